What follows belongs to an exercise in optimizing a design on an open flow for small area; a production flow would make more cautious choices. RTL that was checked went through simulation tests only; none was proved equivalent to the original. Runs are listed by start time; runs that overlapped did not see each other's results, and the first one shown may already differ from the original design. Not every run is shown, and edits may drop behaviour that the tests do not exercise. Function not checked in runs 1 to 4, 8, 9, 11, 19, 20, 22 to 24, 30, 34, 37, 40, 41 and 47: the RTL went through the layout flow alone. No activity file was given, so power comes from the tool's default toggle rates.

==> design/flow/design.v <==
module mux2to1(out, sel, in1 ,in2);
output out;
input sel,in1,in2;
wire a,b,c;
not(a,sel);
nand(b,in1,a);
nand(c,sel,in2);
nand(out,b,c);
endmodule
module carryLookAheadAdder4bit(sum, cout, a, b, c0);
output [3:0] sum;
output cout;
input [3:0] a,b;
input c0;
wire p0,p1,p2,p3,p0not,p1not,p2not,p3not;
wire g0,g1,g2,g3,g0not,g1not,g2not,g3not;
wire c1,c2,c3,c0not;
not(c0not,c0);
nand(g0not,a[0],b[0]);
not(g0,g0not);
xnor(p0not,a[0],b[0]);
not(p0,p0not);
nand(g1not,a[1],b[1]);
not(g1,g1not);
xnor(p1not,a[1],b[1]);
not(p1,p1not);
nand(g2not,a[2],b[2]);
not(g2,g2not);
xnor(p2not,a[2],b[2]);
not(p2,p2not);
nand(g3not,a[3],b[3]);
not(g3,g3not);
xnor(p3not,a[3],b[3]);
not(p3,p3not);
cy1 carry1(.c1(c1),.p0(p0),.c0(c0),.g0not(g0not));
cy2 carry2(.c2(c2),.p0(p0),.p1(p1),.c0not(c0not),.g0(g0),.g1not(g1not));
cy3 carry3(.c3(c3),.p1(p1),.p2(p2),.p0not(p0not),.c0(c0),.g0not(g0not),.g1(g1),.g2not(g2not));
cy4 carry4(.c4(cout),.p2(p2),.p3(p3),.p1(p1),.p0(p0),.c0not(c0not),.g0(g0),.g1(g1),.g2(g2),.g3(g3));
xor(sum[0],p0,c0);
xor(sum[1],p1,c1);
xor(sum[2],p2,c2);
xor(sum[3],p3,c3);
endmodule 
module cy1(c1,p0,c0,g0not);
output c1;
input p0,c0,g0not;
wire a;
nand(a,p0,c0);
nand(c1,a,g0not);
endmodule
module cy2(c2,p0,p1,c0not,g0,g1not);
output c2;
input p0,p1,c0not,g0,g1not;
wire a,b,c,d;
nand(a,p0,p1);
nor(c,a,c0not);
nand(b,p1,g0);
nand(d,b,g1not);
or(c2,c,d);
endmodule
module cy3(c3,p1,p2,p0not,c0,g0not,g1,g2not);
output c3;
input p1,p2,p0not,c0,g0not,g1,g2not;
wire a,b,c,e,f,g,h;
nand(a,p1,p2);
or(g,a,g0not);
nand(b,p2,g1);
nor(c,a,p0not);
nand(e,b,g2not);
nand(f,c,c0);
nand(h,f,g);
or(c3,h,e);
endmodule 
module cy4(c4,p2,p3,p1,p0,c0not,g0,g1,g2,g3);
output c4;
input p2,p3,p1,p0,c0not,g0,g1,g2,g3;
wire a,b,c,d,e,f,g,h,i,j,k,l,m;
and(a,p3,g2);
and(b,p3,p2);
nand(c,p3,p2);
nand(d,p1,g0);
nand(e,p3,p2);
nand(f,p1,p0);
nor(g,g3,a);
nand(h,b,g1);
or(i,c,d);
or(j,e,f);
and(k,h,i);
or(l,j,c0not);
and(m,k,l);
nand(c4,g,m);
endmodule 
module carrySlelectAdder4bit (sum, cout, a, b, cin);
output [3:0] sum;
output cout;
input [3:0] a,b;
input cin;
wire [3:0] sum_0, sum_1;
wire cout_0, cout_1;
carryLookAheadAdder4bit cla0(sum_0[3:0], cout_0, a, b, 1'b0);
carryLookAheadAdder4bit cla1(sum_1[3:0], cout_1, a, b, 1'b1);
mux2to1 m0(sum[0], cin, sum_0[0], sum_1[0]);
mux2to1 m1(sum[1], cin, sum_0[1], sum_1[1]);
mux2to1 m2(sum[2], cin, sum_0[2], sum_1[2]);
mux2to1 m3(sum[3], cin, sum_0[3], sum_1[3]);
mux2to1 m4(cout, cin, cout_0, cout_1);
endmodule
module carrySelectAdder32bit(sum, in1, in2);
output [31:0] sum;
input [31:0] in1, in2;
wire c0,c1,c2,c3,c4,c5,c6,cout;
carrySlelectAdder4bit cla0(sum[3:0], c0, in1[3:0], in2[3:0], 1'b0);
carrySlelectAdder4bit cla1(sum[7:4], c1, in1[7:4], in2[7:4], c0);
carrySlelectAdder4bit cla2(sum[11:8], c2, in1[11:8], in2[11:8], c1);
carrySlelectAdder4bit cla3(sum[15:12], c3, in1[15:12], in2[15:12], c2);
carrySlelectAdder4bit cla4(sum[19:16], c4, in1[19:16], in2[19:16], c3);
carrySlelectAdder4bit cla5(sum[23:20], c5, in1[23:20], in2[23:20], c4);
carrySlelectAdder4bit cla6(sum[27:24], c6, in1[27:24], in2[27:24], c5);
carrySlelectAdder4bit cla7(sum[31:28], cout, in1[31:28], in2[31:28], c6);
endmodule
module carrySelectAdder40bit(sum, in1, in2);
output [39:0] sum;
input [39:0] in1, in2;
wire c0,c1,c2,c3,c4,c5,c6,c7,c8,cout;
carrySlelectAdder4bit cla0(sum[3:0], c0, in1[3:0], in2[3:0], 1'b0);
carrySlelectAdder4bit cla1(sum[7:4], c1, in1[7:4], in2[7:4], c0);
carrySlelectAdder4bit cla2(sum[11:8], c2, in1[11:8], in2[11:8], c1);
carrySlelectAdder4bit cla3(sum[15:12], c3, in1[15:12], in2[15:12], c2);
carrySlelectAdder4bit cla4(sum[19:16], c4, in1[19:16], in2[19:16], c3);
carrySlelectAdder4bit cla5(sum[23:20], c5, in1[23:20], in2[23:20], c4);
carrySlelectAdder4bit cla6(sum[27:24], c6, in1[27:24], in2[27:24], c5);
carrySlelectAdder4bit cla7(sum[31:28], c7, in1[31:28], in2[31:28], c6);
carrySlelectAdder4bit cla8(sum[35:32], c8, in1[35:32], in2[35:32], c7);
carrySlelectAdder4bit cla9(sum[39:36], cout, in1[39:36], in2[39:36], c8);
endmodule
module fullAdder(sum,cout,a,b,cin);
output sum,cout;
input a,b,cin;
wire m,n,o;
xor(m,a,b);
and(n,a,b);
xor(sum,m,cin);
and(o,m,cin);
or(cout,o,n);
endmodule 
module carrySaveAdder32bit(sum,carry,in1,in2,in3);
output [31:0] sum, carry;
input [31:0] in1, in2, in3;
wire garbage;
assign carry[0] = 1'b0;
fullAdder f0(.sum(sum[0]),.cout(carry[1]),.a(in1[0]),.b(in2[0]),.cin(in3[0]));
fullAdder f1(.sum(sum[1]),.cout(carry[2]),.a(in1[1]),.b(in2[1]),.cin(in3[1]));
fullAdder f2(.sum(sum[2]),.cout(carry[3]),.a(in1[2]),.b(in2[2]),.cin(in3[2]));
fullAdder f3(.sum(sum[3]),.cout(carry[4]),.a(in1[3]),.b(in2[3]),.cin(in3[3]));
fullAdder f4(.sum(sum[4]),.cout(carry[5]),.a(in1[4]),.b(in2[4]),.cin(in3[4]));
fullAdder f5(.sum(sum[5]),.cout(carry[6]),.a(in1[5]),.b(in2[5]),.cin(in3[5]));
fullAdder f6(.sum(sum[6]),.cout(carry[7]),.a(in1[6]),.b(in2[6]),.cin(in3[6]));
fullAdder f7(.sum(sum[7]),.cout(carry[8]),.a(in1[7]),.b(in2[7]),.cin(in3[7]));
fullAdder f8(.sum(sum[8]),.cout(carry[9]),.a(in1[8]),.b(in2[8]),.cin(in3[8]));
fullAdder f9(.sum(sum[9]),.cout(carry[10]),.a(in1[9]),.b(in2[9]),.cin(in3[9]));
fullAdder f10(.sum(sum[10]),.cout(carry[11]),.a(in1[10]),.b(in2[10]),.cin(in3[10]));
fullAdder f11(.sum(sum[11]),.cout(carry[12]),.a(in1[11]),.b(in2[11]),.cin(in3[11]));
fullAdder f12(.sum(sum[12]),.cout(carry[13]),.a(in1[12]),.b(in2[12]),.cin(in3[12]));
fullAdder f13(.sum(sum[13]),.cout(carry[14]),.a(in1[13]),.b(in2[13]),.cin(in3[13]));
fullAdder f14(.sum(sum[14]),.cout(carry[15]),.a(in1[14]),.b(in2[14]),.cin(in3[14]));
fullAdder f15(.sum(sum[15]),.cout(carry[16]),.a(in1[15]),.b(in2[15]),.cin(in3[15]));
fullAdder f16(.sum(sum[16]),.cout(carry[17]),.a(in1[16]),.b(in2[16]),.cin(in3[16]));
fullAdder f17(.sum(sum[17]),.cout(carry[18]),.a(in1[17]),.b(in2[17]),.cin(in3[17]));
fullAdder f18(.sum(sum[18]),.cout(carry[19]),.a(in1[18]),.b(in2[18]),.cin(in3[18]));
fullAdder f19(.sum(sum[19]),.cout(carry[20]),.a(in1[19]),.b(in2[19]),.cin(in3[19]));
fullAdder f20(.sum(sum[20]),.cout(carry[21]),.a(in1[20]),.b(in2[20]),.cin(in3[20]));
fullAdder f21(.sum(sum[21]),.cout(carry[22]),.a(in1[21]),.b(in2[21]),.cin(in3[21]));
fullAdder f22(.sum(sum[22]),.cout(carry[23]),.a(in1[22]),.b(in2[22]),.cin(in3[22]));
fullAdder f23(.sum(sum[23]),.cout(carry[24]),.a(in1[23]),.b(in2[23]),.cin(in3[23]));
fullAdder f24(.sum(sum[24]),.cout(carry[25]),.a(in1[24]),.b(in2[24]),.cin(in3[24]));
fullAdder f25(.sum(sum[25]),.cout(carry[26]),.a(in1[25]),.b(in2[25]),.cin(in3[25]));
fullAdder f26(.sum(sum[26]),.cout(carry[27]),.a(in1[26]),.b(in2[26]),.cin(in3[26]));
fullAdder f27(.sum(sum[27]),.cout(carry[28]),.a(in1[27]),.b(in2[27]),.cin(in3[27]));
fullAdder f28(.sum(sum[28]),.cout(carry[29]),.a(in1[28]),.b(in2[28]),.cin(in3[28]));
fullAdder f29(.sum(sum[29]),.cout(carry[30]),.a(in1[29]),.b(in2[29]),.cin(in3[29]));
fullAdder f30(.sum(sum[30]),.cout(carry[31]),.a(in1[30]),.b(in2[30]),.cin(in3[30]));
fullAdder f31(.sum(sum[31]),.cout(garbage),.a(in1[31]),.b(in2[31]),.cin(in3[31]));
endmodule 
module boothEncoderDecoder(PPIJ, BIP1, BI, BIM1, AJ, AJM1);
output PPIJ;
input BIP1, BI, BIM1, AJ, AJM1;
wire a,b,c,d,e,f,g,h,i;
xor(a,BI,BIM1);
xor(b,BIP1,BI);
xor(c,BIP1,AJM1);
xor(d,BI,BIM1);
xor(e,BIP1,AJ);
nand(f,b,c);
nand(g,d,e);
nor(h,a,f);
not(i,h);
nand(PPIJ,i,g);
endmodule  
module partialProductGenerator(PP, neg, MD, MRIP1, MRI, MRIM1);
output [17:0] PP;
output neg;
input [15:0] MD;
input MRIP1, MRI, MRIM1;
boothEncoderDecoder PP0(PP[0], MRIP1, MRI, MRIM1, MD[0], 1'b0);
boothEncoderDecoder PP1(PP[1], MRIP1, MRI, MRIM1, MD[1], MD[0]);
boothEncoderDecoder PP2(PP[2], MRIP1, MRI, MRIM1, MD[2], MD[1]);
boothEncoderDecoder PP3(PP[3], MRIP1, MRI, MRIM1, MD[3], MD[2]);
boothEncoderDecoder PP4(PP[4], MRIP1, MRI, MRIM1, MD[4], MD[3]);
boothEncoderDecoder PP5(PP[5], MRIP1, MRI, MRIM1, MD[5], MD[4]);
boothEncoderDecoder PP6(PP[6], MRIP1, MRI, MRIM1, MD[6], MD[5]);
boothEncoderDecoder PP7(PP[7], MRIP1, MRI, MRIM1, MD[7], MD[6]);
boothEncoderDecoder PP8(PP[8], MRIP1, MRI, MRIM1, MD[8], MD[7]);
boothEncoderDecoder PP9(PP[9], MRIP1, MRI, MRIM1, MD[9], MD[8]);
boothEncoderDecoder PP10(PP[10], MRIP1, MRI, MRIM1, MD[10], MD[9]);
boothEncoderDecoder PP11(PP[11], MRIP1, MRI, MRIM1, MD[11], MD[10]);
boothEncoderDecoder PP12(PP[12], MRIP1, MRI, MRIM1, MD[12], MD[11]);
boothEncoderDecoder PP13(PP[13], MRIP1, MRI, MRIM1, MD[13], MD[12]);
boothEncoderDecoder PP14(PP[14], MRIP1, MRI, MRIM1, MD[14], MD[13]);
boothEncoderDecoder PP15(PP[15], MRIP1, MRI, MRIM1, MD[15], MD[14]);
boothEncoderDecoder PP16(PP[16], MRIP1, MRI, MRIM1, MD[15], MD[15]);
boothEncoderDecoder PP17(PP[17], MRIP1, MRI, MRIM1, MD[15], MD[15]);
getNegBit n0(neg,MD[15],PP[17],MRIP1, MRI, MRIM1);
endmodule
module getNegBit(neg,MD_MSB, PP_MSB,MRIP1, MRI, MRIM1);
output neg;
input MRIP1, MRI, MRIM1, MD_MSB, PP_MSB;
wire all_1, all_0, a,b,c,d,e,f;
nand(a,MRIP1,MRI);
not(b,MRIM1);
nor(all_1,a,b);
nor(c,MRIP1,MRI);
not(d,MRIM1);
and(all_0,c,d);
nor(e,all_0,all_1);
xor(f,PP_MSB,MD_MSB);
and(neg,e,f);
endmodule
module generatePartialProducts(PP0,PP1,PP2,PP3,PP4,PP5,PP6,PP7,PP8,neg,MD,MR);
output [17:0] PP0,PP1,PP2,PP3,PP4,PP5,PP6,PP7,PP8;
output [7:0] neg;
input [15:0] MD, MR;
wire not_used;
partialProductGenerator P0(PP0, neg[0], MD, MR[1], MR[0], 1'b0);
partialProductGenerator P1(PP1, neg[1], MD, MR[3], MR[2], MR[1]);
partialProductGenerator P2(PP2, neg[2], MD, MR[5], MR[4], MR[3]);
partialProductGenerator P3(PP3, neg[3], MD, MR[7], MR[6], MR[5]);
partialProductGenerator P4(PP4, neg[4], MD, MR[9], MR[8], MR[7]);
partialProductGenerator P5(PP5, neg[5], MD, MR[11], MR[10], MR[9]);
partialProductGenerator P6(PP6, neg[6], MD, MR[13], MR[12], MR[11]);
partialProductGenerator P7(PP7, neg[7], MD, MR[15], MR[14], MR[13]);
partialProductGenerator P8(PP8, not_used, MD, MR[15] ,MR[15], MR[15]);
endmodule
module mac_16bit(out_rounded,md,mr,clk,rst);
parameter NON_ZERO_WEIGHTS = 27,
					FRACTIONAL_BITS = 8;
output reg [26:0] out_rounded;
input [15:0] md,mr;               
input clk,rst;
reg [15:0] MD,MR;
reg [39:0] acc;
wire [39:0] mult_out;
wire [17:0] PP0,PP1,PP2,PP3,PP4,PP5,PP6,PP7,PP8;
reg [31:0] PP0_reg,PP1_reg,PP2_reg,PP3_reg,PP4_reg,PP5_reg,PP6_reg,PP7_reg,PP8_reg;
wire [31:0] PP0_FULL,PP1_FULL,PP2_FULL,PP3_FULL,PP4_FULL,PP5_FULL,PP6_FULL,PP7_FULL,PP8_FULL;
wire [7:0] neg;
wire [31:0] sum0,carry0,sum1,carry1,sum2,carry2,sum3,carry3,sum4,carry4,sum5,carry5,sum6,carry6;
wire [39:0] new_acc;
reg [2:0] setup_count;
reg setup_completed;
reg signed [$clog2(NON_ZERO_WEIGHTS)+1:0] count;
wire [26:0] out_rounded_wire;
generatePartialProducts PP(.PP0(PP0),.PP1(PP1),.PP2(PP2),.PP3(PP3),.PP4(PP4),.PP5(PP5),.PP6(PP6),.PP7(PP7),.PP8(PP8),.neg(neg),.MD(MD),.MR(MR));
genvar i;
assign PP0_FULL[16:0] = PP0;
for(i=31; i>16; i=i-1) begin
  assign PP0_FULL[i] = PP0_FULL[16];
end
assign PP1_FULL[18:2] = PP1;
for(i=31; i>18; i=i-1) begin
  assign PP1_FULL[i] = PP1_FULL[18];
end
assign PP1_FULL[1] = 1'b0;
assign PP1_FULL[0] = neg[0];
assign PP2_FULL[20:4] = PP2;
for(i=31; i>20; i=i-1) begin
  assign PP2_FULL[i] = PP2_FULL[20];
end
assign PP2_FULL[3] = 1'b0;
assign PP2_FULL[2] = neg[1];
for(i=0; i<2; i=i+1) begin
  assign PP2_FULL[i] = 1'b0;
end
assign PP3_FULL[22:6] = PP3;
for(i=31; i>22; i=i-1) begin
  assign PP3_FULL[i] = PP3_FULL[22];
end
assign PP3_FULL[5] = 1'b0;
assign PP3_FULL[4] = neg[2];
for(i=0; i<4; i=i+1) begin
  assign PP3_FULL[i] = 1'b0;
end
assign PP4_FULL[24:8] = PP4;
for(i=31; i>24; i=i-1) begin
  assign PP4_FULL[i] = PP4_FULL[24];
end
assign PP4_FULL[7] = 1'b0;
assign PP4_FULL[6] = neg[3];
for(i=0; i<6; i=i+1) begin
  assign PP4_FULL[i] = 1'b0;
end
assign PP5_FULL[26:10] = PP5;
for(i=31; i>26; i=i-1) begin
  assign PP5_FULL[i] = PP5_FULL[26];
end
assign PP5_FULL[9] = 1'b0;
assign PP5_FULL[8] = neg[4];
for(i=0; i<8; i=i+1) begin
  assign PP5_FULL[i] = 1'b0;
end
assign PP6_FULL[28:12] = PP6;
for(i=31; i>28; i=i-1) begin
  assign PP6_FULL[i] = PP6_FULL[28];
end
assign PP6_FULL[11] = 1'b0;
assign PP6_FULL[10] = neg[5];
for(i=0; i<10; i=i+1) begin
  assign PP6_FULL[i] = 1'b0;
end
assign PP7_FULL[30:14] = PP7;
assign PP7_FULL[31] = PP7_FULL[30];
assign PP7_FULL[13] = 1'b0;
assign PP7_FULL[12] = neg[6];
for(i=0; i<12; i=i+1) begin
  assign PP7_FULL[i] = 1'b0;
end
assign PP8_FULL[31:16] = PP8[15:0];
assign PP8_FULL[15] = 1'b0;
assign PP8_FULL[14] = neg[7];
for(i=0; i<14; i=i+1) begin
  assign PP8_FULL[i] = 1'b0;
end
carrySaveAdder32bit csa0(.sum(sum0),.carry(carry0),.in1(PP0_reg),.in2(PP1_reg),.in3(PP2_reg));
carrySaveAdder32bit csa1(.sum(sum1),.carry(carry1),.in1(PP3_reg),.in2(PP4_reg),.in3(PP5_reg));
carrySaveAdder32bit csa2(.sum(sum2),.carry(carry2),.in1(PP6_reg),.in2(PP7_reg),.in3(PP8_reg));
carrySaveAdder32bit csa3(.sum(sum3),.carry(carry3),.in1(sum0),.in2(carry0),.in3(sum1));
carrySaveAdder32bit csa4(.sum(sum4),.carry(carry4),.in1(carry1),.in2(sum2),.in3(carry2));
carrySaveAdder32bit csa5(.sum(sum5),.carry(carry5),.in1(sum3),.in2(carry3),.in3(sum4));
carrySaveAdder32bit csa6(.sum(sum6),.carry(carry6),.in1(sum5),.in2(carry5),.in3(carry4));
carrySelectAdder32bit cla0(.sum(mult_out[31:0]), .in1(sum6), .in2(carry6));
for(i=32; i<40; i=i+1) begin
  assign mult_out[i] = mult_out[31];
end
carrySelectAdder40bit cla1(.sum(new_acc), .in1(mult_out), .in2(acc));
assign out_rounded_wire = acc[FRACTIONAL_BITS + 26 : FRACTIONAL_BITS];
always @ (posedge clk) begin
		if(setup_count == 3 && !setup_completed && rst) begin
				setup_completed <= 1;
				MD <= md;
				MR <= mr;
				PP0_reg <= PP0_FULL;
				PP1_reg <= PP1_FULL;
				PP2_reg <= PP2_FULL;
				PP3_reg <= PP3_FULL;
				PP4_reg <= PP4_FULL;
				PP5_reg <= PP5_FULL;
				PP6_reg <= PP6_FULL;
				PP7_reg <= PP7_FULL;
				PP8_reg <= PP8_FULL;
				acc <= new_acc;
				out_rounded <= out_rounded_wire;
				count <= 1;
		end
		else if(!setup_completed && rst) begin
				MD <= md;
				MR <= mr;
				PP0_reg <= PP0_FULL;
				PP1_reg <= PP1_FULL;
				PP2_reg <= PP2_FULL;
				PP3_reg <= PP3_FULL;
				PP4_reg <= PP4_FULL;
				PP5_reg <= PP5_FULL;
				PP6_reg <= PP6_FULL;
				PP7_reg <= PP7_FULL;
				PP8_reg <= PP8_FULL;
				acc <= new_acc;
				out_rounded <= out_rounded_wire;
				setup_count <= setup_count + 1;
		end
		if(count >0 && rst) begin
				MD <= md;
				MR <= mr;
				PP0_reg <= PP0_FULL;
				PP1_reg <= PP1_FULL;
				PP2_reg <= PP2_FULL;
				PP3_reg <= PP3_FULL;
				PP4_reg <= PP4_FULL;
				PP5_reg <= PP5_FULL;
				PP6_reg <= PP6_FULL;
				PP7_reg <= PP7_FULL;
				PP8_reg <= PP8_FULL;
				if (count == NON_ZERO_WEIGHTS) begin
						acc <= mult_out;
						count <= 1;
				end
				else begin
						acc <= new_acc;
						count <= count + 1;
				end
				out_rounded <= out_rounded_wire;
		end
		if(!rst) begin
				acc <= 0;
				MD <= 0;
				MR <= 0;
				out_rounded <= 0;
				setup_count <= 0;
				setup_completed <= 0;
				count <= 0;
				PP0_reg <= 0;
				PP1_reg <= 0;
				PP2_reg <= 0;
				PP3_reg <= 0;
				PP4_reg <= 0;
				PP5_reg <= 0;
				PP6_reg <= 0;
				PP7_reg <= 0;
				PP8_reg <= 0;
		end
		if(count == 256) begin
				acc <= 0;
				out_rounded <= 0;
				setup_count <= 1;
				setup_completed <= 0;
				count <= 0;
				PP0_reg <= 0;
				PP1_reg <= 0;
				PP2_reg <= 0;
				PP3_reg <= 0;
				PP4_reg <= 0;
				PP5_reg <= 0;
				PP6_reg <= 0;
				PP7_reg <= 0;
				PP8_reg <= 0;
		end
end
endmodule
module processing_element(activation, weight, out, clk, rst);
parameter NON_ZERO_WEIGHTS = 108,
					SPECIAL_CASE = 0,
					FRACTIONAL_BITS = 8,
					BIT_SIZE = 16;
output reg signed [BIT_SIZE-1:0] out;
input [BIT_SIZE-1:0] activation, weight;
input clk, rst;
wire signed [26:0] out_27bit;
reg signed [26:0] shifted_out;
reg [BIT_SIZE-1:0] activation_reg, weight_reg;
mac_16bit #(.NON_ZERO_WEIGHTS(NON_ZERO_WEIGHTS), .FRACTIONAL_BITS(FRACTIONAL_BITS)) mac0 (out_27bit,activation_reg,weight_reg,clk,rst);
always @ (posedge clk) begin
		if(!rst) begin
				activation_reg <= 0;
				weight_reg <= 0;
				out <= 0;
				shifted_out <= 0;
		end
		else begin
		activation_reg <= activation;
		weight_reg <= weight;
		out <= out_27bit[BIT_SIZE-1:0];
		end
end
endmodule
==> design/flow/run.sh <==
#!/bin/bash
# synth_recipe.tcl (not shown) runs the flow's synth.tcl, then flattens the netlist and writes it again
# the make line also repeats each setting of config.mk as NAME=value (left out here)
make -C /OpenROAD-flow-scripts/flow DESIGN_CONFIG=/design/flow/config.mk WORK_HOME=/design/flow/orfs CLKGATE_MAP_FILE= SYNTH_SCRIPT=/design/flow/synth_recipe.tcl finish
==> design/flow/config.mk <==
export PLATFORM = sky130hd
export DESIGN_NAME = processing_element
export DESIGN_NICKNAME = processing_element
export VERILOG_FILES = /design/flow/design.v
export SDC_FILE = /design/flow/constraint.sdc
export NUM_CORES = 4
export LEC_CHECK = 0
export CAP_MARGIN = 20
export CORE_MARGIN = 2
export CORE_UTILIZATION = 40
export SLEW_MARGIN = 20
==> design/flow/constraint.sdc <==
create_clock -name core_clock -period 6.5 [get_ports {clk}]
set_input_delay 1.3000 -clock core_clock [delete_from_list [all_inputs] [get_ports {clk}]]
set_output_delay 1.3000 -clock core_clock [all_outputs]
set_load 0.01 [all_outputs]
==> results of run 1 <==
cell usage in the layout (no fill, tap or decap), types with 4 or more instances in the layout:
cell type,n
a211oi_1,32
a2111oi_0,6
fa_1,96
a21oi_1,215
nand2_1,265
inv_1,196
clkbuf_16,31
xor2_1,22
o211ai_1,11
and3_1,19
and2_1,62
a221o_1,92
clkdlybuf4s50_1,48
a311oi_1,8
mux2i_1,12
nor2_1,93
dfxtp_1,258
or3_1,5
clkbuf_8,6
a21o_1,7
nor4_1,6
nand2b_1,4
o221ai_1,92
buf_4,37
nand3b_1,4
nor3_1,9
bufinv_16,5
a31oi_1,7
ha_1,117
clkinv_2,6
o21ai_0,35
nand3_1,103
xnor2_1,52
a2bb2oi_1,9
layer usage:
metal | vias to the layer above | part of all wire [%] | global-route usage (%)
li1 | 7089 | - | -
met1 | 6963 | 47 | 27.64
met2 | 397 | 45 | 31.84
met3 | 75 | 5.5 | 2.853
met4 | 0 | 3.1 | 6.270
met5 | - | 0 | 0
worst register-to-register path: stages (launching register included):
cell	delay, ps
dfxtp_1	330
fa_1	530
inv_1	60
fa_1	500
fa_1	540
inv_1	50
fa_1	590
ha_2	330
ha_1	210
o21a_1	170
o21ai_0	180
and2_1	180
and2_4	160
mux2i_2	230
ha_1	300
ha_1	210
or4_1	580
nor3_4	330
o31ai_4	130
or2_1	250
a211oi_2	180
o31a_1	140
cell type report:
type	count	area (um^2)
Clock buffer	39	865.8
Clock inverter	16	232.7
Fill cell	4295	23630
Inverter	197	744.5
Multi-Input combinational cell	1438	10850
Sequential cell	261	5238
Tap cell	585	732.0
Timing Repair Buffer	87	783.3
final timing paths:
kind | cells past startpoint | from | to | slack [ps]
min | 2 | weight_reg[12] | mac0.MR[12] | 430
min reg2reg | 2 | weight_reg[12] | mac0.MR[12] | 430
max reg2reg | 21 | mac0.PP1_reg[13] | mac0.acc[23] | 280
max | 21 | mac0.PP1_reg[13] | mac0.acc[23] | 280
stage by stage:
| step | hold slack (ps) | utilization (%) |
|---|---|---|
| after floorplan | 421.8 | - |
| after global placement | 426.5 | 42.43 |
| after detailed placement | 428.7 | 42.47 |
| after CTS | 432.9 | 45.02 |
| after global routing | 448.9 | 45.13 |
| final | 429.5 | 45.13 |
cell families (layout without fill, tap and decap cells):
logic type               count (synthesis)  count (layout)  synth area share (%)
AO/OA/AOI/OAI                          547             547                 22.33
XOR/XNOR                                78              78                 3.987
adder cells (fa/ha/maj)                214             214                 19.44
buffers and inverters                  386             339                 8.333
flip-flops                             261             261                 29.95
multiplexers                            14              14                0.8018
AND/OR/NAND/NOR                        585             585                 15.15
power groups by stage:
stage                     clock network [mW]  logic [mW]  registers [mW]
after CTS                               1.91        1.77            1.87
after global routing                    1.97        2.02            1.89
after floorplan                            0        1.38            1.86
final                                   1.86        1.80            1.87
after global placement                     0        1.72            1.90
after detailed placement                   0        1.76            1.91
timing repair:
action	in CTS	in global routing
endpoints found under the setup margin	0	3
hold buffers	0	0
setup buffers	0	3
gates resized for setup	0	5
endpoints found under the hold margin	0	0
==> results.json, run 1 <==
{
  "place_area_um2": 18290,
  "pwr-share-seq_pct": 33.8,
  "row_count": 76,
  "cp.required_ps": 7020,
  "hpwlAfterDp_mm": 29.76,
  "overflow": 0,
  "p_int_mw": 3.587,
  "finalWorstPathRequiredPeriod_ps": 6218,
  "hp-class": "reg -> reg",
  "path_max_fanout": 6,
  "critPathTopFamily": "adder cells",
  "cp_slowest_stage_delay_ps": 590,
  "startpoint_type": "register",
  "port_buffers": 49,
  "yosys-top-cells-area": "dfxtp_1, fa_1, ha_1",
  "cp_data_arrival_time_ps": 6740,
  "drive_above_1_share_pct": 5.741,
  "die_h_um": 213.0,
  "cts.sinks": 261,
  "wl_per_cell_um": 16.98,
  "start_util_pct": 40.57,
  "synth-main-ff-cell": "dfxtp_1",
  "hold_viol_final": 0,
  "clockBufferDepth": 3,
  "synth-edff-count": 1,
  "clkLatencyLatePin_ps": 600,
  "worst_clock_skew_ps": 29.70,
  "antenna_found_initial": 0,
  "outcome": "no timing/DRC/antenna violations",
  "setup.worst_path.class": "reg -> reg",
  "avgSynthCellArea_um2": 8.383,
  "grt_setup_unrepaired": "false",
  "timing.fmax_mhz": 160.8,
  "swShare_pct": 35.18,
  "final_area_um2": 19440,
  "ys_types": 63,
  "drv_slew": 0,
  "grt_pass1_wl_mm": 72.59,
  "coreArea_um2": 43080,
  "io_pins": 50,
  "routed_via_density": 5.537,
  "power_frac_clock_pct": 33.6,
  "yosysMostFrequentCell": "nand2_1",
  "largest_reg_flops": 24,
  "crit_top_cell": "fa_1",
  "synthArstFlopShare_pct": 0,
  "synth_top_cell_area_share_pct": 29.78,
  "routed_wl_mm": 44.54,
  "dieWidth_um": 213.0,
  "grt_pass1_vias": 13710,
  "fin_tns_setup_ps": 0,
  "yosysSeqAreaShare_pct": 29.95,
  "ctsHtreeMaxLevel": 1,
  "yosys_warnings": 2,
  "yosysTopAreaCell": "dfxtp_1",
  "drtIter0Drc": 1263,
  "first_pass_iters": 5,
  "p_comb_share_pct": 32.5,
  "final_min_period_over_clock_period_pct": 95.66,
  "grt_max_degree": 168,
  "slowest_stage": "fa_1",
  "placed_cells": 2565,
  "fp.dieArea_um2": 45380,
  "worst_slack_ps": 282.4,
  "diodes": 0,
  "path_cells": "fa_1, inv_1, fa_1, fa_1, inv_1, fa_1, ha_2, ha_1, o21a_1, o21ai_0, and2_1, and2_4, mux2i_2, ha_1, ha_1, or4_1, nor3_4, o31ai_4, or2_1, a211oi_2, o31a_1",
  "p_per_area_nw_per_um2": 284.7,
  "ant_nets": 0,
  "crit_buf_inv": 2,
  "drc_errors": 0,
  "fin_nets": 2264,
  "cts_tree": "built",
  "peakVddDrop_mv": 0.2320,
  "p_switching_mw": 1.947,
  "areaGrowthSynthToFinish_pct": 11.24,
  "p_total_mw": 5.534,
  "cap_violations": 0,
  "dp_slack_ps": 186.6,
  "p_leak_nw": 7.480,
  "fin_cells": 2623,
  "track_usage_pct": 19.88,
  "cts_inserted_buffers": 31,
  "via_count": 14520,
  "setup_viol_count_final": 0,
  "largest_register": "mac0.acc",
  "gp_congestion": 0.8436,
  "relSlewSlack_pct": 23.09,
  "synthesis.area_um2": 17480,
  "cts-root-buf": "clkbuf_16",
  "synth_commonest_cells": "nand2_1, dfxtp_1, a21oi_1, inv_1, clkbuf_1",
  "worstSetupEndpointType": "register",
  "worst_pin_slew_ps": 1152,
  "syn_inst": 2085,
  "synth_seq_cells": 261,
  "clkTransAtPathRegs_ps": 60
}
==> run 2, diff against run 1 <==
==> design/flow/design.v (replaced) <==
module processing_element(activation, weight, out, clk, rst);
parameter NON_ZERO_WEIGHTS = 108,
          SPECIAL_CASE = 0,
          FRACTIONAL_BITS = 8,
          BIT_SIZE = 16;
output reg signed [BIT_SIZE-1:0] out;
input [BIT_SIZE-1:0] activation, weight;
input clk, rst;
reg [23:0] s;
reg [15:0] d1, d2, d3, d4;
reg [6:0] cnt;       
reg valid;           
wire [23:0] prod = $signed(activation) * $signed(weight);
wire load = (cnt == 0);
always @(posedge clk) begin
  s <= (load ? 24'd0 : s) + prod;
  d1 <= s[FRACTIONAL_BITS+15:FRACTIONAL_BITS];
  d2 <= d1;
  d3 <= d2;
  d4 <= d3;
  if (!rst) begin
    cnt <= 0;
    valid <= 1'b0;
    out <= 0;
  end else begin
    cnt <= (cnt == NON_ZERO_WEIGHTS - 1) ? 7'd0 : cnt + 7'd1;
    valid <= valid | (cnt == 4);
    out <= valid ? d4 : 16'd0;
  end
end
endmodule
==> run 2 against run 1 <==
  * Critical path depth shrank 2
  * Die area shrank 35%
  * Largest cell class unchanged
  * Clock skew shrank 20 ps
  * Setup slack lost 150 ps
  * Final cell count shrank 36%
==> results.json, run 2 <==
{
  "largest_reg_flops": 24,
  "row_count": 61,
  "placed_cells": 1663,
  "cp.required_ps": 6770,
  "hpwlAfterDp_mm": 19.77,
  "syn_inst": 1162,
  "coreArea_um2": 27780,
  "wl_per_cell_um": 13.94,
  "worst_clock_skew_ps": 9.521,
  "grt_pass1_vias": 8003,
  "cts_inserted_buffers": 9,
  "die_h_um": 171.8,
  "startpoint_type": "primary input",
  "synth_top_cell_area_share_pct": 37.14,
  "track_usage_pct": 16.58,
  "clkTransAtPathRegs_ps": 70,
  "overflow": 0,
  "cts_tree": "built",
  "worst_pin_slew_ps": 845.0,
  "worstHoldStart": "d3[4]",
  "slowest_stage": "fa_1",
  "setup_viol_count_final": 0,
  "cap_violations": 0,
  "gp_congestion": 0.8340,
  "r2r-start": "cnt[0]",
  "cp.depth": 19,
  "first_pass_iters": 6,
  "path_cells": "clkdlybuf4s50_1, buf_6, and2_1, fa_1, fa_1, inv_1, fa_1, inv_1, fa_1, fa_1, inv_1, fa_1, inv_2, ha_4, nand4_1, a2111oi_4, o2111ai_2, a21oi_2, xnor2_1",
  "synth-main-ff-cell": "dfxtp_1",
  "final_min_period_over_clock_period_pct": 98.01,
  "hp-class": "reg -> reg",
  "critPathLaunch": "activation[13]",
  "avgSynthCellArea_um2": 9.695,
  "routed_via_density": 4.528,
  "io_pins": 50,
  "relSlewSlack_pct": 42.93,
  "path_max_fanout": 11,
  "port_buffers": 49,
  "diodes": 0,
  "via_count": 7634,
  "fp.dieArea_um2": 29520,
  "drtIter0Drc": 270,
  "yosys_warnings": 1,
  "start_util_pct": 40.55,
  "ctsHtreeMaxLevel": 3,
  "drive_above_1_share_pct": 13.07,
  "post-route-util_pct": 49.02,
  "worstHoldPathCells": 0,
  "yosysTopAreaCell": "fa_1",
  "fin_nets": 1630,
  "hold_ws_ps": 325.0,
  "dp_slack_ps": -585.5,
  "worstSetupEndpointType": "register",
  "yosysMostFrequentCell": "inv_1",
  "crit_buf_inv": 6,
  "drv_slew": 0,
  "yosys-top-cells-area": "fa_1, dfxtp_1, inv_1",
  "hold_viol_final": 0,
  "finalWorstPathRequiredPeriod_ps": 6371,
  "largest_register": "s",
  "areaGrowthSynthToFinish_pct": 20.89,
  "ys_types": 45,
  "dieWidth_um": 171.8,
  "synth_commonest_cells": "inv_1, fa_1, and2_1, dfxtp_1, nand2_1",
  "nFillCells": 2669,
  "final_common_cell": "inv_1",
  "r2r_cells": 20,
  "ant_nets": 0,
  "synth-edff-count": 0,
  "synthesis.area_um2": 11270,
  "outcome": "no timing/DRC/antenna violations",
  "cp_data_arrival_time_ps": 6640,
  "setup.worst_path.class": "in -> reg",
  "crit_top_cell": "fa_1",
  "clockBufferDepth": 2,
  "critPathTopFamily": "adder cells",
  "synthArstFlopShare_pct": 0,
  "cp_slowest_stage_delay_ps": 520,
  "layout_common_cells": "inv_1, fa_1, and2_1",
  "grt_max_degree": 21,
  "worst_slack_ps": 129.3,
  "routed_wl_mm": 23.50,
  "clkLatencyLatePin_ps": 340,
  "synth_seq_cells": 112,
  "grt_pass1_wl_mm": 38.32,
  "cts.sinks": 112,
  "drc_errors": 0,
  "timing.fmax_mhz": 157.0,
  "cts-root-buf": "clkbuf_16",
  "antenna_found_initial": 0,
  "fin_cells": 1686,
  "yosysSeqAreaShare_pct": 19.90
}
## run 2: cell count changes after synthesis, sizes merged, moves of 112 or more
cell and delta:
a21oi -205, nand2 -176, dfxtp -148, fa +113
inv +112, clkbuf -139
## run 2: metal layers
layer  GRT usage (%)  wire length, um
met4           3.434              350
met1           21.07             9823
met2           30.14            12610
met5               0                0
met3           2.209              715
## run 2: worst reg2reg max path, stage by stage (launching register included)
cell,delay (ps)
dfxtp_1,330
inv_1,60
ha_1,160
nand4b_1,510
and2_1,430
ha_1,290
inv_1,50
fa_1,490
inv_1,50
fa_1,500
inv_1,60
fa_1,480
fa_1,500
inv_1,50
ha_1,320
and4_4,230
o21ai_2,90
a2111oi_4,460
o2111ai_2,200
a21oi_2,160
xnor2_1,140
## run 2: worst paths after layout
path | to | slack [ps]
hold reg to reg | d4[4] | 320
hold / removal | d4[4] | 320
setup / recovery | s[23] | 130
setup reg to reg | s[23] | 870
## run 2: repair_timing
action                                  CTS  global route
hold buffers                              0             0
buffers inserted                          0             3
pin swaps                                 3            23
endpoints found under the setup margin    5            11
gates resized for setup                  12            57
gates cloned                              0             5
## run 2: logic make-up (layout without fill, tap and decap cells)
group	count (synthesis)	after routing	share of synthesized area, %
and+or+nand+nor	314	314	15.07
adders and majority gates	292	292	46.36
buffers and inverters	344	490	11.49
muxes	1	1	0.08885
AOI/OAI and AO/OA	52	52	3.365
xor gates and xnor gates	47	47	3.721
DFF	112	112	19.90
## run 2: cell type report
cell class	instances	area, um^2	area share (%)
tap	378	473.0	3.473
clock inverter	4	37.54	0.2756
sequential	112	2242	16.46
clock buffer	11	252.7	1.856
inverter	308	1156	8.489
multi-input combinational	706	7880	57.86
timing repair buffer	167	1578	11.58
## run 2: stage by stage
step	area [um^2]	setup TNS (ps)
after CTS	13350	0
final	13620	0
after global placement	13030	-4111
after floorplan	11270	0
after detailed placement	13030	-4769
after global routing	13620	-16.06
Power of run 2 is not shown: default switching activity piles up to over one toggle a cycle in this logic, so the estimate is an artifact.
--- run 3: outline of the changes from run 2 ---
design/flow/design.v: 31 -> 1216 lines; modules unchanged: 0
  processing_element: edited, 31 -> 1210 lines, not shown
  pe_fa: new, 6 lines
==> module pe_fa as of run 3 <==
module pe_fa(a, b, c, s, co);
input a, b, c;
output s, co;
assign s = a ^ b ^ c;
assign co = (a & b) | (a & c) | (b & c);
endmodule
--- a/design/flow/config.mk
+++ b/design/flow/config.mk
@@ -11 +11,2 @@
 export SLEW_MARGIN = 20
+export SYNTH_HIERARCHICAL = 1
==> run 3 against run 2 <==
  * The layout now fails its checks (setup timing)
  * Die area down 25%
  * Design area down 26%
  * Sequential cell count unchanged
  * Setup slack got worse by 4200 ps
  * Synthesized cell count decreased by 41%
  * Critical path type unchanged
  * Clock-buffer cell count fell by 1
  * Critical path depth is 10 higher
  * Sequential share of layout area is 5.8 points higher
  * Maximum frequency down 40%
  * Clock skew is 2.8 ps lower
==> results.json, run 3 <==
{
  "synth-edff-count": 0,
  "clkTransAtPathRegs_ps": 70,
  "coreArea_um2": 20820,
  "cts_inserted_buffers": 9,
  "routed_wl_mm": 20.59,
  "yosysTopAreaCell": "fa_1",
  "ant_nets": 0,
  "worst_slack_ps": -4096,
  "largest_register": "s_n",
  "final_min_period_over_clock_period_pct": 163.0,
  "drv_slew": 0,
  "clkLatencyLatePin_ps": 330,
  "yosys-top-cells-area": "fa_1, dfxtp_1, nand2_1",
  "synth-main-ff-cell": "dfxtp_1",
  "worst_pin_slew_ps": 790.0,
  "grt_pass1_vias": 5964,
  "synth_commonest_cells": "fa_1, nand2_1, dfxtp_1, clkbuf_1, or2_2",
  "avgSynthCellArea_um2": 12.20,
  "cts.sinks": 112,
  "yosys_warnings": 7,
  "grt_max_degree": 20,
  "outcome": "finished with violations",
  "timing.rr.end": "s_n[23]",
  "drc_errors": 0,
  "setup.worst_path.class": "in -> reg",
  "cap_violations": 0,
  "drive_above_1_share_pct": 19.11,
  "antenna_found_initial": 0,
  "crit_top_cell": "fa_2",
  "gp_congestion": 0.9171,
  "diodes": 0,
  "synth_seq_cells": 112,
  "grt_pass1_wl_mm": 32.76,
  "finalWorstPathRequiredPeriod_ps": 10600,
  "cp-endpoint": "s_n[23]",
  "largest_reg_flops": 24,
  "dieWidth_um": 149.2,
  "die_h_um": 149.2,
  "start_util_pct": 40.48,
  "clockBufferDepth": 2,
  "final_common_cell": "nand2_1",
  "drtIter0Drc": 408,
  "io_pins": 50,
  "routed_via_density": 4.996,
  "grt_setup_unrepaired": "true",
  "worst_clock_skew_ps": 6.697,
  "fin_nets": 1049,
  "overflow": 0,
  "hp-class": "reg -> reg",
  "worstHoldStart": "d2[2]",
  "critPathLaunch": "weight[1]",
  "track_usage_pct": 19.67,
  "ctsHtreeMaxLevel": 3,
  "timing.fmax_mhz": 94.37,
  "worstSetupEndpointType": "register",
  "synth_top_cell_area_share_pct": 53.92,
  "cp_data_arrival_time_ps": 10820,
  "r2r_cells": 32,
  "cp_slowest_stage_delay_ps": 480,
  "hpwlAfterDp_mm": 16.27,
  "syn_inst": 691,
  "slowest_stage": "fa_1",
  "yosysMostFrequentCell": "fa_1",
  "hold_viol_final": 0,
  "synthesis.area_um2": 8428,
  "cp.required_ps": 6720,
  "row_count": 53,
  "layout_common_cells": "nand2_1, fa_1, dfxtp_1",
  "synthArstFlopShare_pct": 0,
  "r2r-start": "cnt[1]",
  "cts-root-buf": "clkbuf_16",
  "path_max_fanout": 3,
  "fp.dieArea_um2": 22250,
  "reg2reg_slack_ps": -4070,
  "first_pass_iters": 7,
  "relSlewSlack_pct": 46.65,
  "placed_cells": 1042,
  "yosysSeqAreaShare_pct": 26.60,
  "startpoint_type": "primary input",
  "areaGrowthSynthToFinish_pct": 19.39,
  "cts_tree": "built",
  "port_buffers": 49,
  "via_count": 5321,
  "setup_viol_count_final": 11,
  "ys_types": 25,
  "violations": "setup timing",
  "fin_cells": 1065,
  "wl_per_cell_um": 19.33
}
## run 3: cell types whose count changed after synthesis, moves of 4 or more
cell / delta
fa_1: +18
a21o_1: -12
and3_1: -18
nand2_1: +126
or2_2: +23
a21oi_1: -12
xnor2_1: -26
ha_1: -81
and2_1: -145
inv_1: -304
nand2b_1: -4
xor2_1: -6
## run 3: modules after synthesis (local to each module, per instance)
module,cells,area (um^2),flip-flops and latches,copies in the design
processing_element,464,3884,112,1
pe_fa,1,20.02,0,227
## run 3: stage by stage
step	instance area, um^2	hold slack, ps	worst slack, ps	util, %	setup TNS, ps
3_3_place_gp	9662	311.9	-5084	46.40	-34460
3_5_place_dp	9662	312.1	-5193	46.40	-35310
6_report	10060	325.2	-4096	48.32	-21950
5_1_grt	10060	332.4	-4346	48.32	-23830
4_1_cts	10060	324.6	-4118	48.31	-22070
2_1_floorplan	8645	309.6	-3887	-	-19490
## run 3: worst min-delay path by stage
stage | to | slack (ps) | cells after the start
2_1_floorplan | d2[0] | 310 | 0
3_3_place_gp | d4[1] | 310 | 0
3_5_place_dp | d4[0] | 310 | 0
4_1_cts | d2[4] | 320 | 0
5_1_grt | d3[2] | 330 | 0
6_report | d3[2] | 330 | 0
## run 3: area by class of cell
type / instances / area, um^2
fill: 1878 / 10760
multi-input combinational: 554 / 6225
sequential: 112 / 2245
timing repair buffer: 105 / 932.1
tap: 275 / 344.1
clock buffer: 10 / 239.0
clock inverter: 5 / 62.56
inverter: 4 / 15.01
## run 3: metal layers
layer	track usage (%)	up-vias	routed length, um
li1	-	2234	-
met1	27.08	2795	8489
met2	31.31	259	9849
met3	5.076	33	1902
met4	5.143	0	345
met5	0	-	0
## run 3: critical path, delay by kind of cell
kind | cells | cell delay (ps)
fa+ha+maj | 23 | 8400
xor+xnor | 4 | 840
buf+inv | 1 | 220
simple gates | 1 | 60
## run 3: what timing repair did
action,CTS,global route
gates resized for setup,35,1
setup endpoints to repair,13,11
pin swaps,24,0
setup buffers,8,0
hold buffers,0,0
## run 3: cells by family (layout without fill, tap and decap cells)
family | count (synthesis) | in the layout | share of synthesized area (%)
DFF | 112 | 112 | 26.60
adders and majority gates | 229 | 229 | 54.22
AOI/OAI and AO/OA | 5 | 5 | 0.4009
buffers and inverters | 40 | 124 | 1.781
and+or+nand+nor | 285 | 285 | 14.37
other | 2 | 17 | 0.08911
xor gates and xnor gates | 18 | 18 | 2.539
Power of run 3 is not shown: the default activity estimate is doubtful for this run.
==> run 4, diff against run 3 <==
--- a/design/flow/design.v
+++ b/design/flow/design.v
@@ -682,25 +682,2 @@
 wire fs668;
-wire rc669;
-wire rc670;
-wire rc671;
-wire rc672;
-wire rc673;
-wire rc674;
-wire rc675;
-wire rc676;
-wire rc677;
-wire rc678;
-wire rc679;
-wire rc680;
-wire rc681;
-wire rc682;
-wire rc683;
-wire rc684;
-wire rc685;
-wire rc686;
-wire rc687;
-wire rc688;
-wire rc689;
-wire rc690;
-wire rc691;
 assign pp1 = ~(activation[0] & weight[0]);
@@ -1169,26 +1146,3 @@
 assign fs668 = fs666 ^ fc658 ^ fs667;
-pe_fa u_fa205 (.a(pp1), .b(ac229), .c(1'b1), .s(nxt[0]), .co(rc669));
-pe_fa u_fa206 (.a(fs253), .b(1'b1), .c(rc669), .s(nxt[1]), .co(rc670));
-pe_fa u_fa207 (.a(fs257), .b(1'b1), .c(rc670), .s(nxt[2]), .co(rc671));
-pe_fa u_fa208 (.a(fs263), .b(1'b1), .c(rc671), .s(nxt[3]), .co(rc672));
-pe_fa u_fa209 (.a(fs271), .b(1'b1), .c(rc672), .s(nxt[4]), .co(rc673));
-pe_fa u_fa210 (.a(fs281), .b(1'b1), .c(rc673), .s(nxt[5]), .co(rc674));
-pe_fa u_fa211 (.a(fs293), .b(1'b1), .c(rc674), .s(nxt[6]), .co(rc675));
-pe_fa u_fa212 (.a(fs307), .b(1'b1), .c(rc675), .s(nxt[7]), .co(rc676));
-pe_fa u_fa213 (.a(fs323), .b(1'b1), .c(rc676), .s(nxt[8]), .co(rc677));
-pe_fa u_fa214 (.a(fs341), .b(1'b1), .c(rc677), .s(nxt[9]), .co(rc678));
-pe_fa u_fa215 (.a(fs361), .b(1'b1), .c(rc678), .s(nxt[10]), .co(rc679));
-pe_fa u_fa216 (.a(fs383), .b(1'b1), .c(rc679), .s(nxt[11]), .co(rc680));
-pe_fa u_fa217 (.a(fs407), .b(1'b1), .c(rc680), .s(nxt[12]), .co(rc681));
-pe_fa u_fa218 (.a(fs433), .b(1'b1), .c(rc681), .s(nxt[13]), .co(rc682));
-pe_fa u_fa219 (.a(fs461), .b(1'b1), .c(rc682), .s(nxt[14]), .co(rc683));
-pe_fa u_fa220 (.a(fs491), .b(1'b1), .c(rc683), .s(nxt[15]), .co(rc684));
-pe_fa u_fa221 (.a(fc492), .b(fs521), .c(rc684), .s(nxt[16]), .co(rc685));
-pe_fa u_fa222 (.a(fc522), .b(fs549), .c(rc685), .s(nxt[17]), .co(rc686));
-pe_fa u_fa223 (.a(fc550), .b(fs575), .c(rc686), .s(nxt[18]), .co(rc687));
-pe_fa u_fa224 (.a(fc576), .b(fs599), .c(rc687), .s(nxt[19]), .co(rc688));
-pe_fa u_fa225 (.a(fc600), .b(fs621), .c(rc688), .s(nxt[20]), .co(rc689));
-pe_fa u_fa226 (.a(fc622), .b(fs641), .c(rc689), .s(nxt[21]), .co(rc690));
-pe_fa u_fa227 (.a(fc642), .b(fs659), .c(rc690), .s(nxt[22]), .co(rc691));
-assign nxt[23] = fc660 ^ fs668 ^ rc691;
+assign nxt = {fc660, fc642, fc622, fc600, fc576, fc550, fc522, fc492, fs491, fs461, fs433, fs407, fs383, fs361, fs341, fs323, fs307, fs293, fs281, fs271, fs263, fs257, fs253, pp1} + {fs668, fs659, fs641, fs621, fs599, fs575, fs549, fs521, 1'b1, 1'b1, 1'b1, 1'b1, 1'b1, 1'b1, 1'b1, 1'b1, 1'b1, 1'b1, 1'b1, 1'b1, 1'b1, 1'b1, 1'b1, ac229} + 24'd1;
 always @(posedge clk) begin
==> run 4 against run 3 <==
  * Still fails the layout checks on setup timing
  * Global-route usage up 0.32 points
  * Clock skew up 3.4 ps
  * Wire length up 1.7%
  * Area after synthesis up 1.6%
  * Clock-buffer cell count down 1
  * Setup slack better by 2400 ps
  * Utilization up 1.2 points
  * Sequential cell count unchanged
  * Design area up 3.5%
  * Non-clock buffer count up 25
  * Highest routed layer unchanged
==> results.json, run 4 <==
{
  "synthArstFlopShare_pct": 0,
  "hpwlAfterDp_mm": 16.71,
  "multi_input_area_um2": 6360,
  "path_max_fanout": 4,
  "via_count": 5619,
  "setup.worst_path.class": "in -> reg",
  "worstSetupEndpointType": "register",
  "fin_cells": 1146,
  "crit_buf_inv": 2,
  "gp_congestion": 0.9195,
  "cts_inserted_buffers": 9,
  "worst_slack_ps": -1669,
  "coreArea_um2": 21020,
  "largest_reg_flops": 24,
  "yosysSeqAreaShare_pct": 26.19,
  "wl_per_cell_um": 18.27,
  "cap_violations": 0,
  "start_util_pct": 40.73,
  "grt_max_degree": 21,
  "overflow": 0,
  "drive_above_1_share_pct": 18.76,
  "routed_wl_mm": 20.94,
  "cts.sinks": 112,
  "path_cells": "dlygate4sd2_1, buf_6, nand2_4, fa_2, fa_2, fa_2, fa_2, fa_2, fa_2, fa_2, fa_2, fa_2, fa_2, fa_2, fa_2, fa_2, fa_2, fa_2, or4_4, o211ai_4, a31oi_4, o41ai_2, xnor2_1",
  "first_pass_iters": 5,
  "dieWidth_um": 150.3,
  "yosysMostFrequentCell": "nand2_1",
  "worst_pin_slew_ps": 553.7,
  "finalWorstPathRequiredPeriod_ps": 8169,
  "cp_slowest_stage_delay_ps": 460,
  "routed_via_density": 4.903,
  "synth_seq_cells": 112,
  "die_h_um": 150.3,
  "outcome": "finished with violations",
  "synth_top_cell_area_share_pct": 47.70,
  "setup_viol_count_final": 11,
  "ys_types": 36,
  "clkTransAtPathRegs_ps": 70,
  "drtIter0Drc": 358,
  "grt_pass1_wl_mm": 33.66,
  "ant_nets": 0,
  "port_buffers": 49,
  "yosysTopAreaCell": "fa_1",
  "placed_cells": 1124,
  "track_usage_pct": 19.99,
  "regArea_um2": 2243,
  "fp.dieArea_um2": 22590,
  "row_count": 53,
  "slowest_stage": "fa_2",
  "cts-root-buf": "clkbuf_16",
  "synth-main-ff-cell": "dfxtp_1",
  "ctsHtreeMaxLevel": 3,
  "synth-edff-count": 0,
  "fin_nets": 1113,
  "drc_errors": 0,
  "final_common_cell": "nand2_1",
  "synth_commonest_cells": "nand2_1, fa_1, dfxtp_1, clkbuf_1, nor2_1",
  "cp_data_arrival_time_ps": 8440,
  "violations": "setup timing",
  "io_pins": 50,
  "timing.fmax_mhz": 122.4,
  "startpoint_type": "primary input",
  "avgSynthCellArea_um2": 11.30,
  "grt_setup_unrepaired": "true",
  "areaGrowthSynthToFinish_pct": 21.63,
  "synthesis.area_um2": 8562,
  "yosys-top-cells-area": "fa_1, dfxtp_1, nand2_1",
  "place_area_um2": 9937,
  "met2_usage_pct": 30.89,
  "final_area_um2": 10410,
  "met3_usage_pct": 4.000,
  "cts_tree": "built",
  "layout_common_cells": "nand2_1, fa_1, dfxtp_1",
  "crit_top_cell": "fa_2",
  "clkLatencyLatePin_ps": 340,
  "final_min_period_over_clock_period_pct": 125.7,
  "syn_inst": 758,
  "drv_slew": 0,
  "antenna_found_initial": 2,
  "cp.required_ps": 6770,
  "hold_viol_final": 0,
  "largest_register": "s_n",
  "grt.met1_usage_pct": 28.64,
  "hold_ws_ps": 327.7,
  "clockBufferDepth": 2,
  "hp-class": "reg -> reg",
  "nFillCells": 1903,
  "dp_slack_ps": -2410,
  "critPathTopFamily": "adder cells",
  "yosys_warnings": 7,
  "busiest_layer": "met2",
  "worst_clock_skew_ps": 10.08,
  "relSlewSlack_pct": 62.69,
  "grt_pass1_vias": 6048
}
[run 4: changes by cell type in the layout (fill, tap and decap cells not counted), moves of 4 or more]
cell | before | now
nand3_1 | 3 | 7
conb_1 | 17 | 1
fa_2 | 41 | 16
nor3_1 | 0 | 5
nor2_1 | 22 | 33
buf_4 | 47 | 71
nand2_1 | 210 | 215
inv_1 | 2 | 6
ha_1 | 1 | 9
xor2_1 | 3 | 12
xnor2_1 | 11 | 26
[run 4: modules after synthesis, one instance, submodules excluded]
module	cell area [um^2]	flip-flops and latches	copies in the design
pe_fa	20.02	0	204
processing_element	4478	112	1
[run 4: path summary, 6_finish.rpt]
check / slack (ps) / cells past startpoint / to / start
hold / removal: 330 / 0 / d2[7] / d1[7]
setup reg to reg: -1640 / 25 / s_n[22] / cnt[0]
setup / recovery: -1670 / 23 / s_n[22] / weight[2]
hold reg to reg: 330 / 0 / d2[7] / d1[7]
[run 4: metal layers]
metal / vias to the layer above / wire [um]
met5: - / 0
met4: 0 / 391
met3: 31 / 1423
met2: 201 / 9517
met1: 2850 / 9609
li1: 2537 / -
[run 4: area by class of cell]
cell class              count  area share [%]
well taps                 275           3.304
clock buffers               9           2.163
flip-flops and latches    112           21.54
inverters                   9          0.3244
diodes                      2         0.04806
clock inverters             7          0.5647
multi-input cells         602           61.07
repair buffers            130           10.98
[run 4: cell families (layout without fill, tap and decap cells)]
logic type               after synthesis  count (layout)  share of synthesized area [%]
AND/OR/NAND/NOR                      328             328                          16.79
adder cells (fa/ha/maj)              215             215                          49.31
other                                  1               3                        0.04380
buffers and inverters                 44             155                          1.929
XOR/XNOR                              40              40                          4.253
flip-flops                           112             112                          26.19
AO/OA/AOI/OAI                         18              18                          1.491
[run 4: timing repair]
item,CTS,global route
hold buffers,0,0
resized for setup,40,9
buffers inserted,3,3
setup endpoints to repair,12,11
hold endpoints to repair,0,0
pin swaps,12,5
[run 4: stage by stage]
stage	TNS, ps	util [%]
2_1_floorplan	-11770	-
3_3_place_gp	-20660	47.27
3_5_place_dp	-21360	47.27
4_1_cts	-13420	49.26
5_1_grt	-15110	49.54
6_report	-13370	49.54
Power of run 4 is left out: the tool's default activity adds up to more than one toggle a clock period on the data nets, which glitch-free logic cannot reach.
--- run 5: outline of the changes from run 4 ---
design/flow/design.v: 1170 -> 1176 lines; modules unchanged: 1
  processing_element: edited, 1164 -> 1164 lines, not shown
  pe_ha: new, 6 lines
==> module pe_ha as of run 5 <==
module pe_ha(a, b, s, co);
input a, b;
output s, co;
assign s = ~(a ^ b);
assign co = a | b;
endmodule
==> run 5 against run 4 <==
  * The run now finishes clean
  * Synthesized cell count grew 16%
  * Critical path depth fell by 7
  * Via count is 8.8% higher
  * Final cell count grew 8.7%
  * First-iteration DRC count increased by 25%
  * Global-route usage is 1.9 points lower
  * Sequential cell count is the same
==> results.json, run 5 <==
{
  "avgSynthCellArea_um2": 10.45,
  "synth-main-ff-cell": "dfxtp_1",
  "fin_nets": 1220,
  "r2r_cells": 21,
  "overflow": 0,
  "startpoint_type": "primary input",
  "drv_slew": 0,
  "io_pins": 50,
  "clkTransAtPathRegs_ps": 80,
  "worst_pin_slew_ps": 554.0,
  "synth-edff-count": 0,
  "start_util_pct": 40.69,
  "routed_via_density": 4.909,
  "relSlewSlack_pct": 62.68,
  "setup_viol_count_final": 0,
  "yosysTopAreaCell": "fa_1",
  "grt_setup_unrepaired": "false",
  "hold_viol_final": 0,
  "track_usage_pct": 18.05,
  "ys_types": 49,
  "cap_violations": 0,
  "synthesis.area_um2": 9185,
  "syn_inst": 879,
  "cts_setup_buffers": 0,
  "drtIter0Drc": 448,
  "row_count": 55,
  "fin_tns_setup_ps": 0,
  "drc_errors": 0,
  "cp.required_ps": 6790,
  "dieWidth_um": 155.5,
  "yosysMostFrequentCell": "nand2_1",
  "cp-endpoint": "s_n[21]",
  "reg2reg_slack_ps": 640,
  "antenna_found_initial": 0,
  "ctsHtreeMaxLevel": 3,
  "nFillCells": 2146,
  "diodes": 0,
  "grt_pass1_wl_mm": 34.09,
  "clkLatencyLatePin_ps": 350,
  "synth_seq_cells": 112,
  "yosys_warnings": 7,
  "port_buffers": 49,
  "hpwlAfterDp_mm": 17.10,
  "cts_tree": "built",
  "grt_pass1_vias": 6407,
  "wl_per_cell_um": 16.26,
  "first_pass_iters": 5,
  "synth_commonest_cells": "nand2_1, fa_1, dfxtp_1, inv_1, ha_1",
  "largest_register": "s_n",
  "final_min_period_over_clock_period_pct": 94.45,
  "finalWorstPathRequiredPeriod_ps": 6140,
  "layout_common_cells": "nand2_1, fa_1, dfxtp_1",
  "r2r-start": "cnt[0]",
  "cts_inserted_buffers": 9,
  "via_count": 6116,
  "outcome": "no timing/DRC/antenna violations",
  "worstSetupEndpointType": "register",
  "largest_reg_flops": 24,
  "yosysSeqAreaShare_pct": 24.41,
  "synth_top_cell_area_share_pct": 41.41,
  "final_common_cell": "nand2_1",
  "die_h_um": 155.5,
  "drive_above_1_share_pct": 11.13,
  "cts_resized": 0,
  "worst_clock_skew_ps": 9.906,
  "grt_max_degree": 25,
  "cp_data_arrival_time_ps": 6430,
  "areaGrowthSynthToFinish_pct": 15.72,
  "routed_wl_mm": 20.26,
  "fp.dieArea_um2": 24190,
  "setup.worst_path.class": "in -> reg",
  "path_max_fanout": 6,
  "coreArea_um2": 22570,
  "clockBufferDepth": 2,
  "cts-root-buf": "clkbuf_16",
  "critPathLaunch": "activation[3]",
  "hp-class": "reg -> reg",
  "cts.sinks": 112,
  "gp_congestion": 0.8911,
  "timing.rr.end": "s_n[21]",
  "cts_hold_buf": 0,
  "timing.fmax_mhz": 162.9,
  "ant_nets": 0,
  "yosys-top-cells-area": "fa_1, dfxtp_1, nand2_1",
  "synthArstFlopShare_pct": 0
}
-- run 5: how the worst min path moves through the flow --
stage / start / to / slack [ps] / cells after the start
after global routing: d2[6] / d3[6] / 330 / 0
final: d1[9] / d2[9] / 320 / 0
after detailed placement: d2[10] / d3[10] / 310 / 0
after CTS: d1[9] / d2[9] / 320 / 0
after floorplan: d1[0] / d2[0] / 310 / 0
after global placement: d3[0] / d4[0] / 310 / 0
-- run 5: area by class of cell --
cell class,instances,area [um^2],share of cell area [%]
multi-input cells,659,6520,61.34
repair buffers,106,930.9,8.758
clock inverters,7,98.84,0.9300
well taps,285,356.6,3.355
flip-flops and latches,112,2242,21.09
inverters,68,255.2,2.401
clock buffers,9,225.2,2.119
-- run 5: per-stage QoR --
stage	instances	hold slack (ps)	worst slack, ps	area, um^2	util [%]
floorplan	879	309.6	528.8	9185	-
global placement	1230	310.9	50.36	10300	45.65
finish	1246	321.6	360.5	10630	47.09
global route	1246	325.6	104.9	10630	47.09
CTS	1246	322.4	383.7	10630	47.09
detailed placement	1230	312.1	40.79	10300	45.65
-- run 5: cell families (layout without fill, tap and decap cells) --
group                    after synthesis  after routing  synth area share, %
AO/OA/AOI/OAI                         53             53                4.318
XOR/XNOR                              41             41                3.910
adder cells (fa/ha/maj)              230            230                46.86
buffers and inverters                108            190                4.604
flip-flops                           112            112                24.41
multiplexers                           1              1               0.1090
other                                  1              1              0.04083
AND/OR/NAND/NOR                      333            333                15.75
-- run 5: Yosys stat by module (local to each module, per instance) --
module              copies in the design  cells inside
pe_fa                                189             1
processing_element                     1           615
pe_ha                                 15             5
-- run 5: worst max-delay path, stage by stage --
cell and delay (ps):
clkdlybuf4s50_1 620, nand2_1 130, fa_1 560, fa_1 430, fa_1 470, fa_1 400
fa_1 510, fa_1 410, ha_1 320, a21o_1 210, a21o_1 170, a21oi_1 170
nor2b_1 180, a31oi_2 80, nor4b_1 310, a211o_1 140
-- run 5: metal layers --
| layer | GRT usage (%) | share of wire, % | vias to the layer above |
|---|---|---|---|
| met5 | 0 | 0 | - |
| met4 | 3.189 | 0.70 | 0 |
| met3 | 2.389 | 5.6 | 8 |
| met2 | 27.71 | 44 | 203 |
| met1 | 27.75 | 50 | 3064 |
| li1 | - | - | 2841 |
Power of run 5 is left out for the same reason.
==> run 6, diff against run 5 <==
--- a/design/flow/config.mk
+++ b/design/flow/config.mk
@@ -10,2 +10,3 @@
 export CORE_UTILIZATION = 40
+export GPL_TIMING_DRIVEN = 0
 export SLEW_MARGIN = 20
==> run 6 against run 5 <==
  * Register-to-register slack got worse by 70 ps
  * First-iteration DRC count decreased by 33%
  * Clock-buffer cell count unchanged
  * Global-route usage decreased by 0.43 points
==> results.json, run 6 <==
{
  "outcome": "no timing/DRC/antenna violations",
  "cp.required_ps": 6740,
  "yosysSeqAreaShare_pct": 24.41,
  "cts-root-buf": "clkbuf_16",
  "clkLatencyLatePin_ps": 340,
  "clkTransAtPathRegs_ps": 80,
  "startpoint_type": "primary input",
  "synthAdderAreaFrac_pct": 46.86,
  "finalWorstPathRequiredPeriod_ps": 6266,
  "cp_data_arrival_time_ps": 6510,
  "antenna_found_initial": 0,
  "hp-class": "reg -> reg",
  "final_min_period_over_clock_period_pct": 96.40,
  "cts_hold_buf": 0,
  "largest_reg_flops": 24,
  "track_usage_pct": 17.62,
  "synth_top_cell_area_share_pct": 41.41,
  "cts.sinks": 112,
  "worstHoldStart": "d2[6]",
  "diodes": 0,
  "synth_commonest_cells": "nand2_1, fa_1, dfxtp_1, inv_1, ha_1",
  "largest_register": "s_n",
  "synth_compound_area_share_pct": 4.318,
  "final_common_cell": "nand2_1",
  "place_area_um2": 9992,
  "synth-main-ff-cell": "dfxtp_1",
  "path_cells": "clkdlybuf4s50_1, buf_2, nand2_1, fa_1, fa_1, fa_1, fa_1, fa_1, ha_1, nand2_1, nor3_1, o21ai_1, a31oi_2, nor4b_2, a211o_1",
  "coreArea_um2": 22570,
  "path_max_fanout": 10,
  "via_count": 5951,
  "fp.dieArea_um2": 24190,
  "muxShareOfSynthArea_pct": 0.1090,
  "hold_viol_final": 0,
  "overflow": 0,
  "synth_seq_cells": 112,
  "yosysTopAreaCell": "fa_1",
  "worstHoldPathCells": 0,
  "r2r-start": "cnt[0]",
  "worst_pin_slew_ps": 725.5,
  "fin_tns_setup_ps": 0,
  "row_count": 55,
  "r2r_cells": 21,
  "grt_pass1_wl_mm": 33.17,
  "synthArstFlopShare_pct": 0,
  "grt_max_degree": 23,
  "drtIter0Drc": 300,
  "cts_inserted_buffers": 9,
  "first_pass_iters": 5,
  "yosys_warnings": 7,
  "final_area_um2": 10350,
  "drive_above_1_share_pct": 8.244,
  "timing.rr.end": "s_n[18]",
  "grt_pass1_vias": 6256,
  "post-route-util_pct": 45.85,
  "worst_clock_skew_ps": 10.74,
  "routed_wl_mm": 19.84,
  "placed_cells": 1209,
  "critPathLaunch": "activation[4]",
  "synth-edff-count": 0,
  "drv_slew": 0,
  "yosys.area_share.simple_pct": 15.75,
  "crit_top_cell": "fa_1",
  "areaGrowthSynthToFinish_pct": 12.67,
  "hpwlAfterDp_mm": 16.18,
  "avgSynthCellArea_um2": 10.45,
  "fin_cells": 1219,
  "port_buffers": 45,
  "setup_viol_count_final": 0,
  "synthesis.area_um2": 9185,
  "worstSetupEndpointType": "register",
  "setup.worst_path.class": "in -> reg",
  "wl_per_cell_um": 16.28,
  "timing.fmax_mhz": 159.6,
  "fin_nets": 1193,
  "reg2reg_slack_ps": 570,
  "gp_congestion": 0.8707,
  "cts_setup_buffers": 0,
  "start_util_pct": 40.69,
  "regArea_um2": 2242,
  "clockBufferDepth": 2,
  "relSlewSlack_pct": 51.55,
  "ys_types": 49,
  "die_h_um": 155.5,
  "ctsHtreeMaxLevel": 3,
  "syn_inst": 879,
  "yosys.area_share.xor_xnor_pct": 3.910,
  "synth_top_family_by_area": "adder cells",
  "io_pins": 50,
  "nFillCells": 2165,
  "multi_input_area_um2": 6536,
  "slowest_stage": "clkdlybuf4s50_1",
  "cp_slowest_stage_delay_ps": 660,
  "drc_errors": 0,
  "min_to": "d3[6]",
  "yosysMostFrequentCell": "nand2_1",
  "ant_nets": 0,
  "cap_violations": 0,
  "routed_via_density": 4.882,
  "cts_tree": "built",
  "grt_setup_unrepaired": "false",
  "dieWidth_um": 155.5,
  "yosys-top-cells-area": "fa_1, dfxtp_1, nand2_1",
  "layout_common_cells": "nand2_1, fa_1, dfxtp_1"
}
[run 6: cell counts after synthesis]
Identical to the previous run, type by type.
[run 6: cells by family after synthesis]
family | count (synthesis)
other | 1
buffers and inverters | 108
DFF | 112
AOI/OAI and AO/OA | 53
adders and majority gates | 230
xor gates and xnor gates | 41
muxes | 1
and+or+nand+nor | 333
[run 6: layout make-up]
class	instances	share of cell area, %
Clock inverter	7	0.7254
Inverter	68	2.466
Clock buffer	9	2.176
Sequential cell	112	21.67
Multi-Input combinational cell	659	63.16
Timing Repair Buffer	45	4.546
Tap cell	285	3.446
Buffer	34	1.814
[run 6: critical path, delay by kind of cell]
family,cells,cell delay (ps)
compound gates,3,790
fa+ha+maj,6,2940
buf+inv,2,980
simple gates,4,490
[run 6: timing repair]
item	4_1_cts	5_1_grt
setup endpoints to repair	6	7
gates resized for setup	14	44
endpoints found under the hold margin	0	0
[run 6: worst max-delay path by stage]
stage | endpoint | slack [ps] | cells after the start
floorplan | s_n[21] | 530 | 16
detailed placement | s_n[21] | -600 | 17
finish | s_n[21] | 230 | 15
CTS | s_n[21] | 10 | 17
global placement | s_n[21] | -540 | 17
global route | s_n[21] | 1 | 17
[run 6: metal layers]
metal,global-route usage [%],vias to the layer above,wire (um)
li1,-,2781,-
met1,25.76,2991,9501
met2,28.32,165,9154
met3,2.194,14,986
met4,3.888,0,201
met5,0,-,0
[run 6: Yosys stat by module (local to each module, per instance)]
module              copies in the design  flops+latches  area (um^2)
processing_element                     1            112         4989
pe_ha                                 15              0        27.53
pe_fa                                189              0        20.02
[run 6: metrics by stage]
stage               setup slack [ps]  hold WS [ps]
finish                         233.9         324.0
global placement              -543.7         309.9
floorplan                      528.8         309.6
CTS                            13.68         322.3
global route                  0.9903         331.4
detailed placement            -601.6         312.1
Power of run 6 is left out for the same reason.
==> run 7, diff against run 6 <==
--- a/design/flow/config.mk
+++ b/design/flow/config.mk
@@ -10,2 +10,3 @@
 export CORE_UTILIZATION = 40
+export CTS_BUF_LIST = sky130_fd_sc_hd__clkbuf_8
 export GPL_TIMING_DRIVEN = 0
==> run 7 against run 6 <==
  * Critical path depth up 1
  * Die area stayed put
  * Maximum frequency down 0.57%
  * Still clean
  * First-iteration DRC count is 16% lower
  * Synthesized cell count unchanged
  * Final cell count is 0.16% higher
==> results.json, run 7 <==
{
  "finalWorstPathRequiredPeriod_ps": 6302,
  "port_buffers": 45,
  "overflow": 0,
  "setup_viol_count_final": 0,
  "worstSetupEndpointType": "register",
  "routed_wl_mm": 19.79,
  "ctsHtreeMaxLevel": 3,
  "hpwlAfterDp_mm": 16.18,
  "cts_inserted_buffers": 9,
  "row_count": 55,
  "setup.worst_path.class": "in -> reg",
  "grt_pass1_wl_mm": 33.06,
  "drtIter0Drc": 251,
  "hp-class": "reg -> reg",
  "dp_slack_ps": -601.6,
  "ant_nets": 0,
  "cp_data_arrival_time_ps": 6560,
  "final_min_period_over_clock_period_pct": 96.96,
  "cp.required_ps": 6760,
  "nFillCells": 2175,
  "synth-edff-count": 0,
  "yosysTopAreaCell": "fa_1",
  "yosys_warnings": 7,
  "io_pins": 50,
  "startpoint_type": "primary input",
  "wl_per_cell_um": 16.20,
  "fp.dieArea_um2": 24190,
  "fin_tns_setup_ps": 0,
  "yosysSeqAreaShare_pct": 24.41,
  "synth_commonest_cells": "nand2_1, fa_1, dfxtp_1, inv_1, ha_1",
  "cts_resized": 10,
  "cts_tree": "built",
  "gp_congestion": 0.8707,
  "cap_violations": 0,
  "synth_top_cell_area_share_pct": 41.41,
  "layout_common_cells": "nand2_1, fa_1, dfxtp_1",
  "first_pass_iters": 5,
  "synth-main-ff-cell": "dfxtp_1",
  "hold_ws_ps": 327.2,
  "synthesis.area_um2": 9185,
  "coreArea_um2": 22570,
  "yosys-top-cells-area": "fa_1, dfxtp_1, nand2_1",
  "timing.fmax_mhz": 158.7,
  "drive_above_1_share_pct": 8.226,
  "grt_max_degree": 23,
  "clkTransAtPathRegs_ps": 120,
  "path_max_fanout": 7,
  "diodes": 0,
  "relSlewSlack_pct": 52.91,
  "drv_slew": 0,
  "regArea_um2": 2242,
  "multi_input_area_um2": 6534,
  "outcome": "no timing/DRC/antenna violations",
  "drc_errors": 0,
  "syn_inst": 879,
  "ys_types": 49,
  "cts_hold_buf": 0,
  "final_common_cell": "nand2_1",
  "routed_via_density": 4.863,
  "cts.sinks": 112,
  "grt_pass1_vias": 6297,
  "clkLatencyLatePin_ps": 370,
  "largest_register": "s_n",
  "synth_seq_cells": 112,
  "clockBufferDepth": 2,
  "worst_slack_ps": 197.9,
  "via_count": 5938,
  "dieWidth_um": 155.5,
  "avgSynthCellArea_um2": 10.45,
  "cts-root-buf": "clkbuf_8",
  "hold_viol_final": 0,
  "grt_setup_unrepaired": "false",
  "cts_setup_buffers": 0,
  "track_usage_pct": 17.63,
  "largest_reg_flops": 24,
  "areaGrowthSynthToFinish_pct": 11.59,
  "die_h_um": 155.5,
  "start_util_pct": 40.69,
  "worst_pin_slew_ps": 705.2,
  "worst_clock_skew_ps": 16.63,
  "yosysMostFrequentCell": "nand2_1",
  "synthArstFlopShare_pct": 0,
  "antenna_found_initial": 0,
  "fin_nets": 1195
}
run 7: path summary, 6_finish.rpt:
check,from,end,slack [ps],cells past startpoint
hold reg to reg,d1[8],d2[8],330,0
setup reg to reg,cnt[0],s_n[18],580,21
hold / removal,d1[8],d2[8],330,0
setup / recovery,activation[1],s_n[23],200,16
run 7: metrics by stage:
step | util [%] | instances | area (um^2)
6_report | 45.41 | 1221 | 10250
5_1_grt | 45.41 | 1221 | 10250
4_1_cts | 45.15 | 1222 | 10190
3_5_place_dp | 44.27 | 1209 | 9992
3_3_place_gp | 44.27 | 1209 | 9992
2_1_floorplan | - | 879 | 9185
run 7: layout make-up:
| type | instances | share of cell area, % |
|---|---|---|
| plain buffers | 36 | 1.917 |
| clock buffers | 9 | 1.209 |
| clock inverters | 7 | 0.7324 |
| inverters | 68 | 2.490 |
| multi-input cells | 659 | 63.75 |
| flip-flops and latches | 112 | 21.88 |
| well taps | 285 | 3.479 |
| repair buffers | 45 | 4.553 |
run 7: metal layers:
layer / GRT usage [%] / part of all wire [%]
met1: 25.21 / 47
met5: 0 / 0
met4: 4.631 / 1.3
met3: 2.944 / 5.5
met2: 28.04 / 46
run 7: kinds of logic after synthesis:
| family | after synthesis | share of synthesized area [%] |
|---|---|---|
| compound gates | 53 | 4.318 |
| other cells | 1 | 0.04083 |
| flops | 112 | 24.41 |
| mux | 1 | 0.1090 |
| xor+xnor | 41 | 3.910 |
| buf+inv | 108 | 4.604 |
| fa+ha+maj | 230 | 46.86 |
| simple gates | 333 | 15.75 |
run 7: per-module statistics from Yosys, one instance, submodules excluded:
module | flip-flops and latches | cells
pe_fa | 0 | 1
pe_ha | 0 | 5
processing_element | 112 | 615
run 7: worst max-delay path, stage by stage:
cell and delay, ps:
clkdlybuf4s50_1 730, nand2_1 150, fa_1 510, fa_1 530, fa_1 420, fa_1 390, fa_1 510, fa_1 420
ha_1 370, a21o_1 220, a21o_1 170, a21oi_1 190, nor2b_1 190, a31oi_2 90, a31oi_1 260, xnor2_1 90
Power of run 7 is left out for the same reason.
==> run 8: too many edits to list; what changed since run 7 <==
design/flow/design.v: 1176 -> 1316 lines; modules unchanged: 1
  processing_element: edited, 1164 -> 1294 lines, not shown
  pe_a22o: new, 5 lines
  pe_a22oi: new, 5 lines
  pe_ha: edited, 6 -> 6 lines
==> module pe_a22o as of run 8 <==
module pe_a22o(a, b, c, d, y);
input a, b, c, d;
output y;
assign y = (a & b) | (c & d);
endmodule
==> module pe_a22oi as of run 8 <==
module pe_a22oi(a, b, c, d, y);
input a, b, c, d;
output y;
assign y = ~((a & b) | (c & d));
endmodule
==> module pe_ha as of run 8 <==
module pe_ha(a, b, s, co);
input a, b;
output s, co;
assign s = a ^ b;
assign co = a & b;
endmodule
==> run 8 against run 7 <==
  * Still clean on timing, DRC and antenna
  * Setup slack worse by 31 ps
  * Worst hold slack better by 1.1 ps
  * Area after synthesis fell by 5.0%
  * Wire length fell by 6.4%
==> results.json, run 8 <==
{
  "cts_tree": "built",
  "port_buffers": 32,
  "grt_setup_unrepaired": "false",
  "reg2reg_slack_ps": 600,
  "slowest_stage": "fa_1",
  "hpwlAfterDp_mm": 15.77,
  "outcome": "no timing/DRC/antenna violations",
  "clockBufferDepth": 2,
  "synthArstFlopShare_pct": 0,
  "avgSynthCellArea_um2": 11.39,
  "overflow": 0,
  "grt_max_degree": 22,
  "cts-root-buf": "clkbuf_8",
  "yosysTopAreaCell": "fa_1",
  "worstSetupEndpointType": "register",
  "routed_wl_mm": 18.52,
  "yosysMostFrequentCell": "fa_1",
  "start_util_pct": 40.36,
  "synth-main-ff-cell": "dfxtp_1",
  "yosysSeqAreaShare_pct": 25.70,
  "critPathLaunch": "weight[10]",
  "routed_via_density": 5.066,
  "multi_input_area_um2": 6391,
  "grt_pass1_wl_mm": 30.28,
  "clkTransAtPathRegs_ps": 110,
  "cts_inserted_buffers": 9,
  "fin_nets": 1015,
  "regArea_um2": 2242,
  "startpoint_type": "primary input",
  "drv_slew": 0,
  "dieWidth_um": 151.7,
  "setup.worst_path.class": "in -> reg",
  "final_common_cell": "fa_1",
  "synthesis.area_um2": 8726,
  "cap_violations": 0,
  "yosys-top-cells-area": "fa_1, dfxtp_1, xnor2_1",
  "drtIter0Drc": 199,
  "clkLatencyLatePin_ps": 370,
  "worst_pin_slew_ps": 987.8,
  "timing.fmax_mhz": 157.9,
  "row_count": 54,
  "ant_nets": 0,
  "nFillCells": 2123,
  "relSlewSlack_pct": 33.45,
  "layout_common_cells": "fa_1, xnor2_1, a22o_1",
  "diodes": 0,
  "synth_commonest_cells": "fa_1, xnor2_1, a22o_1, dfxtp_1, ha_1",
  "fin_tns_setup_ps": 0,
  "syn_inst": 766,
  "largest_reg_flops": 24,
  "crit_top_cell": "fa_1",
  "coreArea_um2": 21620,
  "cp_slowest_stage_delay_ps": 590,
  "cts_hold_buf": 0,
  "grt_pass1_vias": 5564,
  "ys_types": 47,
  "hp-class": "reg -> reg",
  "yosys_warnings": 7,
  "synth-edff-count": 0,
  "path_max_fanout": 10,
  "drive_above_1_share_pct": 6.137,
  "final_area_um2": 9784,
  "fp.dieArea_um2": 23010,
  "path_cells": "clkdlybuf4s50_1, ha_1, nand2b_2, buf_4, xnor2_1, a22o_1, fa_1, fa_1, fa_1, fa_1, ha_1, a21o_1, a21oi_2, nand3_1, a221o_1, inv_1, fa_1, inv_1",
  "place_area_um2": 9497,
  "finalWorstPathRequiredPeriod_ps": 6333,
  "largest_register": "s",
  "post-route-util_pct": 45.25,
  "first_pass_iters": 4,
  "drc_errors": 0,
  "areaGrowthSynthToFinish_pct": 12.13,
  "track_usage_pct": 17.14,
  "ctsHtreeMaxLevel": 3,
  "final_min_period_over_clock_period_pct": 97.44,
  "wl_per_cell_um": 16.67,
  "cts.sinks": 112,
  "cp_data_arrival_time_ps": 6650,
  "hold_viol_final": 0,
  "worstHoldStart": "d1[11]",
  "setup_viol_count_final": 0,
  "synth_seq_cells": 112,
  "gp_congestion": 0.8473,
  "antenna_found_initial": 0,
  "cp.required_ps": 6820,
  "via_count": 5628,
  "worst_clock_skew_ps": 14.90,
  "io_pins": 50,
  "synth_top_cell_area_share_pct": 28.45,
  "die_h_um": 151.7,
  "r2r-start": "cnt[0]"
}
[run 8: path summary, 6_finish.rpt]
kind | cells past startpoint | end
max reg2reg | 18 | s[22]
min reg2reg | 0 | d2[11]
min | 0 | d2[11]
max | 18 | s[16]
[run 8: logic make-up (layout without fill, tap and decap cells)]
logic type	count (synthesis)	count (layout)	share of synthesized area [%]
fa+ha+maj	155	155	32.89
xor+xnor	143	143	14.35
simple gates	119	119	8.044
compound gates	168	168	15.82
mux	2	2	0.2294
buf+inv	65	109	2.882
other cells	2	23	0.08607
flops	112	112	25.70
[run 8: cell type report]
class | count | share of cell area [%]
clock buffers | 9 | 1.266
repair buffers | 35 | 3.657
multi-input cells | 610 | 65.32
clock inverters | 7 | 0.7289
plain buffers | 29 | 1.419
well taps | 280 | 3.581
flip-flops and latches | 112 | 22.92
inverters | 29 | 1.113
[run 8: timing repair]
item,in CTS,in global routing
gates resized for setup,22,11
buffers inserted,2,0
setup endpoints to repair,12,6
cloned,0,0
[run 8: per-stage QoR]
stage	setup slack (ps)	hold slack (ps)	std cells
after floorplan	33.31	309.6	787
after detailed placement	-1321	312.1	1100
after CTS	12.15	330.0	1112
final	166.6	328.3	1111
after global routing	1.789	333.3	1111
after global placement	-1256	311.3	1099
[run 8: worst max-delay path, delay by kind of cell]
family / cells / cell delay (ps)
AOI/OAI and AO/OA: 4 / 1060
buffers and inverters: 4 / 830
and+or+nand+nor: 2 / 390
xor gates and xnor gates: 1 / 150
adders and majority gates: 7 / 2900
[run 8: Yosys stat by module (local to each module, per instance)]
module	copies in the design	flops+latches	cells inside
processing_element	1	112	535
pe_fa	119	0	1
pe_a22o	108	0	1
pe_a22oi	4	0	1
[run 8: layer usage]
metal / vias up / global-route usage, % / share of wire, %
li1: 2746 / - / -
met1: 2751 / 24.99 / 51
met3: 22 / 1.317 / 2.7
met4: 0 / 4.537 / 1.4
met2: 109 / 27.64 / 45
met5: - / 0 / 0
Power of run 8 is not shown: the default activity estimate is doubtful for this run.
==> run 9, diff against run 8 <==
--- a/design/flow/design.v
+++ b/design/flow/design.v
@@ -671,24 +671,2 @@
 wire P657;
-wire G658;
-wire P659;
-wire G660;
-wire P661;
-wire G662;
-wire P663;
-wire G664;
-wire P665;
-wire G666;
-wire P667;
-wire G668;
-wire P669;
-wire G670;
-wire P671;
-wire G672;
-wire P673;
-wire G674;
-wire P675;
-wire G676;
-wire P677;
-wire G678;
-wire P679;
 assign one1 = weight[0] ^ 1'b0;
@@ -1173,82 +1151,60 @@
 assign P599 = p575 & p573;
-assign G600 = g532 | (p533 & G576);
-assign P601 = p533 & P577;
-assign G602 = G578 | (P579 & G576);
-assign P603 = P579 & P577;
-assign G604 = g540 | (p541 & G580);
-assign P605 = p541 & P581;
-assign G606 = G582 | (P583 & G580);
-assign P607 = P583 & P581;
-assign G608 = g548 | (p549 & G584);
-assign P609 = p549 & P585;
-assign G610 = G586 | (P587 & G584);
-assign P611 = P587 & P585;
-assign G612 = g556 | (p557 & G588);
-assign P613 = p557 & P589;
-assign G614 = G590 | (P591 & G588);
-assign P615 = P591 & P589;
-assign G616 = g564 | (p565 & G592);
-assign P617 = p565 & P593;
-assign G618 = G594 | (P595 & G592);
-assign P619 = P595 & P593;
-assign G620 = g572 | (p573 & G596);
-assign P621 = p573 & P597;
-assign G622 = G598 | (P599 & G596);
-assign P623 = P599 & P597;
-assign G624 = g536 | (p537 & G602);
-assign P625 = p537 & P603;
-assign G626 = G580 | (P581 & G602);
-assign P627 = P581 & P603;
-assign G628 = G604 | (P605 & G602);
-assign P629 = P605 & P603;
-assign G630 = G606 | (P607 & G602);
-assign P631 = P607 & P603;
-assign G632 = g552 | (p553 & G610);
-assign P633 = p553 & P611;
-assign G634 = G588 | (P589 & G610);
-assign P635 = P589 & P611;
-assign G636 = G612 | (P613 & G610);
-assign P637 = P613 & P611;
-assign G638 = G614 | (P615 & G610);
-assign P639 = P615 & P611;
-assign G640 = g568 | (p569 & G618);
-assign P641 = p569 & P619;
-assign G642 = G596 | (P597 & G618);
-assign P643 = P597 & P619;
-assign G644 = G620 | (P621 & G618);
-assign P645 = P621 & P619;
-assign G646 = G622 | (P623 & G618);
-assign P647 = P623 & P619;
-assign G648 = g544 | (p545 & G630);
-assign P649 = p545 & P631;
-assign G650 = G584 | (P585 & G630);
-assign P651 = P585 & P631;
-assign G652 = G608 | (P609 & G630);
-assign P653 = P609 & P631;
-assign G654 = G610 | (P611 & G630);
-assign P655 = P611 & P631;
-assign G656 = G632 | (P633 & G630);
-assign P657 = P633 & P631;
-assign G658 = G634 | (P635 & G630);
-assign P659 = P635 & P631;
-assign G660 = G636 | (P637 & G630);
-assign P661 = P637 & P631;
-assign G662 = G638 | (P639 & G630);
-assign P663 = P639 & P631;
-assign G664 = g560 | (p561 & G662);
-assign P665 = p561 & P663;
-assign G666 = G592 | (P593 & G662);
-assign P667 = P593 & P663;
-assign G668 = G616 | (P617 & G662);
-assign P669 = P617 & P663;
-assign G670 = G618 | (P619 & G662);
-assign P671 = P619 & P663;
-assign G672 = G640 | (P641 & G662);
-assign P673 = P641 & P663;
-assign G674 = G642 | (P643 & G662);
-assign P675 = P643 & P663;
-assign G676 = G644 | (P645 & G662);
-assign P677 = P645 & P663;
-assign G678 = G646 | (P647 & G662);
-assign P679 = P647 & P663;
+assign G600 = G578 | (P579 & G576);
+assign P601 = P579 & P577;
+assign G602 = G582 | (P583 & G580);
+assign P603 = P583 & P581;
+assign G604 = G586 | (P587 & G584);
+assign P605 = P587 & P585;
+assign G606 = G590 | (P591 & G588);
+assign P607 = P591 & P589;
+assign G608 = G594 | (P595 & G592);
+assign P609 = P595 & P593;
+assign G610 = G598 | (P599 & G596);
+assign P611 = P599 & P597;
+assign G612 = G602 | (P603 & G600);
+assign P613 = P603 & P601;
+assign G614 = G606 | (P607 & G604);
+assign P615 = P607 & P605;
+assign G616 = G610 | (P611 & G608);
+assign P617 = P611 & P609;
+assign G618 = G614 | (P615 & G612);
+assign P619 = P615 & P613;
+assign G620 = G616 | (P617 & G618);
+assign P621 = P617 & P619;
+assign G622 = G604 | (P605 & G612);
+assign P623 = P605 & P613;
+assign G624 = G608 | (P609 & G618);
+assign P625 = P609 & P619;
+assign G626 = G580 | (P581 & G600);
+assign P627 = P581 & P601;
+assign G628 = G584 | (P585 & G612);
+assign P629 = P585 & P613;
+assign G630 = G588 | (P589 & G622);
+assign P631 = P589 & P623;
+assign G632 = G592 | (P593 & G618);
+assign P633 = P593 & P619;
+assign G634 = G596 | (P597 & G624);
+assign P635 = P597 & P625;
+assign G636 = g532 | (p533 & G576);
+assign P637 = p533 & P577;
+assign G638 = g536 | (p537 & G600);
+assign P639 = p537 & P601;
+assign G640 = g540 | (p541 & G626);
+assign P641 = p541 & P627;
+assign G642 = g544 | (p545 & G612);
+assign P643 = p545 & P613;
+assign G644 = g548 | (p549 & G628);
+assign P645 = p549 & P629;
+assign G646 = g552 | (p553 & G622);
+assign P647 = p553 & P623;
+assign G648 = g556 | (p557 & G630);
+assign P649 = p557 & P631;
+assign G650 = g560 | (p561 & G618);
+assign P651 = p561 & P619;
+assign G652 = g564 | (p565 & G632);
+assign P653 = p565 & P633;
+assign G654 = g568 | (p569 & G624);
+assign P655 = p569 & P625;
+assign G656 = g572 | (p573 & G634);
+assign P657 = p573 & P635;
 assign nxt[0] = p529;
@@ -1256,23 +1212,23 @@
 assign nxt[2] = (p533 ^ G576);
-assign nxt[3] = (p535 ^ G600);
-assign nxt[4] = (p537 ^ G602);
-assign nxt[5] = (p539 ^ G624);
+assign nxt[3] = (p535 ^ G636);
+assign nxt[4] = (p537 ^ G600);
+assign nxt[5] = (p539 ^ G638);
 assign nxt[6] = (p541 ^ G626);
-assign nxt[7] = (p543 ^ G628);
-assign nxt[8] = (p545 ^ G630);
-assign nxt[9] = (p547 ^ G648);
-assign nxt[10] = (p549 ^ G650);
-assign nxt[11] = (p551 ^ G652);
-assign nxt[12] = (p553 ^ G654);
-assign nxt[13] = (p555 ^ G656);
-assign nxt[14] = (p557 ^ G658);
-assign nxt[15] = (p559 ^ G660);
-assign nxt[16] = (p561 ^ G662);
-assign nxt[17] = (p563 ^ G664);
-assign nxt[18] = (p565 ^ G666);
-assign nxt[19] = (p567 ^ G668);
-assign nxt[20] = (p569 ^ G670);
-assign nxt[21] = (p571 ^ G672);
-assign nxt[22] = (p573 ^ G674);
-assign nxt[23] = (p575 ^ G676);
+assign nxt[7] = (p543 ^ G640);
+assign nxt[8] = (p545 ^ G612);
+assign nxt[9] = (p547 ^ G642);
+assign nxt[10] = (p549 ^ G628);
+assign nxt[11] = (p551 ^ G644);
+assign nxt[12] = (p553 ^ G622);
+assign nxt[13] = (p555 ^ G646);
+assign nxt[14] = (p557 ^ G630);
+assign nxt[15] = (p559 ^ G648);
+assign nxt[16] = (p561 ^ G618);
+assign nxt[17] = (p563 ^ G650);
+assign nxt[18] = (p565 ^ G632);
+assign nxt[19] = (p567 ^ G652);
+assign nxt[20] = (p569 ^ G624);
+assign nxt[21] = (p571 ^ G654);
+assign nxt[22] = (p573 ^ G634);
+assign nxt[23] = (p575 ^ G656);
 always @(posedge clk) begin
==> run 9 against run 8 <==
  * Still clean
  * Clock skew rose by 4.2 ps
  * Wire length is 0.90% lower
  * Non-clock buffer count increased by 18
  * Highest routed layer unchanged
==> results.json, run 9 <==
{
  "cts_inserted_buffers": 9,
  "cts_tree": "built",
  "fin_nets": 1008,
  "worstHoldPathCells": 0,
  "io_pins": 50,
  "yosysMostFrequentCell": "fa_1",
  "synthesis.area_um2": 8621,
  "min_to": "d2[11]",
  "timing.rr.end": "s[23]",
  "clkLatencyLatePin_ps": 390,
  "wl_per_cell_um": 16.79,
  "r2r_cells": 20,
  "final_min_period_over_clock_period_pct": 97.34,
  "drv_slew": 0,
  "r2r-start": "cnt[4]",
  "timing.fmax_mhz": 158.1,
  "areaGrowthSynthToFinish_pct": 17.29,
  "die_h_um": 150.8,
  "row_count": 53,
  "worstSetupEndpointType": "register",
  "cp.required_ps": 6820,
  "hp-class": "reg -> reg",
  "hold_ws_ps": 333.3,
  "routed_wl_mm": 18.35,
  "cts.sinks": 112,
  "yosysTopAreaCell": "fa_1",
  "placed_cells": 1066,
  "routed_via_density": 5.027,
  "synth_commonest_cells": "fa_1, xnor2_1, a22o_1, dfxtp_1, ha_1",
  "port_buffers": 32,
  "grt_pass1_wl_mm": 30.50,
  "hold_viol_final": 0,
  "relSlewSlack_pct": 46.12,
  "fin_cells": 1093,
  "worst_slack_ps": 173.0,
  "setup.worst_path.class": "in -> reg",
  "gp_congestion": 0.8384,
  "slowest_stage": "fa_1",
  "first_pass_iters": 4,
  "via_count": 5494,
  "grt_pass1_vias": 5711,
  "yosys-top-cells-area": "fa_1, dfxtp_1, xnor2_1",
  "clkTransAtPathRegs_ps": 110,
  "fp.dieArea_um2": 22740,
  "largest_reg_flops": 24,
  "largest_register": "s",
  "synth-main-ff-cell": "dfxtp_1",
  "avgSynthCellArea_um2": 11.71,
  "ys_types": 40,
  "cp_data_arrival_time_ps": 6650,
  "yosys_warnings": 7,
  "nFillCells": 1977,
  "layout_common_cells": "a22o_1, dfxtp_1, xnor2_1",
  "drtIter0Drc": 264,
  "critPathTopFamily": "adder cells",
  "coreArea_um2": 21090,
  "syn_inst": 736,
  "fin_tns_setup_ps": 0,
  "reg2reg_slack_ps": 500,
  "synth_seq_cells": 112,
  "ant_nets": 0,
  "crit_top_cell": "fa_1",
  "outcome": "no timing/DRC/antenna violations",
  "dieWidth_um": 150.8,
  "synth_top_cell_area_share_pct": 30.42,
  "yosysSeqAreaShare_pct": 26.01,
  "start_util_pct": 40.88,
  "ctsHtreeMaxLevel": 3,
  "cp.depth": 20,
  "path_cells": "clkdlybuf4s50_1, ha_1, nand2b_4, buf_6, inv_2, fa_1, fa_2, fa_1, fa_1, fa_1, ha_4, a21oi_4, o21ai_4, a31oi_4, a31oi_4, o41a_1, fa_2, xnor2_2, xnor2_1, xnor2_1",
  "hpwlAfterDp_mm": 15.04,
  "track_usage_pct": 17.72,
  "crit_buf_inv": 3,
  "startpoint_type": "primary input",
  "setup_viol_count_final": 0,
  "synth-edff-count": 0,
  "antenna_found_initial": 0,
  "cts-root-buf": "clkbuf_8",
  "overflow": 0,
  "cp_slowest_stage_delay_ps": 590,
  "clockBufferDepth": 2,
  "drc_errors": 0,
  "drive_above_1_share_pct": 14.67,
  "finalWorstPathRequiredPeriod_ps": 6327,
  "worstHoldStart": "d1[11]",
  "dp_slack_ps": -1329,
  "path_max_fanout": 4,
  "cap_violations": 0,
  "worst_pin_slew_ps": 808.2,
  "final_common_cell": "a22o_1",
  "cts_hold_buf": 0,
  "grt_max_degree": 22,
  "worst_clock_skew_ps": 19.10,
  "synthArstFlopShare_pct": 0,
  "diodes": 0
}
-- run 9: cell type report --
cell class	instances	area, um^2	share of cell area (%)
plain buffers	33	226.5	2.240
clock inverters	7	71.32	0.7054
flip-flops and latches	112	2242	22.18
inverters	27	101.3	1.002
clock buffers	9	123.9	1.225
well taps	275	344.1	3.403
multi-input cells	581	6541	64.70
repair buffers	49	460.4	4.554
-- run 9: kinds of logic (layout without fill, tap and decap cells) --
kind of cell / Yosys count / count (layout) / share of synthesized area, %
compound gates: 154 / 154 / 14.73
xor+xnor: 141 / 141 / 14.33
fa+ha+maj: 161 / 161 / 34.78
buf+inv: 64 / 125 / 3.019
flops: 112 / 112 / 26.01
other cells: 2 / 23 / 0.08712
simple gates: 102 / 102 / 7.054
-- run 9: per-module statistics from Yosys (local to each module, per instance) --
module / times used / cells / cell area, um^2
processing_element: 1 / 505 / 5243
pe_a22o: 108 / 1 / 8.758
pe_a22oi: 4 / 1 / 12.51
pe_fa: 119 / 1 / 20.02
-- run 9: worst max-delay path by stage --
stage                     endpoint        from  slack (ps)
after global routing         s[23]  weight[14]          -3
after CTS                    s[23]   weight[2]         0.9
final                        s[23]  weight[14]         170
after global placement       s[23]   weight[9]       -1490
after detailed placement     s[23]   weight[1]       -1330
after floorplan              s[23]   weight[1]           7
-- run 9: worst reg2reg max path: stages, from the launching register on --
cell and delay, ps:
dfxtp_1 380, nor4_1 270, and2_1 170, and2b_2 280
buf_2 280, nor2b_1 110, fa_1 560, fa_2 450
fa_2 400, fa_1 470, fa_1 590, ha_4 230
a21oi_4 160, o21ai_4 90, a31oi_4 190, a31oi_4 130
o41a_1 370, fa_2 370, xnor2_2 140, xnor2_1 170
xnor2_1 130
-- run 9: metrics by stage --
step	utilization [%]	area (um^2)
final	47.95	10110
after global placement	44.44	9371
after detailed placement	44.57	9398
after CTS	47.48	10010
after floorplan	-	8707
after global routing	47.95	10110
-- run 9: timing repair --
item                                    4_1_cts  5_1_grt
endpoints found under the setup margin       11        1
resized for setup                            93       28
pin swaps                                    34       32
buffers inserted                             14        1
-- run 9: layer usage --
layer	wire length [um]	global-route usage (%)	up-vias
met5	0	0	-
met4	223	4.065	0
met3	599	2.380	14
met2	8548	28.66	106
met1	8975	25.46	2732
li1	-	-	2642
Power of run 9 is not shown: the default activity estimate is doubtful for this run.
--- run 10: outline of the changes from run 9 ---
design/flow/design.v: 1272 -> 1316 lines; modules unchanged: 4
  processing_element: edited, 1250 -> 1294 lines, shown in part
==> module processing_element, changes in run 10, first 26 of 274 lines <==
@@ -671,2 +671,24 @@
 wire P657;
+wire G658;
+wire P659;
+wire G660;
+wire P661;
+wire G662;
+wire P663;
+wire G664;
+wire P665;
+wire G666;
+wire P667;
+wire G668;
+wire P669;
+wire G670;
+wire P671;
+wire G672;
+wire P673;
+wire G674;
+wire P675;
+wire G676;
+wire P677;
+wire G678;
+wire P679;
 assign one1 = weight[0] ^ 1'b0;
@@ -955,18 +977,18 @@
removed: design/flow/run.sh
==> design/flow/flow/run.sh (new file) <==
#!/bin/bash
# Standard layout, with ports buffered by a small buffer instead of ORFS's default choice.
set -euo pipefail
export BUFFER_PORTS_ARGS="-buffer_cell sky130_fd_sc_hd__buf_2"
bash standard.sh > standard_flow.log 2>&1
==> design/flow/standard.sh (new file) <==
#!/bin/bash
# synth_recipe.tcl (not shown) runs the flow's synth.tcl, then flattens the netlist and writes it again
# the make line also repeats each setting of config.mk as NAME=value (left out here)
make -C /OpenROAD-flow-scripts/flow DESIGN_CONFIG=/design/flow/config.mk WORK_HOME=/design/flow/orfs CLKGATE_MAP_FILE= SYNTH_SCRIPT=/design/flow/synth_recipe.tcl "${@:-finish}"
==> run 10 against run 9 <==
  * Sequential cell count is the same
  * Area after synthesis shrank 0.48%
  * Critical path depth shrank 2
  * Design area shrank 7.6%
  * Utilization shrank 3.5 points
  * Setup slack gained 68 ps
  * Register-to-register slack gained 210 ps
  * Global-route usage shrank 0.72 points
  * First-iteration DRC count shrank 8.3%
  * Worst hold slack lost 9.1 ps
  * Wire length shrank 2.6%
  * Final cell count shrank 0.18%
==> results.json, run 10 <==
{
  "cts_tree": "built",
  "cp_data_arrival_time_ps": 6580,
  "final_min_period_over_clock_period_pct": 96.30,
  "clkTransAtPathRegs_ps": 110,
  "final_common_cell": "xnor2_1",
  "grt_max_degree": 21,
  "worst_clock_skew_ps": 11.40,
  "slowest_stage": "fa_1",
  "cts.sinks": 112,
  "diodes": 0,
  "overflow": 0,
  "synth_top_cell_area_share_pct": 26.13,
  "ys_types": 47,
  "cp.required_ps": 6820,
  "avgSynthCellArea_um2": 11.22,
  "dp_slack_ps": -689.3,
  "die_h_um": 150.5,
  "synth-edff-count": 0,
  "hold_viol_final": 0,
  "via_count": 5578,
  "ctsHtreeMaxLevel": 3,
  "routed_via_density": 5.113,
  "routed_wl_mm": 17.87,
  "layout_common_cells": "xnor2_1, a22o_1, dfxtp_1",
  "fp.dieArea_um2": 22640,
  "row_count": 53,
  "synthesis.area_um2": 8579,
  "track_usage_pct": 16.99,
  "timing.fmax_mhz": 159.8,
  "cap_violations": 0,
  "synth_top_family_by_area": "adder cells",
  "coreArea_um2": 21020,
  "cts_hold_buf": 0,
  "ant_nets": 0,
  "yosysSeqAreaShare_pct": 26.13,
  "clkLatencyLatePin_ps": 380,
  "gp_congestion": 0.8538,
  "io_pins": 50,
  "largest_register": "s",
  "crit_buf_inv": 4,
  "yosys.area_share.xor_xnor_pct": 14.60,
  "grt_pass1_vias": 5526,
  "synth-main-ff-cell": "dfxtp_1",
  "outcome": "no timing/DRC/antenna violations",
  "drive_above_1_share_pct": 8.824,
  "grt_pass1_wl_mm": 29.75,
  "path_max_fanout": 10,
  "critPathTopFamily": "adder cells",
  "yosys_warnings": 7,
  "syn_inst": 765,
  "worst_slack_ps": 240.8,
  "synthArstFlopShare_pct": 0,
  "hp-class": "reg -> reg",
  "drtIter0Drc": 242,
  "port_buffers": 32,
  "first_pass_iters": 4,
  "worst_pin_slew_ps": 963.8,
  "antenna_found_initial": 0,
  "path_cells": "buf_2, ha_1, nand2b_1, buf_2, xnor2_1, a22o_1, fa_1, fa_1, fa_1, fa_1, ha_1, a21o_1, a21oi_1, nand3_1, a221o_1, inv_1, fa_1, inv_1",
  "synth_seq_cells": 112,
  "wl_per_cell_um": 16.38,
  "cts_inserted_buffers": 9,
  "finalWorstPathRequiredPeriod_ps": 6259,
  "cp_slowest_stage_delay_ps": 560,
  "crit_top_cell": "fa_1",
  "clockBufferDepth": 2,
  "hpwlAfterDp_mm": 15.36,
  "cts-root-buf": "clkbuf_8",
  "largest_reg_flops": 24,
  "dieWidth_um": 150.5,
  "setup_viol_count_final": 0,
  "nFillCells": 2004,
  "yosysMostFrequentCell": "xnor2_1",
  "areaGrowthSynthToFinish_pct": 8.838,
  "synth_commonest_cells": "xnor2_1, a22o_1, dfxtp_1, fa_1, ha_1",
  "synth_compound_area_share_pct": 16.09,
  "fin_nets": 1000,
  "yosys-top-cells-area": "dfxtp_1, fa_1, xnor2_1",
  "start_util_pct": 40.81,
  "yosys.area_share.simple_pct": 8.181,
  "worstSetupEndpointType": "register",
  "startpoint_type": "primary input",
  "muxShareOfSynthArea_pct": 0.2333,
  "drc_errors": 0,
  "relSlewSlack_pct": 35.07,
  "setup.worst_path.class": "in -> reg",
  "drv_slew": 0,
  "synthAdderAreaFrac_pct": 31.79,
  "yosysTopAreaCell": "dfxtp_1",
  "grt_setup_unrepaired": "false"
}
-- run 10: logic make-up (layout without fill, tap and decap cells) --
kind of cell    Yosys count  count (layout)
xor+xnor                143             143
other cells               1               4
fa+ha+maj               155             155
buf+inv                  65             113
simple gates            119             119
mux                       2               2
compound gates          168             168
flops                   112             112
-- run 10: final cells by class --
class / instances / area (um^2) / share of cell area, %
inverter: 29 / 108.9 / 1.166
clock buffer: 10 / 137.6 / 1.474
timing repair buffer: 36 / 202.7 / 2.171
tap: 275 / 344.1 / 3.685
buffer: 32 / 128.9 / 1.380
multi-input combinational: 591 / 6112 / 65.46
sequential: 112 / 2242 / 24.01
clock inverter: 6 / 61.31 / 0.6566
-- run 10: path summary, 6_finish.rpt --
path                                start  endpoint  slack (ps)  cells after the start
worst max-delay path            weight[3]     s[16]         240                     18
worst min register to register      d3[6]     d4[6]         320                      0
worst min-delay path                d3[6]     d4[6]         320                      0
worst max register to register     cnt[0]     s[22]         710                     18
-- run 10: stage by stage --
stage	cell area, um^2	instances	setup TNS, ps	hold WS [ps]	utilization (%)
after detailed placement	9128	1078	-3600	312.1	43.42
after global placement	9097	1075	-4235	310.3	43.28
after floorplan	8593	768	0	309.6	-
after CTS	9333	1094	0	323.1	44.40
after global routing	9338	1091	0	328.3	44.42
final	9338	1091	0	324.2	44.42
-- run 10: per-module statistics from Yosys, one instance, submodules excluded --
module,cells inside,times used
pe_a22o,1,108
pe_a22oi,1,4
pe_fa,1,100
pe_ha,1,19
processing_element,534,1
-- run 10: timing repair --
item                                    CTS  global route
setup buffers                             0             1
hold endpoints to repair                  0             0
endpoints found under the setup margin    5             3
resized for setup                         2             0
-- run 10: metal layers --
metal | share of wire (%) | routed length, um | up-vias | GRT usage (%)
li1 | - | - | 2750 | -
met1 | 51 | 9095 | 2728 | 24.73
met2 | 45 | 8017 | 87 | 27.14
met3 | 3.0 | 543 | 13 | 1.939
met4 | 1.2 | 210 | 0 | 4.009
met5 | 0 | 0 | - | 0
Power of run 10 is not shown: the default activity estimate is doubtful for this run.
==> run 11, diff against run 10 <==
--- a/design/flow/design.v
+++ b/design/flow/design.v
@@ -671,24 +671,2 @@
 wire P657;
-wire G658;
-wire P659;
-wire G660;
-wire P661;
-wire G662;
-wire P663;
-wire G664;
-wire P665;
-wire G666;
-wire P667;
-wire G668;
-wire P669;
-wire G670;
-wire P671;
-wire G672;
-wire P673;
-wire G674;
-wire P675;
-wire G676;
-wire P677;
-wire G678;
-wire P679;
 assign one1 = weight[0] ^ 1'b0;
@@ -1173,82 +1151,60 @@
 assign P599 = p575 & p573;
-assign G600 = g532 | (p533 & G576);
-assign P601 = p533 & P577;
-assign G602 = G578 | (P579 & G576);
-assign P603 = P579 & P577;
-assign G604 = g540 | (p541 & G580);
-assign P605 = p541 & P581;
-assign G606 = G582 | (P583 & G580);
-assign P607 = P583 & P581;
-assign G608 = g548 | (p549 & G584);
-assign P609 = p549 & P585;
-assign G610 = G586 | (P587 & G584);
-assign P611 = P587 & P585;
-assign G612 = g556 | (p557 & G588);
-assign P613 = p557 & P589;
-assign G614 = G590 | (P591 & G588);
-assign P615 = P591 & P589;
-assign G616 = g564 | (p565 & G592);
-assign P617 = p565 & P593;
-assign G618 = G594 | (P595 & G592);
-assign P619 = P595 & P593;
-assign G620 = g572 | (p573 & G596);
-assign P621 = p573 & P597;
-assign G622 = G598 | (P599 & G596);
-assign P623 = P599 & P597;
-assign G624 = g536 | (p537 & G602);
-assign P625 = p537 & P603;
-assign G626 = G580 | (P581 & G602);
-assign P627 = P581 & P603;
-assign G628 = G604 | (P605 & G602);
-assign P629 = P605 & P603;
-assign G630 = G606 | (P607 & G602);
-assign P631 = P607 & P603;
-assign G632 = g552 | (p553 & G610);
-assign P633 = p553 & P611;
-assign G634 = G588 | (P589 & G610);
-assign P635 = P589 & P611;
-assign G636 = G612 | (P613 & G610);
-assign P637 = P613 & P611;
-assign G638 = G614 | (P615 & G610);
-assign P639 = P615 & P611;
-assign G640 = g568 | (p569 & G618);
-assign P641 = p569 & P619;
-assign G642 = G596 | (P597 & G618);
-assign P643 = P597 & P619;
-assign G644 = G620 | (P621 & G618);
-assign P645 = P621 & P619;
-assign G646 = G622 | (P623 & G618);
-assign P647 = P623 & P619;
-assign G648 = g544 | (p545 & G630);
-assign P649 = p545 & P631;
-assign G650 = G584 | (P585 & G630);
-assign P651 = P585 & P631;
-assign G652 = G608 | (P609 & G630);
-assign P653 = P609 & P631;
-assign G654 = G610 | (P611 & G630);
-assign P655 = P611 & P631;
-assign G656 = G632 | (P633 & G630);
-assign P657 = P633 & P631;
-assign G658 = G634 | (P635 & G630);
-assign P659 = P635 & P631;
-assign G660 = G636 | (P637 & G630);
-assign P661 = P637 & P631;
-assign G662 = G638 | (P639 & G630);
-assign P663 = P639 & P631;
-assign G664 = g560 | (p561 & G662);
-assign P665 = p561 & P663;
-assign G666 = G592 | (P593 & G662);
-assign P667 = P593 & P663;
-assign G668 = G616 | (P617 & G662);
-assign P669 = P617 & P663;
-assign G670 = G618 | (P619 & G662);
-assign P671 = P619 & P663;
-assign G672 = G640 | (P641 & G662);
-assign P673 = P641 & P663;
-assign G674 = G642 | (P643 & G662);
-assign P675 = P643 & P663;
-assign G676 = G644 | (P645 & G662);
-assign P677 = P645 & P663;
-assign G678 = G646 | (P647 & G662);
-assign P679 = P647 & P663;
+assign G600 = G578 | (P579 & G576);
+assign P601 = P579 & P577;
+assign G602 = G582 | (P583 & G580);
+assign P603 = P583 & P581;
+assign G604 = G586 | (P587 & G584);
+assign P605 = P587 & P585;
+assign G606 = G590 | (P591 & G588);
+assign P607 = P591 & P589;
+assign G608 = G594 | (P595 & G592);
+assign P609 = P595 & P593;
+assign G610 = G598 | (P599 & G596);
+assign P611 = P599 & P597;
+assign G612 = G602 | (P603 & G600);
+assign P613 = P603 & P601;
+assign G614 = G606 | (P607 & G604);
+assign P615 = P607 & P605;
+assign G616 = G610 | (P611 & G608);
+assign P617 = P611 & P609;
+assign G618 = G614 | (P615 & G612);
+assign P619 = P615 & P613;
+assign G620 = G616 | (P617 & G618);
+assign P621 = P617 & P619;
+assign G622 = G604 | (P605 & G612);
+assign P623 = P605 & P613;
+assign G624 = G608 | (P609 & G618);
+assign P625 = P609 & P619;
+assign G626 = G580 | (P581 & G600);
+assign P627 = P581 & P601;
+assign G628 = G584 | (P585 & G612);
+assign P629 = P585 & P613;
+assign G630 = G588 | (P589 & G622);
+assign P631 = P589 & P623;
+assign G632 = G592 | (P593 & G618);
+assign P633 = P593 & P619;
+assign G634 = G596 | (P597 & G624);
+assign P635 = P597 & P625;
+assign G636 = g532 | (p533 & G576);
+assign P637 = p533 & P577;
+assign G638 = g536 | (p537 & G600);
+assign P639 = p537 & P601;
+assign G640 = g540 | (p541 & G626);
+assign P641 = p541 & P627;
+assign G642 = g544 | (p545 & G612);
+assign P643 = p545 & P613;
+assign G644 = g548 | (p549 & G628);
+assign P645 = p549 & P629;
+assign G646 = g552 | (p553 & G622);
+assign P647 = p553 & P623;
+assign G648 = g556 | (p557 & G630);
+assign P649 = p557 & P631;
+assign G650 = g560 | (p561 & G618);
+assign P651 = p561 & P619;
+assign G652 = g564 | (p565 & G632);
+assign P653 = p565 & P633;
+assign G654 = g568 | (p569 & G624);
+assign P655 = p569 & P625;
+assign G656 = g572 | (p573 & G634);
+assign P657 = p573 & P635;
 assign nxt[0] = p529;
@@ -1256,23 +1212,23 @@
 assign nxt[2] = (p533 ^ G576);
-assign nxt[3] = (p535 ^ G600);
-assign nxt[4] = (p537 ^ G602);
-assign nxt[5] = (p539 ^ G624);
+assign nxt[3] = (p535 ^ G636);
+assign nxt[4] = (p537 ^ G600);
+assign nxt[5] = (p539 ^ G638);
 assign nxt[6] = (p541 ^ G626);
-assign nxt[7] = (p543 ^ G628);
-assign nxt[8] = (p545 ^ G630);
-assign nxt[9] = (p547 ^ G648);
-assign nxt[10] = (p549 ^ G650);
-assign nxt[11] = (p551 ^ G652);
-assign nxt[12] = (p553 ^ G654);
-assign nxt[13] = (p555 ^ G656);
-assign nxt[14] = (p557 ^ G658);
-assign nxt[15] = (p559 ^ G660);
-assign nxt[16] = (p561 ^ G662);
-assign nxt[17] = (p563 ^ G664);
-assign nxt[18] = (p565 ^ G666);
-assign nxt[19] = (p567 ^ G668);
-assign nxt[20] = (p569 ^ G670);
-assign nxt[21] = (p571 ^ G672);
-assign nxt[22] = (p573 ^ G674);
-assign nxt[23] = (p575 ^ G676);
+assign nxt[7] = (p543 ^ G640);
+assign nxt[8] = (p545 ^ G612);
+assign nxt[9] = (p547 ^ G642);
+assign nxt[10] = (p549 ^ G628);
+assign nxt[11] = (p551 ^ G644);
+assign nxt[12] = (p553 ^ G622);
+assign nxt[13] = (p555 ^ G646);
+assign nxt[14] = (p557 ^ G630);
+assign nxt[15] = (p559 ^ G648);
+assign nxt[16] = (p561 ^ G618);
+assign nxt[17] = (p563 ^ G650);
+assign nxt[18] = (p565 ^ G632);
+assign nxt[19] = (p567 ^ G652);
+assign nxt[20] = (p569 ^ G624);
+assign nxt[21] = (p571 ^ G654);
+assign nxt[22] = (p573 ^ G634);
+assign nxt[23] = (p575 ^ G656);
 always @(posedge clk) begin
==> design/flow/run.sh (new file) <==
#!/bin/bash
# synth_recipe.tcl (not shown) runs the flow's synth.tcl, then flattens the netlist and writes it again
# the make line also repeats each setting of config.mk as NAME=value (left out here)
make -C /OpenROAD-flow-scripts/flow DESIGN_CONFIG=/design/flow/config.mk WORK_HOME=/design/flow/orfs CLKGATE_MAP_FILE= SYNTH_SCRIPT=/design/flow/synth_recipe.tcl finish
removed: design/flow/flow/run.sh
removed: design/flow/standard.sh
==> run 11 against run 10 <==
  * Synthesized cell count fell by 3.9%
  * Worst hold slack got worse by 5.7 ps
  * Design area rose by 5.0%
  * First-iteration DRC count fell by 2.9%
  * Area after synthesis fell by 1.2%
  * Register-to-register slack got worse by 280 ps
  * Sequential cell count did not move
  * Die area fell by 1.2%
  * Wire length rose by 0.94%
  * Setup slack got worse by 55 ps
  * Highest routed layer unchanged
  * Utilization rose by 2.5 points
==> results.json, run 11 <==
{
  "grt_setup_unrepaired": "false",
  "drc_errors": 0,
  "path_cells": "clkbuf_4, buf_8, buf_12, nor2b_4, a22oi_2, fa_1, fa_1, fa_2, fa_1, fa_1, ha_4, a21oi_2, o31ai_1, a31oi_1, buf_4, a31oi_2, o41a_1, fa_2, xnor2_2, xnor2_1, xnor2_1",
  "finalWorstPathRequiredPeriod_ps": 6314,
  "timing.fmax_mhz": 158.4,
  "outcome": "no timing/DRC/antenna violations",
  "synth-edff-count": 0,
  "hp-class": "reg -> reg",
  "diodes": 0,
  "startpoint_type": "primary input",
  "overflow": 0,
  "synthesis.area_um2": 8474,
  "worst_clock_skew_ps": 17.05,
  "path_max_fanout": 10,
  "cap_violations": 0,
  "dieWidth_um": 149.6,
  "via_count": 5462,
  "slowest_stage": "fa_1",
  "synth_commonest_cells": "xnor2_1, a22o_1, dfxtp_1, fa_1, ha_1",
  "synth_top_cell_area_share_pct": 26.46,
  "layout_common_cells": "xnor2_1, a22o_1, dfxtp_1",
  "wl_per_cell_um": 16.68,
  "port_buffers": 32,
  "yosysMostFrequentCell": "xnor2_1",
  "setup_viol_count_final": 0,
  "worst_pin_slew_ps": 820.6,
  "ys_types": 40,
  "cts_inserted_buffers": 9,
  "clockBufferDepth": 2,
  "cp_slowest_stage_delay_ps": 570,
  "cts.sinks": 112,
  "crit_top_cell": "fa_1",
  "io_pins": 50,
  "fp.dieArea_um2": 22370,
  "relSlewSlack_pct": 45.30,
  "yosys-top-cells-area": "dfxtp_1, fa_1, xnor2_1",
  "antenna_found_initial": 0,
  "fin_nets": 996,
  "gp_congestion": 0.8731,
  "cp.required_ps": 6810,
  "grt_max_degree": 23,
  "cts-root-buf": "clkbuf_8",
  "die_h_um": 149.6,
  "ant_nets": 0,
  "drv_slew": 0,
  "cts_tree": "built",
  "routed_via_density": 5.053,
  "largest_register": "s",
  "first_pass_iters": 5,
  "areaGrowthSynthToFinish_pct": 15.68,
  "synth_seq_cells": 112,
  "ctsHtreeMaxLevel": 3,
  "row_count": 53,
  "synth-main-ff-cell": "dfxtp_1",
  "avgSynthCellArea_um2": 11.53,
  "final_min_period_over_clock_period_pct": 97.14,
  "drive_above_1_share_pct": 13.28,
  "yosysSeqAreaShare_pct": 26.46,
  "cp_data_arrival_time_ps": 6630,
  "track_usage_pct": 17.27,
  "hpwlAfterDp_mm": 14.58,
  "worstSetupEndpointType": "register",
  "clkTransAtPathRegs_ps": 120,
  "hold_viol_final": 0,
  "grt_pass1_wl_mm": 29.82,
  "start_util_pct": 40.57,
  "largest_reg_flops": 24,
  "coreArea_um2": 20890,
  "yosys_warnings": 7,
  "fin_cells": 1081,
  "synthArstFlopShare_pct": 0,
  "setup.worst_path.class": "in -> reg",
  "syn_inst": 735,
  "routed_wl_mm": 18.03,
  "yosysTopAreaCell": "dfxtp_1",
  "placed_cells": 1047,
  "drtIter0Drc": 235,
  "clkLatencyLatePin_ps": 390,
  "grt_pass1_vias": 5672
}
[run 11: timing repair]
item                                    CTS  global route
hold buffers                              0             0
gates resized for setup                  65            37
pin swaps                                18            22
setup buffers                            11             9
endpoints found under the setup margin    9             1
[run 11: critical path: cells and delay by family]
family                   cells  cell delay [ps]
XOR/XNOR                     3              450
AND/OR/NAND/NOR              1              240
buffers and inverters        4              600
AO/OA/AOI/OAI                6              900
adder cells (fa/ha/maj)      7             3110
[run 11: final cells by class]
type	instances	area [um^2]
fillers	1997	11090
multi-input cells	562	6188
flip-flops and latches	112	2242
repair buffers	54	465.4
well taps	275	344.1
plain buffers	35	261.5
clock buffers	9	123.9
inverters	27	101.3
clock inverters	7	76.32
[run 11: cells by family after synthesis]
family                   synth area share (%)
adder cells (fa/ha/maj)                 33.69
AO/OA/AOI/OAI                           14.99
flip-flops                              26.46
XOR/XNOR                                14.57
buffers and inverters                   3.071
AND/OR/NAND/NOR                         7.175
other                                 0.04425
[run 11: modules after synthesis, one instance, submodules excluded]
module / flip-flops and latches / area [um^2] / copies in the design / cells
pe_a22o: 0 / 8.758 / 108 / 1
pe_a22oi: 0 / 12.51 / 4 / 1
pe_fa: 0 / 20.02 / 100 / 1
pe_ha: 0 / 12.51 / 19 / 1
processing_element: 112 / 5239 / 1 / 504
[run 11: metrics by stage]
stage | setup slack, ps | TNS [ps] | hold slack (ps) | cell area [um^2] | utilization (%)
final | 186.1 | 0 | 318.5 | 9803 | 46.93
after global routing | 7.231 | 0 | 327.1 | 9803 | 46.93
after CTS | 4.660 | 0 | 318.2 | 9629 | 46.10
after detailed placement | -1308 | -7481 | 312.1 | 9184 | 43.97
after global placement | -1386 | -8526 | 310.4 | 9158 | 43.84
after floorplan | 35.47 | 0 | 309.6 | 8493 | -
[run 11: path summary, 6_finish.rpt]
check / start / to / slack (ps) / depth (start not counted)
worst max-delay path: weight[1] / s[23] / 190 / 21
worst min register to register: d1[11] / d2[11] / 320 / 0
worst min-delay path: d1[11] / d2[11] / 320 / 0
worst max register to register: cnt[4] / s[23] / 430 / 21
[run 11: routing by layer]
metal | track usage [%] | wire [um]
met5 | 0 | 0
met4 | 4.619 | 213
met3 | 3.262 | 710
met2 | 27.68 | 8386
met1 | 24.00 | 8724
Power of run 11 is not shown: the default activity estimate is doubtful for this run.
==> run 12, diff against run 11 <==
==> design/flow/design.v: back to that of run 10 <==
==> design/flow/flow/run.sh (new file) <==
#!/bin/bash
# Standard layout, with ports buffered by a small buffer instead of ORFS's default choice.
set -euo pipefail
export BUFFER_PORTS_ARGS="-buffer_cell sky130_fd_sc_hd__buf_1"
bash standard.sh > standard_flow.log 2>&1
==> design/flow/standard.sh (new file) <==
#!/bin/bash
# synth_recipe.tcl (not shown) runs the flow's synth.tcl, then flattens the netlist and writes it again
# the make line also repeats each setting of config.mk as NAME=value (left out here)
make -C /OpenROAD-flow-scripts/flow DESIGN_CONFIG=/design/flow/config.mk WORK_HOME=/design/flow/orfs CLKGATE_MAP_FILE= SYNTH_SCRIPT=/design/flow/synth_recipe.tcl "${@:-finish}"
removed: design/flow/run.sh
==> run 12 against run 11 <==
  * Non-clock buffer count down 19
  * Clock skew down 1.9 ps
  * Final cell count up 1.2%
  * Clock-buffer cell count unchanged
  * Via count up 2.4%
==> results.json, run 12 <==
{
  "clockBufferDepth": 2,
  "worst_slack_ps": 199.9,
  "first_pass_iters": 4,
  "final_common_cell": "xnor2_1",
  "clkLatencyLatePin_ps": 380,
  "io_pins": 50,
  "synth_seq_cells": 112,
  "synthArstFlopShare_pct": 0,
  "placed_cells": 1078,
  "gp_congestion": 0.8532,
  "largest_reg_flops": 24,
  "syn_inst": 765,
  "yosys_warnings": 7,
  "path_max_fanout": 11,
  "ys_types": 47,
  "wl_met2_mm": 8.045,
  "regArea_um2": 2242,
  "worstSetupEndpointType": "register",
  "cts_tree": "built",
  "synth_commonest_cells": "xnor2_1, a22o_1, dfxtp_1, fa_1, ha_1",
  "dp_slack_ps": -745.9,
  "yosysMostFrequentCell": "xnor2_1",
  "yosys.area_share.xor_xnor_pct": 14.60,
  "synthAdderAreaFrac_pct": 31.79,
  "wl_met3_um": 564,
  "hold_viol_final": 0,
  "routed_via_density": 5.112,
  "clkTransAtPathRegs_ps": 110,
  "setup_viol_count_final": 0,
  "reg2reg_slack_ps": 760,
  "yosysSeqAreaShare_pct": 26.13,
  "track_usage_pct": 17.00,
  "wl_met1_mm": 9.141,
  "critPathLaunch": "weight[1]",
  "synth_compound_area_share_pct": 16.09,
  "cp.required_ps": 6780,
  "row_count": 53,
  "routed_wl_mm": 17.96,
  "hp-class": "reg -> reg",
  "top_layer_used": "met4",
  "dieWidth_um": 150.5,
  "timing.fmax_mhz": 158.7,
  "worst_pin_slew_ps": 959.6,
  "cts_inserted_buffers": 9,
  "wl_per_cell_um": 16.42,
  "start_util_pct": 40.81,
  "finalWorstPathRequiredPeriod_ps": 6300,
  "cts-root-buf": "clkbuf_8",
  "ctsHtreeMaxLevel": 3,
  "cap_violations": 0,
  "muxShareOfSynthArea_pct": 0.2333,
  "grt_max_degree": 23,
  "yosys.area_share.simple_pct": 8.181,
  "diodes": 0,
  "avgSynthCellArea_um2": 11.22,
  "yosysTopAreaCell": "dfxtp_1",
  "drive_above_1_share_pct": 5.861,
  "synthesis.area_um2": 8579,
  "synth-edff-count": 0,
  "nFillCells": 2042,
  "antenna_found_initial": 0,
  "cp_data_arrival_time_ps": 6580,
  "synth-main-ff-cell": "dfxtp_1",
  "worstHoldStart": "d1[10]",
  "drtIter0Drc": 211,
  "overflow": 0,
  "cts.sinks": 112,
  "port_buffers": 32,
  "ant_nets": 0,
  "final_min_period_over_clock_period_pct": 96.92,
  "grt_pass1_wl_mm": 29.72,
  "grt_setup_unrepaired": "false",
  "outcome": "no timing/DRC/antenna violations",
  "layout_common_cells": "xnor2_1, a22o_1, dfxtp_1",
  "fp.dieArea_um2": 22640,
  "die_h_um": 150.5,
  "fin_cells": 1094,
  "hpwlAfterDp_mm": 15.32,
  "largest_register": "s",
  "startpoint_type": "primary input",
  "cts_hold_buf": 0,
  "setup.worst_path.class": "in -> reg",
  "grt_pass1_vias": 5519,
  "relSlewSlack_pct": 35.35,
  "via_count": 5593,
  "drc_errors": 0,
  "synth_top_family_by_area": "adder cells",
  "yosys-top-cells-area": "dfxtp_1, fa_1, xnor2_1",
  "fin_nets": 1003,
  "worst_clock_skew_ps": 15.18,
  "drv_slew": 0,
  "coreArea_um2": 21020,
  "areaGrowthSynthToFinish_pct": 8.736,
  "r2r-start": "cnt[0]",
  "synth_top_cell_area_share_pct": 26.13,
  "multi_input_area_um2": 6137
}
-- run 12: cell count changes in the layout (fill, tap and decap cells not counted), moves of 8 or more --
cell / previous run / this run
fa_1: 97 / 105
clkdlybuf4s50_1: 18 / 0
and2_1: 2 / 25
nor2b_1: 24 / 7
buf_4: 22 / 6
fa_2: 15 / 0
xnor2_1: 114 / 122
buf_1: 0 / 34
-- run 12: final timing paths --
path | endpoint | cells after the start
hold / removal | d2[10] | 0
setup / recovery | s[22] | 17
setup reg to reg | s[22] | 18
hold reg to reg | d2[10] | 0
-- run 12: modules after synthesis (local to each module, per instance) --
module,cells,flip-flops and latches
pe_a22o,1,0
pe_a22oi,1,0
pe_fa,1,0
pe_ha,1,0
processing_element,534,112
-- run 12: routing by layer --
metal	GRT usage, %	vias to the layer above
li1	-	2761
met1	24.68	2724
met2	27.18	93
met3	2.061	15
met4	3.868	0
met5	0	-
-- run 12: cell families (layout without fill, tap and decap cells) --
| logic type | count (synthesis) | in the layout |
|---|---|---|
| and+or+nand+nor | 119 | 120 |
| buffers and inverters | 65 | 115 |
| AOI/OAI and AO/OA | 168 | 168 |
| other | 1 | 4 |
| xor gates and xnor gates | 143 | 143 |
| adders and majority gates | 155 | 155 |
| DFF | 112 | 112 |
| muxes | 2 | 2 |
-- run 12: what timing repair did --
item	CTS	global route
setup buffers	0	3
gates cloned	0	1
hold endpoints to repair	0	0
resized for setup	2	5
endpoints found under the setup margin	6	6
-- run 12: worst max-delay path: stages --
cell	delay (ps)
buf_1	190
clkbuf_2	340
buf_2	340
nor2b_4	330
a22oi_2	120
fa_1	540
fa_1	420
fa_1	400
fa_1	520
fa_1	420
ha_1	350
and3_2	230
nand3_1	220
a2111oi_2	440
or3_4	240
a21oi_2	60
xnor2_1	120
-- run 12: final cells by class --
cell class / instances / area share, %
inverter: 29 / 1.167
multi-input combinational: 592 / 65.79
tap: 275 / 3.688
buffer: 32 / 1.381
clock buffer: 9 / 1.328
clock inverter: 7 / 0.8450
sequential: 112 / 24.03
timing repair buffer: 38 / 1.770
-- run 12: per-stage QoR --
step | utilization, % | TNS (ps) | cell area [um^2] | hold slack, ps
2_1_floorplan | - | 0 | 8593 | 309.6
6_report | 44.38 | 0 | 9329 | 323.0
3_5_place_dp | 43.23 | -4397 | 9087 | 312.1
5_1_grt | 44.38 | 0 | 9329 | 318.9
3_3_place_gp | 43.09 | -4940 | 9057 | 311.2
4_1_cts | 44.22 | 0 | 9296 | 320.9
Power of run 12 is not shown: the default activity estimate is doubtful for this run.
==> run 13, diff against run 12 <==
--- a/design/flow/design.v
+++ b/design/flow/design.v
@@ -8,4 +8,4 @@
 input clk, rst;
-reg [23:0] s;
-reg [15:0] d1, d2, d3, d4;
+reg [23:0] s_n;        
+reg [15:0] d1, d2, d3, d4;   
 reg [6:0] cnt;       
@@ -953,26 +953,26 @@
 pe_a22o u_sel112 (.a(one238), .b(x250), .c(two239), .d(x249), .y(pp260));
-assign ac261 = s[0] & ~load;
-assign ac262 = s[1] & ~load;
-assign ac263 = s[2] & ~load;
-assign ac264 = s[3] & ~load;
-assign ac265 = s[4] & ~load;
-assign ac266 = s[5] & ~load;
-assign ac267 = s[6] & ~load;
-assign ac268 = s[7] & ~load;
-assign ac269 = s[8] & ~load;
-assign ac270 = s[9] & ~load;
-assign ac271 = s[10] & ~load;
-assign ac272 = s[11] & ~load;
-assign ac273 = s[12] & ~load;
-assign ac274 = s[13] & ~load;
-assign ac275 = s[14] & ~load;
-assign ac276 = s[15] & ~load;
-assign ac277 = s[16] & ~load;
-assign ac278 = s[17] & ~load;
-assign ac279 = s[18] & ~load;
-assign ac280 = s[19] & ~load;
-assign ac281 = s[20] & ~load;
-assign ac282 = s[21] & ~load;
-assign ac283 = s[22] & ~load;
-assign ac284 = s[23] & ~load;
+assign ac261 = ~(s_n[0] | load);
+assign ac262 = ~(s_n[1] | load);
+assign ac263 = ~(s_n[2] | load);
+assign ac264 = ~(s_n[3] | load);
+assign ac265 = ~(s_n[4] | load);
+assign ac266 = ~(s_n[5] | load);
+assign ac267 = ~(s_n[6] | load);
+assign ac268 = ~(s_n[7] | load);
+assign ac269 = ~(s_n[8] | load);
+assign ac270 = ~(s_n[9] | load);
+assign ac271 = ~(s_n[10] | load);
+assign ac272 = ~(s_n[11] | load);
+assign ac273 = ~(s_n[12] | load);
+assign ac274 = ~(s_n[13] | load);
+assign ac275 = ~(s_n[14] | load);
+assign ac276 = ~(s_n[15] | load);
+assign ac277 = ~(s_n[16] | load);
+assign ac278 = ~(s_n[17] | load);
+assign ac279 = ~(s_n[18] | load);
+assign ac280 = ~(s_n[19] | load);
+assign ac281 = ~(s_n[20] | load);
+assign ac282 = ~(s_n[21] | load);
+assign ac283 = ~(s_n[22] | load);
+assign ac284 = ~(s_n[23] | load);
 pe_ha u_ha113 (.a(ac275), .b(neg240), .s(hs285), .co(hc286));
@@ -1278,4 +1278,4 @@
 always @(posedge clk) begin
-  s <= nxt;
-  d1 <= s[FRACTIONAL_BITS+15:FRACTIONAL_BITS];
+  s_n <= ~nxt;
+  d1 <= s_n[FRACTIONAL_BITS+15:FRACTIONAL_BITS];
   d2 <= d1;
@@ -1290,3 +1290,3 @@
     valid <= valid | (cnt == 4);
-    out <= valid ? d4 : 16'd0;
+    out <= valid ? ~d4 : 16'd0;
   end
==> run 13 against run 12 <==
  * Still clean on timing, DRC and antenna
  * Maximum frequency up 1.2%
  * Register-to-register slack worse by 180 ps
  * Area after synthesis down 0.67%
  * Clock-buffer cell count unchanged
  * Design area down 0.60%
  * Worst hold slack better by 6.9 ps
  * Utilization down 0.13 points
  * Setup slack better by 74 ps
  * Largest cell class unchanged
  * Highest routed layer unchanged
==> results.json, run 13 <==
{
  "final_common_cell": "a22o_1",
  "timing.fmax_mhz": 160.6,
  "cap_violations": 0,
  "io_pins": 50,
  "largest_register": "s_n",
  "fin_tns_setup_ps": 0,
  "synth_top_family_by_area": "adder cells",
  "yosys-top-cells-area": "dfxtp_1, fa_1, a22o_1",
  "r2r_cells": 19,
  "clockBufferDepth": 2,
  "clkTransAtPathRegs_ps": 100,
  "routed_wl_mm": 17.65,
  "yosysSeqAreaShare_pct": 26.31,
  "grt.met1_usage_pct": 24.55,
  "cp_data_arrival_time_ps": 6470,
  "syn_inst": 756,
  "setup.worst_path.class": "in -> reg",
  "first_pass_iters": 4,
  "via_count": 5506,
  "ant_nets": 0,
  "hold_viol_final": 0,
  "cp.depth": 17,
  "dieWidth_um": 150.0,
  "die_h_um": 150.0,
  "finalWorstPathRequiredPeriod_ps": 6226,
  "overflow": 0,
  "yosys_warnings": 7,
  "place_area_um2": 9030,
  "diodes": 0,
  "areaGrowthSynthToFinish_pct": 8.809,
  "final_area_um2": 9273,
  "worst_clock_skew_ps": 9.740,
  "drc_errors": 0,
  "synthesis.area_um2": 8522,
  "grt_pass1_wl_mm": 29.04,
  "layout_common_cells": "a22o_1, xnor2_1, dfxtp_1",
  "worst_pin_slew_ps": 933.8,
  "hold_ws_ps": 329.8,
  "cts-root-buf": "clkbuf_8",
  "routed_via_density": 5.079,
  "met3_usage_pct": 1.402,
  "final_min_period_over_clock_period_pct": 95.78,
  "synth_seq_cells": 112,
  "synth_compound_area_share_pct": 16.94,
  "synth_top_cell_area_share_pct": 26.31,
  "outcome": "no timing/DRC/antenna violations",
  "ctsHtreeMaxLevel": 3,
  "synth-main-ff-cell": "dfxtp_1",
  "largest_reg_flops": 24,
  "busiest_layer": "met2",
  "grt_pass1_vias": 5430,
  "grt_setup_unrepaired": "false",
  "crit_top_cell": "fa_1",
  "cts_hold_buf": 0,
  "wl_per_cell_um": 16.28,
  "ys_types": 53,
  "met2_usage_pct": 26.10,
  "antenna_found_initial": 0,
  "row_count": 53,
  "critPathTopFamily": "adder cells",
  "synth-edff-count": 0,
  "fin_nets": 995,
  "synth_commonest_cells": "a22o_1, xnor2_1, dfxtp_1, fa_1",
  "synthArstFlopShare_pct": 0,
  "hpwlAfterDp_mm": 15.20,
  "yosysTopAreaCell": "dfxtp_1",
  "yosysMostFrequentCell": "a22o_1",
  "cts.sinks": 112,
  "drv_slew": 0,
  "drive_above_1_share_pct": 7.664,
  "relSlewSlack_pct": 37.09,
  "worstHoldPathCells": 0,
  "cp.required_ps": 6750,
  "drtIter0Drc": 206,
  "worstSetupEndpointType": "register",
  "cts_inserted_buffers": 9,
  "avgSynthCellArea_um2": 11.27,
  "port_buffers": 33,
  "path_max_fanout": 10,
  "crit_buf_inv": 2,
  "cp_slowest_stage_delay_ps": 530,
  "setup_viol_count_final": 0,
  "yosys.area_share.xor_xnor_pct": 14.80,
  "synthAdderAreaFrac_pct": 32.01,
  "muxShareOfSynthArea_pct": 0.1321,
  "slowest_stage": "fa_1",
  "start_util_pct": 40.67,
  "clkLatencyLatePin_ps": 350,
  "hp-class": "reg -> reg",
  "grt_max_degree": 19,
  "coreArea_um2": 20960,
  "cts_tree": "built",
  "path_cells": "buf_1, ha_1, nand2b_2, buf_2, xnor2_1, a22o_1, fa_1, fa_1, fa_1, fa_1, ha_1, nand4_1, a2111oi_2, o21ai_2, a211oi_2, o21ai_1, o2bb2ai_1",
  "track_usage_pct": 16.50,
  "fp.dieArea_um2": 22490,
  "yosys.area_share.simple_pct": 7.018,
  "startpoint_type": "primary input",
  "gp_congestion": 0.8712
}
-- run 13: cell types whose count changed after synthesis, moves of 3 or more --
cell | previous run | this run
a21o_1 | 10 | 5
and2_1 | 25 | 5
and3_1 | 18 | 2
inv_1 | 29 | 24
nand2_1 | 7 | 10
nand3_1 | 7 | 4
nor2_1 | 14 | 50
nor2b_1 | 8 | 5
nor3_1 | 6 | 3
nor4_1 | 0 | 4
o21ai_0 | 14 | 11
xnor2_1 | 122 | 114
xor2_1 | 21 | 30
-- run 13: kinds of logic after synthesis --
family	Yosys count
AOI/OAI and AO/OA	168
adders and majority gates	155
xor gates and xnor gates	144
and+or+nand+nor	115
DFF	112
buffers and inverters	60
other	1
muxes	1
-- run 13: Yosys stat by module, one instance, submodules excluded --
module              times used  cell area [um^2]  cells  flip-flops and latches
processing_element           1              5286    525                     112
pe_fa                      100             20.02      1                       0
pe_a22oi                     4             12.51      1                       0
pe_ha                       19             12.51      1                       0
pe_a22o                    108             8.758      1                       0
-- run 13: what timing repair did --
action	4_1_cts	5_1_grt
setup endpoints to repair	7	4
gates resized for setup	2	8
setup buffers	0	6
-- run 13: worst paths after layout --
check             slack [ps]  startpoint       to
setup reg to reg         580      cnt[0]  s_n[23]
hold / removal           330       d2[6]    d3[6]
setup / recovery         270   weight[3]  s_n[23]
hold reg to reg          330       d2[6]    d3[6]
-- run 13: layer usage --
| layer | up-vias | wire length (um) |
|---|---|---|
| li1 | 2722 | - |
| met2 | 91 | 7821 |
| met3 | 9 | 546 |
| met5 | - | 0 |
| met1 | 2684 | 9101 |
| met4 | 0 | 176 |
-- run 13: final cells by class --
class                   count  area (um^2)
plain buffers              31        131.4
clock buffers               9        123.9
clock inverters             5        71.32
fillers                  2052        11680
inverters                  24        90.09
multi-input cells         587         6086
flip-flops and latches    112         2242
well taps                 275        344.1
repair buffers             41        183.9
-- run 13: metrics by stage --
| step | utilization, % | setup WS [ps] | cells |
|---|---|---|---|
| 4_1_cts | 44.02 | 100.7 | 1081 |
| 3_3_place_gp | 42.97 | -623.7 | 1067 |
| 5_1_grt | 44.25 | 9.399 | 1084 |
| 3_5_place_dp | 43.09 | -673.0 | 1069 |
| 2_1_floorplan | - | 190.8 | 759 |
| 6_report | 44.25 | 274.4 | 1084 |
Power of run 13 is not shown: the default activity estimate is doubtful for this run.
==> run 14, diff against run 13 <==
--- a/design/flow/config.mk
+++ b/design/flow/config.mk
@@ -9,3 +9,3 @@
 export CORE_MARGIN = 2
-export CORE_UTILIZATION = 40
+export CORE_UTILIZATION = 60
 export CTS_BUF_LIST = sky130_fd_sc_hd__clkbuf_8
==> run 14 against run 13 <==
  * Worst hold slack lost 11 ps
  * Via count grew 2.9%
  * Sequential share of layout area increased by 0.33 points
  * Area after synthesis unchanged
  * Die area fell by 33%
  * Setup slack got worse by 20 ps
  * Sequential cell count unchanged
  * Register-to-register slack worse by 90 ps
  * Utilization grew 22 points
  * Maximum frequency shrank 0.32%
==> results.json, run 14 <==
{
  "synth_compound_area_share_pct": 16.94,
  "dieWidth_um": 123.2,
  "startpoint_type": "primary input",
  "cts_inserted_buffers": 9,
  "synthArstFlopShare_pct": 0,
  "fin_cells": 985,
  "cts_tree": "built",
  "muxShareOfSynthArea_pct": 0.1321,
  "hold_viol_final": 0,
  "hpwlAfterDp_mm": 14.98,
  "synth_top_family_by_area": "adder cells",
  "ctsHtreeMaxLevel": 3,
  "cts-root-buf": "clkbuf_8",
  "synth-main-ff-cell": "dfxtp_1",
  "via_count": 5666,
  "path_max_fanout": 16,
  "worstHoldPathCells": 0,
  "coreArea_um2": 13880,
  "diodes": 0,
  "yosys.area_share.simple_pct": 7.018,
  "clkLatencyLatePin_ps": 380,
  "r2r-start": "cnt[0]",
  "hp-class": "reg -> reg",
  "yosys-top-cells-area": "dfxtp_1, fa_1, a22o_1",
  "worst_clock_skew_ps": 15.48,
  "critPathLaunch": "weight[1]",
  "track_usage_pct": 25.89,
  "worstHoldStart": "d1[10]",
  "outcome": "no timing/DRC/antenna violations",
  "largest_reg_flops": 24,
  "clockBufferDepth": 2,
  "yosys.area_share.xor_xnor_pct": 14.80,
  "routed_via_density": 5.752,
  "final_min_period_over_clock_period_pct": 96.08,
  "yosysSeqAreaShare_pct": 26.31,
  "grt_pass1_wl_mm": 29.66,
  "layout_common_cells": "a22o_1, xnor2_1, dfxtp_1",
  "start_util_pct": 61.39,
  "antenna_found_initial": 0,
  "placed_cells": 973,
  "synth_commonest_cells": "a22o_1, xnor2_1, dfxtp_1, fa_1",
  "r2r_cells": 19,
  "yosys_warnings": 7,
  "setup_viol_count_final": 0,
  "largest_register": "s_n",
  "reg2reg_slack_ps": 490,
  "relSlewSlack_pct": 29.12,
  "io_pins": 50,
  "synth-edff-count": 0,
  "drtIter0Drc": 355,
  "avgSynthCellArea_um2": 11.27,
  "cts_hold_buf": 0,
  "synth_seq_cells": 112,
  "cp.required_ps": 6770,
  "grt_pass1_vias": 5853,
  "yosysMostFrequentCell": "a22o_1",
  "synthesis.area_um2": 8522,
  "drc_errors": 0,
  "ys_types": 53,
  "worstSetupEndpointType": "register",
  "cts.sinks": 112,
  "port_buffers": 33,
  "cp_data_arrival_time_ps": 6520,
  "timing.fmax_mhz": 160.1,
  "fin_nets": 989,
  "drive_above_1_share_pct": 7.453,
  "first_pass_iters": 5,
  "finalWorstPathRequiredPeriod_ps": 6245,
  "die_h_um": 123.2,
  "ant_nets": 0,
  "grt_max_degree": 22,
  "synthAdderAreaFrac_pct": 32.01,
  "nFillCells": 1142,
  "syn_inst": 756,
  "fp.dieArea_um2": 15170,
  "gp_congestion": 0.9079,
  "worst_pin_slew_ps": 1056,
  "routed_wl_mm": 18.13,
  "areaGrowthSynthToFinish_pct": 7.326,
  "timing.rr.end": "s_n[23]",
  "min_to": "d2[10]",
  "wl_per_cell_um": 18.41,
  "cap_violations": 0,
  "synth_top_cell_area_share_pct": 26.31,
  "overflow": 0,
  "drv_slew": 0,
  "setup.worst_path.class": "in -> reg",
  "final_common_cell": "a22o_1",
  "row_count": 43,
  "yosysTopAreaCell": "dfxtp_1",
  "clkTransAtPathRegs_ps": 120
}
run 14: timing repair:
action | in CTS | in global routing
pin swaps | 0 | 0
gates resized for setup | 2 | 14
buffers inserted | 0 | 1
endpoints found under the hold margin | 0 | 0
endpoints found under the setup margin | 6 | 6
run 14: cell families (layout without fill, tap and decap cells):
group                      count (synthesis)  count (layout)
AOI/OAI and AO/OA                        168             168
xor gates and xnor gates                 144             144
adders and majority gates                155             155
buffers and inverters                     60             106
DFF                                      112             112
muxes                                      1               1
other                                      1               4
and+or+nand+nor                          115             115
run 14: worst max-delay path: stages:
cell and delay [ps]:
buf_1 170, clkbuf_2 350, buf_2 360, nor2b_4 220, buf_12 160, a22oi_2 70, fa_1 540, fa_1 430
fa_1 400, fa_1 520, fa_1 410, ha_1 330, a21o_1 190, a21o_1 220, a221o_1 340, and2_1 200
nor4_1 210, o2bb2ai_1 90
run 14: per-module statistics from Yosys, one instance, submodules excluded:
module	flops+latches	copies in the design	area, um^2
pe_a22o	0	108	8.758
processing_element	112	1	5286
pe_a22oi	0	4	12.51
pe_fa	0	100	20.02
pe_ha	0	19	12.51
run 14: cell type report:
class                      instances  area (um^2)  share of cell area (%)
clock buffer                      10        137.6                   1.505
sequential                       112         2242                   24.51
multi-input combinational        587         6088                   66.57
timing repair buffer              35        151.4                   1.655
clock inverter                     6        71.32                  0.7798
inverter                          24        90.09                  0.9850
tap                              180        225.2                   2.462
buffer                            31        140.1                   1.532
run 14: routing by layer:
metal | vias up | GRT usage, % | share of wire (%)
met1 | 2751 | 36.02 | 47
met3 | 32 | 5.028 | 6.0
met5 | - | 0 | 0
li1 | 2707 | - | -
met4 | 0 | 7.102 | 1.9
met2 | 176 | 41.45 | 45
run 14: stage by stage:
step | TNS (ps) | cell area (um^2) | setup slack, ps | hold slack, ps | util [%]
finish | 0 | 9146 | 254.6 | 319.3 | 65.89
global route | -1.398 | 9146 | -1.398 | 325.7 | 65.89
CTS | 0 | 9111 | 37.72 | 318.2 | 65.64
detailed placement | -4264 | 8904 | -697.9 | 312.1 | 64.14
global placement | -3844 | 8885 | -620.8 | 310.2 | 64.01
floorplan | 0 | 8536 | 190.8 | 309.6 | -
run 14: how the worst max path moves through the flow:
stage	to	slack, ps	depth (start not counted)
detailed placement	s_n[23]	-700	17
finish	s_n[23]	250	18
global placement	s_n[23]	-620	15
CTS	s_n[23]	40	18
global route	s_n[23]	-1	18
floorplan	s_n[23]	190	16
Power of run 14 is not shown: the default activity estimate is doubtful for this run.
==> run 15, diff against run 14 <==
--- a/design/flow/config.mk
+++ b/design/flow/config.mk
@@ -9,4 +9,5 @@
 export CORE_MARGIN = 2
-export CORE_UTILIZATION = 60
-export CTS_BUF_LIST = sky130_fd_sc_hd__clkbuf_8
+export CORE_UTILIZATION = 40
+export CTS_BUF_LIST = sky130_fd_sc_hd__clkbuf_16
+export CTS_CLUSTER_SIZE = 30
 export GPL_TIMING_DRIVEN = 0
==> run 15 against run 14 <==
  * Final cell count increased by 10%
  * Sequential share of layout area shrank 0.62 points
  * Area after synthesis is the same
  * Wire length is 2.4% lower
  * Non-clock buffer count up 6
  * Clock skew shrank 7.7 ps
  * Critical endpoint unchanged
==> results.json, run 15 <==
{
  "fin_nets": 996,
  "grt_pass1_vias": 5411,
  "largest_register": "s_n",
  "hp-class": "reg -> reg",
  "worst_clock_skew_ps": 7.799,
  "dieWidth_um": 150.0,
  "syn_inst": 756,
  "dp_slack_ps": -673.0,
  "synth_commonest_cells": "a22o_1, xnor2_1, dfxtp_1, fa_1",
  "fin_cells": 1085,
  "grt_max_degree": 19,
  "worst_pin_slew_ps": 995.5,
  "setup_viol_count_final": 0,
  "antenna_found_initial": 0,
  "ctsHtreeMaxLevel": 3,
  "finalWorstPathRequiredPeriod_ps": 6223,
  "die_h_um": 150.0,
  "hold_ws_ps": 324.4,
  "drive_above_1_share_pct": 7.778,
  "cts.sinks": 112,
  "grt_setup_unrepaired": "false",
  "cts_inserted_buffers": 9,
  "post-route-util_pct": 44.78,
  "port_buffers": 33,
  "clkTransAtPathRegs_ps": 70,
  "setup.worst_path.class": "in -> reg",
  "synthesis.area_um2": 8522,
  "slowest_stage": "fa_1",
  "start_util_pct": 40.67,
  "areaGrowthSynthToFinish_pct": 10.10,
  "diodes": 0,
  "cts_tree": "built",
  "grt_pass1_wl_mm": 29.06,
  "crit_top_cell": "fa_1",
  "layout_common_cells": "a22o_1, xnor2_1, dfxtp_1",
  "hold_viol_final": 0,
  "track_usage_pct": 16.51,
  "worstSetupEndpointType": "register",
  "yosysTopAreaCell": "dfxtp_1",
  "cts_hold_buf": 0,
  "crit_buf_inv": 2,
  "cp_slowest_stage_delay_ps": 530,
  "yosys_warnings": 7,
  "routed_via_density": 5.088,
  "yosys-top-cells-area": "dfxtp_1, fa_1, a22o_1",
  "final_min_period_over_clock_period_pct": 95.75,
  "synth_top_cell_area_share_pct": 26.31,
  "timing.fmax_mhz": 160.7,
  "io_pins": 50,
  "drtIter0Drc": 217,
  "cap_violations": 0,
  "fp.dieArea_um2": 22490,
  "ys_types": 53,
  "placed_cells": 1069,
  "first_pass_iters": 4,
  "ant_nets": 0,
  "synth_seq_cells": 112,
  "drc_errors": 0,
  "hpwlAfterDp_mm": 15.20,
  "via_count": 5520,
  "startpoint_type": "primary input",
  "drv_slew": 0,
  "routed_wl_mm": 17.69,
  "critPathTopFamily": "adder cells",
  "synth-main-ff-cell": "dfxtp_1",
  "yosysMostFrequentCell": "a22o_1",
  "coreArea_um2": 20960,
  "worst_slack_ps": 276.6,
  "cts-root-buf": "clkbuf_16",
  "wl_per_cell_um": 16.30,
  "path_cells": "buf_1, ha_1, nand2b_2, buf_2, xnor2_1, a22o_1, fa_1, fa_1, fa_1, fa_1, ha_1, nand4_1, a2111oi_2, o21ai_2, a211oi_2, o21ai_1, o2bb2ai_1",
  "largest_reg_flops": 24,
  "path_max_fanout": 10,
  "final_common_cell": "a22o_1",
  "row_count": 53,
  "cp.required_ps": 6720,
  "synth-edff-count": 0,
  "yosysSeqAreaShare_pct": 26.31,
  "relSlewSlack_pct": 33.63,
  "cp_data_arrival_time_ps": 6440,
  "overflow": 0,
  "clockBufferDepth": 2,
  "outcome": "no timing/DRC/antenna violations",
  "clkLatencyLatePin_ps": 330,
  "avgSynthCellArea_um2": 11.27,
  "synthArstFlopShare_pct": 0,
  "gp_congestion": 0.8712,
  "nFillCells": 2041
}
## run 15: cell types whose count changed in the layout (fill, tap and decap cells not counted), sizes merged
cell,previous run,this run
nor2b,5,6
clkbuf,37,33
buf,39,48
bufinv,0,1
inv,26,24
## run 15: per-stage QoR
| stage | instance area (um^2) | setup TNS (ps) |
|---|---|---|
| after floorplan | 8536 | 0 |
| after global placement | 9004 | -4111 |
| after detailed placement | 9030 | -3831 |
| after CTS | 9325 | 0 |
| after global routing | 9383 | 0 |
| final | 9383 | 0 |
## run 15: final cells by class
cell class / instances / area [um^2] / share of cell area, %
plain buffers: 31 / 131.4 / 1.400
flip-flops and latches: 112 / 2242 / 23.90
inverters: 24 / 90.09 / 0.9601
well taps: 275 / 344.1 / 3.667
clock inverters: 5 / 71.32 / 0.7601
repair buffers: 41 / 183.9 / 1.960
multi-input cells: 588 / 6095 / 64.96
clock buffers: 9 / 225.2 / 2.400
## run 15: per-module statistics from Yosys (local to each module, per instance)
module	cells	area (um^2)
pe_fa	1	20.02
processing_element	525	5286
pe_ha	1	12.51
pe_a22oi	1	12.51
pe_a22o	1	8.758
## run 15: path summary, 6_finish.rpt
check	start	to	slack, ps	depth (start not counted)
setup / recovery	weight[3]	s_n[23]	280	17
hold / removal	d1[3]	d2[3]	320	0
setup reg to reg	cnt[0]	s_n[23]	590	19
hold reg to reg	d1[3]	d2[3]	320	0
## run 15: cells by family after synthesis
| family | share of synthesized area [%] |
|---|---|
| other cells | 0.04400 |
| compound gates | 16.94 |
| simple gates | 7.018 |
| flops | 26.31 |
| xor+xnor | 14.80 |
| buf+inv | 2.746 |
| fa+ha+maj | 32.01 |
| mux | 0.1321 |
## run 15: routing by layer
layer,global-route usage (%),vias to the layer above,share of wire (%)
met1,24.64,2679,50
met3,1.585,11,4.2
met5,0,-,0
li1,-,2730,-
met4,3.491,0,0.96
met2,26.00,100,44
## run 15: worst reg2reg max path, cell delays in order (launching register included)
cell,delay (ps)
dfxtp_1,330
inv_1,60
ha_1,140
nor4b_2,340
and2_1,180
clkbuf_1,270
clkbuf_1,380
nor2_1,130
ha_1,330
fa_1,510
fa_1,460
fa_1,530
fa_1,420
ha_1,420
nand4_1,160
a2111oi_2,330
o21ai_2,180
a211oi_2,380
o21ai_1,130
o2bb2ai_1,140
## run 15: repair_timing
| action | in CTS | in global routing |
|---|---|---|
| gates resized for setup | 2 | 8 |
| endpoints found under the setup margin | 7 | 6 |
| setup buffers | 0 | 6 |
| gates cloned | 0 | 1 |
Power of run 15 is not shown: the default activity estimate is doubtful for this run.
==> run 16, diff against run 15 <==
==> design/flow/flow/run.sh (replaced) <==
#!/bin/bash
# Standard layout; ports buffered with a small buffer, synthesis buffers removed before placement.
set -euo pipefail
export BUFFER_PORTS_ARGS="-buffer_cell sky130_fd_sc_hd__buf_1"
export REMOVE_ABC_BUFFERS=1
bash standard.sh > standard_flow.log 2>&1
--- a/design/flow/config.mk
+++ b/design/flow/config.mk
@@ -10,4 +10,3 @@
 export CORE_UTILIZATION = 40
-export CTS_BUF_LIST = sky130_fd_sc_hd__clkbuf_16
-export CTS_CLUSTER_SIZE = 30
+export CTS_BUF_LIST = sky130_fd_sc_hd__clkbuf_8
 export GPL_TIMING_DRIVEN = 0
==> run 16 against run 15 <==
  * Design area down 2.4%
  * Worst hold slack worse by 4.7 ps
  * Critical path depth down 1
  * Non-clock buffer count down 20
  * Register-to-register slack better by 50 ps
  * Utilization down 1.1 points
  * Maximum frequency up 1.0%
  * Sequential cell count unchanged
  * Synthesized cell count unchanged
  * Sequential share of layout area up 0.60 points
  * Clock skew up 12 ps
  * Clock-buffer cell count up 1
==> results.json, run 16 <==
{
  "reg2reg_slack_ps": 640,
  "routed_via_density": 5.076,
  "cts.sinks": 112,
  "dieWidth_um": 150.0,
  "gp_congestion": 0.8132,
  "grt_setup_unrepaired": "false",
  "fp.dieArea_um2": 22490,
  "synth_seq_cells": 112,
  "first_pass_iters": 5,
  "cap_violations": 0,
  "r2r-start": "cnt[1]",
  "overflow": 0,
  "drive_above_1_share_pct": 6.068,
  "worstSetupEndpointType": "register",
  "startpoint_type": "primary input",
  "syn_inst": 756,
  "avgSynthCellArea_um2": 11.27,
  "critPathLaunch": "weight[1]",
  "grt_max_degree": 24,
  "r2r_cells": 17,
  "io_pins": 50,
  "cts_inserted_buffers": 9,
  "synth-edff-count": 0,
  "drc_errors": 0,
  "clkLatencyLatePin_ps": 370,
  "crit_buf_inv": 1,
  "synth_commonest_cells": "a22o_1, xnor2_1, dfxtp_1, fa_1",
  "synth-main-ff-cell": "dfxtp_1",
  "cp_data_arrival_time_ps": 6430,
  "yosysMostFrequentCell": "a22o_1",
  "cp.required_ps": 6770,
  "cts_hold_buf": 0,
  "coreArea_um2": 20960,
  "yosys_warnings": 7,
  "cp_slowest_stage_delay_ps": 550,
  "final_min_period_over_clock_period_pct": 94.78,
  "synthesis.area_um2": 8522,
  "antenna_found_initial": 0,
  "via_count": 5411,
  "cp.depth": 16,
  "synth_top_cell_area_share_pct": 26.31,
  "crit_top_cell": "fa_1",
  "clockBufferDepth": 2,
  "hp-class": "reg -> reg",
  "outcome": "no timing/DRC/antenna violations",
  "wl_per_cell_um": 15.29,
  "layout_common_cells": "a22o_1, xnor2_1, dfxtp_1",
  "timing.rr.end": "s_n[23]",
  "row_count": 53,
  "relSlewSlack_pct": 32.54,
  "cts-root-buf": "clkbuf_8",
  "fin_nets": 975,
  "final_common_cell": "a22o_1",
  "cts_tree": "built",
  "diodes": 0,
  "critPathTopFamily": "adder cells",
  "hold_ws_ps": 319.6,
  "placed_cells": 1050,
  "drv_slew": 0,
  "slowest_stage": "fa_1",
  "track_usage_pct": 15.50,
  "worst_clock_skew_ps": 19.69,
  "yosysSeqAreaShare_pct": 26.31,
  "largest_reg_flops": 24,
  "yosys-top-cells-area": "dfxtp_1, fa_1, a22o_1",
  "path_max_fanout": 22,
  "timing.fmax_mhz": 162.3,
  "grt_pass1_wl_mm": 27.70,
  "hold_viol_final": 0,
  "fin_cells": 1066,
  "grt_pass1_vias": 5396,
  "ys_types": 53,
  "worst_pin_slew_ps": 1005,
  "ctsHtreeMaxLevel": 3,
  "hpwlAfterDp_mm": 14.21,
  "worstHoldStart": "d1[2]",
  "ant_nets": 0,
  "port_buffers": 49,
  "areaGrowthSynthToFinish_pct": 7.414,
  "path_cells": "buf_2, ha_1, nand2b_2, xnor2_1, a22o_1, fa_1, fa_1, fa_1, fa_1, ha_1, nand4_1, a2111oi_2, o21ai_2, a211oi_2, o21ai_1, o2bb2ai_1",
  "largest_register": "s_n",
  "cp-endpoint": "s_n[23]",
  "finalWorstPathRequiredPeriod_ps": 6161,
  "yosysTopAreaCell": "dfxtp_1",
  "clkTransAtPathRegs_ps": 110,
  "synthArstFlopShare_pct": 0,
  "die_h_um": 150.0,
  "start_util_pct": 40.67,
  "routed_wl_mm": 16.30,
  "drtIter0Drc": 218,
  "setup_viol_count_final": 0,
  "setup.worst_path.class": "in -> reg"
}
[run 16: worst register-to-register path: stages, from the launching register on]
cell and delay (ps):
dfxtp_1 340, inv_1 60, ha_1 140, nor4b_2 320, and2_1 790, nor2_1 140
ha_1 360, fa_1 510, fa_1 470, fa_1 530, fa_1 420, ha_1 420
nand4_1 150, a2111oi_2 330, o21ai_2 180, a211oi_2 360, o21ai_1 120, o2bb2ai_1 130
[run 16: cell families after synthesis]
| group | count (synthesis) | synth area share (%) |
|---|---|---|
| buffers and inverters | 60 | 2.746 |
| AND/OR/NAND/NOR | 115 | 7.018 |
| AO/OA/AOI/OAI | 168 | 16.94 |
| other | 1 | 0.04400 |
| flip-flops | 112 | 26.31 |
| XOR/XNOR | 144 | 14.80 |
| multiplexers | 1 | 0.1321 |
| adder cells (fa/ha/maj) | 155 | 32.01 |
[run 16: per-layer routing]
metal | wire length, um | vias to the layer above | part of all wire [%] | track usage [%]
met5 | 0 | - | 0 | 0
met4 | 248 | 0 | 1.5 | 4.811
li1 | - | 2679 | - | -
met2 | 7101 | 98 | 44 | 24.43
met3 | 616 | 20 | 3.8 | 1.799
met1 | 8335 | 2614 | 51 | 22.28
[run 16: worst min-delay path by stage]
stage	slack (ps)	depth (start not counted)	end
2_1_floorplan	310	0	d2[0]
3_3_place_gp	310	0	d4[13]
3_5_place_dp	310	0	d2[9]
4_1_cts	320	0	d2[2]
5_1_grt	320	0	d2[2]
6_report	320	0	d2[2]
[run 16: final cells by class]
| class | instances | area (um^2) |
|---|---|---|
| fillers | 2035 | 11800 |
| flip-flops and latches | 112 | 2242 |
| multi-input cells | 587 | 6073 |
| well taps | 275 | 344.1 |
| clock inverters | 6 | 58.81 |
| repair buffers | 52 | 207.7 |
| clock buffers | 10 | 137.6 |
| inverters | 24 | 90.09 |
[run 16: through the flow]
stage / setup TNS, ps / setup slack [ps] / utilization [%] / instance area (um^2)
after floorplan: 0 / 413.3 / - / 8389
after global placement: -7314 / -970.5 / 42.55 / 8917
after detailed placement: -2486 / -422.0 / 42.69 / 8945
after CTS: 0 / 162.7 / 43.64 / 9144
after global routing: 0 / 7.764 / 43.68 / 9154
final: 0 / 339.4 / 43.68 / 9154
[run 16: Yosys stat by module (local to each module, per instance)]
| module | flops+latches | copies in the design |
|---|---|---|
| processing_element | 112 | 1 |
| pe_a22oi | 0 | 4 |
| pe_a22o | 0 | 108 |
| pe_ha | 0 | 19 |
| pe_fa | 0 | 100 |
[run 16: what timing repair did]
item,CTS,global route
gates cloned,0,0
resized for setup,1,3
buffers inserted,0,0
setup endpoints to repair,1,4
Power of run 16 is not shown: the default activity estimate is doubtful for this run.
==> run 17, diff against run 16 <==
--- a/design/flow/flow/run.sh
+++ b/design/flow/flow/run.sh
@@ -5,2 +5,4 @@
 export REMOVE_ABC_BUFFERS=1
+export RECOVER_POWER=100
+export CTS_ARGS="-sink_clustering_enable -sink_clustering_size 30 -sink_clustering_max_diameter 200 -buf_list sky130_fd_sc_hd__clkbuf_16 -repair_clock_nets"
 bash standard.sh > standard_flow.log 2>&1
==> run 17 against run 16 <==
  * Clock skew shrank 9.2 ps
  * Die area is the same
  * Maximum frequency shrank 0.93%
  * Area after synthesis is the same
  * Critical path type unchanged
  * Sequential cell count is the same
  * Clock-buffer cell count shrank 1
  * Synthesized cell count is the same
  * Critical endpoint is now s_n[17]
  * Global-route usage is essentially flat
  * Utilization grew 0.35 points
  * Non-clock buffer count is the same
  * Wire length grew 0.22%
  * Via count shrank 0.22%
  * Highest routed layer unchanged
==> results.json, run 17 <==
{
  "diodes": 0,
  "hpwlAfterDp_mm": 14.21,
  "avgSynthCellArea_um2": 11.27,
  "die_h_um": 150.0,
  "synth-main-ff-cell": "dfxtp_1",
  "syn_inst": 756,
  "finalWorstPathRequiredPeriod_ps": 6218,
  "final_min_period_over_clock_period_pct": 95.66,
  "worstHoldStart": "d1[2]",
  "ys_types": 53,
  "grt_pass1_wl_mm": 27.66,
  "drtIter0Drc": 213,
  "dp_slack_ps": -422.0,
  "io_pins": 50,
  "fp.dieArea_um2": 22490,
  "antenna_found_initial": 0,
  "clockBufferDepth": 2,
  "drive_above_1_share_pct": 5.563,
  "cts.sinks": 112,
  "worst_slack_ps": 281.9,
  "grt_setup_unrepaired": "false",
  "path_max_fanout": 15,
  "via_count": 5399,
  "r2r-start": "cnt[0]",
  "start_util_pct": 40.67,
  "critPathTopFamily": "adder cells",
  "routed_wl_mm": 16.34,
  "setup.worst_path.class": "in -> reg",
  "hp-class": "reg -> reg",
  "relSlewSlack_pct": 34.08,
  "clkLatencyLatePin_ps": 340,
  "areaGrowthSynthToFinish_pct": 8.281,
  "synthArstFlopShare_pct": 0,
  "cts-root-buf": "clkbuf_16",
  "cts_tree": "built",
  "timing.fmax_mhz": 160.8,
  "final_common_cell": "a22o_1",
  "synth_top_cell_area_share_pct": 26.31,
  "drv_slew": 0,
  "largest_reg_flops": 24,
  "first_pass_iters": 4,
  "cp_data_arrival_time_ps": 6450,
  "slowest_stage": "nand2b_1",
  "routed_via_density": 5.065,
  "ant_nets": 0,
  "cp.required_ps": 6730,
  "hold_viol_final": 0,
  "largest_register": "s_n",
  "worstSetupEndpointType": "register",
  "cap_violations": 0,
  "worst_clock_skew_ps": 10.44,
  "layout_common_cells": "a22o_1, xnor2_1, dfxtp_1",
  "clkTransAtPathRegs_ps": 70,
  "cts_setup_buffers": 0,
  "yosysMostFrequentCell": "a22o_1",
  "path_cells": "clkbuf_1, ha_1, nand2b_1, xnor2_1, a22o_1, fa_1, fa_1, fa_1, fa_1, ha_1, and4_1, a221oi_2, nand2_4, fa_1, xnor2_1",
  "startpoint_type": "primary input",
  "wl_per_cell_um": 15.33,
  "worst_pin_slew_ps": 982.2,
  "drc_errors": 0,
  "yosys-top-cells-area": "dfxtp_1, fa_1, a22o_1",
  "cp_slowest_stage_delay_ps": 640,
  "crit_top_cell": "fa_1",
  "grt_pass1_vias": 5387,
  "yosysTopAreaCell": "dfxtp_1",
  "crit_buf_inv": 1,
  "synth_seq_cells": 112,
  "gp_congestion": 0.8132,
  "critPathLaunch": "weight[9]",
  "yosysSeqAreaShare_pct": 26.31,
  "synth_commonest_cells": "a22o_1, xnor2_1, dfxtp_1, fa_1",
  "cts_inserted_buffers": 9,
  "port_buffers": 49,
  "row_count": 53,
  "fin_nets": 975,
  "synth-edff-count": 0,
  "dieWidth_um": 150.0,
  "setup_viol_count_final": 0,
  "yosys_warnings": 7,
  "track_usage_pct": 15.47,
  "outcome": "no timing/DRC/antenna violations",
  "grt_max_degree": 24,
  "nFillCells": 2026,
  "ctsHtreeMaxLevel": 3,
  "coreArea_um2": 20960,
  "synthesis.area_um2": 8522,
  "cts_hold_buf": 0,
  "overflow": 0
}
[run 17: final cells by class]
| class | instances | area [um^2] | share of cell area (%) |
|---|---|---|---|
| clock buffer | 9 | 225.2 | 2.441 |
| clock inverter | 7 | 62.56 | 0.6780 |
| inverter | 24 | 90.09 | 0.9763 |
| multi-input combinational | 587 | 6056 | 65.63 |
| sequential | 112 | 2242 | 24.30 |
| tap | 275 | 344.1 | 3.729 |
| timing repair buffer | 52 | 207.7 | 2.251 |
[run 17: layer usage]
metal	vias up	GRT usage, %	part of all wire [%]
li1	2677	-	-
met1	2602	22.30	51
met2	101	24.38	44
met3	19	1.890	3.5
met4	0	4.528	1.5
met5	-	0	0
[run 17: through the flow]
step                      setup TNS [ps]  instances  instance area [um^2]  utilization (%)  hold slack [ps]
final                                  0       1066                  9228            44.04            320.5
after CTS                              0       1066                  9235            44.07            321.2
after global routing                   0       1066                  9228            44.04            322.9
after global placement             -7314       1047                  8917            42.55            311.7
after detailed placement           -2486       1050                  8945            42.69            312.1
after floorplan                        0        723                  8389                -            309.6
[run 17: logic make-up after synthesis]
group                    share of synthesized area, %
AO/OA/AOI/OAI                                   16.94
XOR/XNOR                                        14.80
adder cells (fa/ha/maj)                         32.01
buffers and inverters                           2.746
flip-flops                                      26.31
multiplexers                                   0.1321
other                                         0.04400
AND/OR/NAND/NOR                                 7.018
[run 17: worst reg2reg max path, stage by stage, from the launching register on]
cell      delay [ps]
dfxtp_1          330
inv_1             60
ha_1             150
nor4b_2          320
and2_1           790
nor2_1           140
ha_1             350
fa_1             510
fa_1             470
fa_1             530
fa_1             420
ha_1             370
and4_1           190
a221oi_2         530
nand2_4          120
fa_1             400
xnor2_1          130
[run 17: what timing repair did]
action,CTS,global route
setup endpoints to repair,4,4
endpoints found under the hold margin,0,0
resized for setup,1,4
[run 17: worst paths after layout]
path	endpoint	slack, ps	cells past startpoint
setup reg to reg	s_n[17]	590	16
hold / removal	d2[2]	320	0
setup / recovery	s_n[17]	280	15
hold reg to reg	d2[2]	320	0
[run 17: modules after synthesis, one instance, submodules excluded]
| module | cells | area, um^2 | flip-flops and latches |
|---|---|---|---|
| pe_a22oi | 1 | 12.51 | 0 |
| pe_a22o | 1 | 8.758 | 0 |
| pe_fa | 1 | 20.02 | 0 |
| processing_element | 525 | 5286 | 112 |
| pe_ha | 1 | 12.51 | 0 |
Power of run 17 is not shown: the default activity estimate is doubtful for this run.
==> run 18, diff against run 17 <==
==> design/flow/flow/run.sh (replaced) <==
#!/bin/bash
# Standard layout; ports buffered with a small buffer, synthesis buffers removed before placement.
set -euo pipefail
export BUFFER_PORTS_ARGS="-buffer_cell sky130_fd_sc_hd__buf_1"
export REMOVE_ABC_BUFFERS=1
export RECOVER_POWER=100
export CTS_ARGS="-buf_list sky130_fd_sc_hd__clkbuf_16 -repair_clock_nets"
bash standard.sh > standard_flow.log 2>&1
==> run 18 against run 17 <==
  * Still clean on timing, DRC and antenna
  * Largest cell class unchanged
  * Wire length did not move
  * Critical path depth stayed put
  * Non-clock buffer count unchanged
  * Sequential cell count is the same
  * Area after synthesis unchanged
  * Design area stayed put
  * Sequential share of layout area did not move
  * Register-to-register slack about the same
  * Synthesized cell count unchanged
  * Global-route usage unchanged
  * Clock skew is the same
  * Critical endpoint unchanged
==> results.json, run 18 <==
{
  "drtIter0Drc": 213,
  "min_to": "d2[2]",
  "largest_register": "s_n",
  "slowest_stage": "nand2b_1",
  "clkTransAtPathRegs_ps": 70,
  "worst_pin_slew_ps": 982.2,
  "timing.fmax_mhz": 160.8,
  "startpoint_type": "primary input",
  "cp.required_ps": 6730,
  "cts-root-buf": "clkbuf_16",
  "synth_top_cell_area_share_pct": 26.31,
  "areaGrowthSynthToFinish_pct": 8.281,
  "yosysSeqAreaShare_pct": 26.31,
  "hpwlAfterDp_mm": 14.21,
  "layout_common_cells": "a22o_1, xnor2_1, dfxtp_1",
  "antenna_found_initial": 0,
  "drc_errors": 0,
  "yosys_warnings": 7,
  "synthesis.area_um2": 8522,
  "setup.worst_path.class": "in -> reg",
  "syn_inst": 756,
  "wl_per_cell_um": 15.33,
  "hold_viol_final": 0,
  "grt_setup_unrepaired": "false",
  "dieWidth_um": 150.0,
  "gp_congestion": 0.8132,
  "synth_commonest_cells": "a22o_1, xnor2_1, dfxtp_1, fa_1",
  "finalWorstPathRequiredPeriod_ps": 6218,
  "largest_reg_flops": 24,
  "reg2reg_slack_ps": 590,
  "ant_nets": 0,
  "coreArea_um2": 20960,
  "path_max_fanout": 15,
  "cts_tree": "built",
  "worstHoldStart": "d1[2]",
  "final_area_um2": 9228,
  "yosysTopAreaCell": "dfxtp_1",
  "cts.sinks": 112,
  "worstSetupEndpointType": "register",
  "synth-main-ff-cell": "dfxtp_1",
  "grt_pass1_wl_mm": 27.66,
  "critPathLaunch": "weight[9]",
  "setup_viol_count_final": 0,
  "drv_slew": 0,
  "r2r_cells": 16,
  "via_count": 5399,
  "io_pins": 50,
  "fin_tns_setup_ps": 0,
  "path_cells": "clkbuf_1, ha_1, nand2b_1, xnor2_1, a22o_1, fa_1, fa_1, fa_1, fa_1, ha_1, and4_1, a221oi_2, nand2_4, fa_1, xnor2_1",
  "grt_max_degree": 24,
  "ys_types": 53,
  "cap_violations": 0,
  "fp.dieArea_um2": 22490,
  "nFillCells": 2026,
  "row_count": 53,
  "yosys-top-cells-area": "dfxtp_1, fa_1, a22o_1",
  "cp_data_arrival_time_ps": 6450,
  "final_min_period_over_clock_period_pct": 95.66,
  "grt_pass1_vias": 5387,
  "r2r-start": "cnt[0]",
  "yosysMostFrequentCell": "a22o_1",
  "worstHoldPathCells": 0,
  "drive_above_1_share_pct": 5.563,
  "place_area_um2": 8945,
  "port_buffers": 49,
  "overflow": 0,
  "worst_clock_skew_ps": 10.44,
  "timing.rr.end": "s_n[17]",
  "die_h_um": 150.0,
  "avgSynthCellArea_um2": 11.27,
  "first_pass_iters": 4,
  "routed_wl_mm": 16.34,
  "relSlewSlack_pct": 34.08,
  "clockBufferDepth": 2,
  "synth-edff-count": 0,
  "hp-class": "reg -> reg",
  "fin_nets": 975,
  "cts_inserted_buffers": 9,
  "cp_slowest_stage_delay_ps": 640,
  "synthArstFlopShare_pct": 0,
  "cts_setup_buffers": 0,
  "outcome": "no timing/DRC/antenna violations",
  "diodes": 0,
  "ctsHtreeMaxLevel": 3,
  "start_util_pct": 40.67,
  "routed_via_density": 5.065,
  "clkLatencyLatePin_ps": 340,
  "final_common_cell": "a22o_1",
  "synth_seq_cells": 112,
  "track_usage_pct": 15.47,
  "crit_top_cell": "fa_1"
}
## run 18: worst max-delay path: cells and delay by family
| kind | cells | cell delay [ps] |
|---|---|---|
| adders and majority gates | 7 | 2860 |
| and+or+nand+nor | 3 | 950 |
| AOI/OAI and AO/OA | 2 | 800 |
| xor gates and xnor gates | 2 | 320 |
| buffers and inverters | 1 | 220 |
## run 18: routing by layer
layer  up-vias  global-route usage (%)  wire length [um]
li1       2677                       -                 -
met1      2602                   22.30              8385
met2       101                   24.38              7132
met3        19                   1.890               572
met4         0                   4.528               248
met5         -                       0                 0
## run 18: area by class of cell
| cell class | instances | area, um^2 | share of cell area [%] |
|---|---|---|---|
| inverter | 24 | 90.09 | 0.9763 |
| sequential | 112 | 2242 | 24.30 |
| tap | 275 | 344.1 | 3.729 |
| multi-input combinational | 587 | 6056 | 65.63 |
| timing repair buffer | 52 | 207.7 | 2.251 |
| clock inverter | 7 | 62.56 | 0.6780 |
| clock buffer | 9 | 225.2 | 2.441 |
## run 18: worst max path at each step
stage	end	cells after the start	slack, ps
2_1_floorplan	s_n[17]	13	410
3_3_place_gp	s_n[23]	16	-970
3_5_place_dp	s_n[23]	16	-420
4_1_cts	s_n[23]	15	120
5_1_grt	s_n[23]	16	80
6_report	s_n[17]	15	280
## run 18: logic make-up (layout without fill, tap and decap cells)
kind of cell	count (synthesis)	after routing	synth area share [%]
AOI/OAI and AO/OA	168	168	16.94
adders and majority gates	155	155	32.01
xor gates and xnor gates	144	144	14.80
and+or+nand+nor	115	115	7.018
DFF	112	112	26.31
buffers and inverters	60	92	2.746
other	1	4	0.04400
muxes	1	1	0.1321
## run 18: stage by stage
stage               std cells  worst slack, ps  hold slack (ps)  util (%)
floorplan                 723            413.3            309.6         -
global placement         1047           -970.5            311.7     42.55
detailed placement       1050           -422.0            312.1     42.69
CTS                      1066            118.5            321.2     44.07
global route             1066            76.72            322.9     44.04
finish                   1066            281.9            320.5     44.04
## run 18: modules after synthesis, one instance, submodules excluded
module | area (um^2) | copies in the design
processing_element | 5286 | 1
pe_fa | 20.02 | 100
pe_a22oi | 12.51 | 4
pe_ha | 12.51 | 19
pe_a22o | 8.758 | 108
## run 18: repair_timing
| action | CTS | global route |
|---|---|---|
| resized for setup | 1 | 4 |
| setup endpoints to repair | 4 | 4 |
| hold buffers | 0 | 0 |
| pin swaps | 0 | 0 |
Power of run 18 is not shown: the default activity estimate is doubtful for this run.
--- run 19: outline of the changes from run 18 ---
design/flow/design.v: 1316 -> 1132 lines; modules unchanged: 4
  processing_element: edited, 1294 -> 1110 lines, not shown
--- a/design/flow/flow/run.sh
+++ b/design/flow/flow/run.sh
@@ -6,3 +6,2 @@
 export RECOVER_POWER=100
-export CTS_ARGS="-buf_list sky130_fd_sc_hd__clkbuf_16 -repair_clock_nets"
 bash standard.sh > standard_flow.log 2>&1
==> run 19 against run 18 <==
  * Utilization increased by 2.4 points
  * Die area decreased by 1.5%
  * Sequential share of layout area about the same
  * Global-route usage increased by 1.8 points
  * Design area increased by 2.8%
  * Clock skew increased by 10 ps
  * Critical path depth increased by 2
  * Maximum frequency decreased by 1.7%
  * Via count decreased by 1.7%
  * Clock-buffer cell count increased by 8
  * Critical endpoint is now s[17]
==> results.json, run 19 <==
{
  "synthAdderAreaFrac_pct": 36.59,
  "cp_data_arrival_time_ps": 6630,
  "cts_hold_buf": 0,
  "hold_ws_ps": 325.1,
  "synth_top_family_by_area": "adder cells",
  "placed_cells": 966,
  "track_usage_pct": 17.26,
  "finalWorstPathRequiredPeriod_ps": 6326,
  "yosys.area_share.xor_xnor_pct": 13.79,
  "largest_register": "s",
  "drtIter0Drc": 344,
  "synth-edff-count": 0,
  "fin_cells": 1015,
  "worstSetupEndpointType": "register",
  "overflow": 0,
  "first_pass_iters": 4,
  "cap_violations": 0,
  "syn_inst": 680,
  "synthesis.area_um2": 8391,
  "relSlewSlack_pct": 43.72,
  "fin_nets": 937,
  "yosysMostFrequentCell": "fa_1",
  "die_h_um": 148.8,
  "clockBufferDepth": 2,
  "hpwlAfterDp_mm": 13.64,
  "fin_tns_setup_ps": 0,
  "hold_viol_final": 0,
  "drc_errors": 0,
  "startpoint_type": "primary input",
  "port_buffers": 49,
  "cts.sinks": 115,
  "setup_viol_count_final": 0,
  "io_pins": 50,
  "yosysTopAreaCell": "fa_1",
  "row_count": 52,
  "start_util_pct": 41.07,
  "p_total_mw": 4.587,
  "synthArstFlopShare_pct": 0,
  "drv_slew": 0,
  "p_leak_nw": 3.930,
  "outcome": "no timing/DRC/antenna violations",
  "via_count": 5306,
  "yosysSeqAreaShare_pct": 27.44,
  "ctsHtreeMaxLevel": 4,
  "peakVddDrop_mv": 0.6807,
  "path_max_fanout": 22,
  "worst_pin_slew_ps": 833.3,
  "synth_seq_cells": 115,
  "grt_pass1_wl_mm": 29.53,
  "reg2reg_slack_ps": 430,
  "ant_nets": 0,
  "timing.fmax_mhz": 158.1,
  "routed_wl_mm": 17.93,
  "wl_per_cell_um": 17.67,
  "coreArea_um2": 20430,
  "grt_setup_unrepaired": "false",
  "yosys-top-cells-area": "fa_1, dfxtp_1, a22o_1",
  "areaGrowthSynthToFinish_pct": 13.05,
  "ys_types": 29,
  "setup.worst_path.class": "in -> reg",
  "avgSynthCellArea_um2": 12.34,
  "final_min_period_over_clock_period_pct": 97.33,
  "hp-class": "reg -> reg",
  "layout_common_cells": "a22o_1, dfxtp_1, fa_1",
  "routed_via_density": 5.228,
  "worst_clock_skew_ps": 20.51,
  "yosys.area_share.simple_pct": 6.069,
  "synth_top_cell_area_share_pct": 29.59,
  "gp_congestion": 0.8564,
  "cts_inserted_buffers": 17,
  "synth_commonest_cells": "fa_1, a22o_1, dfxtp_1, xnor2_1, ha_1",
  "clkTransAtPathRegs_ps": 80,
  "muxShareOfSynthArea_pct": 0,
  "cts-root-buf": "clkbuf_8",
  "cp.required_ps": 6810,
  "drive_above_1_share_pct": 13.02,
  "p_per_area_nw_per_um2": 483.6,
  "grt_max_degree": 27,
  "diodes": 0,
  "largest_reg_flops": 24,
  "clkLatencyLatePin_ps": 440,
  "dieWidth_um": 148.8,
  "synth_compound_area_share_pct": 13.67,
  "fp.dieArea_um2": 22150,
  "antenna_found_initial": 0,
  "synth-main-ff-cell": "dfxtp_1",
  "yosys_warnings": 7,
  "grt_pass1_vias": 5669,
  "cts_tree": "built"
}
-- run 19: cell count changes in the layout (fill, tap and decap cells not counted), moves of 11 or more --
cell / delta
nor2_1: -45
and2_1: +18
clkbuf_8: +17
and3_1: +14
buf_4: +13
inv_1: -13
xor2_1: -12
fa_2: +11
-- run 19: cells by family after synthesis --
group,after synthesis
adders and majority gates,171
AOI/OAI and AO/OA,133
xor gates and xnor gates,129
DFF,115
and+or+nand+nor,83
buffers and inverters,48
other,1
-- run 19: layout make-up --
type / instances / area, um^2
clock buffer: 17 / 234.0
clock inverter: 15 / 133.9
sequential: 115 / 2302
timing repair buffer: 66 / 329.1
tap: 270 / 337.8
multi-input combinational: 521 / 6107
fill: 1898 / 10940
inverter: 11 / 41.29
-- run 19: per-stage QoR --
step	utilization [%]	area, um^2	setup WS [ps]
3_5_place_dp	43.03	8791	-1612
3_3_place_gp	42.90	8765	-2069
6_report	46.43	9485	173.6
5_1_grt	46.43	9485	29.36
2_1_floorplan	-	8243	-659.2
4_1_cts	46.26	9450	17.36
-- run 19: where the power goes --
part           leakage [nW]  switching (mW)  internal, mW
Clock                 0.180           0.331         0.279
Sequential            0.962          0.0897          1.10
Combinational          2.79            1.36          1.42
Total                  3.93            1.78          2.81
-- run 19: worst paths after layout --
check | cells past startpoint | from | endpoint
max | 17 | weight[1] | s[17]
min | 0 | d2[3] | d3[3]
max reg2reg | 16 | cnt[2] | s[23]
min reg2reg | 0 | d2[3] | d3[3]
-- run 19: timing repair --
action	in CTS	in global routing
gates resized for setup	54	6
pin swaps	3	3
buffers inserted	15	1
gates cloned	0	1
setup endpoints to repair	5	1
endpoints found under the hold margin	0	0
-- run 19: Yosys stat by module (local to each module, per instance) --
module              copies in the design  area (um^2)  flip-flops and latches  cells
pe_fa                                124        20.02                       0      1
pe_a22o                              108        8.758                       0      1
pe_ha                                 38        12.51                       0      1
pe_a22oi                               4        12.51                       0      1
processing_element                     1         4437                     115    406
-- run 19: worst max-delay path, cell delays in order --
cell and delay [ps]:
buf_8 200, ha_2 200, nand2b_4 210, buf_4 190, buf_4 210, xnor2_1 110, a22o_1 230, fa_1 440
fa_1 390, fa_1 510, fa_1 410, ha_1 200, fa_1 380, fa_1 390, fa_1 400, fa_1 400
fa_1 420
-- run 19: layer usage --
layer	share of wire [%]	vias to the layer above	wire length (um)	global-route usage, %
met4	2.0	0	364	5.857
met1	47	2672	8340	23.68
met5	0	-	0	0
met3	4.9	24	882	3.456
met2	47	155	8344	27.48
li1	-	2455	-	-
## Run 20: large edit since run 19, in outline
design/flow/design.v: 1132 -> 1117 lines; modules unchanged: 4
  processing_element: edited, 1110 -> 1095 lines, shown in part
==> module processing_element, changes in run 20, first 63 of 957 lines <==
@@ -14,4 +14,4 @@
 wire [23:0] nxt;
-reg [2:0] cr;          
-wire [2:0] nxt_c;
+reg [1:0] cr;          
+wire [1:0] nxt_c;
 wire [23:0] res;        
@@ -303,252 +303,252 @@
 wire ak286;
-wire ak287;
-wire hs288;
-wire hc289;
-wire hs290;
-wire hc291;
-wire hs292;
-wire hc293;
-wire fs294;
-wire fc295;
-wire hs296;
-wire hc297;
-wire hs298;
-wire hc299;
-wire hs300;
-wire hc301;
-wire hs302;
-wire hc303;
-wire hs304;
-wire hc305;
-wire fs306;
-wire fc307;
-wire hs308;
-wire hc309;
-wire fs310;
-wire fc311;
-wire hs312;
-wire hc313;
-wire fs314;
-wire fc315;
-wire fs316;
-wire fc317;
-wire hs318;
-wire hc319;
-wire fs320;
-wire fc321;
-wire fs322;
-wire fc323;
-wire fs324;
-wire fc325;
-wire fs326;
-wire fc327;
-wire fs328;
-wire fc329;
-wire fs330;
-wire fc331;
-wire fs332;
-wire fc333;
-wire fs334;
-wire fc335;
-wire fs336;
-wire fc337;
-wire fs338;
-wire fc339;
-wire fs340;
==> run 20 against run 19 <==
  * Now fails the layout checks on setup timing
  * Critical path depth rose by 2
  * Area after synthesis shrank 1.0%
  * Combinational power is 4% higher
  * Clock skew shrank 1.6 ps
  * Clock-buffer cell count up 1
  * Largest cell class unchanged
  * Highest routed layer unchanged
==> results.json, run 20 <==
{
  "reg2reg_slack_ps": -220,
  "fin_tns_setup_ps": -328.0,
  "die_h_um": 148.1,
  "largest_reg_flops": 24,
  "drive_above_1_share_pct": 19.50,
  "cts-root-buf": "clkbuf_8",
  "dp_slack_ps": -2412,
  "ctsHtreeMaxLevel": 4,
  "drc_errors": 0,
  "grt_max_degree": 23,
  "p_leak_nw": 4.082,
  "met2_usage_pct": 30.67,
  "clockBufferDepth": 2,
  "worst_pin_slew_ps": 803.7,
  "routed_via_density": 5.250,
  "setup_viol_count_final": 1,
  "avgSynthCellArea_um2": 12.32,
  "overflow": 0,
  "met3_usage_pct": 3.313,
  "synth_top_cell_area_share_pct": 29.64,
  "cts_hold_buf": 0,
  "outcome": "finished with violations",
  "gp_congestion": 0.8853,
  "worst_slack_ps": -328.0,
  "worst_clock_skew_ps": 18.93,
  "peakVddDrop_mv": 0.4895,
  "cp_data_arrival_time_ps": 7140,
  "r2r-start": "cnt[0]",
  "ant_nets": 0,
  "hp-class": "reg -> reg",
  "p_per_area_nw_per_um2": 482.6,
  "worstSetupEndpointType": "register",
  "fin_nets": 952,
  "relSlewSlack_pct": 45.72,
  "first_pass_iters": 4,
  "setup.worst_path.class": "in -> reg",
  "hold_ws_ps": 326.1,
  "drv_slew": 0,
  "cap_violations": 0,
  "cp.required_ps": 6820,
  "cts.sinks": 114,
  "startpoint_type": "primary input",
  "via_count": 5429,
  "yosysSeqAreaShare_pct": 27.47,
  "synth_commonest_cells": "fa_1, a22o_1, dfxtp_1, xnor2_1, ha_1",
  "grt_setup_unrepaired": "true",
  "timing.rr.end": "s[23]",
  "yosys-top-cells-area": "fa_1, dfxtp_1, a22o_1",
  "wl_per_cell_um": 18.25,
  "violations": "setup timing",
  "cts_inserted_buffers": 17,
  "yosysMostFrequentCell": "fa_1",
  "areaGrowthSynthToFinish_pct": 17.55,
  "hold_viol_final": 0,
  "synthArstFlopShare_pct": 0,
  "synth-main-ff-cell": "dfxtp_1",
  "r2r_cells": 20,
  "path_max_fanout": 22,
  "clkLatencyLatePin_ps": 440,
  "syn_inst": 674,
  "synth-edff-count": 0,
  "yosysTopAreaCell": "fa_1",
  "start_util_pct": 40.92,
  "yosys_warnings": 7,
  "layout_common_cells": "a22o_1, dfxtp_1, fa_1",
  "grt_pass1_vias": 5892,
  "routed_wl_mm": 18.87,
  "port_buffers": 49,
  "final_min_period_over_clock_period_pct": 105.0,
  "clkTransAtPathRegs_ps": 70,
  "drtIter0Drc": 298,
  "synth_seq_cells": 114,
  "grt_pass1_wl_mm": 31.35,
  "row_count": 52,
  "diodes": 0,
  "fp.dieArea_um2": 21940,
  "timing.fmax_mhz": 146.5,
  "antenna_found_initial": 0,
  "track_usage_pct": 18.48,
  "coreArea_um2": 20300,
  "cts_tree": "built",
  "grt.met1_usage_pct": 24.68,
  "dieWidth_um": 148.1,
  "finalWorstPathRequiredPeriod_ps": 6828,
  "p_total_mw": 4.713,
  "largest_register": "s",
  "critPathLaunch": "weight[1]",
  "synthesis.area_um2": 8307,
  "cp-endpoint": "s[23]",
  "final_common_cell": "a22o_1",
  "ys_types": 29,
  "busiest_layer": "met2",
  "hpwlAfterDp_mm": 13.85,
  "io_pins": 50
}
-- run 20: layer usage --
| metal | part of all wire, % | routed length (um) |
|---|---|---|
| met5 | 0 | 0 |
| met1 | 45 | 8494 |
| met3 | 4.7 | 883 |
| met4 | 1.5 | 286 |
| met2 | 49 | 9206 |
-- run 20: cells by family after synthesis --
group / count (synthesis) / synth area share, %
adders and majority gates: 167 / 36.27
AOI/OAI and AO/OA: 133 / 13.81
xor gates and xnor gates: 129 / 13.93
DFF: 114 / 27.47
and+or+nand+nor: 82 / 6.055
buffers and inverters: 48 / 2.410
other: 1 / 0.04514
-- run 20: worst min-delay path by stage --
stage | from | end | slack [ps] | depth (start not counted)
after floorplan | d1[0] | d2[0] | 310 | 0
after global placement | d2[4] | d3[4] | 310 | 0
after detailed placement | d1[9] | d2[9] | 310 | 0
after CTS | d3[5] | d4[5] | 330 | 0
after global routing | d2[7] | d3[7] | 330 | 0
final | d2[4] | d3[4] | 330 | 0
-- run 20: per-stage QoR --
stage / cells / util, % / area [um^2]
floorplan: 640 / - / 8159
global placement: 959 / 42.76 / 8681
global route: 1034 / 48.10 / 9764
detailed placement: 961 / 42.95 / 8718
finish: 1034 / 48.10 / 9764
CTS: 1015 / 46.70 / 9479
-- run 20: what timing repair did --
action                                  4_1_cts  5_1_grt
gates resized for setup                      64       38
endpoints found under the setup margin        8        4
buffers inserted                             20       19
pin swaps                                    15       24
gates cloned                                  2        0
-- run 20: final cells by class --
class                           count  area, um^2
Tap cell                          270       337.8
Timing Repair Buffer               90       565.5
Clock inverter                     14       138.9
Inverter                           11       41.29
Fill cell                        1890       10540
Sequential cell                   114        2282
Multi-Input combinational cell    517        6151
Clock buffer                       18       247.7
-- run 20: power breakdown --
| group | leakage (nW) | switching (mW) | internal, mW |
|---|---|---|---|
| clock | 0.200 | 0.290 | 0.348 |
| combinational | 2.93 | 1.43 | 1.46 |
| sequential | 0.953 | 0.0841 | 1.10 |
-- run 20: modules after synthesis, one instance, submodules excluded --
module	cells	cell area, um^2	copies in the design
processing_element	404	4410	1
pe_fa	1	20.02	123
pe_a22oi	1	12.51	4
pe_ha	1	12.51	35
pe_a22o	1	8.758	108
-- run 20: worst max-delay path: stages --
cell	delay, ps
buf_12	150
ha_4	190
nand2b_4	220
xnor2_1	180
a22o_1	230
ha_1	300
fa_1	470
fa_2	370
fa_1	510
fa_1	440
fa_2	380
fa_2	350
fa_2	350
fa_2	360
fa_2	380
fa_2	400
xor2_2	150
xnor3_1	200
xnor3_1	200
==> run 21, diff against run 20 <==
==> design/flow/design.v: back to that of run 13 <==
==> run 21 against run 20 <==
  * The run now finishes clean
  * Area after synthesis increased by 2.6%
  * Utilization decreased by 4.5 points
  * Die area increased by 2.5%
  * Setup slack improved by 690 ps
  * Clock-buffer cell count decreased by 8
  * Clock skew increased by 0.51 ps
  * Sequential cell count decreased by 2
  * Design area decreased by 6.4%
  * Wire length decreased by 14%
  * Synthesized cell count increased by 12%
  * Via count decreased by 0.39%
  * Worst hold slack got worse by 6.4 ps
==> results.json, run 21 <==
{
  "outcome": "no timing/DRC/antenna violations",
  "drtIter0Drc": 215,
  "relSlewSlack_pct": 32.62,
  "worstSetupEndpointType": "register",
  "synth_commonest_cells": "a22o_1, xnor2_1, dfxtp_1, fa_1",
  "wl_per_cell_um": 15.31,
  "overflow": 0,
  "reg2reg_slack_ps": 670,
  "grt_pass1_vias": 5396,
  "ctsHtreeMaxLevel": 3,
  "diodes": 0,
  "crit_top_cell": "fa_1",
  "setup.worst_path.class": "in -> reg",
  "startpoint_type": "primary input",
  "timing.fmax_mhz": 162.8,
  "hp-class": "reg -> reg",
  "routed_wl_mm": 16.32,
  "clkTransAtPathRegs_ps": 110,
  "fin_cells": 1066,
  "synth-edff-count": 0,
  "first_pass_iters": 4,
  "yosysTopAreaCell": "dfxtp_1",
  "fin_nets": 975,
  "yosysSeqAreaShare_pct": 26.31,
  "final_common_cell": "a22o_1",
  "clockBufferDepth": 2,
  "ant_nets": 0,
  "avgSynthCellArea_um2": 11.27,
  "synthesis.area_um2": 8522,
  "dp_slack_ps": -422.0,
  "areaGrowthSynthToFinish_pct": 7.224,
  "finalWorstPathRequiredPeriod_ps": 6141,
  "row_count": 53,
  "drv_slew": 0,
  "die_h_um": 150.0,
  "via_count": 5408,
  "fp.dieArea_um2": 22490,
  "placed_cells": 1050,
  "worst_pin_slew_ps": 1004,
  "synthArstFlopShare_pct": 0,
  "routed_via_density": 5.073,
  "yosys_warnings": 7,
  "port_buffers": 49,
  "synth_seq_cells": 112,
  "largest_reg_flops": 24,
  "hold_viol_final": 0,
  "final_min_period_over_clock_period_pct": 94.48,
  "cts-root-buf": "clkbuf_8",
  "cts.sinks": 112,
  "drive_above_1_share_pct": 5.563,
  "syn_inst": 756,
  "layout_common_cells": "a22o_1, xnor2_1, dfxtp_1",
  "hpwlAfterDp_mm": 14.21,
  "worst_slack_ps": 359.0,
  "setup_viol_count_final": 0,
  "start_util_pct": 40.67,
  "grt_setup_unrepaired": "false",
  "coreArea_um2": 20960,
  "cp.required_ps": 6770,
  "synth_top_cell_area_share_pct": 26.31,
  "drc_errors": 0,
  "cap_violations": 0,
  "cp_slowest_stage_delay_ps": 550,
  "clkLatencyLatePin_ps": 370,
  "track_usage_pct": 15.50,
  "yosysMostFrequentCell": "a22o_1",
  "worst_clock_skew_ps": 19.44,
  "slowest_stage": "fa_1",
  "grt_max_degree": 24,
  "synth-main-ff-cell": "dfxtp_1",
  "path_max_fanout": 22,
  "io_pins": 50,
  "gp_congestion": 0.8132,
  "dieWidth_um": 150.0,
  "ys_types": 53,
  "cts_tree": "built",
  "grt_pass1_wl_mm": 27.70,
  "path_cells": "buf_2, ha_1, nand2b_2, xnor2_1, a22o_1, fa_1, fa_1, fa_1, fa_1, ha_1, nand4_1, a2111oi_2, o21ai_2, a211oi_2, nor3_1, xor2_1",
  "yosys-top-cells-area": "dfxtp_1, fa_1, a22o_1",
  "largest_register": "s_n",
  "cts_inserted_buffers": 9,
  "cp_data_arrival_time_ps": 6410,
  "antenna_found_initial": 0
}
-- run 21: cell types whose count changed in the layout (fill, tap and decap cells not counted), sizes merged, moves of 11 or more --
cell / delta
nor2: +45
inv: +13
clkbuf: -20
and2: -21
a21oi: +11
xor2: +11
and3: -14
fa: -18
buf: -26
-- run 21: logic make-up (layout without fill, tap and decap cells) --
group / Yosys count / in the layout / synth area share (%)
other: 1 / 4 / 0.04400
AND/OR/NAND/NOR: 115 / 115 / 7.018
adder cells (fa/ha/maj): 155 / 155 / 32.01
AO/OA/AOI/OAI: 168 / 168 / 16.94
multiplexers: 1 / 1 / 0.1321
buffers and inverters: 60 / 92 / 2.746
flip-flops: 112 / 112 / 26.31
XOR/XNOR: 144 / 144 / 14.80
-- run 21: path summary, 6_finish.rpt --
| kind | startpoint | to | depth (start not counted) |
|---|---|---|---|
| min | d1[2] | d2[2] | 0 |
| min reg2reg | d1[2] | d2[2] | 0 |
| max reg2reg | cnt[0] | s_n[22] | 17 |
| max | weight[1] | s_n[22] | 16 |
-- run 21: area by class of cell --
cell class / instances / area, um^2
fillers: 2040 / 11820
multi-input cells: 587 / 6057
flip-flops and latches: 112 / 2242
well taps: 275 / 344.1
repair buffers: 52 / 207.7
clock buffers: 10 / 137.6
inverters: 24 / 90.09
clock inverters: 6 / 58.81
-- run 21: modules after synthesis (local to each module, per instance) --
module | flip-flops and latches | cells inside | copies in the design | area [um^2]
processing_element | 112 | 525 | 1 | 5286
pe_fa | 0 | 1 | 100 | 20.02
pe_a22oi | 0 | 1 | 4 | 12.51
pe_ha | 0 | 1 | 19 | 12.51
pe_a22o | 0 | 1 | 108 | 8.758
-- run 21: worst max-delay path: cells and delay by family --
family	cells	cell delay [ps]
buffers and inverters	1	430
xor gates and xnor gates	2	300
and+or+nand+nor	3	700
AOI/OAI and AO/OA	4	1100
adders and majority gates	6	2560
-- run 21: layer usage --
layer  up-vias  routed length, um  track usage (%)
met5         -                  0                0
met4         0                248            4.811
met1      2614               8364            22.28
li1       2677                  -                -
met3        20                595            1.799
met2        97               7114            24.43
-- run 21: through the flow --
| step | setup TNS [ps] | instance area [um^2] | hold slack (ps) | utilization [%] |
|---|---|---|---|---|
| finish | 0 | 9138 | 319.6 | 43.61 |
| global route | 0 | 9138 | 324.8 | 43.61 |
| CTS | 0 | 9144 | 321.9 | 43.64 |
| detailed placement | -2486 | 8945 | 312.1 | 42.69 |
| global placement | -7314 | 8917 | 311.7 | 42.55 |
| floorplan | 0 | 8389 | 309.6 | - |
-- run 21: timing repair --
action / CTS / global route
hold buffers: 0 / 0
setup buffers: 0 / 0
pin swaps: 0 / 0
resized for setup: 1 / 3
setup endpoints to repair: 1 / 4
Power of run 21 is not shown: the default activity estimate is doubtful for this run.
## Run 22: large edit since run 21, in outline
design/flow/design.v: 1316 -> 1325 lines; modules unchanged: 4
  processing_element: edited, 1294 -> 1303 lines, shown in part
==> module processing_element, changes in run 22, first 68 of 772 lines <==
@@ -298,87 +298,87 @@
 wire ac284;
-wire hs285;
-wire hc286;
-wire hs287;
-wire hc288;
-wire fs289;
-wire fc290;
-wire hs291;
-wire hc292;
-wire hs293;
-wire hc294;
-wire hs295;
-wire hc296;
-wire fs297;
-wire fc298;
-wire hs299;
-wire hc300;
-wire fs301;
-wire fc302;
-wire hs303;
-wire hc304;
-wire fs305;
-wire fc306;
-wire fs307;
-wire fc308;
-wire hs309;
-wire hc310;
-wire fs311;
-wire fc312;
-wire fs313;
-wire fc314;
-wire hs315;
-wire hc316;
-wire fs317;
-wire fc318;
-wire fs319;
-wire fc320;
-wire fs321;
-wire fc322;
-wire fs323;
-wire fc324;
-wire fs325;
-wire fc326;
-wire fs327;
-wire fc328;
-wire fs329;
-wire fc330;
-wire fs331;
-wire fc332;
-wire fs333;
-wire fc334;
-wire fs335;
-wire fc336;
-wire fs337;
-wire fc338;
-wire fs339;
-wire fc340;
-wire fs341;
-wire fc342;
-wire fs343;
-wire fc344;
-wire fs345;
-wire fc346;
-wire fs347;
-wire fc348;
-wire fs349;
-wire fc350;
==> run 22 against run 21 <==
  * Die area fell by 1.4%
  * Sequential cell count did not move
  * Maximum frequency fell by 1.5%
==> results.json, run 22 <==
{
  "io_pins": 50,
  "overflow": 0,
  "cts_hold_buf": 0,
  "yosysSeqAreaShare_pct": 26.70,
  "routed_via_density": 5.045,
  "cp.required_ps": 6780,
  "drv_slew": 0,
  "finalWorstPathRequiredPeriod_ps": 6233,
  "synth_commonest_cells": "xnor2_1, a22o_1, dfxtp_1, fa_1, ha_1",
  "row_count": 53,
  "grt_max_degree": 25,
  "grt_pass1_vias": 5437,
  "yosys.area_share.simple_pct": 6.691,
  "path_cells": "clkbuf_4, ha_1, nand2b_2, xnor2_1, a22o_1, fa_1, fa_1, fa_1, fa_1, ha_1, a21o_1, a21o_1, a21o_1, nor3_1, o21ai_1, and4_1, o211a_1, a211o_1",
  "crit_top_cell": "fa_1",
  "setup.worst_path.class": "in -> reg",
  "fin_nets": 970,
  "timing.fmax_mhz": 160.4,
  "die_h_um": 148.9,
  "synthArstFlopShare_pct": 0,
  "path_max_fanout": 22,
  "setup_viol_count_final": 0,
  "coreArea_um2": 20820,
  "yosys_warnings": 7,
  "final_common_cell": "xnor2_1",
  "cp_slowest_stage_delay_ps": 530,
  "antenna_found_initial": 0,
  "cts_setup_buffers": 0,
  "clockBufferDepth": 2,
  "synth_seq_cells": 112,
  "drive_above_1_share_pct": 5.478,
  "areaGrowthSynthToFinish_pct": 8.210,
  "cts_resized": 1,
  "largest_register": "s_n",
  "ys_types": 39,
  "first_pass_iters": 4,
  "muxShareOfSynthArea_pct": 0,
  "via_count": 5348,
  "clkLatencyLatePin_ps": 390,
  "worstSetupEndpointType": "register",
  "hpwlAfterDp_mm": 13.75,
  "startpoint_type": "primary input",
  "avgSynthCellArea_um2": 11.18,
  "cap_violations": 0,
  "synth-edff-count": 0,
  "routed_wl_mm": 16.81,
  "synthAdderAreaFrac_pct": 32.36,
  "clkTransAtPathRegs_ps": 110,
  "gp_congestion": 0.8345,
  "cts.sinks": 112,
  "fin_cells": 1060,
  "ctsHtreeMaxLevel": 3,
  "hold_viol_final": 0,
  "grt_setup_unrepaired": "false",
  "yosysTopAreaCell": "dfxtp_1",
  "yosysMostFrequentCell": "xnor2_1",
  "placed_cells": 1043,
  "worst_clock_skew_ps": 21.41,
  "drtIter0Drc": 257,
  "wl_per_cell_um": 15.86,
  "synth_top_family_by_area": "adder cells",
  "drc_errors": 0,
  "synth_top_cell_area_share_pct": 26.70,
  "cts-root-buf": "clkbuf_8",
  "synth_compound_area_share_pct": 16.06,
  "grt_pass1_wl_mm": 28.17,
  "port_buffers": 49,
  "worst_pin_slew_ps": 925.3,
  "synth-main-ff-cell": "dfxtp_1",
  "layout_common_cells": "xnor2_1, a22o_1, dfxtp_1",
  "yosys.area_share.xor_xnor_pct": 15.32,
  "yosys-top-cells-area": "dfxtp_1, fa_1, xnor2_1",
  "start_util_pct": 40.33,
  "cts_tree": "built",
  "diodes": 0,
  "outcome": "no timing/DRC/antenna violations",
  "dieWidth_um": 148.9,
  "track_usage_pct": 16.26,
  "cp_data_arrival_time_ps": 6510,
  "hp-class": "reg -> reg",
  "relSlewSlack_pct": 38.32,
  "synthesis.area_um2": 8397,
  "ant_nets": 0,
  "syn_inst": 751,
  "final_min_period_over_clock_period_pct": 95.89,
  "fp.dieArea_um2": 22170,
  "largest_reg_flops": 24,
  "cts_inserted_buffers": 9,
  "slowest_stage": "fa_1"
}
## run 22: worst paths after layout
check	from	to	slack, ps	depth (start not counted)
setup reg to reg	cnt[0]	s_n[23]	440	20
setup / recovery	weight[1]	s_n[23]	270	18
hold / removal	d2[0]	d3[0]	330	0
hold reg to reg	d2[0]	d3[0]	330	0
## run 22: area by class of cell
type	instances	area, um^2
fill	2084	11740
multi-input combinational	575	5937
sequential	112	2242
tap	275	344.1
timing repair buffer	53	229.0
clock buffer	9	123.9
inverter	29	108.9
clock inverter	7	101.3
## run 22: cells by family (layout without fill, tap and decap cells)
family / after synthesis / count (layout)
compound gates: 165 / 165
fa+ha+maj: 156 / 156
xor+xnor: 146 / 146
flops: 112 / 112
simple gates: 108 / 108
buf+inv: 64 / 98
## run 22: per-module statistics from Yosys (local to each module, per instance)
module              copies in the design  cells inside  cell area [um^2]
pe_ha                                 21             1             12.51
pe_fa                                 97             1             20.02
pe_a22oi                               4             1             12.51
pe_a22o                              108             1             8.758
processing_element                     1           521              5196
## run 22: per-layer routing
metal / up-vias / wire length, um / GRT usage, %
met5: - / 0 / 0
met4: 0 / 265 / 4.286
met3: 16 / 702 / 2.477
met2: 99 / 7402 / 26.18
met1: 2590 / 8444 / 22.95
li1: 2643 / - / -
## run 22: through the flow
step / worst slack [ps] / setup TNS, ps / util (%) / area [um^2] / hold slack, ps
after global placement: -1367 / -11240 / 42.23 / 8793 / 312.2
after floorplan: 303.6 / 0 / - / 8265 / 309.6
after global routing: 92.50 / 0 / 43.64 / 9086 / 341.1
after CTS: 88.88 / 0 / 43.52 / 9062 / 330.7
after detailed placement: -633.3 / -3005 / 42.43 / 8835 / 312.1
final: 267.1 / 0 / 43.64 / 9086 / 328.8
## run 22: worst max-delay path, delay by kind of cell
family	cells	cell delay, ps
buffers and inverters	1	280
adder cells (fa/ha/maj)	6	2430
XOR/XNOR	1	260
AO/OA/AOI/OAI	7	1390
AND/OR/NAND/NOR	3	830
Power of run 22 is not shown: the default activity estimate is doubtful for this run.
## Run 23: large edit since run 22, in outline
design/flow/design.v: 1325 -> 1272 lines; modules unchanged: 4
  processing_element: edited, 1303 -> 1250 lines, shown in part
==> module processing_element, changes in run 23, first 66 of 1282 lines <==
@@ -305,28 +305,28 @@
 wire es291;
-wire ec292;
-wire es293;
-wire ec294;
-wire es295;
-wire ec296;
-wire es297;
-wire es298;
-wire ec299;
-wire es300;
-wire ec301;
-wire es302;
-wire ec303;
-wire es304;
-wire es305;
-wire ec306;
-wire es307;
+wire hs292;
+wire hc293;
+wire hs294;
+wire hc295;
+wire fs296;
+wire fc297;
+wire hs298;
+wire hc299;
+wire fs300;
+wire fc301;
+wire hs302;
+wire hc303;
+wire fs304;
+wire fc305;
+wire fs306;
+wire fc307;
 wire hs308;
 wire hc309;
-wire hs310;
-wire hc311;
-wire hs312;
-wire hc313;
-wire fs314;
-wire fc315;
-wire hs316;
-wire hc317;
+wire fs310;
+wire fc311;
+wire fs312;
+wire fc313;
+wire hs314;
+wire hc315;
+wire fs316;
+wire fc317;
 wire fs318;
@@ -343,4 +343,4 @@
 wire fc329;
-wire hs330;
-wire hc331;
+wire fs330;
+wire fc331;
 wire fs332;
@@ -363,336 +363,309 @@
 wire fc349;
-wire fs350;
-wire fc351;
+wire hs350;
+wire hc351;
==> run 23 against run 22 <==
  * Design area is 5.0% higher
  * Worst hold slack worse by 6.5 ps
  * Maximum frequency is 0.36% lower
  * Still clean
  * Critical path type unchanged
  * Setup slack worse by 23 ps
  * Largest cell class unchanged
  * Die area is 0.26% higher
  * Wire length is 9.9% higher
==> results.json, run 23 <==
{
  "worstHoldStart": "d2[11]",
  "coreArea_um2": 20820,
  "hp-class": "reg -> reg",
  "cp.required_ps": 6830,
  "worst_clock_skew_ps": 14.02,
  "clkLatencyLatePin_ps": 390,
  "worst_slack_ps": 244.4,
  "synth-main-ff-cell": "dfxtp_1",
  "grt_pass1_vias": 5539,
  "yosysMostFrequentCell": "a22o_1",
  "cts_tree": "built",
  "io_pins": 50,
  "syn_inst": 742,
  "cts.sinks": 112,
  "synth_top_cell_area_share_pct": 26.63,
  "fp.dieArea_um2": 22220,
  "startpoint_type": "primary input",
  "drtIter0Drc": 251,
  "grt_pass1_wl_mm": 29.70,
  "gp_congestion": 0.8320,
  "avgSynthCellArea_um2": 11.35,
  "timing.fmax_mhz": 159.9,
  "areaGrowthSynthToFinish_pct": 13.29,
  "cts_inserted_buffers": 9,
  "row_count": 53,
  "yosys-top-cells-area": "dfxtp_1, fa_1, a22o_1",
  "worstSetupEndpointType": "register",
  "drive_above_1_share_pct": 11.55,
  "worst_pin_slew_ps": 745.5,
  "dieWidth_um": 149.1,
  "start_util_pct": 40.43,
  "dp_slack_ps": -1524,
  "synth-edff-count": 0,
  "clkTransAtPathRegs_ps": 120,
  "critPathLaunch": "weight[3]",
  "fin_nets": 994,
  "wl_per_cell_um": 17.11,
  "fin_cells": 1080,
  "final_area_um2": 9538,
  "grt_max_degree": 23,
  "drc_errors": 0,
  "final_common_cell": "a22o_1",
  "cap_violations": 0,
  "hold_viol_final": 0,
  "via_count": 5564,
  "cp_data_arrival_time_ps": 6580,
  "clockBufferDepth": 2,
  "place_area_um2": 8838,
  "drv_slew": 0,
  "cts_hold_buf": 0,
  "setup.worst_path.class": "in -> reg",
  "diodes": 0,
  "final_min_period_over_clock_period_pct": 96.24,
  "synthesis.area_um2": 8419,
  "die_h_um": 149.1,
  "antenna_found_initial": 0,
  "outcome": "no timing/DRC/antenna violations",
  "routed_via_density": 5.152,
  "finalWorstPathRequiredPeriod_ps": 6256,
  "yosysSeqAreaShare_pct": 26.63,
  "cts-root-buf": "clkbuf_8",
  "relSlewSlack_pct": 50.14,
  "ys_types": 39,
  "setup_viol_count_final": 0,
  "synthArstFlopShare_pct": 0,
  "yosys_warnings": 7,
  "ctsHtreeMaxLevel": 3,
  "ant_nets": 0,
  "hpwlAfterDp_mm": 14.21,
  "track_usage_pct": 17.40,
  "port_buffers": 49,
  "path_max_fanout": 6,
  "largest_reg_flops": 24,
  "synth_commonest_cells": "a22o_1, xnor2_1, dfxtp_1, fa_1, ha_1",
  "largest_register": "s_n",
  "placed_cells": 1034,
  "routed_wl_mm": 18.48,
  "synth_seq_cells": 112,
  "layout_common_cells": "a22o_1, xnor2_1, dfxtp_1",
  "grt_setup_unrepaired": "false",
  "first_pass_iters": 7,
  "yosysTopAreaCell": "dfxtp_1",
  "r2r-start": "cnt[0]",
  "overflow": 0
}
## run 23: changes by cell type in the layout (fill, tap and decap cells not counted), sizes merged, moves of 3 or more
cell   delta
buf      +27
inv      +11
fa        +9
o21ai     -6
ha        -5
a21o      +4
or2       -4
xnor2     -4
a21oi     -3
nand2     -3
## run 23: final cells by class
class	instances	area, um^2
Clock buffer	9	123.9
Clock inverter	7	111.4
Fill cell	2029	11280
Inverter	41	153.9
Multi-Input combinational cell	557	6102
Sequential cell	112	2242
Tap cell	275	344.1
Timing Repair Buffer	79	460.4
## run 23: path summary, 6_finish.rpt
| path | slack, ps | endpoint | depth (start not counted) |
|---|---|---|---|
| worst max-delay path | 240 | s_n[23] | 21 |
| worst min-delay path | 320 | d3[11] | 0 |
| worst max register to register | 420 | s_n[23] | 21 |
| worst min register to register | 320 | d3[11] | 0 |
## run 23: worst max-delay path, stage by stage
cell and delay (ps):
buf_2 160, ha_2 190, nand2b_4 190, buf_4 180, xnor2_1 140, a22o_1 250
ha_1 310, fa_1 410, fa_1 510, fa_1 450, ha_4 320, and4_1 250
nand3_1 110, a21o_4 230, a2111oi_4 420, o41ai_2 150, fa_2 370, xnor2_1 180
xnor2_1 150, xnor2_1 150, xnor2_1 130
## run 23: layer usage
layer	vias to the layer above	global-route usage, %	wire length (um)
li1	2645	-	-
met1	2779	23.99	8765
met2	120	27.97	8485
met3	20	3.028	848
met4	0	5.524	380
met5	-	0	0
## run 23: modules after synthesis (local to each module, per instance)
module              area (um^2)  times used
pe_fa                     20.02          99
pe_a22oi                  12.51           4
processing_element         5216           1
pe_a22o                   8.758         108
pe_ha                     12.51          18
## run 23: cells by family after synthesis
family / count (synthesis) / synth area share (%)
fa+ha+maj: 160 / 33.68
compound gates: 156 / 15.60
xor+xnor: 141 / 14.67
flops: 112 / 26.63
simple gates: 97 / 5.900
buf+inv: 75 / 3.477
other cells: 1 / 0.04454
## run 23: what timing repair did
item | CTS | global route
setup endpoints to repair | 9 | 1
setup buffers | 13 | 16
gates cloned | 1 | 0
pin swaps | 2 | 3
gates resized for setup | 35 | 15
## run 23: metrics by stage
stage	hold WS [ps]	utilization [%]	setup TNS [ps]
3_5_place_dp	312.1	42.45	-8077
4_1_cts	318.6	44.89	0
2_1_floorplan	309.6	-	-208.5
5_1_grt	335.8	45.81	0
6_report	322.2	45.81	0
3_3_place_gp	311.2	42.32	-17010
Power of run 23 is not shown: the default activity estimate is doubtful for this run.
--- run 24: outline of the changes from run 23 ---
design/flow/design.v: 1272 -> 1348 lines; modules unchanged: 2
  processing_element: edited, 1250 -> 1326 lines, not shown
  pe_o22ai: new, 5 lines
  pe_o22a: new, 5 lines
  removed: pe_a22o, pe_a22oi
==> module pe_o22ai as of run 24 <==
module pe_o22ai(a, b, c, d, y);
input a, b, c, d;
output y;
assign y = ~((a | b) & (c | d));
endmodule
==> module pe_o22a as of run 24 <==
module pe_o22a(a, b, c, d, y);
input a, b, c, d;
output y;
assign y = (a | b) & (c | d);
endmodule
==> run 24 against run 23 <==
  * Utilization is 1.6 points lower
  * Sequential cell count stayed put
  * Die area is 2.3% lower
  * Final cell count is 0.19% lower
  * Critical path depth is 6 lower
  * First-iteration DRC count is 22% higher
==> results.json, run 24 <==
{
  "cts_tree": "built",
  "largest_register": "s_n",
  "hold_viol_final": 0,
  "io_pins": 50,
  "synth_commonest_cells": "xnor2_1, dfxtp_1, o22ai_1, fa_1",
  "worstSetupEndpointType": "register",
  "grt_pass1_wl_mm": 27.52,
  "routed_wl_mm": 16.18,
  "reg2reg_slack_ps": 700,
  "worst_pin_slew_ps": 1081,
  "nFillCells": 1986,
  "overflow": 0,
  "yosysTopAreaCell": "dfxtp_1",
  "synthArstFlopShare_pct": 0,
  "coreArea_um2": 20170,
  "synth-edff-count": 0,
  "cts-root-buf": "clkbuf_8",
  "path_max_fanout": 22,
  "row_count": 52,
  "via_count": 5540,
  "ctsHtreeMaxLevel": 3,
  "cp.required_ps": 6770,
  "clockBufferDepth": 2,
  "timing.fmax_mhz": 163.5,
  "grt_pass1_vias": 5414,
  "first_pass_iters": 5,
  "cts.sinks": 112,
  "relSlewSlack_pct": 27.91,
  "drtIter0Drc": 306,
  "cts_inserted_buffers": 9,
  "cp_data_arrival_time_ps": 6390,
  "syn_inst": 763,
  "die_h_um": 147.3,
  "areaGrowthSynthToFinish_pct": 8.555,
  "clkLatencyLatePin_ps": 370,
  "grt_max_degree": 24,
  "synth_seq_cells": 112,
  "start_util_pct": 40.75,
  "synth_top_cell_area_share_pct": 27.28,
  "r2r_cells": 19,
  "routed_via_density": 5.139,
  "port_buffers": 49,
  "hpwlAfterDp_mm": 13.70,
  "drc_errors": 0,
  "gp_congestion": 0.8813,
  "diodes": 0,
  "clkTransAtPathRegs_ps": 100,
  "multi_input_area_um2": 5714,
  "wl_per_cell_um": 15.01,
  "ant_nets": 0,
  "avgSynthCellArea_um2": 10.77,
  "track_usage_pct": 15.87,
  "antenna_found_initial": 0,
  "final_common_cell": "xnor2_1",
  "yosys-top-cells-area": "dfxtp_1, fa_1, xnor2_1",
  "yosysMostFrequentCell": "xnor2_1",
  "cap_violations": 0,
  "drive_above_1_share_pct": 5.693,
  "final_min_period_over_clock_period_pct": 94.07,
  "setup_viol_count_final": 0,
  "startpoint_type": "primary input",
  "yosysSeqAreaShare_pct": 27.28,
  "hp-class": "reg -> reg",
  "fp.dieArea_um2": 21710,
  "dp_slack_ps": -448.5,
  "finalWorstPathRequiredPeriod_ps": 6115,
  "synth-main-ff-cell": "dfxtp_1",
  "setup.worst_path.class": "in -> reg",
  "largest_reg_flops": 24,
  "cts_hold_buf": 0,
  "fin_nets": 991,
  "grt_setup_unrepaired": "false",
  "worst_slack_ps": 385.3,
  "layout_common_cells": "xnor2_1, dfxtp_1, o22ai_1",
  "worstHoldPathCells": 0,
  "synthesis.area_um2": 8219,
  "worst_clock_skew_ps": 11.65,
  "ys_types": 53,
  "drv_slew": 0,
  "regArea_um2": 2242,
  "dieWidth_um": 147.3,
  "outcome": "no timing/DRC/antenna violations",
  "yosys_warnings": 7
}
[run 24: cell type report]
class	count	area share [%]
clock inverter	6	0.9255
tap	270	3.786
multi-input combinational	584	64.04
timing repair buffer	58	2.973
inverter	38	1.599
sequential	112	25.13
clock buffer	10	1.543
[run 24: cells by family after synthesis]
kind of cell	count (synthesis)	synth area share, %
compound gates	169	14.23
fa+ha+maj	154	32.94
xor+xnor	144	15.34
simple gates	115	6.896
flops	112	27.28
buf+inv	68	3.258
other cells	1	0.04563
[run 24: worst paths after layout]
path / start / to
setup reg to reg: cnt[4] / s_n[22]
hold reg to reg: d1[2] / d2[2]
hold / removal: d1[2] / d2[2]
setup / recovery: weight[1] / s_n[17]
[run 24: per-module statistics from Yosys, one instance, submodules excluded]
module	flops+latches	copies in the design	cells	cell area [um^2]
pe_ha	0	18	1	12.51
pe_o22a	0	4	1	8.758
pe_o22ai	0	108	1	6.256
processing_element	112	1	534	5301
pe_fa	0	99	1	20.02
[run 24: through the flow]
step | TNS, ps | hold slack (ps) | util (%) | cells | cell area, um^2
final | 0 | 322.8 | 44.24 | 1078 | 8922
after CTS | 0 | 322.7 | 44.03 | 1071 | 8881
after global routing | 0 | 326.2 | 44.24 | 1078 | 8922
after detailed placement | -2378 | 312.1 | 42.92 | 1055 | 8656
after global placement | -6991 | 311.5 | 42.74 | 1053 | 8620
after floorplan | 0 | 309.6 | - | 734 | 8098
[run 24: routing by layer]
metal | part of all wire [%] | GRT usage, % | up-vias
met5 | 0 | 0 | -
met3 | 3.5 | 2.205 | 13
li1 | - | - | 2736
met2 | 44 | 24.21 | 119
met1 | 52 | 23.69 | 2672
met4 | 1.2 | 4.231 | 0
[run 24: critical path, stage by stage]
cell	delay, ps
buf_2	460
nor3_1	160
a21oi_2	590
o22ai_1	200
fa_1	520
fa_1	460
fa_1	530
fa_1	410
ha_1	360
inv_1	190
nor3_1	100
a221oi_4	350
nand2_1	190
fa_1	410
xnor2_1	130
[run 24: what timing repair did]
| item | 4_1_cts | 5_1_grt |
|---|---|---|
| setup endpoints to repair | 1 | 3 |
| resized for setup | 1 | 2 |
| hold endpoints to repair | 0 | 0 |
| pin swaps | 0 | 1 |
| buffers inserted | 0 | 7 |
Power of run 24 is not shown: the default activity estimate is doubtful for this run.
## Run 25: large edit since run 24, in outline
design/flow/design.v: 1348 -> 1357 lines; modules unchanged: 4
  processing_element: edited, 1326 -> 1335 lines, shown in part
==> module processing_element, changes in run 25, first 66 of 1326 lines <==
@@ -321,28 +321,28 @@
 wire es307;
-wire hs308;
-wire hc309;
-wire hs310;
-wire hc311;
-wire fs312;
-wire fc313;
-wire hs314;
-wire hc315;
-wire fs316;
-wire fc317;
-wire hs318;
-wire hc319;
-wire fs320;
-wire fc321;
-wire fs322;
-wire fc323;
+wire ec308;
+wire es309;
+wire ec310;
+wire es311;
+wire ec312;
+wire es313;
+wire es314;
+wire ec315;
+wire es316;
+wire ec317;
+wire es318;
+wire ec319;
+wire es320;
+wire es321;
+wire ec322;
+wire es323;
 wire hs324;
 wire hc325;
-wire fs326;
-wire fc327;
-wire fs328;
-wire fc329;
-wire hs330;
-wire hc331;
-wire fs332;
-wire fc333;
+wire hs326;
+wire hc327;
+wire hs328;
+wire hc329;
+wire fs330;
+wire fc331;
+wire hs332;
+wire hc333;
 wire fs334;
@@ -359,4 +359,4 @@
 wire fc345;
-wire fs346;
-wire fc347;
+wire hs346;
+wire hc347;
 wire fs348;
@@ -379,331 +379,336 @@
 wire fc365;
-wire hs366;
-wire hc367;
+wire fs366;
+wire fc367;
==> run 25 against run 24 <==
  * Final cell count decreased by 1.3%
  * Synthesized cell count is 1.3% lower
  * Critical path depth rose by 4
  * Wire length is 5.3% higher
  * Maximum frequency down 0.93%
  * Clock-buffer cell count shrank 1
  * Non-clock buffer count shrank 3
  * Largest cell class unchanged
==> results.json, run 25 <==
{
  "outcome": "no timing/DRC/antenna violations",
  "largest_register": "s_n",
  "gp_congestion": 0.8968,
  "r2r_cells": 18,
  "start_util_pct": 40.35,
  "yosysTopAreaCell": "dfxtp_1",
  "synthesis.area_um2": 8085,
  "first_pass_iters": 6,
  "cts_inserted_buffers": 9,
  "grt_pass1_wl_mm": 27.84,
  "io_pins": 50,
  "drtIter0Drc": 217,
  "diodes": 0,
  "worstSetupEndpointType": "register",
  "areaGrowthSynthToFinish_pct": 8.929,
  "routed_wl_mm": 17.04,
  "yosysMostFrequentCell": "xnor2_1",
  "yosys_warnings": 7,
  "path_max_fanout": 22,
  "largest_reg_flops": 24,
  "dp_slack_ps": -86.92,
  "overflow": 0,
  "synth-main-ff-cell": "dfxtp_1",
  "synth_top_cell_area_share_pct": 27.73,
  "clkTransAtPathRegs_ps": 100,
  "hpwlAfterDp_mm": 13.57,
  "antenna_found_initial": 0,
  "track_usage_pct": 16.19,
  "relSlewSlack_pct": 19.62,
  "worst_slack_ps": 327.7,
  "startpoint_type": "primary input",
  "row_count": 52,
  "synthArstFlopShare_pct": 0,
  "clkLatencyLatePin_ps": 380,
  "worst_pin_slew_ps": 1199,
  "cts-root-buf": "clkbuf_8",
  "drc_errors": 0,
  "ctsHtreeMaxLevel": 3,
  "routed_via_density": 5.127,
  "critPathLaunch": "weight[1]",
  "coreArea_um2": 20040,
  "syn_inst": 753,
  "fp.dieArea_um2": 21370,
  "fin_nets": 981,
  "hp-class": "reg -> reg",
  "synth_commonest_cells": "xnor2_1, dfxtp_1, o22ai_1, fa_1, ha_1",
  "cts_hold_buf": 0,
  "drive_above_1_share_pct": 5.290,
  "nFillCells": 1979,
  "cap_violations": 0,
  "yosysSeqAreaShare_pct": 27.73,
  "yosys-top-cells-area": "dfxtp_1, fa_1, xnor2_1",
  "synth-edff-count": 0,
  "hold_viol_final": 0,
  "ant_nets": 0,
  "avgSynthCellArea_um2": 10.74,
  "cts.sinks": 112,
  "clockBufferDepth": 2,
  "finalWorstPathRequiredPeriod_ps": 6172,
  "cts_tree": "built",
  "grt_setup_unrepaired": "false",
  "cp.required_ps": 6770,
  "worst_clock_skew_ps": 17.55,
  "fin_cells": 1064,
  "setup_viol_count_final": 0,
  "dieWidth_um": 146.2,
  "via_count": 5455,
  "cts_setup_buffers": 0,
  "cts_resized": 0,
  "synth_seq_cells": 112,
  "wl_per_cell_um": 16.02,
  "reg2reg_slack_ps": 420,
  "drv_slew": 0,
  "cp_data_arrival_time_ps": 6440,
  "layout_common_cells": "xnor2_1, dfxtp_1, o22ai_1",
  "final_min_period_over_clock_period_pct": 94.96,
  "die_h_um": 146.2,
  "timing.fmax_mhz": 162.0,
  "timing.rr.end": "s_n[23]",
  "grt_pass1_vias": 5468,
  "final_common_cell": "xnor2_1",
  "setup.worst_path.class": "in -> reg",
  "placed_cells": 1049,
  "grt_max_degree": 25,
  "cp-endpoint": "s_n[23]",
  "r2r-start": "cnt[0]",
  "ys_types": 41,
  "port_buffers": 49
}
## run 25: modules after synthesis (local to each module, per instance)
module              flops+latches  copies in the design  area (um^2)  cells
pe_fa                           0                    97        20.02      1
pe_ha                           0                    21        12.51      1
pe_o22ai                        0                   108        6.256      1
processing_element            112                     1         5170    523
pe_o22a                         0                     4        8.758      1
## run 25: per-stage QoR
| stage | hold slack, ps | area, um^2 | utilization (%) | setup TNS [ps] |
|---|---|---|---|---|
| floorplan | 309.6 | 7971 | - | 0 |
| global placement | 312.2 | 8493 | 42.38 | -11260 |
| detailed placement | 312.1 | 8592 | 42.88 | -86.92 |
| CTS | 320.2 | 8797 | 43.90 | 0 |
| global route | 334.8 | 8807 | 43.95 | 0 |
| finish | 323.4 | 8807 | 43.95 | 0 |
## run 25: cell type report
cell class | instances | area [um^2] | area share, %
Clock buffer | 9 | 123.9 | 1.406
Timing Repair Buffer | 55 | 252.7 | 2.870
Clock inverter | 5 | 81.33 | 0.9234
Tap cell | 270 | 337.8 | 3.836
Multi-Input combinational cell | 576 | 5630 | 63.93
Inverter | 37 | 138.9 | 1.577
Sequential cell | 112 | 2242 | 25.46
## run 25: cells by family after synthesis
family / count (synthesis) / share of synthesized area (%)
compound gates: 165 / 13.15
fa+ha+maj: 156 / 33.61
xor+xnor: 146 / 15.91
flops: 112 / 27.73
simple gates: 108 / 6.469
buf+inv: 66 / 3.126
## run 25: worst min-delay path by stage
stage,from,end,cells after the start
floorplan,d1[0],d2[0],0
global placement,d3[15],d4[15],0
detailed placement,d1[12],d2[12],0
CTS,d3[11],d4[11],0
global route,d2[8],d3[8],0
finish,d3[11],d4[11],0
## run 25: worst max-delay path: stages
cell,delay (ps)
buf_2,300
ha_1,320
nor2_2,260
buf_6,240
xnor2_1,110
o22ai_1,230
fa_1,470
fa_1,430
fa_1,550
fa_1,420
ha_1,320
a21o_1,170
a21o_1,170
a21o_1,180
nor3_1,120
o21ai_1,150
and4_1,250
o211a_1,230
a211o_1,210
## run 25: metal layers
layer / part of all wire [%] / vias up / GRT usage, % / wire, um
met5: 0 / - / 0 / 0
met4: 1.6 / 0 / 4.660 / 279
met3: 4.6 / 14 / 2.750 / 786
met2: 44 / 123 / 25.78 / 7530
met1: 50 / 2627 / 22.83 / 8443
li1: - / 2691 / - / -
Power of run 25 is not shown: the default activity estimate is doubtful for this run.
==> run 26, diff against run 25 <==
--- a/design/flow/flow/run.sh
+++ b/design/flow/flow/run.sh
@@ -6,2 +6,3 @@
 export RECOVER_POWER=100
+export CTS_ARGS="-sink_clustering_enable -repair_clock_nets -buf_list sky130_fd_sc_hd__clkbuf_8 -dont_use_dummy_load"
 bash standard.sh > standard_flow.log 2>&1
--- a/design/flow/config.mk
+++ b/design/flow/config.mk
@@ -7,3 +7,3 @@
 export LEC_CHECK = 0
-export CAP_MARGIN = 20
+export CAP_MARGIN = 0
 export CORE_MARGIN = 2
@@ -12,3 +12,3 @@
 export GPL_TIMING_DRIVEN = 0
-export SLEW_MARGIN = 20
+export SLEW_MARGIN = 0
 export SYNTH_HIERARCHICAL = 1
==> run 26 against run 25 <==
  * Non-clock buffer count decreased by 2
  * Clock skew rose by 12 ps
  * Sequential cell count stayed put
  * Register-to-register slack improved by 50 ps
  * Critical path type unchanged
  * Via count hardly changed
  * Design area down 1.0%
  * Area after synthesis unchanged
  * Wire length fell by 0.64%
  * Worst hold slack got worse by 10 ps
  * Clock-buffer cell count did not move
  * First-iteration DRC count increased by 1.4%
  * Die area is the same
==> results.json, run 26 <==
{
  "slowest_stage": "nor2_2",
  "drtIter0Drc": 220,
  "synthArstFlopShare_pct": 0,
  "yosys_warnings": 7,
  "cp.required_ps": 6770,
  "cts_hold_buf": 0,
  "fin_cells": 1057,
  "hpwlAfterDp_mm": 13.57,
  "synth_commonest_cells": "xnor2_1, dfxtp_1, o22ai_1, fa_1, ha_1",
  "grt_pass1_wl_mm": 27.67,
  "grt_pass1_vias": 5434,
  "worstHoldStart": "d2[8]",
  "outcome": "no timing/DRC/antenna violations",
  "placed_cells": 1047,
  "synth_top_cell_area_share_pct": 27.73,
  "setup.worst_path.class": "in -> reg",
  "fin_tns_setup_ps": 0,
  "yosys-top-cells-area": "dfxtp_1, fa_1, xnor2_1",
  "fp.dieArea_um2": 21370,
  "r2r-start": "cnt[0]",
  "row_count": 52,
  "clkTransAtPathRegs_ps": 100,
  "hold_viol_final": 0,
  "drv_slew": 0,
  "met3_usage_pct": 2.250,
  "critPathTopFamily": "adder cells",
  "place_area_um2": 8566,
  "yosysSeqAreaShare_pct": 27.73,
  "gp_congestion": 0.8968,
  "clkLatencyLatePin_ps": 380,
  "cts_tree": "built",
  "avgSynthCellArea_um2": 10.74,
  "busiest_layer": "met2",
  "dp_slack_ps": -1032,
  "final_common_cell": "xnor2_1",
  "port_buffers": 49,
  "grt.met1_usage_pct": 22.85,
  "first_pass_iters": 4,
  "worstSetupEndpointType": "register",
  "grt_max_degree": 25,
  "final_min_period_over_clock_period_pct": 94.78,
  "cts.sinks": 112,
  "worst_slack_ps": 339.2,
  "cts_inserted_buffers": 9,
  "multi_input_area_um2": 5629,
  "timing.fmax_mhz": 162.3,
  "fin_nets": 979,
  "drc_errors": 0,
  "syn_inst": 753,
  "path_cells": "buf_1, ha_1, nor2_2, ha_1, ha_1, fa_1, fa_1, fa_1, fa_1, ha_1, a21o_1, a21o_1, nor3_1, o21ai_1, and4_1, o211a_1, a211o_1",
  "synth_seq_cells": 112,
  "areaGrowthSynthToFinish_pct": 7.815,
  "grt_setup_unrepaired": "false",
  "cap_violations": 0,
  "setup_viol_count_final": 0,
  "dieWidth_um": 146.2,
  "ys_types": 41,
  "track_usage_pct": 16.03,
  "die_h_um": 146.2,
  "met2_usage_pct": 25.94,
  "wl_per_cell_um": 16.02,
  "routed_wl_mm": 16.93,
  "relSlewSlack_pct": 19.63,
  "via_count": 5458,
  "final_area_um2": 8717,
  "cts-root-buf": "clkbuf_8",
  "synthesis.area_um2": 8085,
  "drive_above_1_share_pct": 4.447,
  "largest_reg_flops": 24,
  "regArea_um2": 2242,
  "overflow": 0,
  "finalWorstPathRequiredPeriod_ps": 6161,
  "coreArea_um2": 20040,
  "ctsHtreeMaxLevel": 3,
  "largest_register": "s_n",
  "nFillCells": 1976,
  "synth-main-ff-cell": "dfxtp_1",
  "worst_pin_slew_ps": 1199,
  "routed_via_density": 5.164,
  "crit_buf_inv": 1,
  "worst_clock_skew_ps": 29.48,
  "clockBufferDepth": 2,
  "cp_data_arrival_time_ps": 6430,
  "cp_slowest_stage_delay_ps": 630,
  "synth-edff-count": 0,
  "yosysTopAreaCell": "dfxtp_1",
  "start_util_pct": 40.35,
  "yosysMostFrequentCell": "xnor2_1",
  "path_max_fanout": 13,
  "antenna_found_initial": 0,
  "ant_nets": 0,
  "diodes": 0,
  "io_pins": 50,
  "startpoint_type": "primary input",
  "hp-class": "reg -> reg",
  "layout_common_cells": "xnor2_1, dfxtp_1, o22ai_1",
  "critPathLaunch": "weight[11]"
}
[run 26: cell counts after synthesis]
Identical to the previous run, type by type.
[run 26: final cells by class]
| type | count | share of cell area, % |
|---|---|---|
| flip-flops and latches | 112 | 25.72 |
| multi-input cells | 576 | 64.58 |
| clock buffers | 9 | 1.421 |
| well taps | 270 | 3.875 |
| inverters | 37 | 1.593 |
| repair buffers | 53 | 2.813 |
[run 26: per-stage QoR]
stage	util [%]	hold slack (ps)
floorplan	-	309.6
global placement	42.38	312.2
detailed placement	42.74	312.1
CTS	43.43	308.5
global route	43.50	324.8
finish	43.50	313.1
[run 26: cell families after synthesis]
| logic type | after synthesis | synth area share (%) |
|---|---|---|
| AOI/OAI and AO/OA | 165 | 13.15 |
| adders and majority gates | 156 | 33.61 |
| buffers and inverters | 66 | 3.126 |
| DFF | 112 | 27.73 |
| xor gates and xnor gates | 146 | 15.91 |
| and+or+nand+nor | 108 | 6.469 |
[run 26: worst paths after layout]
| check | to | slack [ps] | cells after the start |
|---|---|---|---|
| max | s_n[23] | 340 | 17 |
| min | d3[8] | 310 | 0 |
| max reg2reg | s_n[23] | 470 | 19 |
| min reg2reg | d3[8] | 310 | 0 |
[run 26: metal layers]
metal  vias to the layer above  wire (um)
met5                         -          0
met4                         0        242
met3                        13        660
met2                       106       7617
met1                      2659       8411
li1                       2680          -
[run 26: modules after synthesis, one instance, submodules excluded]
module	flops+latches	area, um^2	times used
pe_fa	0	20.02	97
pe_ha	0	12.51	21
pe_o22a	0	8.758	4
pe_o22ai	0	6.256	108
processing_element	112	5170	1
[run 26: what timing repair did]
item | CTS | global route
cloned | 0 | 1
pin swaps | 0 | 1
resized for setup | 4 | 6
hold endpoints to repair | 0 | 0
setup buffers | 0 | 0
setup endpoints to repair | 9 | 3
Power of run 26 is not shown: the default activity estimate is doubtful for this run.
==> run 27, diff against run 26 <==
--- a/design/flow/config.mk
+++ b/design/flow/config.mk
@@ -7,3 +7,3 @@
 export LEC_CHECK = 0
-export CAP_MARGIN = 0
+export CAP_MARGIN = 20
 export CORE_MARGIN = 2
@@ -12,3 +12,3 @@
 export GPL_TIMING_DRIVEN = 0
-export SLEW_MARGIN = 0
+export SLEW_MARGIN = 20
 export SYNTH_HIERARCHICAL = 1
==> run 27 against run 26 <==
  * Still clean on timing, DRC and antenna
  * Register-to-register slack worse by 40 ps
  * Area after synthesis is the same
  * First-iteration DRC count fell by 2.7%
  * Global-route usage is 0.15 points higher
  * Sequential share of layout area about the same
  * Non-clock buffer count rose by 2
  * Maximum frequency fell by 0.19%
  * Synthesized cell count unchanged
  * Critical path depth up 2
==> results.json, run 27 <==
{
  "drtIter0Drc": 214,
  "cts_tree": "built",
  "first_pass_iters": 5,
  "layout_common_cells": "xnor2_1, dfxtp_1, o22ai_1",
  "cp.required_ps": 6770,
  "clkLatencyLatePin_ps": 370,
  "fin_cells": 1059,
  "worst_pin_slew_ps": 1201,
  "r2r_cells": 18,
  "hold_viol_final": 0,
  "drv_slew": 0,
  "startpoint_type": "primary input",
  "path_max_fanout": 22,
  "avgSynthCellArea_um2": 10.74,
  "routed_via_density": 5.167,
  "finalWorstPathRequiredPeriod_ps": 6172,
  "cap_violations": 0,
  "yosys_warnings": 7,
  "synth-main-ff-cell": "dfxtp_1",
  "ctsHtreeMaxLevel": 3,
  "fin_nets": 981,
  "cp_slowest_stage_delay_ps": 550,
  "yosysTopAreaCell": "dfxtp_1",
  "drc_errors": 0,
  "worstSetupEndpointType": "register",
  "diodes": 0,
  "path_cells": "buf_2, ha_1, nor2_2, buf_6, xnor2_1, o22ai_1, fa_1, fa_1, fa_1, fa_1, ha_1, a21o_1, a21o_1, a21o_1, nor3_1, o21ai_1, and4_1, o211a_1, a211o_1",
  "worst_slack_ps": 327.7,
  "dieWidth_um": 146.2,
  "fp.dieArea_um2": 21370,
  "outcome": "no timing/DRC/antenna violations",
  "syn_inst": 753,
  "ant_nets": 0,
  "timing.fmax_mhz": 162.0,
  "port_buffers": 49,
  "largest_reg_flops": 24,
  "grt_max_degree": 25,
  "critPathTopFamily": "adder cells",
  "yosysSeqAreaShare_pct": 27.73,
  "hpwlAfterDp_mm": 13.57,
  "cts_resized": 0,
  "cp_data_arrival_time_ps": 6440,
  "final_common_cell": "xnor2_1",
  "cts_inserted_buffers": 9,
  "slowest_stage": "fa_1",
  "synth_seq_cells": 112,
  "reg2reg_slack_ps": 430,
  "post-route-util_pct": 43.54,
  "worstHoldPathCells": 0,
  "setup_viol_count_final": 0,
  "antenna_found_initial": 0,
  "synthArstFlopShare_pct": 0,
  "start_util_pct": 40.35,
  "placed_cells": 1049,
  "cts.sinks": 112,
  "routed_wl_mm": 17.02,
  "synth-edff-count": 0,
  "cts_setup_buffers": 0,
  "areaGrowthSynthToFinish_pct": 7.923,
  "ys_types": 41,
  "hp-class": "reg -> reg",
  "synth_commonest_cells": "xnor2_1, dfxtp_1, o22ai_1, fa_1, ha_1",
  "grt_pass1_vias": 5462,
  "crit_top_cell": "fa_1",
  "track_usage_pct": 16.18,
  "synth_top_cell_area_share_pct": 27.73,
  "nFillCells": 1989,
  "via_count": 5472,
  "final_min_period_over_clock_period_pct": 94.96,
  "setup.worst_path.class": "in -> reg",
  "yosysMostFrequentCell": "xnor2_1",
  "crit_buf_inv": 2,
  "die_h_um": 146.2,
  "grt_setup_unrepaired": "false",
  "drive_above_1_share_pct": 4.689,
  "relSlewSlack_pct": 19.49,
  "clkTransAtPathRegs_ps": 100,
  "io_pins": 50,
  "cp.depth": 19,
  "row_count": 52,
  "grt_pass1_wl_mm": 27.81,
  "coreArea_um2": 20040,
  "clockBufferDepth": 2,
  "dp_slack_ps": -86.92,
  "cts_hold_buf": 0,
  "largest_register": "s_n",
  "synthesis.area_um2": 8085,
  "wl_per_cell_um": 16.07,
  "worst_clock_skew_ps": 20.18,
  "cts-root-buf": "clkbuf_8",
  "yosys-top-cells-area": "dfxtp_1, fa_1, xnor2_1",
  "gp_congestion": 0.8968,
  "overflow": 0
}
-- run 27: worst paths after layout --
path | endpoint | startpoint
setup / recovery | s_n[23] | weight[1]
hold / removal | d4[11] | d3[11]
setup reg to reg | s_n[23] | cnt[0]
hold reg to reg | d4[11] | d3[11]
-- run 27: worst reg2reg max path, stage by stage (launching register included) --
cell     delay, ps
dfxtp_1        340
inv_1           60
ha_1           130
or4b_1         610
nor3_4         560
nor2_1         130
ha_1           230
ha_1           190
fa_1           390
fa_1           450
fa_1           420
fa_1           510
fa_1           420
ha_1           330
a21o_1         200
o31a_1         320
and4_1         240
o211a_1        230
a211o_1        210
-- run 27: logic make-up (layout without fill, tap and decap cells) --
| family | Yosys count | count (layout) | synth area share, % |
|---|---|---|---|
| AO/OA/AOI/OAI | 165 | 165 | 13.15 |
| AND/OR/NAND/NOR | 108 | 109 | 6.469 |
| flip-flops | 112 | 112 | 27.73 |
| XOR/XNOR | 146 | 146 | 15.91 |
| adder cells (fa/ha/maj) | 156 | 156 | 33.61 |
| buffers and inverters | 66 | 101 | 3.126 |
-- run 27: stage by stage --
stage	hold slack, ps	cell area [um^2]	setup TNS, ps
final	309.0	8726	0
after global routing	316.4	8726	0
after CTS	306.4	8716	0
after detailed placement	312.1	8592	-86.92
after global placement	312.2	8493	-11260
after floorplan	309.6	7971	0
-- run 27: layout make-up --
| class | instances | area [um^2] | share of cell area (%) |
|---|---|---|---|
| multi-input combinational | 576 | 5630 | 64.53 |
| sequential | 112 | 2242 | 25.70 |
| tap | 270 | 337.8 | 3.872 |
| timing repair buffer | 55 | 252.7 | 2.896 |
| inverter | 37 | 138.9 | 1.592 |
| clock buffer | 9 | 123.9 | 1.420 |
-- run 27: per-module statistics from Yosys, one instance, submodules excluded --
| module | cell area [um^2] | flip-flops and latches | cells inside |
|---|---|---|---|
| processing_element | 5170 | 112 | 523 |
| pe_fa | 20.02 | 0 | 1 |
| pe_ha | 12.51 | 0 | 1 |
| pe_o22a | 8.758 | 0 | 1 |
| pe_o22ai | 6.256 | 0 | 1 |
-- run 27: per-layer routing --
layer	up-vias	GRT usage, %	share of wire (%)	wire length (um)
li1	2685	-	-	-
met5	-	0	0	0
met2	125	25.73	44	7531
met4	0	4.660	1.6	278
met1	2648	22.83	49	8385
met3	14	2.750	4.9	827
Power of run 27 is not shown: the default activity estimate is doubtful for this run.
==> run 28, diff against run 27 <==
--- a/design/flow/flow/run.sh
+++ b/design/flow/flow/run.sh
@@ -6,3 +6,3 @@
 export RECOVER_POWER=100
-export CTS_ARGS="-sink_clustering_enable -repair_clock_nets -buf_list sky130_fd_sc_hd__clkbuf_8 -dont_use_dummy_load"
+export CTS_ARGS="-sink_clustering_enable -repair_clock_nets -buf_list sky130_fd_sc_hd__clkbuf_8 -dont_use_dummy_load -sink_buffer_max_cap_derate 1.0"
 bash standard.sh > standard_flow.log 2>&1
--- a/design/flow/config.mk
+++ b/design/flow/config.mk
@@ -7,3 +7,3 @@
 export LEC_CHECK = 0
-export CAP_MARGIN = 20
+export CAP_MARGIN = 0
 export CORE_MARGIN = 2
@@ -12,3 +12,3 @@
 export GPL_TIMING_DRIVEN = 0
-export SLEW_MARGIN = 20
+export SLEW_MARGIN = 0
 export SYNTH_HIERARCHICAL = 1
==> run 28 against run 27 <==
  * Worst hold slack better by 4.2 ps
  * Clock skew increased by 9.3 ps
  * Sequential share of layout area hardly changed
  * Final cell count fell by 0.19%
  * Utilization about the same
  * Setup slack improved by 11 ps
  * Via count decreased by 0.26%
  * Register-to-register slack better by 40 ps
  * Critical path type unchanged
  * Synthesized cell count did not move
  * Design area is 0.10% lower
  * Maximum frequency rose by 0.19%
  * Clock-buffer cell count unchanged
==> results.json, run 28 <==
{
  "dp_slack_ps": -1032,
  "met2_usage_pct": 25.94,
  "nFillCells": 1976,
  "ctsHtreeMaxLevel": 3,
  "drv_slew": 0,
  "gp_congestion": 0.8968,
  "grt_pass1_wl_mm": 27.67,
  "clkLatencyLatePin_ps": 380,
  "synth_top_cell_area_share_pct": 27.73,
  "layout_common_cells": "xnor2_1, dfxtp_1, o22ai_1",
  "worst_clock_skew_ps": 29.48,
  "final_common_cell": "xnor2_1",
  "coreArea_um2": 20040,
  "cts_tree": "built",
  "routed_via_density": 5.164,
  "worst_slack_ps": 339.2,
  "via_count": 5458,
  "diodes": 0,
  "setup_viol_count_final": 0,
  "die_h_um": 146.2,
  "syn_inst": 753,
  "hold_viol_final": 0,
  "antenna_found_initial": 0,
  "cts.sinks": 112,
  "clkTransAtPathRegs_ps": 100,
  "fin_nets": 979,
  "timing.rr.end": "s_n[23]",
  "r2r_cells": 19,
  "min_to": "d3[8]",
  "synthArstFlopShare_pct": 0,
  "ant_nets": 0,
  "synth_seq_cells": 112,
  "fp.dieArea_um2": 21370,
  "ys_types": 41,
  "synth-edff-count": 0,
  "grt_pass1_vias": 5434,
  "track_usage_pct": 16.03,
  "worst_pin_slew_ps": 1199,
  "startpoint_type": "primary input",
  "avgSynthCellArea_um2": 10.74,
  "grt_max_degree": 25,
  "cap_violations": 0,
  "hp-class": "reg -> reg",
  "worstSetupEndpointType": "register",
  "cts_hold_buf": 0,
  "yosys_warnings": 7,
  "drive_above_1_share_pct": 4.447,
  "r2r-start": "cnt[0]",
  "port_buffers": 49,
  "first_pass_iters": 4,
  "areaGrowthSynthToFinish_pct": 7.815,
  "busiest_layer": "met2",
  "cts-root-buf": "clkbuf_8",
  "hold_ws_ps": 313.1,
  "grt.met1_usage_pct": 22.85,
  "yosysTopAreaCell": "dfxtp_1",
  "cts_inserted_buffers": 9,
  "hpwlAfterDp_mm": 13.57,
  "cp_data_arrival_time_ps": 6430,
  "start_util_pct": 40.35,
  "yosysMostFrequentCell": "xnor2_1",
  "final_min_period_over_clock_period_pct": 94.78,
  "cts_setup_buffers": 0,
  "worstHoldStart": "d2[8]",
  "reg2reg_slack_ps": 470,
  "synth-main-ff-cell": "dfxtp_1",
  "largest_reg_flops": 24,
  "path_max_fanout": 13,
  "io_pins": 50,
  "synthesis.area_um2": 8085,
  "synth_commonest_cells": "xnor2_1, dfxtp_1, o22ai_1, fa_1, ha_1",
  "overflow": 0,
  "yosysSeqAreaShare_pct": 27.73,
  "clockBufferDepth": 2,
  "cp.required_ps": 6770,
  "met3_usage_pct": 2.250,
  "timing.fmax_mhz": 162.3,
  "wl_per_cell_um": 16.02,
  "drtIter0Drc": 220,
  "drc_errors": 0,
  "setup.worst_path.class": "in -> reg",
  "dieWidth_um": 146.2,
  "worstHoldPathCells": 0,
  "grt_setup_unrepaired": "false",
  "yosys-top-cells-area": "dfxtp_1, fa_1, xnor2_1",
  "row_count": 52,
  "routed_wl_mm": 16.93,
  "largest_register": "s_n",
  "finalWorstPathRequiredPeriod_ps": 6161,
  "relSlewSlack_pct": 19.63,
  "outcome": "no timing/DRC/antenna violations"
}
==> run 28: per-stage QoR <==
step                      cells  util (%)  TNS (ps)  area (um^2)
after detailed placement   1047     42.74     -6979         8566
after global placement     1043     42.38    -11260         8493
after floorplan             724         -         0         7971
after global routing       1057     43.50         0         8717
after CTS                  1056     43.43         0         8703
final                      1057     43.50         0         8717
==> run 28: cell families after synthesis <==
logic type | Yosys count | synth area share [%]
compound gates | 165 | 13.15
fa+ha+maj | 156 | 33.61
xor+xnor | 146 | 15.91
flops | 112 | 27.73
simple gates | 108 | 6.469
buf+inv | 66 | 3.126
==> run 28: cell type report <==
class | instances | area, um^2 | share of cell area, %
repair buffers | 53 | 245.2 | 2.813
well taps | 270 | 337.8 | 3.875
clock buffers | 9 | 123.9 | 1.421
flip-flops and latches | 112 | 2242 | 25.72
multi-input cells | 576 | 5629 | 64.58
inverters | 37 | 138.9 | 1.593
==> run 28: worst max path at each step <==
stage                    to        from  cells after the start  slack [ps]
global placement    s_n[23]   weight[1]                     18       -1380
detailed placement  s_n[23]   weight[1]                     17       -1030
global route        s_n[23]   weight[1]                     17          30
CTS                 s_n[23]   weight[1]                     19         120
floorplan           s_n[23]   weight[5]                     17          30
finish              s_n[23]  weight[11]                     17         340
==> run 28: critical path, stage by stage <==
cell,delay (ps)
buf_1,130
ha_1,240
nor2_2,630
ha_1,280
ha_1,250
fa_1,510
fa_1,440
fa_1,540
fa_1,440
ha_1,350
a21o_1,170
a21o_1,180
nor3_1,120
o21ai_1,150
and4_1,260
o211a_1,230
a211o_1,210
==> run 28: modules after synthesis (local to each module, per instance) <==
module              flip-flops and latches  cells inside
pe_fa                                    0             1
processing_element                     112           523
pe_o22a                                  0             1
pe_o22ai                                 0             1
pe_ha                                    0             1
==> run 28: metal layers <==
layer | wire length (um) | share of wire (%)
met3 | 660 | 3.9
met4 | 242 | 1.4
met2 | 7617 | 45
met1 | 8411 | 50
met5 | 0 | 0
==> run 28: repair_timing <==
item | CTS | global route
gates resized for setup | 4 | 6
cloned | 0 | 1
pin swaps | 0 | 1
endpoints found under the setup margin | 9 | 3
Power of run 28 is not shown: the default activity estimate is doubtful for this run.
==> run 29, diff against run 28 <==
==> design/flow/flow/run.sh (replaced) <==
#!/bin/bash
# Standard layout; ports buffered with a small buffer, synthesis buffers removed before placement.
set -euo pipefail
export BUFFER_PORTS_ARGS="-buffer_cell sky130_fd_sc_hd__buf_1"
export REMOVE_ABC_BUFFERS=1
export RECOVER_POWER=100
export CTS_ARGS="-sink_clustering_enable -repair_clock_nets -buf_list sky130_fd_sc_hd__clkbuf_8 -dont_use_dummy_load"
bash standard.sh > standard_flow.log 2>&1
--- a/design/flow/config.mk
+++ b/design/flow/config.mk
@@ -9,3 +9,3 @@
 export CORE_MARGIN = 2
-export CORE_UTILIZATION = 40
+export CORE_UTILIZATION = 65
 export CTS_BUF_LIST = sky130_fd_sc_hd__clkbuf_8
==> run 29 against run 28 <==
  * Critical endpoint unchanged
  * Clock-buffer cell count did not move
  * Worst hold slack got worse by 2.2 ps
  * Still clean
  * Non-clock buffer count did not move
  * Sequential share of layout area rose by 0.35 points
  * Maximum frequency fell by 1.7%
  * Via count rose by 4.8%
  * Synthesized cell count did not move
==> results.json, run 29 <==
{
  "fin_nets": 979,
  "ctsHtreeMaxLevel": 3,
  "finalWorstPathRequiredPeriod_ps": 6267,
  "cts.sinks": 112,
  "drc_errors": 0,
  "syn_inst": 753,
  "relSlewSlack_pct": 25.11,
  "antenna_found_initial": 0,
  "largest_register": "s_n",
  "hp-class": "reg -> reg",
  "cp.depth": 17,
  "worstHoldPathCells": 0,
  "regArea_um2": 2242,
  "place_area_um2": 8438,
  "synth-edff-count": 0,
  "grt_pass1_vias": 5814,
  "setup.worst_path.class": "in -> reg",
  "synth_seq_cells": 112,
  "port_buffers": 49,
  "synthesis.area_um2": 8085,
  "via_count": 5719,
  "multi_input_area_um2": 5639,
  "io_pins": 50,
  "critPathTopFamily": "adder cells",
  "row_count": 40,
  "clkLatencyLatePin_ps": 390,
  "ant_nets": 0,
  "cp_data_arrival_time_ps": 6530,
  "start_util_pct": 67.03,
  "r2r_cells": 19,
  "worst_slack_ps": 233.0,
  "worst_pin_slew_ps": 1123,
  "hpwlAfterDp_mm": 13.90,
  "cp.required_ps": 6770,
  "gp_congestion": 0.9121,
  "dieWidth_um": 115.5,
  "wl_met2_mm": 7.829,
  "cts_hold_buf": 0,
  "path_max_fanout": 22,
  "yosysSeqAreaShare_pct": 27.73,
  "synth_top_cell_area_share_pct": 27.73,
  "final_min_period_over_clock_period_pct": 96.42,
  "drive_above_1_share_pct": 4.574,
  "grt_pass1_wl_mm": 28.79,
  "hold_viol_final": 0,
  "cap_violations": 0,
  "outcome": "no timing/DRC/antenna violations",
  "drv_slew": 0,
  "setup_viol_count_final": 0,
  "worstSetupEndpointType": "register",
  "routed_via_density": 5.988,
  "clockBufferDepth": 2,
  "layout_common_cells": "xnor2_1, dfxtp_1, o22ai_1",
  "wl_met3_mm": 1.333,
  "fp.dieArea_um2": 13350,
  "startpoint_type": "primary input",
  "cts_tree": "built",
  "cts-root-buf": "clkbuf_8",
  "final_common_cell": "xnor2_1",
  "cp_slowest_stage_delay_ps": 540,
  "overflow": 0,
  "synth_commonest_cells": "xnor2_1, dfxtp_1, o22ai_1, fa_1, ha_1",
  "yosys-top-cells-area": "dfxtp_1, fa_1, xnor2_1",
  "coreArea_um2": 12060,
  "grt_max_degree": 25,
  "yosysTopAreaCell": "dfxtp_1",
  "diodes": 0,
  "avgSynthCellArea_um2": 10.74,
  "hold_ws_ps": 311.0,
  "cts_inserted_buffers": 9,
  "grt_setup_unrepaired": "false",
  "routed_wl_mm": 17.35,
  "drtIter0Drc": 447,
  "final_area_um2": 8600,
  "yosysMostFrequentCell": "xnor2_1",
  "crit_buf_inv": 2,
  "yosys_warnings": 7,
  "synth-main-ff-cell": "dfxtp_1",
  "worst_clock_skew_ps": 35.14,
  "die_h_um": 115.5,
  "dp_slack_ps": -1177,
  "nFillCells": 914,
  "areaGrowthSynthToFinish_pct": 6.360,
  "cts_setup_buffers": 0,
  "post-route-util_pct": 71.30,
  "first_pass_iters": 6,
  "largest_reg_flops": 24,
  "ys_types": 41,
  "top_layer_used": "met4",
  "clkTransAtPathRegs_ps": 90,
  "timing.fmax_mhz": 159.6,
  "synthArstFlopShare_pct": 0,
  "path_cells": "buf_2, ha_1, inv_1, o22ai_1, fa_1, fa_1, fa_1, fa_1, ha_1, a21o_1, a21o_1, a21o_1, nor3_1, o21ai_1, and4_1, o211a_1, a211o_1",
  "wl_met1_mm": 7.855,
  "crit_top_cell": "fa_1",
  "track_usage_pct": 27.79,
  "slowest_stage": "fa_1",
  "wl_per_cell_um": 18.17
}
-- run 29: metrics by stage --
step | cells | TNS (ps)
finish | 955 | 0
global route | 955 | 0
floorplan | 724 | 0
detailed placement | 945 | -8708
global placement | 941 | -11050
CTS | 954 | 0
-- run 29: cell families (layout without fill, tap and decap cells) --
family	count (synthesis)	in the layout	synth area share [%]
xor gates and xnor gates	146	146	15.91
DFF	112	112	27.73
buffers and inverters	66	99	3.126
adders and majority gates	156	156	33.61
AOI/OAI and AO/OA	165	165	13.15
and+or+nand+nor	108	109	6.469
-- run 29: timing repair --
action | CTS | global route
pin swaps | 0 | 1
setup endpoints to repair | 10 | 3
cloned | 0 | 1
gates resized for setup | 4 | 8
-- run 29: routing by layer --
| metal | vias up | track usage [%] |
|---|---|---|
| li1 | 2671 | - |
| met1 | 2790 | 38.59 |
| met2 | 231 | 44.17 |
| met3 | 27 | 6.015 |
| met4 | 0 | 8.353 |
| met5 | - | 0 |
-- run 29: area by class of cell --
type | count | share of cell area, %
clock buffer | 9 | 1.440
inverter | 37 | 1.615
tap | 168 | 2.444
timing repair buffer | 53 | 2.852
sequential | 112 | 26.07
multi-input combinational | 576 | 65.58
-- run 29: per-module statistics from Yosys (local to each module, per instance) --
module / cell area (um^2) / cells inside / copies in the design / flops+latches
pe_fa: 20.02 / 1 / 97 / 0
pe_ha: 12.51 / 1 / 21 / 0
pe_o22a: 8.758 / 1 / 4 / 0
pe_o22ai: 6.256 / 1 / 108 / 0
processing_element: 5170 / 523 / 1 / 112
-- run 29: path summary, 6_finish.rpt --
check                 start      end  slack, ps
setup reg to reg     cnt[0]  s_n[23]        430
hold reg to reg       d2[4]    d3[4]        310
hold / removal        d2[4]    d3[4]        310
setup / recovery  weight[1]  s_n[23]        230
Power of run 29 is not shown: the default activity estimate is doubtful for this run.
--- run 30: outline of the changes from run 29 ---
design/flow/design.v: 1357 -> 1348 lines; modules unchanged: 4
  processing_element: edited, 1335 -> 1326 lines, shown in part
==> module processing_element, changes in run 30, first 53 of 815 lines <==
@@ -314,89 +314,89 @@
 wire ac300;
-wire es301;
-wire ec302;
-wire es303;
-wire ec304;
-wire es305;
-wire ec306;
-wire es307;
-wire ec308;
-wire es309;
-wire ec310;
-wire es311;
-wire ec312;
-wire es313;
-wire es314;
-wire ec315;
-wire es316;
-wire ec317;
-wire es318;
-wire ec319;
-wire es320;
-wire es321;
-wire ec322;
-wire es323;
-wire hs324;
-wire hc325;
-wire hs326;
-wire hc327;
-wire hs328;
-wire hc329;
-wire fs330;
-wire fc331;
-wire hs332;
-wire hc333;
-wire fs334;
-wire fc335;
-wire fs336;
-wire fc337;
-wire fs338;
-wire fc339;
-wire fs340;
-wire fc341;
-wire fs342;
-wire fc343;
-wire fs344;
-wire fc345;
-wire hs346;
-wire hc347;
-wire fs348;
-wire fc349;
-wire fs350;
-wire fc351;
--- a/design/flow/config.mk
+++ b/design/flow/config.mk
@@ -9,3 +9,3 @@
 export CORE_MARGIN = 2
-export CORE_UTILIZATION = 65
+export CORE_UTILIZATION = 40
 export CTS_BUF_LIST = sky130_fd_sc_hd__clkbuf_8
==> run 30 against run 29 <==
  * Still clean on timing, DRC and antenna
  * Maximum frequency grew 1.4%
  * Critical path depth grew 1
  * Clock skew fell by 3.1 ps
  * Design area rose by 1.4%
  * Register-to-register slack improved by 710 ps
  * Via count down 3.3%
  * Die area rose by 59%
  * Wire length decreased by 2.4%
  * Utilization is 27 points lower
  * Final cell count up 10%
  * Global-route usage decreased by 11 points
  * Largest cell class unchanged
  * Highest routed layer unchanged
==> results.json, run 30 <==
{
  "final_common_cell": "xnor2_1",
  "multi_input_area_um2": 5627,
  "io_pins": 50,
  "drive_above_1_share_pct": 4.188,
  "syn_inst": 750,
  "hold_viol_final": 0,
  "grt_pass1_vias": 5576,
  "nFillCells": 1919,
  "gp_congestion": 0.8765,
  "drtIter0Drc": 254,
  "fin_tns_setup_ps": 0,
  "largest_reg_flops": 24,
  "slowest_stage": "fa_1",
  "largest_register": "s_n",
  "worst_slack_ps": 316.5,
  "ys_types": 42,
  "grt_setup_unrepaired": "false",
  "clockBufferDepth": 2,
  "cap_violations": 0,
  "yosys_warnings": 7,
  "synthesis.area_um2": 8044,
  "place_area_um2": 8561,
  "overflow": 0,
  "outcome": "no timing/DRC/antenna violations",
  "yosysTopAreaCell": "dfxtp_1",
  "final_min_period_over_clock_period_pct": 95.13,
  "setup.worst_path.class": "in -> reg",
  "first_pass_iters": 5,
  "track_usage_pct": 16.52,
  "start_util_pct": 41.06,
  "synth_seq_cells": 112,
  "final_area_um2": 8716,
  "areaGrowthSynthToFinish_pct": 8.353,
  "layout_common_cells": "xnor2_1, dfxtp_1, o22ai_1",
  "hp-class": "reg -> reg",
  "worstSetupEndpointType": "register",
  "cts_inserted_buffers": 9,
  "dieWidth_um": 145.8,
  "port_buffers": 49,
  "row_count": 51,
  "worst_pin_slew_ps": 1253,
  "cp_slowest_stage_delay_ps": 510,
  "drc_errors": 0,
  "dp_slack_ps": -1163,
  "path_max_fanout": 22,
  "cp_data_arrival_time_ps": 6450,
  "wl_per_cell_um": 16.08,
  "yosysMostFrequentCell": "xnor2_1",
  "routed_wl_mm": 16.93,
  "drv_slew": 0,
  "relSlewSlack_pct": 16.47,
  "crit_buf_inv": 2,
  "finalWorstPathRequiredPeriod_ps": 6184,
  "grt_max_degree": 23,
  "startpoint_type": "primary input",
  "cts_tree": "built",
  "path_cells": "buf_2, ha_1, nor2_2, buf_8, xnor2_1, o22ai_1, fa_1, fa_1, fa_1, fa_1, fa_1, ha_1, a21o_1, a21oi_1, o21ai_0, a31oi_1, o21ai_0, xnor2_1",
  "worst_clock_skew_ps": 31.99,
  "coreArea_um2": 19590,
  "die_h_um": 145.8,
  "avgSynthCellArea_um2": 10.73,
  "ctsHtreeMaxLevel": 3,
  "cts.sinks": 112,
  "synth-main-ff-cell": "dfxtp_1",
  "synth_commonest_cells": "xnor2_1, dfxtp_1, o22ai_1, fa_1, nor2_1",
  "fin_nets": 978,
  "routed_via_density": 5.253,
  "synth-edff-count": 0,
  "regArea_um2": 2242,
  "clkTransAtPathRegs_ps": 110,
  "critPathTopFamily": "adder cells",
  "synthArstFlopShare_pct": 0,
  "fp.dieArea_um2": 21260,
  "hpwlAfterDp_mm": 13.91,
  "yosysSeqAreaShare_pct": 27.87,
  "setup_viol_count_final": 0,
  "cts-root-buf": "clkbuf_8",
  "antenna_found_initial": 0,
  "ant_nets": 0,
  "crit_top_cell": "fa_1",
  "yosys-top-cells-area": "dfxtp_1, fa_1, xnor2_1",
  "clkLatencyLatePin_ps": 380,
  "timing.fmax_mhz": 161.7,
  "grt_pass1_wl_mm": 28.45,
  "diodes": 0,
  "cp.required_ps": 6760,
  "via_count": 5531,
  "hold_ws_ps": 293.3,
  "synth_top_cell_area_share_pct": 27.87
}
[run 30: what timing repair did]
item,4_1_cts,5_1_grt
endpoints found under the hold margin,0,0
endpoints found under the setup margin,11,4
setup buffers,0,0
hold buffers,0,0
gates resized for setup,5,5
[run 30: final cells by class]
class	count	share of cell area (%)
multi-input combinational	581	64.56
sequential	112	25.72
tap	265	3.804
timing repair buffer	55	3.158
clock buffer	9	1.421
inverter	31	1.335
[run 30: cell families after synthesis]
group           after synthesis  synth area share (%)
compound gates              167                 13.52
fa+ha+maj                   154                 33.75
xor+xnor                    145                 15.79
flops                       112                 27.87
simple gates                111                 6.144
buf+inv                      60                 2.877
other cells                   1               0.04662
[run 30: final timing paths]
check	cells after the start	slack, ps	start	to
worst max-delay path	18	320	weight[1]	s_n[23]
worst min-delay path	0	290	d2[11]	d3[11]
worst max register to register	17	1140	cnt[4]	s_n[23]
worst min register to register	0	290	d2[11]	d3[11]
[run 30: layer usage]
metal	vias up	GRT usage, %	part of all wire [%]
met1	2714	23.44	49
met4	0	4.461	1.1
met2	137	26.49	46
met5	-	0	0
li1	2667	-	-
met3	13	2.382	4.4
[run 30: modules after synthesis, one instance, submodules excluded]
module / copies in the design / cell area, um^2 / flops+latches / cells inside
pe_o22ai: 108 / 6.256 / 0 / 1
pe_fa: 101 / 20.02 / 0 / 1
pe_o22a: 4 / 8.758 / 0 / 1
processing_element: 1 / 5086 / 112 / 519
pe_ha: 18 / 12.51 / 0 / 1
[run 30: through the flow]
step                      std cells  util (%)
after floorplan                 724         -
after global placement         1038     43.16
after detailed placement       1044     43.70
after CTS                      1053     44.36
after global routing           1053     44.49
final                          1053     44.49
Power of run 30 is not shown: the default activity estimate is doubtful for this run.
==> run 31: too many edits to list; what changed since run 30 <==
design/flow/design.v: 1348 -> 1348 lines; modules unchanged: 4
  processing_element: edited, 1326 -> 1326 lines, shown in part
==> module processing_element, changes in run 31, first 53 of 1394 lines <==
@@ -314,397 +314,396 @@
 wire ac300;
-wire fs301;
-wire fc302;
-wire fs303;
-wire fc304;
-wire fs305;
-wire fc306;
-wire fs307;
-wire fc308;
-wire fs309;
-wire fc310;
-wire fs311;
-wire fc312;
-wire fs313;
-wire fc314;
-wire fs315;
-wire fc316;
-wire fs317;
-wire fc318;
-wire fs319;
-wire fc320;
-wire fs321;
-wire fc322;
-wire fs323;
-wire fc324;
-wire fs325;
-wire fc326;
-wire fs327;
-wire fc328;
-wire fs329;
-wire fc330;
-wire hs331;
-wire hc332;
-wire fs333;
-wire fc334;
-wire fs335;
-wire fc336;
-wire hs337;
-wire hc338;
-wire fs339;
-wire fc340;
-wire fs341;
-wire fc342;
-wire hs343;
-wire hc344;
-wire fs345;
-wire fc346;
-wire fs347;
-wire fc348;
-wire fs349;
-wire fc350;
-wire fs351;
--- a/design/flow/config.mk
+++ b/design/flow/config.mk
@@ -9,3 +9,3 @@
 export CORE_MARGIN = 2
-export CORE_UTILIZATION = 40
+export CORE_UTILIZATION = 55
 export CTS_BUF_LIST = sky130_fd_sc_hd__clkbuf_8
==> run 31 against run 30 <==
  * Sequential cell count unchanged
  * Clock skew increased by 0.90 ps
  * Design area decreased by 1.4%
  * Worst hold slack got worse by 3.0 ps
  * Area after synthesis unchanged
  * Setup slack got worse by 42 ps
  * Maximum frequency decreased by 0.68%
  * Via count increased by 2.2%
  * Die area decreased by 27%
==> results.json, run 31 <==
{
  "worstHoldStart": "d3[15]",
  "yosys-top-cells-area": "dfxtp_1, fa_1, xnor2_1",
  "worst_clock_skew_ps": 32.89,
  "fin_tns_setup_ps": 0,
  "drive_above_1_share_pct": 4.436,
  "largest_reg_flops": 24,
  "cts_hold_buf": 0,
  "ys_types": 42,
  "cp_data_arrival_time_ps": 6460,
  "grt_max_degree": 23,
  "overflow": 0,
  "cts_inserted_buffers": 9,
  "final_area_um2": 8596,
  "cts_tree": "built",
  "synthesis.area_um2": 8044,
  "busiest_layer": "met2",
  "fin_cells": 973,
  "drv_slew": 0,
  "nFillCells": 1281,
  "synth_seq_cells": 112,
  "gp_congestion": 0.9216,
  "clkLatencyLatePin_ps": 370,
  "met2_usage_pct": 35.13,
  "worst_pin_slew_ps": 1327,
  "cts_setup_buffers": 0,
  "port_buffers": 49,
  "hpwlAfterDp_mm": 14.02,
  "largest_register": "s_n",
  "yosysSeqAreaShare_pct": 27.87,
  "setup.worst_path.class": "in -> reg",
  "cts.sinks": 112,
  "via_count": 5650,
  "synthArstFlopShare_pct": 0,
  "antenna_found_initial": 0,
  "drtIter0Drc": 334,
  "yosys_warnings": 7,
  "ant_nets": 0,
  "grt.met1_usage_pct": 33.46,
  "r2r-start": "cnt[3]",
  "dieWidth_um": 124.9,
  "yosysMostFrequentCell": "xnor2_1",
  "track_usage_pct": 22.55,
  "cp_slowest_stage_delay_ps": 1000,
  "grt_setup_unrepaired": "false",
  "finalWorstPathRequiredPeriod_ps": 6226,
  "yosysTopAreaCell": "dfxtp_1",
  "startpoint_type": "primary input",
  "areaGrowthSynthToFinish_pct": 6.859,
  "path_max_fanout": 16,
  "avgSynthCellArea_um2": 10.68,
  "worstHoldPathCells": 0,
  "io_pins": 50,
  "grt_pass1_wl_mm": 28.31,
  "cts-root-buf": "clkbuf_8",
  "grt_pass1_vias": 5595,
  "critPathLaunch": "weight[9]",
  "cp.required_ps": 6730,
  "fp.dieArea_um2": 15610,
  "synth-main-ff-cell": "dfxtp_1",
  "crit_top_cell": "fa_1",
  "routed_wl_mm": 17.00,
  "outcome": "no timing/DRC/antenna violations",
  "setup_viol_count_final": 0,
  "row_count": 44,
  "final_common_cell": "xnor2_1",
  "diodes": 0,
  "post-route-util_pct": 59.59,
  "timing.fmax_mhz": 160.6,
  "syn_inst": 753,
  "drc_errors": 0,
  "hp-class": "reg -> reg",
  "die_h_um": 124.9,
  "placed_cells": 964,
  "synth-edff-count": 0,
  "ctsHtreeMaxLevel": 3,
  "path_cells": "buf_1, inv_1, nor3_1, a21oi_1, o22ai_1, fa_1, ha_1, fa_1, fa_1, ha_1, o21ai_0, nor2_1, a311o_2, nand2_1, nand2_1, a21oi_1, fa_1",
  "clockBufferDepth": 2,
  "worstSetupEndpointType": "register",
  "cap_violations": 0,
  "slowest_stage": "a21oi_1",
  "wl_per_cell_um": 17.48,
  "synth_top_cell_area_share_pct": 27.87,
  "final_min_period_over_clock_period_pct": 95.78,
  "clkTransAtPathRegs_ps": 110,
  "coreArea_um2": 14420,
  "start_util_pct": 55.77,
  "fin_nets": 978,
  "layout_common_cells": "xnor2_1, dfxtp_1, o22ai_1",
  "met3_usage_pct": 3.637,
  "relSlewSlack_pct": 11.50,
  "r2r_cells": 21,
  "hold_viol_final": 0,
  "synth_commonest_cells": "xnor2_1, dfxtp_1, o22ai_1, fa_1, nor2_1",
  "first_pass_iters": 5,
  "routed_via_density": 5.807,
  "place_area_um2": 8452
}
-- run 31: final timing paths --
check | end | slack (ps)
hold reg to reg | d4[15] | 290
hold / removal | d4[15] | 290
setup reg to reg | s_n[22] | 980
setup / recovery | s_n[16] | 270
-- run 31: cells by family (layout without fill, tap and decap cells) --
group	after synthesis	after routing	share of synthesized area, %
AO/OA/AOI/OAI	167	167	13.52
XOR/XNOR	145	145	15.79
adder cells (fa/ha/maj)	153	153	33.50
buffers and inverters	64	99	3.064
flip-flops	112	112	27.87
other	1	2	0.04662
AND/OR/NAND/NOR	111	111	6.206
-- run 31: metal layers --
| layer | share of wire, % | wire length [um] |
|---|---|---|
| met2 | 45 | 7621 |
| met4 | 0.80 | 136 |
| met5 | 0 | 0 |
| met1 | 49 | 8296 |
| met3 | 5.6 | 949 |
-- run 31: through the flow --
step | hold slack (ps) | worst slack (ps)
6_report | 290.4 | 274.1
5_1_grt | 295.0 | 10.24
4_1_cts | 291.2 | 59.62
3_5_place_dp | 312.1 | -1030
3_3_place_gp | 309.8 | -1243
2_1_floorplan | 309.6 | 135.0
-- run 31: timing repair --
action | 4_1_cts | 5_1_grt
resized for setup | 3 | 5
hold endpoints to repair | 0 | 0
setup endpoints to repair | 11 | 7
-- run 31: Yosys stat by module (local to each module, per instance) --
| module | cells inside | copies in the design |
|---|---|---|
| processing_element | 524 | 1 |
| pe_fa | 1 | 100 |
| pe_ha | 1 | 17 |
| pe_o22a | 1 | 4 |
| pe_o22ai | 1 | 108 |
-- run 31: critical path: cells and delay by family --
family / cells / cell delay (ps)
adders and majority gates: 6 / 2560
AOI/OAI and AO/OA: 5 / 2000
buffers and inverters: 2 / 250
and+or+nand+nor: 4 / 330
-- run 31: layout make-up --
cell class                      instances  area [um^2]  share of cell area, %
Multi-Input combinational cell        578         5593                  65.07
Timing Repair Buffer                   55        275.3                  3.202
Inverter                               35        131.4                  1.528
Tap cell                              184        230.2                  2.678
Clock buffer                            9        123.9                  1.441
Sequential cell                       112         2242                  26.08
Power of run 31 is not shown: the default activity estimate is doubtful for this run.
==> run 32, diff against run 31 <==
--- a/design/flow/config.mk
+++ b/design/flow/config.mk
@@ -9,5 +9,6 @@
 export CORE_MARGIN = 2
-export CORE_UTILIZATION = 55
+export CORE_UTILIZATION = 40
 export CTS_BUF_LIST = sky130_fd_sc_hd__clkbuf_8
 export GPL_TIMING_DRIVEN = 0
+export PLACE_DENSITY = 0.7
 export SLEW_MARGIN = 0
==> run 32 against run 31 <==
  * Maximum frequency up 1.8%
  * Non-clock buffer count up 1
  * Critical path depth unchanged
  * Via count down 2.8%
  * Clock-buffer cell count unchanged
  * Design area up 1.2%
  * Global-route usage down 6.4 points
  * Final cell count up 8.4%
  * Synthesized cell count unchanged
  * Worst hold slack better by 18 ps
==> results.json, run 32 <==
{
  "io_pins": 50,
  "met3_usage_pct": 3.292,
  "gp_congestion": 0.9190,
  "fin_nets": 979,
  "busiest_layer": "met2",
  "ctsHtreeMaxLevel": 3,
  "crit_buf_inv": 2,
  "worstHoldPathCells": 0,
  "diodes": 0,
  "path_max_fanout": 22,
  "drv_slew": 0,
  "multi_input_area_um2": 5587,
  "ant_nets": 0,
  "hp-class": "reg -> reg",
  "areaGrowthSynthToFinish_pct": 8.135,
  "crit_top_cell": "fa_1",
  "r2r-start": "cnt[4]",
  "routed_wl_mm": 16.23,
  "grt_pass1_vias": 5530,
  "die_h_um": 145.8,
  "synth_top_cell_area_share_pct": 27.87,
  "drive_above_1_share_pct": 4.304,
  "finalWorstPathRequiredPeriod_ps": 6117,
  "wl_per_cell_um": 15.38,
  "grt_setup_unrepaired": "false",
  "ys_types": 42,
  "row_count": 51,
  "worst_clock_skew_ps": 23.97,
  "final_common_cell": "xnor2_1",
  "setup.worst_path.class": "in -> reg",
  "cp_slowest_stage_delay_ps": 510,
  "cts.sinks": 112,
  "overflow": 0,
  "port_buffers": 49,
  "worst_pin_slew_ps": 1262,
  "outcome": "no timing/DRC/antenna violations",
  "path_cells": "buf_2, ha_1, nor2_2, buf_8, xnor2_1, o22ai_1, fa_1, fa_1, fa_1, fa_1, ha_1, a21o_1, a21oi_1, o21ai_0, a41oi_1, o21ai_0, xnor2_1",
  "relSlewSlack_pct": 15.89,
  "min_to": "d4[11]",
  "worstSetupEndpointType": "register",
  "coreArea_um2": 19590,
  "synthArstFlopShare_pct": 0,
  "dieWidth_um": 145.8,
  "synth-main-ff-cell": "dfxtp_1",
  "grt_max_degree": 23,
  "cap_violations": 0,
  "yosys-top-cells-area": "dfxtp_1, fa_1, xnor2_1",
  "fp.dieArea_um2": 21260,
  "start_util_pct": 41.06,
  "drtIter0Drc": 346,
  "nFillCells": 1922,
  "cts_inserted_buffers": 9,
  "clkLatencyLatePin_ps": 380,
  "worstHoldStart": "d3[11]",
  "antenna_found_initial": 0,
  "regArea_um2": 2242,
  "largest_register": "s_n",
  "r2r_cells": 21,
  "cp.required_ps": 6770,
  "timing.rr.end": "s_n[23]",
  "via_count": 5492,
  "yosysSeqAreaShare_pct": 27.87,
  "cp.depth": 17,
  "yosys_warnings": 7,
  "yosysTopAreaCell": "dfxtp_1",
  "startpoint_type": "primary input",
  "cp_data_arrival_time_ps": 6390,
  "largest_reg_flops": 24,
  "clockBufferDepth": 2,
  "cts_hold_buf": 0,
  "grt_pass1_wl_mm": 27.87,
  "cts-root-buf": "clkbuf_8",
  "synth_seq_cells": 112,
  "hpwlAfterDp_mm": 13.27,
  "reg2reg_slack_ps": 910,
  "yosysMostFrequentCell": "xnor2_1",
  "setup_viol_count_final": 0,
  "hold_ws_ps": 308.4,
  "cts_tree": "built",
  "drc_errors": 0,
  "hold_viol_final": 0,
  "met2_usage_pct": 25.12,
  "track_usage_pct": 16.10,
  "synth_commonest_cells": "xnor2_1, dfxtp_1, o22ai_1, fa_1, nor2_1",
  "routed_via_density": 5.206,
  "synthesis.area_um2": 8044,
  "avgSynthCellArea_um2": 10.68,
  "critPathTopFamily": "adder cells",
  "synth-edff-count": 0,
  "slowest_stage": "fa_1",
  "first_pass_iters": 5,
  "clkTransAtPathRegs_ps": 100,
  "layout_common_cells": "xnor2_1, dfxtp_1, o22ai_1",
  "fin_tns_setup_ps": 0,
  "grt.met1_usage_pct": 22.49,
  "final_min_period_over_clock_period_pct": 94.10,
  "timing.fmax_mhz": 163.5,
  "syn_inst": 753
}
run 32: stage by stage:
step,utilization [%],cells,cell area (um^2),worst slack [ps]
finish,44.40,1055,8698,383.2
floorplan,-,725,7933,135.0
global route,44.40,1055,8698,63.68
CTS,44.35,1054,8688,163.3
detailed placement,43.66,1045,8553,-861.3
global placement,43.12,1039,8448,-1188
run 32: worst max-delay path by stage:
| stage | from | to | slack [ps] |
|---|---|---|---|
| floorplan | weight[1] | s_n[16] | 130 |
| global placement | weight[1] | s_n[23] | -1190 |
| detailed placement | weight[1] | s_n[23] | -860 |
| CTS | weight[1] | s_n[23] | 160 |
| global route | weight[9] | s_n[23] | 60 |
| finish | weight[1] | s_n[23] | 380 |
run 32: metal layers:
| metal | wire (um) | vias to the layer above |
|---|---|---|
| li1 | - | 2676 |
| met2 | 7368 | 156 |
| met3 | 917 | 15 |
| met4 | 198 | 0 |
| met5 | 0 | - |
| met1 | 7741 | 2645 |
run 32: modules after synthesis (local to each module, per instance):
module,cell area [um^2],cells inside,copies in the design,flip-flops and latches
pe_ha,12.51,1,17,0
pe_o22a,8.758,1,4,0
pe_o22ai,6.256,1,108,0
processing_element,5119,524,1,112
pe_fa,20.02,1,100,0
run 32: kinds of logic (layout without fill, tap and decap cells):
logic type / count (synthesis) / count (layout) / share of synthesized area (%)
AO/OA/AOI/OAI: 167 / 167 / 13.52
adder cells (fa/ha/maj): 153 / 153 / 33.50
XOR/XNOR: 145 / 145 / 15.79
flip-flops: 112 / 112 / 27.87
AND/OR/NAND/NOR: 111 / 111 / 6.206
buffers and inverters: 64 / 100 / 3.064
other: 1 / 2 / 0.04662
run 32: layout make-up:
class / instances / area share (%)
repair buffers: 56 / 3.251
multi-input cells: 578 / 64.23
well taps: 265 / 3.812
clock buffers: 9 / 1.424
inverters: 35 / 1.510
flip-flops and latches: 112 / 25.78
run 32: repair_timing:
action	CTS	global route
endpoints found under the setup margin	9	5
pin swaps	0	0
buffers inserted	0	0
gates resized for setup	3	5
Power of run 32 is not shown: the default activity estimate is doubtful for this run.
==> run 33, diff against run 32 <==
--- a/design/flow/config.mk
+++ b/design/flow/config.mk
@@ -12,3 +12,2 @@
 export GPL_TIMING_DRIVEN = 0
-export PLACE_DENSITY = 0.7
 export SLEW_MARGIN = 0
==> run 33 against run 32 <==
  * Critical endpoint is now s_n[16]
  * Largest cell class unchanged
  * Register-to-register slack barely moved
  * Synthesized cell count unchanged
  * Area after synthesis is the same
==> results.json, run 33 <==
{
  "outcome": "no timing/DRC/antenna violations",
  "largest_reg_flops": 24,
  "hp-class": "reg -> reg",
  "fin_nets": 978,
  "setup.worst_path.class": "in -> reg",
  "cts_tree": "built",
  "final_min_period_over_clock_period_pct": 95.28,
  "cts.sinks": 112,
  "clockBufferDepth": 2,
  "nFillCells": 1953,
  "cp.required_ps": 6770,
  "yosys-top-cells-area": "dfxtp_1, fa_1, xnor2_1",
  "worstHoldPathCells": 0,
  "ctsHtreeMaxLevel": 3,
  "ys_types": 42,
  "dp_slack_ps": -1014,
  "synth-edff-count": 0,
  "wl_per_cell_um": 15.98,
  "track_usage_pct": 16.80,
  "overflow": 0,
  "fp.dieArea_um2": 21260,
  "avgSynthCellArea_um2": 10.68,
  "coreArea_um2": 19590,
  "r2r-start": "cnt[4]",
  "worst_pin_slew_ps": 1366,
  "startpoint_type": "primary input",
  "first_pass_iters": 7,
  "synth_commonest_cells": "xnor2_1, dfxtp_1, o22ai_1, fa_1, nor2_1",
  "yosys_warnings": 7,
  "regArea_um2": 2242,
  "synthesis.area_um2": 8044,
  "reg2reg_slack_ps": 910,
  "synth_top_cell_area_share_pct": 27.87,
  "cap_violations": 0,
  "ant_nets": 0,
  "clkTransAtPathRegs_ps": 110,
  "port_buffers": 49,
  "largest_register": "s_n",
  "worst_clock_skew_ps": 26.41,
  "setup_viol_count_final": 0,
  "die_h_um": 145.8,
  "drv_slew": 0,
  "cts_inserted_buffers": 9,
  "grt_setup_unrepaired": "false",
  "yosysTopAreaCell": "dfxtp_1",
  "min_to": "d4[11]",
  "start_util_pct": 41.06,
  "drc_errors": 0,
  "timing.rr.end": "s_n[23]",
  "multi_input_area_um2": 5594,
  "worstHoldStart": "d3[11]",
  "layout_common_cells": "xnor2_1, dfxtp_1, o22ai_1",
  "routed_via_density": 5.167,
  "dieWidth_um": 145.8,
  "cp_data_arrival_time_ps": 6470,
  "clkLatencyLatePin_ps": 380,
  "antenna_found_initial": 0,
  "yosysSeqAreaShare_pct": 27.87,
  "grt_max_degree": 23,
  "synthArstFlopShare_pct": 0,
  "yosysMostFrequentCell": "xnor2_1",
  "hpwlAfterDp_mm": 13.84,
  "routed_wl_mm": 16.85,
  "areaGrowthSynthToFinish_pct": 8.135,
  "critPathLaunch": "weight[7]",
  "place_area_um2": 8553,
  "synth-main-ff-cell": "dfxtp_1",
  "synth_seq_cells": 112,
  "path_max_fanout": 17,
  "drtIter0Drc": 338,
  "worst_slack_ps": 306.6,
  "cts_hold_buf": 0,
  "cts-root-buf": "clkbuf_8",
  "final_common_cell": "xnor2_1",
  "r2r_cells": 21,
  "diodes": 0,
  "worstSetupEndpointType": "register",
  "via_count": 5446,
  "syn_inst": 753,
  "cts_setup_buffers": 0,
  "relSlewSlack_pct": 8.965,
  "hold_viol_final": 0,
  "gp_congestion": 0.8972,
  "timing.fmax_mhz": 161.5,
  "io_pins": 50,
  "final_area_um2": 8698,
  "row_count": 51,
  "grt_pass1_vias": 5491,
  "finalWorstPathRequiredPeriod_ps": 6193,
  "grt_pass1_wl_mm": 28.66,
  "drive_above_1_share_pct": 4.436
}
[run 33: layer usage]
layer | up-vias | part of all wire (%) | track usage [%]
met2 | 139 | 45 | 25.97
met3 | 21 | 5.5 | 3.103
met1 | 2602 | 48 | 24.33
met4 | 0 | 1.4 | 4.216
met5 | - | 0 | 0
li1 | 2684 | - | -
[run 33: per-module statistics from Yosys, one instance, submodules excluded]
| module | cell area [um^2] | copies in the design | cells inside | flip-flops and latches |
|---|---|---|---|---|
| processing_element | 5119 | 1 | 524 | 112 |
| pe_o22a | 8.758 | 4 | 1 | 0 |
| pe_ha | 12.51 | 17 | 1 | 0 |
| pe_fa | 20.02 | 100 | 1 | 0 |
| pe_o22ai | 6.256 | 108 | 1 | 0 |
[run 33: worst max-delay path: stages]
cell and delay, ps:
buf_1 120, inv_1 120, nor3_1 60, a21oi_1 1030, o22ai_1 260, fa_1 520
ha_1 300, fa_1 500, fa_1 430, ha_1 340, o21ai_0 170, nor2_1 70
a311o_2 440, nand2_1 90, nand2_1 70, a21oi_1 200, fa_1 430
[run 33: cell families (layout without fill, tap and decap cells)]
logic type,count (synthesis),after routing,synth area share [%]
DFF,112,112,27.87
xor gates and xnor gates,145,145,15.79
other,1,2,0.04662
buffers and inverters,64,99,3.064
AOI/OAI and AO/OA,167,167,13.52
adders and majority gates,153,153,33.50
and+or+nand+nor,111,111,6.206
[run 33: area by class of cell]
cell class / count / area share, %
Timing Repair Buffer: 55 / 3.165
Multi-Input combinational cell: 578 / 64.31
Sequential cell: 112 / 25.78
Clock buffer: 9 / 1.424
Tap cell: 265 / 3.812
Inverter: 35 / 1.510
[run 33: stage by stage]
step / setup TNS [ps] / cells / utilization, % / hold WS [ps]
2_1_floorplan: 0 / 725 / - / 309.6
3_3_place_gp: -14510 / 1039 / 43.12 / 311.7
3_5_place_dp: -8927 / 1045 / 43.66 / 312.1
4_1_cts: 0 / 1054 / 44.35 / 307.2
5_1_grt: 0 / 1054 / 44.40 / 310.9
6_report: 0 / 1054 / 44.40 / 306.1
[run 33: worst max-delay path by stage]
stage               to  slack (ps)
2_1_floorplan  s_n[16]         130
3_3_place_gp   s_n[23]       -1320
3_5_place_dp   s_n[22]       -1010
4_1_cts        s_n[22]          50
5_1_grt        s_n[16]          30
6_report       s_n[16]         310
[run 33: repair_timing]
action / 4_1_cts / 5_1_grt
cloned: 0 / 0
endpoints found under the hold margin: 0 / 0
gates resized for setup: 3 / 4
setup endpoints to repair: 10 / 6
Power of run 33 is not shown: the default activity estimate is doubtful for this run.
==> run 34, diff against run 33 <==
--- a/design/flow/design.v
+++ b/design/flow/design.v
@@ -686,24 +686,2 @@
 wire P672;
-wire G673;
-wire P674;
-wire G675;
-wire P676;
-wire G677;
-wire P678;
-wire G679;
-wire P680;
-wire G681;
-wire P682;
-wire G683;
-wire P684;
-wire G685;
-wire P686;
-wire G687;
-wire P688;
-wire G689;
-wire P690;
-wire G691;
-wire P692;
-wire G693;
-wire P694;
 assign one1 = weight[0] ^ 1'b0;
@@ -1205,82 +1183,60 @@
 assign P614 = p590 & p588;
-assign G615 = g547 | (p548 & G591);
-assign P616 = p548 & P592;
-assign G617 = G593 | (P594 & G591);
-assign P618 = P594 & P592;
-assign G619 = g555 | (p556 & G595);
-assign P620 = p556 & P596;
-assign G621 = G597 | (P598 & G595);
-assign P622 = P598 & P596;
-assign G623 = g563 | (p564 & G599);
-assign P624 = p564 & P600;
-assign G625 = G601 | (P602 & G599);
-assign P626 = P602 & P600;
-assign G627 = g571 | (p572 & G603);
-assign P628 = p572 & P604;
-assign G629 = G605 | (P606 & G603);
-assign P630 = P606 & P604;
-assign G631 = g579 | (p580 & G607);
-assign P632 = p580 & P608;
-assign G633 = G609 | (P610 & G607);
-assign P634 = P610 & P608;
-assign G635 = g587 | (p588 & G611);
-assign P636 = p588 & P612;
-assign G637 = G613 | (P614 & G611);
-assign P638 = P614 & P612;
-assign G639 = g551 | (p552 & G617);
-assign P640 = p552 & P618;
-assign G641 = G595 | (P596 & G617);
-assign P642 = P596 & P618;
-assign G643 = G619 | (P620 & G617);
-assign P644 = P620 & P618;
-assign G645 = G621 | (P622 & G617);
-assign P646 = P622 & P618;
-assign G647 = g567 | (p568 & G625);
-assign P648 = p568 & P626;
-assign G649 = G603 | (P604 & G625);
-assign P650 = P604 & P626;
-assign G651 = G627 | (P628 & G625);
-assign P652 = P628 & P626;
-assign G653 = G629 | (P630 & G625);
-assign P654 = P630 & P626;
-assign G655 = g583 | (p584 & G633);
-assign P656 = p584 & P634;
-assign G657 = G611 | (P612 & G633);
-assign P658 = P612 & P634;
-assign G659 = G635 | (P636 & G633);
-assign P660 = P636 & P634;
-assign G661 = G637 | (P638 & G633);
-assign P662 = P638 & P634;
-assign G663 = g559 | (p560 & G645);
-assign P664 = p560 & P646;
-assign G665 = G599 | (P600 & G645);
-assign P666 = P600 & P646;
-assign G667 = G623 | (P624 & G645);
-assign P668 = P624 & P646;
-assign G669 = G625 | (P626 & G645);
-assign P670 = P626 & P646;
-assign G671 = G647 | (P648 & G645);
-assign P672 = P648 & P646;
-assign G673 = G649 | (P650 & G645);
-assign P674 = P650 & P646;
-assign G675 = G651 | (P652 & G645);
-assign P676 = P652 & P646;
-assign G677 = G653 | (P654 & G645);
-assign P678 = P654 & P646;
-assign G679 = g575 | (p576 & G677);
-assign P680 = p576 & P678;
-assign G681 = G607 | (P608 & G677);
-assign P682 = P608 & P678;
-assign G683 = G631 | (P632 & G677);
-assign P684 = P632 & P678;
-assign G685 = G633 | (P634 & G677);
-assign P686 = P634 & P678;
-assign G687 = G655 | (P656 & G677);
-assign P688 = P656 & P678;
-assign G689 = G657 | (P658 & G677);
-assign P690 = P658 & P678;
-assign G691 = G659 | (P660 & G677);
-assign P692 = P660 & P678;
-assign G693 = G661 | (P662 & G677);
-assign P694 = P662 & P678;
+assign G615 = G593 | (P594 & G591);
+assign P616 = P594 & P592;
+assign G617 = G597 | (P598 & G595);
+assign P618 = P598 & P596;
+assign G619 = G601 | (P602 & G599);
+assign P620 = P602 & P600;
+assign G621 = G605 | (P606 & G603);
+assign P622 = P606 & P604;
+assign G623 = G609 | (P610 & G607);
+assign P624 = P610 & P608;
+assign G625 = G613 | (P614 & G611);
+assign P626 = P614 & P612;
+assign G627 = G617 | (P618 & G615);
+assign P628 = P618 & P616;
+assign G629 = G621 | (P622 & G619);
+assign P630 = P622 & P620;
+assign G631 = G625 | (P626 & G623);
+assign P632 = P626 & P624;
+assign G633 = G629 | (P630 & G627);
+assign P634 = P630 & P628;
+assign G635 = G631 | (P632 & G633);
+assign P636 = P632 & P634;
+assign G637 = G619 | (P620 & G627);
+assign P638 = P620 & P628;
+assign G639 = G623 | (P624 & G633);
+assign P640 = P624 & P634;
+assign G641 = G595 | (P596 & G615);
+assign P642 = P596 & P616;
+assign G643 = G599 | (P600 & G627);
+assign P644 = P600 & P628;
+assign G645 = G603 | (P604 & G637);
+assign P646 = P604 & P638;
+assign G647 = G607 | (P608 & G633);
+assign P648 = P608 & P634;
+assign G649 = G611 | (P612 & G639);
+assign P650 = P612 & P640;
+assign G651 = g547 | (p548 & G591);
+assign P652 = p548 & P592;
+assign G653 = g551 | (p552 & G615);
+assign P654 = p552 & P616;
+assign G655 = g555 | (p556 & G641);
+assign P656 = p556 & P642;
+assign G657 = g559 | (p560 & G627);
+assign P658 = p560 & P628;
+assign G659 = g563 | (p564 & G643);
+assign P660 = p564 & P644;
+assign G661 = g567 | (p568 & G637);
+assign P662 = p568 & P638;
+assign G663 = g571 | (p572 & G645);
+assign P664 = p572 & P646;
+assign G665 = g575 | (p576 & G633);
+assign P666 = p576 & P634;
+assign G667 = g579 | (p580 & G647);
+assign P668 = p580 & P648;
+assign G669 = g583 | (p584 & G639);
+assign P670 = p584 & P640;
+assign G671 = g587 | (p588 & G649);
+assign P672 = p588 & P650;
 assign nxt[0] = p544;
@@ -1288,23 +1244,23 @@
 assign nxt[2] = (p548 ^ G591);
-assign nxt[3] = (p550 ^ G615);
-assign nxt[4] = (p552 ^ G617);
-assign nxt[5] = (p554 ^ G639);
+assign nxt[3] = (p550 ^ G651);
+assign nxt[4] = (p552 ^ G615);
+assign nxt[5] = (p554 ^ G653);
 assign nxt[6] = (p556 ^ G641);
-assign nxt[7] = (p558 ^ G643);
-assign nxt[8] = (p560 ^ G645);
-assign nxt[9] = (p562 ^ G663);
-assign nxt[10] = (p564 ^ G665);
-assign nxt[11] = (p566 ^ G667);
-assign nxt[12] = (p568 ^ G669);
-assign nxt[13] = (p570 ^ G671);
-assign nxt[14] = (p572 ^ G673);
-assign nxt[15] = (p574 ^ G675);
-assign nxt[16] = (p576 ^ G677);
-assign nxt[17] = (p578 ^ G679);
-assign nxt[18] = (p580 ^ G681);
-assign nxt[19] = (p582 ^ G683);
-assign nxt[20] = (p584 ^ G685);
-assign nxt[21] = (p586 ^ G687);
-assign nxt[22] = (p588 ^ G689);
-assign nxt[23] = (p590 ^ G691);
+assign nxt[7] = (p558 ^ G655);
+assign nxt[8] = (p560 ^ G627);
+assign nxt[9] = (p562 ^ G657);
+assign nxt[10] = (p564 ^ G643);
+assign nxt[11] = (p566 ^ G659);
+assign nxt[12] = (p568 ^ G637);
+assign nxt[13] = (p570 ^ G661);
+assign nxt[14] = (p572 ^ G645);
+assign nxt[15] = (p574 ^ G663);
+assign nxt[16] = (p576 ^ G633);
+assign nxt[17] = (p578 ^ G665);
+assign nxt[18] = (p580 ^ G647);
+assign nxt[19] = (p582 ^ G667);
+assign nxt[20] = (p584 ^ G639);
+assign nxt[21] = (p586 ^ G669);
+assign nxt[22] = (p588 ^ G649);
+assign nxt[23] = (p590 ^ G671);
 always @(posedge clk) begin
==> run 34 against run 33 <==
  * Critical endpoint is now s_n[23]
  * Largest cell class unchanged
  * Non-clock buffer count rose by 21
  * Clock-buffer cell count did not move
  * Still clean on timing, DRC and antenna
  * Area after synthesis rose by 0.76%
  * Final cell count rose by 2.0%
==> results.json, run 34 <==
{
  "first_pass_iters": 4,
  "cts_tree": "built",
  "critPathLaunch": "weight[13]",
  "yosysMostFrequentCell": "xnor2_1",
  "cts.sinks": 112,
  "via_count": 5482,
  "drv_slew": 0,
  "areaGrowthSynthToFinish_pct": 12.32,
  "post-route-util_pct": 45.43,
  "outcome": "no timing/DRC/antenna violations",
  "final_common_cell": "xnor2_1",
  "largest_reg_flops": 24,
  "start_util_pct": 40.45,
  "cp_data_arrival_time_ps": 6510,
  "worst_pin_slew_ps": 980.8,
  "timing.fmax_mhz": 161.2,
  "top_layer_used": "met4",
  "synth-main-ff-cell": "dfxtp_1",
  "clockBufferDepth": 2,
  "yosysTopAreaCell": "dfxtp_1",
  "largest_register": "s_n",
  "synth-edff-count": 0,
  "ant_nets": 0,
  "track_usage_pct": 16.54,
  "drc_errors": 0,
  "startpoint_type": "primary input",
  "dieWidth_um": 146.4,
  "multi_input_area_um2": 5737,
  "setup_viol_count_final": 0,
  "worstHoldStart": "d1[13]",
  "clkLatencyLatePin_ps": 360,
  "coreArea_um2": 20040,
  "final_min_period_over_clock_period_pct": 95.45,
  "cts_hold_buf": 0,
  "grt_pass1_wl_mm": 28.58,
  "syn_inst": 746,
  "drtIter0Drc": 283,
  "relSlewSlack_pct": 34.26,
  "synth_commonest_cells": "xnor2_1, dfxtp_1, fa_1, o22ai_1, nor2_1",
  "fp.dieArea_um2": 21420,
  "layout_common_cells": "xnor2_1, dfxtp_1, fa_1",
  "ctsHtreeMaxLevel": 3,
  "overflow": 0,
  "synth_top_cell_area_share_pct": 27.66,
  "cp.required_ps": 6800,
  "hp-class": "reg -> reg",
  "port_buffers": 49,
  "cap_violations": 0,
  "synthesis.area_um2": 8105,
  "yosys_warnings": 7,
  "reg2reg_slack_ps": 360,
  "worst_clock_skew_ps": 30.39,
  "yosys-top-cells-area": "dfxtp_1, fa_1, xnor2_1",
  "regArea_um2": 2242,
  "wl_met3_um": 530,
  "finalWorstPathRequiredPeriod_ps": 6204,
  "synth_seq_cells": 112,
  "placed_cells": 1039,
  "clkTransAtPathRegs_ps": 110,
  "row_count": 52,
  "wl_per_cell_um": 15.69,
  "path_max_fanout": 5,
  "hold_ws_ps": 309.0,
  "hold_viol_final": 0,
  "synthArstFlopShare_pct": 0,
  "nFillCells": 1973,
  "drive_above_1_share_pct": 8.820,
  "setup.worst_path.class": "in -> reg",
  "wl_met2_mm": 7.860,
  "grt_max_degree": 23,
  "diodes": 0,
  "cts_inserted_buffers": 9,
  "hpwlAfterDp_mm": 13.65,
  "yosysSeqAreaShare_pct": 27.66,
  "cts-root-buf": "clkbuf_8",
  "fin_cells": 1075,
  "worst_slack_ps": 295.5,
  "dp_slack_ps": -1519,
  "antenna_found_initial": 0,
  "r2r-start": "cnt[0]",
  "avgSynthCellArea_um2": 10.86,
  "io_pins": 50,
  "ys_types": 40,
  "worstSetupEndpointType": "register",
  "fin_nets": 1000,
  "wl_met1_mm": 8.340,
  "grt_pass1_vias": 5597,
  "routed_wl_mm": 16.86,
  "die_h_um": 146.4,
  "gp_congestion": 0.8605,
  "routed_via_density": 5.100
}
-- run 34: cell count changes after synthesis, sizes merged, moves of 3 or more --
| cell | previous run | this run |
|---|---|---|
| fa | 104 | 111 |
| a21o | 7 | 4 |
| nor2b | 11 | 8 |
| inv | 35 | 48 |
| xor2 | 9 | 12 |
| o21ai | 10 | 5 |
| clkbuf | 14 | 10 |
| buf | 15 | 18 |
| nor2 | 61 | 55 |
| nand2 | 11 | 6 |
| xnor2 | 136 | 129 |
| a31oi | 4 | 0 |
| and2 | 1 | 4 |
-- run 34: Yosys stat by module (local to each module, per instance) --
| module | copies in the design | cells | flip-flops and latches |
|---|---|---|---|
| pe_o22a | 4 | 1 | 0 |
| pe_o22ai | 108 | 1 | 0 |
| pe_fa | 100 | 1 | 0 |
| pe_ha | 17 | 1 | 0 |
| processing_element | 1 | 517 | 112 |
-- run 34: cell type report --
class / instances / area share [%]
well taps: 270 / 3.711
inverters: 48 / 2.144
multi-input cells: 560 / 63.02
repair buffers: 76 / 5.140
clock buffers: 9 / 1.361
flip-flops and latches: 112 / 24.63
-- run 34: worst paths after layout --
check,cells past startpoint,end
worst min register to register,0,d2[13]
worst max-delay path,21,s_n[23]
worst min-delay path,0,d2[13]
worst max register to register,25,s_n[23]
-- run 34: critical path, stage by stage --
cell and delay (ps):
buf_1 130, ha_1 270, nor2_4 190, buf_4 180
xnor2_1 90, o22ai_1 380, fa_1 500, fa_1 390
fa_1 520, fa_1 440, ha_1 350, nand3_1 100
nor3_2 170, nand4_1 160, nand2_2 130, o221ai_1 160
fa_1 410, xnor2_1 150, xnor2_1 190, xnor2_1 160
xnor2_1 130
-- run 34: logic make-up after synthesis --
group	Yosys count	synth area share, %
simple gates	101	6.067
flops	112	27.66
xor+xnor	141	15.24
other cells	1	0.04627
compound gates	156	12.49
fa+ha+maj	159	34.83
buf+inv	76	3.674
-- run 34: what timing repair did --
item | 4_1_cts | 5_1_grt
buffers inserted | 18 | 8
cloned | 1 | 0
gates resized for setup | 19 | 25
pin swaps | 6 | 1
endpoints found under the setup margin | 12 | 1
-- run 34: stage by stage --
step | TNS, ps | instance area (um^2)
finish | 0 | 9104
global route | -1.108 | 9104
CTS | 0 | 8915
detailed placement | -11010 | 8531
global placement | -10170 | 8513
floorplan | -198.5 | 7991
-- run 34: per-layer routing --
layer	GRT usage (%)	vias up
li1	-	2698
met4	3.592	0
met2	27.24	84
met5	0	-
met3	1.469	13
met1	23.93	2687
Power of run 34 is not shown: the default activity estimate is doubtful for this run.
## Run 35: large edit since run 34, in outline
design/flow/design.v: 1304 -> 1329 lines; modules unchanged: 4
  processing_element: edited, 1282 -> 1307 lines, shown in part
==> module processing_element, changes in run 35, first 68 of 600 lines <==
@@ -511,14 +511,14 @@
 wire fc497;
-wire hs498;
-wire hc499;
-wire hs500;
-wire hc501;
-wire hs502;
-wire hc503;
-wire hs504;
-wire hc505;
-wire hs506;
-wire hc507;
-wire hs508;
-wire hc509;
+wire fs498;
+wire fc499;
+wire fs500;
+wire fc501;
+wire fs502;
+wire fc503;
+wire fs504;
+wire fc505;
+wire fs506;
+wire fc507;
+wire fs508;
+wire fc509;
 wire fs510;
@@ -542,16 +542,16 @@
 wire fs528;
-wire fc529;
-wire fs530;
-wire fc531;
-wire fs532;
-wire fc533;
-wire fs534;
-wire fc535;
-wire fs536;
-wire fc537;
-wire fs538;
-wire fc539;
-wire fs540;
-wire fc541;
-wire fs542;
+wire g529;
+wire p530;
+wire g531;
+wire p532;
+wire g533;
+wire p534;
+wire g535;
+wire p536;
+wire g537;
+wire p538;
+wire g539;
+wire p540;
+wire g541;
+wire p542;
 wire g543;
@@ -591,97 +591,106 @@
 wire g577;
-wire p578;
-wire g579;
-wire p580;
-wire g581;
-wire p582;
-wire g583;
-wire p584;
-wire g585;
==> run 35 against run 34 <==
  * Maximum frequency increased by 1.4%
  * Clock-buffer cell count unchanged
  * Critical path depth fell by 5
  * Worst hold slack better by 11 ps
  * First-iteration DRC count decreased by 4.9%
==> results.json, run 35 <==
{
  "cap_violations": 0,
  "grt_max_degree": 23,
  "hold_viol_final": 0,
  "relSlewSlack_pct": 26.08,
  "worstSetupEndpointType": "register",
  "worst_pin_slew_ps": 1109,
  "die_h_um": 144.8,
  "io_pins": 50,
  "cts-root-buf": "clkbuf_8",
  "final_common_cell": "xnor2_1",
  "drtIter0Drc": 269,
  "wl_per_cell_um": 15.07,
  "cts_hold_buf": 0,
  "port_buffers": 49,
  "hold_ws_ps": 320.4,
  "ys_types": 41,
  "drv_slew": 0,
  "setup_viol_count_final": 0,
  "final_min_period_over_clock_period_pct": 94.16,
  "cts_inserted_buffers": 9,
  "track_usage_pct": 16.10,
  "grt_pass1_wl_mm": 26.59,
  "setup.worst_path.class": "in -> reg",
  "start_util_pct": 40.75,
  "worst_clock_skew_ps": 30.25,
  "largest_register": "s_n",
  "avgSynthCellArea_um2": 10.75,
  "crit_buf_inv": 1,
  "diodes": 0,
  "outcome": "no timing/DRC/antenna violations",
  "grt_pass1_vias": 5110,
  "timing.fmax_mhz": 163.4,
  "clkTransAtPathRegs_ps": 100,
  "post-route-util_pct": 44.12,
  "startpoint_type": "primary input",
  "yosys-top-cells-area": "dfxtp_1, fa_1, xnor2_1",
  "drc_errors": 0,
  "grt_setup_unrepaired": "false",
  "cts_tree": "built",
  "yosys_warnings": 7,
  "first_pass_iters": 4,
  "path_cells": "buf_2, nor2_1, a21oi_2, o22ai_1, fa_1, fa_1, fa_1, fa_1, ha_1, a21o_1, a21oi_1, o21ai_1, or3_1, o21ai_2, o2111ai_1, xnor2_1",
  "layout_common_cells": "xnor2_1, dfxtp_1, o22ai_1",
  "yosysSeqAreaShare_pct": 28.27,
  "slowest_stage": "a21oi_2",
  "cp.required_ps": 6750,
  "cp_slowest_stage_delay_ps": 620,
  "cp_data_arrival_time_ps": 6370,
  "drive_above_1_share_pct": 4.393,
  "synth_seq_cells": 112,
  "routed_wl_mm": 15.65,
  "largest_reg_flops": 24,
  "synth_top_cell_area_share_pct": 28.27,
  "synth-main-ff-cell": "dfxtp_1",
  "ctsHtreeMaxLevel": 3,
  "gp_congestion": 0.8279,
  "overflow": 0,
  "yosysMostFrequentCell": "xnor2_1",
  "syn_inst": 738,
  "finalWorstPathRequiredPeriod_ps": 6120,
  "cts_setup_buffers": 0,
  "row_count": 51,
  "synth_commonest_cells": "xnor2_1, dfxtp_1, o22ai_1, fa_1, nor2_1",
  "coreArea_um2": 19460,
  "routed_via_density": 5.048,
  "antenna_found_initial": 0,
  "synthArstFlopShare_pct": 0,
  "hp-class": "reg -> reg",
  "areaGrowthSynthToFinish_pct": 8.266,
  "fin_nets": 956,
  "path_max_fanout": 22,
  "synthesis.area_um2": 7931,
  "via_count": 5245,
  "critPathTopFamily": "adder cells",
  "synth-edff-count": 0,
  "hpwlAfterDp_mm": 13.32,
  "clockBufferDepth": 2,
  "yosysTopAreaCell": "dfxtp_1",
  "fp.dieArea_um2": 20970,
  "clkLatencyLatePin_ps": 350,
  "cts.sinks": 112,
  "crit_top_cell": "fa_1",
  "ant_nets": 0,
  "dieWidth_um": 144.8
}
## run 35: stage by stage
step | worst slack (ps) | setup TNS (ps) | std cells | cell area [um^2]
2_1_floorplan | 118.8 | 0 | 710 | 7818
3_3_place_gp | -1298 | -12780 | 1024 | 8333
3_5_place_dp | -938.9 | -7195 | 1030 | 8451
4_1_cts | 9.790 | 0 | 1039 | 8586
5_1_grt | 39.71 | 0 | 1039 | 8587
6_report | 379.6 | 0 | 1039 | 8587
## run 35: path summary, 6_finish.rpt
check	cells past startpoint	endpoint	slack [ps]	start
min reg2reg	0	d2[1]	320	d1[1]
max reg2reg	21	s_n[23]	680	cnt[0]
min	0	d2[1]	320	d1[1]
max	16	s_n[23]	380	weight[1]
## run 35: cell type report
class	count	area, um^2
fill	1916	10880
multi-input combinational	565	5478
sequential	112	2242
tap	265	331.6
timing repair buffer	55	287.8
clock buffer	9	123.9
inverter	33	123.9
## run 35: per-module statistics from Yosys (local to each module, per instance)
module / area [um^2] / cells
pe_o22ai: 6.256 / 1
pe_fa: 20.02 / 1
processing_element: 5101 / 516
pe_ha: 12.51 / 1
pe_o22a: 8.758 / 1
## run 35: what timing repair did
item	4_1_cts	5_1_grt
gates resized for setup	3	6
setup endpoints to repair	9	3
pin swaps	0	0
## run 35: routing by layer
metal | share of wire [%] | global-route usage, %
met5 | 0 | 0
met4 | 0.81 | 3.373
met3 | 4.7 | 2.468
met2 | 43 | 24.55
met1 | 51 | 24.24
## run 35: kinds of logic after synthesis
kind of cell	Yosys count	share of synthesized area (%)
other	1	0.04728
DFF	112	28.27
buffers and inverters	62	3.045
xor gates and xnor gates	145	16.01
AOI/OAI and AO/OA	160	13.13
adders and majority gates	146	32.97
and+or+nand+nor	112	6.531
Power of run 35 is not shown: the default activity estimate is doubtful for this run.
==> run 36, diff against run 35 <==
--- a/design/flow/flow/run.sh
+++ b/design/flow/flow/run.sh
@@ -1,3 +1,8 @@
 #!/bin/bash
-# Standard layout; ports buffered with a small buffer, synthesis buffers removed before placement.
+# The standard layout (standard.sh, unchanged synthesis) with a few ORFS knobs:
+#  - ports buffered with the smallest buffer instead of ORFS's default pick,
+#  - synthesis buffers removed before placement (repair_design re-buffers),
+#  - power recovery (downsizing of non-critical cells) after global routing,
+#  - CTS without dummy load cells.
+# All tool output goes to standard_flow.log here and ORFS's own logs under orfs/logs.
 set -euo pipefail
==> run 36 against run 35 <==
  * Maximum frequency did not move
  * Critical path depth did not move
  * Via count did not move
  * Synthesized cell count did not move
  * Global-route usage did not move
  * Clock-buffer cell count did not move
  * Sequential share of layout area did not move
  * Critical endpoint unchanged
  * Largest cell class unchanged
  * Highest routed layer unchanged
==> results.json, run 36 <==
{
  "outcome": "no timing/DRC/antenna violations",
  "clkLatencyLatePin_ps": 350,
  "timing.rr.end": "s_n[23]",
  "drtIter0Drc": 269,
  "cts.sinks": 112,
  "worstSetupEndpointType": "register",
  "layout_common_cells": "xnor2_1, dfxtp_1, o22ai_1",
  "worst_slack_ps": 379.6,
  "syn_inst": 738,
  "synth-edff-count": 0,
  "ant_nets": 0,
  "cp_slowest_stage_delay_ps": 620,
  "path_cells": "buf_2, nor2_1, a21oi_2, o22ai_1, fa_1, fa_1, fa_1, fa_1, ha_1, a21o_1, a21oi_1, o21ai_1, or3_1, o21ai_2, o2111ai_1, xnor2_1",
  "worst_pin_slew_ps": 1109,
  "fin_cells": 1039,
  "reg2reg_slack_ps": 680,
  "cts_tree": "built",
  "io_pins": 50,
  "cp.depth": 16,
  "fin_tns_setup_ps": 0,
  "hpwlAfterDp_mm": 13.32,
  "drc_errors": 0,
  "via_count": 5245,
  "r2r-start": "cnt[0]",
  "cts_hold_buf": 0,
  "final_min_period_over_clock_period_pct": 94.16,
  "synth_seq_cells": 112,
  "relSlewSlack_pct": 26.08,
  "fin_nets": 956,
  "dieWidth_um": 144.8,
  "routed_via_density": 5.048,
  "areaGrowthSynthToFinish_pct": 8.266,
  "clkTransAtPathRegs_ps": 100,
  "drive_above_1_share_pct": 4.393,
  "yosysSeqAreaShare_pct": 28.27,
  "grt_pass1_vias": 5110,
  "start_util_pct": 40.75,
  "synthesis.area_um2": 7931,
  "cts_inserted_buffers": 9,
  "worstHoldPathCells": 0,
  "cp_data_arrival_time_ps": 6370,
  "antenna_found_initial": 0,
  "dp_slack_ps": -938.9,
  "largest_register": "s_n",
  "synth_top_cell_area_share_pct": 28.27,
  "synthArstFlopShare_pct": 0,
  "worstHoldStart": "d1[1]",
  "slowest_stage": "a21oi_2",
  "path_max_fanout": 22,
  "cp.required_ps": 6750,
  "ys_types": 41,
  "avgSynthCellArea_um2": 10.75,
  "track_usage_pct": 16.10,
  "worst_clock_skew_ps": 30.25,
  "hold_viol_final": 0,
  "row_count": 51,
  "diodes": 0,
  "placed_cells": 1030,
  "timing.fmax_mhz": 163.4,
  "crit_top_cell": "fa_1",
  "cts-root-buf": "clkbuf_8",
  "yosys-top-cells-area": "dfxtp_1, fa_1, xnor2_1",
  "die_h_um": 144.8,
  "clockBufferDepth": 2,
  "crit_buf_inv": 1,
  "cap_violations": 0,
  "wl_per_cell_um": 15.07,
  "yosysTopAreaCell": "dfxtp_1",
  "post-route-util_pct": 44.12,
  "grt_setup_unrepaired": "false",
  "yosys_warnings": 7,
  "gp_congestion": 0.8279,
  "synth_commonest_cells": "xnor2_1, dfxtp_1, o22ai_1, fa_1, nor2_1",
  "coreArea_um2": 19460,
  "first_pass_iters": 4,
  "fp.dieArea_um2": 20970,
  "largest_reg_flops": 24,
  "hp-class": "reg -> reg",
  "setup_viol_count_final": 0,
  "startpoint_type": "primary input",
  "grt_pass1_wl_mm": 26.59,
  "ctsHtreeMaxLevel": 3,
  "final_common_cell": "xnor2_1",
  "critPathTopFamily": "adder cells",
  "drv_slew": 0,
  "grt_max_degree": 23,
  "routed_wl_mm": 15.65,
  "min_to": "d2[1]",
  "port_buffers": 49,
  "overflow": 0,
  "r2r_cells": 21,
  "finalWorstPathRequiredPeriod_ps": 6120,
  "synth-main-ff-cell": "dfxtp_1",
  "setup.worst_path.class": "in -> reg",
  "cts_setup_buffers": 0,
  "yosysMostFrequentCell": "xnor2_1"
}
## run 36: cell counts after synthesis
Identical to the previous run, type by type.
## run 36: routing by layer
layer / vias up / GRT usage [%] / wire length (um)
met5: - / 0 / 0
met4: 0 / 3.373 / 127
met2: 94 / 24.55 / 6744
met1: 2533 / 24.24 / 8047
li1: 2609 / - / -
met3: 9 / 2.468 / 733
## run 36: timing repair
action / 4_1_cts / 5_1_grt
endpoints found under the setup margin: 9 / 3
gates resized for setup: 3 / 6
endpoints found under the hold margin: 0 / 0
## run 36: cell families after synthesis
family                   count (synthesis)  share of synthesized area, %
XOR/XNOR                               145                         16.01
adder cells (fa/ha/maj)                146                         32.97
flip-flops                             112                         28.27
AND/OR/NAND/NOR                        112                         6.531
other                                    1                       0.04728
buffers and inverters                   62                         3.045
AO/OA/AOI/OAI                          160                         13.13
## run 36: per-module statistics from Yosys, one instance, submodules excluded
module	copies in the design	cells inside
pe_o22a	4	1
pe_fa	99	1
processing_element	1	516
pe_o22ai	108	1
pe_ha	11	1
## run 36: worst max path at each step
| stage | startpoint | to |
|---|---|---|
| final | weight[1] | s_n[23] |
| after global routing | weight[1] | s_n[23] |
| after CTS | weight[11] | s_n[23] |
| after detailed placement | weight[1] | s_n[23] |
| after global placement | weight[1] | s_n[23] |
| after floorplan | weight[3] | s_n[23] |
## run 36: layout make-up
class	instances	area, um^2
Tap cell	265	331.6
Sequential cell	112	2242
Inverter	33	123.9
Multi-Input combinational cell	565	5478
Clock buffer	9	123.9
Fill cell	1916	10880
Timing Repair Buffer	55	287.8
## run 36: through the flow
stage / hold slack, ps / instance area [um^2]
2_1_floorplan: 309.6 / 7818
3_3_place_gp: 311.8 / 8333
3_5_place_dp: 312.1 / 8451
4_1_cts: 319.8 / 8586
5_1_grt: 335.9 / 8587
6_report: 320.4 / 8587
Power of run 36 is not shown: the default activity estimate is doubtful for this run.
## Run 37: large edit since run 36, in outline
design/flow/design.v: 1329 -> 1317 lines; modules unchanged: 4
  processing_element: edited, 1307 -> 1295 lines, shown in part
==> module processing_element, changes in run 37, first 66 of 750 lines <==
@@ -343,4 +343,4 @@
 wire fc329;
-wire hs330;
-wire hc331;
+wire fs330;
+wire fc331;
 wire fs332;
@@ -361,4 +361,4 @@
 wire fc347;
-wire fs348;
-wire fc349;
+wire hs348;
+wire hc349;
 wire fs350;
@@ -379,4 +379,4 @@
 wire fc365;
-wire hs366;
-wire hc367;
+wire fs366;
+wire fc367;
 wire fs368;
@@ -392,86 +392,86 @@
 wire fs378;
-wire fs379;
-wire fc380;
-wire fs381;
-wire fc382;
-wire fs383;
-wire fc384;
-wire fs385;
-wire fc386;
-wire fs387;
-wire fc388;
-wire hs389;
-wire hc390;
-wire fs391;
-wire fc392;
-wire hs393;
-wire hc394;
-wire fs395;
-wire fc396;
-wire hs397;
-wire hc398;
+wire fc379;
+wire fs380;
+wire fc381;
+wire fs382;
+wire fc383;
+wire hs384;
+wire hc385;
+wire fs386;
+wire fc387;
+wire fs388;
+wire fc389;
+wire fs390;
+wire fc391;
+wire fs392;
+wire fc393;
+wire fs394;
+wire fc395;
+wire fs396;
+wire fc397;
+wire fs398;
 wire fs399;
-wire fc400;
-wire hs401;
==> run 37 against run 36 <==
  * Global-route usage down 0.24 points
  * Via count is 0.90% lower
  * First-iteration DRC count fell by 5.2%
  * Clock skew rose by 0.66 ps
  * Final cell count down 0.58%
  * Setup slack got worse by 31 ps
  * Critical path depth is the same
  * Critical path type unchanged
  * Highest routed layer unchanged
==> results.json, run 37 <==
{
  "antenna_found_initial": 0,
  "syn_inst": 733,
  "outcome": "no timing/DRC/antenna violations",
  "top_layer_used": "met4",
  "die_h_um": 144.5,
  "wl_met1_mm": 7.818,
  "r2r_cells": 24,
  "timing.rr.end": "s_n[22]",
  "drc_errors": 0,
  "relSlewSlack_pct": 9.053,
  "first_pass_iters": 5,
  "io_pins": 50,
  "row_count": 51,
  "ctsHtreeMaxLevel": 3,
  "post-route-util_pct": 43.97,
  "grt_pass1_wl_mm": 25.92,
  "hold_viol_final": 0,
  "setup.worst_path.class": "in -> reg",
  "synth-edff-count": 0,
  "clockBufferDepth": 2,
  "grt_max_degree": 25,
  "routed_wl_mm": 15.48,
  "min_to": "d2[7]",
  "yosysSeqAreaShare_pct": 28.39,
  "cts_inserted_buffers": 9,
  "startpoint_type": "primary input",
  "place_area_um2": 8403,
  "diodes": 0,
  "synth_commonest_cells": "xnor2_1, dfxtp_1, o22ai_1, fa_1, nor2_1",
  "yosys-top-cells-area": "dfxtp_1, fa_1, xnor2_1",
  "cts_tree": "built",
  "worstHoldPathCells": 0,
  "worst_pin_slew_ps": 1364,
  "reg2reg_slack_ps": 1040,
  "final_area_um2": 8529,
  "drv_slew": 0,
  "largest_reg_flops": 24,
  "cts_hold_buf": 0,
  "hpwlAfterDp_mm": 13.48,
  "fin_nets": 946,
  "hp-class": "reg -> reg",
  "wl_met2_mm": 6.951,
  "cts-root-buf": "clkbuf_8",
  "gp_congestion": 0.8680,
  "ant_nets": 0,
  "final_common_cell": "xnor2_1",
  "synth-main-ff-cell": "dfxtp_1",
  "ys_types": 46,
  "track_usage_pct": 15.87,
  "port_buffers": 49,
  "layout_common_cells": "xnor2_1, dfxtp_1, o22ai_1",
  "fp.dieArea_um2": 20880,
  "clkLatencyLatePin_ps": 360,
  "setup_viol_count_final": 0,
  "routed_via_density": 5.032,
  "drtIter0Drc": 255,
  "largest_register": "s_n",
  "overflow": 0,
  "cts.sinks": 112,
  "areaGrowthSynthToFinish_pct": 8.018,
  "worst_clock_skew_ps": 30.92,
  "timing.fmax_mhz": 162.6,
  "via_count": 5198,
  "worstSetupEndpointType": "register",
  "cts_setup_buffers": 0,
  "synth_top_cell_area_share_pct": 28.39,
  "cp.required_ps": 6760,
  "clkTransAtPathRegs_ps": 100,
  "worstHoldStart": "d1[7]",
  "yosys_warnings": 7,
  "coreArea_um2": 19400,
  "synth_seq_cells": 112,
  "wl_per_cell_um": 14.98,
  "grt_setup_unrepaired": "false",
  "yosysMostFrequentCell": "xnor2_1",
  "start_util_pct": 40.71,
  "synthArstFlopShare_pct": 0,
  "finalWorstPathRequiredPeriod_ps": 6151,
  "grt_pass1_vias": 4995,
  "cap_violations": 0,
  "avgSynthCellArea_um2": 10.77,
  "wl_met3_um": 554,
  "final_min_period_over_clock_period_pct": 94.63,
  "r2r-start": "cnt[0]",
  "yosysTopAreaCell": "dfxtp_1",
  "path_max_fanout": 17,
  "dieWidth_um": 144.5,
  "synthesis.area_um2": 7896,
  "drive_above_1_share_pct": 3.906,
  "cp_data_arrival_time_ps": 6410
}
## run 37: changes by cell type after synthesis, sizes merged, moves of 3 or more
| cell | previous run | this run |
|---|---|---|
| a21oi | 12 | 16 |
| a31oi | 0 | 3 |
| ha | 41 | 37 |
| nand3 | 8 | 5 |
| nor2 | 61 | 58 |
| o21ai | 9 | 5 |
## run 37: worst max-delay path by stage
| stage | start | endpoint | slack [ps] | cells after the start |
|---|---|---|---|---|
| global placement | weight[1] | s_n[17] | -1120 | 16 |
| detailed placement | weight[1] | s_n[22] | -790 | 16 |
| finish | weight[7] | s_n[17] | 350 | 16 |
| global route | weight[5] | s_n[17] | 80 | 16 |
| floorplan | weight[1] | s_n[22] | 210 | 16 |
| CTS | weight[13] | s_n[22] | 90 | 20 |
## run 37: cells by family (layout without fill, tap and decap cells)
family | after synthesis | after routing | synth area share, %
adder cells (fa/ha/maj) | 142 | 142 | 32.48
AND/OR/NAND/NOR | 108 | 108 | 6.449
buffers and inverters | 63 | 97 | 3.074
other | 1 | 2 | 0.04749
flip-flops | 112 | 112 | 28.39
XOR/XNOR | 145 | 145 | 16.08
AO/OA/AOI/OAI | 162 | 162 | 13.47
## run 37: worst max-delay path, cell delays in order
cell	delay, ps
buf_1	130
inv_1	130
nor3_1	60
a21oi_1	1030
o22ai_1	210
fa_1	580
fa_1	450
fa_1	530
fa_1	410
ha_1	340
a21oi_1	130
o21ai_0	200
a21oi_2	230
inv_1	130
fa_1	390
xnor2_1	130
## run 37: area by class of cell
class,count,area [um^2]
Inverter,34,127.6
Timing Repair Buffer,54,279.0
Clock buffer,9,123.9
Multi-Input combinational cell,559,5425
Tap cell,265,331.6
Fill cell,1894,10870
Sequential cell,112,2242
## run 37: Yosys stat by module, one instance, submodules excluded
module,copies in the design,cell area [um^2]
pe_ha,7,12.51
pe_fa,99,20.02
processing_element,1,5116
pe_o22a,4,8.758
pe_o22ai,108,6.256
## run 37: what timing repair did
item / CTS / global route
gates resized for setup: 3 / 1
setup endpoints to repair: 10 / 3
gates cloned: 0 / 0
## run 37: routing by layer
layer	vias up	GRT usage, %
met4	0	4.701
met3	13	1.854
met5	-	0
li1	2596	-
met1	2496	23.27
met2	93	24.69
## run 37: per-stage QoR
stage / worst slack, ps / std cells / TNS [ps] / hold WS (ps)
floorplan: 207.3 / 705 / 0 / 309.6
global placement: -1115 / 1019 / -10970 / 312.2
detailed placement: -786.6 / 1024 / -6626 / 312.1
CTS: 93.52 / 1033 / 0 / 315.0
global route: 79.67 / 1033 / 0 / 320.3
finish: 349.0 / 1033 / 0 / 313.8
Power of run 37 is not shown: the default activity estimate is doubtful for this run.
==> run 38: too many edits to list; what changed since run 37 <==
design/flow/design.v: 1317 -> 1317 lines; modules unchanged: 4
  processing_element: edited, 1295 -> 1295 lines, shown in part
==> module processing_element, changes in run 38, first 22 of 272 lines <==
@@ -692,19 +692,19 @@
 assign ntwo5 = ~two2;
-assign nx6 = ~(activation[0] ^ neg3);
-assign nx7 = ~(activation[1] ^ neg3);
-assign nx8 = ~(activation[2] ^ neg3);
-assign nx9 = ~(activation[3] ^ neg3);
-assign nx10 = ~(activation[4] ^ neg3);
-assign nx11 = ~(activation[5] ^ neg3);
-assign nx12 = ~(activation[6] ^ neg3);
-assign nx13 = ~(activation[7] ^ neg3);
-assign nx14 = ~(activation[8] ^ neg3);
-assign nx15 = ~(activation[9] ^ neg3);
-assign nx16 = ~(activation[10] ^ neg3);
-assign nx17 = ~(activation[11] ^ neg3);
-assign nx18 = ~(activation[12] ^ neg3);
-assign nx19 = ~(activation[13] ^ neg3);
-assign nx20 = ~(activation[14] ^ neg3);
-assign nx21 = ~(activation[15] ^ neg3);
-assign pp22 = ((one1 & ~nx6) | (two2 & neg3));
+assign nx6 = ~(activation[0] ^ weight[1]);
+assign nx7 = ~(activation[1] ^ weight[1]);
+assign nx8 = ~(activation[2] ^ weight[1]);
==> run 38 against run 37 <==
  * Final cell count fell by 0.39%
  * Die area rose by 0.63%
  * Utilization down 0.34 points
  * Worst hold slack got worse by 0.81 ps
  * Register-to-register slack worse by 120 ps
  * Non-clock buffer count down 4
  * Sequential share of layout area rose by 0.12 points
  * Critical endpoint is now s_n[22]
==> results.json, run 38 <==
{
  "outcome": "no timing/DRC/antenna violations",
  "drive_above_1_share_pct": 4.058,
  "largest_register": "s_n",
  "setup.worst_path.class": "in -> reg",
  "crit_top_cell": "fa_1",
  "synth_commonest_cells": "xnor2_1, dfxtp_1, o22ai_1, fa_1, nor2_1",
  "synth_seq_cells": 112,
  "yosys_warnings": 7,
  "timing.rr.end": "s_n[22]",
  "fp.dieArea_um2": 21010,
  "fin_nets": 942,
  "cp-endpoint": "s_n[22]",
  "worst_clock_skew_ps": 31.99,
  "gp_congestion": 0.8825,
  "nFillCells": 1895,
  "synth_compound_area_share_pct": 13.35,
  "startpoint_type": "primary input",
  "hpwlAfterDp_mm": 13.31,
  "synth-edff-count": 0,
  "finalWorstPathRequiredPeriod_ps": 6179,
  "cp_data_arrival_time_ps": 6480,
  "critPathLaunch": "weight[7]",
  "relSlewSlack_pct": 46.51,
  "cts.sinks": 112,
  "routed_via_density": 5.057,
  "track_usage_pct": 15.56,
  "ant_nets": 0,
  "clkTransAtPathRegs_ps": 100,
  "path_cells": "clkdlybuf4s15_2, nor3b_1, a21oi_2, o22ai_1, fa_1, fa_1, fa_1, fa_1, ha_1, a21o_1, a31oi_1, nor2_1, a21oi_1, nand3b_1, a21oi_1, xor2_1",
  "worst_slack_ps": 321.3,
  "first_pass_iters": 7,
  "cts-root-buf": "clkbuf_8",
  "grt_max_degree": 25,
  "areaGrowthSynthToFinish_pct": 6.832,
  "drtIter0Drc": 239,
  "cts_inserted_buffers": 9,
  "largest_reg_flops": 24,
  "ctsHtreeMaxLevel": 3,
  "drv_slew": 0,
  "row_count": 51,
  "muxShareOfSynthArea_pct": 0,
  "synthesis.area_um2": 7948,
  "yosys.area_share.xor_xnor_pct": 15.98,
  "final_min_period_over_clock_period_pct": 95.06,
  "cp.required_ps": 6800,
  "hold_viol_final": 0,
  "synthAdderAreaFrac_pct": 32.27,
  "synth_top_family_by_area": "adder cells",
  "overflow": 0,
  "grt_pass1_wl_mm": 26.68,
  "yosys-top-cells-area": "dfxtp_1, fa_1, xnor2_1",
  "port_buffers": 49,
  "dp_slack_ps": -798.8,
  "clockBufferDepth": 2,
  "yosys.area_share.simple_pct": 7.021,
  "worstSetupEndpointType": "register",
  "setup_viol_count_final": 0,
  "routed_wl_mm": 15.62,
  "worstHoldPathCells": 0,
  "r2r-start": "cnt[0]",
  "synthArstFlopShare_pct": 0,
  "yosysSeqAreaShare_pct": 28.21,
  "yosysTopAreaCell": "dfxtp_1",
  "cts_hold_buf": 0,
  "diodes": 0,
  "timing.fmax_mhz": 161.8,
  "via_count": 5204,
  "cts_tree": "built",
  "cap_violations": 0,
  "synth_top_cell_area_share_pct": 28.21,
  "coreArea_um2": 19460,
  "io_pins": 50,
  "syn_inst": 742,
  "start_util_pct": 40.84,
  "cp_slowest_stage_delay_ps": 600,
  "drc_errors": 0,
  "grt_setup_unrepaired": "false",
  "hp-class": "reg -> reg",
  "grt_pass1_vias": 5144,
  "ys_types": 45,
  "avgSynthCellArea_um2": 10.71,
  "antenna_found_initial": 0,
  "die_h_um": 145.0,
  "layout_common_cells": "xnor2_1, dfxtp_1, o22ai_1",
  "path_max_fanout": 22,
  "hold_ws_ps": 313.0,
  "reg2reg_slack_ps": 920,
  "clkLatencyLatePin_ps": 360,
  "yosysMostFrequentCell": "xnor2_1",
  "final_common_cell": "xnor2_1",
  "worst_pin_slew_ps": 802.4,
  "synth-main-ff-cell": "dfxtp_1",
  "slowest_stage": "a21oi_2",
  "regArea_um2": 2242,
  "multi_input_area_um2": 5478,
  "wl_per_cell_um": 15.18,
  "r2r_cells": 24,
  "dieWidth_um": 145.0
}
run 38: cells by family (layout without fill, tap and decap cells):
logic type                 Yosys count  count (layout)
buffers and inverters               65              86
DFF                                112             112
AOI/OAI and AO/OA                  164             164
adders and majority gates          142             142
other                                1               2
xor gates and xnor gates           145             145
and+or+nand+nor                    113             113
run 38: worst min path at each step:
stage,slack (ps),end,start
finish,310,d2[2],d1[2]
floorplan,310,d2[0],d1[0]
CTS,310,d2[2],d1[2]
global route,320,d3[12],d2[12]
global placement,310,d2[12],d1[12]
detailed placement,310,d3[12],d2[12]
run 38: Yosys stat by module, one instance, submodules excluded:
module              copies in the design  flops+latches  cells inside
pe_o22ai                             108              0             1
pe_ha                                  7              0             1
processing_element                     1            112           524
pe_o22a                                4              0             1
pe_fa                                 99              0             1
run 38: critical path, delay by kind of cell:
family / cells / cell delay, ps
compound gates: 6 / 1660
xor+xnor: 1 / 160
fa+ha+maj: 5 / 2330
buf+inv: 1 / 480
simple gates: 3 / 530
run 38: timing repair:
action / CTS / global route
buffers inserted: 0 / 0
gates cloned: 0 / 0
resized for setup: 11 / 9
setup endpoints to repair: 10 / 9
run 38: layer usage:
layer / share of wire, % / vias to the layer above / GRT usage [%]
li1: - / 2586 / -
met1: 51 / 2477 / 22.59
met2: 44 / 128 / 24.69
met3: 4.5 / 13 / 1.950
met4: 1.0 / 0 / 3.960
met5: 0 / - / 0
run 38: layout make-up:
class	instances	share of cell area, %
Timing Repair Buffer	50	2.520
Clock buffer	9	1.459
Tap cell	265	3.905
Multi-Input combinational cell	566	64.52
Sequential cell	112	26.41
Inverter	27	1.194
run 38: metrics by stage:
stage,instance area [um^2],utilization [%],cells,setup TNS (ps)
6_report,8491,43.63,1029,0
5_1_grt,8491,43.63,1029,0
4_1_cts,8513,43.74,1029,0
3_5_place_dp,8338,42.84,1020,-6453
3_3_place_gp,8320,42.75,1019,-5769
2_1_floorplan,7805,-,705,0
Power of run 38 is not shown: the default activity estimate is doubtful for this run.
==> run 39, diff against run 38 <==
--- a/design/flow/design.v
+++ b/design/flow/design.v
@@ -10,5 +10,15 @@
 reg [15:0] d1, d2, d3, d4;   
+function [6:0] lfsr_state;
+  input integer k;
+  integer i;
+  begin
+    lfsr_state = 7'd0;
+    for (i = 0; i < k; i = i + 1)
+      lfsr_state = {lfsr_state[5:0], ~(lfsr_state[6] ^ lfsr_state[5])};
+  end
+endfunction
+localparam [6:0] LAST = lfsr_state(NON_ZERO_WEIGHTS - 1);
 reg [6:0] cnt;       
 reg valid;           
-wire load = (cnt == 0);
+wire load = (cnt == 7'd0);
 wire [23:0] nxt;
@@ -1289,4 +1299,4 @@
   end else begin
-    cnt <= (cnt == NON_ZERO_WEIGHTS - 1) ? 7'd0 : cnt + 7'd1;
-    valid <= valid | (cnt == 4);
+    cnt <= (cnt == LAST) ? 7'd0 : {cnt[5:0], ~(cnt[6] ^ cnt[5])};
+    valid <= valid | cnt[3];    
     out <= valid ? ~d4 : 16'd0;
==> run 39 against run 38 <==
  * Still clean
  * Sequential share of layout area grew 0.24 points
  * Via count down 2.1%
  * Critical path depth grew 1
  * Maximum frequency decreased by 0.79%
  * Critical endpoint is now s_n[17]
  * Largest cell class unchanged
==> results.json, run 39 <==
{
  "ant_nets": 0,
  "coreArea_um2": 19330,
  "port_buffers": 49,
  "cp_data_arrival_time_ps": 6470,
  "grt_pass1_wl_mm": 25.79,
  "timing.fmax_mhz": 160.6,
  "ctsHtreeMaxLevel": 3,
  "io_pins": 50,
  "cp.required_ps": 6740,
  "yosys-top-cells-area": "dfxtp_1, fa_1, xnor2_1",
  "final_common_cell": "xnor2_1",
  "r2r_cells": 21,
  "syn_inst": 724,
  "track_usage_pct": 15.87,
  "cts_tree": "built",
  "post-route-util_pct": 43.51,
  "yosysMostFrequentCell": "xnor2_1",
  "cts-root-buf": "clkbuf_8",
  "largest_reg_flops": 24,
  "timing.rr.end": "s_n[22]",
  "path_max_fanout": 19,
  "drtIter0Drc": 214,
  "first_pass_iters": 4,
  "grt_max_degree": 25,
  "die_h_um": 144.0,
  "r2r-start": "cnt[3]",
  "worst_pin_slew_ps": 1051,
  "clkTransAtPathRegs_ps": 110,
  "worstHoldStart": "d1[10]",
  "worstHoldPathCells": 0,
  "yosys_warnings": 7,
  "synthArstFlopShare_pct": 0,
  "min_to": "d2[10]",
  "relSlewSlack_pct": 29.90,
  "yosys.area_share.simple_pct": 6.699,
  "clockBufferDepth": 2,
  "wl_per_cell_um": 15.18,
  "start_util_pct": 40.57,
  "final_min_period_over_clock_period_pct": 95.81,
  "synth_seq_cells": 112,
  "overflow": 0,
  "yosys.area_share.xor_xnor_pct": 15.85,
  "hold_viol_final": 0,
  "largest_register": "s_n",
  "yosysTopAreaCell": "dfxtp_1",
  "cts_inserted_buffers": 9,
  "nFillCells": 1888,
  "reg2reg_slack_ps": 790,
  "setup.worst_path.class": "in -> reg",
  "routed_wl_mm": 15.37,
  "dieWidth_um": 144.0,
  "worst_clock_skew_ps": 44.98,
  "fin_nets": 923,
  "synthAdderAreaFrac_pct": 32.38,
  "grt_pass1_vias": 5024,
  "yosysSeqAreaShare_pct": 28.58,
  "setup_viol_count_final": 0,
  "finalWorstPathRequiredPeriod_ps": 6228,
  "layout_common_cells": "xnor2_1, dfxtp_1, o22ai_1",
  "avgSynthCellArea_um2": 10.84,
  "areaGrowthSynthToFinish_pct": 7.241,
  "grt_setup_unrepaired": "false",
  "ys_types": 46,
  "drv_slew": 0,
  "synth_top_cell_area_share_pct": 28.58,
  "routed_via_density": 5.037,
  "synth_compound_area_share_pct": 13.44,
  "synth-main-ff-cell": "dfxtp_1",
  "drc_errors": 0,
  "outcome": "no timing/DRC/antenna violations",
  "synthesis.area_um2": 7845,
  "fp.dieArea_um2": 20750,
  "synth_commonest_cells": "xnor2_1, dfxtp_1, o22ai_1, fa_1, nor2_1",
  "synth_top_family_by_area": "adder cells",
  "muxShareOfSynthArea_pct": 0,
  "hp-class": "reg -> reg",
  "row_count": 51,
  "diodes": 0,
  "clkLatencyLatePin_ps": 370,
  "startpoint_type": "primary input",
  "fin_tns_setup_ps": 0,
  "antenna_found_initial": 0,
  "worstSetupEndpointType": "register",
  "cts.sinks": 112,
  "via_count": 5097,
  "hpwlAfterDp_mm": 13.18,
  "drive_above_1_share_pct": 3.882,
  "cap_violations": 0,
  "gp_congestion": 0.8623,
  "synth-edff-count": 0
}
==> run 39: repair_timing <==
item / 4_1_cts / 5_1_grt
buffers inserted: 0 / 0
endpoints found under the setup margin: 10 / 8
pin swaps: 0 / 0
resized for setup: 13 / 5
hold buffers: 0 / 0
==> run 39: how the worst max path moves through the flow <==
stage / from / endpoint / slack [ps]
after floorplan: cnt[0] / s_n[22] / 720
after global placement: weight[1] / s_n[17] / -700
after detailed placement: weight[3] / s_n[17] / -760
after CTS: weight[11] / s_n[17] / 40
after global routing: weight[13] / s_n[17] / 30
final: weight[13] / s_n[17] / 270
==> run 39: per-stage QoR <==
| stage | instance area, um^2 | hold slack [ps] | setup slack (ps) | std cells |
|---|---|---|---|---|
| final | 8413 | 302.4 | 272.3 | 1012 |
| after floorplan | 7707 | 309.6 | 724.3 | 688 |
| after global placement | 8223 | 312.2 | -699.0 | 1002 |
| after CTS | 8424 | 304.2 | 35.02 | 1012 |
| after detailed placement | 8247 | 312.1 | -761.9 | 1003 |
| after global routing | 8413 | 307.2 | 26.23 | 1012 |
==> run 39: critical path, stage by stage <==
cell and delay, ps:
clkbuf_1 760, ha_1 390, inv_1 220, o22ai_1 110, nand2_1 110, o21ai_1 100
fa_1 540, fa_1 420, fa_1 550, fa_1 420, ha_1 340, a21oi_1 140
o21ai_0 210, a21oi_2 250, inv_2 90, fa_1 390, xnor2_1 130
==> run 39: layer usage <==
layer | wire length (um) | global-route usage [%] | part of all wire, %
met5 | 0 | 0 | 0
met4 | 186 | 3.664 | 1.2
met3 | 784 | 2.020 | 5.1
met2 | 6758 | 25.39 | 44
met1 | 7638 | 23.05 | 50
==> run 39: layout make-up <==
type	instances	area, um^2	area share, %
clock buffers	9	123.9	1.472
inverters	25	93.84	1.115
flip-flops and latches	112	2242	26.65
multi-input cells	551	5396	64.14
repair buffers	50	225.2	2.677
well taps	265	331.6	3.941
==> run 39: logic make-up after synthesis <==
group | Yosys count
buffers and inverters | 62
AND/OR/NAND/NOR | 105
flip-flops | 112
adder cells (fa/ha/maj) | 140
XOR/XNOR | 142
AO/OA/AOI/OAI | 162
other | 1
==> run 39: modules after synthesis (local to each module, per instance) <==
| module | area (um^2) | flip-flops and latches |
|---|---|---|
| processing_element | 5065 | 112 |
| pe_o22a | 8.758 | 0 |
| pe_ha | 12.51 | 0 |
| pe_o22ai | 6.256 | 0 |
| pe_fa | 20.02 | 0 |
Power of run 39 is not shown: the default activity estimate is doubtful for this run.
==> run 40, diff against run 39 <==
--- a/design/flow/design.v
+++ b/design/flow/design.v
@@ -699,5 +699,5 @@
 assign two2 = (weight[1] & ~weight[0] & ~1'b0) | (~weight[1] & weight[0] & 1'b0);
-assign neg3 = weight[1] & ~(weight[0] & 1'b0);
-assign none4 = ~one1;
-assign ntwo5 = ~two2;
+assign none4 = ~(weight[0] ^ 1'b0);
+assign ntwo5 = ~(none4 & (weight[1] ^ weight[0]));
+assign neg3 = weight[1] & ~(none4 & weight[0]);
 assign nx6 = ~(activation[0] ^ weight[1]);
@@ -718,3 +718,3 @@
 assign nx21 = ~(activation[15] ^ weight[1]);
-assign pp22 = ((one1 & ~nx6) | (two2 & weight[1]));
+assign pp22 = ((~none4 & ~nx6) | (~ntwo5 & weight[1]));
 pe_o22ai u_sel1 (.a(none4), .b(nx7), .c(ntwo5), .d(nx6), .y(pp23));
@@ -737,5 +737,5 @@
 assign two40 = (weight[3] & ~weight[2] & ~weight[1]) | (~weight[3] & weight[2] & weight[1]);
-assign neg41 = weight[3] & ~(weight[2] & weight[1]);
-assign none42 = ~one39;
-assign ntwo43 = ~two40;
+assign none42 = ~(weight[2] ^ weight[1]);
+assign ntwo43 = ~(none42 & (weight[3] ^ weight[2]));
+assign neg41 = weight[3] & ~(none42 & weight[2]);
 assign nx44 = ~(activation[0] ^ weight[3]);
@@ -756,3 +756,3 @@
 assign nx59 = ~(activation[15] ^ weight[3]);
-assign pp60 = ((one39 & ~nx44) | (two40 & weight[3]));
+assign pp60 = ((~none42 & ~nx44) | (~ntwo43 & weight[3]));
 pe_o22ai u_sel17 (.a(none42), .b(nx45), .c(ntwo43), .d(nx44), .y(pp61));
@@ -775,5 +775,5 @@
 assign two78 = (weight[5] & ~weight[4] & ~weight[3]) | (~weight[5] & weight[4] & weight[3]);
-assign neg79 = weight[5] & ~(weight[4] & weight[3]);
-assign none80 = ~one77;
-assign ntwo81 = ~two78;
+assign none80 = ~(weight[4] ^ weight[3]);
+assign ntwo81 = ~(none80 & (weight[5] ^ weight[4]));
+assign neg79 = weight[5] & ~(none80 & weight[4]);
 assign nx82 = ~(activation[0] ^ weight[5]);
@@ -794,3 +794,3 @@
 assign nx97 = ~(activation[15] ^ weight[5]);
-assign pp98 = ((one77 & ~nx82) | (two78 & weight[5]));
+assign pp98 = ((~none80 & ~nx82) | (~ntwo81 & weight[5]));
 pe_o22ai u_sel33 (.a(none80), .b(nx83), .c(ntwo81), .d(nx82), .y(pp99));
@@ -813,5 +813,5 @@
 assign two116 = (weight[7] & ~weight[6] & ~weight[5]) | (~weight[7] & weight[6] & weight[5]);
-assign neg117 = weight[7] & ~(weight[6] & weight[5]);
-assign none118 = ~one115;
-assign ntwo119 = ~two116;
+assign none118 = ~(weight[6] ^ weight[5]);
+assign ntwo119 = ~(none118 & (weight[7] ^ weight[6]));
+assign neg117 = weight[7] & ~(none118 & weight[6]);
 assign nx120 = ~(activation[0] ^ weight[7]);
@@ -832,3 +832,3 @@
 assign nx135 = ~(activation[15] ^ weight[7]);
-assign pp136 = ((one115 & ~nx120) | (two116 & weight[7]));
+assign pp136 = ((~none118 & ~nx120) | (~ntwo119 & weight[7]));
 pe_o22ai u_sel49 (.a(none118), .b(nx121), .c(ntwo119), .d(nx120), .y(pp137));
@@ -851,5 +851,5 @@
 assign two154 = (weight[9] & ~weight[8] & ~weight[7]) | (~weight[9] & weight[8] & weight[7]);
-assign neg155 = weight[9] & ~(weight[8] & weight[7]);
-assign none156 = ~one153;
-assign ntwo157 = ~two154;
+assign none156 = ~(weight[8] ^ weight[7]);
+assign ntwo157 = ~(none156 & (weight[9] ^ weight[8]));
+assign neg155 = weight[9] & ~(none156 & weight[8]);
 assign nx158 = ~(activation[0] ^ weight[9]);
@@ -870,3 +870,3 @@
 assign nx173 = ~(activation[15] ^ weight[9]);
-assign pp174 = ((one153 & ~nx158) | (two154 & weight[9]));
+assign pp174 = ((~none156 & ~nx158) | (~ntwo157 & weight[9]));
 pe_o22ai u_sel65 (.a(none156), .b(nx159), .c(ntwo157), .d(nx158), .y(pp175));
@@ -888,5 +888,5 @@
 assign two191 = (weight[11] & ~weight[10] & ~weight[9]) | (~weight[11] & weight[10] & weight[9]);
-assign neg192 = weight[11] & ~(weight[10] & weight[9]);
-assign none193 = ~one190;
-assign ntwo194 = ~two191;
+assign none193 = ~(weight[10] ^ weight[9]);
+assign ntwo194 = ~(none193 & (weight[11] ^ weight[10]));
+assign neg192 = weight[11] & ~(none193 & weight[10]);
 assign nx195 = ~(activation[0] ^ weight[11]);
@@ -905,3 +905,3 @@
 assign nx208 = ~(activation[13] ^ weight[11]);
-assign pp209 = ((one190 & ~nx195) | (two191 & weight[11]));
+assign pp209 = ((~none193 & ~nx195) | (~ntwo194 & weight[11]));
 pe_o22ai u_sel80 (.a(none193), .b(nx196), .c(ntwo194), .d(nx195), .y(pp210));
@@ -921,5 +921,5 @@
 assign two224 = (weight[13] & ~weight[12] & ~weight[11]) | (~weight[13] & weight[12] & weight[11]);
-assign neg225 = weight[13] & ~(weight[12] & weight[11]);
-assign none226 = ~one223;
-assign ntwo227 = ~two224;
+assign none226 = ~(weight[12] ^ weight[11]);
+assign ntwo227 = ~(none226 & (weight[13] ^ weight[12]));
+assign neg225 = weight[13] & ~(none226 & weight[12]);
 assign nx228 = ~(activation[0] ^ weight[13]);
@@ -936,3 +936,3 @@
 assign nx239 = ~(activation[11] ^ weight[13]);
-assign pp240 = ((one223 & ~nx228) | (two224 & weight[13]));
+assign pp240 = ((~none226 & ~nx228) | (~ntwo227 & weight[13]));
 pe_o22ai u_sel93 (.a(none226), .b(nx229), .c(ntwo227), .d(nx228), .y(pp241));
@@ -950,5 +950,5 @@
 assign two253 = (weight[15] & ~weight[14] & ~weight[13]) | (~weight[15] & weight[14] & weight[13]);
-assign neg254 = weight[15] & ~(weight[14] & weight[13]);
-assign none255 = ~one252;
-assign ntwo256 = ~two253;
+assign none255 = ~(weight[14] ^ weight[13]);
+assign ntwo256 = ~(none255 & (weight[15] ^ weight[14]));
+assign neg254 = weight[15] & ~(none255 & weight[14]);
 assign nx257 = ~(activation[0] ^ weight[15]);
@@ -963,3 +963,3 @@
 assign nx266 = ~(activation[9] ^ weight[15]);
-assign pp267 = ((one252 & ~nx257) | (two253 & weight[15]));
+assign pp267 = ((~none255 & ~nx257) | (~ntwo256 & weight[15]));
 pe_o22ai u_sel104 (.a(none255), .b(nx258), .c(ntwo256), .d(nx257), .y(pp268));
==> run 40 against run 39 <==
  * Critical path type unchanged
  * Critical path depth is 1 lower
  * Still clean
  * Final cell count down 0.20%
  * Register-to-register slack improved by 20 ps
  * First-iteration DRC count is 12% higher
  * Maximum frequency shrank 1.7%
  * Clock-buffer cell count is the same
==> results.json, run 40 <==
{
  "outcome": "no timing/DRC/antenna violations",
  "cap_violations": 0,
  "wl_per_cell_um": 14.97,
  "muxShareOfSynthArea_pct": 0,
  "cts_hold_buf": 0,
  "worstHoldPathCells": 0,
  "final_area_um2": 8436,
  "cts_resized": 15,
  "final_min_period_over_clock_period_pct": 97.43,
  "path_max_fanout": 18,
  "drtIter0Drc": 240,
  "grt_pass1_wl_mm": 25.65,
  "routed_via_density": 4.966,
  "synthArstFlopShare_pct": 0,
  "worst_clock_skew_ps": 41.35,
  "cp_data_arrival_time_ps": 6580,
  "synth_compound_area_share_pct": 13.09,
  "avgSynthCellArea_um2": 10.85,
  "start_util_pct": 40.39,
  "yosys-top-cells-area": "dfxtp_1, fa_1, xnor2_1",
  "clkTransAtPathRegs_ps": 110,
  "diodes": 0,
  "grt_pass1_vias": 4970,
  "timing.fmax_mhz": 157.9,
  "ys_types": 43,
  "clockBufferDepth": 2,
  "placed_cells": 1001,
  "dp_slack_ps": -891.9,
  "setup_viol_count_final": 0,
  "cp.required_ps": 6750,
  "clkLatencyLatePin_ps": 370,
  "r2r-start": "cnt[0]",
  "synth_commonest_cells": "xnor2_1, dfxtp_1, o22ai_1, fa_1, nor2_1",
  "syn_inst": 720,
  "drc_errors": 0,
  "timing.rr.end": "s_n[22]",
  "cts_tree": "built",
  "yosysTopAreaCell": "dfxtp_1",
  "finalWorstPathRequiredPeriod_ps": 6333,
  "die_h_um": 143.7,
  "min_to": "d3[12]",
  "synthAdderAreaFrac_pct": 32.53,
  "gp_congestion": 0.8597,
  "grt_max_degree": 22,
  "yosysMostFrequentCell": "xnor2_1",
  "port_buffers": 49,
  "row_count": 51,
  "drv_slew": 0,
  "via_count": 5016,
  "drive_above_1_share_pct": 4.430,
  "place_area_um2": 8220,
  "synthesis.area_um2": 7809,
  "hpwlAfterDp_mm": 13.13,
  "hold_ws_ps": 311.9,
  "layout_common_cells": "xnor2_1, dfxtp_1, o22ai_1",
  "dieWidth_um": 143.7,
  "synth_top_cell_area_share_pct": 28.71,
  "synth-main-ff-cell": "dfxtp_1",
  "hp-class": "reg -> reg",
  "grt_setup_unrepaired": "false",
  "worst_slack_ps": 166.8,
  "cts-root-buf": "clkbuf_8",
  "ctsHtreeMaxLevel": 3,
  "setup.worst_path.class": "in -> reg",
  "relSlewSlack_pct": 51.55,
  "fp.dieArea_um2": 20660,
  "areaGrowthSynthToFinish_pct": 8.028,
  "coreArea_um2": 19330,
  "io_pins": 50,
  "startpoint_type": "primary input",
  "first_pass_iters": 5,
  "worstSetupEndpointType": "register",
  "synth-edff-count": 0,
  "fin_cells": 1010,
  "cts.sinks": 112,
  "hold_viol_final": 0,
  "routed_wl_mm": 15.12,
  "synth_top_family_by_area": "adder cells",
  "r2r_cells": 21,
  "worst_pin_slew_ps": 726.7,
  "synth_seq_cells": 112,
  "cts_inserted_buffers": 9,
  "final_common_cell": "xnor2_1",
  "cts_setup_buffers": 0,
  "antenna_found_initial": 0,
  "yosysSeqAreaShare_pct": 28.71,
  "reg2reg_slack_ps": 810,
  "overflow": 0,
  "largest_register": "s_n",
  "track_usage_pct": 15.74,
  "yosys_warnings": 7,
  "ant_nets": 0,
  "worstHoldStart": "d2[12]",
  "fin_nets": 921,
  "yosys.area_share.simple_pct": 5.736,
  "largest_reg_flops": 24,
  "yosys.area_share.xor_xnor_pct": 16.71
}
==> run 40: cell types whose count changed after synthesis, sizes merged <==
cell and delta:
a21oi +5, buf -2, inv +6, nand2 +3, nand3 +1, nor2 -3
nor2b -6, nor3b -6, o21ai -3, o21bai -4, o22ai -2, xor2 +7
==> run 40: layout make-up <==
cell class | instances | area (um^2)
clock buffers | 9 | 123.9
fillers | 1881 | 10900
multi-input cells | 543 | 5365
flip-flops and latches | 112 | 2242
inverters | 31 | 135.1
repair buffers | 50 | 237.7
well taps | 265 | 331.6
==> run 40: how the worst max path moves through the flow <==
stage               startpoint      end  cells past startpoint
floorplan               cnt[0]  s_n[22]                     20
global placement     weight[1]  s_n[17]                     16
detailed placement   weight[1]  s_n[17]                     16
CTS                  weight[7]  s_n[17]                     16
global route         weight[3]  s_n[22]                     17
finish              weight[11]  s_n[17]                     16
==> run 40: critical path, stage by stage <==
cell,delay (ps)
clkdlybuf4s18_2,430
ha_1,440
inv_1,300
nand2_1,340
o22ai_1,270
fa_1,510
fa_1,420
fa_1,540
fa_1,420
ha_1,340
a21oi_1,130
o21ai_0,170
a21oi_1,330
inv_2,110
fa_1,390
xnor2_1,130
==> run 40: logic make-up (layout without fill, tap and decap cells) <==
family,after synthesis,count (layout)
xor+xnor,149,149
simple gates,94,94
other cells,1,2
compound gates,158,158
fa+ha+maj,140,140
flops,112,112
buf+inv,66,90
==> run 40: modules after synthesis (local to each module, per instance) <==
module,times used,cells inside
processing_element,1,502
pe_fa,99,1
pe_ha,7,1
pe_o22a,4,1
pe_o22ai,108,1
==> run 40: metrics by stage <==
stage | TNS (ps) | utilization [%]
floorplan | 0 | -
global placement | -6679 | 42.39
detailed placement | -7442 | 42.52
CTS | 0 | 43.43
global route | 0 | 43.63
finish | 0 | 43.63
==> run 40: per-layer routing <==
layer	track usage [%]	wire, um	vias to the layer above
met3	2.166	630	7
li1	-	-	2499
met4	3.715	144	0
met2	25.01	6680	100
met1	22.80	7661	2410
met5	0	0	-
Power of run 40 is not shown: the default activity estimate is doubtful for this run.
--- run 41: outline of the changes from run 40 ---
design/flow/design.v: 1327 -> 1312 lines; modules unchanged: 4
  processing_element: edited, 1305 -> 1290 lines, shown in part
==> module processing_element, changes in run 41, first 67 of 1357 lines <==
@@ -324,143 +324,143 @@
 wire ac300;
-wire es301;
-wire ec302;
-wire es303;
-wire ec304;
-wire es305;
-wire ec306;
-wire es307;
-wire fs308;
-wire fc309;
-wire fs310;
-wire fc311;
-wire fs312;
-wire fc313;
-wire fs314;
-wire fc315;
-wire fs316;
-wire fc317;
-wire fs318;
-wire fc319;
-wire fs320;
-wire fc321;
-wire fs322;
-wire fc323;
-wire fs324;
-wire fc325;
-wire fs326;
-wire fc327;
-wire fs328;
-wire fc329;
-wire fs330;
-wire fc331;
-wire fs332;
-wire fc333;
-wire fs334;
-wire fc335;
-wire fs336;
-wire fc337;
-wire fs338;
-wire fc339;
-wire fs340;
-wire fc341;
-wire fs342;
-wire fc343;
-wire fs344;
-wire fc345;
-wire fs346;
-wire fc347;
-wire hs348;
-wire hc349;
-wire fs350;
-wire fc351;
-wire fs352;
-wire fc353;
-wire fs354;
-wire fc355;
-wire fs356;
-wire fc357;
-wire fs358;
-wire fc359;
-wire fs360;
-wire fc361;
-wire fs362;
-wire fc363;
-wire fs364;
-wire fc365;
==> run 41 against run 40 <==
  * Die area increased by 0.17%
  * Critical path type unchanged
  * Setup slack gained 79 ps
  * Critical path depth unchanged
  * Global-route usage increased by 0.053 points
  * Worst hold slack got worse by 2.7 ps
  * Via count is 0.22% higher
  * Clock-buffer cell count unchanged
  * Maximum frequency up 1.3%
  * Sequential share of layout area hardly changed
  * First-iteration DRC count grew 25%
  * Synthesized cell count increased by 1.4%
  * Still clean on timing, DRC and antenna
  * Wire length up 0.20%
==> results.json, run 41 <==
{
  "outcome": "no timing/DRC/antenna violations",
  "antenna_found_initial": 0,
  "synth-edff-count": 0,
  "grt_max_degree": 25,
  "cap_violations": 0,
  "clkTransAtPathRegs_ps": 110,
  "cts_inserted_buffers": 9,
  "regArea_um2": 2242,
  "synthArstFlopShare_pct": 0,
  "fin_nets": 927,
  "synth_seq_cells": 112,
  "finalWorstPathRequiredPeriod_ps": 6254,
  "yosys-top-cells-area": "dfxtp_1, fa_1, xnor2_1",
  "row_count": 51,
  "reg2reg_slack_ps": 1120,
  "synth_commonest_cells": "xnor2_1, dfxtp_1, o22ai_1, fa_1, nor2_1",
  "coreArea_um2": 19330,
  "drive_above_1_share_pct": 3.974,
  "worstHoldPathCells": 0,
  "fin_tns_setup_ps": 0,
  "cts_tree": "built",
  "hold_viol_final": 0,
  "fp.dieArea_um2": 20690,
  "final_min_period_over_clock_period_pct": 96.21,
  "setup.worst_path.class": "in -> reg",
  "relSlewSlack_pct": 37.60,
  "ctsHtreeMaxLevel": 3,
  "worstHoldStart": "d1[1]",
  "hpwlAfterDp_mm": 12.90,
  "drtIter0Drc": 300,
  "startpoint_type": "primary input",
  "cp_data_arrival_time_ps": 6560,
  "gp_congestion": 0.8885,
  "synthesis.area_um2": 7823,
  "die_h_um": 143.8,
  "final_common_cell": "xnor2_1",
  "timing.rr.end": "s_n[23]",
  "path_max_fanout": 22,
  "largest_register": "s_n",
  "io_pins": 50,
  "worst_clock_skew_ps": 45.40,
  "yosysTopAreaCell": "dfxtp_1",
  "worstSetupEndpointType": "register",
  "routed_wl_mm": 15.15,
  "syn_inst": 730,
  "grt_setup_unrepaired": "false",
  "worst_pin_slew_ps": 936.0,
  "fin_cells": 1020,
  "ant_nets": 0,
  "via_count": 5027,
  "routed_via_density": 4.928,
  "multi_input_area_um2": 5431,
  "placed_cells": 1011,
  "synth_top_cell_area_share_pct": 28.66,
  "start_util_pct": 40.46,
  "nFillCells": 1866,
  "cts-root-buf": "clkbuf_8",
  "overflow": 0,
  "port_buffers": 49,
  "cts_setup_buffers": 0,
  "clockBufferDepth": 2,
  "cp.required_ps": 6810,
  "cts_hold_buf": 0,
  "hold_ws_ps": 309.2,
  "wl_per_cell_um": 14.85,
  "track_usage_pct": 15.79,
  "grt_pass1_vias": 4838,
  "dieWidth_um": 143.8,
  "first_pass_iters": 4,
  "synth-main-ff-cell": "dfxtp_1",
  "diodes": 0,
  "cts.sinks": 112,
  "hp-class": "reg -> reg",
  "timing.fmax_mhz": 159.9,
  "setup_viol_count_final": 0,
  "grt_pass1_wl_mm": 25.66,
  "areaGrowthSynthToFinish_pct": 7.918,
  "clkLatencyLatePin_ps": 370,
  "min_to": "d2[1]",
  "yosysSeqAreaShare_pct": 28.66,
  "drv_slew": 0,
  "yosysMostFrequentCell": "xnor2_1",
  "r2r-start": "cnt[3]",
  "yosys_warnings": 7,
  "avgSynthCellArea_um2": 10.72,
  "drc_errors": 0,
  "largest_reg_flops": 24,
  "ys_types": 43,
  "layout_common_cells": "xnor2_1, o22ai_1, dfxtp_1",
  "r2r_cells": 16
}
## run 41: cell count changes after synthesis, sizes merged, moves of 4 or more
cell / delta
nor3b: +6
or2: -4
nand2: +6
ha: -4
o21ai: +10
inv: -12
o22ai: +4
nor2b: +6
xor2: -8
buf: +4
## run 41: kinds of logic (layout without fill, tap and decap cells)
logic type	Yosys count	in the layout	share of synthesized area (%)
adder cells (fa/ha/maj)	136	136	31.83
flip-flops	112	112	28.66
AND/OR/NAND/NOR	115	115	7.262
buffers and inverters	56	78	2.719
other	1	4	0.04794
XOR/XNOR	141	141	15.79
AO/OA/AOI/OAI	168	168	13.56
multiplexers	1	1	0.1280
## run 41: what timing repair did
action / in CTS / in global routing
resized for setup: 19 / 8
endpoints found under the setup margin: 10 / 2
endpoints found under the hold margin: 0 / 0
## run 41: cell type report
class	instances	share of cell area, %
multi-input cells	565	64.34
flip-flops and latches	112	26.56
well taps	265	3.928
repair buffers	50	2.816
clock buffers	9	1.467
inverters	19	0.8893
## run 41: worst max-delay path by stage
stage | start | endpoint | slack, ps | cells past startpoint
2_1_floorplan | weight[3] | s_n[23] | 620 | 15
3_3_place_gp | weight[1] | s_n[23] | -930 | 16
3_5_place_dp | weight[1] | s_n[23] | -980 | 16
4_1_cts | weight[13] | s_n[23] | 180 | 16
5_1_grt | weight[1] | s_n[23] | 4 | 16
6_report | weight[7] | s_n[23] | 250 | 16
## run 41: modules after synthesis, one instance, submodules excluded
module	times used	flops+latches	cells inside	area, um^2
pe_ha	3	0	1	12.51
processing_element	1	112	515	5072
pe_o22ai	108	0	1	6.256
pe_fa	100	0	1	20.02
pe_o22a	4	0	1	8.758
## run 41: through the flow
| step | util [%] | worst slack (ps) | cell area [um^2] |
|---|---|---|---|
| global route | 43.66 | 4.398 | 8442 |
| finish | 43.66 | 246.3 | 8442 |
| global placement | 42.45 | -933.0 | 8208 |
| floorplan | - | 618.0 | 7692 |
| detailed placement | 42.55 | -980.5 | 8228 |
| CTS | 43.58 | 179.6 | 8426 |
## run 41: routing by layer
metal  GRT usage [%]  up-vias  wire length, um
li1                -     2554                -
met1           23.39     2378             7672
met2           24.51       89             6649
met3           2.366        6              693
met4           3.406        0              130
met5               0        -                0
## run 41: worst max-delay path, stage by stage
cell and delay (ps):
clkdlybuf4s15_2 460, nor3b_1 300, a21oi_2 580, o22ai_1 210
fa_1 440, fa_1 550, fa_1 430, fa_1 400
fa_1 460, ha_1 350, a21o_1 190, a211oi_1 230
nor2_1 110, o21a_1 180, a211oi_2 210, xnor2_1 130
Power of run 41 is not shown: the default activity estimate is doubtful for this run.
==> run 42, diff against run 41 <==
==> design/flow/design.v: back to that of run 39 <==
--- a/design/flow/flow/run.sh
+++ b/design/flow/flow/run.sh
@@ -11,3 +11,3 @@
 export RECOVER_POWER=100
-export CTS_ARGS="-sink_clustering_enable -repair_clock_nets -buf_list sky130_fd_sc_hd__clkbuf_8 -dont_use_dummy_load"
+export CTS_ARGS="-repair_clock_nets -buf_list sky130_fd_sc_hd__clkbuf_8 -dont_use_dummy_load"
 bash standard.sh > standard_flow.log 2>&1
==> run 42 against run 41 <==
  * First-iteration DRC count shrank 29%
  * Area after synthesis up 0.29%
  * Critical path depth is 1 higher
  * Setup slack better by 26 ps
==> results.json, run 42 <==
{
  "yosys_warnings": 7,
  "yosysTopAreaCell": "dfxtp_1",
  "setup.worst_path.class": "in -> reg",
  "drc_errors": 0,
  "yosysMostFrequentCell": "xnor2_1",
  "routed_via_density": 5.037,
  "antenna_found_initial": 0,
  "fin_nets": 923,
  "yosysSeqAreaShare_pct": 28.58,
  "drive_above_1_share_pct": 3.882,
  "largest_register": "s_n",
  "synth_top_cell_area_share_pct": 28.58,
  "overflow": 0,
  "hp-class": "reg -> reg",
  "ant_nets": 0,
  "start_util_pct": 40.57,
  "final_min_period_over_clock_period_pct": 95.81,
  "ctsHtreeMaxLevel": 3,
  "cts_tree": "built",
  "first_pass_iters": 4,
  "drtIter0Drc": 214,
  "r2r_cells": 21,
  "met3_usage_pct": 2.020,
  "grt_pass1_vias": 5024,
  "place_area_um2": 8247,
  "ys_types": 46,
  "cts.sinks": 112,
  "clkLatencyLatePin_ps": 370,
  "wl_per_cell_um": 15.18,
  "cp.required_ps": 6740,
  "drv_slew": 0,
  "synth_commonest_cells": "xnor2_1, dfxtp_1, o22ai_1, fa_1, nor2_1",
  "final_area_um2": 8413,
  "timing.fmax_mhz": 160.6,
  "coreArea_um2": 19330,
  "nFillCells": 1888,
  "grt_pass1_wl_mm": 25.79,
  "layout_common_cells": "xnor2_1, dfxtp_1, o22ai_1",
  "port_buffers": 49,
  "cp_data_arrival_time_ps": 6470,
  "clockBufferDepth": 2,
  "fin_tns_setup_ps": 0,
  "worstHoldPathCells": 0,
  "finalWorstPathRequiredPeriod_ps": 6228,
  "synth_seq_cells": 112,
  "synthArstFlopShare_pct": 0,
  "busiest_layer": "met2",
  "yosys-top-cells-area": "dfxtp_1, fa_1, xnor2_1",
  "grt_max_degree": 25,
  "final_common_cell": "xnor2_1",
  "routed_wl_mm": 15.37,
  "fp.dieArea_um2": 20750,
  "outcome": "no timing/DRC/antenna violations",
  "row_count": 51,
  "worstSetupEndpointType": "register",
  "syn_inst": 724,
  "die_h_um": 144.0,
  "cts-root-buf": "clkbuf_8",
  "gp_congestion": 0.8623,
  "dieWidth_um": 144.0,
  "areaGrowthSynthToFinish_pct": 7.241,
  "hpwlAfterDp_mm": 13.18,
  "worst_clock_skew_ps": 44.98,
  "setup_viol_count_final": 0,
  "met2_usage_pct": 25.39,
  "worst_pin_slew_ps": 1051,
  "post-route-util_pct": 43.51,
  "cts_inserted_buffers": 9,
  "grt.met1_usage_pct": 23.05,
  "synthesis.area_um2": 7845,
  "avgSynthCellArea_um2": 10.84,
  "hold_viol_final": 0,
  "largest_reg_flops": 24,
  "diodes": 0,
  "synth-main-ff-cell": "dfxtp_1",
  "startpoint_type": "primary input",
  "cap_violations": 0,
  "clkTransAtPathRegs_ps": 110,
  "relSlewSlack_pct": 29.90,
  "grt_setup_unrepaired": "false",
  "cts_setup_buffers": 0,
  "synth-edff-count": 0,
  "path_max_fanout": 19,
  "track_usage_pct": 15.87,
  "via_count": 5097,
  "io_pins": 50
}
==> run 42: changes by cell type after synthesis, sizes merged, moves of 3 or more <==
cell    before  now
a21oi       19   15
a31oi        0    3
ha          31   35
inv         19   25
nand2       22   13
nand2b       5    2
o21ai       13    6
or2          2    6
==> run 42: cells by family (layout without fill, tap and decap cells) <==
| family | after synthesis | after routing | share of synthesized area [%] |
|---|---|---|---|
| XOR/XNOR | 142 | 142 | 15.85 |
| other | 1 | 2 | 0.04780 |
| buffers and inverters | 62 | 84 | 2.998 |
| AND/OR/NAND/NOR | 105 | 105 | 6.699 |
| flip-flops | 112 | 112 | 28.58 |
| adder cells (fa/ha/maj) | 140 | 140 | 32.38 |
| AO/OA/AOI/OAI | 162 | 162 | 13.44 |
==> run 42: per-module statistics from Yosys, one instance, submodules excluded <==
| module | cell area [um^2] | copies in the design | flops+latches |
|---|---|---|---|
| processing_element | 5065 | 1 | 112 |
| pe_fa | 20.02 | 99 | 0 |
| pe_ha | 12.51 | 7 | 0 |
| pe_o22a | 8.758 | 4 | 0 |
| pe_o22ai | 6.256 | 108 | 0 |
==> run 42: final timing paths <==
path              startpoint       to  slack, ps
hold reg to reg       d1[10]   d2[10]        300
hold / removal        d1[10]   d2[10]        300
setup / recovery  weight[13]  s_n[17]        270
setup reg to reg      cnt[3]  s_n[22]        790
==> run 42: stage by stage <==
stage	setup slack (ps)	instances	hold slack [ps]
after floorplan	724.3	688	309.6
after global placement	-699.0	1002	312.2
after detailed placement	-761.9	1003	312.1
after CTS	35.02	1012	304.2
after global routing	26.23	1012	307.2
final	272.3	1012	302.4
==> run 42: layout make-up <==
class                   instances  area, um^2  area share [%]
clock buffers                   9       123.9           1.472
inverters                      25       93.84           1.115
multi-input cells             551        5396           64.14
flip-flops and latches        112        2242           26.65
well taps                     265       331.6           3.941
repair buffers                 50       225.2           2.677
==> run 42: metal layers <==
metal	vias up	wire, um
li1	2520	-
met1	2452	7638
met2	112	6758
met3	13	784
met4	0	186
met5	-	0
==> run 42: what timing repair did <==
action                                  4_1_cts  5_1_grt
hold buffers                                  0        0
gates resized for setup                      13        5
hold endpoints to repair                      0        0
cloned                                        0        0
endpoints found under the setup margin       10        8
==> run 42: critical path, stage by stage <==
cell	delay, ps
clkbuf_1	760
ha_1	390
inv_1	220
o22ai_1	110
nand2_1	110
o21ai_1	100
fa_1	540
fa_1	420
fa_1	550
fa_1	420
ha_1	340
a21oi_1	140
o21ai_0	210
a21oi_2	250
inv_2	90
fa_1	390
xnor2_1	130
Power of run 42 is not shown: the default activity estimate is doubtful for this run.
==> run 43, diff against run 42 <==
--- a/design/flow/flow/run.sh
+++ b/design/flow/flow/run.sh
@@ -11,3 +11,3 @@
 export RECOVER_POWER=100
-export CTS_ARGS="-repair_clock_nets -buf_list sky130_fd_sc_hd__clkbuf_8 -dont_use_dummy_load"
+export CTS_ARGS="-sink_clustering_enable -sink_buffer_max_cap_derate 0.001 -repair_clock_nets -buf_list sky130_fd_sc_hd__clkbuf_8 -dont_use_dummy_load"
 bash standard.sh > standard_flow.log 2>&1
==> run 43 against run 42 <==
  * Final cell count unchanged
  * Clock-buffer cell count unchanged
  * Critical path depth unchanged
  * Utilization did not move
  * Die area is the same
  * Register-to-register slack is essentially flat
  * Worst hold slack stayed put
  * Clock skew unchanged
  * Area after synthesis unchanged
  * Wire length stayed put
  * Global-route usage stayed put
==> results.json, run 43 <==
{
  "drc_errors": 0,
  "cts_hold_buf": 0,
  "worst_clock_skew_ps": 44.98,
  "path_cells": "clkbuf_1, ha_1, inv_1, o22ai_1, nand2_1, o21ai_1, fa_1, fa_1, fa_1, fa_1, ha_1, a21oi_1, o21ai_0, a21oi_2, inv_2, fa_1, xnor2_1",
  "ctsHtreeMaxLevel": 3,
  "syn_inst": 724,
  "track_usage_pct": 15.87,
  "setup_viol_count_final": 0,
  "areaGrowthSynthToFinish_pct": 7.241,
  "dieWidth_um": 144.0,
  "cap_violations": 0,
  "crit_top_cell": "fa_1",
  "yosysTopAreaCell": "dfxtp_1",
  "regArea_um2": 2242,
  "critPathTopFamily": "adder cells",
  "io_pins": 50,
  "yosysSeqAreaShare_pct": 28.58,
  "yosys-top-cells-area": "dfxtp_1, fa_1, xnor2_1",
  "nFillCells": 1888,
  "die_h_um": 144.0,
  "layout_common_cells": "xnor2_1, dfxtp_1, o22ai_1",
  "start_util_pct": 40.57,
  "final_min_period_over_clock_period_pct": 95.81,
  "overflow": 0,
  "outcome": "no timing/DRC/antenna violations",
  "diodes": 0,
  "clockBufferDepth": 2,
  "hp-class": "reg -> reg",
  "synth-edff-count": 0,
  "slowest_stage": "clkbuf_1",
  "drtIter0Drc": 214,
  "ant_nets": 0,
  "cp.required_ps": 6740,
  "final_common_cell": "xnor2_1",
  "timing.fmax_mhz": 160.6,
  "clkTransAtPathRegs_ps": 110,
  "startpoint_type": "primary input",
  "synth_seq_cells": 112,
  "synth-main-ff-cell": "dfxtp_1",
  "via_count": 5097,
  "cts_tree": "built",
  "grt_max_degree": 25,
  "antenna_found_initial": 0,
  "synth_commonest_cells": "xnor2_1, dfxtp_1, o22ai_1, fa_1, nor2_1",
  "cp_data_arrival_time_ps": 6470,
  "first_pass_iters": 4,
  "crit_buf_inv": 3,
  "hpwlAfterDp_mm": 13.18,
  "wl_per_cell_um": 15.18,
  "worstSetupEndpointType": "register",
  "yosys_warnings": 7,
  "port_buffers": 49,
  "cts_inserted_buffers": 9,
  "synthArstFlopShare_pct": 0,
  "routed_wl_mm": 15.37,
  "yosysMostFrequentCell": "xnor2_1",
  "worst_pin_slew_ps": 1051,
  "fin_nets": 923,
  "hold_viol_final": 0,
  "largest_reg_flops": 24,
  "coreArea_um2": 19330,
  "fp.dieArea_um2": 20750,
  "path_max_fanout": 19,
  "drive_above_1_share_pct": 3.882,
  "gp_congestion": 0.8623,
  "routed_via_density": 5.037,
  "drv_slew": 0,
  "grt_pass1_vias": 5024,
  "ys_types": 46,
  "synth_top_cell_area_share_pct": 28.58,
  "largest_register": "s_n",
  "multi_input_area_um2": 5396,
  "grt_pass1_wl_mm": 25.79,
  "grt_setup_unrepaired": "false",
  "post-route-util_pct": 43.51,
  "relSlewSlack_pct": 29.90,
  "finalWorstPathRequiredPeriod_ps": 6228,
  "avgSynthCellArea_um2": 10.84,
  "synthesis.area_um2": 7845,
  "cts.sinks": 112,
  "clkLatencyLatePin_ps": 370,
  "cts-root-buf": "clkbuf_8",
  "setup.worst_path.class": "in -> reg",
  "row_count": 51,
  "cp_slowest_stage_delay_ps": 760
}
run 43: cell counts after synthesis:
No cell type changed its count.
run 43: repair_timing:
action / CTS / global route
setup endpoints to repair: 10 / 8
cloned: 0 / 0
hold endpoints to repair: 0 / 0
resized for setup: 13 / 5
setup buffers: 0 / 0
run 43: kinds of logic (layout without fill, tap and decap cells):
| group | Yosys count | count (layout) | synth area share (%) |
|---|---|---|---|
| compound gates | 162 | 162 | 13.44 |
| xor+xnor | 142 | 142 | 15.85 |
| fa+ha+maj | 140 | 140 | 32.38 |
| buf+inv | 62 | 84 | 2.998 |
| flops | 112 | 112 | 28.58 |
| other cells | 1 | 2 | 0.04780 |
| simple gates | 105 | 105 | 6.699 |
run 43: path summary, 6_finish.rpt:
check | endpoint | slack [ps] | from | cells past startpoint
hold / removal | d2[10] | 300 | d1[10] | 0
hold reg to reg | d2[10] | 300 | d1[10] | 0
setup / recovery | s_n[17] | 270 | weight[13] | 17
setup reg to reg | s_n[22] | 790 | cnt[3] | 21
run 43: worst reg2reg max path, cell delays in order, from the launching register on:
cell and delay (ps):
dfxtp_1 330, or4_1 570, nor4_4 430, buf_8 230, nor2_1 70, ha_1 210, ha_1 180, inv_1 50
ha_1 220, inv_1 70, fa_1 430, fa_1 390, fa_1 510, fa_1 420, ha_1 350, a21o_1 210
a31oi_1 230, nor2_1 90, a21oi_1 180, nand3b_1 140, a21oi_1 200, xor2_1 150
run 43: Yosys stat by module (local to each module, per instance):
module | copies in the design | cells inside
pe_fa | 99 | 1
pe_ha | 7 | 1
pe_o22a | 4 | 1
pe_o22ai | 108 | 1
processing_element | 1 | 506
run 43: final cells by class:
cell class	count	share of cell area (%)
well taps	265	3.941
repair buffers	50	2.677
flip-flops and latches	112	26.65
inverters	25	1.115
multi-input cells	551	64.14
clock buffers	9	1.472
run 43: per-layer routing:
layer	vias to the layer above	global-route usage (%)	part of all wire, %
li1	2520	-	-
met1	2452	23.05	50
met2	112	25.39	44
met3	13	2.020	5.1
met4	0	3.664	1.2
met5	-	0	0
run 43: stage by stage:
step	cell area, um^2	instances	setup slack (ps)	hold WS (ps)	TNS (ps)
after CTS	8424	1012	35.02	304.2	0
after detailed placement	8247	1003	-761.9	312.1	-6367
after floorplan	7707	688	724.3	309.6	0
after global placement	8223	1002	-699.0	312.2	-5704
final	8413	1012	272.3	302.4	0
after global routing	8413	1012	26.23	307.2	0
Power of run 43 is not shown: the default activity estimate is doubtful for this run.
==> run 44, diff against run 43 <==
--- a/design/flow/flow/run.sh
+++ b/design/flow/flow/run.sh
@@ -11,3 +11,3 @@
 export RECOVER_POWER=100
-export CTS_ARGS="-sink_clustering_enable -sink_buffer_max_cap_derate 0.001 -repair_clock_nets -buf_list sky130_fd_sc_hd__clkbuf_8 -dont_use_dummy_load"
+export CTS_ARGS="-sink_clustering_enable -sink_clustering_size 30 -sink_clustering_max_diameter 300 -repair_clock_nets -buf_list sky130_fd_sc_hd__clkbuf_8 -dont_use_dummy_load"
 bash standard.sh > standard_flow.log 2>&1
==> run 44 against run 43 <==
  * Still clean
  * Sequential cell count did not move
  * Register-to-register slack barely moved
  * Wire length did not move
  * Utilization did not move
  * Via count did not move
  * Non-clock buffer count did not move
  * Critical path depth did not move
  * Critical path type unchanged
==> results.json, run 44 <==
{
  "outcome": "no timing/DRC/antenna violations",
  "cp_slowest_stage_delay_ps": 760,
  "grt_setup_unrepaired": "false",
  "hold_viol_final": 0,
  "ctsHtreeMaxLevel": 3,
  "clkTransAtPathRegs_ps": 110,
  "yosys_warnings": 7,
  "grt_max_degree": 25,
  "timing.rr.end": "s_n[22]",
  "path_max_fanout": 19,
  "ys_types": 46,
  "critPathTopFamily": "adder cells",
  "clkLatencyLatePin_ps": 370,
  "worst_pin_slew_ps": 1051,
  "cp.depth": 17,
  "worst_clock_skew_ps": 44.98,
  "synth_top_cell_area_share_pct": 28.58,
  "timing.fmax_mhz": 160.6,
  "cts_setup_buffers": 0,
  "via_count": 5097,
  "synth-main-ff-cell": "dfxtp_1",
  "layout_common_cells": "xnor2_1, dfxtp_1, o22ai_1",
  "crit_top_cell": "fa_1",
  "slowest_stage": "clkbuf_1",
  "drv_slew": 0,
  "io_pins": 50,
  "crit_buf_inv": 3,
  "track_usage_pct": 15.87,
  "hpwlAfterDp_mm": 13.18,
  "overflow": 0,
  "routed_via_density": 5.037,
  "drive_above_1_share_pct": 3.882,
  "start_util_pct": 40.57,
  "relSlewSlack_pct": 29.90,
  "r2r-start": "cnt[3]",
  "antenna_found_initial": 0,
  "syn_inst": 724,
  "hp-class": "reg -> reg",
  "yosysSeqAreaShare_pct": 28.58,
  "startpoint_type": "primary input",
  "first_pass_iters": 4,
  "yosysTopAreaCell": "dfxtp_1",
  "wl_per_cell_um": 15.18,
  "row_count": 51,
  "dieWidth_um": 144.0,
  "synth_commonest_cells": "xnor2_1, dfxtp_1, o22ai_1, fa_1, nor2_1",
  "post-route-util_pct": 43.51,
  "largest_reg_flops": 24,
  "cts.sinks": 112,
  "setup.worst_path.class": "in -> reg",
  "nFillCells": 1888,
  "final_common_cell": "xnor2_1",
  "ant_nets": 0,
  "cap_violations": 0,
  "critPathLaunch": "weight[13]",
  "avgSynthCellArea_um2": 10.84,
  "worstSetupEndpointType": "register",
  "cp-endpoint": "s_n[17]",
  "cp.required_ps": 6740,
  "yosys-top-cells-area": "dfxtp_1, fa_1, xnor2_1",
  "cts_inserted_buffers": 9,
  "cp_data_arrival_time_ps": 6470,
  "final_min_period_over_clock_period_pct": 95.81,
  "diodes": 0,
  "path_cells": "clkbuf_1, ha_1, inv_1, o22ai_1, nand2_1, o21ai_1, fa_1, fa_1, fa_1, fa_1, ha_1, a21oi_1, o21ai_0, a21oi_2, inv_2, fa_1, xnor2_1",
  "cts_tree": "built",
  "die_h_um": 144.0,
  "grt_pass1_vias": 5024,
  "synth-edff-count": 0,
  "setup_viol_count_final": 0,
  "synthArstFlopShare_pct": 0,
  "port_buffers": 49,
  "grt_pass1_wl_mm": 25.79,
  "finalWorstPathRequiredPeriod_ps": 6228,
  "gp_congestion": 0.8623,
  "largest_register": "s_n",
  "cts-root-buf": "clkbuf_8",
  "routed_wl_mm": 15.37,
  "yosysMostFrequentCell": "xnor2_1",
  "clockBufferDepth": 2,
  "fin_nets": 923,
  "coreArea_um2": 19330,
  "synthesis.area_um2": 7845,
  "areaGrowthSynthToFinish_pct": 7.241,
  "reg2reg_slack_ps": 790,
  "drtIter0Drc": 214,
  "drc_errors": 0,
  "fp.dieArea_um2": 20750,
  "r2r_cells": 21,
  "synth_seq_cells": 112
}
## run 44: cell counts after synthesis
Identical to the previous run, type by type.
## run 44: per-stage QoR
stage / area [um^2] / hold WS [ps] / setup slack [ps] / std cells / TNS (ps)
global route: 8413 / 307.2 / 26.23 / 1012 / 0
global placement: 8223 / 312.2 / -699.0 / 1002 / -5704
floorplan: 7707 / 309.6 / 724.3 / 688 / 0
CTS: 8424 / 304.2 / 35.02 / 1012 / 0
finish: 8413 / 302.4 / 272.3 / 1012 / 0
detailed placement: 8247 / 312.1 / -761.9 / 1003 / -6367
## run 44: worst min-delay path by stage
stage                      start      to  slack, ps  cells after the start
after floorplan            d1[0]   d2[0]        310                      0
after global placement     d2[0]   d3[0]        310                      0
after detailed placement  d1[10]  d2[10]        310                      0
after CTS                 d1[10]  d2[10]        300                      0
after global routing      d1[10]  d2[10]        310                      0
final                     d1[10]  d2[10]        300                      0
## run 44: worst reg2reg max path: stages (launching register included)
cell	delay (ps)
dfxtp_1	330
or4_1	570
nor4_4	430
buf_8	230
nor2_1	70
ha_1	210
ha_1	180
inv_1	50
ha_1	220
inv_1	70
fa_1	430
fa_1	390
fa_1	510
fa_1	420
ha_1	350
a21o_1	210
a31oi_1	230
nor2_1	90
a21oi_1	180
nand3b_1	140
a21oi_1	200
xor2_1	150
## run 44: timing repair
item,in CTS,in global routing
setup endpoints to repair,10,8
gates resized for setup,13,5
hold buffers,0,0
cloned,0,0
## run 44: area by class of cell
cell class              count  area [um^2]  share of cell area (%)
clock buffers               9        123.9                   1.472
inverters                  25        93.84                   1.115
multi-input cells         551         5396                   64.14
flip-flops and latches    112         2242                   26.65
well taps                 265        331.6                   3.941
repair buffers             50        225.2                   2.677
## run 44: cell families after synthesis
group	after synthesis	synth area share (%)
other	1	0.04780
xor gates and xnor gates	142	15.85
AOI/OAI and AO/OA	162	13.44
buffers and inverters	62	2.998
adders and majority gates	140	32.38
and+or+nand+nor	105	6.699
DFF	112	28.58
## run 44: metal layers
layer / routed length (um) / GRT usage [%] / vias to the layer above / share of wire (%)
met2: 6758 / 25.39 / 112 / 44
met5: 0 / 0 / - / 0
met3: 784 / 2.020 / 13 / 5.1
met1: 7638 / 23.05 / 2452 / 50
met4: 186 / 3.664 / 0 / 1.2
li1: - / - / 2520 / -
## run 44: modules after synthesis (local to each module, per instance)
module | cell area [um^2] | flops+latches | cells inside | times used
processing_element | 5065 | 112 | 506 | 1
pe_ha | 12.51 | 0 | 1 | 7
pe_o22ai | 6.256 | 0 | 1 | 108
pe_fa | 20.02 | 0 | 1 | 99
pe_o22a | 8.758 | 0 | 1 | 4
Power of run 44 is not shown: the default activity estimate is doubtful for this run.
==> run 45, diff against run 44 <==
--- a/design/flow/flow/run.sh
+++ b/design/flow/flow/run.sh
@@ -11,3 +11,4 @@
 export RECOVER_POWER=100
-export CTS_ARGS="-sink_clustering_enable -sink_clustering_size 30 -sink_clustering_max_diameter 300 -repair_clock_nets -buf_list sky130_fd_sc_hd__clkbuf_8 -dont_use_dummy_load"
+export SKIP_CTS_REPAIR_TIMING=1
+export CTS_ARGS="-sink_clustering_enable -repair_clock_nets -buf_list sky130_fd_sc_hd__clkbuf_8 -dont_use_dummy_load"
 bash standard.sh > standard_flow.log 2>&1
==> run 45 against run 44 <==
  * Utilization rose by 0.071 points
  * Wire length fell by 0.43%
  * Synthesized cell count did not move
  * Final cell count rose by 0.20%
  * First-iteration DRC count rose by 17%
  * Clock-buffer cell count did not move
  * Die area did not move
  * Highest routed layer unchanged
==> results.json, run 45 <==
{
  "crit_top_cell": "fa_1",
  "yosysMostFrequentCell": "xnor2_1",
  "yosys_warnings": 7,
  "post-route-util_pct": 43.58,
  "drtIter0Drc": 251,
  "clkTransAtPathRegs_ps": 110,
  "grt_pass1_wl_mm": 25.70,
  "cap_violations": 0,
  "routed_via_density": 5.032,
  "wl_per_cell_um": 15.09,
  "cp_data_arrival_time_ps": 6470,
  "startpoint_type": "primary input",
  "final_min_period_over_clock_period_pct": 95.78,
  "synthArstFlopShare_pct": 0,
  "synth-main-ff-cell": "dfxtp_1",
  "drive_above_1_share_pct": 3.605,
  "io_pins": 50,
  "critPathTopFamily": "adder cells",
  "setup_viol_count_final": 0,
  "areaGrowthSynthToFinish_pct": 7.416,
  "hp-class": "reg -> reg",
  "drc_errors": 0,
  "ant_nets": 0,
  "finalWorstPathRequiredPeriod_ps": 6226,
  "cts_tree": "built",
  "syn_inst": 724,
  "worst_pin_slew_ps": 1053,
  "slowest_stage": "clkbuf_1",
  "die_h_um": 144.0,
  "layout_common_cells": "xnor2_1, dfxtp_1, o22ai_1",
  "fin_nets": 925,
  "largest_register": "s_n",
  "final_area_um2": 8427,
  "synth_commonest_cells": "xnor2_1, dfxtp_1, o22ai_1, fa_1, nor2_1",
  "first_pass_iters": 4,
  "cts.sinks": 112,
  "coreArea_um2": 19330,
  "nFillCells": 1886,
  "largest_reg_flops": 24,
  "grt_pass1_vias": 4994,
  "crit_buf_inv": 3,
  "dieWidth_um": 144.0,
  "timing.fmax_mhz": 160.6,
  "cts_inserted_buffers": 9,
  "ctsHtreeMaxLevel": 3,
  "row_count": 51,
  "relSlewSlack_pct": 29.77,
  "cts-root-buf": "clkbuf_8",
  "synthesis.area_um2": 7845,
  "setup.worst_path.class": "in -> reg",
  "grt_setup_unrepaired": "false",
  "path_max_fanout": 19,
  "yosysTopAreaCell": "dfxtp_1",
  "diodes": 0,
  "cp.required_ps": 6740,
  "synth_top_cell_area_share_pct": 28.58,
  "grt_max_degree": 25,
  "gp_congestion": 0.8623,
  "track_usage_pct": 15.83,
  "worstSetupEndpointType": "register",
  "drv_slew": 0,
  "yosysSeqAreaShare_pct": 28.58,
  "final_common_cell": "xnor2_1",
  "antenna_found_initial": 0,
  "hpwlAfterDp_mm": 13.18,
  "path_cells": "clkbuf_1, ha_1, inv_1, o22ai_1, nand2_1, o21ai_1, fa_1, fa_1, fa_1, fa_1, ha_1, a21oi_1, o21ai_0, a21oi_2, inv_2, fa_1, xnor2_1",
  "clkLatencyLatePin_ps": 370,
  "clockBufferDepth": 2,
  "fp.dieArea_um2": 20750,
  "routed_wl_mm": 15.30,
  "overflow": 0,
  "yosys-top-cells-area": "dfxtp_1, fa_1, xnor2_1",
  "hold_viol_final": 0,
  "via_count": 5102,
  "cp_slowest_stage_delay_ps": 760,
  "start_util_pct": 40.57,
  "outcome": "no timing/DRC/antenna violations",
  "ys_types": 46,
  "port_buffers": 49,
  "synth-edff-count": 0,
  "worst_clock_skew_ps": 44.99,
  "place_area_um2": 8247,
  "avgSynthCellArea_um2": 10.84,
  "synth_seq_cells": 112
}
[run 45: cell counts after synthesis]
Identical to the previous run, type by type.
[run 45: worst reg2reg max path, stage by stage (launching register included)]
cell and delay (ps):
dfxtp_1 330, or4_1 570, nor4_4 430, buf_8 230, nor2_1 70, ha_1 210, ha_1 180, inv_1 50
ha_1 220, inv_1 70, fa_1 430, fa_1 390, fa_1 510, fa_1 420, ha_1 350, a21o_1 210
a31oi_1 240, nor2_1 90, a21oi_1 180, nand3b_1 140, a21oi_1 200, xor2_1 150
[run 45: area by class of cell]
class,count,area (um^2),share of cell area (%)
multi-input cells,551,5389,63.95
flip-flops and latches,112,2242,26.61
well taps,265,331.6,3.935
repair buffers,52,246.5,2.925
clock buffers,9,123.9,1.470
inverters,25,93.84,1.114
[run 45: kinds of logic (layout without fill, tap and decap cells)]
kind of cell	Yosys count	in the layout	share of synthesized area, %
adders and majority gates	140	140	32.38
other	1	2	0.04780
AOI/OAI and AO/OA	162	162	13.44
buffers and inverters	62	86	2.998
and+or+nand+nor	105	105	6.699
DFF	112	112	28.58
xor gates and xnor gates	142	142	15.85
[run 45: metrics by stage]
stage               hold WS, ps  setup WS [ps]  TNS (ps)  cells
finish                    301.1          274.2         0   1014
detailed placement        312.1         -761.9     -6367   1003
floorplan                 309.6          724.3         0    688
global route              307.2          26.23         0   1014
CTS                       304.2         -378.0     -2148   1012
global placement          312.2         -699.0     -5704   1002
[run 45: per-module statistics from Yosys (local to each module, per instance)]
module,cells inside,area (um^2),copies in the design
pe_o22a,1,8.758,4
pe_ha,1,12.51,7
pe_o22ai,1,6.256,108
processing_element,506,5065,1
pe_fa,1,20.02,99
[run 45: layer usage]
metal	vias to the layer above	track usage, %	share of wire (%)
li1	2525	-	-
met1	2470	23.07	50
met2	92	25.21	44
met3	15	2.020	4.3
met4	0	3.664	1.3
met5	-	0	0
[run 45: path summary, 6_finish.rpt]
| path | start | end | slack (ps) | cells after the start |
|---|---|---|---|---|
| worst min-delay path | d1[10] | d2[10] | 300 | 0 |
| worst max-delay path | weight[13] | s_n[17] | 270 | 17 |
| worst max register to register | cnt[3] | s_n[22] | 790 | 21 |
| worst min register to register | d1[10] | d2[10] | 300 | 0 |
Power of run 45 is not shown: the default activity estimate is doubtful for this run.
==> run 46, diff against run 45 <==
--- a/design/flow/flow/run.sh
+++ b/design/flow/flow/run.sh
@@ -12,2 +12,3 @@
 export SKIP_CTS_REPAIR_TIMING=1
+export SKIP_INCREMENTAL_REPAIR=1
 export CTS_ARGS="-sink_clustering_enable -repair_clock_nets -buf_list sky130_fd_sc_hd__clkbuf_8 -dont_use_dummy_load"
==> run 46 against run 45 <==
  * Now fails the layout checks on setup timing
  * Design area is 0.76% lower
  * Register-to-register slack barely moved
  * Sequential cell count is the same
  * Clock-buffer cell count did not move
  * Maximum frequency shrank 10%
  * Area after synthesis is the same
  * Critical path depth down 2
  * First-iteration DRC count down 9.6%
  * Final cell count down 0.20%
==> results.json, run 46 <==
{
  "path_max_fanout": 24,
  "cap_violations": 0,
  "drc_errors": 0,
  "finalWorstPathRequiredPeriod_ps": 6927,
  "met2_usage_pct": 25.21,
  "first_pass_iters": 4,
  "routed_wl_mm": 15.30,
  "synth-edff-count": 0,
  "wl_per_cell_um": 15.12,
  "cts_inserted_buffers": 9,
  "grt_pass1_vias": 4994,
  "clockBufferDepth": 2,
  "busiest_layer": "met2",
  "worst_clock_skew_ps": 44.98,
  "io_pins": 50,
  "routed_via_density": 5.029,
  "yosysMostFrequentCell": "xnor2_1",
  "layout_common_cells": "xnor2_1, dfxtp_1, o22ai_1",
  "final_common_cell": "xnor2_1",
  "clkLatencyLatePin_ps": 370,
  "path_cells": "buf_1, nor3b_1, a21oi_1, o22ai_1, fa_1, fa_1, fa_1, fa_1, ha_1, a21oi_1, o21ai_0, a21oi_2, inv_2, fa_1, xnor2_1",
  "synth_seq_cells": 112,
  "yosys_warnings": 7,
  "coreArea_um2": 19330,
  "post-route-util_pct": 43.25,
  "cts_tree": "built",
  "outcome": "finished with violations",
  "hpwlAfterDp_mm": 13.18,
  "cts.sinks": 112,
  "synth-main-ff-cell": "dfxtp_1",
  "antenna_found_initial": 0,
  "reg2reg_slack_ps": 780,
  "grt_max_degree": 25,
  "grt.met1_usage_pct": 23.07,
  "ctsHtreeMaxLevel": 3,
  "crit_top_cell": "fa_1",
  "yosysSeqAreaShare_pct": 28.58,
  "row_count": 51,
  "die_h_um": 144.0,
  "drv_slew": 0,
  "hold_viol_final": 0,
  "diodes": 0,
  "crit_buf_inv": 2,
  "yosysTopAreaCell": "dfxtp_1",
  "critPathTopFamily": "adder cells",
  "startpoint_type": "primary input",
  "fin_nets": 923,
  "ys_types": 46,
  "dieWidth_um": 144.0,
  "overflow": 0,
  "fp.dieArea_um2": 20750,
  "start_util_pct": 40.57,
  "cp_data_arrival_time_ps": 7170,
  "areaGrowthSynthToFinish_pct": 6.603,
  "hp-class": "reg -> reg",
  "track_usage_pct": 15.83,
  "synth_top_cell_area_share_pct": 28.58,
  "setup_viol_count_final": 10,
  "relSlewSlack_pct": 4.794,
  "clkTransAtPathRegs_ps": 110,
  "synthesis.area_um2": 7845,
  "met3_usage_pct": 2.020,
  "worstSetupEndpointType": "register",
  "syn_inst": 724,
  "drive_above_1_share_pct": 2.142,
  "violations": "setup timing",
  "synthArstFlopShare_pct": 0,
  "cp_slowest_stage_delay_ps": 1000,
  "port_buffers": 49,
  "slowest_stage": "a21oi_1",
  "largest_register": "s_n",
  "setup.worst_path.class": "in -> reg",
  "largest_reg_flops": 24,
  "timing.fmax_mhz": 144.4,
  "worst_slack_ps": -427.3,
  "via_count": 5089,
  "synth_commonest_cells": "xnor2_1, dfxtp_1, o22ai_1, fa_1, nor2_1",
  "final_min_period_over_clock_period_pct": 106.6,
  "worst_pin_slew_ps": 1428,
  "grt_pass1_wl_mm": 25.70,
  "cp.required_ps": 6740,
  "avgSynthCellArea_um2": 10.84,
  "cts-root-buf": "clkbuf_8",
  "yosys-top-cells-area": "dfxtp_1, fa_1, xnor2_1",
  "drtIter0Drc": 227,
  "ant_nets": 0,
  "gp_congestion": 0.8623
}
-- run 46: cell counts after synthesis --
Identical to the previous run, type by type.
-- run 46: path summary, 6_finish.rpt --
kind,start,end,cells after the start
setup reg to reg,cnt[3],s_n[22],21
hold / removal,d1[10],d2[10],0
setup / recovery,weight[3],s_n[17],15
hold reg to reg,d1[10],d2[10],0
-- run 46: cell type report --
type / instances / area [um^2]
Multi-Input combinational cell: 551 / 5373
Inverter: 25 / 93.84
Timing Repair Buffer: 50 / 198.9
Sequential cell: 112 / 2242
Fill cell: 1890 / 10970
Clock buffer: 9 / 123.9
Tap cell: 265 / 331.6
-- run 46: metal layers --
metal / part of all wire [%] / vias up
met5: 0 / -
met4: 1.2 / 0
met3: 4.9 / 13
met2: 44 / 93
met1: 50 / 2457
li1: - / 2526
-- run 46: cell families after synthesis --
family,after synthesis,synth area share [%]
other,1,0.04780
and+or+nand+nor,105,6.699
xor gates and xnor gates,142,15.85
AOI/OAI and AO/OA,162,13.44
buffers and inverters,62,2.998
DFF,112,28.58
adders and majority gates,140,32.38
-- run 46: metrics by stage --
stage          hold slack (ps)  TNS, ps  std cells  area [um^2]  worst slack, ps
5_1_grt                  307.2    -6756       1012         8363           -849.3
4_1_cts                  304.2    -2148       1012         8371           -378.0
2_1_floorplan            309.6        0        688         7707            724.3
6_report                 301.4    -2472       1012         8363           -427.3
3_5_place_dp             312.1    -6367       1003         8247           -761.9
3_3_place_gp             312.2    -5704       1002         8223           -699.0
-- run 46: Yosys stat by module, one instance, submodules excluded --
module	times used	cells	cell area, um^2
pe_ha	7	1	12.51
pe_o22a	4	1	8.758
pe_fa	99	1	20.02
processing_element	1	506	5065
pe_o22ai	108	1	6.256
Power of run 46 is not shown: the default activity estimate is doubtful for this run.
==> run 47, diff against run 46 <==
--- a/design/flow/design.v
+++ b/design/flow/design.v
@@ -703,17 +703,17 @@
 assign nx6 = ~(activation[0] ^ weight[1]);
-assign nx7 = ~(activation[1] ^ weight[1]);
+assign nx7 = ~(activation[1] ^ neg3);
 assign nx8 = ~(activation[2] ^ weight[1]);
-assign nx9 = ~(activation[3] ^ weight[1]);
+assign nx9 = ~(activation[3] ^ neg3);
 assign nx10 = ~(activation[4] ^ weight[1]);
-assign nx11 = ~(activation[5] ^ weight[1]);
+assign nx11 = ~(activation[5] ^ neg3);
 assign nx12 = ~(activation[6] ^ weight[1]);
-assign nx13 = ~(activation[7] ^ weight[1]);
+assign nx13 = ~(activation[7] ^ neg3);
 assign nx14 = ~(activation[8] ^ weight[1]);
-assign nx15 = ~(activation[9] ^ weight[1]);
+assign nx15 = ~(activation[9] ^ neg3);
 assign nx16 = ~(activation[10] ^ weight[1]);
-assign nx17 = ~(activation[11] ^ weight[1]);
+assign nx17 = ~(activation[11] ^ neg3);
 assign nx18 = ~(activation[12] ^ weight[1]);
-assign nx19 = ~(activation[13] ^ weight[1]);
+assign nx19 = ~(activation[13] ^ neg3);
 assign nx20 = ~(activation[14] ^ weight[1]);
-assign nx21 = ~(activation[15] ^ weight[1]);
+assign nx21 = ~(activation[15] ^ neg3);
 assign pp22 = ((one1 & ~nx6) | (two2 & weight[1]));
@@ -741,17 +741,17 @@
 assign nx44 = ~(activation[0] ^ weight[3]);
-assign nx45 = ~(activation[1] ^ weight[3]);
+assign nx45 = ~(activation[1] ^ neg41);
 assign nx46 = ~(activation[2] ^ weight[3]);
-assign nx47 = ~(activation[3] ^ weight[3]);
+assign nx47 = ~(activation[3] ^ neg41);
 assign nx48 = ~(activation[4] ^ weight[3]);
-assign nx49 = ~(activation[5] ^ weight[3]);
+assign nx49 = ~(activation[5] ^ neg41);
 assign nx50 = ~(activation[6] ^ weight[3]);
-assign nx51 = ~(activation[7] ^ weight[3]);
+assign nx51 = ~(activation[7] ^ neg41);
 assign nx52 = ~(activation[8] ^ weight[3]);
-assign nx53 = ~(activation[9] ^ weight[3]);
+assign nx53 = ~(activation[9] ^ neg41);
 assign nx54 = ~(activation[10] ^ weight[3]);
-assign nx55 = ~(activation[11] ^ weight[3]);
+assign nx55 = ~(activation[11] ^ neg41);
 assign nx56 = ~(activation[12] ^ weight[3]);
-assign nx57 = ~(activation[13] ^ weight[3]);
+assign nx57 = ~(activation[13] ^ neg41);
 assign nx58 = ~(activation[14] ^ weight[3]);
-assign nx59 = ~(activation[15] ^ weight[3]);
+assign nx59 = ~(activation[15] ^ neg41);
 assign pp60 = ((one39 & ~nx44) | (two40 & weight[3]));
@@ -779,17 +779,17 @@
 assign nx82 = ~(activation[0] ^ weight[5]);
-assign nx83 = ~(activation[1] ^ weight[5]);
+assign nx83 = ~(activation[1] ^ neg79);
 assign nx84 = ~(activation[2] ^ weight[5]);
-assign nx85 = ~(activation[3] ^ weight[5]);
+assign nx85 = ~(activation[3] ^ neg79);
 assign nx86 = ~(activation[4] ^ weight[5]);
-assign nx87 = ~(activation[5] ^ weight[5]);
+assign nx87 = ~(activation[5] ^ neg79);
 assign nx88 = ~(activation[6] ^ weight[5]);
-assign nx89 = ~(activation[7] ^ weight[5]);
+assign nx89 = ~(activation[7] ^ neg79);
 assign nx90 = ~(activation[8] ^ weight[5]);
-assign nx91 = ~(activation[9] ^ weight[5]);
+assign nx91 = ~(activation[9] ^ neg79);
 assign nx92 = ~(activation[10] ^ weight[5]);
-assign nx93 = ~(activation[11] ^ weight[5]);
+assign nx93 = ~(activation[11] ^ neg79);
 assign nx94 = ~(activation[12] ^ weight[5]);
-assign nx95 = ~(activation[13] ^ weight[5]);
+assign nx95 = ~(activation[13] ^ neg79);
 assign nx96 = ~(activation[14] ^ weight[5]);
-assign nx97 = ~(activation[15] ^ weight[5]);
+assign nx97 = ~(activation[15] ^ neg79);
 assign pp98 = ((one77 & ~nx82) | (two78 & weight[5]));
@@ -817,17 +817,17 @@
 assign nx120 = ~(activation[0] ^ weight[7]);
-assign nx121 = ~(activation[1] ^ weight[7]);
+assign nx121 = ~(activation[1] ^ neg117);
 assign nx122 = ~(activation[2] ^ weight[7]);
-assign nx123 = ~(activation[3] ^ weight[7]);
+assign nx123 = ~(activation[3] ^ neg117);
 assign nx124 = ~(activation[4] ^ weight[7]);
-assign nx125 = ~(activation[5] ^ weight[7]);
+assign nx125 = ~(activation[5] ^ neg117);
 assign nx126 = ~(activation[6] ^ weight[7]);
-assign nx127 = ~(activation[7] ^ weight[7]);
+assign nx127 = ~(activation[7] ^ neg117);
 assign nx128 = ~(activation[8] ^ weight[7]);
-assign nx129 = ~(activation[9] ^ weight[7]);
+assign nx129 = ~(activation[9] ^ neg117);
 assign nx130 = ~(activation[10] ^ weight[7]);
-assign nx131 = ~(activation[11] ^ weight[7]);
+assign nx131 = ~(activation[11] ^ neg117);
 assign nx132 = ~(activation[12] ^ weight[7]);
-assign nx133 = ~(activation[13] ^ weight[7]);
+assign nx133 = ~(activation[13] ^ neg117);
 assign nx134 = ~(activation[14] ^ weight[7]);
-assign nx135 = ~(activation[15] ^ weight[7]);
+assign nx135 = ~(activation[15] ^ neg117);
 assign pp136 = ((one115 & ~nx120) | (two116 & weight[7]));
@@ -855,17 +855,17 @@
 assign nx158 = ~(activation[0] ^ weight[9]);
-assign nx159 = ~(activation[1] ^ weight[9]);
+assign nx159 = ~(activation[1] ^ neg155);
 assign nx160 = ~(activation[2] ^ weight[9]);
-assign nx161 = ~(activation[3] ^ weight[9]);
+assign nx161 = ~(activation[3] ^ neg155);
 assign nx162 = ~(activation[4] ^ weight[9]);
-assign nx163 = ~(activation[5] ^ weight[9]);
+assign nx163 = ~(activation[5] ^ neg155);
 assign nx164 = ~(activation[6] ^ weight[9]);
-assign nx165 = ~(activation[7] ^ weight[9]);
+assign nx165 = ~(activation[7] ^ neg155);
 assign nx166 = ~(activation[8] ^ weight[9]);
-assign nx167 = ~(activation[9] ^ weight[9]);
+assign nx167 = ~(activation[9] ^ neg155);
 assign nx168 = ~(activation[10] ^ weight[9]);
-assign nx169 = ~(activation[11] ^ weight[9]);
+assign nx169 = ~(activation[11] ^ neg155);
 assign nx170 = ~(activation[12] ^ weight[9]);
-assign nx171 = ~(activation[13] ^ weight[9]);
+assign nx171 = ~(activation[13] ^ neg155);
 assign nx172 = ~(activation[14] ^ weight[9]);
-assign nx173 = ~(activation[15] ^ weight[9]);
+assign nx173 = ~(activation[15] ^ neg155);
 assign pp174 = ((one153 & ~nx158) | (two154 & weight[9]));
@@ -892,15 +892,15 @@
 assign nx195 = ~(activation[0] ^ weight[11]);
-assign nx196 = ~(activation[1] ^ weight[11]);
+assign nx196 = ~(activation[1] ^ neg192);
 assign nx197 = ~(activation[2] ^ weight[11]);
-assign nx198 = ~(activation[3] ^ weight[11]);
+assign nx198 = ~(activation[3] ^ neg192);
 assign nx199 = ~(activation[4] ^ weight[11]);
-assign nx200 = ~(activation[5] ^ weight[11]);
+assign nx200 = ~(activation[5] ^ neg192);
 assign nx201 = ~(activation[6] ^ weight[11]);
-assign nx202 = ~(activation[7] ^ weight[11]);
+assign nx202 = ~(activation[7] ^ neg192);
 assign nx203 = ~(activation[8] ^ weight[11]);
-assign nx204 = ~(activation[9] ^ weight[11]);
+assign nx204 = ~(activation[9] ^ neg192);
 assign nx205 = ~(activation[10] ^ weight[11]);
-assign nx206 = ~(activation[11] ^ weight[11]);
+assign nx206 = ~(activation[11] ^ neg192);
 assign nx207 = ~(activation[12] ^ weight[11]);
-assign nx208 = ~(activation[13] ^ weight[11]);
+assign nx208 = ~(activation[13] ^ neg192);
 assign pp209 = ((one190 & ~nx195) | (two191 & weight[11]));
@@ -925,13 +925,13 @@
 assign nx228 = ~(activation[0] ^ weight[13]);
-assign nx229 = ~(activation[1] ^ weight[13]);
+assign nx229 = ~(activation[1] ^ neg225);
 assign nx230 = ~(activation[2] ^ weight[13]);
-assign nx231 = ~(activation[3] ^ weight[13]);
+assign nx231 = ~(activation[3] ^ neg225);
 assign nx232 = ~(activation[4] ^ weight[13]);
-assign nx233 = ~(activation[5] ^ weight[13]);
+assign nx233 = ~(activation[5] ^ neg225);
 assign nx234 = ~(activation[6] ^ weight[13]);
-assign nx235 = ~(activation[7] ^ weight[13]);
+assign nx235 = ~(activation[7] ^ neg225);
 assign nx236 = ~(activation[8] ^ weight[13]);
-assign nx237 = ~(activation[9] ^ weight[13]);
+assign nx237 = ~(activation[9] ^ neg225);
 assign nx238 = ~(activation[10] ^ weight[13]);
-assign nx239 = ~(activation[11] ^ weight[13]);
+assign nx239 = ~(activation[11] ^ neg225);
 assign pp240 = ((one223 & ~nx228) | (two224 & weight[13]));
@@ -954,11 +954,11 @@
 assign nx257 = ~(activation[0] ^ weight[15]);
-assign nx258 = ~(activation[1] ^ weight[15]);
+assign nx258 = ~(activation[1] ^ neg254);
 assign nx259 = ~(activation[2] ^ weight[15]);
-assign nx260 = ~(activation[3] ^ weight[15]);
+assign nx260 = ~(activation[3] ^ neg254);
 assign nx261 = ~(activation[4] ^ weight[15]);
-assign nx262 = ~(activation[5] ^ weight[15]);
+assign nx262 = ~(activation[5] ^ neg254);
 assign nx263 = ~(activation[6] ^ weight[15]);
-assign nx264 = ~(activation[7] ^ weight[15]);
+assign nx264 = ~(activation[7] ^ neg254);
 assign nx265 = ~(activation[8] ^ weight[15]);
-assign nx266 = ~(activation[9] ^ weight[15]);
+assign nx266 = ~(activation[9] ^ neg254);
 assign pp267 = ((one252 & ~nx257) | (two253 & weight[15]));
--- a/design/flow/flow/run.sh
+++ b/design/flow/flow/run.sh
@@ -11,4 +11,2 @@
 export RECOVER_POWER=100
-export SKIP_CTS_REPAIR_TIMING=1
-export SKIP_INCREMENTAL_REPAIR=1
 export CTS_ARGS="-sink_clustering_enable -repair_clock_nets -buf_list sky130_fd_sc_hd__clkbuf_8 -dont_use_dummy_load"
==> run 47 against run 46 <==
  * Clock-buffer cell count is the same
  * Critical path depth rose by 1
  * Wire length increased by 6.7%
  * Design area increased by 0.78%
  * Final cell count did not move
  * Die area about the same
  * Critical endpoint unchanged
  * The run now finishes clean
==> results.json, run 47 <==
{
  "nFillCells": 1906,
  "ys_types": 45,
  "drive_above_1_share_pct": 4.016,
  "synthesis.area_um2": 7839,
  "clkLatencyLatePin_ps": 370,
  "cts_tree": "built",
  "final_common_cell": "xnor2_1",
  "fin_cells": 1012,
  "grt_setup_unrepaired": "true",
  "io_pins": 50,
  "cts_inserted_buffers": 9,
  "largest_reg_flops": 24,
  "grt_pass1_wl_mm": 27.09,
  "antenna_found_initial": 0,
  "cts_setup_buffers": 0,
  "coreArea_um2": 19330,
  "start_util_pct": 40.54,
  "gp_congestion": 0.8600,
  "cp_data_arrival_time_ps": 6520,
  "hold_viol_final": 0,
  "setup_viol_count_final": 0,
  "cap_violations": 0,
  "yosys_warnings": 7,
  "routed_via_density": 5.139,
  "outcome": "no timing/DRC/antenna violations",
  "yosysTopAreaCell": "dfxtp_1",
  "first_pass_iters": 4,
  "layout_common_cells": "xnor2_1, dfxtp_1, o22ai_1",
  "port_buffers": 49,
  "finalWorstPathRequiredPeriod_ps": 6272,
  "relSlewSlack_pct": 35.22,
  "via_count": 5201,
  "cts-root-buf": "clkbuf_8",
  "hpwlAfterDp_mm": 13.78,
  "track_usage_pct": 16.88,
  "placed_cells": 1003,
  "synth_commonest_cells": "xnor2_1, dfxtp_1, o22ai_1, fa_1, nor2_1",
  "synth_top_cell_area_share_pct": 28.60,
  "synth_seq_cells": 112,
  "synthArstFlopShare_pct": 0,
  "routed_wl_mm": 16.34,
  "yosysMostFrequentCell": "xnor2_1",
  "drv_slew": 0,
  "avgSynthCellArea_um2": 10.84,
  "largest_register": "s_n",
  "fin_nets": 923,
  "cts.sinks": 112,
  "fp.dieArea_um2": 20730,
  "yosysSeqAreaShare_pct": 28.60,
  "final_min_period_over_clock_period_pct": 96.49,
  "grt_max_degree": 23,
  "synth-main-ff-cell": "dfxtp_1",
  "syn_inst": 723,
  "wl_per_cell_um": 16.14,
  "row_count": 51,
  "drtIter0Drc": 222,
  "overflow": 0,
  "worst_pin_slew_ps": 971.6,
  "worst_clock_skew_ps": 43.98,
  "dp_slack_ps": -789.4,
  "die_h_um": 144.0,
  "setup.worst_path.class": "in -> reg",
  "clockBufferDepth": 2,
  "ant_nets": 0,
  "grt_pass1_vias": 5156,
  "areaGrowthSynthToFinish_pct": 7.518,
  "yosys-top-cells-area": "dfxtp_1, fa_1, xnor2_1",
  "worst_slack_ps": 228.3,
  "diodes": 0,
  "synth-edff-count": 0,
  "timing.fmax_mhz": 159.4,
  "path_max_fanout": 15,
  "dieWidth_um": 144.0,
  "hp-class": "reg -> reg",
  "ctsHtreeMaxLevel": 3,
  "worstSetupEndpointType": "register",
  "hold_ws_ps": 303.5,
  "startpoint_type": "primary input",
  "cp.required_ps": 6750,
  "clkTransAtPathRegs_ps": 90,
  "drc_errors": 0
}
run 47: changes by cell type in the layout (fill, tap and decap cells not counted), sizes merged:
cell           previous run  this run
buf                      48        45
clkbuf                   11        13
clkdlybuf4s15             0         1
run 47: timing repair:
action,in CTS,in global routing
hold buffers,0,0
pin swaps,0,0
resized for setup,10,8
setup endpoints to repair,9,9
run 47: per-layer routing:
layer  global-route usage (%)  vias up  part of all wire (%)
met5                        0        -                     0
met4                    5.057        0                   1.4
met3                    1.656       14                   4.4
met2                    27.07      108                    46
met1                    24.30     2552                    49
li1                         -     2527                     -
run 47: modules after synthesis, one instance, submodules excluded:
module	times used	cell area, um^2
pe_o22ai	108	6.256
pe_o22a	4	8.758
processing_element	1	5059
pe_ha	7	12.51
pe_fa	99	20.02
run 47: critical path: stages:
cell and delay, ps:
buf_1 390, ha_1 390, nor2b_2 530, xnor2_1 220, o22ai_1 140, fa_1 600
fa_1 440, fa_1 540, fa_1 410, ha_1 340, a21oi_1 130, o21ai_0 210
a21oi_2 250, inv_2 100, fa_1 380, xnor2_1 130
run 47: final timing paths:
check	depth (start not counted)	start	slack, ps	endpoint
max	16	weight[9]	230	s_n[17]
min	0	d1[0]	300	d2[0]
max reg2reg	21	cnt[0]	850	s_n[22]
min reg2reg	0	d1[0]	300	d2[0]
run 47: final cells by class:
| class | instances | area (um^2) | share of cell area (%) |
|---|---|---|---|
| multi-input cells | 551 | 5434 | 64.47 |
| well taps | 265 | 331.6 | 3.934 |
| flip-flops and latches | 112 | 2242 | 26.60 |
| clock buffers | 9 | 123.9 | 1.470 |
| inverters | 25 | 93.84 | 1.113 |
| repair buffers | 50 | 202.7 | 2.405 |
run 47: cells by family after synthesis:
group | share of synthesized area [%]
AO/OA/AOI/OAI | 13.46
XOR/XNOR | 15.87
adder cells (fa/ha/maj) | 32.40
buffers and inverters | 2.921
flip-flops | 28.60
other | 0.04784
AND/OR/NAND/NOR | 6.704
run 47: metrics by stage:
stage	util [%]	cell area (um^2)	TNS [ps]
2_1_floorplan	-	7707	0
3_3_place_gp	42.53	8223	-6212
3_5_place_dp	42.63	8243	-6574
4_1_cts	43.43	8398	0
5_1_grt	43.59	8428	-1.925
6_report	43.59	8428	0
Power of run 47 is not shown: the default activity estimate is doubtful for this run.

separate check: timing with driven ports:
The results above use ideal ports. As a check the final layouts listed here were re-extracted and re-timed, cells and wires unchanged. Step 1: set_driving_cell puts a clkbuf_16 on clk and a buf_2 on each other input, an assumption about the parent block. Step 2 times the ports against the registers' clock, not the clock port: input delays grow and output delays shrink by t, the midpoint of the rising clock arrivals with the driver on. Three values: ideal ports, drivers, drivers and shift; two values: the first two.
run	t (ns)	slack for setup (ns)	worst register clock-pin slew, ns	pins driven straight from the clock port
run 1	0.643	0.282 / 0.282 / 0.282	0.06 / 0.06	1
run 2	0.376	0.129 / 0.141 / -0.234	0.07 / 0.07	1
run 3	0.373	-4.096 / -4.093 / -4.466	0.07 / 0.07	1
run 4	0.369	-1.669 / -1.653 / -2.022	0.07 / 0.07	1
run 5	0.380	0.360 / 0.376 / -0.004	0.08 / 0.08	1
run 6	0.376	0.234 / 0.248 / -0.127	0.08 / 0.08	1
run 7	0.394	0.198 / 0.209 / -0.185	0.12 / 0.12	1
run 8	0.401	0.167 / 0.179 / -0.223	0.11 / 0.11	1
run 9	0.421	0.173 / 0.191 / -0.231	0.12 / 0.12	1
run 10	0.407	0.241 / 0.256 / -0.151	0.11 / 0.11	1
run 11	0.417	0.186 / 0.198 / -0.220	0.12 / 0.12	1
run 12	0.406	0.200 / 0.210 / -0.196	0.11 / 0.11	1
run 13	0.383	0.274 / 0.290 / -0.093	0.10 / 0.10	1
run 14	0.417	0.255 / 0.276 / -0.141	0.12 / 0.12	1
run 15	0.370	0.277 / 0.295 / -0.075	0.07 / 0.07	1
run 16	0.395	0.339 / 0.352 / -0.043	0.11 / 0.11	1
run 17	0.373	0.282 / 0.297 / -0.076	0.08 / 0.08	1
run 18	0.373	0.282 / 0.297 / -0.076	0.08 / 0.08	1
run 19	0.464	0.174 / 0.163 / -0.300	0.09 / 0.09	1
run 20	0.466	-0.328 / -0.335 / -0.801	0.09 / 0.09	1
run 21	0.395	0.359 / 0.372 / -0.023	0.11 / 0.11	1
run 22	0.414	0.267 / 0.283 / -0.131	0.12 / 0.12	1
run 23	0.422	0.244 / 0.259 / -0.163	0.12 / 0.12	1
run 24	0.409	0.385 / 0.407 / -0.002	0.11 / 0.11	1
run 25	0.407	0.328 / 0.342 / -0.065	0.11 / 0.11	1
run 26	0.398	0.339 / 0.356 / -0.042	0.11 / 0.11	1
run 27	0.401	0.328 / 0.342 / -0.059	0.10 / 0.10	1
run 28	0.398	0.339 / 0.356 / -0.042	0.11 / 0.11	1
run 29	0.408	0.233 / 0.250 / -0.158	0.11 / 0.11	1
run 30	0.407	0.316 / 0.338 / -0.069	0.11 / 0.11	1
run 31	0.397	0.274 / 0.295 / -0.102	0.11 / 0.11	1
run 32	0.403	0.383 / 0.401 / -0.002	0.10 / 0.10	1
run 33	0.409	0.307 / 0.326 / -0.083	0.11 / 0.11	1
run 34	0.377	0.296 / 0.298 / -0.079	0.11 / 0.11	1
run 35	0.380	0.380 / 0.397 / 0.017	0.10 / 0.10	1
run 36	0.380	0.380 / 0.397 / 0.017	0.10 / 0.10	1
run 37	0.375	0.349 / 0.361 / -0.014	0.10 / 0.10	1
run 38	0.379	0.321 / 0.334 / -0.045	0.10 / 0.10	1
run 39	0.383	0.272 / 0.276 / -0.107	0.11 / 0.11	1
run 40	0.381	0.167 / 0.180 / -0.201	0.11 / 0.11	1
run 41	0.377	0.246 / 0.256 / -0.121	0.11 / 0.11	1
run 42	0.383	0.272 / 0.276 / -0.107	0.11 / 0.11	1
run 43	0.383	0.272 / 0.276 / -0.107	0.11 / 0.11	1
run 44	0.383	0.272 / 0.276 / -0.107	0.11 / 0.11	1
run 45	0.383	0.274 / 0.278 / -0.105	0.11 / 0.11	1
run 46	0.383	-0.427 / -0.426 / -0.809	0.11 / 0.11	1
run 47	0.381	0.228 / 0.243 / -0.138	0.11 / 0.11	1
With both steps, setup timing fails in 40 of these runs, where it was met with ideal ports. The setup slack of run 19, which loses most, moves by -0.011 ns with the drivers and by -0.474 ns with both steps.
